This design comes from an exercise in tuning for small area, a short achievable clock period and few clock cycles on the open sky130 flow, not from production work.
Where RTL was checked, it was by simulation tests only, not by an equivalence proof against the original.
Order is by start time. A run may have started before the one above it ended, and the first run may already hold edits.
Some runs may be left out. An edit can pass the tests and still lose a function that they never use.
Function not checked in runs 9 to 13: the RTL went through the layout flow alone.

==> flow/design.v <==
module interpolation (
    input           clk,
    input           RST,
    input           START,
    input   [5:0]   H0,
    input   [5:0]   V0,
    input   [3:0]   SW,
    input   [3:0]   SH,
    output          REN,
    input   [7:0]   R_DATA,
    output  [11:0]  ADDR,
    output  [7:0]   O_DATA,
    output          O_VALID
);
reg [5:0] reg_H0, reg_H0_next;
reg [5:0] reg_V0, reg_V0_next;
reg [3:0] reg_SW, reg_SW_next;
reg [3:0] reg_SH, reg_SH_next;
reg [11:0] reg_ADDR, reg_ADDR_next;
reg        output_valid, output_valid_next;  
reg        done, done_next;  
assign ADDR = reg_ADDR;
assign REN = 1'b0;
assign O_VALID = output_valid;
reg [9:0] width_sum, width_sum_next;
reg [9:0] height_sum, height_sum_next;
wire [5:0] X_lower, X_upper, Y_lower, Y_upper;
reg [5:0] last_y_row, last_y_row_next;  
reg x_divide, y_divide, x_divide_next, y_divide_next;
assign X_lower = width_sum[9:4];
assign X_upper = x_divide_next ? width_sum[9:4] : width_sum[9:4] + 1;
assign Y_lower = height_sum[9:4];
assign Y_upper = y_divide_next ? height_sum[9:4] : height_sum[9:4] + 1;
wire [5:0] next_X_lower, next_X_upper, next_Y_lower, next_Y_upper;
assign next_X_lower = width_sum_next[9:4];
assign next_X_upper = (width_sum_next[3:0] == 0) ? width_sum_next[9:4] : width_sum_next[9:4] + 1;
assign next_Y_lower = height_sum_next[9:4];
assign next_Y_upper = (height_sum_next[3:0] == 0) ? height_sum_next[9:4] : height_sum_next[9:4] + 1;
reg [3:0] x_ratio, x_ratio_next;  
reg [3:0] y_ratio, y_ratio_next;  
wire [7:0] left_margin, right_margin;
reg [7:0] data_y_lower [0:1];
reg [7:0] data_y_lower_next [0:1];
reg [7:0] data_y_upper [0:1];
reg [7:0] data_y_upper_next [0:1];
reg [4:0] count_cycle, count_cycle_next;
reg [1:0] pre_pre_state, pre_state, state, state_next;
wire pre_pre_state_is_11, pre_pre_state_is_10, pre_pre_state_is_01, pre_pre_state_is_00;
assign pre_pre_state_is_11 = pre_pre_state[1] & pre_pre_state[1];
assign pre_pre_state_is_00 = ~pre_pre_state[1] & ~pre_pre_state[0];
wire [5:0] x_ADDR, y_ADDR;
assign x_ADDR = state[1] ? X_upper : X_lower;
assign y_ADDR = state[0] ? Y_upper : Y_lower;
    Cal_Interpolation cal_inter_left (
        .DATA_1(data_y_lower[0]),
        .DATA_2(data_y_upper[0]),
        .ratio(y_ratio),
        .Out_DATA(left_margin)
    );
    Cal_Interpolation cal_inter_right (
        .DATA_1(data_y_lower[1]),
        .DATA_2(data_y_upper[1]),
        .ratio(y_ratio),
        .Out_DATA(right_margin)
    );
    Cal_Interpolation cal_inter (
        .DATA_1(left_margin),
        .DATA_2(right_margin),
        .ratio(x_ratio),
        .Out_DATA(O_DATA)
    );
always @(*)begin
    count_cycle_next = count_cycle;
    case(state)
        2'b00: begin
            if(y_divide_next | x_divide_next) begin
                state_next = 2'b11;
            end
            else begin
                state_next = 2'b01;
            end
        end
        2'b01: begin
            state_next = 2'b10;
        end
        2'b10: begin
            state_next = 2'b11;
        end
        2'b11: begin
            count_cycle_next = (count_cycle == 5'd16) ? 0 : count_cycle + 1;
            if(X_lower == next_X_lower && Y_upper == next_Y_upper) begin
                state_next = (X_upper == next_X_upper) ? 2'b11 : 2'b01;
            end
            else if(X_upper == next_X_lower) begin
                state_next = 2'b10;
            end
            else begin
                state_next = 2'b00;
            end
        end
    endcase
end
always @(*)begin
    reg_ADDR_next[5:0] = x_ADDR + reg_H0;
    reg_ADDR_next[11:6] = y_ADDR + reg_V0;
    output_valid_next = pre_state[1] & pre_state[0];
end
always @(*)begin
    case(pre_state)
        2'b00: begin
            data_y_lower_next[0] = R_DATA;
            data_y_lower_next[1] = x_divide ? R_DATA : data_y_lower[1];
            data_y_upper_next[0] = y_divide ? R_DATA : data_y_upper[0];
            data_y_upper_next[1] = data_y_upper[1];
        end
        2'b01: begin
            data_y_upper_next[0] = R_DATA;
            data_y_lower_next[0] = data_y_lower[0];
            data_y_lower_next[1] = data_y_lower[1];
            data_y_upper_next[1] = data_y_upper[1];
        end
        2'b10: begin
            data_y_lower_next[1] = R_DATA;
            data_y_lower_next[0] = pre_pre_state_is_11 ? data_y_lower[1] : data_y_lower[0];  
            data_y_upper_next[0] = pre_pre_state_is_11 ? data_y_upper[1] : data_y_upper[0];
            data_y_upper_next[1] = data_y_upper[1];
        end
        2'b11: begin
            data_y_upper_next[1] = R_DATA;
            data_y_lower_next[1] = y_divide ? R_DATA : data_y_lower[1];
            data_y_upper_next[0] = x_divide ? R_DATA : data_y_upper[0];
            data_y_lower_next[0] = y_divide ? data_y_upper[0] :
                                    x_divide ? data_y_lower[1] : data_y_lower[0];
        end
    endcase
end
always @(*)begin
    if(START) begin
        reg_H0_next = H0;
        reg_V0_next = V0;
        reg_SW_next = SW - 1;
        reg_SH_next = SH - 1;
    end
    else begin
        reg_H0_next = reg_H0;
        reg_V0_next = reg_V0;
        reg_SW_next = reg_SW;
        reg_SH_next = reg_SH;
    end
end
always @(*)begin
    if(state == 2'b11) begin
        if(count_cycle == 5'd16) begin
            width_sum_next = 0;
            height_sum_next = height_sum + reg_SH;
        end
        else begin
            width_sum_next = width_sum + reg_SW;
            height_sum_next = height_sum;
        end
    end
    else begin
        width_sum_next = width_sum;
        height_sum_next = height_sum;
    end
    x_divide_next = (width_sum[3:0] == 0);
    y_divide_next = (height_sum[3:0] == 0);
    x_ratio_next = width_sum[3:0];
    y_ratio_next = height_sum[3:0];
    if(height_sum[9:4] == reg_V0_next) begin
        done_next = 0;
    end
    else begin
        done_next = 1;
    end
end
always @(negedge clk) begin
    reg_ADDR <= reg_ADDR_next;
    data_y_lower[0] <= data_y_lower_next[0];
    data_y_lower[1] <= data_y_lower_next[1];
    data_y_upper[0] <= data_y_upper_next[0];
    data_y_upper[1] <= data_y_upper_next[1];
    output_valid <= output_valid_next;
end
always @(posedge clk) begin
    if(RST | START) begin
        width_sum <= 0;
        height_sum <= 0;
        state <= 2'b00;
        pre_state <= 2'b00;
        pre_pre_state <= 2'b00;
        x_divide <= 0;
        y_divide <= 0;
        x_ratio <= 0;
        y_ratio <= 0;
        done <= 1;
        count_cycle <= 0;
    end
    else begin
        width_sum <= width_sum_next;
        height_sum <= height_sum_next;
        state <= state_next;
        pre_state <= state;
        pre_pre_state <= pre_state;
        x_divide <= x_divide_next;
        y_divide <= y_divide_next;
        x_ratio <= x_ratio_next;
        y_ratio <= y_ratio_next;
        done <= done_next;
        count_cycle <= count_cycle_next;
    end
    reg_H0 <= reg_H0_next;
    reg_V0 <= reg_V0_next;
    reg_SW <= reg_SW_next;
    reg_SH <= reg_SH_next;
end
endmodule
module Cal_Interpolation (
    input   [7:0]   DATA_1,
    input   [7:0]   DATA_2,
    input   [3:0]   ratio,
    output  [7:0]   Out_DATA
);
    reg [3:0] flip_ratio;
    wire [7:0] d1_3, d1_2, d1_1, d1_0, d2_3, d2_2, d2_1, d2_0;
    wire [11:0] output_inter;
    assign d1_3 = {8{flip_ratio[3]}} & DATA_1;
    assign d1_2 = {8{flip_ratio[2]}} & DATA_1;
    assign d1_1 = {8{flip_ratio[1]}} & DATA_1;
    assign d1_0 = {8{flip_ratio[0]}} & DATA_1;
    assign d2_3 = {8{ratio[3]}} & DATA_2;
    assign d2_2 = {8{ratio[2]}} & DATA_2;
    assign d2_1 = {8{ratio[1]}} & DATA_2;
    assign d2_0 = {8{ratio[0]}} & DATA_2;
    assign output_inter = {d1_3, 3'b000} + {d1_2, 2'b00} + {d1_1, 1'b0} + d1_0 
                        + {d2_3, 3'b000} + {d2_2, 2'b00} + {d2_1, 1'b0} + d2_0 ;
    assign Out_DATA = (ratio == 4'b0000) ? DATA_1 : output_inter[11:4];
    always @(*)begin
        flip_ratio = ~ratio[3:0] + 1;
    end
endmodule
==> flow/run.sh <==
#!/bin/bash
# synth_recipe.tcl (not shown) runs the flow's synth.tcl, then flattens the netlist and writes it again
# the make line also repeats each setting of config.mk as NAME=value (left out here)
make -C /OpenROAD-flow-scripts/flow DESIGN_CONFIG=/design/flow/config.mk WORK_HOME=/design/flow/orfs CLKGATE_MAP_FILE= SYNTH_SCRIPT=/design/flow/synth_recipe.tcl finish
==> flow/config.mk <==
export PLATFORM = sky130hd
export DESIGN_NAME = interpolation
export DESIGN_NICKNAME = interpolation
export VERILOG_FILES = /design/flow/design.v
export SDC_FILE = /design/flow/constraint.sdc
export NUM_CORES = 4
export LEC_CHECK = 0
export CAP_MARGIN = 20
export CORE_MARGIN = 2
export CORE_UTILIZATION = 40
export SLEW_MARGIN = 20
==> flow/constraint.sdc <==
create_clock -name core_clock -period 32.0 [get_ports {clk}]
set_input_delay 6.4000 -clock core_clock [delete_from_list [all_inputs] [get_ports {clk}]]
set_output_delay 6.4000 -clock core_clock [all_outputs]
set_load 0.01 [all_outputs]
==> flow_summary.toml, run 1 <==
[status]
status = "timing/DRC/antenna clean"

[sta]
tightest_slew_ns = 1.04
maxSlewViolCount = 0
hold_violations = 0
rsz0062_at_grt = "no"
setup_tns_ns = 0
slew_headroom_pct = 30.9
setup_viol = 0
clock_skew_ns = 0.0732

[run]
maxCapViolCount = 0

[critical_path]
critPathTopFamily = "adder cells"
critPathLaunchType = "register"
rr_startpoint = "width_sum[1]$_SDFF_PP0_"
crit_buf_inv = 6
path_class = "register to output pin"
path_common_cell = "fa_1"
r2r_slack_ns = 12.95
cp.arrival_ns = 25.04
crit_required_ns = 25.60
rr_worst_depth = 9
cp_max_fo = 5
timing.rr.end = "reg_ADDR[5]$_DFF_N_"
startpoint = "data_y_upper[0][2]$_DFFE_NP_"
max_stage_delay_ns = 0.59
crit_end = "O_DATA[6]"
cp_num_cells = 31
critPathSlowestCell = "fa_1"
cp-end-kind = "output pin"

[yosys]
synth_commonest_cells = "inv_1, fa_1, nor2_1, and2_1, nand2_1"
synth.area.top_cells = "fa_1, edfxtp_1, dfxtp_1"
ys_seq_area_share_pct = 24.8
avgSynthCellArea_um2 = 9.35
synth-edff-count = 52
ys_seq_elements = 105
yosysMostFrequentCell = "inv_1"
synth_largest_area_cell = "fa_1"
synth_top_area_share_pct = 25.1
netlist_area_um2 = 10600
synth_nets = 1358
yosys_most_used_dff = "dfxtp_1"
yosys.cell_types.count = 62
synthCells = 1133
ys_warn_count = 10
synthArstFlopShare_pct = 0

[grt]
grt_first_pass_wirelength_um = 38500
grt_pass1_vias = 8048
antenna_found_initial = 0
grt_overflow = 0
track_usage_pct = 16.8
grt_max_degree = 33

[die]
dieArea_um2 = 27800
io_pins = 53
coreArea_um2 = 26100
die-height_um = 167
rows = 59
die_w_um = 167
initial_core_util_pct = 40.6

[detailed_routing]
wirelength_um = 22500
wl_per_cell_um = 14.6
drt_drc_violations_left = 0
drt_pass1_iterations = 4
via_per_inst = 4.96
vias = 7661
drt_iter0_drc = 341
postRouteAntennaNets = 0

[layout]
num-fill-cells = 2532
nets = 1430
drive_gt1_share_pct = 4.63
syn2layout_area_growth_pct = 12.8
antennaDiodeCount = 0

[clock_network]
cts_buffer_depth = 2
clockRootBuffer = "clkbuf_16"
clk_latency_ns = 0.43
htreeDepth = 3
clk_pin_slew_ns = 0.08
cts_tree = "built"
cts.sinks = 105
numCtsBuffers = 9

[place]
gp_congestion = 0.886
dp_hpwl_um = 17800
port_buffers = 51

[min_path]
hp-class = "register to register"
min_path_cells = 2
logic make-up (layout without fill, tap and decap cells):
logic type / count (synthesis) / count (layout) / synth area share (%)
other: 1 / 1 / 0.0354
adders and majority gates: 194 / 194 / 32.3
DFF: 105 / 105 / 24.8
buffers and inverters: 206 / 283 / 7.49
and+or+nand+nor: 378 / 378 / 17.7
xor gates and xnor gates: 78 / 78 / 6.45
AOI/OAI and AO/OA: 143 / 143 / 8.45
muxes: 28 / 28 / 2.78
cell type report:
type,count,area (um2),share of cell area (%)
clock buffers,11,275,2.30
clock inverters,50,223,1.86
inverters,162,608,5.09
multi-input cells,822,7220,60.4
flip-flops and latches,105,2620,21.9
well taps,335,419,3.51
repair buffers,60,581,4.86
worst min-delay path: stages, from the launching register on:
cell and delay [ns]:
dfxtp_1 0.34, nand2_1 0.06, a21oi_1 0.05
flip-flops by register name, summed over array words and instances, names as in the netlist:
name / flops
count_cycle: 5
data_y_lower: 16
data_y_upper: 16
height_sum: 10
output_valid: 1
pre_pre_state: 1
pre_state: 2
reg_ADDR: 12
reg_H0: 6
reg_SH: 4
reg_SW: 4
reg_V0: 6
state: 2
width_sum: 10
x_divide: 1
x_ratio: 4
y_divide: 1
y_ratio: 4
placed cells by master, fill, tap and decap left out, types with 2 or more instances in the layout:
cell	Yosys	final
o21a_1	2	2
nor4b_1	2	2
o21bai_1	13	13
mux2_2	11	11
a21oi_2	0	7
nand2b_1	9	9
a21o_1	12	12
o22ai_1	2	2
o21ai_1	2	3
nand4_1	8	8
and3_1	5	5
nand2_1	86	86
mux2i_1	17	16
fa_1	133	133
nor3_1	14	14
nor2b_1	6	6
o211ai_1	3	3
and2_1	97	97
ha_1	61	61
o21ai_0	19	18
edfxtp_1	52	52
xnor2_1	47	46
dfxtp_1	53	53
or2_2	4	4
nor2_2	1	2
nor4_1	5	5
a21oi_1	61	54
or4_1	2	2
nor2_1	108	107
inv_1	162	206
nand3_1	22	22
clkbuf_16	0	11
clkdlybuf4s50_1	0	50
a31oi_1	7	7
buf_4	2	9
a211oi_1	8	8
xor2_1	31	31
clkinv_4	0	2
layer usage:
metal | GRT usage (%) | wire length (um) | part of all wire, % | vias up
met3 | 2.57 | 715 | 3.2 | 20
met2 | 29.9 | 11400 | 51 | 118
met1 | 21.4 | 10100 | 45 | 3751
met4 | 4.61 | 269 | 1.2 | 0
met5 | 0 | 0 | 0 | -
li1 | - | - | - | 3772
worst min-delay path by stage:
stage	slack [ns]	startpoint	endpoint
global placement	0.48	height_sum[2]$_SDFF_PP0_	height_sum[2]$_SDFF_PP0_
global route	0.54	height_sum[0]$_SDFF_PP0_	height_sum[0]$_SDFF_PP0_
floorplan	0.46	height_sum[0]$_SDFF_PP0_	height_sum[0]$_SDFF_PP0_
detailed placement	0.49	height_sum[3]$_SDFF_PP0_	height_sum[3]$_SDFF_PP0_
finish	0.50	height_sum[0]$_SDFF_PP0_	height_sum[0]$_SDFF_PP0_
CTS	0.50	height_sum[3]$_SDFF_PP0_	height_sum[3]$_SDFF_PP0_
through the flow:
step           instances  utilization [%]  hold slack, ns  setup slack (ns)  instance area (um2)
2_1_floorplan       1133                -           0.456              1.62                10600
3_3_place_gp        1480             43.7           0.484             0.619                11400
3_5_place_dp        1480             43.7           0.488             0.501                11400
4_1_cts             1540             45.6           0.503            0.0656                11900
5_1_grt             1545             45.9           0.541            0.0794                11900
6_report            1545             45.9           0.500             0.565                11900
what timing repair did:
action	in CTS	in global routing
buffers inserted	0	5
gates resized for setup	0	11
hold buffers	0	0
setup endpoints to repair	0	3
Testbench counts, summed over its fixed seeds: cycles 126,036.
Power of run 1 is not shown: the default activity estimate is doubtful for this run.
==> inputs of run 2 (changes only) <==
==> flow/design.v (replaced) <==
module interpolation (
    input           clk,
    input           RST,
    input           START,
    input   [5:0]   H0,
    input   [5:0]   V0,
    input   [3:0]   SW,
    input   [3:0]   SH,
    output          REN,
    input   [7:0]   R_DATA,
    output  [11:0]  ADDR,
    output  [7:0]   O_DATA,
    output          O_VALID
);
assign REN = 1'b0;
reg [5:0] h0;
reg [3:0] sw, sh;            
reg [5:0] rrow;              
reg [3:0] ryf;               
reg [3:0] rc;                
reg       rsub;              
reg [11:0] addr;
reg        a_vld, a_bot;     
reg [3:0]  a_yr;
reg        r_vld, r_bot;     
reg [3:0]  r_yr;
reg [7:0] T, B;
reg [3:0] c_yr;
reg       cfull;
reg [7:0] N;
reg       nv;
reg [1:0] cnt;               
reg        active, loaded;
reg [4:0]  oj, oi;
reg [3:0]  xr;
reg [7:0]  vl, vu;
reg [7:0]  odata;
reg        ovalid;
assign ADDR = addr;
assign O_DATA = odata;
assign O_VALID = ovalid;
function [7:0] lerp;
    input [7:0] a, b;
    input [3:0] r;
    reg [8:0]  d;
    reg [11:0] p;
    begin
        d = {1'b0, b} - {1'b0, a};
        p = {{3{d[8]}}, d} * {8'd0, r};
        lerp = a + p[11:4];
    end
endfunction
wire [7:0] vcol = lerp(T, B, c_yr);
wire       row_end = (oj == 5'd16);
wire [4:0] xsum = {1'b0, xr} + {1'b0, sw};
wire       pop_next = row_end | ((xr == 4'd0) ? (sw != 4'd0) : (xsum[4] & (xsum[3:0] != 4'd0)));
wire       avail = nv | cfull;
wire       produce = active & loaded;
wire       want = active & (loaded ? (pop_next & ~(row_end & (oi == 5'd16))) : 1'b1);
wire       take = want & avail;
wire [7:0] src = nv ? N : vcol;
wire       issue = rsub | (cnt != 2'd2) | take;
wire       col_done = rsub | (ryf == 4'd0);
wire [4:0] ysum = {1'b0, ryf} + {1'b0, sh};
wire [7:0] lerp_a = (xr == 4'd0) ? vu : vl;
always @(posedge clk) begin
    addr <= {rrow + {5'd0, rsub}, h0 + {2'd0, rc}};
    a_yr <= ryf;
    a_bot <= rsub;
    r_yr <= a_yr;
    r_bot <= a_bot;
    odata <= lerp(lerp_a, vu, xr);
    if (START) begin
        h0 <= H0;
        sw <= SW - 4'd1;
        sh <= SH - 4'd1;
        rrow <= V0;
        ryf <= 4'd0;
        rc <= 4'd0;
        rsub <= 1'b0;
        a_vld <= 1'b0;
        r_vld <= 1'b0;
        cfull <= 1'b0;
        nv <= 1'b0;
        cnt <= 2'd0;
        active <= 1'b1;
        loaded <= 1'b0;
        oj <= 5'd0;
        oi <= 5'd0;
        xr <= 4'd0;
        ovalid <= 1'b0;
    end else begin
        a_vld <= issue;
        r_vld <= a_vld;
        if (issue) begin
            if (col_done) begin
                rsub <= 1'b0;
                if (rc == sw) begin
                    rc <= 4'd0;
                    ryf <= ysum[3:0];
                    rrow <= rrow + {5'd0, ysum[4]};
                end else begin
                    rc <= rc + 4'd1;
                end
            end else begin
                rsub <= 1'b1;
            end
        end
        cnt <= cnt + {1'b0, issue & ~rsub} - {1'b0, take};
        if (r_vld & ~r_bot)
            T <= R_DATA;
        if (r_vld & (r_bot | (r_yr == 4'd0))) begin
            B <= R_DATA;
            c_yr <= r_yr;
        end
        if (take) begin
            if (nv) begin
                N <= vcol;
                nv <= cfull;
                cfull <= 1'b0;
            end else begin
                cfull <= 1'b0;
            end
        end else if (cfull & ~nv) begin
            N <= vcol;
            nv <= 1'b1;
            cfull <= 1'b0;
        end
        if (r_vld & (r_bot | (r_yr == 4'd0)))
            cfull <= 1'b1;
        ovalid <= produce;
        if (take) begin
            vl <= vu;
            vu <= src;
        end
        if (produce) begin
            if (row_end) begin
                oj <= 5'd0;
                xr <= 4'd0;
                oi <= oi + 5'd1;
                if (oi == 5'd16)
                    active <= 1'b0;
            end else begin
                oj <= oj + 5'd1;
                xr <= xsum[3:0];
            end
            loaded <= ~pop_next | take;
        end else if (take) begin
            loaded <= 1'b1;
        end
        if (RST)
            active <= 1'b0;
    end
end
endmodule
==> flow_summary.toml, run 2 <==
[sta]
hold_violations = 0
clock_skew_ns = 0.0162
slew_headroom_pct = 37.7
setup_viol = 0
period_needed_ns = 7.78
maxSlewViolCount = 0
rsz0062_at_grt = "no"
max_clock_freq_ghz = 0.129
holdWs_ns = 0.326
min_period_over_period_pct = 24.3
setup_tns_ns = 0
tightest_slew_ns = 0.931

[clock_network]
holdBufCountCts = 0
clockRootBuffer = "clkbuf_16"
numCtsBuffers = 17
htreeDepth = 4
clk_pin_slew_ns = 0.05
ctsResizeCount = 0
clk_latency_ns = 0.41
cts.sinks = 126
cts_tree = "built"
cts_buffer_depth = 2
cts_setup_buffers = 0

[yosys]
yosys.cell_types.count = 67
synth_commonest_cells = "inv_1, ha_1, edfxtp_1, nand2_1, dfxtp_1"
ys_seq_elements = 126
yosys_most_used_dff = "edfxtp_1"
synth_nets = 994
ys_warn_count = 1
ys_seq_area_share_pct = 37.5
synthCells = 837
avgSynthCellArea_um2 = 10.1
synthArstFlopShare_pct = 0
netlist_area_um2 = 8440
synth-edff-count = 64
synth_top_area_share_pct = 22.8
synth_largest_area_cell = "edfxtp_1"
synth.area.top_cells = "edfxtp_1, dfxtp_1, ha_1"
yosysMostFrequentCell = "inv_1"

[place]
gp_congestion = 0.798
dp.cells = 1148
dp_hpwl_um = 11700
port_buffers = 51

[detailed_routing]
wirelength_um = 15200
vias = 5583
wl_per_cell_um = 12.9
drt_pass1_iterations = 5
postRouteAntennaNets = 0
drt_drc_violations_left = 0
via_per_inst = 4.73
drt_iter0_drc = 240

[status]
status = "timing/DRC/antenna clean"

[min_path]
min_path_cells = 0
worstHoldStart = "a_yr[0]$_DFF_P_"
whs_endpoint = "r_yr[0]$_DFF_P_"
hp-class = "register to register"

[critical_path]
path_class = "input port to register"
cp.arrival_ns = 7.80
cp_max_fo = 56
rr_startpoint = "xr[0]$_SDFFE_PP0P_"
timing.rr.end = "odata[7]$_DFF_P_"
cp-end-kind = "register"
r2r_slack_ns = 25.20
crit_required_ns = 32.03
critPathLaunchType = "input port"
rr_worst_depth = 28

[layout]
largest-register = "addr"
drive_gt1_share_pct = 6.08
fin_cells = 1180
largest_reg_flops = 12
mostFrequentLayoutCells = "inv_1, ha_1, edfxtp_1, nand2_1, dfxtp_1"
utilization_pct = 46.8
num-fill-cells = 1972
layout_commonest_cell = "inv_1"
nets = 1049
syn2layout_area_growth_pct = 15.8
antennaDiodeCount = 0

[grt]
grt_first_pass_wirelength_um = 26900
antenna_found_initial = 0
grt_overflow = 0
grt_pass1_vias = 5719
grt_max_degree = 57
track_usage_pct = 15.1

[die]
coreArea_um2 = 20900
rows = 53
die_w_um = 149
initial_core_util_pct = 40.4
io_pins = 53
dieArea_um2 = 22300
die-height_um = 149

[run]
maxCapViolCount = 0
==> run 2: cell types whose count changed after synthesis, sizes merged, moves of 27 or more <==
| cell | delta |
|---|---|
| inv | -47 |
| clkbuf | -27 |
| and2 | -65 |
| nor2 | -56 |
| ha | +30 |
| fa | -98 |
==> run 2: stage by stage <==
step	instance area [um2]	setup slack, ns
6_report	9780	24.22
5_1_grt	9780	24.08
4_1_cts	9780	24.20
3_5_place_dp	9230	23.76
3_3_place_gp	9230	23.83
2_1_floorplan	8440	24.10
==> run 2: worst max-delay path by stage <==
stage	from	to	depth (start not counted)
final	START	c_yr[0]$_DFFE_PP_	4
after global routing	START	c_yr[0]$_DFFE_PP_	4
after CTS	START	c_yr[0]$_DFFE_PP_	4
after detailed placement	START	B[4]$_DFFE_PP_	4
after global placement	START	B[4]$_DFFE_PP_	4
after floorplan	START	vl[0]$_DFFE_PP_	3
==> run 2: area by class of cell <==
cell class / instances / area (um2) / area share, %
clock buffer: 28 / 529 / 5.41
clock inverter: 4 / 25.0 / 0.256
inverter: 116 / 435 / 4.45
multi-input combinational: 577 / 4760 / 48.6
sequential: 126 / 3160 / 32.3
tap: 275 / 344 / 3.52
timing repair buffer: 54 / 528 / 5.40
==> run 2: worst max-delay path, stage by stage <==
cell,delay [ns]
buf_2,0.09
buf_4,0.30
nand2b_1,0.26
nor2_1,0.73
==> run 2: logic make-up after synthesis <==
| logic type | share of synthesized area, % |
|---|---|
| simple gates | 14.2 |
| mux | 2.15 |
| flops | 37.5 |
| fa+ha+maj | 21.8 |
| other cells | 0.0444 |
| xor+xnor | 8.61 |
| compound gates | 9.53 |
| buf+inv | 6.21 |
==> run 2: per-layer routing <==
layer,global-route usage (%),wire [um]
met1,20.2,7530
met2,24.7,6960
met3,3.09,414
met4,4.86,277
met5,0,0
Testbench counts for the RTL of run 2, summed over its fixed seeds: cycles 87,218.
Power of run 2 is not shown: the default activity estimate is doubtful for this run.
==> inputs of run 3 (changes only) <==
==> flow/design.v (replaced) <==
module interpolation (
    input           clk,
    input           RST,
    input           START,
    input   [5:0]   H0,
    input   [5:0]   V0,
    input   [3:0]   SW,
    input   [3:0]   SH,
    output          REN,
    input   [7:0]   R_DATA,
    output  [11:0]  ADDR,
    output  [7:0]   O_DATA,
    output          O_VALID
);
assign REN = 1'b0;
reg [5:0] h0;
reg [3:0] sw, sh;            
reg [5:0] rrow;              
reg [3:0] ryf;               
reg [3:0] rc;                
reg       rsub;              
reg [11:0] addr;
reg        a_vld, a_bot;     
reg [3:0]  a_yr;
reg        r_top, r_last;    
reg [7:0] T, B;
reg [3:0] c_yr;
reg       cfull;
reg [7:0] N;
reg       nv;
reg [1:0] cnt;               
reg        active, loaded;
reg [4:0]  oj, oi;
reg [3:0]  xq;                
reg [7:0]  vl, vu;
reg [7:0]  odata;
reg        ovalid;
assign ADDR = addr;
assign O_DATA = odata;
assign O_VALID = ovalid;
function [7:0] lerp;
    input [7:0] a, b;
    input [3:0] r;
    reg [11:0] s;
    begin
        s = {4'd0, a}
          + {4'd0, r[0] ? b : a}
          + {3'd0, r[1] ? b : a, 1'b0}
          + {2'd0, r[2] ? b : a, 2'b0}
          + {1'd0, r[3] ? b : a, 3'b0};
        lerp = s[11:4];
    end
endfunction
wire [7:0] vcol = lerp(T, B, c_yr);
wire       row_end = (oj == 5'd16);
wire [4:0] xdif = {1'b0, xq} - {1'b0, sw};
wire       pop_next = row_end | xdif[4];
wire       avail = nv | cfull;
wire       produce = active & loaded;
wire       want = active & (~loaded | (pop_next & ~(row_end & (oi == 5'd16))));
wire       take = want & avail;
wire [7:0] src = nv ? N : vcol;
wire       issue = rsub | (cnt != 2'd2) | take;
wire       col_done = rsub | (ryf == 4'd0);
wire [4:0] ysum = {1'b0, ryf} + {1'b0, sh};
always @(posedge clk) begin
    addr <= {rrow + {5'd0, rsub}, h0 + {2'd0, rc}};
    a_yr <= ryf;
    a_bot <= rsub;
    odata <= lerp(vu, vl, xq);
    if (r_top)
        T <= R_DATA;
    if (r_last)
        B <= R_DATA;
    if (a_vld & a_bot)
        c_yr <= a_yr;
    if (take) begin
        vl <= vu;
        vu <= src;
    end
    if (nv ? take : ~take)
        N <= vcol;
    if (START) begin
        h0 <= H0;
        sw <= SW - 4'd1;
        sh <= SH - 4'd1;
    end
end
always @(posedge clk) begin
    if (START) begin
        rrow <= V0;
        ryf <= 4'd0;
        rc <= 4'd0;
        rsub <= 1'b0;
        a_vld <= 1'b0;
        r_top <= 1'b0;
        r_last <= 1'b0;
        cfull <= 1'b0;
        nv <= 1'b0;
        cnt <= 2'd0;
        active <= 1'b1;
        loaded <= 1'b0;
        oj <= 5'd0;
        oi <= 5'd0;
        xq <= 4'd0;
        ovalid <= 1'b0;
    end else begin
        a_vld <= issue;
        r_top <= a_vld & ~a_bot;
        r_last <= a_vld & (a_bot | (a_yr == 4'd0));
        if (issue) begin
            if (col_done) begin
                rsub <= 1'b0;
                if (rc == sw) begin
                    rc <= 4'd0;
                    ryf <= ysum[3:0];
                    rrow <= rrow + {5'd0, ysum[4]};
                end else begin
                    rc <= rc + 4'd1;
                end
            end else begin
                rsub <= 1'b1;
            end
        end
        cnt <= cnt + {1'b0, issue & ~rsub} - {1'b0, take};
        if (take)
            nv <= nv & cfull;
        else if (cfull)
            nv <= 1'b1;
        cfull <= r_last | (cfull & nv & ~take);
        ovalid <= produce;
        if (produce) begin
            if (row_end) begin
                oj <= 5'd0;
                xq <= 4'd0;
                oi <= oi + 5'd1;
                if (oi == 5'd16)
                    active <= 1'b0;
            end else begin
                oj <= oj + 5'd1;
                xq <= xdif[3:0];
            end
            loaded <= ~pop_next | take;
        end else if (take) begin
            loaded <= 1'b1;
        end
        if (RST)
            active <= 1'b0;
    end
end
endmodule
==> flow_summary.toml, run 3 <==
[yosys]
synth_top_area_share_pct = 26.2
synth_commonest_cells = "inv_1, edfxtp_1, dfxtp_1, ha_1, mux2i_1"
synth_largest_area_cell = "edfxtp_1"
ys_warn_count = 1
synthArstFlopShare_pct = 0
avgSynthCellArea_um2 = 11.2
synthCells = 657
ys_seq_elements = 122
yosys.cell_types.count = 60
synth.area.top_cells = "edfxtp_1, dfxtp_1, fa_1"
yosysMostFrequentCell = "inv_1"
yosys_most_used_dff = "edfxtp_1"
netlist_area_um2 = 7350
synth_nets = 782
ys_seq_area_share_pct = 42.0
synth-edff-count = 64

[min_path]
hp-class = "register to register"

[detailed_routing]
vias = 4675
wirelength_um = 12600
postRouteAntennaNets = 0
drt_drc_violations_left = 0
wl_per_cell_um = 13.2
drt_pass1_iterations = 4
drt_iter0_drc = 215
via_per_inst = 4.93

[clock_network]
cts_buffer_depth = 2
numCtsBuffers = 17
htreeDepth = 4
clk_pin_slew_ns = 0.05
ctsResizeCount = 0
holdBufCountCts = 0
clk_latency_ns = 0.41
cts_tree = "built"
cts.sinks = 122
cts_setup_buffers = 0
clockRootBuffer = "clkbuf_16"

[critical_path]
critPathTopFamily = "buffers and inverters"
cp_num_cells = 1
crit_required_ns = 25.60
max_stage_delay_ns = 0.54
cp.arrival_ns = 1.26
rr_startpoint = "c_yr[0]$_DFFE_PP_"
cp-end-kind = "output pin"
rr_worst_depth = 14
timing.rr.end = "vu[5]$_DFFE_PP_"
crit_buf_inv = 1
critPathLaunchType = "register"
crit_end = "ADDR[5]"
cp_cell_sequence = "clkdlybuf4s50_1"
r2r_slack_ns = 27.45
path_class = "register to output pin"
critPathSlowestCell = "clkdlybuf4s50_1"
startpoint = "addr[5]$_DFF_P_"
cp_max_fo = 1

[place]
dp_hpwl_um = 9370
port_buffers = 51
gp_congestion = 0.829

[sta]
maxSlewViolCount = 0
rsz0062_at_grt = "no"
slew_headroom_pct = 48.7
tightest_slew_ns = 0.769
hold_violations = 0
max_clock_freq_ghz = 0.131
min_period_over_period_pct = 23.9
period_needed_ns = 7.66
setup_tns_ns = 0
clock_skew_ns = 0.00531
setup_viol = 0

[status]
status = "timing/DRC/antenna clean"

[die]
coreArea_um2 = 18000
die_w_um = 140
dieArea_um2 = 19500
initial_core_util_pct = 40.9
rows = 49
die-height_um = 140
io_pins = 53

[layout]
nets = 831
antennaDiodeCount = 0
largest-register = "addr"
drive_gt1_share_pct = 8.07
layout_commonest_cell = "inv_1"
mostFrequentLayoutCells = "inv_1, edfxtp_1, dfxtp_1, clkdlybuf4s50_1, ha_1"
largest_reg_flops = 12
syn2layout_area_growth_pct = 17.3
num-fill-cells = 1613

[grt]
grt_max_degree = 60
grt_overflow = 0
grt_pass1_vias = 4983
track_usage_pct = 13.7
antenna_found_initial = 0
grt_first_pass_wirelength_um = 22100

[run]
maxCapViolCount = 0
run 3: cell count changes in the layout (fill, tap and decap cells not counted), sizes merged, moves of 4 or more:
cell    change
a21boi      -5
nor2b      -13
a21oi      -13
inv        -22
fa         +10
mux2i      +38
clkbuf      -5
dfxtp       -4
and2       -30
xnor2      -38
nor2       -25
nand2      -30
ha         -42
mux2        +9
run 3: layout make-up:
class                   instances  area [um2]  area share, %
clock buffers                  23         520           6.04
clock inverters                 9        58.8          0.682
inverters                      92         345           4.01
multi-input cells             422        3820           44.3
flip-flops and latches        122        3080           35.8
well taps                     229         287           3.32
repair buffers                 51         508           5.89
run 3: worst min path at each step:
stage                              startpoint              end  slack (ns)  depth (start not counted)
after CTS                 ryf[3]$_SDFFE_PP0P_  a_yr[3]$_DFF_P_        0.40                          0
final                     ryf[3]$_SDFFE_PP0P_  a_yr[3]$_DFF_P_        0.40                          0
after detailed placement  ryf[3]$_SDFFE_PP0P_  a_yr[3]$_DFF_P_        0.39                          0
after global placement    ryf[2]$_SDFFE_PP0P_  a_yr[2]$_DFF_P_        0.38                          0
after floorplan           ryf[3]$_SDFFE_PP0P_  a_yr[3]$_DFF_P_        0.36                          0
after global routing      ryf[3]$_SDFFE_PP0P_  a_yr[3]$_DFF_P_        0.41                          0
run 3: routing by layer:
layer / wire length (um) / global-route usage [%] / vias up
met5: 0 / 0 / -
met4: 235 / 5.64 / 0
met3: 294 / 2.75 / 16
met2: 6370 / 24.1 / 50
met1: 5650 / 16.5 / 2264
li1: - / - / 2345
run 3: kinds of logic (layout without fill, tap and decap cells):
family | count (synthesis) | count (layout) | share of synthesized area (%)
AOI/OAI and AO/OA | 87 | 87 | 7.51
muxes | 64 | 64 | 9.03
and+or+nand+nor | 133 | 133 | 9.66
adders and majority gates | 94 | 94 | 20.6
buffers and inverters | 113 | 175 | 6.06
other | 1 | 1 | 0.0510
xor gates and xnor gates | 43 | 43 | 5.13
DFF | 122 | 122 | 42.0
run 3: stage by stage:
step                      util [%]  area [um2]  instances  worst slack, ns  hold slack, ns
after floorplan                  -        7350        657            24.45           0.363
after detailed placement      44.8        8040        916            24.02           0.389
after global placement        44.8        8040        916            24.09           0.384
after CTS                     48.0        8620        948            24.31           0.397
after global routing          48.0        8620        948            24.29           0.411
final                         48.0        8620        948            24.34           0.396
Testbench counts for the RTL of run 3, summed over its fixed seeds: cycles 87,218.
Power of run 3 is not shown: the default activity estimate is doubtful for this run.
==> inputs of run 4 (changes only) <==
--- a/flow/config.mk
+++ b/flow/config.mk
@@ -9,3 +9,4 @@
 export CORE_MARGIN = 2
 export CORE_UTILIZATION = 40
+export CTS_BUF_LIST = sky130_fd_sc_hd__clkbuf_4
 export SLEW_MARGIN = 20
==> flow_summary.toml, run 4 <==
[critical_path]
cp_cell_sequence = "clkdlybuf4s50_1"
critPathLaunchType = "register"
r2r_slack_ns = 27.45
rr_worst_depth = 14
crit_required_ns = 25.60
timing.rr.end = "vu[5]$_DFFE_PP_"
crit_end = "ADDR[5]"
cp-end-kind = "output pin"
critPathTopFamily = "buffers and inverters"
max_stage_delay_ns = 0.54
path_class = "register to output pin"
cp.arrival_ns = 1.40
startpoint = "addr[5]$_DFF_P_"
cp_max_fo = 1
crit_buf_inv = 1
rr_startpoint = "c_yr[0]$_DFFE_PP_"
cp_num_cells = 1
critPathSlowestCell = "clkdlybuf4s50_1"

[yosys]
synth-edff-count = 64
yosysMostFrequentCell = "inv_1"
netlist_area_um2 = 7350
yosys.cell_types.count = 60
synth_nets = 782
ys_seq_area_share_pct = 42.0
synthCells = 657
ys_warn_count = 1
synth_commonest_cells = "inv_1, edfxtp_1, dfxtp_1, ha_1, mux2i_1"
synthArstFlopShare_pct = 0
synth_largest_area_cell = "edfxtp_1"
synth.area.top_cells = "edfxtp_1, dfxtp_1, fa_1"
ys_seq_elements = 122
yosys_most_used_dff = "edfxtp_1"
synth_top_area_share_pct = 26.2
avgSynthCellArea_um2 = 11.2

[clock_network]
cts_buffer_depth = 2
cts.sinks = 122
clk_pin_slew_ns = 0.10
cts_tree = "built"
clockRootBuffer = "clkbuf_4"
holdBufCountCts = 0
ctsResizeCount = 0
cts_setup_buffers = 0
numCtsBuffers = 17
clk_latency_ns = 0.53
htreeDepth = 4

[die]
io_pins = 53
coreArea_um2 = 18000
die-height_um = 140
rows = 49
initial_core_util_pct = 40.9
dieArea_um2 = 19500
die_w_um = 140

[sta]
setup_tns_ns = 0
hold_violations = 0
tightest_slew_ns = 0.780
setup_viol = 0
maxSlewViolCount = 0
slew_headroom_pct = 48.0
period_needed_ns = 7.80
min_period_over_period_pct = 24.4
rsz0062_at_grt = "no"
clock_skew_ns = 0.0121
max_clock_freq_ghz = 0.128

[detailed_routing]
drt_pass1_iterations = 5
drt_iter0_drc = 214
wirelength_um = 12400
via_per_inst = 4.95
drt_drc_violations_left = 0
vias = 4688
postRouteAntennaNets = 0
wl_per_cell_um = 13.1

[layout]
nets = 831
largest_reg_flops = 12
syn2layout_area_growth_pct = 13.1
largest-register = "addr"
layout_commonest_cell = "inv_1"
mostFrequentLayoutCells = "inv_1, edfxtp_1, dfxtp_1, clkdlybuf4s50_1, ha_1"
antennaDiodeCount = 0
drive_gt1_share_pct = 7.93

[place]
dp_hpwl_um = 9370
port_buffers = 51
gp_congestion = 0.829

[grt]
grt_pass1_vias = 4946
antenna_found_initial = 0
track_usage_pct = 13.7
grt_first_pass_wirelength_um = 21900
grt_max_degree = 60
grt_overflow = 0

[status]
status = "timing/DRC/antenna clean"

[run]
maxCapViolCount = 0

[min_path]
hp-class = "register to register"
## run 4: cell counts after synthesis
Identical to the previous run, type by type.
## run 4: how the worst min path moves through the flow
stage	startpoint	end	slack [ns]	cells after the start
3_3_place_gp	ryf[2]$_SDFFE_PP0P_	a_yr[2]$_DFF_P_	0.38	0
3_5_place_dp	ryf[3]$_SDFFE_PP0P_	a_yr[3]$_DFF_P_	0.39	0
6_report	ryf[3]$_SDFFE_PP0P_	a_yr[3]$_DFF_P_	0.40	0
5_1_grt	ryf[3]$_SDFFE_PP0P_	a_yr[3]$_DFF_P_	0.42	0
4_1_cts	ryf[3]$_SDFFE_PP0P_	a_yr[3]$_DFF_P_	0.40	0
2_1_floorplan	ryf[3]$_SDFFE_PP0P_	a_yr[3]$_DFF_P_	0.36	0
## run 4: logic make-up after synthesis
kind of cell | count (synthesis) | synth area share (%)
AOI/OAI and AO/OA | 87 | 7.51
xor gates and xnor gates | 43 | 5.13
muxes | 64 | 9.03
buffers and inverters | 113 | 6.06
DFF | 122 | 42.0
and+or+nand+nor | 133 | 9.66
other | 1 | 0.0510
adders and majority gates | 94 | 20.6
## run 4: cell type report
type / count / area [um2]
clock buffer: 18 / 135
multi-input combinational: 422 / 3820
timing repair buffer: 51 / 508
tap: 229 / 287
inverter: 92 / 345
sequential: 122 / 3080
fill: 1655 / 9660
clock inverter: 14 / 130
## run 4: metrics by stage
step	cell area, um2	std cells	worst slack, ns	hold slack (ns)	util [%]
floorplan	7350	657	24.45	0.363	-
global placement	8040	916	24.09	0.384	44.8
detailed placement	8040	916	24.02	0.389	44.8
CTS	8300	948	24.13	0.401	46.2
global route	8310	948	24.09	0.419	46.2
finish	8310	948	24.20	0.402	46.2
## run 4: routing by layer
metal | GRT usage [%] | share of wire [%] | up-vias
met3 | 4.09 | 3.0 | 14
li1 | - | - | 2346
met4 | 4.36 | 1.3 | 0
met1 | 16.3 | 45 | 2260
met5 | 0 | 0 | -
met2 | 23.7 | 51 | 68
Power of run 4 is not shown: the default activity estimate is doubtful for this run.
==> inputs of run 5 (changes only) <==
--- a/flow/config.mk
+++ b/flow/config.mk
@@ -9,4 +9,4 @@
 export CORE_MARGIN = 2
 export CORE_UTILIZATION = 40
-export CTS_BUF_LIST = sky130_fd_sc_hd__clkbuf_4
+export CTS_BUF_LIST = sky130_fd_sc_hd__clkbuf_8
 export SLEW_MARGIN = 20
==> flow_summary.toml, run 5 <==
[clock_network]
ctsResizeCount = 0
cts_setup_buffers = 0
clk_latency_ns = 0.44
numCtsBuffers = 17
clockRootBuffer = "clkbuf_8"
clk_pin_slew_ns = 0.07
cts.sinks = 122
htreeDepth = 4
cts_buffer_depth = 2
holdBufCountCts = 0
cts_tree = "built"

[critical_path]
cp_max_fo = 1
cp_cell_sequence = "clkdlybuf4s50_1"
critPathLaunchType = "register"
cp.arrival_ns = 1.29
max_stage_delay_ns = 0.54
path_class = "register to output pin"
timing.rr.end = "vu[5]$_DFFE_PP_"
r2r_slack_ns = 27.46
cp-end-kind = "output pin"
crit_required_ns = 25.60
critPathTopFamily = "buffers and inverters"
rr_worst_depth = 14
crit_buf_inv = 1
critPathSlowestCell = "clkdlybuf4s50_1"
rr_startpoint = "c_yr[0]$_DFFE_PP_"

[grt]
grt_first_pass_wirelength_um = 21900
grt_overflow = 0
grt_max_degree = 60
antenna_found_initial = 0
track_usage_pct = 13.6
grt_pass1_vias = 4915

[sta]
rsz0062_at_grt = "no"
period_needed_ns = 7.69
max_clock_freq_ghz = 0.130
clock_skew_ns = 0.00900
hold_violations = 0
slew_headroom_pct = 47.9
min_period_over_period_pct = 24.0
maxSlewViolCount = 0
setup_viol = 0
setup_tns_ns = 0
tightest_slew_ns = 0.782
holdWs_ns = 0.397

[place]
gp_congestion = 0.829
dp_hpwl_um = 9370
port_buffers = 51

[yosys]
netlist_area_um2 = 7350
avgSynthCellArea_um2 = 11.2
synthArstFlopShare_pct = 0
synth_nets = 782
ys_warn_count = 1
synth_top_area_share_pct = 26.2
ys_seq_area_share_pct = 42.0
synthCells = 657
synth-edff-count = 64
synth_largest_area_cell = "edfxtp_1"
synth_commonest_cells = "inv_1, edfxtp_1, dfxtp_1, ha_1, mux2i_1"
yosys_most_used_dff = "edfxtp_1"
yosys.cell_types.count = 60
synth.area.top_cells = "edfxtp_1, dfxtp_1, fa_1"
ys_seq_elements = 122
yosysMostFrequentCell = "inv_1"

[detailed_routing]
vias = 4684
via_per_inst = 4.94
drt_drc_violations_left = 0
drt_pass1_iterations = 5
wirelength_um = 12500
postRouteAntennaNets = 0
drt_iter0_drc = 234
wl_per_cell_um = 13.2

[run]
maxCapViolCount = 0

[die]
dieArea_um2 = 19500
die-height_um = 140
initial_core_util_pct = 40.9
io_pins = 53
die_w_um = 140
coreArea_um2 = 18000
rows = 49

[min_path]
whs_endpoint = "a_yr[3]$_DFF_P_"
worstHoldStart = "ryf[3]$_SDFFE_PP0P_"
min_path_cells = 0
hp-class = "register to register"

[layout]
layout.area.seq_um2 = 3080
multi_input_area_um2 = 3820
nets = 831
antennaDiodeCount = 0
syn2layout_area_growth_pct = 14.9
layout_commonest_cell = "inv_1"
mostFrequentLayoutCells = "inv_1, edfxtp_1, dfxtp_1, clkdlybuf4s50_1, ha_1"
largest-register = "addr"
num-fill-cells = 1637
largest_reg_flops = 12
drive_gt1_share_pct = 8.07

[status]
status = "timing/DRC/antenna clean"
-- run 5: cell counts after synthesis --
Identical to the previous run, type by type.
-- run 5: worst max-delay path by stage --
stage | start | endpoint | slack [ns] | cells past startpoint
finish | addr[5]$_DFF_P_ | ADDR[5] | 24.31 | 1
global route | addr[3]$_DFF_P_ | ADDR[3] | 24.25 | 1
CTS | addr[5]$_DFF_P_ | ADDR[5] | 24.26 | 1
detailed placement | START | rrow[4]$_DFFE_PP_ | 24.02 | 2
global placement | START | rrow[3]$_DFFE_PP_ | 24.09 | 2
floorplan | START | rrow[0]$_DFFE_PP_ | 24.45 | 3
-- run 5: logic make-up after synthesis --
kind of cell	synth area share [%]
simple gates	9.66
compound gates	7.51
buf+inv	6.06
fa+ha+maj	20.6
xor+xnor	5.13
other cells	0.0510
flops	42.0
mux	9.03
-- run 5: metal layers --
layer	wire length, um	part of all wire [%]	GRT usage (%)
met5	0	0	0
met4	205	1.6	4.84
met3	363	2.9	3.37
met2	6240	50	23.5
met1	5690	46	16.4
-- run 5: layout make-up --
class | count | area share (%)
timing repair buffer | 51 | 6.02
sequential | 122 | 36.5
multi-input combinational | 422 | 45.2
tap | 229 | 3.40
inverter | 92 | 4.09
clock inverter | 12 | 1.45
clock buffer | 20 | 3.26
-- run 5: metrics by stage --
stage	utilization, %	cell area (um2)	setup WS (ns)	instances
3_5_place_dp	44.8	8040	24.02	916
4_1_cts	47.0	8440	24.26	948
5_1_grt	47.0	8440	24.25	948
3_3_place_gp	44.8	8040	24.09	916
2_1_floorplan	-	7350	24.45	657
6_report	47.0	8440	24.31	948
Power of run 5 is not shown: the default activity estimate is doubtful for this run.
==> inputs of run 6 (changes only) <==
--- a/flow/config.mk
+++ b/flow/config.mk
@@ -10,3 +10,5 @@
 export CORE_UTILIZATION = 40
 export CTS_BUF_LIST = sky130_fd_sc_hd__clkbuf_8
+export CTS_CLUSTER_DIAMETER = 200
+export CTS_CLUSTER_SIZE = 60
 export SLEW_MARGIN = 20
==> flow_summary.toml, run 6 <==
[status]
status = "timing/DRC/antenna clean"

[grt]
antenna_found_initial = 0
grt_overflow = 0
grt_pass1_vias = 4915
grt_max_degree = 60
grt_first_pass_wirelength_um = 21900
track_usage_pct = 13.6

[yosys]
avgSynthCellArea_um2 = 11.2
ys_seq_elements = 122
ys_seq_area_share_pct = 42.0
yosys.cell_types.count = 60
synth-edff-count = 64
synthArstFlopShare_pct = 0
yosysMostFrequentCell = "inv_1"
synth_largest_area_cell = "edfxtp_1"
synth_top_area_share_pct = 26.2
synthCells = 657
yosys_most_used_dff = "edfxtp_1"
synth.area.top_cells = "edfxtp_1, dfxtp_1, fa_1"
netlist_area_um2 = 7350
synth_commonest_cells = "inv_1, edfxtp_1, dfxtp_1, ha_1, mux2i_1"
ys_warn_count = 1
synth_nets = 782

[clock_network]
numCtsBuffers = 17
cts_tree = "built"
htreeDepth = 4
ctsResizeCount = 0
clk_latency_ns = 0.44
cts_buffer_depth = 2
cts_setup_buffers = 0
clockRootBuffer = "clkbuf_8"
cts.sinks = 122
clk_pin_slew_ns = 0.07
holdBufCountCts = 0

[layout]
nets = 831
syn2layout_area_growth_pct = 14.9
fin_cells = 948
largest-register = "addr"
drive_gt1_share_pct = 8.07
num-fill-cells = 1637
stdcell_area_um2 = 8440
layout_commonest_cell = "inv_1"
mostFrequentLayoutCells = "inv_1, edfxtp_1, dfxtp_1, clkdlybuf4s50_1, ha_1"
antennaDiodeCount = 0
largest_reg_flops = 12

[place]
dp.cells = 916
dp_hpwl_um = 9370
placed_area_um2 = 8040
port_buffers = 51
gp_congestion = 0.829

[critical_path]
critPathLaunchType = "register"
cp_cell_sequence = "clkdlybuf4s50_1"
timing.rr.end = "vu[5]$_DFFE_PP_"
cp-end-kind = "output pin"
critPathTopFamily = "buffers and inverters"
max_stage_delay_ns = 0.54
crit_required_ns = 25.60
crit_buf_inv = 1
cp.arrival_ns = 1.29
rr_startpoint = "c_yr[0]$_DFFE_PP_"
critPathSlowestCell = "clkdlybuf4s50_1"
path_class = "register to output pin"
cp_max_fo = 1
r2r_slack_ns = 27.46
rr_worst_depth = 14

[sta]
slew_headroom_pct = 47.9
hold_violations = 0
rsz0062_at_grt = "no"
setup_tns_ns = 0
maxSlewViolCount = 0
setup_viol = 0
max_clock_freq_ghz = 0.130
min_period_over_period_pct = 24.0
tightest_slew_ns = 0.782
period_needed_ns = 7.69
clock_skew_ns = 0.00900
holdWs_ns = 0.397

[min_path]
worstHoldStart = "ryf[3]$_SDFFE_PP0P_"
min_path_cells = 0
whs_endpoint = "a_yr[3]$_DFF_P_"
hp-class = "register to register"

[die]
die_w_um = 140
initial_core_util_pct = 40.9
io_pins = 53
coreArea_um2 = 18000
die-height_um = 140
rows = 49
dieArea_um2 = 19500

[detailed_routing]
via_per_inst = 4.94
wl_per_cell_um = 13.2
drt_drc_violations_left = 0
postRouteAntennaNets = 0
drt_iter0_drc = 234
vias = 4684
wirelength_um = 12500
drt_pass1_iterations = 5

[run]
maxCapViolCount = 0
==> run 6: layout make-up <==
| class | count | area (um2) | share of cell area, % |
|---|---|---|---|
| multi-input combinational | 422 | 3820 | 45.2 |
| sequential | 122 | 3080 | 36.5 |
| timing repair buffer | 51 | 508 | 6.02 |
| inverter | 92 | 345 | 4.09 |
| tap | 229 | 287 | 3.40 |
| clock buffer | 20 | 275 | 3.26 |
| clock inverter | 12 | 123 | 1.45 |
==> run 6: worst register-to-register path, stage by stage (launching register included) <==
cell,delay (ns)
edfxtp_1,0.66
mux2i_1,0.18
fa_1,0.52
inv_1,0.05
fa_1,0.53
inv_1,0.06
fa_1,0.46
nor4bb_1,0.41
nand2_1,0.12
fa_1,0.41
nand2b_1,0.17
a21oi_1,0.23
nor3_1,0.09
xnor2_1,0.14
mux2_2,0.26
==> run 6: stage by stage <==
step	util (%)	setup WS, ns
2_1_floorplan	-	24.45
3_3_place_gp	44.8	24.09
3_5_place_dp	44.8	24.02
4_1_cts	47.0	24.26
5_1_grt	47.0	24.25
6_report	47.0	24.31
==> run 6: cells by family (layout without fill, tap and decap cells) <==
| logic type | Yosys count | in the layout | synth area share, % |
|---|---|---|---|
| muxes | 64 | 64 | 9.03 |
| other | 1 | 1 | 0.0510 |
| DFF | 122 | 122 | 42.0 |
| AOI/OAI and AO/OA | 87 | 87 | 7.51 |
| buffers and inverters | 113 | 175 | 6.06 |
| xor gates and xnor gates | 43 | 43 | 5.13 |
| adders and majority gates | 94 | 94 | 20.6 |
| and+or+nand+nor | 133 | 133 | 9.66 |
==> run 6: worst max path at each step <==
| stage | startpoint | to | slack, ns | cells past startpoint |
|---|---|---|---|---|
| 4_1_cts | addr[5]$_DFF_P_ | ADDR[5] | 24.26 | 1 |
| 3_5_place_dp | START | rrow[4]$_DFFE_PP_ | 24.02 | 2 |
| 3_3_place_gp | START | rrow[3]$_DFFE_PP_ | 24.09 | 2 |
| 2_1_floorplan | START | rrow[0]$_DFFE_PP_ | 24.45 | 3 |
| 6_report | addr[5]$_DFF_P_ | ADDR[5] | 24.31 | 1 |
| 5_1_grt | addr[3]$_DFF_P_ | ADDR[3] | 24.25 | 1 |
==> run 6: per-layer routing <==
layer | share of wire, % | global-route usage (%) | vias up | routed length [um]
li1 | - | - | 2343 | -
met1 | 46 | 16.4 | 2265 | 5690
met2 | 50 | 23.5 | 57 | 6240
met3 | 2.9 | 3.37 | 19 | 363
met4 | 1.6 | 4.84 | 0 | 205
met5 | 0 | 0 | - | 0
Power of run 6 is not shown: the default activity estimate is doubtful for this run.
==> inputs of run 7 (changes only) <==
--- a/flow/config.mk
+++ b/flow/config.mk
@@ -9,6 +9,6 @@
 export CORE_MARGIN = 2
 export CORE_UTILIZATION = 40
-export CTS_BUF_LIST = sky130_fd_sc_hd__clkbuf_8
-export CTS_CLUSTER_DIAMETER = 200
-export CTS_CLUSTER_SIZE = 60
+export CTS_BUF_LIST = sky130_fd_sc_hd__clkbuf_16
+export CTS_CLUSTER_DIAMETER = 300
+export CTS_CLUSTER_SIZE = 100
 export SLEW_MARGIN = 20
==> flow_summary.toml, run 7 <==
[die]
io_pins = 53
rows = 49
dieArea_um2 = 19500
initial_core_util_pct = 40.9
die-height_um = 140
die_w_um = 140
coreArea_um2 = 18000

[clock_network]
clk_pin_slew_ns = 0.05
ctsResizeCount = 0
htreeDepth = 4
holdBufCountCts = 0
clockRootBuffer = "clkbuf_16"
numCtsBuffers = 17
cts_setup_buffers = 0
cts_buffer_depth = 2
cts.sinks = 122
clk_latency_ns = 0.41
cts_tree = "built"

[layout]
drive_gt1_share_pct = 7.79
nets = 831
largest_reg_flops = 12
antennaDiodeCount = 0
syn2layout_area_growth_pct = 16.9
layout_commonest_cell = "inv_1"
mostFrequentLayoutCells = "inv_1, edfxtp_1, dfxtp_1, clkdlybuf4s50_1, ha_1"
largest-register = "addr"

[sta]
rsz0062_at_grt = "no"
setup_tns_ns = 0
min_period_over_period_pct = 24.0
max_clock_freq_ghz = 0.130
setup_viol = 0
maxSlewViolCount = 0
clock_skew_ns = 0.00563
period_needed_ns = 7.66
hold_violations = 0
tightest_slew_ns = 0.769
slew_headroom_pct = 48.7

[status]
status = "timing/DRC/antenna clean"

[critical_path]
timing.rr.end = "vu[5]$_DFFE_PP_"
critPathSlowestCell = "clkdlybuf4s50_1"
crit_buf_inv = 1
critPathLaunchType = "register"
crit_end = "ADDR[5]"
cp_cell_sequence = "clkdlybuf4s50_1"
crit_required_ns = 25.60
startpoint = "addr[5]$_DFF_P_"
cp-end-kind = "output pin"
cp_num_cells = 1
path_class = "register to output pin"
rr_worst_depth = 14
rr_startpoint = "c_yr[0]$_DFFE_PP_"
cp_max_fo = 1
cp.arrival_ns = 1.26
critPathTopFamily = "buffers and inverters"
max_stage_delay_ns = 0.54
r2r_slack_ns = 27.45

[yosys]
avgSynthCellArea_um2 = 11.2
ys_seq_area_share_pct = 42.0
synth_commonest_cells = "inv_1, edfxtp_1, dfxtp_1, ha_1, mux2i_1"
synth.area.top_cells = "edfxtp_1, dfxtp_1, fa_1"
ys_warn_count = 1
yosysMostFrequentCell = "inv_1"
yosys_most_used_dff = "edfxtp_1"
ys_seq_elements = 122
synth-edff-count = 64
yosys.cell_types.count = 60
synthCells = 657
synth_nets = 782
synthArstFlopShare_pct = 0
synth_largest_area_cell = "edfxtp_1"
netlist_area_um2 = 7350
synth_top_area_share_pct = 26.2

[grt]
grt_pass1_vias = 5003
grt_overflow = 0
track_usage_pct = 13.8
grt_max_degree = 60
grt_first_pass_wirelength_um = 22200
antenna_found_initial = 0

[detailed_routing]
postRouteAntennaNets = 0
drt_pass1_iterations = 4
vias = 4686
drt_drc_violations_left = 0
wirelength_um = 12600
via_per_inst = 4.94
drt_iter0_drc = 223
wl_per_cell_um = 13.3

[run]
maxCapViolCount = 0

[min_path]
hp-class = "register to register"
min_path_cells = 0

[place]
gp_congestion = 0.829
dp_hpwl_um = 9370
port_buffers = 51
-- run 7: cell count changes in the layout (fill, tap and decap cells not counted) --
cell and delta:
inv_2 +1, clkbuf_16 +19, clkbuf_8 -20, bufinv_16 -2, clkinv_1 +2
-- run 7: metal layers --
layer	global-route usage, %	share of wire (%)	vias to the layer above
li1	-	-	2346
met1	16.5	45	2273
met2	24.2	51	51
met3	2.75	2.4	16
met4	5.64	1.7	0
met5	0	0	-
-- run 7: worst min-delay path by stage --
stage	startpoint	end	slack [ns]
floorplan	ryf[3]$_SDFFE_PP0P_	a_yr[3]$_DFF_P_	0.36
global placement	ryf[2]$_SDFFE_PP0P_	a_yr[2]$_DFF_P_	0.38
detailed placement	ryf[3]$_SDFFE_PP0P_	a_yr[3]$_DFF_P_	0.39
CTS	ryf[3]$_SDFFE_PP0P_	a_yr[3]$_DFF_P_	0.40
global route	ryf[3]$_SDFFE_PP0P_	a_yr[3]$_DFF_P_	0.41
finish	ryf[3]$_SDFFE_PP0P_	a_yr[3]$_DFF_P_	0.40
-- run 7: cell type report --
| class | instances | area [um2] |
|---|---|---|
| Fill cell | 1618 | 9370 |
| Multi-Input combinational cell | 422 | 3820 |
| Sequential cell | 122 | 3080 |
| Timing Repair Buffer | 51 | 508 |
| Clock buffer | 19 | 475 |
| Inverter | 92 | 345 |
| Tap cell | 229 | 287 |
| Clock inverter | 13 | 73.8 |
-- run 7: metrics by stage --
step / utilization (%) / setup slack, ns / instances / hold slack, ns / cell area, um2
final: 47.8 / 24.34 / 948 / 0.397 / 8590
after global routing: 47.8 / 24.29 / 948 / 0.410 / 8590
after CTS: 47.8 / 24.31 / 948 / 0.396 / 8590
after detailed placement: 44.8 / 24.02 / 916 / 0.389 / 8040
after global placement: 44.8 / 24.09 / 916 / 0.384 / 8040
after floorplan: - / 24.45 / 657 / 0.363 / 7350
-- run 7: logic make-up after synthesis --
family          synth area share, %
simple gates                   9.66
other cells                  0.0510
xor+xnor                       5.13
flops                          42.0
fa+ha+maj                      20.6
buf+inv                        6.06
mux                            9.03
compound gates                 7.51
Power of run 7 is not shown: the default activity estimate is doubtful for this run.
==> inputs of run 8 (changes only) <==
==> flow/flow/run.sh (new file) <==
#!/bin/bash
# Standard ORFS flow; the port buffers are buf_2 cells instead of the
# default choice. Each tool's output is logged by ORFS under orfs/logs/;
# the make output goes to flow_make.log here.
set -euo pipefail
export BUFFER_PORTS_ARGS="-buffer_cell sky130_fd_sc_hd__buf_2"
bash standard.sh > flow_make.log 2>&1
==> flow/standard.sh (new file) <==
#!/bin/bash
# synth_recipe.tcl (not shown) runs the flow's synth.tcl, then flattens the netlist and writes it again
# the make line also repeats each setting of config.mk as NAME=value (left out here)
make -C /OpenROAD-flow-scripts/flow DESIGN_CONFIG=/design/flow/config.mk WORK_HOME=/design/flow/orfs CLKGATE_MAP_FILE= SYNTH_SCRIPT=/design/flow/synth_recipe.tcl "${@:-finish}"
--- a/flow/config.mk
+++ b/flow/config.mk
@@ -9,6 +9,3 @@
 export CORE_MARGIN = 2
 export CORE_UTILIZATION = 40
-export CTS_BUF_LIST = sky130_fd_sc_hd__clkbuf_16
-export CTS_CLUSTER_DIAMETER = 300
-export CTS_CLUSTER_SIZE = 100
 export SLEW_MARGIN = 20
removed: flow/run.sh
==> flow_summary.toml, run 8 <==
[detailed_routing]
drt_drc_violations_left = 0
drt_iter0_drc = 222
vias = 4698
wl_per_cell_um = 13.2
postRouteAntennaNets = 0
wirelength_um = 12500
via_per_inst = 4.96
drt_pass1_iterations = 4

[die]
io_pins = 53
initial_core_util_pct = 40.9
die_w_um = 140
coreArea_um2 = 18000
die-height_um = 140
rows = 49
dieArea_um2 = 19500

[grt]
track_usage_pct = 13.6
grt_overflow = 0
antenna_found_initial = 0
grt_pass1_vias = 4908
grt_max_degree = 60
grt_first_pass_wirelength_um = 21800

[critical_path]
cp_max_fo = 1
cp_num_cells = 1
path_class = "register to output pin"
crit_buf_inv = 1
startpoint = "addr[1]$_DFF_P_"
crit_required_ns = 25.60
critPathLaunchType = "register"
cp.arrival_ns = 0.86
max_stage_delay_ns = 0.32
critPathTopFamily = "flip-flops"
timing.rr.end = "vu[5]$_DFFE_PP_"
rr_startpoint = "c_yr[0]$_DFFE_PP_"
critPathSlowestCell = "dfxtp_1"
r2r_slack_ns = 27.52
rr_worst_depth = 14
cp_cell_sequence = "buf_2"
cp-end-kind = "output pin"
crit_end = "ADDR[1]"

[clock_network]
cts_buffer_depth = 2
numCtsBuffers = 17
clockRootBuffer = "clkbuf_16"
cts.sinks = 122
cts_setup_buffers = 0
clk_latency_ns = 0.41
cts_tree = "built"
ctsResizeCount = 0
holdBufCountCts = 0
clk_pin_slew_ns = 0.05
htreeDepth = 4

[layout]
drive_gt1_share_pct = 14.6
stdcell_area_um2 = 8400
antennaDiodeCount = 0
num-fill-cells = 1660
largest-register = "addr"
layout_commonest_cell = "inv_1"
syn2layout_area_growth_pct = 14.4
layout.area.seq_um2 = 3080
multi_input_area_um2 = 3820
largest_reg_flops = 12
mostFrequentLayoutCells = "inv_1, edfxtp_1, dfxtp_1, buf_2, ha_1"
nets = 831

[sta]
max_clock_freq_ghz = 0.138
hold_violations = 0
period_needed_ns = 7.26
maxSlewViolCount = 0
setup_tns_ns = 0
min_period_over_period_pct = 22.7
slew_headroom_pct = 49.4
setup_viol = 0
tightest_slew_ns = 0.759
layout_setup_ws_ns = 24.74
rsz0062_at_grt = "no"
clock_skew_ns = 0.00764

[yosys]
avgSynthCellArea_um2 = 11.2
synth_commonest_cells = "inv_1, edfxtp_1, dfxtp_1, ha_1, mux2i_1"
yosys.area_share.simple_pct = 9.66
yosys_most_used_dff = "edfxtp_1"
ys_warn_count = 1
synth-edff-count = 64
yosysMostFrequentCell = "inv_1"
yosys.cell_types.count = 60
synth_nets = 782
synth_xor_area_share_pct = 5.13
ys_seq_elements = 122
netlist_area_um2 = 7350
synth_top_family_by_area = "adder cells"
synth_top_area_share_pct = 26.2
ys_seq_area_share_pct = 42.0
synth_compound_area_share_pct = 7.51
synthCells = 657
synth_largest_area_cell = "edfxtp_1"
synth_adder_area_share_pct = 20.6
synth_mux_area_share_pct = 9.03
synthArstFlopShare_pct = 0
synth.area.top_cells = "edfxtp_1, dfxtp_1, fa_1"

[place]
placed_area_um2 = 7790
place_ws_ns = 24.01
port_buffers = 51
gp_congestion = 0.818
dp_hpwl_um = 9380

[min_path]
hp-class = "register to register"
worstHoldStart = "ryf[2]$_SDFFE_PP0P_"

[run]
maxCapViolCount = 0

[status]
status = "timing/DRC/antenna clean"
[run 8: cell families after synthesis]
| logic type | Yosys count |
|---|---|
| buffers and inverters | 113 |
| muxes | 64 |
| AOI/OAI and AO/OA | 87 |
| other | 1 |
| and+or+nand+nor | 133 |
| xor gates and xnor gates | 43 |
| adders and majority gates | 94 |
| DFF | 122 |
[run 8: cell type report]
class	count	share of cell area, %
clock buffer	20	5.57
clock inverter	12	1.73
inverter	92	4.11
multi-input combinational	422	45.4
sequential	122	36.7
tap	229	3.41
timing repair buffer	51	3.07
[run 8: worst min path at each step]
stage | depth (start not counted) | to
3_3_place_gp | 0 | a_yr[1]$_DFF_P_
2_1_floorplan | 0 | a_yr[3]$_DFF_P_
3_5_place_dp | 0 | a_yr[2]$_DFF_P_
5_1_grt | 0 | a_yr[2]$_DFF_P_
6_report | 0 | a_yr[2]$_DFF_P_
4_1_cts | 0 | a_yr[2]$_DFF_P_
[run 8: routing by layer]
metal | GRT usage (%) | wire length, um | vias up
li1 | - | - | 2348
met1 | 16.3 | 5720 | 2284
met2 | 23.5 | 6310 | 53
met3 | 3.75 | 317 | 13
met4 | 5.16 | 172 | 0
met5 | 0 | 0 | -
[run 8: stage by stage]
stage          cells  utilization [%]  hold WS (ns)
2_1_floorplan    657                -         0.363
3_3_place_gp     916             43.4         0.384
3_5_place_dp     916             43.4         0.386
4_1_cts          948             46.8         0.391
5_1_grt          948             46.8         0.397
6_report         948             46.8         0.394
Power of run 8 is not shown: the default activity estimate is doubtful for this run.
==> inputs of run 9 (changes only) <==
--- a/flow/design.v
+++ b/flow/design.v
@@ -31,5 +31,5 @@
 reg [1:0] cnt;               
 reg        active, loaded;
-reg [4:0]  oj, oi;
+reg [4:0]  oj, oi;            
 reg [3:0]  xq;                
 reg [7:0]  vl, vu;
@@ -53,10 +53,10 @@
 endfunction
 wire [7:0] vcol = lerp(T, B, c_yr);
-wire       row_end = (oj == 5'd16);
+wire       row_end = (oj == 5'b11000);
 wire [4:0] xdif = {1'b0, xq} - {1'b0, sw};
 wire       pop_next = row_end | xdif[4];
 wire       avail = nv | cfull;
 wire       produce = active & loaded;
-wire       want = active & (~loaded | (pop_next & ~(row_end & (oi == 5'd16))));
+wire       want = active & (~loaded | (pop_next & ~(row_end & (oi == 5'b11000))));
 wire       take = want & avail;
 wire [7:0] src = nv ? N : vcol;
@@ -101,6 +101,6 @@
         active <= 1'b1;
         loaded <= 1'b0;
-        oj <= 5'd0;
-        oi <= 5'd0;
+        oj <= 5'd1;
+        oi <= 5'd1;
         xq <= 4'd0;
         ovalid <= 1'b0;
@@ -132,11 +132,11 @@
         if (produce) begin
             if (row_end) begin
-                oj <= 5'd0;
+                oj <= 5'd1;
                 xq <= 4'd0;
-                oi <= oi + 5'd1;
-                if (oi == 5'd16)
+                oi <= {oi[3:0], oi[4] ^ oi[2]};
+                if (oi == 5'b11000)
                     active <= 1'b0;
             end else begin
-                oj <= oj + 5'd1;
+                oj <= {oj[3:0], oj[4] ^ oj[2]};
                 xq <= xdif[3:0];
             end
==> flow/flow/run.sh (replaced) <==
#!/bin/bash
# Standard ORFS flow with buf_2 port buffers and a clock tree built from
# clkbuf_8 cells with larger sink clusters. The make output goes to
# flow_make.log here; ORFS logs each tool under orfs/logs/.
set -euo pipefail
export BUFFER_PORTS_ARGS="-buffer_cell sky130_fd_sc_hd__buf_2"
export CTS_ARGS="-sink_clustering_enable -repair_clock_nets -sink_clustering_size 40 -sink_clustering_max_diameter 300 -sink_clustering_levels 1 -buf_list sky130_fd_sc_hd__clkbuf_16"
bash standard.sh > flow_make.log 2>&1
==> flow_summary.toml, run 9 <==
[status]
status = "timing/DRC/antenna clean"

[critical_path]
crit_required_ns = 32.07
critPathLaunchType = "input port"
cp-end-kind = "register"
max_stage_delay_ns = 0.71
path_class = "input port to register"
critPathSlowestCell = "buf_2"
critPathTopFamily = "buffers and inverters"
r2r_slack_ns = 27.37
crit_buf_inv = 1
cp_max_fo = 53
timing.rr.end = "vu[7]$_DFFE_PP_"
cp.arrival_ns = 7.61
rr_worst_depth = 15
rr_startpoint = "c_yr[0]$_DFFE_PP_"
cp_cell_sequence = "buf_2 -> or2_1"

[yosys]
synth.area.top_cells = "edfxtp_1, dfxtp_1, fa_1"
synth_largest_area_cell = "edfxtp_1"
yosys.cell_types.count = 53
yosysMostFrequentCell = "inv_1"
ys_seq_area_share_pct = 43.2
synth-edff-count = 64
synth_commonest_cells = "inv_1, edfxtp_1, dfxtp_1, mux2i_1"
yosys_most_used_dff = "edfxtp_1"
ys_seq_elements = 122
avgSynthCellArea_um2 = 11.4
ys_warn_count = 1
netlist_area_um2 = 7130
synthCells = 628
synth_nets = 749
synthArstFlopShare_pct = 0
synth_top_area_share_pct = 26.9

[min_path]
worstHoldStart = "ryf[0]$_SDFFE_PP0P_"
min_path_cells = 0
hp-class = "register to register"
whs_endpoint = "a_yr[0]$_DFF_P_"

[clock_network]
holdBufCountCts = 0
ctsResizeCount = 0
numCtsBuffers = 17
cts_setup_buffers = 0
clk_pin_slew_ns = 0.06
clk_latency_ns = 0.42
clockRootBuffer = "clkbuf_16"
cts_buffer_depth = 2
cts_tree = "built"
htreeDepth = 4
cts.sinks = 122

[grt]
grt_overflow = 0
track_usage_pct = 13.9
grt_first_pass_wirelength_um = 20500
grt_pass1_vias = 4601
antenna_found_initial = 0
grt_max_degree = 54

[sta]
max_clock_freq_ghz = 0.133
slew_headroom_pct = 35.2
min_period_over_period_pct = 23.5
tightest_slew_ns = 0.972
rsz0062_at_grt = "no"
period_needed_ns = 7.54
setup_tns_ns = 0
hold_violations = 0
maxSlewViolCount = 0
clock_skew_ns = 0.00887
layout_setup_ws_ns = 24.46
setup_viol = 0

[layout]
stdcell_area_um2 = 8170
nets = 802
layout_commonest_cell = "inv_1"
drive_gt1_share_pct = 15.9
syn2layout_area_growth_pct = 14.6
largest-register = "addr"
largest_reg_flops = 12
antennaDiodeCount = 0
mostFrequentLayoutCells = "inv_1, edfxtp_1, dfxtp_1, buf_2, mux2i_1"

[place]
place_ws_ns = 24.01
placed_area_um2 = 7600
gp_congestion = 0.773
dp_hpwl_um = 9160
port_buffers = 51

[detailed_routing]
drt_pass1_iterations = 4
vias = 4494
drt_drc_violations_left = 0
wl_per_cell_um = 13.3
postRouteAntennaNets = 0
via_per_inst = 4.89
drt_iter0_drc = 202
wirelength_um = 12200

[die]
coreArea_um2 = 17400
initial_core_util_pct = 41.1
die-height_um = 138
io_pins = 53
dieArea_um2 = 18900
rows = 48
die_w_um = 138

[run]
maxCapViolCount = 0
run 9: cells by family (layout without fill, tap and decap cells):
logic type                 Yosys count  count (layout)  synth area share (%)
other                                1               1                0.0526
buffers and inverters               99             165                  5.31
xor gates and xnor gates            42              42                  5.16
DFF                                122             122                  43.2
adders and majority gates           90              90                  20.5
and+or+nand+nor                    128             128                  8.44
AOI/OAI and AO/OA                   79              79                  7.61
muxes                               67              67                  9.70
run 9: routing by layer:
layer	wire length (um)	part of all wire, %	GRT usage [%]
met1	5240	43	16.0
met2	6410	53	24.4
met3	385	3.2	4.23
met4	159	1.3	5.10
met5	0	0	0
run 9: through the flow:
step | utilization (%) | std cells | hold WS [ns]
floorplan | - | 628 | 0.368
global placement | 43.8 | 887 | 0.422
detailed placement | 43.8 | 887 | 0.414
CTS | 47.1 | 919 | 0.428
global route | 47.1 | 919 | 0.438
finish | 47.1 | 919 | 0.430
run 9: cell type report:
type	instances	area [um2]
Tap cell	225	282
Clock buffer	18	450
Sequential cell	122	3080
Multi-Input combinational cell	407	3670
Clock inverter	14	120
Fill cell	1593	9180
Inverter	81	304
Timing Repair Buffer	52	263
run 9: worst max-delay path by stage:
stage / cells past startpoint / start / slack, ns / endpoint
finish: 2 / START / 24.46 / rrow[3]$_DFFE_PP_
global route: 2 / START / 24.36 / rrow[1]$_DFFE_PP_
CTS: 2 / START / 24.47 / rrow[3]$_DFFE_PP_
detailed placement: 2 / START / 24.01 / rrow[0]$_DFFE_PP_
global placement: 2 / START / 24.04 / rrow[2]$_DFFE_PP_
floorplan: 2 / START / 24.74 / rrow[0]$_DFFE_PP_
Power of run 9 is not shown: the default activity estimate is doubtful for this run.
==> inputs of run 10 (changes only) <==
==> flow/flow/run.sh (replaced) <==
#!/bin/bash
# Standard ORFS flow with buf_2 port buffers and a clock tree built from
# clkbuf_8 cells with larger sink clusters. The make output goes to
# flow_make.log here; ORFS logs each tool under orfs/logs/.
set -euo pipefail
export BUFFER_PORTS_ARGS="-buffer_cell sky130_fd_sc_hd__buf_2"
export CTS_ARGS="-sink_clustering_enable -repair_clock_nets -sink_clustering_size 30 -sink_clustering_max_diameter 200 -buf_list sky130_fd_sc_hd__clkbuf_8"
bash standard.sh > flow_make.log 2>&1
==> flow_summary.toml, run 10 <==
[status]
status = "timing/DRC/antenna clean"

[yosys]
yosys.cell_types.count = 53
netlist_area_um2 = 7130
synthCells = 628
synth-edff-count = 64
ys_warn_count = 1
synth_largest_area_cell = "edfxtp_1"
ys_seq_area_share_pct = 43.2
synth_nets = 749
synth_top_area_share_pct = 26.9
yosys_most_used_dff = "edfxtp_1"
ys_seq_elements = 122
avgSynthCellArea_um2 = 11.4
synth.area.top_cells = "edfxtp_1, dfxtp_1, fa_1"
synth_commonest_cells = "inv_1, edfxtp_1, dfxtp_1, mux2i_1"
yosysMostFrequentCell = "inv_1"
synthArstFlopShare_pct = 0

[critical_path]
r2r_slack_ns = 27.38
rr_worst_depth = 15
cp_cell_sequence = "buf_2 -> or2_1"
critPathLaunchType = "input port"
path_class = "input port to register"
crit_required_ns = 32.11
critPathSlowestCell = "buf_2"
cp.arrival_ns = 7.60
rr_startpoint = "c_yr[0]$_DFFE_PP_"
max_stage_delay_ns = 0.73
cp_max_fo = 53
timing.rr.end = "vu[7]$_DFFE_PP_"
cp-end-kind = "register"
critPathTopFamily = "buffers and inverters"
crit_buf_inv = 1

[sta]
maxSlewViolCount = 0
setup_tns_ns = 0
slew_headroom_pct = 35.1
clock_skew_ns = 0.0110
hold_violations = 0
max_clock_freq_ghz = 0.133
period_needed_ns = 7.50
tightest_slew_ns = 0.973
min_period_over_period_pct = 23.4
setup_viol = 0
rsz0062_at_grt = "no"

[layout]
syn2layout_area_growth_pct = 12.2
drive_gt1_share_pct = 16.1
nets = 802
layout_commonest_cell = "inv_1"
largest-register = "addr"
antennaDiodeCount = 0
largest_reg_flops = 12
mostFrequentLayoutCells = "inv_1, edfxtp_1, dfxtp_1, buf_2, mux2i_1"

[grt]
antenna_found_initial = 0
track_usage_pct = 13.7
grt_pass1_vias = 4590
grt_overflow = 0
grt_max_degree = 54
grt_first_pass_wirelength_um = 20200

[clock_network]
clk_latency_ns = 0.44
cts.sinks = 122
cts_buffer_depth = 2
cts_tree = "built"
cts_setup_buffers = 0
clk_pin_slew_ns = 0.08
ctsResizeCount = 0
numCtsBuffers = 17
holdBufCountCts = 0
clockRootBuffer = "clkbuf_8"
htreeDepth = 4

[die]
initial_core_util_pct = 41.1
coreArea_um2 = 17400
die_w_um = 138
io_pins = 53
die-height_um = 138
rows = 48
dieArea_um2 = 18900

[place]
dp_hpwl_um = 9160
gp_congestion = 0.773
port_buffers = 51

[min_path]
worstHoldStart = "a_bot$_DFF_P_"
whs_endpoint = "r_top$_SDFF_PP0_"
min_path_cells = 1
hp-class = "register to register"

[detailed_routing]
drt_drc_violations_left = 0
drt_iter0_drc = 200
postRouteAntennaNets = 0
wl_per_cell_um = 13.2
drt_pass1_iterations = 4
vias = 4486
via_per_inst = 4.88
wirelength_um = 12100

[run]
maxCapViolCount = 0
==> run 10: through the flow <==
stage          worst slack, ns  instances  util, %  hold WS (ns)  instance area [um2]
4_1_cts                  24.51        919     46.1         0.435                 8010
2_1_floorplan            24.74        628        -         0.368                 7130
3_5_place_dp             24.01        887     43.8         0.414                 7600
6_report                 24.50        919     46.1         0.433                 8010
3_3_place_gp             24.04        887     43.8         0.422                 7600
5_1_grt                  24.42        919     46.1         0.447                 8010
==> run 10: final cells by class <==
class | count | area (um2)
fillers | 1617 | 9350
well taps | 225 | 282
inverters | 81 | 304
clock buffers | 19 | 262
flip-flops and latches | 122 | 3080
multi-input cells | 407 | 3670
clock inverters | 13 | 143
repair buffers | 52 | 263
==> run 10: worst max-delay path by stage <==
stage	startpoint	end	slack, ns	cells after the start
after floorplan	START	rrow[0]$_DFFE_PP_	24.74	2
after global placement	START	rrow[2]$_DFFE_PP_	24.04	2
after detailed placement	START	rrow[0]$_DFFE_PP_	24.01	2
after CTS	START	rrow[5]$_DFFE_PP_	24.51	2
after global routing	START	rrow[1]$_DFFE_PP_	24.42	2
final	START	rrow[1]$_DFFE_PP_	24.50	2
==> run 10: cells by family (layout without fill, tap and decap cells) <==
kind of cell | count (synthesis) | count (layout) | share of synthesized area (%)
AO/OA/AOI/OAI | 79 | 79 | 7.61
XOR/XNOR | 42 | 42 | 5.16
adder cells (fa/ha/maj) | 90 | 90 | 20.5
buffers and inverters | 99 | 165 | 5.31
flip-flops | 122 | 122 | 43.2
multiplexers | 67 | 67 | 9.70
other | 1 | 1 | 0.0526
AND/OR/NAND/NOR | 128 | 128 | 8.44
==> run 10: routing by layer <==
layer	part of all wire, %	vias up	wire (um)	GRT usage [%]
met5	0	-	0	0
met4	1.9	0	227	5.61
met3	2.9	18	351	3.57
li1	-	2237	-	-
met1	43	2181	5210	15.6
met2	52	50	6320	24.5
Power of run 10 is not shown: the default activity estimate is doubtful for this run.
==> inputs of run 11 (changes only) <==
==> flow/flow/run.sh (replaced) <==
#!/bin/bash
# Standard ORFS flow with chosen port buffers: buf_4 on the inputs (placed
# by the pre-global-placement hook), buf_2 on the outputs, and a clock tree
# of clkbuf_8 cells. The make output goes to flow_make.log here; ORFS logs
# each tool under orfs/logs/.
set -euo pipefail
here=$(pwd)
export PRE_GLOBAL_PLACE_TCL=$here/flow/pre_gpl.tcl
export BUFFER_PORTS_ARGS="-outputs -buffer_cell sky130_fd_sc_hd__buf_2"
export CTS_ARGS="-sink_clustering_enable -repair_clock_nets -buf_list sky130_fd_sc_hd__clkbuf_8"
bash standard.sh > flow_make.log 2>&1
==> flow/flow/pre_gpl.tcl (new file) <==
buffer_ports -inputs -buffer_cell sky130_fd_sc_hd__buf_4
==> flow_summary.toml, run 11 <==
[sta]
hold_violations = 0
setup_viol = 0
clock_skew_ns = 0.00923
slew_headroom_pct = 48.8
max_clock_freq_ghz = 0.137
setup_tns_ns = 0
rsz0062_at_grt = "no"
maxSlewViolCount = 0
period_needed_ns = 7.31
min_period_over_period_pct = 22.8
tightest_slew_ns = 0.768

[yosys]
yosys.cell_types.count = 53
synth_largest_area_cell = "edfxtp_1"
netlist_area_um2 = 7130
ys_seq_elements = 122
ys_seq_area_share_pct = 43.2
synth_nets = 749
synthArstFlopShare_pct = 0
synth-edff-count = 64
synth.area.top_cells = "edfxtp_1, dfxtp_1, fa_1"
avgSynthCellArea_um2 = 11.4
yosysMostFrequentCell = "inv_1"
yosys_most_used_dff = "edfxtp_1"
ys_warn_count = 1
synth_top_area_share_pct = 26.9
synth_commonest_cells = "inv_1, edfxtp_1, dfxtp_1, mux2i_1"
synthCells = 628

[die]
rows = 48
coreArea_um2 = 17400
die-height_um = 138
dieArea_um2 = 18900
io_pins = 53
initial_core_util_pct = 41.1
die_w_um = 138

[layout]
syn2layout_area_growth_pct = 10.2
largest-register = "addr"
num-fill-cells = 1607
mostFrequentLayoutCells = "inv_1, edfxtp_1, dfxtp_1, mux2i_1"
largest_reg_flops = 12
drive_gt1_share_pct = 12.3
antennaDiodeCount = 0
nets = 772
layout_commonest_cell = "inv_1"
stdcell_area_um2 = 7860

[grt]
grt_first_pass_wirelength_um = 19900
grt_overflow = 0
grt_pass1_vias = 4578
antenna_found_initial = 0
track_usage_pct = 13.6
grt_max_degree = 54

[critical_path]
r2r_slack_ns = 27.36
crit_buf_inv = 1
critPathSlowestCell = "dfxtp_1"
critPathLaunchType = "register"
crit_required_ns = 25.60
cp_max_fo = 1
max_stage_delay_ns = 0.33
cp.arrival_ns = 0.91
cp-end-kind = "output pin"
path_class = "register to output pin"
cp_cell_sequence = "buf_2"
critPathTopFamily = "flip-flops"

[place]
dp_hpwl_um = 8960
gp_congestion = 0.774
placed_area_um2 = 7450
port_buffers = 51

[detailed_routing]
drt_pass1_iterations = 4
drt_drc_violations_left = 0
wirelength_um = 11600
wl_per_cell_um = 13.0
vias = 4359
drt_iter0_drc = 202
postRouteAntennaNets = 0
via_per_inst = 4.90

[clock_network]
cts_setup_buffers = 0
holdBufCountCts = 0
htreeDepth = 4
ctsResizeCount = 0
clk_pin_slew_ns = 0.08
cts_buffer_depth = 2
cts.sinks = 122
cts_tree = "built"
clockRootBuffer = "clkbuf_8"
clk_latency_ns = 0.45
numCtsBuffers = 17

[status]
status = "timing/DRC/antenna clean"

[run]
maxCapViolCount = 0

[min_path]
hp-class = "register to register"
[run 11: cell counts after synthesis]
No cell type changed its count.
[run 11: cell families after synthesis]
logic type | synth area share, %
buf+inv | 5.31
xor+xnor | 5.16
fa+ha+maj | 20.5
mux | 9.70
compound gates | 7.61
simple gates | 8.44
flops | 43.2
other cells | 0.0526
[run 11: layout make-up]
cell class,instances,area (um2),area share [%]
repair buffers,22,113,1.43
clock buffers,18,248,3.15
multi-input cells,407,3670,46.7
well taps,225,282,3.58
inverters,81,304,3.87
flip-flops and latches,122,3080,39.2
clock inverters,14,159,2.02
[run 11: final timing paths]
check                                        from         endpoint  cells after the start
worst max register to register  c_yr[0]$_DFFE_PP_  vu[7]$_DFFE_PP_                     15
worst min-delay path            rsub$_SDFFE_PP0P_    a_bot$_DFF_P_                      0
worst max-delay path              addr[3]$_DFF_P_          ADDR[3]                      1
worst min register to register  rsub$_SDFFE_PP0P_    a_bot$_DFF_P_                      0
[run 11: per-stage QoR]
stage / setup WS, ns / utilization, % / cells / hold WS [ns]
2_1_floorplan: 24.74 / - / 628 / 0.368
3_3_place_gp: 24.91 / 42.9 / 857 / 0.422
3_5_place_dp: 24.88 / 42.9 / 857 / 0.416
4_1_cts: 24.66 / 45.3 / 889 / 0.431
5_1_grt: 24.65 / 45.3 / 889 / 0.445
6_report: 24.69 / 45.3 / 889 / 0.430
[run 11: worst reg2reg max path: stages (launching register included)]
cell	delay, ns
edfxtp_1	0.64
mux2i_1	0.18
fa_1	0.52
inv_1	0.05
fa_1	0.53
inv_1	0.06
fa_1	0.46
nor4bb_1	0.40
nand2_1	0.12
fa_1	0.41
nor2b_1	0.18
o2111ai_1	0.15
a31oi_1	0.21
nor2_1	0.08
xnor2_1	0.14
mux2_2	0.27
[run 11: metal layers]
layer  vias up  part of all wire (%)  wire length, um  GRT usage (%)
li1       2185                     -                -              -
met2        48                    52             6020           24.1
met4         0                   1.7              194           5.33
met1      2106                    43             5010           15.4
met3        20                   3.1              365           3.79
met5         -                     0                0              0
Power of run 11 is not shown: the default activity estimate is doubtful for this run.
==> inputs of run 12 (changes only) <==
==> flow/flow/run.sh (replaced) <==
#!/bin/bash
# Standard ORFS flow with buf_2 port buffers and a clock tree of clkbuf_8
# cells. The make output goes to flow_make.log here; ORFS logs each tool
# under orfs/logs/.
set -euo pipefail
export BUFFER_PORTS_ARGS="-buffer_cell sky130_fd_sc_hd__buf_2"
export CTS_ARGS="-sink_clustering_enable -repair_clock_nets -buf_list sky130_fd_sc_hd__clkbuf_8"
bash standard.sh > flow_make.log 2>&1
--- a/flow/config.mk
+++ b/flow/config.mk
@@ -9,3 +9,3 @@
 export CORE_MARGIN = 2
 export CORE_UTILIZATION = 40
-export SLEW_MARGIN = 20
+export SLEW_MARGIN = 60
removed: flow/flow/pre_gpl.tcl
==> flow_summary.toml, run 12 <==
[status]
status = "timing/DRC/antenna clean"

[place]
port_buffers = 51
gp_congestion = 0.773
dp_hpwl_um = 9170
placed_area_um2 = 7610

[detailed_routing]
drt_iter0_drc = 180
vias = 4494
via_per_inst = 4.89
wl_per_cell_um = 13.2
drt_drc_violations_left = 0
drt_pass1_iterations = 4
wirelength_um = 12100
postRouteAntennaNets = 0

[yosys]
synthArstFlopShare_pct = 0
synth-edff-count = 64
synth_top_area_share_pct = 26.9
synth_top_family_by_area = "adder cells"
synth_xor_area_share_pct = 5.16
synth_commonest_cells = "inv_1, edfxtp_1, dfxtp_1, mux2i_1"
netlist_area_um2 = 7130
yosysMostFrequentCell = "inv_1"
avgSynthCellArea_um2 = 11.4
yosys_most_used_dff = "edfxtp_1"
ys_seq_area_share_pct = 43.2
synth.area.top_cells = "edfxtp_1, dfxtp_1, fa_1"
synth_compound_area_share_pct = 7.61
yosys.cell_types.count = 53
ys_seq_elements = 122
synth_adder_area_share_pct = 20.5
synth_largest_area_cell = "edfxtp_1"
synthCells = 628
yosys.area_share.simple_pct = 8.44
ys_warn_count = 1
synth_mux_area_share_pct = 9.70
synth_nets = 749

[sta]
maxSlewViolCount = 0
setup_tns_ns = 0
min_period_over_period_pct = 23.0
slew_headroom_pct = 66.4
period_needed_ns = 7.36
tightest_slew_ns = 0.504
max_clock_freq_ghz = 0.136
rsz0062_at_grt = "no"
clock_skew_ns = 0.0152
setup_viol = 0
hold_violations = 0

[die]
io_pins = 53
die_w_um = 138
initial_core_util_pct = 41.1
coreArea_um2 = 17400
rows = 48
dieArea_um2 = 18900
die-height_um = 138

[clock_network]
numCtsBuffers = 17
clk_pin_slew_ns = 0.07
holdBufCountCts = 0
cts.sinks = 122
clk_latency_ns = 0.45
htreeDepth = 4
cts_tree = "built"
cts_buffer_depth = 2
cts_setup_buffers = 0
clockRootBuffer = "clkbuf_8"
ctsResizeCount = 0

[run]
maxCapViolCount = 0

[critical_path]
critPathLaunchType = "register"
timing.rr.end = "vu[7]$_DFFE_PP_"
critPathTopFamily = "flip-flops"
cp_max_fo = 1
cp.arrival_ns = 0.96
crit_required_ns = 25.60
cp_cell_sequence = "buf_2"
crit_buf_inv = 1
r2r_slack_ns = 27.33
rr_worst_depth = 15
max_stage_delay_ns = 0.36
critPathSlowestCell = "dfxtp_1"
path_class = "register to output pin"
cp-end-kind = "output pin"
rr_startpoint = "c_yr[1]$_DFFE_PP_"

[min_path]
min_path_cells = 0
worstHoldStart = "rsub$_SDFFE_PP0P_"
hp-class = "register to register"
whs_endpoint = "a_bot$_DFF_P_"

[grt]
grt_pass1_vias = 4663
grtUsageMet3_pct = 3.46
use_met2_pct = 24.6
busiest_layer = "met2"
grt_max_degree = 54
grt_use_met1_pct = 15.6
antenna_found_initial = 0
track_usage_pct = 13.8
grt_first_pass_wirelength_um = 20400
grt_overflow = 0

[layout]
nets = 802
layout_commonest_cell = "inv_1"
antennaDiodeCount = 0
layout.area.seq_um2 = 3090
largest_reg_flops = 12
stdcell_area_um2 = 8080
mostFrequentLayoutCells = "inv_1, edfxtp_1, dfxtp_1, mux2i_1, buf_2"
largest-register = "addr"
drive_gt1_share_pct = 17.1
syn2layout_area_growth_pct = 13.2
utilization_pct = 46.5
multi_input_area_um2 = 3680
num-fill-cells = 1589
==> run 12: changes by cell type in the layout (fill, tap and decap cells not counted), moves of 2 or more <==
cell and change:
dfxtp_2 +4, inv_6 -2, bufinv_16 +2, buf_2 +29, dfxtp_1 -4
==> run 12: layout make-up <==
type / instances / area share, %
clock inverters: 14 / 2.56
well taps: 225 / 3.49
inverters: 81 / 3.77
repair buffers: 52 / 3.33
multi-input cells: 407 / 45.6
clock buffers: 18 / 3.07
flip-flops and latches: 122 / 38.2
==> run 12: kinds of logic after synthesis <==
kind of cell    Yosys count
compound gates           79
xor+xnor                 42
fa+ha+maj                90
buf+inv                  99
flops                   122
mux                      67
other cells               1
simple gates            128
==> run 12: per-stage QoR <==
step                std cells  hold slack [ns]  worst slack (ns)
detailed placement        887            0.416             24.31
global route              919            0.438             24.59
floorplan                 628            0.368             24.74
global placement          887            0.422             24.04
finish                    919            0.432             24.64
CTS                       919            0.435             24.62
==> run 12: worst max path at each step <==
stage	from	end	slack (ns)	depth (start not counted)
after CTS	ovalid$_SDFF_PP0_	O_VALID	24.62	1
final	ovalid$_SDFF_PP0_	O_VALID	24.64	1
after global routing	ovalid$_SDFF_PP0_	O_VALID	24.59	1
after floorplan	START	rrow[0]$_DFFE_PP_	24.74	2
after detailed placement	START	rrow[3]$_DFFE_PP_	24.31	2
after global placement	START	rrow[2]$_DFFE_PP_	24.04	2
==> run 12: routing by layer <==
metal  vias to the layer above  part of all wire (%)
met5                         -                     0
met4                         0                   1.3
met3                        15                   3.0
met2                        65                    53
met1                      2177                    43
li1                       2237                     -
Power of run 12 is not shown: the default activity estimate is doubtful for this run.
==> inputs of run 13 (changes only) <==
--- a/flow/config.mk
+++ b/flow/config.mk
@@ -9,3 +9,3 @@
 export CORE_MARGIN = 2
 export CORE_UTILIZATION = 40
-export SLEW_MARGIN = 60
+export SLEW_MARGIN = 75
==> flow_summary.toml, run 13 <==
[status]
status = "timing/DRC/antenna clean"

[critical_path]
critPathSlowestCell = "dfxtp_1"
cp-end-kind = "output pin"
crit_required_ns = 25.60
rr_startpoint = "c_yr[0]$_DFFE_PP_"
cp_cell_sequence = "buf_2"
cp.arrival_ns = 0.96
critPathTopFamily = "flip-flops"
timing.rr.end = "vu[7]$_DFFE_PP_"
cp_max_fo = 1
rr_worst_depth = 17
max_stage_delay_ns = 0.37
r2r_slack_ns = 27.36
path_class = "register to output pin"
critPathLaunchType = "register"
crit_buf_inv = 1

[clock_network]
cts_buffer_depth = 2
cts_tree = "built"
cts.sinks = 122
clk_latency_ns = 0.44
ctsResizeCount = 0
clk_pin_slew_ns = 0.07
cts_setup_buffers = 0
holdBufCountCts = 0
clockRootBuffer = "clkbuf_8"
htreeDepth = 4
numCtsBuffers = 17

[sta]
max_clock_freq_ghz = 0.136
min_period_over_period_pct = 23.0
clock_skew_ns = 0.0115
setup_tns_ns = 0
period_needed_ns = 7.36
maxSlewViolCount = 0
rsz0062_at_grt = "no"
setup_viol = 0
hold_violations = 0

[min_path]
whs_endpoint = "a_bot$_DFF_P_"
worstHoldStart = "rsub$_SDFFE_PP0P_"
min_path_cells = 0
hp-class = "register to register"

[detailed_routing]
vias = 4543
postRouteAntennaNets = 0
drt_drc_violations_left = 0
wirelength_um = 12100
wl_per_cell_um = 13.0
drt_pass1_iterations = 4
via_per_inst = 4.90
drt_iter0_drc = 168

[place]
port_buffers = 51
gp_congestion = 0.773
dp.cells = 895
dp_hpwl_um = 9330

[yosys]
synth_commonest_cells = "inv_1, edfxtp_1, dfxtp_1, mux2i_1"
synth_top_area_share_pct = 26.9
yosys_most_used_dff = "edfxtp_1"
yosys.cell_types.count = 53
synth.area.top_cells = "edfxtp_1, dfxtp_1, fa_1"
ys_seq_elements = 122
synth-edff-count = 64
synthCells = 628
synth_nets = 749
synth_largest_area_cell = "edfxtp_1"
netlist_area_um2 = 7130
ys_seq_area_share_pct = 43.2
synthArstFlopShare_pct = 0
avgSynthCellArea_um2 = 11.4
yosysMostFrequentCell = "inv_1"
ys_warn_count = 1

[layout]
drive_gt1_share_pct = 19.4
fin_cells = 927
num-fill-cells = 1600
mostFrequentLayoutCells = "inv_1, edfxtp_1, buf_2, dfxtp_1, mux2i_1"
largest_reg_flops = 12
layout_commonest_cell = "inv_1"
nets = 810
largest-register = "addr"
antennaDiodeCount = 0
syn2layout_area_growth_pct = 13.3

[die]
io_pins = 53
dieArea_um2 = 18900
initial_core_util_pct = 41.1
die-height_um = 138
die_w_um = 138
rows = 48
coreArea_um2 = 17400

[run]
maxCapViolCount = 0

[grt]
grt_pass1_vias = 4600
track_usage_pct = 13.7
busiest_layer = "met2"
grt_overflow = 0
grt_first_pass_wirelength_um = 20300
use_met2_pct = 24.4
grt_use_met1_pct = 16.0
antenna_found_initial = 0
grt_max_degree = 54
grtUsageMet3_pct = 2.91
## run 13: layout make-up
class / instances / area (um2) / share of cell area [%]
Tap cell: 225 / 282 / 3.48
Inverter: 81 / 304 / 3.76
Clock inverter: 14 / 114 / 1.41
Clock buffer: 18 / 248 / 3.06
Sequential cell: 122 / 3090 / 38.2
Timing Repair Buffer: 60 / 317 / 3.91
Multi-Input combinational cell: 407 / 3730 / 46.1
## run 13: worst register-to-register path: stages (launching register included)
cell and delay [ns]:
edfxtp_1 0.35, buf_2 0.18, buf_2 0.17, mux2i_1 0.14
fa_1 0.51, inv_1 0.05, fa_1 0.52, inv_1 0.06
fa_1 0.52, nor4bb_4 0.33, nand2_1 0.11, fa_1 0.42
nor2b_1 0.18, o2111ai_1 0.17, a31oi_1 0.21, nor2_1 0.07
xnor2_1 0.14, mux2_2 0.26
## run 13: per-layer routing
layer | part of all wire [%] | vias to the layer above
met1 | 44 | 2218
met2 | 52 | 54
met4 | 1.5 | 0
met5 | 0 | -
met3 | 2.5 | 13
li1 | - | 2258
## run 13: cell families after synthesis
group	share of synthesized area, %
buffers and inverters	5.31
xor gates and xnor gates	5.16
AOI/OAI and AO/OA	7.61
and+or+nand+nor	8.44
other	0.0526
adders and majority gates	20.5
muxes	9.70
DFF	43.2
## run 13: through the flow
| step | hold slack, ns | instance area (um2) | util [%] | setup slack (ns) |
|---|---|---|---|---|
| after detailed placement | 0.417 | 7710 | 44.4 | 24.65 |
| after global routing | 0.433 | 8090 | 46.6 | 24.60 |
| after global placement | 0.422 | 7600 | 43.8 | 24.04 |
| after CTS | 0.430 | 8080 | 46.5 | 24.63 |
| final | 0.425 | 8090 | 46.6 | 24.64 |
| after floorplan | 0.368 | 7130 | - | 24.74 |
## run 13: worst max path at each step
| stage | start | endpoint | slack (ns) | depth (start not counted) |
|---|---|---|---|---|
| 6_report | ovalid$_SDFF_PP0_ | O_VALID | 24.64 | 1 |
| 3_5_place_dp | START | rrow[0]$_DFFE_PP_ | 24.65 | 2 |
| 4_1_cts | ovalid$_SDFF_PP0_ | O_VALID | 24.63 | 1 |
| 3_3_place_gp | START | rrow[2]$_DFFE_PP_ | 24.04 | 2 |
| 2_1_floorplan | START | rrow[0]$_DFFE_PP_ | 24.74 | 2 |
| 5_1_grt | ovalid$_SDFF_PP0_ | O_VALID | 24.60 | 1 |
Power of run 13 is not shown: the default activity estimate is doubtful for this run.
==> inputs of run 14 (changes only) <==
--- a/flow/design.v
+++ b/flow/design.v
@@ -42,11 +42,16 @@
     input [7:0] a, b;
     input [3:0] r;
-    reg [11:0] s;
+    reg [11:0] x0, x1, x2, x3, x4, s1, c1, s2, c2, s;
     begin
-        s = {4'd0, a}
-          + {4'd0, r[0] ? b : a}
-          + {3'd0, r[1] ? b : a, 1'b0}
-          + {2'd0, r[2] ? b : a, 2'b0}
-          + {1'd0, r[3] ? b : a, 3'b0};
+        x0 = {4'd0, a};
+        x1 = {4'd0, r[0] ? b : a};
+        x2 = {3'd0, r[1] ? b : a, 1'b0};
+        x3 = {2'd0, r[2] ? b : a, 2'b0};
+        x4 = {1'd0, r[3] ? b : a, 3'b0};
+        s1 = x0 ^ x1 ^ x2;
+        c1 = ((x0 & x1) | (x0 & x2) | (x1 & x2)) << 1;
+        s2 = s1 ^ c1 ^ x3;
+        c2 = ((s1 & c1) | (s1 & x3) | (c1 & x3)) << 1;
+        s = s2 + c2 + x4;
         lerp = s[11:4];
     end
--- a/flow/config.mk
+++ b/flow/config.mk
@@ -9,3 +9,3 @@
 export CORE_MARGIN = 2
 export CORE_UTILIZATION = 40
-export SLEW_MARGIN = 75
+export SLEW_MARGIN = 60
==> flow_summary.toml, run 14 <==
[status]
status = "timing/DRC/antenna clean"

[critical_path]
cp-end-kind = "output pin"
critPathTopFamily = "flip-flops"
crit_required_ns = 25.60
r2r_slack_ns = 27.55
critPathLaunchType = "register"
crit_buf_inv = 1
rr_worst_depth = 15
timing.rr.end = "vu[7]$_DFFE_PP_"
startpoint = "odata[7]$_DFF_P_"
rr_startpoint = "c_yr[0]$_DFFE_PP_"
path_class = "register to output pin"
cp_num_cells = 1
cp_cell_sequence = "buf_2"
max_stage_delay_ns = 0.31
cp_max_fo = 1
cp.arrival_ns = 0.87
critPathSlowestCell = "dfxtp_1"

[clock_network]
numCtsBuffers = 17
cts_tree = "built"
htreeDepth = 4
cts_setup_buffers = 0
ctsResizeCount = 0
clk_latency_ns = 0.44
cts_buffer_depth = 2
clockRootBuffer = "clkbuf_8"
clk_pin_slew_ns = 0.07
holdBufCountCts = 0
cts.sinks = 122

[detailed_routing]
drt_iter0_drc = 187
drt_pass1_iterations = 4
wl_per_cell_um = 13.2
vias = 4349
via_per_inst = 4.83
postRouteAntennaNets = 0
wirelength_um = 11900
drt_drc_violations_left = 0

[layout]
mostFrequentLayoutCells = "inv_1, edfxtp_1, dfxtp_1, buf_2, nand2_1"
antennaDiodeCount = 0
largest_reg_flops = 12
drive_gt1_share_pct = 16.6
fin_cells = 900
largest-register = "addr"
syn2layout_area_growth_pct = 12.3
layout_commonest_cell = "inv_1"
stdcell_area_um2 = 7810
nets = 775

[grt]
grt_first_pass_wirelength_um = 20700
grt_overflow = 0
track_usage_pct = 14.2
antenna_found_initial = 0
grt_pass1_vias = 4498
grt_max_degree = 54

[sta]
setup_tns_ns = 0
hold_violations = 0
setup_viol = 0
rsz0062_at_grt = "no"
slew_headroom_pct = 65.3
maxSlewViolCount = 0
max_clock_freq_ghz = 0.137
tightest_slew_ns = 0.511
period_needed_ns = 7.27
clock_skew_ns = 0.0136
min_period_over_period_pct = 22.7

[yosys]
synth_commonest_cells = "inv_1, edfxtp_1, dfxtp_1, nand2_1, fa_1"
yosys.cell_types.count = 55
synthArstFlopShare_pct = 0
yosys_most_used_dff = "edfxtp_1"
ys_seq_elements = 122
synth.area.top_cells = "edfxtp_1, dfxtp_1, fa_1"
avgSynthCellArea_um2 = 11.4
synth_nets = 723
synth-edff-count = 64
synth_largest_area_cell = "edfxtp_1"
synthCells = 610
synth_top_area_share_pct = 27.6
ys_warn_count = 1
ys_seq_area_share_pct = 44.3
yosysMostFrequentCell = "inv_1"
netlist_area_um2 = 6960

[die]
io_pins = 53
die_w_um = 136
dieArea_um2 = 18500
coreArea_um2 = 17200
rows = 48
die-height_um = 136
initial_core_util_pct = 40.5

[place]
dp_hpwl_um = 8730
port_buffers = 51
placed_area_um2 = 7430
gp_congestion = 0.805
dp.cells = 868

[min_path]
whs_endpoint = "a_bot$_DFF_P_"
hp-class = "register to register"
worstHoldStart = "rsub$_SDFFE_PP0P_"
min_path_cells = 0

[run]
maxCapViolCount = 0
-- run 14: how the worst max path moves through the flow --
stage / endpoint / slack (ns)
after global routing: O_DATA[7] / 24.65
after CTS: O_DATA[7] / 24.69
final: O_DATA[7] / 24.73
after floorplan: rrow[0]$_DFFE_PP_ / 24.75
after detailed placement: rrow[0]$_DFFE_PP_ / 24.41
after global placement: rrow[5]$_DFFE_PP_ / 24.11
-- run 14: routing by layer --
| metal | global-route usage (%) | vias to the layer above | share of wire [%] |
|---|---|---|---|
| met5 | 0 | - | 0 |
| li1 | - | 2181 | - |
| met2 | 23.0 | 62 | 48 |
| met3 | 3.50 | 11 | 2.8 |
| met4 | 5.67 | 0 | 1.4 |
| met1 | 18.3 | 2095 | 48 |
-- run 14: final cells by class --
class / count / area [um2]
fill: 1650 / 9360
multi-input combinational: 400 / 3550
sequential: 122 / 3090
tap: 225 / 282
timing repair buffer: 52 / 269
inverter: 69 / 259
clock buffer: 17 / 234
clock inverter: 15 / 134
-- run 14: through the flow --
step	utilization [%]	setup WS [ns]	hold WS [ns]
after floorplan	-	24.75	0.368
after global placement	43.2	24.11	0.399
after detailed placement	43.2	24.41	0.393
after CTS	45.4	24.69	0.407
after global routing	45.5	24.65	0.439
final	45.5	24.73	0.429
-- run 14: kinds of logic (layout without fill, tap and decap cells) --
group / after synthesis / in the layout / share of synthesized area (%)
xor gates and xnor gates: 41 / 41 / 5.16
and+or+nand+nor: 125 / 125 / 8.62
other: 1 / 1 / 0.0539
adders and majority gates: 82 / 82 / 19.8
muxes: 59 / 59 / 8.81
DFF: 122 / 122 / 44.3
AOI/OAI and AO/OA: 92 / 92 / 8.33
buffers and inverters: 88 / 153 / 4.89
Testbench counts for the RTL of run 14, summed over its fixed seeds: cycles 87,218.
Power of run 14 is not shown: the default activity estimate is doubtful for this run.
==> inputs of run 15 (changes only) <==
--- a/flow/config.mk
+++ b/flow/config.mk
@@ -8,4 +8,4 @@
 export CAP_MARGIN = 20
 export CORE_MARGIN = 2
-export CORE_UTILIZATION = 40
+export CORE_UTILIZATION = 60
 export SLEW_MARGIN = 60
==> flow_summary.toml, run 15 <==
[detailed_routing]
wl_met1_um = 5180
drt_pass1_iterations = 4
top_layer = "met4"
drt_iter0_drc = 237
wl_per_cell_um = 13.5
vias = 4311
dr_wl_met3_um = 302
route.met2.wl_um = 5440
via_per_inst = 5.27
drt_drc_violations_left = 0
wirelength_um = 11100
postRouteAntennaNets = 0

[place]
port_buffers = 51
gp_congestion = 0.795
dp_hpwl_um = 8420

[layout]
syn2layout_area_growth_pct = 10.9
nets = 775
drive_gt1_share_pct = 16.7
largest_reg_flops = 12
largest-register = "addr"
mostFrequentLayoutCells = "inv_1, edfxtp_1, dfxtp_1, nand2_1, buf_2"
layout_commonest_cell = "inv_1"
antennaDiodeCount = 0

[clock_network]
cts_buffer_depth = 2
holdBufCountCts = 0
cts.sinks = 122
cts_tree = "built"
htreeDepth = 4
clk_latency_ns = 0.43
clk_pin_slew_ns = 0.07
ctsResizeCount = 0
numCtsBuffers = 17
cts_setup_buffers = 0
clockRootBuffer = "clkbuf_8"

[yosys]
synth_commonest_cells = "inv_1, edfxtp_1, dfxtp_1, nand2_1, fa_1"
ys_warn_count = 1
synth-edff-count = 64
ys_seq_area_share_pct = 44.3
yosys.cell_types.count = 55
synth_largest_area_cell = "edfxtp_1"
netlist_area_um2 = 6960
synth_nets = 723
yosysMostFrequentCell = "inv_1"
yosys_most_used_dff = "edfxtp_1"
avgSynthCellArea_um2 = 11.4
synthArstFlopShare_pct = 0
synth_top_area_share_pct = 27.6
synthCells = 610
ys_seq_elements = 122
synth.area.top_cells = "edfxtp_1, dfxtp_1, fa_1"

[critical_path]
crit_required_ns = 25.60
max_stage_delay_ns = 0.31
r2r_slack_ns = 27.53
cp-end-kind = "output pin"
cp_cell_sequence = "buf_2"
rr_worst_depth = 15
rr_startpoint = "c_yr[1]$_DFFE_PP_"
cp.arrival_ns = 0.85
crit_buf_inv = 1
critPathSlowestCell = "dfxtp_1"
critPathLaunchType = "register"
critPathTopFamily = "flip-flops"
timing.rr.end = "vu[7]$_DFFE_PP_"
cp_max_fo = 1
path_class = "register to output pin"

[sta]
hold_violations = 0
slew_headroom_pct = 64.2
setup_viol = 0
tightest_slew_ns = 0.536
period_needed_ns = 7.25
rsz0062_at_grt = "no"
min_period_over_period_pct = 22.7
setup_tns_ns = 0
max_clock_freq_ghz = 0.138
clock_skew_ns = 0.00891
maxSlewViolCount = 0

[min_path]
worstHoldStart = "rsub$_SDFFE_PP0P_"
hp-class = "register to register"
whs_endpoint = "a_bot$_DFF_P_"
min_path_cells = 0

[die]
die_w_um = 112
io_pins = 53
initial_core_util_pct = 61.2
rows = 39
dieArea_um2 = 12500
die-height_um = 112
coreArea_um2 = 11400

[grt]
track_usage_pct = 19.8
grt_pass1_vias = 4507
grt_max_degree = 54
grt_first_pass_wirelength_um = 19800
grt_overflow = 0
antenna_found_initial = 0

[run]
maxCapViolCount = 0

[status]
status = "timing/DRC/antenna clean"
==> run 15: cell counts after synthesis <==
Identical to the previous run, type by type.
==> run 15: per-stage QoR <==
step           util (%)  hold WS (ns)  std cells  setup slack [ns]  area [um2]
3_3_place_gp       64.4         0.398        786             24.13        7320
6_report           67.9         0.423        818             24.75        7720
5_1_grt            67.9         0.440        818             24.67        7720
4_1_cts            67.7         0.412        818             24.70        7690
3_5_place_dp       64.4         0.398        786             24.42        7320
2_1_floorplan         -         0.368        610             24.75        6960
==> run 15: kinds of logic (layout without fill, tap and decap cells) <==
group / count (synthesis) / in the layout / share of synthesized area, %
buf+inv: 88 / 153 / 4.89
flops: 122 / 122 / 44.3
mux: 59 / 59 / 8.81
xor+xnor: 41 / 41 / 5.16
other cells: 1 / 1 / 0.0539
simple gates: 125 / 125 / 8.62
compound gates: 92 / 92 / 8.33
fa+ha+maj: 82 / 82 / 19.8
==> run 15: metal layers <==
| layer | up-vias | global-route usage [%] |
|---|---|---|
| li1 | 2188 | - |
| met1 | 2064 | 24.7 |
| met2 | 48 | 32.8 |
| met3 | 11 | 5.82 |
| met4 | 0 | 7.90 |
| met5 | - | 0 |
==> run 15: how the worst max path moves through the flow <==
stage / to / cells past startpoint / slack [ns] / from
2_1_floorplan: rrow[0]$_DFFE_PP_ / 2 / 24.75 / START
3_3_place_gp: rrow[5]$_DFFE_PP_ / 2 / 24.13 / START
3_5_place_dp: rrow[5]$_DFFE_PP_ / 2 / 24.42 / START
4_1_cts: ADDR[10] / 1 / 24.70 / addr[10]$_DFF_P_
5_1_grt: ADDR[8] / 1 / 24.67 / addr[8]$_DFF_P_
6_report: ADDR[10] / 1 / 24.75 / addr[10]$_DFF_P_
==> run 15: area by class of cell <==
cell class | instances | area, um2
sequential | 122 | 3090
timing repair buffer | 52 | 269
clock inverter | 15 | 134
inverter | 69 | 259
multi-input combinational | 400 | 3560
tap | 143 | 179
fill | 886 | 3650
clock buffer | 17 | 234
Power of run 15 is not shown: the default activity estimate is doubtful for this run.
==> inputs of run 16 (changes only) <==
--- a/flow/flow/run.sh
+++ b/flow/flow/run.sh
@@ -5,4 +5,4 @@
 set -euo pipefail
 export BUFFER_PORTS_ARGS="-buffer_cell sky130_fd_sc_hd__buf_2"
-export CTS_ARGS="-sink_clustering_enable -repair_clock_nets -buf_list sky130_fd_sc_hd__clkbuf_8"
+export CTS_ARGS="-sink_clustering_enable -repair_clock_nets -root_buf sky130_fd_sc_hd__clkbuf_16 -buf_list sky130_fd_sc_hd__clkbuf_8 -sink_clustering_size 20 -sink_clustering_max_diameter 100 -balance_levels"
 bash standard.sh > flow_make.log 2>&1
--- a/flow/config.mk
+++ b/flow/config.mk
@@ -8,4 +8,4 @@
 export CAP_MARGIN = 20
 export CORE_MARGIN = 2
-export CORE_UTILIZATION = 60
+export CORE_UTILIZATION = 40
 export SLEW_MARGIN = 60
==> flow_summary.toml, run 16 <==
[yosys]
avgSynthCellArea_um2 = 11.4
synth_top_area_share_pct = 27.6
synth-edff-count = 64
netlist_area_um2 = 6960
synth_nets = 723
yosysMostFrequentCell = "inv_1"
synth_largest_area_cell = "edfxtp_1"
synthArstFlopShare_pct = 0
synth.area.top_cells = "edfxtp_1, dfxtp_1, fa_1"
ys_seq_elements = 122
ys_seq_area_share_pct = 44.3
yosys_most_used_dff = "edfxtp_1"
yosys.cell_types.count = 55
synth_commonest_cells = "inv_1, edfxtp_1, dfxtp_1, nand2_1, fa_1"
ys_warn_count = 1
synthCells = 610

[critical_path]
cp_cell_sequence = "buf_2"
path_class = "register to output pin"
max_stage_delay_ns = 0.31
rr_worst_depth = 15
cp_max_fo = 1
critPathLaunchType = "register"
crit_required_ns = 25.60
critPathSlowestCell = "dfxtp_1"
cp.arrival_ns = 0.80
cp-end-kind = "output pin"
critPathTopFamily = "flip-flops"
crit_buf_inv = 1
cp_num_cells = 1

[layout]
fin_cells = 900
antennaDiodeCount = 0
mostFrequentLayoutCells = "inv_1, edfxtp_1, dfxtp_1, buf_2, nand2_1"
layout_commonest_cell = "inv_1"
largest_reg_flops = 12
num-fill-cells = 1646
nets = 775
largest-register = "addr"
drive_gt1_share_pct = 16.6
syn2layout_area_growth_pct = 12.5

[sta]
hold_violations = 0
min_period_over_period_pct = 22.5
maxSlewViolCount = 0
period_needed_ns = 7.20
max_clock_freq_ghz = 0.139
setup_viol = 0
slew_headroom_pct = 65.2
layout_setup_ws_ns = 24.80
clock_skew_ns = 0.0108
tightest_slew_ns = 0.512
rsz0062_at_grt = "no"
setup_tns_ns = 0

[status]
status = "timing/DRC/antenna clean"

[detailed_routing]
postRouteAntennaNets = 0
wl_per_cell_um = 13.2
wirelength_um = 11900
via_per_inst = 4.85
vias = 4369
drt_drc_violations_left = 0
drt_pass1_iterations = 4
drt_iter0_drc = 184

[die]
die_w_um = 136
io_pins = 53
dieArea_um2 = 18500
coreArea_um2 = 17200
die-height_um = 136
rows = 48
initial_core_util_pct = 40.5

[clock_network]
numCtsBuffers = 17
cts.sinks = 122
clk_pin_slew_ns = 0.07
clk_latency_ns = 0.37
holdBufCountCts = 0
htreeDepth = 4
clockRootBuffer = "clkbuf_16"
cts_buffer_depth = 2
cts_setup_buffers = 0
cts_tree = "built"
ctsResizeCount = 0

[min_path]
hp-class = "register to register"
min_path_cells = 0

[grt]
track_usage_pct = 14.2
grt_pass1_vias = 4488
grt_overflow = 0
grt_max_degree = 54
antenna_found_initial = 0
grt_first_pass_wirelength_um = 20700

[place]
gp_congestion = 0.805
dp.cells = 868
dp_hpwl_um = 8730
port_buffers = 51
place_ws_ns = 24.41

[run]
maxCapViolCount = 0
## run 16: cell families (layout without fill, tap and decap cells)
logic type / count (synthesis) / in the layout / synth area share (%)
AOI/OAI and AO/OA: 92 / 92 / 8.33
xor gates and xnor gates: 41 / 41 / 5.16
adders and majority gates: 82 / 82 / 19.8
buffers and inverters: 88 / 153 / 4.89
DFF: 122 / 122 / 44.3
muxes: 59 / 59 / 8.81
other: 1 / 1 / 0.0539
and+or+nand+nor: 125 / 125 / 8.62
## run 16: metal layers
layer	vias up	share of wire [%]	track usage [%]
li1	2179	-	-
met1	2112	48	18.3
met4	0	1.3	4.98
met5	-	0	0
met2	65	47	23.0
met3	13	2.8	3.95
## run 16: final cells by class
type | instances | area [um2] | area share, %
clock buffers | 17 | 245 | 3.13
flip-flops and latches | 122 | 3090 | 39.4
clock inverters | 15 | 134 | 1.71
well taps | 225 | 282 | 3.60
inverters | 69 | 259 | 3.31
multi-input cells | 400 | 3550 | 45.4
repair buffers | 52 | 269 | 3.44
## run 16: worst paths after layout
| kind | slack, ns | endpoint | startpoint |
|---|---|---|---|
| worst max-delay path | 24.80 | ADDR[8] | addr[8]$_DFF_P_ |
| worst min-delay path | 0.43 | a_bot$_DFF_P_ | rsub$_SDFFE_PP0P_ |
| worst max register to register | 27.55 | vu[7]$_DFFE_PP_ | c_yr[0]$_DFFE_PP_ |
| worst min register to register | 0.43 | a_bot$_DFF_P_ | rsub$_SDFFE_PP0P_ |
## run 16: through the flow
stage	area, um2	hold WS (ns)	util, %
final	7830	0.428	45.6
after global routing	7830	0.439	45.6
after CTS	7810	0.407	45.4
after detailed placement	7430	0.393	43.2
after global placement	7420	0.399	43.2
after floorplan	6960	0.368	-
Power of run 16 is not shown: the default activity estimate is doubtful for this run.
==> inputs of run 17 (changes only) <==
==> flow/flow/run.sh (replaced) <==
#!/bin/bash
# Standard ORFS flow with buf_2 port buffers and a clock tree of clkbuf_8
# cells. The make output goes to flow_make.log here; ORFS logs each tool
# under orfs/logs/.
set -euo pipefail
export BUFFER_PORTS_ARGS="-buffer_cell sky130_fd_sc_hd__buf_2"
export CTS_ARGS="-sink_clustering_enable -repair_clock_nets -buf_list sky130_fd_sc_hd__clkbuf_16 -sink_clustering_size 30 -sink_clustering_max_diameter 150"
bash standard.sh > flow_make.log 2>&1
==> flow_summary.toml, run 17 <==
[yosys]
synth_largest_area_cell = "edfxtp_1"
yosys.cell_types.count = 55
synth_commonest_cells = "inv_1, edfxtp_1, dfxtp_1, nand2_1, fa_1"
synthCells = 610
yosys_most_used_dff = "edfxtp_1"
avgSynthCellArea_um2 = 11.4
synth-edff-count = 64
synth_nets = 723
ys_seq_area_share_pct = 44.3
ys_warn_count = 1
netlist_area_um2 = 6960
synth_top_area_share_pct = 27.6
synth.area.top_cells = "edfxtp_1, dfxtp_1, fa_1"
yosysMostFrequentCell = "inv_1"
synthArstFlopShare_pct = 0
ys_seq_elements = 122

[layout]
layout_commonest_cell = "inv_1"
antennaDiodeCount = 0
nets = 775
syn2layout_area_growth_pct = 15.1
largest-register = "addr"
num-fill-cells = 1626
drive_gt1_share_pct = 16.6
mostFrequentLayoutCells = "inv_1, edfxtp_1, dfxtp_1, buf_2, nand2_1"
stdcell_area_um2 = 8010
largest_reg_flops = 12

[critical_path]
cp.arrival_ns = 0.84
cp-end-kind = "output pin"
cp_max_fo = 1
max_stage_delay_ns = 0.31
critPathTopFamily = "flip-flops"
crit_buf_inv = 1
critPathSlowestCell = "dfxtp_1"
cp_cell_sequence = "buf_2"
path_class = "register to output pin"
crit_required_ns = 25.60
critPathLaunchType = "register"

[grt]
grt_max_degree = 54
grt_first_pass_wirelength_um = 20600
grt_pass1_vias = 4514
antenna_found_initial = 0
grt_overflow = 0
track_usage_pct = 14.1

[clock_network]
clk_latency_ns = 0.41
ctsResizeCount = 0
numCtsBuffers = 17
clk_pin_slew_ns = 0.06
cts_tree = "built"
cts_buffer_depth = 2
holdBufCountCts = 0
clockRootBuffer = "clkbuf_16"
cts_setup_buffers = 0
cts.sinks = 122
htreeDepth = 4

[status]
status = "timing/DRC/antenna clean"

[detailed_routing]
via_per_inst = 4.81
drt_pass1_iterations = 4
vias = 4328
wl_per_cell_um = 13.2
drt_iter0_drc = 192
wirelength_um = 11900
postRouteAntennaNets = 0
drt_drc_violations_left = 0

[sta]
period_needed_ns = 7.24
clock_skew_ns = 0.00595
hold_violations = 0
setup_tns_ns = 0
maxSlewViolCount = 0
setup_viol = 0
slew_headroom_pct = 63.4
max_clock_freq_ghz = 0.138
tightest_slew_ns = 0.549
holdWs_ns = 0.422
rsz0062_at_grt = "no"
min_period_over_period_pct = 22.6

[die]
rows = 48
die-height_um = 136
coreArea_um2 = 17200
io_pins = 53
die_w_um = 136
initial_core_util_pct = 40.5
dieArea_um2 = 18500

[place]
placed_area_um2 = 7430
port_buffers = 51
dp_hpwl_um = 8730
gp_congestion = 0.805

[run]
maxCapViolCount = 0

[min_path]
hp-class = "register to register"
[run 17: cell counts after synthesis]
Identical to the previous run, type by type.
[run 17: worst paths after layout]
check | start | cells after the start | to | slack, ns
worst max-delay path | addr[0]$_DFF_P_ | 1 | ADDR[0] | 24.76
worst min-delay path | rsub$_SDFFE_PP0P_ | 0 | a_bot$_DFF_P_ | 0.42
worst max register to register | c_yr[0]$_DFFE_PP_ | 15 | vu[7]$_DFFE_PP_ | 27.56
worst min register to register | rsub$_SDFFE_PP0P_ | 0 | a_bot$_DFF_P_ | 0.42
[run 17: logic make-up after synthesis]
kind of cell	synth area share [%]
XOR/XNOR	5.16
multiplexers	8.81
buffers and inverters	4.89
AND/OR/NAND/NOR	8.62
flip-flops	44.3
other	0.0539
adder cells (fa/ha/maj)	19.8
AO/OA/AOI/OAI	8.33
[run 17: area by class of cell]
cell class | instances | area, um2 | share of cell area, %
Clock buffer | 17 | 425 | 5.31
Clock inverter | 15 | 134 | 1.67
Inverter | 69 | 259 | 3.24
Multi-Input combinational cell | 400 | 3550 | 44.4
Sequential cell | 122 | 3090 | 38.5
Tap cell | 225 | 282 | 3.52
Timing Repair Buffer | 52 | 269 | 3.36
[run 17: through the flow]
| step | setup WS [ns] | utilization, % | cells |
|---|---|---|---|
| detailed placement | 24.41 | 43.2 | 868 |
| global placement | 24.11 | 43.2 | 868 |
| CTS | 24.73 | 46.5 | 900 |
| floorplan | 24.75 | - | 610 |
| finish | 24.76 | 46.6 | 900 |
| global route | 24.70 | 46.6 | 900 |
[run 17: per-layer routing]
metal	GRT usage, %	vias up	part of all wire (%)
met5	0	-	0
met4	5.73	0	1.1
met3	3.39	9	3.0
met2	23.1	58	48
met1	18.1	2078	48
li1	-	2183	-
Power of run 17 is not shown: the default activity estimate is doubtful for this run.
==> inputs of run 18 (changes only) <==
--- a/flow/design.v
+++ b/flow/design.v
@@ -32,5 +32,5 @@
 reg        active, loaded;
 reg [4:0]  oj, oi;            
-reg [3:0]  xq;                
+reg [3:0]  xp;                
 reg [7:0]  vl, vu;
 reg [7:0]  odata;
@@ -39,10 +39,10 @@
 assign O_DATA = odata;
 assign O_VALID = ovalid;
-function [7:0] lerp;
-    input [7:0] a, b;
+function [7:0] lerp3;
+    input [7:0] c, a, b;
     input [3:0] r;
     reg [11:0] x0, x1, x2, x3, x4, s1, c1, s2, c2, s;
     begin
-        x0 = {4'd0, a};
+        x0 = {4'd0, c};
         x1 = {4'd0, r[0] ? b : a};
         x2 = {3'd0, r[1] ? b : a, 1'b0};
@@ -54,11 +54,11 @@
         c2 = ((s1 & c1) | (s1 & x3) | (c1 & x3)) << 1;
         s = s2 + c2 + x4;
-        lerp = s[11:4];
+        lerp3 = s[11:4];
     end
 endfunction
-wire [7:0] vcol = lerp(T, B, c_yr);
+wire [7:0] vcol = lerp3(T, T, B, c_yr);
 wire       row_end = (oj == 5'b11000);
-wire [4:0] xdif = {1'b0, xq} - {1'b0, sw};
-wire       pop_next = row_end | xdif[4];
+wire [4:0] xsum = {1'b0, xp} + {1'b0, sw};
+wire       pop_next = row_end | xsum[4];
 wire       avail = nv | cfull;
 wire       produce = active & loaded;
@@ -73,5 +73,5 @@
     a_yr <= ryf;
     a_bot <= rsub;
-    odata <= lerp(vu, vl, xq);
+    odata <= lerp3(vu, vl, vu, xp);    
     if (r_top)
         T <= R_DATA;
@@ -108,5 +108,5 @@
         oj <= 5'd1;
         oi <= 5'd1;
-        xq <= 4'd0;
+        xp <= 4'd15;
         ovalid <= 1'b0;
     end else begin
@@ -138,5 +138,5 @@
             if (row_end) begin
                 oj <= 5'd1;
-                xq <= 4'd0;
+                xp <= 4'd15;
                 oi <= {oi[3:0], oi[4] ^ oi[2]};
                 if (oi == 5'b11000)
@@ -144,5 +144,5 @@
             end else begin
                 oj <= {oj[3:0], oj[4] ^ oj[2]};
-                xq <= xdif[3:0];
+                xp <= xsum[3:0];
             end
             loaded <= ~pop_next | take;
==> flow/flow/run.sh (replaced) <==
#!/bin/bash
# Standard ORFS flow with buf_2 port buffers and a clock tree of clkbuf_8
# cells. The make output goes to flow_make.log here; ORFS logs each tool
# under orfs/logs/.
set -euo pipefail
export BUFFER_PORTS_ARGS="-buffer_cell sky130_fd_sc_hd__buf_2"
export CTS_ARGS="-sink_clustering_enable -repair_clock_nets -root_buf sky130_fd_sc_hd__clkbuf_16 -buf_list sky130_fd_sc_hd__clkbuf_8 -sink_clustering_size 20 -sink_clustering_max_diameter 100 -balance_levels"
bash standard.sh > flow_make.log 2>&1
==> flow_summary.toml, run 18 <==
[clock_network]
clk_latency_ns = 0.37
cts.sinks = 122
clockRootBuffer = "clkbuf_16"
holdBufCountCts = 0
cts_tree = "built"
clk_pin_slew_ns = 0.07
cts_buffer_depth = 2
htreeDepth = 4
ctsResizeCount = 0
numCtsBuffers = 17
cts_setup_buffers = 0

[yosys]
synthCells = 593
ys_seq_elements = 122
synth_commonest_cells = "edfxtp_1, inv_1, dfxtp_1, fa_1, mux2i_1"
synth_top_area_share_pct = 27.7
yosys_most_used_dff = "edfxtp_1"
synthArstFlopShare_pct = 0
ys_seq_area_share_pct = 44.5
netlist_area_um2 = 6940
synth_largest_area_cell = "edfxtp_1"
synth.area.top_cells = "edfxtp_1, dfxtp_1, fa_1"
synth_nets = 706
yosys.cell_types.count = 50
synth-edff-count = 64
yosysMostFrequentCell = "edfxtp_1"
avgSynthCellArea_um2 = 11.7
ys_warn_count = 1

[sta]
min_period_over_period_pct = 22.5
setup_viol = 0
setup_tns_ns = 0
rsz0062_at_grt = "no"
slew_headroom_pct = 65.2
hold_violations = 0
period_needed_ns = 7.21
tightest_slew_ns = 0.522
maxSlewViolCount = 0
clock_skew_ns = 0.0108
max_clock_freq_ghz = 0.139

[die]
die-height_um = 136
rows = 48
io_pins = 53
coreArea_um2 = 17100
dieArea_um2 = 18400
initial_core_util_pct = 40.5
die_w_um = 136

[grt]
grt_use_met1_pct = 15.7
grt_max_degree = 54
antenna_found_initial = 0
grt_overflow = 0
grt_pass1_vias = 4484
busiest_layer = "met2"
use_met2_pct = 24.0
track_usage_pct = 13.7
grtUsageMet3_pct = 3.48
grt_first_pass_wirelength_um = 19800

[critical_path]
cp-end-kind = "output pin"
cp.arrival_ns = 0.81
crit_buf_inv = 1
crit_required_ns = 25.60
path_class = "register to output pin"
cp_cell_sequence = "buf_2"
critPathSlowestCell = "dfxtp_1"
critPathLaunchType = "register"
max_stage_delay_ns = 0.32
critPathTopFamily = "flip-flops"
cp_max_fo = 1

[layout]
drive_gt1_share_pct = 17.8
utilization_pct = 45.7
layout_commonest_cell = "edfxtp_1"
nets = 756
syn2layout_area_growth_pct = 12.8
stdcell_area_um2 = 7830
antennaDiodeCount = 0
mostFrequentLayoutCells = "edfxtp_1, inv_1, dfxtp_1, buf_2, fa_1"
largest_reg_flops = 12
largest-register = "addr"

[min_path]
hp-class = "register to register"

[detailed_routing]
vias = 4338
drt_iter0_drc = 209
via_per_inst = 4.92
drt_pass1_iterations = 4
wl_per_cell_um = 13.2
drt_drc_violations_left = 0
postRouteAntennaNets = 0
wirelength_um = 11600

[status]
status = "timing/DRC/antenna clean"

[place]
gp_congestion = 0.769
dp_hpwl_um = 8550
port_buffers = 51
placed_area_um2 = 7400

[run]
maxCapViolCount = 0
==> run 18: changes by cell type after synthesis, sizes merged, moves of 4 or more <==
cell | before | now
a21oi | 28 | 20
o21bai | 1 | 5
inv | 68 | 60
nand2 | 50 | 38
nor2 | 27 | 35
mux2i | 41 | 46
mux2 | 18 | 22
or2 | 1 | 6
o21ai | 36 | 22
==> run 18: final timing paths <==
check	from	end	slack (ns)	cells past startpoint
setup / recovery	addr[11]$_DFF_P_	ADDR[11]	24.79	1
hold / removal	ryf[0]$_SDFFE_PP0P_	a_yr[0]$_DFF_P_	0.39	0
setup reg to reg	c_yr[1]$_DFFE_PP_	vu[5]$_DFFE_PP_	27.65	14
hold reg to reg	ryf[0]$_SDFFE_PP0P_	a_yr[0]$_DFF_P_	0.39	0
==> run 18: logic make-up (layout without fill, tap and decap cells) <==
group | after synthesis | after routing | synth area share (%)
compound gates | 78 | 78 | 7.36
other cells | 1 | 1 | 0.0541
fa+ha+maj | 83 | 83 | 20.0
xor+xnor | 40 | 40 | 5.05
mux | 68 | 68 | 10.2
buf+inv | 81 | 144 | 4.53
flops | 122 | 122 | 44.5
simple gates | 120 | 120 | 8.32
==> run 18: layout make-up <==
type / instances / area (um2)
multi-input cells: 390 / 3540
well taps: 225 / 282
fillers: 1583 / 9290
flip-flops and latches: 122 / 3090
clock buffers: 19 / 273
inverters: 61 / 229
clock inverters: 13 / 150
repair buffers: 51 / 262
==> run 18: stage by stage <==
step | instances | hold slack, ns | setup slack [ns]
floorplan | 593 | 0.366 | 24.74
global placement | 849 | 0.387 | 24.07
detailed placement | 849 | 0.389 | 24.30
CTS | 881 | 0.398 | 24.70
global route | 881 | 0.420 | 24.73
finish | 881 | 0.393 | 24.79
==> run 18: metal layers <==
metal	part of all wire [%]	vias to the layer above	wire length, um
li1	-	2122	-
met2	52	70	6050
met5	0	-	0
met1	43	2129	5010
met3	3.2	17	373
met4	1.6	0	187
Testbench counts for the RTL of run 18, summed over its fixed seeds: cycles 87,218.
Power of run 18 is not shown: the default activity estimate is doubtful for this run.
==> inputs of run 19 (changes only) <==
--- a/flow/flow/run.sh
+++ b/flow/flow/run.sh
@@ -4,5 +4,5 @@
 # under orfs/logs/.
 set -euo pipefail
-export BUFFER_PORTS_ARGS="-buffer_cell sky130_fd_sc_hd__buf_2"
+export BUFFER_PORTS_ARGS="-buffer_cell sky130_fd_sc_hd__buf_1"
 export CTS_ARGS="-sink_clustering_enable -repair_clock_nets -root_buf sky130_fd_sc_hd__clkbuf_16 -buf_list sky130_fd_sc_hd__clkbuf_8 -sink_clustering_size 20 -sink_clustering_max_diameter 100 -balance_levels"
 bash standard.sh > flow_make.log 2>&1
==> flow_summary.toml, run 19 <==
[critical_path]
cp_cell_sequence = "buf_1"
critPathLaunchType = "register"
cp-end-kind = "output pin"
r2r_slack_ns = 27.68
critPathTopFamily = "flip-flops"
rr_startpoint = "c_yr[0]$_DFFE_PP_"
timing.rr.end = "vu[5]$_DFFE_PP_"
cp_max_fo = 1
crit_buf_inv = 1
cp.arrival_ns = 0.84
critPathSlowestCell = "dfxtp_1"
max_stage_delay_ns = 0.32
path_class = "register to output pin"
rr_worst_depth = 14
crit_required_ns = 25.60

[min_path]
whs_endpoint = "a_yr[2]$_DFF_P_"
min_path_cells = 0
hp-class = "register to register"
worstHoldStart = "ryf[2]$_SDFFE_PP0P_"

[yosys]
netlist_area_um2 = 6940
ys_seq_elements = 122
synth_nets = 706
synthArstFlopShare_pct = 0
synth_commonest_cells = "edfxtp_1, inv_1, dfxtp_1, fa_1, mux2i_1"
synth_top_area_share_pct = 27.7
yosys.cell_types.count = 50
ys_seq_area_share_pct = 44.5
ys_warn_count = 1
yosysMostFrequentCell = "edfxtp_1"
synth.area.top_cells = "edfxtp_1, dfxtp_1, fa_1"
synth_largest_area_cell = "edfxtp_1"
synth-edff-count = 64
avgSynthCellArea_um2 = 11.7
synthCells = 593
yosys_most_used_dff = "edfxtp_1"

[sta]
slew_headroom_pct = 64.0
tightest_slew_ns = 0.534
period_needed_ns = 7.24
rsz0062_at_grt = "no"
clock_skew_ns = 0.00748
layout_setup_ws_ns = 24.76
max_clock_freq_ghz = 0.138
min_period_over_period_pct = 22.6
setup_tns_ns = 0
hold_violations = 0
maxSlewViolCount = 0
setup_viol = 0

[die]
rows = 48
io_pins = 53
die-height_um = 136
die_w_um = 136
dieArea_um2 = 18400
coreArea_um2 = 17100
initial_core_util_pct = 40.5

[grt]
use_met2_pct = 23.8
grt_first_pass_wirelength_um = 19600
grt_use_met1_pct = 15.5
grt_overflow = 0
grtUsageMet3_pct = 3.63
busiest_layer = "met2"
grt_pass1_vias = 4443
grt_max_degree = 54
track_usage_pct = 13.5
antenna_found_initial = 0

[clock_network]
clk_latency_ns = 0.37
cts.sinks = 122
holdBufCountCts = 0
cts_buffer_depth = 2
clk_pin_slew_ns = 0.07
clockRootBuffer = "clkbuf_16"
cts_setup_buffers = 0
htreeDepth = 4
cts_tree = "built"
ctsResizeCount = 0
numCtsBuffers = 17

[layout]
mostFrequentLayoutCells = "edfxtp_1, inv_1, dfxtp_1, buf_1, fa_1"
nets = 756
layout_commonest_cell = "edfxtp_1"
stdcell_area_um2 = 7810
syn2layout_area_growth_pct = 12.6
antennaDiodeCount = 0
num-fill-cells = 1605
drive_gt1_share_pct = 10.5
largest-register = "addr"
utilization_pct = 45.6
largest_reg_flops = 12

[detailed_routing]
drt_pass1_iterations = 5
wirelength_um = 11500
postRouteAntennaNets = 0
wl_per_cell_um = 13.0
via_per_inst = 4.90
vias = 4313
drt_drc_violations_left = 0
drt_iter0_drc = 136

[status]
status = "timing/DRC/antenna clean"

[place]
dp_hpwl_um = 8540
place_ws_ns = 24.27
port_buffers = 51
placed_area_um2 = 7330
gp_congestion = 0.757

[run]
maxCapViolCount = 0
-- run 19: per-layer routing --
layer  routed length [um]  share of wire, %
met1                 5040                44
met2                 5960                52
met3                  277               2.4
met4                  185               1.6
met5                    0                 0
-- run 19: area by class of cell --
cell class              count  area, um2  area share [%]
well taps                 225        282            3.60
flip-flops and latches    122       3090            39.5
inverters                  61        229            2.93
multi-input cells         390       3550            45.4
clock inverters            15        223            2.85
clock buffers              17        245            3.14
repair buffers             51        199            2.55
-- run 19: how the worst max path moves through the flow --
stage	startpoint	endpoint	depth (start not counted)
3_3_place_gp	START	rrow[0]$_DFFE_PP_	2
6_report	addr[4]$_DFF_P_	ADDR[4]	1
3_5_place_dp	START	rrow[0]$_DFFE_PP_	2
2_1_floorplan	START	rrow[0]$_DFFE_PP_	2
5_1_grt	odata[1]$_DFF_P_	O_DATA[1]	1
4_1_cts	START	rrow[2]$_DFFE_PP_	2
-- run 19: per-stage QoR --
step	instances	hold slack, ns
finish	881	0.393
global route	881	0.417
CTS	881	0.401
detailed placement	849	0.388
global placement	849	0.386
floorplan	593	0.366
-- run 19: cells by family after synthesis --
kind of cell	count (synthesis)	share of synthesized area (%)
xor+xnor	40	5.05
buf+inv	81	4.53
compound gates	78	7.36
other cells	1	0.0541
flops	122	44.5
mux	68	10.2
simple gates	120	8.32
fa+ha+maj	83	20.0
Power of run 19 is not shown: the default activity estimate is doubtful for this run.
==> inputs of run 20 (changes only) <==
==> flow/flow/run.sh (replaced) <==
#!/bin/bash
# Standard ORFS flow with buf_2 port buffers and a clock tree of clkbuf_8
# cells. The make output goes to flow_make.log here; ORFS logs each tool
# under orfs/logs/.
set -euo pipefail
export BUFFER_PORTS_ARGS="-buffer_cell sky130_fd_sc_hd__buf_2"
export CTS_ARGS="-sink_clustering_enable -repair_clock_nets -root_buf sky130_fd_sc_hd__clkbuf_16 -buf_list sky130_fd_sc_hd__clkbuf_8 -sink_clustering_size 20 -sink_clustering_max_diameter 100 -balance_levels -dont_use_dummy_load"
bash standard.sh > flow_make.log 2>&1
==> flow_summary.toml, run 20 <==
[clock_network]
clk_latency_ns = 0.36
cts_setup_buffers = 0
cts_buffer_depth = 2
cts.sinks = 122
clk_pin_slew_ns = 0.07
holdBufCountCts = 0
htreeDepth = 4
cts_tree = "built"
numCtsBuffers = 17
clockRootBuffer = "clkbuf_16"
ctsResizeCount = 0

[run]
maxCapViolCount = 0

[critical_path]
critPathTopFamily = "flip-flops"
path_class = "register to output pin"
critPathLaunchType = "register"
critPathSlowestCell = "dfxtp_1"
max_stage_delay_ns = 0.31
crit_required_ns = 25.60
cp-end-kind = "output pin"
cp_cell_sequence = "buf_2"
cp_max_fo = 1
cp.arrival_ns = 0.80
crit_buf_inv = 1

[yosys]
synthCells = 593
synth_top_area_share_pct = 27.7
yosys.cell_types.count = 50
synth-edff-count = 64
yosysMostFrequentCell = "edfxtp_1"
ys_seq_elements = 122
ys_warn_count = 1
synth.area.top_cells = "edfxtp_1, dfxtp_1, fa_1"
synth_commonest_cells = "edfxtp_1, inv_1, dfxtp_1, fa_1, mux2i_1"
netlist_area_um2 = 6940
synth_largest_area_cell = "edfxtp_1"
yosys_most_used_dff = "edfxtp_1"
synth_nets = 706
avgSynthCellArea_um2 = 11.7
synthArstFlopShare_pct = 0
ys_seq_area_share_pct = 44.5

[sta]
clock_skew_ns = 0.0134
maxSlewViolCount = 0
max_clock_freq_ghz = 0.139
setup_tns_ns = 0
layout_setup_ws_ns = 24.80
hold_violations = 0
slew_headroom_pct = 65.3
period_needed_ns = 7.20
tightest_slew_ns = 0.520
min_period_over_period_pct = 22.5
rsz0062_at_grt = "no"
setup_viol = 0

[die]
die-height_um = 136
dieArea_um2 = 18400
rows = 48
io_pins = 53
coreArea_um2 = 17100
initial_core_util_pct = 40.5
die_w_um = 136

[grt]
track_usage_pct = 13.5
grt_overflow = 0
grt_max_degree = 54
antenna_found_initial = 0
grt_first_pass_wirelength_um = 19700
grt_pass1_vias = 4453

[detailed_routing]
postRouteAntennaNets = 0
wirelength_um = 11500
drt_drc_violations_left = 0
drt_iter0_drc = 167
wl_per_cell_um = 13.3
vias = 4321
drt_pass1_iterations = 6
via_per_inst = 4.99

[place]
port_buffers = 51
dp.cells = 849
dp_hpwl_um = 8550
gp_congestion = 0.769
place_ws_ns = 24.30

[min_path]
hp-class = "register to register"

[layout]
syn2layout_area_growth_pct = 10.3
largest-register = "addr"
layout_commonest_cell = "edfxtp_1"
fin_cells = 866
largest_reg_flops = 12
drive_gt1_share_pct = 16.1
antennaDiodeCount = 0
nets = 756
mostFrequentLayoutCells = "edfxtp_1, inv_1, dfxtp_1, buf_2, fa_1"
num-fill-cells = 1590

[status]
status = "timing/DRC/antenna clean"
run 20: cell counts after synthesis:
No cell type changed its count.
run 20: layout make-up:
type                    instances  area [um2]  area share (%)
well taps                     225         282            3.68
multi-input cells             390        3540            46.3
flip-flops and latches        122        3090            40.4
repair buffers                 51         262            3.42
clock buffers                  17         245            3.21
inverters                      61         229            2.99
run 20: worst paths after layout:
check | start | endpoint | slack, ns | cells after the start
min reg2reg | ryf[0]$_SDFFE_PP0P_ | a_yr[0]$_DFF_P_ | 0.39 | 0
max | addr[4]$_DFF_P_ | ADDR[4] | 24.80 | 1
min | ryf[0]$_SDFFE_PP0P_ | a_yr[0]$_DFF_P_ | 0.39 | 0
max reg2reg | c_yr[0]$_DFFE_PP_ | vu[5]$_DFFE_PP_ | 27.65 | 14
run 20: kinds of logic after synthesis:
family,share of synthesized area [%]
DFF,44.5
and+or+nand+nor,8.32
adders and majority gates,20.0
buffers and inverters,4.53
AOI/OAI and AO/OA,7.36
muxes,10.2
xor gates and xnor gates,5.05
other,0.0541
run 20: layer usage:
metal  global-route usage, %  part of all wire, %  up-vias
met1                    15.7                   44     2129
met5                       0                    0        -
met3                    3.37                  3.2       11
met2                    23.8                   52       72
met4                    5.84                  1.3        0
li1                        -                    -     2109
run 20: per-stage QoR:
| stage | utilization (%) | hold WS, ns | cell area (um2) |
|---|---|---|---|
| 6_report | 44.7 | 0.392 | 7650 |
| 3_5_place_dp | 43.2 | 0.389 | 7400 |
| 4_1_cts | 44.6 | 0.391 | 7640 |
| 3_3_place_gp | 43.2 | 0.387 | 7390 |
| 5_1_grt | 44.7 | 0.410 | 7650 |
| 2_1_floorplan | - | 0.366 | 6940 |
Power of run 20 is not shown: the default activity estimate is doubtful for this run.
==> inputs of run 21 (changes only) <==
==> flow/flow/run.sh (replaced) <==
#!/bin/bash
# Standard ORFS flow with buf_2 port buffers and a clock tree of clkbuf_8
# cells. The make output goes to flow_make.log here; ORFS logs each tool
# under orfs/logs/.
set -euo pipefail
export BUFFER_PORTS_ARGS="-buffer_cell sky130_fd_sc_hd__buf_2"
export CTS_ARGS="-sink_clustering_enable -repair_clock_nets -root_buf sky130_fd_sc_hd__clkbuf_16 -buf_list sky130_fd_sc_hd__clkbuf_8 -dont_use_dummy_load"
bash standard.sh > flow_make.log 2>&1
==> flow_summary.toml, run 21 <==
[clock_network]
ctsResizeCount = 0
clk_pin_slew_ns = 0.07
clockRootBuffer = "clkbuf_16"
numCtsBuffers = 17
cts_buffer_depth = 2
clk_latency_ns = 0.36
cts_tree = "built"
htreeDepth = 4
holdBufCountCts = 0
cts_setup_buffers = 0
cts.sinks = 122

[yosys]
synthArstFlopShare_pct = 0
synth_top_area_share_pct = 27.7
synth-edff-count = 64
avgSynthCellArea_um2 = 11.7
synth_commonest_cells = "edfxtp_1, inv_1, dfxtp_1, fa_1, mux2i_1"
synth_largest_area_cell = "edfxtp_1"
yosys_most_used_dff = "edfxtp_1"
yosysMostFrequentCell = "edfxtp_1"
ys_seq_area_share_pct = 44.5
yosys.cell_types.count = 50
ys_seq_elements = 122
synth.area.top_cells = "edfxtp_1, dfxtp_1, fa_1"
netlist_area_um2 = 6940
synthCells = 593
ys_warn_count = 1
synth_nets = 706

[detailed_routing]
route.met2.wl_um = 5980
vias = 4321
drt_pass1_iterations = 6
wl_per_cell_um = 13.3
drt_drc_violations_left = 0
dr_wl_met3_um = 366
drt_iter0_drc = 167
wl_met1_um = 5010
postRouteAntennaNets = 0
top_layer = "met4"
wirelength_um = 11500
via_per_inst = 4.99

[die]
die-height_um = 136
io_pins = 53
rows = 48
initial_core_util_pct = 40.5
die_w_um = 136
coreArea_um2 = 17100
dieArea_um2 = 18400

[layout]
nets = 756
layout.area.seq_um2 = 3090
drive_gt1_share_pct = 16.1
mostFrequentLayoutCells = "edfxtp_1, inv_1, dfxtp_1, buf_2, fa_1"
layout_commonest_cell = "edfxtp_1"
num-fill-cells = 1590
largest_reg_flops = 12
syn2layout_area_growth_pct = 10.3
multi_input_area_um2 = 3540
antennaDiodeCount = 0
largest-register = "addr"

[place]
gp_congestion = 0.769
port_buffers = 51
dp_hpwl_um = 8550

[grt]
grt_first_pass_wirelength_um = 19700
grt_max_degree = 54
grt_pass1_vias = 4453
antenna_found_initial = 0
track_usage_pct = 13.5
grt_overflow = 0

[sta]
maxSlewViolCount = 0
tightest_slew_ns = 0.520
setup_viol = 0
max_clock_freq_ghz = 0.139
setup_tns_ns = 0
holdWs_ns = 0.392
rsz0062_at_grt = "no"
min_period_over_period_pct = 22.5
period_needed_ns = 7.20
hold_violations = 0
clock_skew_ns = 0.0134
slew_headroom_pct = 65.3

[critical_path]
cp.arrival_ns = 0.80
critPathLaunchType = "register"
cp_max_fo = 1
max_stage_delay_ns = 0.31
critPathSlowestCell = "dfxtp_1"
critPathTopFamily = "flip-flops"
crit_required_ns = 25.60
crit_buf_inv = 1
r2r_slack_ns = 27.65
cp-end-kind = "output pin"
cp_cell_sequence = "buf_2"
path_class = "register to output pin"

[status]
status = "timing/DRC/antenna clean"

[run]
maxCapViolCount = 0

[min_path]
hp-class = "register to register"
-- run 21: cell counts after synthesis --
No cell type changed its count.
-- run 21: cells by family (layout without fill, tap and decap cells) --
family / after synthesis / after routing / share of synthesized area (%)
adder cells (fa/ha/maj): 83 / 83 / 20.0
AO/OA/AOI/OAI: 78 / 78 / 7.36
flip-flops: 122 / 122 / 44.5
XOR/XNOR: 40 / 40 / 5.05
multiplexers: 68 / 68 / 10.2
AND/OR/NAND/NOR: 120 / 120 / 8.32
buffers and inverters: 81 / 129 / 4.53
other: 1 / 1 / 0.0541
-- run 21: area by class of cell --
class	count	area share, %
sequential	122	40.4
tap	225	3.68
clock buffer	17	3.21
inverter	61	2.99
timing repair buffer	51	3.42
multi-input combinational	390	46.3
-- run 21: per-stage QoR --
stage | cell area, um2 | setup WS (ns) | utilization, % | std cells
5_1_grt | 7650 | 24.73 | 44.7 | 866
2_1_floorplan | 6940 | 24.74 | - | 593
6_report | 7650 | 24.80 | 44.7 | 866
3_5_place_dp | 7400 | 24.30 | 43.2 | 849
4_1_cts | 7640 | 24.68 | 44.6 | 866
3_3_place_gp | 7390 | 24.07 | 43.2 | 849
-- run 21: final timing paths --
check	startpoint	to	cells after the start
worst max-delay path	addr[4]$_DFF_P_	ADDR[4]	1
worst min register to register	ryf[0]$_SDFFE_PP0P_	a_yr[0]$_DFF_P_	0
worst min-delay path	ryf[0]$_SDFFE_PP0P_	a_yr[0]$_DFF_P_	0
worst max register to register	c_yr[0]$_DFFE_PP_	vu[5]$_DFFE_PP_	14
-- run 21: layer usage --
layer	global-route usage [%]	vias up
met3	3.37	11
met1	15.7	2129
met2	23.8	72
met4	5.84	0
li1	-	2109
met5	0	-
Power of run 21 is not shown: the default activity estimate is doubtful for this run.
==> inputs of run 22 (changes only) <==
==> flow/flow/run.sh (replaced) <==
#!/bin/bash
# Standard ORFS flow with buf_2 port buffers and a clock tree of clkbuf_8
# cells. The make output goes to flow_make.log here; ORFS logs each tool
# under orfs/logs/.
set -euo pipefail
export BUFFER_PORTS_ARGS="-buffer_cell sky130_fd_sc_hd__buf_2"
export CTS_ARGS="-sink_clustering_enable -repair_clock_nets -root_buf sky130_fd_sc_hd__clkbuf_8 -buf_list sky130_fd_sc_hd__clkbuf_8 -dont_use_dummy_load"
bash standard.sh > flow_make.log 2>&1
==> flow_summary.toml, run 22 <==
[status]
status = "timing/DRC/antenna clean"

[die]
dieArea_um2 = 18400
io_pins = 53
coreArea_um2 = 17100
die_w_um = 136
initial_core_util_pct = 40.5
rows = 48
die-height_um = 136

[clock_network]
cts_tree = "built"
ctsResizeCount = 0
clk_latency_ns = 0.43
numCtsBuffers = 17
clk_pin_slew_ns = 0.07
cts_setup_buffers = 0
htreeDepth = 4
holdBufCountCts = 0
cts.sinks = 122
cts_buffer_depth = 2
clockRootBuffer = "clkbuf_8"

[yosys]
synth_nets = 706
synthArstFlopShare_pct = 0
synth_mux_area_share_pct = 10.2
synth_top_family_by_area = "adder cells"
synth_largest_area_cell = "edfxtp_1"
synth_commonest_cells = "edfxtp_1, inv_1, dfxtp_1, fa_1, mux2i_1"
netlist_area_um2 = 6940
synth_adder_area_share_pct = 20.0
yosysMostFrequentCell = "edfxtp_1"
ys_seq_elements = 122
yosys.area_share.simple_pct = 8.32
synthCells = 593
yosys_most_used_dff = "edfxtp_1"
synth_top_area_share_pct = 27.7
ys_seq_area_share_pct = 44.5
synth.area.top_cells = "edfxtp_1, dfxtp_1, fa_1"
synth_compound_area_share_pct = 7.36
yosys.cell_types.count = 50
synth_xor_area_share_pct = 5.05
avgSynthCellArea_um2 = 11.7
ys_warn_count = 1
synth-edff-count = 64

[detailed_routing]
drt_drc_violations_left = 0
drt_pass1_iterations = 4
wirelength_um = 11500
postRouteAntennaNets = 0
vias = 4309
drt_iter0_drc = 166
wl_per_cell_um = 13.3
via_per_inst = 4.98

[critical_path]
r2r_slack_ns = 27.65
cp_cell_sequence = "buf_2"
critPathLaunchType = "register"
crit_buf_inv = 1
critPathSlowestCell = "dfxtp_1"
cp.arrival_ns = 0.87
rr_worst_depth = 14
cp-end-kind = "output pin"
cp_num_cells = 1
max_stage_delay_ns = 0.31
critPathTopFamily = "flip-flops"
path_class = "register to output pin"
crit_required_ns = 25.60
cp_max_fo = 1

[layout]
largest_reg_flops = 12
antennaDiodeCount = 0
mostFrequentLayoutCells = "edfxtp_1, inv_1, dfxtp_1, buf_2, fa_1"
layout_commonest_cell = "edfxtp_1"
nets = 756
stdcell_area_um2 = 7640
largest-register = "addr"
drive_gt1_share_pct = 16.1
syn2layout_area_growth_pct = 10.1

[grt]
grt_pass1_vias = 4453
grt_max_degree = 54
antenna_found_initial = 0
grt_first_pass_wirelength_um = 19700
track_usage_pct = 13.5
grt_overflow = 0

[sta]
hold_violations = 0
tightest_slew_ns = 0.537
maxSlewViolCount = 0
period_needed_ns = 7.27
slew_headroom_pct = 64.2
min_period_over_period_pct = 22.7
clock_skew_ns = 0.0128
max_clock_freq_ghz = 0.138
rsz0062_at_grt = "no"
setup_viol = 0
setup_tns_ns = 0

[min_path]
hp-class = "register to register"
min_path_cells = 0

[run]
maxCapViolCount = 0

[place]
gp_congestion = 0.769
port_buffers = 51
placed_area_um2 = 7400
dp_hpwl_um = 8550
-- run 22: changes by cell type in the layout (fill, tap and decap cells not counted) --
cell | before | now
clkbuf_16 | 1 | 0
clkbuf_8 | 16 | 17
-- run 22: kinds of logic after synthesis --
logic type      Yosys count
xor+xnor                 40
buf+inv                  81
simple gates            120
fa+ha+maj                83
mux                      68
compound gates           78
flops                   122
other cells               1
-- run 22: final timing paths --
check,from,endpoint
worst min register to register,ryf[0]$_SDFFE_PP0P_,a_yr[0]$_DFF_P_
worst min-delay path,ryf[0]$_SDFFE_PP0P_,a_yr[0]$_DFF_P_
worst max register to register,c_yr[0]$_DFFE_PP_,vu[5]$_DFFE_PP_
worst max-delay path,addr[4]$_DFF_P_,ADDR[4]
-- run 22: stage by stage --
stage          std cells  utilization [%]  hold slack (ns)  setup slack [ns]
6_report             866             44.6            0.392             24.73
5_1_grt              866             44.6            0.410             24.65
4_1_cts              866             44.6            0.392             24.69
3_5_place_dp         849             43.2            0.389             24.30
3_3_place_gp         849             43.2            0.387             24.07
2_1_floorplan        593                -            0.366             24.74
-- run 22: cell type report --
class | count | area [um2]
Tap cell | 225 | 282
Sequential cell | 122 | 3090
Inverter | 61 | 229
Multi-Input combinational cell | 390 | 3540
Fill cell | 1590 | 9480
Clock buffer | 17 | 234
Timing Repair Buffer | 51 | 262
-- run 22: per-layer routing --
metal | wire length (um) | track usage [%] | vias up
li1 | - | - | 2108
met1 | 5050 | 15.7 | 2123
met2 | 5980 | 23.8 | 65
met3 | 325 | 3.37 | 13
met4 | 160 | 5.84 | 0
met5 | 0 | 0 | -
Power of run 22 is not shown: the default activity estimate is doubtful for this run.
==> inputs of run 23 (changes only) <==
==> flow/flow/run.sh (replaced) <==
#!/bin/bash
# Standard ORFS flow with buf_2 port buffers and a clock tree of clkbuf_8
# cells. The make output goes to flow_make.log here; ORFS logs each tool
# under orfs/logs/.
set -euo pipefail
export BUFFER_PORTS_ARGS="-buffer_cell sky130_fd_sc_hd__buf_2"
export CTS_ARGS="-sink_clustering_enable -repair_clock_nets -root_buf sky130_fd_sc_hd__clkbuf_16 -buf_list sky130_fd_sc_hd__clkbuf_4 -dont_use_dummy_load"
bash standard.sh > flow_make.log 2>&1
==> flow_summary.toml, run 23 <==
[detailed_routing]
via_per_inst = 4.98
drt_drc_violations_left = 0
postRouteAntennaNets = 0
vias = 4310
wirelength_um = 11500
drt_pass1_iterations = 4
wl_per_cell_um = 13.2
drt_iter0_drc = 168

[clock_network]
holdBufCountCts = 0
clk_pin_slew_ns = 0.11
ctsResizeCount = 0
numCtsBuffers = 17
clk_latency_ns = 0.36
clockRootBuffer = "clkbuf_16"
cts.sinks = 122
cts_tree = "built"
cts_setup_buffers = 0
cts_buffer_depth = 2
htreeDepth = 4

[yosys]
synth_adder_area_share_pct = 20.0
netlist_area_um2 = 6940
synth_xor_area_share_pct = 5.05
synth_commonest_cells = "edfxtp_1, inv_1, dfxtp_1, fa_1, mux2i_1"
ys_seq_elements = 122
avgSynthCellArea_um2 = 11.7
synth_compound_area_share_pct = 7.36
synth_top_family_by_area = "adder cells"
yosysMostFrequentCell = "edfxtp_1"
synth_top_area_share_pct = 27.7
yosys.cell_types.count = 50
ys_seq_area_share_pct = 44.5
yosys.area_share.simple_pct = 8.32
synth.area.top_cells = "edfxtp_1, dfxtp_1, fa_1"
synthArstFlopShare_pct = 0
synth-edff-count = 64
synth_mux_area_share_pct = 10.2
synth_nets = 706
ys_warn_count = 1
yosys_most_used_dff = "edfxtp_1"
synthCells = 593
synth_largest_area_cell = "edfxtp_1"

[grt]
grt_max_degree = 54
grt_pass1_vias = 4423
track_usage_pct = 13.4
grtUsageMet3_pct = 3.37
grt_overflow = 0
grt_first_pass_wirelength_um = 19600
grt_use_met1_pct = 15.5
antenna_found_initial = 0
busiest_layer = "met2"
use_met2_pct = 23.8

[sta]
slew_headroom_pct = 65.0
setup_tns_ns = 0
min_period_over_period_pct = 22.5
tightest_slew_ns = 0.524
clock_skew_ns = 0.0219
setup_viol = 0
maxSlewViolCount = 0
max_clock_freq_ghz = 0.139
hold_violations = 0
rsz0062_at_grt = "no"
period_needed_ns = 7.21

[critical_path]
crit_required_ns = 25.60
critPathSlowestCell = "dfxtp_1"
path_class = "register to output pin"
rr_startpoint = "c_yr[0]$_DFFE_PP_"
crit_buf_inv = 1
critPathTopFamily = "flip-flops"
startpoint = "addr[4]$_DFF_P_"
critPathLaunchType = "register"
cp_cell_sequence = "buf_2"
cp.arrival_ns = 0.81
cp-end-kind = "output pin"
max_stage_delay_ns = 0.33
cp_max_fo = 1

[status]
status = "timing/DRC/antenna clean"

[min_path]
hp-class = "register to register"
worstHoldStart = "ryf[3]$_SDFFE_PP0P_"

[place]
gp_congestion = 0.769
dp_hpwl_um = 8550
port_buffers = 51

[layout]
mostFrequentLayoutCells = "edfxtp_1, inv_1, dfxtp_1, buf_2, fa_1"
layout_commonest_cell = "edfxtp_1"
drive_gt1_share_pct = 16.1
largest-register = "addr"
antennaDiodeCount = 0
nets = 756
largest_reg_flops = 12
syn2layout_area_growth_pct = 8.82

[die]
dieArea_um2 = 18400
rows = 48
io_pins = 53
coreArea_um2 = 17100
die_w_um = 136
die-height_um = 136
initial_core_util_pct = 40.5

[run]
maxCapViolCount = 0
run 23: cell types whose count changed in the layout (fill, tap and decap cells not counted):
cell / before / now
clkbuf_8: 17 / 0
clkbuf_4: 0 / 16
clkbuf_16: 0 / 1
run 23: path summary, 6_finish.rpt:
| path | to | slack (ns) | cells after the start |
|---|---|---|---|
| worst max-delay path | ADDR[4] | 24.79 | 1 |
| worst min register to register | a_yr[3]$_DFF_P_ | 0.39 | 0 |
| worst max register to register | vu[5]$_DFFE_PP_ | 27.65 | 14 |
| worst min-delay path | a_yr[3]$_DFF_P_ | 0.39 | 0 |
run 23: per-stage QoR:
stage                     area, um2  cells  setup WS [ns]  util (%)  hold WS, ns
after floorplan                6940    593          24.74         -        0.366
after global placement         7390    849          24.07      43.2        0.387
after detailed placement       7400    849          24.30      43.2        0.389
after CTS                      7540    866          24.68      44.1        0.387
after global routing           7550    866          24.71      44.1        0.406
final                          7550    866          24.79      44.1        0.392
run 23: area by class of cell:
type,instances,area (um2)
repair buffers,51,262
well taps,225,282
inverters,61,229
fillers,1595,9570
clock buffers,17,145
multi-input cells,390,3540
flip-flops and latches,122,3090
run 23: kinds of logic (layout without fill, tap and decap cells):
logic type,count (synthesis),in the layout
compound gates,78,78
mux,68,68
flops,122,122
fa+ha+maj,83,83
xor+xnor,40,40
simple gates,120,120
buf+inv,81,129
other cells,1,1
run 23: routing by layer:
| metal | share of wire (%) | wire length, um | up-vias |
|---|---|---|---|
| li1 | - | - | 2112 |
| met1 | 43 | 4920 | 2110 |
| met2 | 52 | 5950 | 70 |
| met3 | 3.4 | 386 | 18 |
| met4 | 1.7 | 192 | 0 |
| met5 | 0 | 0 | - |
Power of run 23 is not shown: the default activity estimate is doubtful for this run.
==> inputs of run 24 (changes only) <==
==> flow/flow/run.sh (replaced) <==
#!/bin/bash
# Standard ORFS flow with buf_2 port buffers and a clock tree of clkbuf_8
# cells. The make output goes to flow_make.log here; ORFS logs each tool
# under orfs/logs/.
set -euo pipefail
export BUFFER_PORTS_ARGS="-buffer_cell sky130_fd_sc_hd__buf_2"
export CTS_ARGS="-sink_clustering_enable -repair_clock_nets -root_buf sky130_fd_sc_hd__clkbuf_16 -buf_list {sky130_fd_sc_hd__clkbuf_4 sky130_fd_sc_hd__clkbuf_8} -dont_use_dummy_load"
bash standard.sh > flow_make.log 2>&1
==> flow_summary.toml, run 24 <==
[clock_network]
cts_buffer_depth = 2
clockRootBuffer = "clkbuf_16"
clk_latency_ns = 0.36
numCtsBuffers = 17
cts.sinks = 122
clk_pin_slew_ns = 0.07
cts_setup_buffers = 0
htreeDepth = 4
cts_tree = "built"
holdBufCountCts = 0
ctsResizeCount = 0

[yosys]
yosysMostFrequentCell = "edfxtp_1"
netlist_area_um2 = 6940
yosys_most_used_dff = "edfxtp_1"
avgSynthCellArea_um2 = 11.7
synthCells = 593
ys_seq_area_share_pct = 44.5
synth-edff-count = 64
synth.area.top_cells = "edfxtp_1, dfxtp_1, fa_1"
yosys.cell_types.count = 50
synth_commonest_cells = "edfxtp_1, inv_1, dfxtp_1, fa_1, mux2i_1"
ys_warn_count = 1
ys_seq_elements = 122
synth_largest_area_cell = "edfxtp_1"
synth_top_area_share_pct = 27.7
synth_nets = 706
synthArstFlopShare_pct = 0

[layout]
num-fill-cells = 1590
syn2layout_area_growth_pct = 10.3
largest_reg_flops = 12
mostFrequentLayoutCells = "edfxtp_1, inv_1, dfxtp_1, buf_2, fa_1"
layout.area.seq_um2 = 3090
drive_gt1_share_pct = 16.1
largest-register = "addr"
multi_input_area_um2 = 3540
layout_commonest_cell = "edfxtp_1"
nets = 756
antennaDiodeCount = 0

[grt]
antenna_found_initial = 0
grt_pass1_vias = 4453
grtUsageMet3_pct = 3.37
grt_first_pass_wirelength_um = 19700
use_met2_pct = 23.8
grt_overflow = 0
busiest_layer = "met2"
track_usage_pct = 13.5
grt_max_degree = 54
grt_use_met1_pct = 15.7

[sta]
clock_skew_ns = 0.0134
max_clock_freq_ghz = 0.139
rsz0062_at_grt = "no"
slew_headroom_pct = 65.3
setup_viol = 0
hold_violations = 0
setup_tns_ns = 0
maxSlewViolCount = 0
min_period_over_period_pct = 22.5
tightest_slew_ns = 0.520
period_needed_ns = 7.20

[detailed_routing]
wl_per_cell_um = 13.3
postRouteAntennaNets = 0
via_per_inst = 4.99
drt_iter0_drc = 167
wirelength_um = 11500
drt_drc_violations_left = 0
drt_pass1_iterations = 6
vias = 4321

[place]
dp_hpwl_um = 8550
port_buffers = 51
gp_congestion = 0.769

[critical_path]
critPathTopFamily = "flip-flops"
critPathLaunchType = "register"
cp-end-kind = "output pin"
max_stage_delay_ns = 0.31
crit_required_ns = 25.60
cp.arrival_ns = 0.80
path_class = "register to output pin"
critPathSlowestCell = "dfxtp_1"
cp_max_fo = 1
crit_buf_inv = 1
cp_cell_sequence = "buf_2"

[die]
io_pins = 53
die-height_um = 136
die_w_um = 136
coreArea_um2 = 17100
initial_core_util_pct = 40.5
dieArea_um2 = 18400
rows = 48

[run]
maxCapViolCount = 0

[status]
status = "timing/DRC/antenna clean"

[min_path]
hp-class = "register to register"
==> run 24: stage by stage <==
stage | util, % | worst slack, ns | hold WS (ns) | cell area [um2] | instances
after global routing | 44.7 | 24.73 | 0.410 | 7650 | 866
after global placement | 43.2 | 24.07 | 0.387 | 7390 | 849
after floorplan | - | 24.74 | 0.366 | 6940 | 593
after CTS | 44.6 | 24.68 | 0.391 | 7640 | 866
final | 44.7 | 24.80 | 0.392 | 7650 | 866
after detailed placement | 43.2 | 24.30 | 0.389 | 7400 | 849
==> run 24: final cells by class <==
cell class / instances / area share (%)
tap: 225 / 3.68
sequential: 122 / 40.4
inverter: 61 / 2.99
clock buffer: 17 / 3.21
multi-input combinational: 390 / 46.3
timing repair buffer: 51 / 3.42
==> run 24: final timing paths <==
check                           cells past startpoint           startpoint  slack (ns)               to
worst max-delay path                                1      addr[4]$_DFF_P_       24.80          ADDR[4]
worst max register to register                     14    c_yr[0]$_DFFE_PP_       27.65  vu[5]$_DFFE_PP_
worst min register to register                      0  ryf[0]$_SDFFE_PP0P_        0.39  a_yr[0]$_DFF_P_
worst min-delay path                                0  ryf[0]$_SDFFE_PP0P_        0.39  a_yr[0]$_DFF_P_
==> run 24: logic make-up after synthesis <==
family                     after synthesis  share of synthesized area [%]
adders and majority gates               83                           20.0
muxes                                   68                           10.2
and+or+nand+nor                        120                           8.32
buffers and inverters                   81                           4.53
AOI/OAI and AO/OA                       78                           7.36
DFF                                    122                           44.5
other                                    1                         0.0541
xor gates and xnor gates                40                           5.05
==> run 24: layer usage <==
metal | share of wire, % | wire length (um)
met1 | 44 | 5010
met2 | 52 | 5980
met3 | 3.2 | 366
met4 | 1.3 | 154
met5 | 0 | 0
Power of run 24 is not shown: the default activity estimate is doubtful for this run.
==> inputs of run 25 (changes only) <==
==> flow/flow/run.sh (replaced) <==
#!/bin/bash
# Standard ORFS flow with buf_2 port buffers and a clock tree of clkbuf_8
# cells. The make output goes to flow_make.log here; ORFS logs each tool
# under orfs/logs/.
set -euo pipefail
export BUFFER_PORTS_ARGS="-buffer_cell sky130_fd_sc_hd__buf_2"
export CTS_ARGS="-sink_clustering_enable -repair_clock_nets -root_buf sky130_fd_sc_hd__clkbuf_8 -buf_list sky130_fd_sc_hd__clkbuf_4 -dont_use_dummy_load"
bash standard.sh > flow_make.log 2>&1
==> flow_summary.toml, run 25 <==
[status]
status = "timing/DRC/antenna clean"

[yosys]
ys_seq_elements = 122
ys_warn_count = 1
synth_top_area_share_pct = 27.7
synthArstFlopShare_pct = 0
yosys_most_used_dff = "edfxtp_1"
synth.area.top_cells = "edfxtp_1, dfxtp_1, fa_1"
synth_commonest_cells = "edfxtp_1, inv_1, dfxtp_1, fa_1, mux2i_1"
avgSynthCellArea_um2 = 11.7
synthCells = 593
synth-edff-count = 64
netlist_area_um2 = 6940
synth_nets = 706
synth_largest_area_cell = "edfxtp_1"
yosysMostFrequentCell = "edfxtp_1"
yosys.cell_types.count = 50
ys_seq_area_share_pct = 44.5

[die]
die_w_um = 136
coreArea_um2 = 17100
io_pins = 53
rows = 48
initial_core_util_pct = 40.5
dieArea_um2 = 18400
die-height_um = 136

[clock_network]
holdBufCountCts = 0
clk_pin_slew_ns = 0.11
numCtsBuffers = 17
clk_latency_ns = 0.41
cts_setup_buffers = 0
ctsResizeCount = 0
cts.sinks = 122
cts_buffer_depth = 2
cts_tree = "built"
clockRootBuffer = "clkbuf_8"
htreeDepth = 4

[layout]
layout_commonest_cell = "edfxtp_1"
mostFrequentLayoutCells = "edfxtp_1, inv_1, dfxtp_1, buf_2, fa_1"
syn2layout_area_growth_pct = 8.66
drive_gt1_share_pct = 16.1
largest_reg_flops = 12
largest-register = "addr"
antennaDiodeCount = 0
nets = 756

[sta]
clock_skew_ns = 0.0224
tightest_slew_ns = 0.515
setup_tns_ns = 0
hold_violations = 0
period_needed_ns = 7.27
rsz0062_at_grt = "no"
max_clock_freq_ghz = 0.138
maxSlewViolCount = 0
slew_headroom_pct = 65.6
setup_viol = 0
min_period_over_period_pct = 22.7

[grt]
grt_pass1_vias = 4423
track_usage_pct = 13.4
grt_overflow = 0
antenna_found_initial = 0
grt_max_degree = 54
grt_first_pass_wirelength_um = 19600

[detailed_routing]
drt_drc_violations_left = 0
wl_met1_um = 4890
dr_wl_met3_um = 395
drt_iter0_drc = 167
wirelength_um = 11500
route.met2.wl_um = 5990
vias = 4301
drt_pass1_iterations = 6
via_per_inst = 4.97
top_layer = "met4"
wl_per_cell_um = 13.3
postRouteAntennaNets = 0

[critical_path]
crit_buf_inv = 1
cp_max_fo = 1
critPathLaunchType = "register"
crit_required_ns = 25.60
critPathTopFamily = "flip-flops"
max_stage_delay_ns = 0.33
critPathSlowestCell = "dfxtp_1"
cp_cell_sequence = "buf_2"
cp-end-kind = "output pin"
path_class = "register to output pin"
cp.arrival_ns = 0.87

[place]
port_buffers = 51
dp_hpwl_um = 8550
gp_congestion = 0.769

[min_path]
hp-class = "register to register"

[run]
maxCapViolCount = 0
[run 25: layout make-up]
type / count / area, um2
fill: 1595 / 9580
multi-input combinational: 390 / 3540
sequential: 122 / 3090
tap: 225 / 282
timing repair buffer: 51 / 262
inverter: 61 / 229
clock buffer: 17 / 134
[run 25: metrics by stage]
step                      instances  area (um2)  setup slack [ns]  utilization (%)  hold slack [ns]
final                           866        7540             24.73             44.0            0.392
after global routing            866        7540             24.64             44.0            0.407
after CTS                       866        7530             24.69             44.0            0.388
after detailed placement        849        7400             24.30             43.2            0.389
after global placement          849        7390             24.07             43.2            0.387
after floorplan                 593        6940             24.74                -            0.366
[run 25: cell families after synthesis]
| kind of cell | count (synthesis) | share of synthesized area, % |
|---|---|---|
| compound gates | 78 | 7.36 |
| xor+xnor | 40 | 5.05 |
| fa+ha+maj | 83 | 20.0 |
| buf+inv | 81 | 4.53 |
| flops | 122 | 44.5 |
| mux | 68 | 10.2 |
| other cells | 1 | 0.0541 |
| simple gates | 120 | 8.32 |
[run 25: worst paths after layout]
check | start | end | slack (ns) | cells past startpoint
setup / recovery | addr[4]$_DFF_P_ | ADDR[4] | 24.73 | 1
hold / removal | ryf[3]$_SDFFE_PP0P_ | a_yr[3]$_DFF_P_ | 0.39 | 0
setup reg to reg | c_yr[0]$_DFFE_PP_ | vu[5]$_DFFE_PP_ | 27.65 | 14
hold reg to reg | ryf[3]$_SDFFE_PP0P_ | a_yr[3]$_DFF_P_ | 0.39 | 0
[run 25: routing by layer]
metal,GRT usage (%),vias to the layer above
li1,-,2110
met4,5.50,0
met5,0,-
met2,23.8,69
met1,15.5,2105
met3,3.37,17
[run 25: worst register-to-register path, stage by stage (launching register included)]
cell and delay (ns):
edfxtp_1 0.63, mux2i_1 0.30, fa_1 0.47, fa_1 0.55
inv_1 0.06, fa_1 0.49, and4b_1 0.22, nand2_1 0.08
fa_1 0.40, nor2b_1 0.13, o21a_1 0.14, o21a_1 0.15
o31a_1 0.14, a21oi_1 0.07, mux2_2 0.27
Power of run 25 is not shown: the default activity estimate is doubtful for this run.
==> inputs of run 26 (changes only) <==
==> flow/flow/run.sh (replaced) <==
#!/bin/bash
# Standard ORFS flow with buf_2 port buffers and a clock tree of clkbuf_4
# leaf cells under a clkbuf_16 root, without dummy loads. The make output goes to flow_make.log here; ORFS logs each tool
# under orfs/logs/.
set -euo pipefail
export BUFFER_PORTS_ARGS="-buffer_cell sky130_fd_sc_hd__buf_2"
export CTS_ARGS="-sink_clustering_enable -repair_clock_nets -root_buf sky130_fd_sc_hd__clkbuf_16 -buf_list sky130_fd_sc_hd__clkbuf_4 -dont_use_dummy_load"
bash standard.sh > flow_make.log 2>&1
==> flow_summary.toml, run 26 <==
[yosys]
synth_commonest_cells = "edfxtp_1, inv_1, dfxtp_1, fa_1, mux2i_1"
yosys_most_used_dff = "edfxtp_1"
synthCells = 593
yosysMostFrequentCell = "edfxtp_1"
ys_seq_elements = 122
ys_warn_count = 1
netlist_area_um2 = 6940
synth_largest_area_cell = "edfxtp_1"
avgSynthCellArea_um2 = 11.7
synth_top_area_share_pct = 27.7
synth.area.top_cells = "edfxtp_1, dfxtp_1, fa_1"
synth_nets = 706
synth-edff-count = 64
synthArstFlopShare_pct = 0
yosys.cell_types.count = 50
ys_seq_area_share_pct = 44.5

[sta]
holdWs_ns = 0.392
setup_tns_ns = 0
slew_headroom_pct = 65.0
rsz0062_at_grt = "no"
setup_viol = 0
tightest_slew_ns = 0.524
clock_skew_ns = 0.0219
min_period_over_period_pct = 22.5
hold_violations = 0
maxSlewViolCount = 0
max_clock_freq_ghz = 0.139
period_needed_ns = 7.21

[critical_path]
crit_required_ns = 25.60
critPathTopFamily = "flip-flops"
critPathSlowestCell = "dfxtp_1"
cp_max_fo = 1
path_class = "register to output pin"
cp_cell_sequence = "buf_2"
max_stage_delay_ns = 0.33
cp-end-kind = "output pin"
cp.arrival_ns = 0.81
crit_buf_inv = 1
critPathLaunchType = "register"

[min_path]
hp-class = "register to register"

[detailed_routing]
drt_drc_violations_left = 0
via_per_inst = 4.98
vias = 4310
drt_pass1_iterations = 4
wl_per_cell_um = 13.2
postRouteAntennaNets = 0
wirelength_um = 11500
drt_iter0_drc = 168

[clock_network]
cts_buffer_depth = 2
holdBufCountCts = 0
cts_tree = "built"
cts.sinks = 122
numCtsBuffers = 17
htreeDepth = 4
clockRootBuffer = "clkbuf_16"
ctsResizeCount = 0
cts_setup_buffers = 0
clk_pin_slew_ns = 0.11
clk_latency_ns = 0.36

[die]
die-height_um = 136
initial_core_util_pct = 40.5
die_w_um = 136
coreArea_um2 = 17100
rows = 48
io_pins = 53
dieArea_um2 = 18400

[layout]
layout_commonest_cell = "edfxtp_1"
largest-register = "addr"
drive_gt1_share_pct = 16.1
num-fill-cells = 1595
antennaDiodeCount = 0
nets = 756
largest_reg_flops = 12
syn2layout_area_growth_pct = 8.82
mostFrequentLayoutCells = "edfxtp_1, inv_1, dfxtp_1, buf_2, fa_1"

[status]
status = "timing/DRC/antenna clean"

[run]
maxCapViolCount = 0

[place]
gp_congestion = 0.769
port_buffers = 51
dp_hpwl_um = 8550

[grt]
grt_pass1_vias = 4423
grt_first_pass_wirelength_um = 19600
grt_max_degree = 54
track_usage_pct = 13.4
antenna_found_initial = 0
grt_overflow = 0
run 26: metrics by stage:
| step | util [%] | cells | setup slack (ns) | instance area, um2 |
|---|---|---|---|---|
| CTS | 44.1 | 866 | 24.68 | 7540 |
| global route | 44.1 | 866 | 24.71 | 7550 |
| finish | 44.1 | 866 | 24.79 | 7550 |
| detailed placement | 43.2 | 849 | 24.30 | 7400 |
| global placement | 43.2 | 849 | 24.07 | 7390 |
| floorplan | - | 593 | 24.74 | 6940 |
run 26: area by class of cell:
type                    instances  area (um2)  share of cell area (%)
multi-input cells             390        3540                    46.9
clock buffers                  17         145                    1.92
repair buffers                 51         262                    3.46
flip-flops and latches        122        3090                    40.9
well taps                     225         282                    3.73
inverters                      61         229                    3.03
run 26: path summary, 6_finish.rpt:
kind                       startpoint              end  slack [ns]  cells after the start
setup reg to reg    c_yr[0]$_DFFE_PP_  vu[5]$_DFFE_PP_       27.65                     14
setup / recovery      addr[4]$_DFF_P_          ADDR[4]       24.79                      1
hold / removal    ryf[3]$_SDFFE_PP0P_  a_yr[3]$_DFF_P_        0.39                      0
hold reg to reg   ryf[3]$_SDFFE_PP0P_  a_yr[3]$_DFF_P_        0.39                      0
run 26: layer usage:
metal  global-route usage, %  share of wire, %  vias up
met5                       0                 0        -
met4                    5.50               1.7        0
met3                    3.37               3.4       18
met2                    23.8                52       70
met1                    15.5                43     2110
li1                        -                 -     2112
run 26: logic make-up after synthesis:
logic type	after synthesis	synth area share, %
xor+xnor	40	5.05
mux	68	10.2
buf+inv	81	4.53
fa+ha+maj	83	20.0
flops	122	44.5
other cells	1	0.0541
compound gates	78	7.36
simple gates	120	8.32
Power of run 26 is not shown: the default activity estimate is doubtful for this run.
==> inputs of run 27 (changes only) <==
--- a/flow/config.mk
+++ b/flow/config.mk
@@ -9,3 +9,3 @@
 export CORE_MARGIN = 2
 export CORE_UTILIZATION = 40
-export SLEW_MARGIN = 60
+export SLEW_MARGIN = 40
==> flow_summary.toml, run 27 <==
[status]
status = "timing/DRC/antenna clean"

[critical_path]
critPathTopFamily = "buffers and inverters"
crit_buf_inv = 1
rr_startpoint = "c_yr[1]$_DFFE_PP_"
cp_max_fo = 53
cp_cell_sequence = "buf_4 -> or2_1"
cp.arrival_ns = 7.28
rr_worst_depth = 14
critPathLaunchType = "input port"
max_stage_delay_ns = 0.44
critPathSlowestCell = "buf_4"
path_class = "input port to register"
cp-end-kind = "register"
r2r_slack_ns = 27.63
timing.rr.end = "vu[5]$_DFFE_PP_"
crit_required_ns = 32.00

[clock_network]
htreeDepth = 4
cts_setup_buffers = 0
ctsResizeCount = 0
numCtsBuffers = 17
clk_pin_slew_ns = 0.08
cts.sinks = 122
cts_tree = "built"
holdBufCountCts = 0
clk_latency_ns = 0.35
cts_buffer_depth = 2
clockRootBuffer = "clkbuf_16"

[detailed_routing]
wirelength_um = 11400
wl_per_cell_um = 13.1
vias = 4293
postRouteAntennaNets = 0
via_per_inst = 4.96
drt_pass1_iterations = 4
drt_iter0_drc = 129
drt_drc_violations_left = 0

[yosys]
netlist_area_um2 = 6940
synth_adder_area_share_pct = 20.0
ys_warn_count = 1
synth.area.top_cells = "edfxtp_1, dfxtp_1, fa_1"
yosys_most_used_dff = "edfxtp_1"
synth_nets = 706
synthArstFlopShare_pct = 0
yosysMostFrequentCell = "edfxtp_1"
yosys.area_share.simple_pct = 8.32
synth_commonest_cells = "edfxtp_1, inv_1, dfxtp_1, fa_1, mux2i_1"
synth_xor_area_share_pct = 5.05
ys_seq_area_share_pct = 44.5
synth_top_family_by_area = "adder cells"
avgSynthCellArea_um2 = 11.7
synthCells = 593
synth_top_area_share_pct = 27.7
synth_mux_area_share_pct = 10.2
ys_seq_elements = 122
synth_largest_area_cell = "edfxtp_1"
synth-edff-count = 64
synth_compound_area_share_pct = 7.36
yosys.cell_types.count = 50

[die]
initial_core_util_pct = 40.5
die_w_um = 136
die-height_um = 136
rows = 48
io_pins = 53
dieArea_um2 = 18400
coreArea_um2 = 17100

[min_path]
whs_endpoint = "a_yr[2]$_DFF_P_"
worstHoldStart = "ryf[2]$_SDFFE_PP0P_"
min_path_cells = 0
hp-class = "register to register"

[layout]
stdcell_area_um2 = 7540
drive_gt1_share_pct = 15.6
mostFrequentLayoutCells = "edfxtp_1, inv_1, dfxtp_1, buf_2, fa_1"
largest_reg_flops = 12
layout_commonest_cell = "edfxtp_1"
antennaDiodeCount = 0
syn2layout_area_growth_pct = 8.71
fin_cells = 866
largest-register = "addr"
nets = 756

[grt]
antenna_found_initial = 0
grt_pass1_vias = 4450
track_usage_pct = 13.5
grt_overflow = 0
grt_first_pass_wirelength_um = 19600
grt_max_degree = 54

[place]
dp.cells = 849
port_buffers = 51
gp_congestion = 0.769
dp_hpwl_um = 8570
placed_area_um2 = 7390

[run]
maxCapViolCount = 0

[sta]
holdWs_ns = 0.395
max_clock_freq_ghz = 0.137
tightest_slew_ns = 0.648
clock_skew_ns = 0.0213
period_needed_ns = 7.28
setup_viol = 0
hold_violations = 0
rsz0062_at_grt = "no"
slew_headroom_pct = 56.8
setup_tns_ns = 0
min_period_over_period_pct = 22.8
maxSlewViolCount = 0
-- run 27: cell counts after synthesis --
No cell type changed its count.
-- run 27: area by class of cell --
type                       instances  area, um2
fill                            1604       9580
multi-input combinational        390       3540
sequential                       122       3080
tap                              225        282
timing repair buffer              51        258
inverter                          61        229
clock buffer                      17        145
-- run 27: metrics by stage --
step,setup WS (ns),utilization [%]
6_report,24.72,44.0
5_1_grt,24.62,44.0
4_1_cts,24.69,44.0
3_5_place_dp,24.30,43.2
3_3_place_gp,24.07,43.2
2_1_floorplan,24.74,-
-- run 27: cells by family after synthesis --
family                   Yosys count
adder cells (fa/ha/maj)           83
multiplexers                      68
AND/OR/NAND/NOR                  120
XOR/XNOR                          40
other                              1
buffers and inverters             81
flip-flops                       122
AO/OA/AOI/OAI                     78
-- run 27: metal layers --
metal | vias up | share of wire (%) | global-route usage [%]
li1 | 2119 | - | -
met1 | 2089 | 43 | 15.4
met2 | 66 | 52 | 24.0
met3 | 19 | 3.0 | 3.14
met4 | 0 | 1.9 | 5.90
met5 | - | 0 | 0
-- run 27: worst max path at each step --
stage	start	end	cells past startpoint
finish	START	rrow[1]$_DFFE_PP_	2
global route	START	rrow[1]$_DFFE_PP_	2
CTS	START	rrow[1]$_DFFE_PP_	2
detailed placement	START	rrow[0]$_DFFE_PP_	2
global placement	START	rrow[0]$_DFFE_PP_	2
floorplan	START	rrow[0]$_DFFE_PP_	2
Power of run 27 is not shown: the default activity estimate is doubtful for this run.
==> inputs of run 28 (changes only) <==
--- a/flow/design.v
+++ b/flow/design.v
@@ -30,6 +30,6 @@
 reg       nv;
 reg [1:0] cnt;               
-reg        active, loaded;
-reg [4:0]  oj, oi;            
+reg        loaded;
+reg [4:0]  oj;                
 reg [3:0]  xp;                
 reg [7:0]  vl, vu;
@@ -62,6 +62,6 @@
 wire       pop_next = row_end | xsum[4];
 wire       avail = nv | cfull;
-wire       produce = active & loaded;
-wire       want = active & (~loaded | (pop_next & ~(row_end & (oi == 5'b11000))));
+wire       produce = loaded;
+wire       want = ~loaded | pop_next;
 wire       take = want & avail;
 wire [7:0] src = nv ? N : vcol;
@@ -104,8 +104,6 @@
         nv <= 1'b0;
         cnt <= 2'd0;
-        active <= 1'b1;
         loaded <= 1'b0;
         oj <= 5'd1;
-        oi <= 5'd1;
         xp <= 4'd15;
         ovalid <= 1'b0;
@@ -134,12 +132,9 @@
             nv <= 1'b1;
         cfull <= r_last | (cfull & nv & ~take);
-        ovalid <= produce;
+        ovalid <= produce & ~RST;
         if (produce) begin
             if (row_end) begin
                 oj <= 5'd1;
                 xp <= 4'd15;
-                oi <= {oi[3:0], oi[4] ^ oi[2]};
-                if (oi == 5'b11000)
-                    active <= 1'b0;
             end else begin
                 oj <= {oj[3:0], oj[4] ^ oj[2]};
@@ -150,6 +145,4 @@
             loaded <= 1'b1;
         end
-        if (RST)
-            active <= 1'b0;
     end
 end
--- a/flow/flow/run.sh
+++ b/flow/flow/run.sh
@@ -1,5 +1,6 @@
 #!/bin/bash
 # Standard ORFS flow with buf_2 port buffers and a clock tree of clkbuf_4
-# leaf cells under a clkbuf_16 root, without dummy loads. The make output goes to flow_make.log here; ORFS logs each tool
+# leaf cells under a clkbuf_16 root, without dummy loads. The make output
+# goes to flow_make.log here; ORFS logs each tool
 # under orfs/logs/.
 set -euo pipefail
--- a/flow/config.mk
+++ b/flow/config.mk
@@ -9,3 +9,3 @@
 export CORE_MARGIN = 2
 export CORE_UTILIZATION = 40
-export SLEW_MARGIN = 40
+export SLEW_MARGIN = 60
==> flow_summary.toml, run 28 <==
[detailed_routing]
postRouteAntennaNets = 0
drt_drc_violations_left = 0
wirelength_um = 11100
drt_iter0_drc = 121
vias = 4173
drt_pass1_iterations = 6
via_per_inst = 4.99
wl_per_cell_um = 13.2

[critical_path]
critPathSlowestCell = "dfxtp_1"
cp.arrival_ns = 0.80
critPathTopFamily = "flip-flops"
critPathLaunchType = "register"
cp_cell_sequence = "buf_2"
path_class = "register to output pin"
cp_max_fo = 1
crit_buf_inv = 1
max_stage_delay_ns = 0.33
cp-end-kind = "output pin"
crit_required_ns = 25.60

[sta]
max_clock_freq_ghz = 0.139
slew_headroom_pct = 63.6
setup_tns_ns = 0
clock_skew_ns = 0.0303
period_needed_ns = 7.20
tightest_slew_ns = 0.539
maxSlewViolCount = 0
setup_viol = 0
hold_violations = 0
rsz0062_at_grt = "no"
min_period_over_period_pct = 22.5

[yosys]
ys_warn_count = 1
synth-edff-count = 64
synthArstFlopShare_pct = 0
synth.area.top_cells = "edfxtp_1, dfxtp_1, fa_1"
synth_commonest_cells = "edfxtp_1, inv_1, dfxtp_1, fa_1, mux2i_1"
synth_largest_area_cell = "edfxtp_1"
yosys.cell_types.count = 50
avgSynthCellArea_um2 = 11.9
ys_seq_area_share_pct = 44.0
yosys_most_used_dff = "edfxtp_1"
ys_seq_elements = 116
synth_nets = 679
netlist_area_um2 = 6740
synth_top_area_share_pct = 28.5
yosysMostFrequentCell = "edfxtp_1"
synthCells = 566

[clock_network]
cts_buffer_depth = 2
htreeDepth = 4
clockRootBuffer = "clkbuf_16"
cts_tree = "built"
clk_pin_slew_ns = 0.09
clk_latency_ns = 0.36
ctsResizeCount = 0
holdBufCountCts = 0
numCtsBuffers = 17
cts_setup_buffers = 0
cts.sinks = 116

[layout]
utilization_pct = 44.6
num-fill-cells = 1559
stdcell_area_um2 = 7370
layout_commonest_cell = "edfxtp_1"
largest-register = "addr"
mostFrequentLayoutCells = "edfxtp_1, inv_1, buf_2, fa_1, dfxtp_1"
syn2layout_area_growth_pct = 9.38
largest_reg_flops = 12
drive_gt1_share_pct = 18.0
nets = 732
antennaDiodeCount = 0

[place]
gp_congestion = 0.801
placed_area_um2 = 7210
dp_hpwl_um = 8300
port_buffers = 51

[die]
dieArea_um2 = 17900
die_w_um = 134
rows = 47
coreArea_um2 = 16500
initial_core_util_pct = 40.8
die-height_um = 134
io_pins = 53

[grt]
track_usage_pct = 13.8
grt_max_degree = 52
grt_overflow = 0
grt_pass1_vias = 4420
grt_first_pass_wirelength_um = 19800
antenna_found_initial = 0

[run]
maxCapViolCount = 0

[status]
status = "timing/DRC/antenna clean"

[min_path]
hp-class = "register to register"
-- run 28: cells by family (layout without fill, tap and decap cells) --
family          count (synthesis)  count (layout)  synth area share, %
other cells                     1               1               0.0556
mux                            69              69                 10.7
flops                         116             116                 44.0
fa+ha+maj                      82              82                 20.5
compound gates                 82              82                 7.59
xor+xnor                       38              38                 5.05
simple gates                  100             100                 7.63
buf+inv                        78             129                 4.55
-- run 28: per-layer routing --
metal	global-route usage, %	wire [um]
met3	3.55	382
met1	16.5	4900
met2	23.8	5610
met4	5.38	176
met5	0	0
-- run 28: final cells by class --
cell class / count / area [um2] / area share (%)
Clock buffer: 17 / 145 / 1.97
Sequential cell: 116 / 2970 / 40.3
Inverter: 60 / 225 / 3.06
Multi-Input combinational cell: 372 / 3490 / 47.4
Tap cell: 220 / 275 / 3.73
Timing Repair Buffer: 52 / 265 / 3.60
-- run 28: final timing paths --
kind	startpoint	end	slack [ns]	cells past startpoint
hold reg to reg	rsub$_SDFFE_PP0P_	a_bot$_DFF_P_	0.42	0
setup reg to reg	c_yr[0]$_DFFE_PP_	vu[7]$_DFFE_PP_	27.51	13
hold / removal	rsub$_SDFFE_PP0P_	a_bot$_DFF_P_	0.42	0
setup / recovery	addr[9]$_DFF_P_	ADDR[9]	24.80	1
-- run 28: stage by stage --
step                setup slack, ns  instances  hold slack, ns
floorplan                     24.61        566           0.368
global placement              24.25        820           0.406
CTS                           24.76        837           0.420
global route                  24.73        837           0.433
finish                        24.80        837           0.421
detailed placement            24.49        820           0.422
Testbench counts for the RTL of run 28, summed over its fixed seeds: cycles 87,218.
Power of run 28 is not shown: the default activity estimate is doubtful for this run.
==> inputs of run 29 (changes only) <==
--- a/flow/design.v
+++ b/flow/design.v
@@ -16,11 +16,10 @@
 reg [5:0] h0;
 reg [3:0] sw, sh;            
+reg       start_q;           
 reg [5:0] rrow;              
 reg [3:0] ryf;               
 reg [3:0] rc;                
 reg       rsub;              
-reg [11:0] addr;
-reg        a_vld, a_bot;     
-reg [3:0]  a_yr;
+reg [11:0] addr;             
 reg        r_top, r_last;    
 reg [7:0] T, B;
@@ -66,11 +65,15 @@
 wire       take = want & avail;
 wire [7:0] src = nv ? N : vcol;
-wire       issue = rsub | (cnt != 2'd2) | take;
+wire       issue = ~start_q & (rsub | (cnt != 2'd2) | take);
 wire       col_done = rsub | (ryf == 4'd0);
+wire       row_done = issue & col_done & (rc == sw);
 wire [4:0] ysum = {1'b0, ryf} + {1'b0, sh};
+wire       rsub_n = issue ? ~col_done : rsub;
+wire [3:0] rc_n = (issue & col_done) ? (row_done ? 4'd0 : rc + 4'd1) : rc;
+wire [3:0] ryf_n = row_done ? ysum[3:0] : ryf;
+wire [5:0] rrow_n = rrow + {5'd0, row_done & ysum[4]};
 always @(posedge clk) begin
-    addr <= {rrow + {5'd0, rsub}, h0 + {2'd0, rc}};
-    a_yr <= ryf;
-    a_bot <= rsub;
+    start_q <= START;
+    addr <= {rrow_n + {5'd0, rsub_n}, h0 + {2'd0, rc_n}};
     odata <= lerp3(vu, vl, vu, xp);    
     if (r_top)
@@ -78,6 +81,6 @@
     if (r_last)
         B <= R_DATA;
-    if (a_vld & a_bot)
-        c_yr <= a_yr;
+    if (issue & rsub)
+        c_yr <= ryf;
     if (take) begin
         vl <= vu;
@@ -98,5 +101,4 @@
         rc <= 4'd0;
         rsub <= 1'b0;
-        a_vld <= 1'b0;
         r_top <= 1'b0;
         r_last <= 1'b0;
@@ -109,21 +111,10 @@
         ovalid <= 1'b0;
     end else begin
-        a_vld <= issue;
-        r_top <= a_vld & ~a_bot;
-        r_last <= a_vld & (a_bot | (a_yr == 4'd0));
-        if (issue) begin
-            if (col_done) begin
-                rsub <= 1'b0;
-                if (rc == sw) begin
-                    rc <= 4'd0;
-                    ryf <= ysum[3:0];
-                    rrow <= rrow + {5'd0, ysum[4]};
-                end else begin
-                    rc <= rc + 4'd1;
-                end
-            end else begin
-                rsub <= 1'b1;
-            end
-        end
+        rrow <= rrow_n;
+        ryf <= ryf_n;
+        rc <= rc_n;
+        rsub <= rsub_n;
+        r_top <= issue & ~rsub;
+        r_last <= issue & col_done;
         cnt <= cnt + {1'b0, issue & ~rsub} - {1'b0, take};
         if (take)
==> flow_summary.toml, run 29 <==
[status]
status = "timing/DRC/antenna clean"

[critical_path]
critPathLaunchType = "register"
critPathTopFamily = "flip-flops"
cp-end-kind = "output pin"
cp_max_fo = 1
cp_cell_sequence = "buf_2"
max_stage_delay_ns = 0.32
startpoint = "addr[4]$_DFF_P_"
crit_buf_inv = 1
critPathSlowestCell = "dfxtp_1"
rr_startpoint = "c_yr[0]$_DFFE_PP_"
crit_required_ns = 25.60
cp.arrival_ns = 0.80
path_class = "register to output pin"

[yosys]
ys_seq_area_share_pct = 41.6
synth.area.top_cells = "edfxtp_1, dfxtp_1, fa_1"
synth_largest_area_cell = "edfxtp_1"
synth_nets = 697
yosysMostFrequentCell = "inv_1"
yosys_most_used_dff = "edfxtp_1"
yosys.cell_types.count = 59
synthCells = 584
ys_warn_count = 1
avgSynthCellArea_um2 = 11.5
netlist_area_um2 = 6740
ys_seq_elements = 111
synth_top_area_share_pct = 25.8
synth-edff-count = 58
synth_commonest_cells = "inv_1, edfxtp_1, dfxtp_1, fa_1, mux2i_1"
synthArstFlopShare_pct = 0

[clock_network]
clk_pin_slew_ns = 0.08
numCtsBuffers = 9
holdBufCountCts = 0
cts.sinks = 111
ctsResizeCount = 0
cts_buffer_depth = 2
clockRootBuffer = "clkbuf_16"
cts_setup_buffers = 0
clk_latency_ns = 0.35
htreeDepth = 3
cts_tree = "built"

[grt]
antenna_found_initial = 0
grt_first_pass_wirelength_um = 19400
grt_max_degree = 50
track_usage_pct = 13.4
grt_overflow = 0
grt_pass1_vias = 4284

[die]
die-height_um = 134
die_w_um = 134
rows = 47
dieArea_um2 = 17900
io_pins = 53
initial_core_util_pct = 40.8
coreArea_um2 = 16500

[place]
port_buffers = 51
place_ws_ns = 24.63
placed_area_um2 = 7190
dp_hpwl_um = 8410
gp_congestion = 0.778

[sta]
setup_viol = 0
layout_setup_ws_ns = 24.80
min_period_over_period_pct = 22.5
period_needed_ns = 7.20
setup_tns_ns = 0
tightest_slew_ns = 0.539
slew_headroom_pct = 64.0
hold_violations = 0
rsz0062_at_grt = "no"
max_clock_freq_ghz = 0.139
maxSlewViolCount = 0
clock_skew_ns = 0.0243

[layout]
layout_commonest_cell = "inv_1"
layout.area.seq_um2 = 2810
nets = 741
largest-register = "addr"
stdcell_area_um2 = 7420
largest_reg_flops = 12
drive_gt1_share_pct = 17.9
num-fill-cells = 1526
antennaDiodeCount = 0
syn2layout_area_growth_pct = 10.1
mostFrequentLayoutCells = "inv_1, edfxtp_1, buf_2, dfxtp_1, fa_1"
multi_input_area_um2 = 3600

[detailed_routing]
vias = 4194
drt_drc_violations_left = 0
wirelength_um = 11100
via_per_inst = 4.96
wl_per_cell_um = 13.1
drt_pass1_iterations = 4
postRouteAntennaNets = 0
drt_iter0_drc = 181

[min_path]
worstHoldStart = "h0[5]$_DFFE_PP_"
hp-class = "register to register"

[run]
maxCapViolCount = 0
run 29: cell type report:
| class | instances | share of cell area, % |
|---|---|---|
| Tap cell | 220 | 3.71 |
| Sequential cell | 111 | 37.9 |
| Clock buffer | 9 | 3.04 |
| Inverter | 65 | 3.29 |
| Timing Repair Buffer | 52 | 3.58 |
| Multi-Input combinational cell | 389 | 48.5 |
run 29: metal layers:
metal / routed length [um] / GRT usage (%) / vias to the layer above
li1: - / - / 2091
met1: 5030 / 16.6 / 2030
met2: 5590 / 23.3 / 57
met3: 296 / 2.19 / 16
met4: 196 / 5.38 / 0
met5: 0 / 0 / -
run 29: cells by family after synthesis:
logic type / Yosys count / share of synthesized area [%]
xor+xnor: 36 / 4.68
other cells: 1 / 0.0557
flops: 111 / 41.6
simple gates: 110 / 8.17
mux: 67 / 10.5
compound gates: 92 / 9.27
buf+inv: 84 / 5.07
fa+ha+maj: 83 / 20.6
run 29: final timing paths:
check | endpoint | depth (start not counted) | slack (ns)
worst min register to register | addr[5]$_DFF_P_ | 1 | 0.46
worst min-delay path | addr[5]$_DFF_P_ | 1 | 0.46
worst max-delay path | ADDR[4] | 1 | 24.80
worst max register to register | N[5]$_DFFE_PP_ | 13 | 27.57
run 29: per-stage QoR:
stage / utilization (%) / instances / hold slack, ns
after detailed placement: 43.5 / 837 / 0.454
after CTS: 44.9 / 846 / 0.474
after floorplan: - / 584 / 0.432
final: 44.9 / 846 / 0.464
after global routing: 44.9 / 846 / 0.485
after global placement: 43.4 / 837 / 0.456
Testbench counts for the RTL of run 29, summed over its fixed seeds: cycles 85,208.
Power of run 29 is not shown: the default activity estimate is doubtful for this run.
==> inputs of run 30 (changes only) <==
--- a/flow/design.v
+++ b/flow/design.v
@@ -14,8 +14,6 @@
 );
 assign REN = 1'b0;
-reg [5:0] h0;
 reg [3:0] sw, sh;            
 reg       start_q;           
-reg [5:0] rrow;              
 reg [3:0] ryf;               
 reg [3:0] rc;                
@@ -70,10 +68,15 @@
 wire [4:0] ysum = {1'b0, ryf} + {1'b0, sh};
 wire       rsub_n = issue ? ~col_done : rsub;
+wire       col_up = issue & col_done;
+wire [5:0] acol_n = addr[5:0] + {row_done ? {2'b11, ~sw} : 6'd0} + {5'd0, col_up};
 wire [3:0] rc_n = (issue & col_done) ? (row_done ? 4'd0 : rc + 4'd1) : rc;
 wire [3:0] ryf_n = row_done ? ysum[3:0] : ryf;
-wire [5:0] rrow_n = rrow + {5'd0, row_done & ysum[4]};
+wire       row_up = issue & ~rsub & (~col_done | (row_done & ysum[4]));
+wire       row_dn = issue & rsub & ~(row_done & ysum[4]);
+wire [5:0] arow_n = addr[11:6] + {{5{row_dn}}, row_dn | row_up};
 always @(posedge clk) begin
     start_q <= START;
-    addr <= {rrow_n + {5'd0, rsub_n}, h0 + {2'd0, rc_n}};
+    addr[5:0] <= START ? H0 : acol_n;
+    addr[11:6] <= START ? V0 : arow_n;
     odata <= lerp3(vu, vl, vu, xp);    
     if (r_top)
@@ -90,5 +93,4 @@
         N <= vcol;
     if (START) begin
-        h0 <= H0;
         sw <= SW - 4'd1;
         sh <= SH - 4'd1;
@@ -97,5 +99,4 @@
 always @(posedge clk) begin
     if (START) begin
-        rrow <= V0;
         ryf <= 4'd0;
         rc <= 4'd0;
@@ -111,5 +112,4 @@
         ovalid <= 1'b0;
     end else begin
-        rrow <= rrow_n;
         ryf <= ryf_n;
         rc <= rc_n;
==> flow_summary.toml, run 30 <==
[status]
status = "timing/DRC/antenna clean"

[place]
port_buffers = 51
gp_congestion = 0.828
dp.cells = 831
dp_hpwl_um = 8300

[clock_network]
cts_tree = "built"
cts_buffer_depth = 2
clk_latency_ns = 0.34
numCtsBuffers = 9
cts.sinks = 99
ctsResizeCount = 0
htreeDepth = 3
clockRootBuffer = "clkbuf_16"
holdBufCountCts = 0
cts_setup_buffers = 0
clk_pin_slew_ns = 0.07

[die]
dieArea_um2 = 17300
io_pins = 53
coreArea_um2 = 15900
die-height_um = 132
die_w_um = 132
initial_core_util_pct = 40.9
rows = 46

[detailed_routing]
vias = 4151
wirelength_um = 10800
drt_pass1_iterations = 4
wl_per_cell_um = 12.9
postRouteAntennaNets = 0
drt_iter0_drc = 119
drt_drc_violations_left = 0
via_per_inst = 4.94

[grt]
grt_first_pass_wirelength_um = 19000
grt_max_degree = 59
antenna_found_initial = 0
track_usage_pct = 13.2
grt_overflow = 0
grt_pass1_vias = 4324

[min_path]
hp-class = "register to register"
whs_endpoint = "rc[3]$_SDFFE_PP0P_"
worstHoldStart = "rc[3]$_SDFFE_PP0P_"
min_path_cells = 2

[sta]
clock_skew_ns = 0.0113
setup_viol = 0
min_period_over_period_pct = 22.7
hold_violations = 0
max_clock_freq_ghz = 0.138
rsz0062_at_grt = "no"
setup_tns_ns = 0
period_needed_ns = 7.26
maxSlewViolCount = 0
tightest_slew_ns = 0.547
slew_headroom_pct = 63.5

[yosys]
synth_mux_area_share_pct = 11.9
synth_xor_area_share_pct = 4.44
ys_seq_elements = 99
yosys_most_used_dff = "edfxtp_1"
avgSynthCellArea_um2 = 11.2
yosysMostFrequentCell = "inv_1"
synth_adder_area_share_pct = 22.0
yosys.cell_types.count = 52
synth_nets = 698
synth_compound_area_share_pct = 7.77
netlist_area_um2 = 6500
ys_seq_area_share_pct = 38.5
yosys.area_share.simple_pct = 9.27
synth-edff-count = 52
synth_top_area_share_pct = 24.0
synth_top_family_by_area = "adder cells"
ys_warn_count = 1
synthCells = 582
synth_commonest_cells = "inv_1, edfxtp_1, fa_1, dfxtp_1, mux2_2"
synth_largest_area_cell = "edfxtp_1"
synthArstFlopShare_pct = 0
synth.area.top_cells = "edfxtp_1, fa_1, dfxtp_1"

[run]
maxCapViolCount = 0

[layout]
antennaDiodeCount = 0
mostFrequentLayoutCells = "inv_1, edfxtp_1, buf_2, fa_1, dfxtp_1"
largest-register = "addr"
syn2layout_area_growth_pct = 10.5
utilization_pct = 45.3
nets = 742
layout_commonest_cell = "inv_1"
drive_gt1_share_pct = 20.0
fin_cells = 840
num-fill-cells = 1526
largest_reg_flops = 12

[critical_path]
path_class = "register to output pin"
cp-end-kind = "output pin"
max_stage_delay_ns = 0.37
crit_buf_inv = 1
r2r_slack_ns = 27.47
cp.arrival_ns = 0.86
timing.rr.end = "vu[5]$_DFFE_PP_"
critPathLaunchType = "register"
rr_worst_depth = 15
critPathSlowestCell = "dfxtp_1"
rr_startpoint = "c_yr[1]$_DFFE_PP_"
cp_max_fo = 4
crit_required_ns = 25.60
cp_cell_sequence = "buf_2"
critPathTopFamily = "flip-flops"
## run 30: how the worst max path moves through the flow
stage / startpoint / end / slack [ns] / depth (start not counted)
floorplan: START / cfull$_SDFF_PP0_ / 24.90 / 3
global placement: START / addr[6]$_DFF_P_ / 24.33 / 2
detailed placement: START / addr[6]$_DFF_P_ / 24.61 / 2
CTS: addr[5]$_DFF_P_ / ADDR[5] / 24.73 / 1
global route: addr[5]$_DFF_P_ / ADDR[5] / 24.68 / 1
finish: addr[5]$_DFF_P_ / ADDR[5] / 24.74 / 1
## run 30: cells by family after synthesis
family	after synthesis
multiplexers	72
flip-flops	99
XOR/XNOR	33
buffers and inverters	97
AO/OA/AOI/OAI	83
other	1
AND/OR/NAND/NOR	112
adder cells (fa/ha/maj)	85
## run 30: cell type report
class                      count  area [um2]  share of cell area (%)
inverter                      77         289                    4.02
timing repair buffer          53         277                    3.85
tap                          216         270                    3.76
multi-input combinational    386        3620                    50.4
clock buffer                   9         225                    3.13
sequential                    99        2500                    34.8
## run 30: routing by layer
metal / GRT usage (%) / share of wire, % / vias up
li1: - / - / 2053
met1: 15.8 / 44 / 2008
met2: 23.1 / 51 / 71
met3: 2.58 / 3.3 / 19
met4: 5.86 / 2.4 / 0
met5: 0 / 0 / -
## run 30: metrics by stage
step | setup WS (ns) | instance area [um2] | hold WS [ns]
floorplan | 24.90 | 6500 | 0.456
global placement | 24.33 | 6940 | 0.477
detailed placement | 24.61 | 6960 | 0.495
CTS | 24.73 | 7180 | 0.505
global route | 24.68 | 7190 | 0.529
finish | 24.74 | 7190 | 0.503
Testbench counts for the RTL of run 30, summed over its fixed seeds: cycles 85,208.
Power of run 30 is not shown: the default activity estimate is doubtful for this run.
==> inputs of run 31 (changes only) <==
--- a/flow/design.v
+++ b/flow/design.v
@@ -15,5 +15,4 @@
 assign REN = 1'b0;
 reg [3:0] sw, sh;            
-reg       start_q;           
 reg [3:0] ryf;               
 reg [3:0] rc;                
@@ -26,5 +25,4 @@
 reg [7:0] N;
 reg       nv;
-reg [1:0] cnt;               
 reg        loaded;
 reg [4:0]  oj;                
@@ -63,5 +61,5 @@
 wire       take = want & avail;
 wire [7:0] src = nv ? N : vcol;
-wire       issue = ~start_q & (rsub | (cnt != 2'd2) | take);
+wire       issue = (rsub | ~(nv & cfull | nv & r_last | cfull & r_last) | take);
 wire       col_done = rsub | (ryf == 4'd0);
 wire       row_done = issue & col_done & (rc == sw);
@@ -76,5 +74,4 @@
 wire [5:0] arow_n = addr[11:6] + {{5{row_dn}}, row_dn | row_up};
 always @(posedge clk) begin
-    start_q <= START;
     addr[5:0] <= START ? H0 : acol_n;
     addr[11:6] <= START ? V0 : arow_n;
@@ -106,5 +103,4 @@
         cfull <= 1'b0;
         nv <= 1'b0;
-        cnt <= 2'd0;
         loaded <= 1'b0;
         oj <= 5'd1;
@@ -117,5 +113,4 @@
         r_top <= issue & ~rsub;
         r_last <= issue & col_done;
-        cnt <= cnt + {1'b0, issue & ~rsub} - {1'b0, take};
         if (take)
             nv <= nv & cfull;
==> flow_summary.toml, run 31 <==
[status]
status = "timing/DRC/antenna clean"

[yosys]
synth.area.top_cells = "edfxtp_1, fa_1, dfxtp_1"
yosys.cell_types.count = 59
synthArstFlopShare_pct = 0
ys_warn_count = 1
avgSynthCellArea_um2 = 11.4
netlist_area_um2 = 6350
synthCells = 557
ys_seq_area_share_pct = 38.5
ys_seq_elements = 96
synth_commonest_cells = "inv_1, edfxtp_1, fa_1, dfxtp_1, mux2_2"
synth_nets = 671
synth_top_area_share_pct = 24.6
yosys_most_used_dff = "edfxtp_1"
yosysMostFrequentCell = "inv_1"
synth_largest_area_cell = "edfxtp_1"
synth-edff-count = 52

[sta]
setup_tns_ns = 0
maxSlewViolCount = 0
slew_headroom_pct = 64.6
holdWs_ns = 0.498
min_period_over_period_pct = 22.7
setup_viol = 0
clock_skew_ns = 0.0160
hold_violations = 0
period_needed_ns = 7.27
max_clock_freq_ghz = 0.138
rsz0062_at_grt = "no"
tightest_slew_ns = 0.530

[clock_network]
numCtsBuffers = 9
cts_setup_buffers = 0
cts_buffer_depth = 2
clk_pin_slew_ns = 0.06
clk_latency_ns = 0.34
htreeDepth = 3
holdBufCountCts = 0
clockRootBuffer = "clkbuf_16"
cts_tree = "built"
ctsResizeCount = 0
cts.sinks = 96

[grt]
grt_max_degree = 59
track_usage_pct = 13.8
grt_overflow = 0
grt_pass1_vias = 4000
grt_first_pass_wirelength_um = 18400
antenna_found_initial = 0

[place]
port_buffers = 51
gp_congestion = 0.787
dp_hpwl_um = 8190

[detailed_routing]
drt_drc_violations_left = 0
wl_per_cell_um = 13.2
vias = 3997
via_per_inst = 4.91
drt_iter0_drc = 118
wirelength_um = 10700
drt_pass1_iterations = 4
postRouteAntennaNets = 0

[critical_path]
cp_cell_sequence = "buf_2"
critPathLaunchType = "register"
cp_max_fo = 4
crit_buf_inv = 1
critPathSlowestCell = "dfxtp_1"
crit_required_ns = 25.60
critPathTopFamily = "flip-flops"
cp-end-kind = "output pin"
max_stage_delay_ns = 0.37
cp.arrival_ns = 0.87
path_class = "register to output pin"

[layout]
mostFrequentLayoutCells = "inv_1, edfxtp_1, buf_2, fa_1"
layout_commonest_cell = "inv_1"
syn2layout_area_growth_pct = 10.9
multi_input_area_um2 = 3540
drive_gt1_share_pct = 20.4
nets = 714
antennaDiodeCount = 0
largest_reg_flops = 12
largest-register = "addr"
num-fill-cells = 1487
layout.area.seq_um2 = 2450

[run]
maxCapViolCount = 0

[die]
die-height_um = 130
dieArea_um2 = 16900
die_w_um = 130
initial_core_util_pct = 40.4
io_pins = 53
rows = 46
coreArea_um2 = 15700

[min_path]
hp-class = "register to register"
## run 31: per-stage QoR
stage          setup slack (ns)  cell area (um2)  utilization [%]  instances
4_1_cts                   24.72             7020             44.7        814
6_report                  24.73             7040             44.8        814
3_5_place_dp              24.60             6800             43.3        805
3_3_place_gp              24.32             6780             43.2        805
2_1_floorplan             24.86             6350                -        557
5_1_grt                   24.69             7040             44.8        814
## run 31: area by class of cell
type / instances / share of cell area, %
Timing Repair Buffer: 52 / 3.82
Tap cell: 216 / 3.84
Sequential cell: 96 / 34.8
Multi-Input combinational cell: 366 / 50.4
Inverter: 75 / 4.00
Clock buffer: 9 / 3.20
## run 31: per-layer routing
metal | part of all wire [%] | global-route usage, % | vias to the layer above
li1 | - | - | 1981
met1 | 46 | 17.2 | 1939
met2 | 50 | 23.7 | 64
met3 | 2.9 | 3.03 | 13
met4 | 1.3 | 4.87 | 0
met5 | 0 | 0 | -
## run 31: cell families after synthesis
logic type,count (synthesis),synth area share [%]
flops,96,38.5
buf+inv,95,5.95
simple gates,93,7.81
compound gates,91,9.66
fa+ha+maj,84,22.3
mux,67,11.4
xor+xnor,30,4.36
other cells,1,0.0591
## run 31: worst paths after layout
| kind | start | end | slack, ns | depth (start not counted) |
|---|---|---|---|---|
| max | addr[5]$_DFF_P_ | ADDR[5] | 24.73 | 1 |
| min | rc[3]$_SDFFE_PP0P_ | rc[3]$_SDFFE_PP0P_ | 0.50 | 1 |
| max reg2reg | c_yr[0]$_DFFE_PP_ | vu[6]$_DFFE_PP_ | 27.35 | 13 |
| min reg2reg | rc[3]$_SDFFE_PP0P_ | rc[3]$_SDFFE_PP0P_ | 0.50 | 1 |
## run 31: worst register-to-register path, delay by kind of cell (launching register included)
kind | cells | cell delay [ns]
AOI/OAI and AO/OA | 4 | 0.93
xor gates and xnor gates | 1 | 0.15
adders and majority gates | 4 | 1.87
buffers and inverters | 2 | 0.09
DFF | 1 | 0.65
muxes | 2 | 0.69
Testbench counts for the RTL of run 31, summed over its fixed seeds: cycles 84,952.
Power of run 31 is not shown: default switching activity piles up to over one toggle a cycle in this logic, so the estimate is an artifact.
==> inputs of run 32 (changes only) <==
--- a/flow/config.mk
+++ b/flow/config.mk
@@ -9,3 +9,4 @@
 export CORE_MARGIN = 2
 export CORE_UTILIZATION = 40
+export GPL_TIMING_DRIVEN = 0
 export SLEW_MARGIN = 60
==> flow_summary.toml, run 32 <==
[clock_network]
htreeDepth = 3
holdBufCountCts = 0
ctsResizeCount = 0
cts_buffer_depth = 2
clk_pin_slew_ns = 0.07
cts_tree = "built"
clk_latency_ns = 0.35
clockRootBuffer = "clkbuf_16"
cts_setup_buffers = 0
cts.sinks = 96
numCtsBuffers = 9

[yosys]
synth_nets = 671
ys_warn_count = 1
avgSynthCellArea_um2 = 11.4
netlist_area_um2 = 6350
synth_commonest_cells = "inv_1, edfxtp_1, fa_1, dfxtp_1, mux2_2"
synth_largest_area_cell = "edfxtp_1"
synthCells = 557
synth-edff-count = 52
synth.area.top_cells = "edfxtp_1, fa_1, dfxtp_1"
synth_top_area_share_pct = 24.6
yosysMostFrequentCell = "inv_1"
ys_seq_area_share_pct = 38.5
synthArstFlopShare_pct = 0
ys_seq_elements = 96
yosys.cell_types.count = 59
yosys_most_used_dff = "edfxtp_1"

[die]
rows = 46
initial_core_util_pct = 40.4
die-height_um = 130
dieArea_um2 = 16900
io_pins = 53
coreArea_um2 = 15700
die_w_um = 130

[critical_path]
critPathSlowestCell = "clkbuf_1"
cp-end-kind = "register"
max_stage_delay_ns = 0.47
critPathLaunchType = "input port"
r2r_slack_ns = 27.44
crit_required_ns = 32.21
cp_max_fo = 13
cp_cell_sequence = "buf_2 -> clkbuf_1 -> buf_1 -> nor2_1"
rr_startpoint = "c_yr[1]$_DFFE_PP_"
path_class = "input port to register"
timing.rr.end = "vu[6]$_DFFE_PP_"
rr_worst_depth = 14
cp.arrival_ns = 7.68

[detailed_routing]
drt_pass1_iterations = 4
wl_per_cell_um = 13.3
drt_iter0_drc = 140
wirelength_um = 11100
postRouteAntennaNets = 0
via_per_inst = 4.86
vias = 4049
drt_drc_violations_left = 0

[sta]
setup_tns_ns = 0
setup_viol = 0
max_clock_freq_ghz = 0.134
hold_violations = 0
rsz0062_at_grt = "no"
holdWs_ns = 0.494
min_period_over_period_pct = 23.3
clock_skew_ns = 0.0118
period_needed_ns = 7.47
tightest_slew_ns = 0.542
slew_headroom_pct = 63.5
maxSlewViolCount = 0

[layout]
largest-register = "addr"
utilization_pct = 45.3
drive_gt1_share_pct = 21.1
largest_reg_flops = 12
mostFrequentLayoutCells = "inv_1, buf_2, edfxtp_1, fa_1, dfxtp_1"
num-fill-cells = 1484
layout_commonest_cell = "inv_1"
nets = 733
syn2layout_area_growth_pct = 12.3
antennaDiodeCount = 0
fin_cells = 833

[min_path]
worstHoldStart = "ryf[0]$_SDFFE_PP0N_"
min_path_cells = 0
whs_endpoint = "c_yr[0]$_DFFE_PP_"
hp-class = "register to register"

[grt]
grt_first_pass_wirelength_um = 19000
grt_overflow = 0
grt_max_degree = 17
track_usage_pct = 14.2
grt_pass1_vias = 4217
antenna_found_initial = 0

[place]
dp_hpwl_um = 8770
port_buffers = 51
dp.cells = 824
gp_congestion = 0.785

[run]
maxCapViolCount = 0

[status]
status = "timing/DRC/antenna clean"
run 32: cell counts after synthesis:
No cell type changed its count.
run 32: layer usage:
metal  part of all wire (%)  track usage [%]  vias up
li1                       -                -     2031
met4                    1.2             4.74        0
met1                     46             17.1     1958
met2                     50             25.1       48
met5                      0                0        -
met3                    3.1             3.44       12
run 32: area by class of cell:
class / count / area [um2] / area share, %
plain buffers: 20 / 105 / 1.47
clock buffers: 9 / 225 / 3.16
inverters: 75 / 282 / 3.95
multi-input cells: 366 / 3550 / 49.8
flip-flops and latches: 96 / 2440 / 34.3
well taps: 216 / 270 / 3.79
repair buffers: 51 / 255 / 3.58
run 32: cell families (layout without fill, tap and decap cells):
family | after synthesis | count (layout) | synth area share (%)
adders and majority gates | 84 | 84 | 22.3
AOI/OAI and AO/OA | 91 | 91 | 9.66
buffers and inverters | 95 | 155 | 5.95
DFF | 96 | 96 | 38.5
and+or+nand+nor | 93 | 93 | 7.81
muxes | 67 | 67 | 11.4
xor gates and xnor gates | 30 | 30 | 4.36
other | 1 | 1 | 0.0591
run 32: worst max-delay path, delay by kind of cell:
kind                   cells  cell delay, ns
and+or+nand+nor            1            0.10
buffers and inverters      3            1.17
run 32: stage by stage:
step,instance area (um2),worst slack (ns)
2_1_floorplan,6350,24.86
4_1_cts,7120,24.51
3_3_place_gp,6870,24.19
5_1_grt,7130,24.39
3_5_place_dp,6890,24.15
6_report,7130,24.53
run 32: worst max path at each step:
stage	start	end	slack, ns	cells past startpoint
floorplan	START	cfull$_SDFF_PP0_	24.86	3
global placement	START	r_last$_SDFF_PP0_	24.19	4
detailed placement	START	oj[1]$_SDFFE_PP0P_	24.15	4
CTS	START	oj[1]$_SDFFE_PP0P_	24.51	4
global route	START	ryf[3]$_SDFFE_PP0N_	24.39	4
finish	START	oj[1]$_SDFFE_PP0P_	24.53	4
Power of run 32 is left out for the same reason.
==> inputs of run 33 (changes only) <==
--- a/flow/flow/run.sh
+++ b/flow/flow/run.sh
@@ -6,4 +6,4 @@
 set -euo pipefail
 export BUFFER_PORTS_ARGS="-buffer_cell sky130_fd_sc_hd__buf_2"
-export CTS_ARGS="-sink_clustering_enable -repair_clock_nets -root_buf sky130_fd_sc_hd__clkbuf_16 -buf_list sky130_fd_sc_hd__clkbuf_4 -dont_use_dummy_load"
+export CTS_ARGS="-sink_clustering_enable -repair_clock_nets -root_buf sky130_fd_sc_hd__clkbuf_16 -buf_list sky130_fd_sc_hd__clkbuf_8 -dont_use_dummy_load"
 bash standard.sh > flow_make.log 2>&1
--- a/flow/config.mk
+++ b/flow/config.mk
@@ -9,4 +9,3 @@
 export CORE_MARGIN = 2
 export CORE_UTILIZATION = 40
-export GPL_TIMING_DRIVEN = 0
 export SLEW_MARGIN = 60
==> flow_summary.toml, run 33 <==
[die]
coreArea_um2 = 15700
io_pins = 53
die-height_um = 130
dieArea_um2 = 16900
die_w_um = 130
initial_core_util_pct = 40.4
rows = 46

[detailed_routing]
wl_per_cell_um = 13.2
drt_drc_violations_left = 0
vias = 3997
drt_pass1_iterations = 4
via_per_inst = 4.91
postRouteAntennaNets = 0
wirelength_um = 10700
drt_iter0_drc = 118

[clock_network]
ctsResizeCount = 0
htreeDepth = 3
clk_latency_ns = 0.34
clockRootBuffer = "clkbuf_16"
cts.sinks = 96
cts_tree = "built"
cts_buffer_depth = 2
clk_pin_slew_ns = 0.06
numCtsBuffers = 9
holdBufCountCts = 0
cts_setup_buffers = 0

[critical_path]
startpoint = "addr[5]$_DFF_P_"
critPathTopFamily = "flip-flops"
critPathSlowestCell = "dfxtp_1"
timing.rr.end = "vu[6]$_DFFE_PP_"
rr_worst_depth = 13
rr_startpoint = "c_yr[0]$_DFFE_PP_"
cp.arrival_ns = 0.87
critPathLaunchType = "register"
crit_buf_inv = 1
cp_max_fo = 4
r2r_slack_ns = 27.35
path_class = "register to output pin"
cp_num_cells = 1
cp_cell_sequence = "buf_2"
crit_required_ns = 25.60
max_stage_delay_ns = 0.37
cp-end-kind = "output pin"

[grt]
antenna_found_initial = 0
grt_first_pass_wirelength_um = 18400
grt_pass1_vias = 4000
grt_max_degree = 59
grt_overflow = 0
track_usage_pct = 13.8

[sta]
slew_headroom_pct = 64.6
hold_violations = 0
clock_skew_ns = 0.0160
setup_tns_ns = 0
rsz0062_at_grt = "no"
max_clock_freq_ghz = 0.138
maxSlewViolCount = 0
setup_viol = 0
tightest_slew_ns = 0.530
period_needed_ns = 7.27
layout_setup_ws_ns = 24.73
min_period_over_period_pct = 22.7

[layout]
nets = 714
largest-register = "addr"
largest_reg_flops = 12
stdcell_area_um2 = 7040
layout_commonest_cell = "inv_1"
antennaDiodeCount = 0
syn2layout_area_growth_pct = 10.9
fin_cells = 814
drive_gt1_share_pct = 20.4
mostFrequentLayoutCells = "inv_1, edfxtp_1, buf_2, fa_1"

[yosys]
avgSynthCellArea_um2 = 11.4
synth.area.top_cells = "edfxtp_1, fa_1, dfxtp_1"
synth_nets = 671
yosys_most_used_dff = "edfxtp_1"
synthCells = 557
netlist_area_um2 = 6350
synthArstFlopShare_pct = 0
ys_warn_count = 1
synth-edff-count = 52
yosysMostFrequentCell = "inv_1"
synth_commonest_cells = "inv_1, edfxtp_1, fa_1, dfxtp_1, mux2_2"
synth_top_area_share_pct = 24.6
yosys.cell_types.count = 59
synth_largest_area_cell = "edfxtp_1"
ys_seq_elements = 96
ys_seq_area_share_pct = 38.5

[place]
place_ws_ns = 24.60
placed_area_um2 = 6800
dp.cells = 805
gp_congestion = 0.787
port_buffers = 51
dp_hpwl_um = 8190

[min_path]
min_path_cells = 1
worstHoldStart = "rc[3]$_SDFFE_PP0P_"
whs_endpoint = "rc[3]$_SDFFE_PP0P_"
hp-class = "register to register"

[status]
status = "timing/DRC/antenna clean"

[run]
maxCapViolCount = 0
run 33: cells by family (layout without fill, tap and decap cells):
| logic type | Yosys count | count (layout) | share of synthesized area (%) |
|---|---|---|---|
| AO/OA/AOI/OAI | 91 | 91 | 9.66 |
| buffers and inverters | 95 | 136 | 5.95 |
| adder cells (fa/ha/maj) | 84 | 84 | 22.3 |
| multiplexers | 67 | 67 | 11.4 |
| flip-flops | 96 | 96 | 38.5 |
| XOR/XNOR | 30 | 30 | 4.36 |
| other | 1 | 1 | 0.0591 |
| AND/OR/NAND/NOR | 93 | 93 | 7.81 |
run 33: cell type report:
class	count	area [um2]
timing repair buffer	52	269
fill	1487	8670
tap	216	270
clock buffer	9	225
sequential	96	2450
inverter	75	282
multi-input combinational	366	3540
run 33: worst reg2reg max path: cells and delay by family, from the launching register on:
family,cells,cell delay [ns]
DFF,1,0.65
adders and majority gates,4,1.87
xor gates and xnor gates,1,0.15
buffers and inverters,2,0.09
muxes,2,0.69
AOI/OAI and AO/OA,4,0.93
run 33: routing by layer:
| metal | vias to the layer above | part of all wire, % | global-route usage [%] |
|---|---|---|---|
| met3 | 13 | 2.9 | 3.03 |
| li1 | 1981 | - | - |
| met1 | 1939 | 46 | 17.2 |
| met2 | 64 | 50 | 23.7 |
| met5 | - | 0 | 0 |
| met4 | 0 | 1.3 | 4.87 |
run 33: worst max path at each step:
stage | endpoint | slack [ns]
3_3_place_gp | addr[6]$_DFF_P_ | 24.32
5_1_grt | ADDR[5] | 24.69
4_1_cts | ADDR[7] | 24.72
6_report | ADDR[5] | 24.73
3_5_place_dp | addr[6]$_DFF_P_ | 24.60
2_1_floorplan | cfull$_SDFF_PP0_ | 24.86
run 33: metrics by stage:
| stage | util [%] | hold slack [ns] |
|---|---|---|
| 2_1_floorplan | - | 0.456 |
| 3_3_place_gp | 43.2 | 0.475 |
| 3_5_place_dp | 43.3 | 0.486 |
| 4_1_cts | 44.7 | 0.498 |
| 5_1_grt | 44.8 | 0.521 |
| 6_report | 44.8 | 0.498 |
Power of run 33 is left out for the same reason.
==> inputs of run 34 (changes only) <==
--- a/flow/flow/run.sh
+++ b/flow/flow/run.sh
@@ -6,4 +6,4 @@
 set -euo pipefail
 export BUFFER_PORTS_ARGS="-buffer_cell sky130_fd_sc_hd__buf_2"
-export CTS_ARGS="-sink_clustering_enable -repair_clock_nets -root_buf sky130_fd_sc_hd__clkbuf_16 -buf_list sky130_fd_sc_hd__clkbuf_8 -dont_use_dummy_load"
+export CTS_ARGS="-sink_clustering_enable -root_buf sky130_fd_sc_hd__clkbuf_16 -buf_list sky130_fd_sc_hd__clkbuf_4 -dont_use_dummy_load"
 bash standard.sh > flow_make.log 2>&1
==> flow_summary.toml, run 34 <==
[layout]
largest_reg_flops = 12
syn2layout_area_growth_pct = 10.9
layout_commonest_cell = "inv_1"
mostFrequentLayoutCells = "inv_1, edfxtp_1, buf_2, fa_1"
nets = 714
num-fill-cells = 1487
largest-register = "addr"
antennaDiodeCount = 0
drive_gt1_share_pct = 20.4

[sta]
setup_tns_ns = 0
clock_skew_ns = 0.0160
slew_headroom_pct = 64.6
tightest_slew_ns = 0.530
maxSlewViolCount = 0
hold_violations = 0
rsz0062_at_grt = "no"
max_clock_freq_ghz = 0.138
holdWs_ns = 0.498
min_period_over_period_pct = 22.7
setup_viol = 0
period_needed_ns = 7.27

[critical_path]
max_stage_delay_ns = 0.37
rr_worst_depth = 13
cp.arrival_ns = 0.87
crit_buf_inv = 1
critPathTopFamily = "flip-flops"
timing.rr.end = "vu[6]$_DFFE_PP_"
crit_required_ns = 25.60
cp_cell_sequence = "buf_2"
cp-end-kind = "output pin"
r2r_slack_ns = 27.35
path_class = "register to output pin"
cp_num_cells = 1
cp_max_fo = 4
critPathLaunchType = "register"
critPathSlowestCell = "dfxtp_1"
rr_startpoint = "c_yr[0]$_DFFE_PP_"

[yosys]
synth_compound_area_share_pct = 9.66
yosys.cell_types.count = 59
synth_top_family_by_area = "adder cells"
ys_warn_count = 1
synth_top_area_share_pct = 24.6
avgSynthCellArea_um2 = 11.4
yosys.area_share.simple_pct = 7.81
ys_seq_area_share_pct = 38.5
synth.area.top_cells = "edfxtp_1, fa_1, dfxtp_1"
netlist_area_um2 = 6350
ys_seq_elements = 96
synth_largest_area_cell = "edfxtp_1"
synthCells = 557
synth_nets = 671
synth_commonest_cells = "inv_1, edfxtp_1, fa_1, dfxtp_1, mux2_2"
synth_xor_area_share_pct = 4.36
yosys_most_used_dff = "edfxtp_1"
synth_adder_area_share_pct = 22.3
yosysMostFrequentCell = "inv_1"
synth_mux_area_share_pct = 11.4
synth-edff-count = 52
synthArstFlopShare_pct = 0

[die]
coreArea_um2 = 15700
die_w_um = 130
dieArea_um2 = 16900
rows = 46
io_pins = 53
initial_core_util_pct = 40.4
die-height_um = 130

[detailed_routing]
drt_drc_violations_left = 0
wl_per_cell_um = 13.2
wirelength_um = 10700
vias = 3997
drt_iter0_drc = 118
drt_pass1_iterations = 4
via_per_inst = 4.91
postRouteAntennaNets = 0

[grt]
grt_overflow = 0
track_usage_pct = 13.8
antenna_found_initial = 0
grt_first_pass_wirelength_um = 18400
grt_max_degree = 59
grt_pass1_vias = 4000

[min_path]
worstHoldStart = "rc[3]$_SDFFE_PP0P_"
whs_endpoint = "rc[3]$_SDFFE_PP0P_"
min_path_cells = 1
hp-class = "register to register"

[clock_network]
numCtsBuffers = 9
clk_latency_ns = 0.34
cts_setup_buffers = 0
holdBufCountCts = 0
clk_pin_slew_ns = 0.06
cts.sinks = 96
htreeDepth = 3
cts_buffer_depth = 2
cts_tree = "built"
clockRootBuffer = "clkbuf_16"
ctsResizeCount = 0

[place]
dp_hpwl_um = 8190
port_buffers = 51
gp_congestion = 0.787

[status]
status = "timing/DRC/antenna clean"

[run]
maxCapViolCount = 0
## run 34: cell counts after synthesis
Identical to the previous run, type by type.
## run 34: per-layer routing
metal	part of all wire, %	track usage (%)	vias to the layer above
met5	0	0	-
met4	1.3	4.87	0
met3	2.9	3.03	13
met2	50	23.7	64
met1	46	17.2	1939
li1	-	-	1981
## run 34: area by class of cell
| cell class | instances | area [um2] | area share [%] |
|---|---|---|---|
| timing repair buffer | 52 | 269 | 3.82 |
| inverter | 75 | 282 | 4.00 |
| clock buffer | 9 | 225 | 3.20 |
| sequential | 96 | 2450 | 34.8 |
| multi-input combinational | 366 | 3540 | 50.4 |
| tap | 216 | 270 | 3.84 |
## run 34: how the worst max path moves through the flow
| stage | endpoint | from |
|---|---|---|
| final | ADDR[5] | addr[5]$_DFF_P_ |
| after global routing | ADDR[5] | addr[5]$_DFF_P_ |
| after CTS | ADDR[7] | addr[7]$_DFF_P_ |
| after detailed placement | addr[6]$_DFF_P_ | START |
| after global placement | addr[6]$_DFF_P_ | START |
| after floorplan | cfull$_SDFF_PP0_ | START |
## run 34: kinds of logic after synthesis
logic type / after synthesis
adder cells (fa/ha/maj): 84
other: 1
AND/OR/NAND/NOR: 93
multiplexers: 67
buffers and inverters: 95
AO/OA/AOI/OAI: 91
XOR/XNOR: 30
flip-flops: 96
## run 34: through the flow
stage               worst slack (ns)  instance area (um2)  std cells  utilization, %
global route                   24.69                 7040        814            44.8
CTS                            24.72                 7020        814            44.7
finish                         24.73                 7040        814            44.8
floorplan                      24.86                 6350        557               -
detailed placement             24.60                 6800        805            43.3
global placement               24.32                 6780        805            43.2
Power of run 34 is left out for the same reason.
==> inputs of run 35 (changes only) <==
--- a/flow/flow/run.sh
+++ b/flow/flow/run.sh
@@ -6,4 +6,4 @@
 set -euo pipefail
 export BUFFER_PORTS_ARGS="-buffer_cell sky130_fd_sc_hd__buf_2"
-export CTS_ARGS="-sink_clustering_enable -root_buf sky130_fd_sc_hd__clkbuf_16 -buf_list sky130_fd_sc_hd__clkbuf_4 -dont_use_dummy_load"
+export CTS_ARGS="-sink_clustering_enable -repair_clock_nets -root_buf sky130_fd_sc_hd__clkbuf_8 -buf_list sky130_fd_sc_hd__clkbuf_4 -dont_use_dummy_load"
 bash standard.sh > flow_make.log 2>&1
==> flow_summary.toml, run 35 <==
[clock_network]
numCtsBuffers = 9
cts.sinks = 96
htreeDepth = 3
holdBufCountCts = 0
cts_setup_buffers = 0
cts_buffer_depth = 2
ctsResizeCount = 0
clockRootBuffer = "clkbuf_8"
cts_tree = "built"
clk_pin_slew_ns = 0.09
clk_latency_ns = 0.38

[yosys]
synth-edff-count = 52
yosys.cell_types.count = 59
synthArstFlopShare_pct = 0
yosys_most_used_dff = "edfxtp_1"
ys_seq_area_share_pct = 38.5
synth_commonest_cells = "inv_1, edfxtp_1, fa_1, dfxtp_1, mux2_2"
synth.area.top_cells = "edfxtp_1, fa_1, dfxtp_1"
synthCells = 557
synth_nets = 671
synth_top_area_share_pct = 24.6
ys_seq_elements = 96
avgSynthCellArea_um2 = 11.4
yosysMostFrequentCell = "inv_1"
ys_warn_count = 1
synth_largest_area_cell = "edfxtp_1"
netlist_area_um2 = 6350

[grt]
grt_first_pass_wirelength_um = 18300
grt_overflow = 0
grt_pass1_vias = 4023
antenna_found_initial = 0
track_usage_pct = 13.7
grt_max_degree = 59

[sta]
layout_setup_ws_ns = 24.70
clock_skew_ns = 0.0222
slew_headroom_pct = 64.4
rsz0062_at_grt = "no"
tightest_slew_ns = 0.533
max_clock_freq_ghz = 0.137
min_period_over_period_pct = 22.8
setup_viol = 0
setup_tns_ns = 0
hold_violations = 0
maxSlewViolCount = 0
period_needed_ns = 7.30

[critical_path]
cp_cell_sequence = "buf_2"
critPathSlowestCell = "dfxtp_1"
r2r_slack_ns = 27.34
path_class = "register to output pin"
crit_buf_inv = 1
crit_required_ns = 25.60
rr_startpoint = "c_yr[0]$_DFFE_PP_"
rr_worst_depth = 13
cp_max_fo = 4
max_stage_delay_ns = 0.38
timing.rr.end = "vu[6]$_DFFE_PP_"
critPathTopFamily = "flip-flops"
cp.arrival_ns = 0.90
cp-end-kind = "output pin"
critPathLaunchType = "register"

[min_path]
hp-class = "register to register"
min_path_cells = 1
whs_endpoint = "rc[3]$_SDFFE_PP0P_"
worstHoldStart = "rc[3]$_SDFFE_PP0P_"

[layout]
largest_reg_flops = 12
antennaDiodeCount = 0
drive_gt1_share_pct = 20.4
layout_commonest_cell = "inv_1"
syn2layout_area_growth_pct = 9.28
fin_cells = 814
nets = 714
largest-register = "addr"
mostFrequentLayoutCells = "inv_1, edfxtp_1, buf_2, fa_1"

[detailed_routing]
postRouteAntennaNets = 0
drt_iter0_drc = 150
wl_per_cell_um = 13.1
drt_pass1_iterations = 4
drt_drc_violations_left = 0
via_per_inst = 4.90
wirelength_um = 10700
vias = 3991

[die]
initial_core_util_pct = 40.4
io_pins = 53
dieArea_um2 = 16900
rows = 46
die-height_um = 130
coreArea_um2 = 15700
die_w_um = 130

[place]
dp.cells = 805
gp_congestion = 0.787
dp_hpwl_um = 8190
port_buffers = 51
place_ws_ns = 24.60

[status]
status = "timing/DRC/antenna clean"

[run]
maxCapViolCount = 0
-- run 35: cells by family after synthesis --
group	count (synthesis)	synth area share, %
and+or+nand+nor	93	7.81
AOI/OAI and AO/OA	91	9.66
adders and majority gates	84	22.3
other	1	0.0591
muxes	67	11.4
buffers and inverters	95	5.95
xor gates and xnor gates	30	4.36
DFF	96	38.5
-- run 35: how the worst max path moves through the flow --
stage,start,endpoint,cells after the start
6_report,addr[5]$_DFF_P_,ADDR[5],1
5_1_grt,addr[5]$_DFF_P_,ADDR[5],1
4_1_cts,addr[7]$_DFF_P_,ADDR[7],1
3_5_place_dp,START,addr[6]$_DFF_P_,2
3_3_place_gp,START,addr[6]$_DFF_P_,2
2_1_floorplan,START,cfull$_SDFF_PP0_,3
-- run 35: metal layers --
layer	GRT usage (%)	part of all wire [%]	vias up
met3	2.46	2.8	13
met1	17.1	46	1939
met5	0	0	-
met2	23.1	49	59
li1	-	-	1980
met4	6.07	1.8	0
-- run 35: area by class of cell --
class                   count  area (um2)
fillers                  1494        8780
inverters                  75         282
flip-flops and latches     96        2450
repair buffers             52         269
multi-input cells         366        3540
well taps                 216         270
clock buffers               9         124
-- run 35: through the flow --
stage               hold slack, ns  util, %  area, um2
floorplan                    0.456        -       6350
global placement             0.475     43.2       6780
detailed placement           0.486     43.3       6800
CTS                          0.502     44.1       6920
global route                 0.516     44.1       6940
finish                       0.500     44.1       6940
-- run 35: worst register-to-register path, cell delays in order, from the launching register on --
cell	delay, ns
edfxtp_1	0.66
mux2_2	0.41
fa_1	0.50
fa_1	0.55
inv_1	0.05
fa_1	0.49
inv_1	0.04
ha_1	0.33
a21o_1	0.19
a41o_1	0.24
a221o_1	0.31
a21o_1	0.19
xor2_1	0.15
mux2_2	0.28
Power of run 35 is left out for the same reason.
==> inputs of run 36 (changes only) <==
--- a/flow/flow/run.sh
+++ b/flow/flow/run.sh
@@ -6,4 +6,4 @@
 set -euo pipefail
 export BUFFER_PORTS_ARGS="-buffer_cell sky130_fd_sc_hd__buf_2"
-export CTS_ARGS="-sink_clustering_enable -repair_clock_nets -root_buf sky130_fd_sc_hd__clkbuf_8 -buf_list sky130_fd_sc_hd__clkbuf_4 -dont_use_dummy_load"
+export CTS_ARGS="-sink_clustering_enable -repair_clock_nets -root_buf sky130_fd_sc_hd__clkbuf_8 -buf_list sky130_fd_sc_hd__clkbuf_2 -dont_use_dummy_load"
 bash standard.sh > flow_make.log 2>&1
==> flow_summary.toml, run 36 <==
[critical_path]
critPathLaunchType = "register"
startpoint = "addr[5]$_DFF_P_"
cp-end-kind = "output pin"
critPathSlowestCell = "dfxtp_1"
cp_cell_sequence = "buf_2"
max_stage_delay_ns = 0.38
path_class = "register to output pin"
rr_startpoint = "c_yr[0]$_DFFE_PP_"
crit_buf_inv = 1
cp_max_fo = 4
critPathTopFamily = "flip-flops"
crit_required_ns = 25.60
cp.arrival_ns = 0.90

[yosys]
netlist_area_um2 = 6350
yosysMostFrequentCell = "inv_1"
synth_adder_area_share_pct = 22.3
ys_seq_elements = 96
yosys_most_used_dff = "edfxtp_1"
ys_seq_area_share_pct = 38.5
synth_nets = 671
synth_xor_area_share_pct = 4.36
synth_mux_area_share_pct = 11.4
synth_commonest_cells = "inv_1, edfxtp_1, fa_1, dfxtp_1, mux2_2"
synth_top_area_share_pct = 24.6
synth.area.top_cells = "edfxtp_1, fa_1, dfxtp_1"
avgSynthCellArea_um2 = 11.4
synthArstFlopShare_pct = 0
yosys.area_share.simple_pct = 7.81
ys_warn_count = 1
yosys.cell_types.count = 59
synth_compound_area_share_pct = 9.66
synth_largest_area_cell = "edfxtp_1"
synth_top_family_by_area = "adder cells"
synthCells = 557
synth-edff-count = 52

[die]
rows = 46
die_w_um = 130
io_pins = 53
initial_core_util_pct = 40.4
dieArea_um2 = 16900
die-height_um = 130
coreArea_um2 = 15700

[clock_network]
cts_buffer_depth = 2
cts_tree = "built"
ctsResizeCount = 0
numCtsBuffers = 9
clockRootBuffer = "clkbuf_8"
clk_latency_ns = 0.38
htreeDepth = 3
cts.sinks = 96
holdBufCountCts = 0
cts_setup_buffers = 0
clk_pin_slew_ns = 0.09

[sta]
slew_headroom_pct = 64.4
clock_skew_ns = 0.0222
maxSlewViolCount = 0
min_period_over_period_pct = 22.8
tightest_slew_ns = 0.533
period_needed_ns = 7.30
rsz0062_at_grt = "no"
hold_violations = 0
setup_tns_ns = 0
max_clock_freq_ghz = 0.137
setup_viol = 0

[place]
dp_hpwl_um = 8190
gp_congestion = 0.787
port_buffers = 51

[status]
status = "timing/DRC/antenna clean"

[detailed_routing]
postRouteAntennaNets = 0
drt_iter0_drc = 150
drt_pass1_iterations = 4
wl_per_cell_um = 13.1
drt_drc_violations_left = 0
wirelength_um = 10700
vias = 3991
via_per_inst = 4.90

[layout]
largest-register = "addr"
largest_reg_flops = 12
nets = 714
drive_gt1_share_pct = 20.4
mostFrequentLayoutCells = "inv_1, edfxtp_1, buf_2, fa_1"
antennaDiodeCount = 0
layout_commonest_cell = "inv_1"
syn2layout_area_growth_pct = 9.28
num-fill-cells = 1494

[grt]
track_usage_pct = 13.7
grt_first_pass_wirelength_um = 18300
antenna_found_initial = 0
grt_max_degree = 59
grt_pass1_vias = 4023
grt_overflow = 0

[run]
maxCapViolCount = 0

[min_path]
hp-class = "register to register"
worstHoldStart = "rc[3]$_SDFFE_PP0P_"
[run 36: cell counts in the layout (fill, tap and decap cells not counted)]
Identical to the previous run, type by type.
[run 36: worst paths after layout]
path / endpoint / slack (ns) / cells past startpoint
max: ADDR[5] / 24.70 / 1
min reg2reg: rc[3]$_SDFFE_PP0P_ / 0.50 / 1
min: rc[3]$_SDFFE_PP0P_ / 0.50 / 1
max reg2reg: vu[6]$_DFFE_PP_ / 27.34 / 13
[run 36: area by class of cell]
| cell class | count | area (um2) | area share (%) |
|---|---|---|---|
| clock buffers | 9 | 124 | 1.79 |
| well taps | 216 | 270 | 3.90 |
| repair buffers | 52 | 269 | 3.88 |
| inverters | 75 | 282 | 4.06 |
| flip-flops and latches | 96 | 2450 | 35.3 |
| multi-input cells | 366 | 3540 | 51.1 |
[run 36: cells by family after synthesis]
group	after synthesis
flip-flops	96
multiplexers	67
AO/OA/AOI/OAI	91
AND/OR/NAND/NOR	93
adder cells (fa/ha/maj)	84
other	1
buffers and inverters	95
XOR/XNOR	30
[run 36: per-layer routing]
| layer | global-route usage [%] | part of all wire (%) |
|---|---|---|
| met1 | 17.1 | 46 |
| met2 | 23.1 | 49 |
| met3 | 2.46 | 2.8 |
| met4 | 6.07 | 1.8 |
| met5 | 0 | 0 |
[run 36: stage by stage]
step	setup slack [ns]	cells	area [um2]	utilization, %	hold WS, ns
floorplan	24.86	557	6350	-	0.456
global placement	24.32	805	6780	43.2	0.475
detailed placement	24.60	805	6800	43.3	0.486
CTS	24.68	814	6920	44.1	0.502
global route	24.65	814	6940	44.1	0.516
finish	24.70	814	6940	44.1	0.500
Power of run 36 is left out for the same reason.
==> inputs of run 37 (changes only) <==
==> flow/flow/run.sh (replaced) <==
#!/bin/bash
# Standard ORFS flow with buf_2 port buffers and a clock tree of clkbuf_8
# cells (root and leaves), without dummy loads. The make output
# goes to flow_make.log here; ORFS logs each tool
# under orfs/logs/.
set -euo pipefail
export BUFFER_PORTS_ARGS="-buffer_cell sky130_fd_sc_hd__buf_2"
export CTS_ARGS="-sink_clustering_enable -repair_clock_nets -root_buf sky130_fd_sc_hd__clkbuf_8 -buf_list sky130_fd_sc_hd__clkbuf_4 -dont_use_dummy_load"
bash standard.sh > flow_make.log 2>&1
==> flow_summary.toml, run 37 <==
[status]
status = "timing/DRC/antenna clean"

[place]
placed_area_um2 = 6800
place_ws_ns = 24.60
gp_congestion = 0.787
dp_hpwl_um = 8190
port_buffers = 51

[die]
die-height_um = 130
die_w_um = 130
rows = 46
initial_core_util_pct = 40.4
io_pins = 53
coreArea_um2 = 15700
dieArea_um2 = 16900

[critical_path]
cp_max_fo = 4
path_class = "register to output pin"
cp.arrival_ns = 0.90
max_stage_delay_ns = 0.38
r2r_slack_ns = 27.34
cp-end-kind = "output pin"
timing.rr.end = "vu[6]$_DFFE_PP_"
crit_required_ns = 25.60
cp_cell_sequence = "buf_2"
critPathLaunchType = "register"
rr_startpoint = "c_yr[0]$_DFFE_PP_"
critPathTopFamily = "flip-flops"
rr_worst_depth = 13
critPathSlowestCell = "dfxtp_1"
crit_buf_inv = 1

[clock_network]
cts_buffer_depth = 2
htreeDepth = 3
clockRootBuffer = "clkbuf_8"
cts_setup_buffers = 0
ctsResizeCount = 0
cts_tree = "built"
clk_pin_slew_ns = 0.09
clk_latency_ns = 0.38
numCtsBuffers = 9
holdBufCountCts = 0
cts.sinks = 96

[layout]
antennaDiodeCount = 0
largest_reg_flops = 12
stdcell_area_um2 = 6940
largest-register = "addr"
nets = 714
layout_commonest_cell = "inv_1"
syn2layout_area_growth_pct = 9.28
num-fill-cells = 1494
mostFrequentLayoutCells = "inv_1, edfxtp_1, buf_2, fa_1"
drive_gt1_share_pct = 20.4

[yosys]
yosys.cell_types.count = 59
ys_seq_area_share_pct = 38.5
synth_commonest_cells = "inv_1, edfxtp_1, fa_1, dfxtp_1, mux2_2"
avgSynthCellArea_um2 = 11.4
yosysMostFrequentCell = "inv_1"
synthCells = 557
synth-edff-count = 52
yosys_most_used_dff = "edfxtp_1"
synth_top_area_share_pct = 24.6
synth.area.top_cells = "edfxtp_1, fa_1, dfxtp_1"
netlist_area_um2 = 6350
synth_nets = 671
ys_warn_count = 1
synth_largest_area_cell = "edfxtp_1"
synthArstFlopShare_pct = 0
ys_seq_elements = 96

[grt]
antenna_found_initial = 0
grt_max_degree = 59
grt_first_pass_wirelength_um = 18300
track_usage_pct = 13.7
grt_overflow = 0
grt_pass1_vias = 4023

[detailed_routing]
wl_per_cell_um = 13.1
drt_drc_violations_left = 0
via_per_inst = 4.90
vias = 3991
wirelength_um = 10700
drt_pass1_iterations = 4
drt_iter0_drc = 150
postRouteAntennaNets = 0

[sta]
period_needed_ns = 7.30
tightest_slew_ns = 0.533
setup_viol = 0
rsz0062_at_grt = "no"
holdWs_ns = 0.500
max_clock_freq_ghz = 0.137
slew_headroom_pct = 64.4
clock_skew_ns = 0.0222
setup_tns_ns = 0
maxSlewViolCount = 0
min_period_over_period_pct = 22.8
layout_setup_ws_ns = 24.70
hold_violations = 0

[min_path]
worstHoldStart = "rc[3]$_SDFFE_PP0P_"
whs_endpoint = "rc[3]$_SDFFE_PP0P_"
hp-class = "register to register"
min_path_cells = 1

[run]
maxCapViolCount = 0
[run 37: cell counts in the layout (fill, tap and decap cells not counted)]
Identical to the previous run, type by type.
[run 37: cell families (layout without fill, tap and decap cells)]
family | count (synthesis) | after routing | synth area share, %
compound gates | 91 | 91 | 9.66
xor+xnor | 30 | 30 | 4.36
fa+ha+maj | 84 | 84 | 22.3
buf+inv | 95 | 136 | 5.95
flops | 96 | 96 | 38.5
mux | 67 | 67 | 11.4
other cells | 1 | 1 | 0.0591
simple gates | 93 | 93 | 7.81
[run 37: worst max-delay path by stage]
stage / startpoint / slack, ns / depth (start not counted) / to
floorplan: START / 24.86 / 3 / cfull$_SDFF_PP0_
global placement: START / 24.32 / 2 / addr[6]$_DFF_P_
detailed placement: START / 24.60 / 2 / addr[6]$_DFF_P_
CTS: addr[7]$_DFF_P_ / 24.68 / 1 / ADDR[7]
global route: addr[5]$_DFF_P_ / 24.65 / 1 / ADDR[5]
finish: addr[5]$_DFF_P_ / 24.70 / 1 / ADDR[5]
[run 37: worst reg2reg max path: cells and delay by family, from the launching register on]
family / cells / cell delay, ns
fa+ha+maj: 4 / 1.87
buf+inv: 2 / 0.09
flops: 1 / 0.66
compound gates: 4 / 0.93
mux: 2 / 0.69
xor+xnor: 1 / 0.15
[run 37: metrics by stage]
step                      instances  util [%]
after floorplan                 557         -
after global placement          805      43.2
after detailed placement        805      43.3
after CTS                       814      44.1
after global routing            814      44.1
final                           814      44.1
[run 37: layout make-up]
cell class                      instances  area [um2]  area share (%)
Sequential cell                        96        2450            35.3
Timing Repair Buffer                   52         269            3.88
Multi-Input combinational cell        366        3540            51.1
Clock buffer                            9         124            1.79
Inverter                               75         282            4.06
Tap cell                              216         270            3.90
[run 37: routing by layer]
| metal | vias to the layer above | track usage [%] | share of wire (%) |
|---|---|---|---|
| met2 | 59 | 23.1 | 49 |
| met4 | 0 | 6.07 | 1.8 |
| met3 | 13 | 2.46 | 2.8 |
| li1 | 1980 | - | - |
| met5 | - | 0 | 0 |
| met1 | 1939 | 17.1 | 46 |
Power of run 37 is left out for the same reason.
==> inputs of run 38 (changes only) <==
--- a/flow/design.v
+++ b/flow/design.v
@@ -48,5 +48,7 @@
         s2 = s1 ^ c1 ^ x3;
         c2 = ((s1 & c1) | (s1 & x3) | (c1 & x3)) << 1;
-        s = s2 + c2 + x4;
+        s1 = s2 ^ c2 ^ x4;
+        c1 = ((s2 & c2) | (s2 & x4) | (c2 & x4)) << 1;
+        s = s1 + c1;
         lerp3 = s[11:4];
     end
==> flow_summary.toml, run 38 <==
[critical_path]
critPathTopFamily = "flip-flops"
path_class = "register to output pin"
cp-end-kind = "output pin"
critPathSlowestCell = "dfxtp_1"
r2r_slack_ns = 27.63
cp_cell_sequence = "buf_2"
cp_max_fo = 3
crit_buf_inv = 1
max_stage_delay_ns = 0.38
critPathLaunchType = "register"
cp.arrival_ns = 0.89
crit_required_ns = 25.60

[layout]
nets = 688
num-fill-cells = 1439
multi_input_area_um2 = 3510
stdcell_area_um2 = 6820
antennaDiodeCount = 0
layout.area.seq_um2 = 2450
mostFrequentLayoutCells = "inv_1, edfxtp_1, buf_2, fa_1"
largest-register = "addr"
layout_commonest_cell = "inv_1"
syn2layout_area_growth_pct = 9.02
largest_reg_flops = 12
drive_gt1_share_pct = 21.3
utilization_pct = 44.7

[clock_network]
clk_latency_ns = 0.37
cts_buffer_depth = 2
htreeDepth = 3
cts_tree = "built"
clk_pin_slew_ns = 0.09
ctsResizeCount = 0
cts.sinks = 96
holdBufCountCts = 0
clockRootBuffer = "clkbuf_8"
cts_setup_buffers = 0
numCtsBuffers = 9

[yosys]
synth_nets = 644
netlist_area_um2 = 6260
synth_top_area_share_pct = 25.0
yosys.cell_types.count = 55
synthCells = 530
avgSynthCellArea_um2 = 11.8
synth_largest_area_cell = "edfxtp_1"
synthArstFlopShare_pct = 0
synth_compound_area_share_pct = 9.18
synth.area.top_cells = "edfxtp_1, fa_1, dfxtp_1"
yosysMostFrequentCell = "inv_1"
synth-edff-count = 52
ys_warn_count = 1
synth_mux_area_share_pct = 11.5
synth_adder_area_share_pct = 22.5
ys_seq_elements = 96
yosys_most_used_dff = "edfxtp_1"
yosys.area_share.simple_pct = 7.22
synth_xor_area_share_pct = 5.52
synth_commonest_cells = "inv_1, edfxtp_1, fa_1, dfxtp_1, mux2_2"
synth_top_family_by_area = "adder cells"
ys_seq_area_share_pct = 39.0

[place]
dp_hpwl_um = 7930
placed_area_um2 = 6690
port_buffers = 51
gp_congestion = 0.758

[die]
io_pins = 53
initial_core_util_pct = 41.0
die_w_um = 129
dieArea_um2 = 16700
coreArea_um2 = 15300
die-height_um = 129
rows = 45

[grt]
grt_max_degree = 56
track_usage_pct = 13.5
grt_pass1_vias = 4171
antenna_found_initial = 0
grt_overflow = 0
grt_first_pass_wirelength_um = 18100

[sta]
clock_skew_ns = 0.0190
holdWs_ns = 0.531
setup_tns_ns = 0
setup_viol = 0
max_clock_freq_ghz = 0.137
hold_violations = 0
slew_headroom_pct = 63.9
min_period_over_period_pct = 22.8
maxSlewViolCount = 0
tightest_slew_ns = 0.540
period_needed_ns = 7.29
rsz0062_at_grt = "no"

[detailed_routing]
drt_pass1_iterations = 4
vias = 3855
via_per_inst = 4.92
wl_per_cell_um = 13.1
drt_iter0_drc = 121
postRouteAntennaNets = 0
drt_drc_violations_left = 0
wirelength_um = 10200

[status]
status = "timing/DRC/antenna clean"

[min_path]
hp-class = "register to register"

[run]
maxCapViolCount = 0
-- run 38: changes by cell type after synthesis, sizes merged, moves of 3 or more --
| cell | delta |
|---|---|
| inv | -20 |
| xnor2 | +9 |
| nor3 | +4 |
| nand3 | -3 |
| nand3b | -3 |
| nand4 | +3 |
| o21ai | -3 |
| or3 | +3 |
-- run 38: stage by stage --
| stage | setup WS (ns) | cells |
|---|---|---|
| after detailed placement | 24.64 | 774 |
| after global routing | 24.65 | 783 |
| after global placement | 24.37 | 774 |
| after floorplan | 24.86 | 530 |
| final | 24.71 | 783 |
| after CTS | 24.66 | 783 |
-- run 38: metal layers --
layer | track usage [%] | share of wire, % | wire length [um]
met1 | 16.0 | 46 | 4680
met2 | 24.3 | 49 | 5060
met3 | 2.35 | 2.9 | 299
met4 | 5.69 | 2.1 | 212
met5 | 0 | 0 | 0
-- run 38: area by class of cell --
class | count | area share, %
multi-input cells | 360 | 51.5
flip-flops and latches | 96 | 35.9
repair buffers | 52 | 3.89
well taps | 211 | 3.87
inverters | 55 | 3.06
clock buffers | 9 | 1.82
-- run 38: final timing paths --
check,endpoint,startpoint,cells past startpoint
worst min-delay path,c_yr[3]$_DFFE_PP_,ryf[3]$_SDFFE_PP0N_,0
worst max register to register,vu[7]$_DFFE_PP_,c_yr[0]$_DFFE_PP_,14
worst max-delay path,ADDR[7],addr[7]$_DFF_P_,1
worst min register to register,c_yr[3]$_DFFE_PP_,ryf[3]$_SDFFE_PP0N_,0
-- run 38: cells by family after synthesis --
kind of cell / Yosys count
other: 1
XOR/XNOR: 36
flip-flops: 96
AND/OR/NAND/NOR: 89
multiplexers: 67
buffers and inverters: 74
AO/OA/AOI/OAI: 84
adder cells (fa/ha/maj): 83
Testbench counts for the RTL of run 38, summed over its fixed seeds: cycles 84,952.
Power of run 38 is left out for the same reason.
==> inputs of run 39 (changes only) <==
==> flow/flow/run.sh (replaced) <==
#!/bin/bash
# Standard ORFS flow with buf_2 port buffers and a clock tree of clkbuf_8
# cells (root and leaves), without dummy loads. The make output
# goes to flow_make.log here; ORFS logs each tool
# under orfs/logs/.
set -euo pipefail
export BUFFER_PORTS_ARGS="-buffer_cell sky130_fd_sc_hd__buf_2"
export CTS_ARGS="-sink_clustering_enable -repair_clock_nets -root_buf sky130_fd_sc_hd__clkbuf_8 -buf_list sky130_fd_sc_hd__clkbuf_4 -dont_use_dummy_load -sink_clustering_size 30 -sink_clustering_max_diameter 150"
bash standard.sh > flow_make.log 2>&1
==> flow_summary.toml, run 39 <==
[status]
status = "timing/DRC/antenna clean"

[yosys]
synth-edff-count = 52
ys_seq_elements = 96
yosys_most_used_dff = "edfxtp_1"
synth_largest_area_cell = "edfxtp_1"
yosysMostFrequentCell = "inv_1"
synth.area.top_cells = "edfxtp_1, fa_1, dfxtp_1"
synthArstFlopShare_pct = 0
synth_top_area_share_pct = 25.0
synth_nets = 644
netlist_area_um2 = 6260
ys_seq_area_share_pct = 39.0
avgSynthCellArea_um2 = 11.8
ys_warn_count = 1
yosys.cell_types.count = 55
synthCells = 530
synth_commonest_cells = "inv_1, edfxtp_1, fa_1, dfxtp_1, mux2_2"

[min_path]
min_path_cells = 0
hp-class = "register to register"

[clock_network]
cts_setup_buffers = 0
holdBufCountCts = 0
ctsResizeCount = 0
clk_pin_slew_ns = 0.09
htreeDepth = 3
clockRootBuffer = "clkbuf_8"
cts_tree = "built"
cts_buffer_depth = 2
cts.sinks = 96
clk_latency_ns = 0.37
numCtsBuffers = 9

[detailed_routing]
vias = 3855
via_per_inst = 4.92
drt_pass1_iterations = 4
postRouteAntennaNets = 0
drt_iter0_drc = 121
drt_drc_violations_left = 0
wirelength_um = 10200
wl_per_cell_um = 13.1

[layout]
multi_input_area_um2 = 3510
syn2layout_area_growth_pct = 9.02
layout_commonest_cell = "inv_1"
layout.area.seq_um2 = 2450
largest-register = "addr"
drive_gt1_share_pct = 21.3
antennaDiodeCount = 0
mostFrequentLayoutCells = "inv_1, edfxtp_1, buf_2, fa_1"
num-fill-cells = 1439
largest_reg_flops = 12
utilization_pct = 44.7
nets = 688

[sta]
tightest_slew_ns = 0.540
max_clock_freq_ghz = 0.137
period_needed_ns = 7.29
hold_violations = 0
clock_skew_ns = 0.0190
slew_headroom_pct = 63.9
rsz0062_at_grt = "no"
setup_tns_ns = 0
maxSlewViolCount = 0
setup_viol = 0
min_period_over_period_pct = 22.8

[critical_path]
max_stage_delay_ns = 0.38
critPathSlowestCell = "dfxtp_1"
cp.arrival_ns = 0.89
critPathTopFamily = "flip-flops"
rr_worst_depth = 14
cp_cell_sequence = "buf_2"
crit_required_ns = 25.60
critPathLaunchType = "register"
cp_max_fo = 3
crit_buf_inv = 1
path_class = "register to output pin"
cp-end-kind = "output pin"
cp_num_cells = 1

[die]
initial_core_util_pct = 41.0
io_pins = 53
coreArea_um2 = 15300
die_w_um = 129
dieArea_um2 = 16700
die-height_um = 129
rows = 45

[grt]
grt_overflow = 0
antenna_found_initial = 0
grt_pass1_vias = 4171
track_usage_pct = 13.5
grt_first_pass_wirelength_um = 18100
grt_max_degree = 56

[run]
maxCapViolCount = 0

[place]
gp_congestion = 0.758
dp_hpwl_um = 7930
port_buffers = 51
## run 39: cell counts in the layout (fill, tap and decap cells not counted)
Identical to the previous run, type by type.
## run 39: final cells by class
type	count	area share [%]
clock buffers	9	1.82
inverters	55	3.06
multi-input cells	360	51.5
flip-flops and latches	96	35.9
well taps	211	3.87
repair buffers	52	3.89
## run 39: cells by family after synthesis
kind of cell | count (synthesis) | synth area share [%]
fa+ha+maj | 83 | 22.5
flops | 96 | 39.0
compound gates | 84 | 9.18
xor+xnor | 36 | 5.52
mux | 67 | 11.5
other cells | 1 | 0.0599
simple gates | 89 | 7.22
buf+inv | 74 | 4.98
## run 39: final timing paths
path                            end  slack (ns)                start
hold / removal    c_yr[3]$_DFFE_PP_        0.53  ryf[3]$_SDFFE_PP0N_
hold reg to reg   c_yr[3]$_DFFE_PP_        0.53  ryf[3]$_SDFFE_PP0N_
setup / recovery            ADDR[7]       24.71      addr[7]$_DFF_P_
setup reg to reg    vu[7]$_DFFE_PP_       27.63    c_yr[0]$_DFFE_PP_
## run 39: stage by stage
step | setup slack [ns] | hold slack, ns | cell area, um2 | cells
2_1_floorplan | 24.86 | 0.456 | 6260 | 530
3_3_place_gp | 24.37 | 0.489 | 6680 | 774
3_5_place_dp | 24.64 | 0.514 | 6690 | 774
4_1_cts | 24.66 | 0.532 | 6820 | 783
5_1_grt | 24.65 | 0.553 | 6820 | 783
6_report | 24.71 | 0.531 | 6820 | 783
## run 39: layer usage
layer / up-vias / wire length (um) / track usage [%] / part of all wire, %
met5: - / 0 / 0 / 0
met2: 52 / 5060 / 24.3 / 49
met1: 1879 / 4680 / 16.0 / 46
li1: 1909 / - / - / -
met3: 15 / 299 / 2.35 / 2.9
met4: 0 / 212 / 5.69 / 2.1
Power of run 39 is left out for the same reason.
==> inputs of run 40 (changes only) <==
==> flow/flow/run.sh (replaced) <==
#!/bin/bash
# Standard ORFS flow with buf_1 input-port buffers, buf_2 output-port
# buffers (the post-global-placement hook resizes them) and a clock tree of
# clkbuf_8 cells (root and leaves), without dummy loads. The make output
# goes to flow_make.log here; ORFS logs each tool under orfs/logs/.
set -euo pipefail
here=$(pwd)
export BUFFER_PORTS_ARGS="-buffer_cell sky130_fd_sc_hd__buf_1"
export POST_GLOBAL_PLACE_TCL=$here/flow/post_gpl.tcl
export CTS_ARGS="-sink_clustering_enable -repair_clock_nets -root_buf sky130_fd_sc_hd__clkbuf_8 -buf_list sky130_fd_sc_hd__clkbuf_4 -dont_use_dummy_load"
bash standard.sh > flow_make.log 2>&1
==> flow/flow/post_gpl.tcl (new file) <==
# Resize the buffer that drives each output port to buf_2.
set buf2 [get_lib_cells sky130_fd_sc_hd__buf_2]
foreach port [get_ports -filter "direction == output"] {
  foreach pin [get_pins -of_objects [get_nets -of_objects $port] -filter "direction == output"] {
    replace_cell [get_cells -of_objects $pin] $buf2
  }
}
==> flow_summary.toml, run 40 <==
[status]
status = "did not finish"
failed_stage = "global placement (3_3_place_gp)"
firstError = "[ERROR STA-0100] unsupported object type Port."

[yosys]
synthCells = 530
ys_seq_area_share_pct = 39.0
synth-edff-count = 52
netlist_area_um2 = 6260
synth_top_area_share_pct = 25.0
synth_largest_area_cell = "edfxtp_1"
synthArstFlopShare_pct = 0
ys_seq_elements = 96
yosys_most_used_dff = "edfxtp_1"
yosys.cell_types.count = 55
ys_warn_count = 1
synth.area.top_cells = "edfxtp_1, fa_1, dfxtp_1"
synth_nets = 644
avgSynthCellArea_um2 = 11.8
yosysMostFrequentCell = "inv_1"
synth_commonest_cells = "inv_1, edfxtp_1, fa_1, dfxtp_1, mux2_2"

[die]
rows = 45
die-height_um = 129
die_w_um = 129
initial_core_util_pct = 41.0
io_pins = 53

[place]
port_buffers = 51
[run 40: cell counts after synthesis]
Identical to the previous run, type by type.
[run 40: logic make-up after synthesis]
logic type	count (synthesis)	synth area share (%)
flops	96	39.0
compound gates	84	9.18
xor+xnor	36	5.52
other cells	1	0.0599
buf+inv	74	4.98
mux	67	11.5
fa+ha+maj	83	22.5
simple gates	89	7.22
==> inputs of run 41 (changes only) <==
==> flow/flow/post_gpl.tcl (replaced) <==
# Resize the buffer that drives each output port to buf_2.
set buf2 [get_lib_cells sky130_fd_sc_hd__buf_2]
foreach port [get_ports -filter "direction == output"] {
  foreach pin [get_pins -of_objects [get_nets [get_full_name $port]] -filter "direction == output"] {
    replace_cell [get_cells -of_objects $pin] $buf2
  }
}
==> flow_summary.toml, run 41 <==
[die]
die-height_um = 129
rows = 45
io_pins = 53
die_w_um = 129
initial_core_util_pct = 41.0
dieArea_um2 = 16700
coreArea_um2 = 15300

[layout]
syn2layout_area_growth_pct = 8.60
layout.area.seq_um2 = 2450
num-fill-cells = 1433
largest_reg_flops = 12
multi_input_area_um2 = 3510
fin_cells = 784
nets = 689
layout_commonest_cell = "inv_1"
stdcell_area_um2 = 6800
largest-register = "addr"
mostFrequentLayoutCells = "inv_1, edfxtp_1, fa_1, mux2_2, dfxtp_1"
drive_gt1_share_pct = 16.6
antennaDiodeCount = 0

[place]
place_ws_ns = 24.57
dp.cells = 774
dp_hpwl_um = 7880
placed_area_um2 = 6660
port_buffers = 51

[critical_path]
path_class = "register to output pin"
cp_cell_sequence = "buf_2"
cp_max_fo = 3
crit_buf_inv = 1
cp-end-kind = "output pin"
crit_required_ns = 25.60
critPathLaunchType = "register"
critPathSlowestCell = "dfxtp_1"
critPathTopFamily = "flip-flops"
max_stage_delay_ns = 0.37
cp.arrival_ns = 0.89

[grt]
grt_overflow = 0
antenna_found_initial = 0
grt_first_pass_wirelength_um = 17900
grt_pass1_vias = 4153
grt_max_degree = 56
track_usage_pct = 13.4

[sta]
min_period_over_period_pct = 22.8
period_needed_ns = 7.29
hold_violations = 0
layout_setup_ws_ns = 24.71
slew_headroom_pct = 66.5
max_clock_freq_ghz = 0.137
rsz0062_at_grt = "no"
tightest_slew_ns = 0.502
setup_viol = 0
maxSlewViolCount = 0
clock_skew_ns = 0.0149
setup_tns_ns = 0

[yosys]
synth_commonest_cells = "inv_1, edfxtp_1, fa_1, dfxtp_1, mux2_2"
avgSynthCellArea_um2 = 11.8
synth_nets = 644
yosys_most_used_dff = "edfxtp_1"
netlist_area_um2 = 6260
yosys.cell_types.count = 55
ys_warn_count = 1
synth-edff-count = 52
synth_top_area_share_pct = 25.0
yosysMostFrequentCell = "inv_1"
ys_seq_elements = 96
synth.area.top_cells = "edfxtp_1, fa_1, dfxtp_1"
synth_largest_area_cell = "edfxtp_1"
synthArstFlopShare_pct = 0
synthCells = 530
ys_seq_area_share_pct = 39.0

[clock_network]
holdBufCountCts = 0
clk_latency_ns = 0.36
htreeDepth = 3
cts_tree = "built"
cts_buffer_depth = 2
numCtsBuffers = 9
clockRootBuffer = "clkbuf_8"
clk_pin_slew_ns = 0.09
ctsResizeCount = 0
cts.sinks = 96
cts_setup_buffers = 0

[detailed_routing]
wl_per_cell_um = 12.9
drt_iter0_drc = 98
via_per_inst = 4.91
postRouteAntennaNets = 0
wirelength_um = 10100
drt_drc_violations_left = 0
vias = 3846
drt_pass1_iterations = 4

[min_path]
hp-class = "register to register"

[status]
status = "timing/DRC/antenna clean"

[run]
maxCapViolCount = 0
==> run 41: cell counts after synthesis <==
No cell type changed its count.
==> run 41: final timing paths <==
kind | start | depth (start not counted) | to | slack [ns]
worst min-delay path | vu[0]$_DFFE_PP_ | 0 | vl[0]$_DFFE_PP_ | 0.52
worst max register to register | c_yr[0]$_DFFE_PP_ | 13 | vu[7]$_DFFE_PP_ | 27.69
worst min register to register | vu[0]$_DFFE_PP_ | 0 | vl[0]$_DFFE_PP_ | 0.52
worst max-delay path | addr[7]$_DFF_P_ | 1 | ADDR[7] | 24.71
==> run 41: per-stage QoR <==
step / utilization, % / hold slack (ns)
2_1_floorplan: - / 0.456
3_3_place_gp: 43.4 / 0.488
3_5_place_dp: 43.6 / 0.507
4_1_cts: 44.4 / 0.537
5_1_grt: 44.5 / 0.551
6_report: 44.5 / 0.524
==> run 41: per-layer routing <==
layer / GRT usage, % / vias to the layer above / part of all wire, % / wire length, um
li1: - / 1909 / - / -
met1: 16.0 / 1869 / 46 / 4640
met2: 23.6 / 53 / 49 / 4910
met3: 2.27 / 15 / 2.7 / 273
met4: 6.52 / 0 / 2.6 / 258
met5: 0 / - / 0 / 0
==> run 41: kinds of logic (layout without fill, tap and decap cells) <==
family	count (synthesis)	in the layout	share of synthesized area, %
AND/OR/NAND/NOR	89	89	7.22
multiplexers	67	67	11.5
other	1	1	0.0599
buffers and inverters	74	117	4.98
AO/OA/AOI/OAI	84	84	9.18
adder cells (fa/ha/maj)	83	83	22.5
XOR/XNOR	36	36	5.52
flip-flops	96	96	39.0
==> run 41: final cells by class <==
| class | count | area share, % |
|---|---|---|
| multi-input combinational | 360 | 51.7 |
| sequential | 96 | 36.0 |
| tap | 211 | 3.89 |
| timing repair buffer | 53 | 3.50 |
| inverter | 55 | 3.07 |
| clock buffer | 9 | 1.82 |
==> run 41: worst register-to-register path, cell delays in order (launching register included) <==
cell	delay, ns
edfxtp_1	0.61
mux2_2	0.41
fa_1	0.44
fa_1	0.43
fa_1	0.46
nand4_1	0.16
nor2_1	0.08
fa_1	0.39
a21o_1	0.19
a21oi_1	0.22
nor2b_1	0.10
o31a_1	0.25
o21ai_0	0.22
a21oi_1	0.11
Power of run 41 is left out for the same reason.
==> inputs of run 42 (changes only) <==
==> flow/flow/post_gpl.tcl (replaced) <==
# Resize the buffer that drives each output port to buf_4, and the
# flip-flop that drives that buffer to dfxtp_4.
set buf2 [get_lib_cells sky130_fd_sc_hd__buf_4]
set ff2 [get_lib_cells sky130_fd_sc_hd__dfxtp_4]
foreach port [get_ports -filter "direction == output"] {
  foreach pin [get_pins -of_objects [get_nets [get_full_name $port]] -filter "direction == output"] {
    set buf [get_cells -of_objects $pin]
    replace_cell $buf $buf2
    foreach ipin [get_pins -of_objects $buf -filter "direction == input"] {
      foreach dpin [get_pins -of_objects [get_nets -of_objects $ipin] -filter "direction == output"] {
        set drv [get_cells -of_objects $dpin]
        if {[get_property [get_lib_cells -of_objects $drv] name] eq "sky130_fd_sc_hd__dfxtp_1"} { replace_cell $drv $ff2 }
      }
    }
  }
}
==> flow_summary.toml, run 42 <==
[die]
io_pins = 53
rows = 45
dieArea_um2 = 16700
initial_core_util_pct = 41.0
die-height_um = 129
coreArea_um2 = 15300
die_w_um = 129

[run]
maxCapViolCount = 0

[critical_path]
max_stage_delay_ns = 0.36
cp-end-kind = "output pin"
critPathTopFamily = "flip-flops"
crit_end = "ADDR[10]"
critPathLaunchType = "register"
timing.rr.end = "vu[7]$_DFFE_PP_"
rr_worst_depth = 14
cp_num_cells = 1
critPathSlowestCell = "dfxtp_4"
path_class = "register to output pin"
cp_max_fo = 2
crit_buf_inv = 1
cp.arrival_ns = 0.88
rr_startpoint = "c_yr[0]$_DFFE_PP_"
startpoint = "addr[10]$_DFF_P_"
crit_required_ns = 25.60
cp_cell_sequence = "buf_4"
r2r_slack_ns = 27.67

[sta]
setup_viol = 0
rsz0062_at_grt = "no"
hold_violations = 0
slew_headroom_pct = 65.8
tightest_slew_ns = 0.513
maxSlewViolCount = 0
period_needed_ns = 7.28
min_period_over_period_pct = 22.7
holdWs_ns = 0.526
clock_skew_ns = 0.0215
max_clock_freq_ghz = 0.137
setup_tns_ns = 0

[yosys]
avgSynthCellArea_um2 = 11.8
synth-edff-count = 52
synthCells = 530
synth_nets = 644
yosys.cell_types.count = 55
synth_top_area_share_pct = 25.0
synthArstFlopShare_pct = 0
netlist_area_um2 = 6260
synth_largest_area_cell = "edfxtp_1"
ys_warn_count = 1
synth.area.top_cells = "edfxtp_1, fa_1, dfxtp_1"
yosys_most_used_dff = "edfxtp_1"
ys_seq_area_share_pct = 39.0
synth_commonest_cells = "inv_1, edfxtp_1, fa_1, dfxtp_1, mux2_2"
ys_seq_elements = 96
yosysMostFrequentCell = "inv_1"

[clock_network]
holdBufCountCts = 0
clk_pin_slew_ns = 0.10
htreeDepth = 3
clockRootBuffer = "clkbuf_8"
clk_latency_ns = 0.38
cts_tree = "built"
cts.sinks = 96
cts_setup_buffers = 0
ctsResizeCount = 0
cts_buffer_depth = 2
numCtsBuffers = 9

[status]
status = "timing/DRC/antenna clean"

[place]
dp_hpwl_um = 7970
placed_area_um2 = 6790
port_buffers = 51

[min_path]
hp-class = "register to register"

[layout]
drive_gt1_share_pct = 20.2
antennaDiodeCount = 0
utilization_pct = 45.4
stdcell_area_um2 = 6930
layout_commonest_cell = "inv_1"
nets = 689
layout.area.seq_um2 = 2530
largest_reg_flops = 12
mostFrequentLayoutCells = "inv_1, edfxtp_1, fa_1, mux2_2, ha_1"
syn2layout_area_growth_pct = 10.7
multi_input_area_um2 = 3510
largest-register = "addr"
num-fill-cells = 1408

[detailed_routing]
drt_drc_violations_left = 0
via_per_inst = 4.88
drt_pass1_iterations = 4
wirelength_um = 10300
drt_iter0_drc = 101
wl_per_cell_um = 13.2
vias = 3829
postRouteAntennaNets = 0

[grt]
track_usage_pct = 13.6
grt_overflow = 0
grt_pass1_vias = 4164
grt_max_degree = 56
antenna_found_initial = 0
grt_first_pass_wirelength_um = 18100
==> run 42: per-layer routing <==
metal | part of all wire [%] | up-vias | GRT usage [%]
li1 | - | 1910 | -
met3 | 2.4 | 13 | 2.19
met2 | 49 | 56 | 24.2
met1 | 47 | 1850 | 16.4
met5 | 0 | - | 0
met4 | 1.8 | 0 | 5.69
==> run 42: logic make-up after synthesis <==
| family | Yosys count | synth area share (%) |
|---|---|---|
| adder cells (fa/ha/maj) | 83 | 22.5 |
| multiplexers | 67 | 11.5 |
| AND/OR/NAND/NOR | 89 | 7.22 |
| XOR/XNOR | 36 | 5.52 |
| AO/OA/AOI/OAI | 84 | 9.18 |
| flip-flops | 96 | 39.0 |
| other | 1 | 0.0599 |
| buffers and inverters | 74 | 4.98 |
==> run 42: final cells by class <==
| cell class | count | area share (%) |
|---|---|---|
| tap | 211 | 3.81 |
| timing repair buffer | 53 | 4.19 |
| clock buffer | 9 | 1.79 |
| multi-input combinational | 360 | 50.7 |
| inverter | 55 | 3.02 |
| sequential | 96 | 36.5 |
==> run 42: metrics by stage <==
step           cells  setup slack, ns
3_3_place_gp     774            24.30
3_5_place_dp     774            24.58
6_report         784            24.72
5_1_grt          784            24.69
4_1_cts          783            24.71
2_1_floorplan    530            24.86
==> run 42: worst min path at each step <==
stage	slack [ns]	endpoint	from	cells after the start
3_5_place_dp	0.51	c_yr[2]$_DFFE_PP_	ryf[2]$_SDFFE_PP0N_	0
2_1_floorplan	0.46	c_yr[0]$_DFFE_PP_	ryf[0]$_SDFFE_PP0N_	0
3_3_place_gp	0.49	c_yr[2]$_DFFE_PP_	ryf[2]$_SDFFE_PP0N_	0
6_report	0.53	c_yr[2]$_DFFE_PP_	ryf[2]$_SDFFE_PP0N_	0
4_1_cts	0.53	c_yr[2]$_DFFE_PP_	ryf[2]$_SDFFE_PP0N_	0
5_1_grt	0.54	c_yr[3]$_DFFE_PP_	ryf[3]$_SDFFE_PP0N_	0
Power of run 42 is not shown: the default activity estimate is doubtful for this run.
==> inputs of run 43 (changes only) <==
--- a/flow/flow/post_gpl.tcl
+++ b/flow/flow/post_gpl.tcl
@@ -1,6 +1,6 @@
-# Resize the buffer that drives each output port to buf_4, and the
-# flip-flop that drives that buffer to dfxtp_4.
-set buf2 [get_lib_cells sky130_fd_sc_hd__buf_4]
-set ff2 [get_lib_cells sky130_fd_sc_hd__dfxtp_4]
+# Resize the buffer that drives each output port to buf_2, and the
+# flip-flop that drives that buffer to dfxtp_2.
+set buf2 [get_lib_cells sky130_fd_sc_hd__buf_2]
+set ff2 [get_lib_cells sky130_fd_sc_hd__dfxtp_2]
 foreach port [get_ports -filter "direction == output"] {
   foreach pin [get_pins -of_objects [get_nets [get_full_name $port]] -filter "direction == output"] {
==> flow_summary.toml, run 43 <==
[layout]
antennaDiodeCount = 0
layout_commonest_cell = "inv_1"
largest-register = "addr"
mostFrequentLayoutCells = "inv_1, edfxtp_1, fa_1, mux2_2, ha_1"
utilization_pct = 44.7
largest_reg_flops = 12
nets = 688
syn2layout_area_growth_pct = 8.94
drive_gt1_share_pct = 20.1

[grt]
antenna_found_initial = 0
grt_max_degree = 56
grt_pass1_vias = 4136
track_usage_pct = 13.8
grt_first_pass_wirelength_um = 18300
grt_overflow = 0

[critical_path]
crit_end = "ADDR[7]"
cp_max_fo = 3
timing.rr.end = "vu[7]$_DFFE_PP_"
critPathSlowestCell = "dfxtp_2"
cp.arrival_ns = 0.87
crit_buf_inv = 1
max_stage_delay_ns = 0.36
cp_cell_sequence = "buf_2"
critPathLaunchType = "register"
cp_num_cells = 1
rr_startpoint = "c_yr[0]$_DFFE_PP_"
r2r_slack_ns = 27.70
crit_required_ns = 25.60
rr_worst_depth = 14
cp-end-kind = "output pin"
critPathTopFamily = "flip-flops"
path_class = "register to output pin"
startpoint = "addr[7]$_DFF_P_"

[sta]
rsz0062_at_grt = "no"
period_needed_ns = 7.27
tightest_slew_ns = 0.518
hold_violations = 0
setup_tns_ns = 0
max_clock_freq_ghz = 0.138
maxSlewViolCount = 0
slew_headroom_pct = 65.3
clock_skew_ns = 0.0245
min_period_over_period_pct = 22.7
setup_viol = 0

[yosys]
avgSynthCellArea_um2 = 11.8
synth.area.top_cells = "edfxtp_1, fa_1, dfxtp_1"
synthArstFlopShare_pct = 0
synthCells = 530
synth_adder_area_share_pct = 22.5
yosys.cell_types.count = 55
synth_largest_area_cell = "edfxtp_1"
ys_seq_area_share_pct = 39.0
synth-edff-count = 52
yosys.area_share.simple_pct = 7.22
synth_xor_area_share_pct = 5.52
yosys_most_used_dff = "edfxtp_1"
synth_top_family_by_area = "adder cells"
synth_mux_area_share_pct = 11.5
synth_nets = 644
synth_compound_area_share_pct = 9.18
ys_warn_count = 1
synth_top_area_share_pct = 25.0
ys_seq_elements = 96
synth_commonest_cells = "inv_1, edfxtp_1, fa_1, dfxtp_1, mux2_2"
yosysMostFrequentCell = "inv_1"
netlist_area_um2 = 6260

[clock_network]
cts_buffer_depth = 2
cts_setup_buffers = 0
clk_latency_ns = 0.38
holdBufCountCts = 0
numCtsBuffers = 9
clk_pin_slew_ns = 0.10
clockRootBuffer = "clkbuf_8"
ctsResizeCount = 0
cts_tree = "built"
cts.sinks = 96
htreeDepth = 3

[status]
status = "timing/DRC/antenna clean"

[die]
die_w_um = 129
dieArea_um2 = 16700
io_pins = 53
rows = 45
coreArea_um2 = 15300
initial_core_util_pct = 41.0
die-height_um = 129

[detailed_routing]
vias = 3867
wirelength_um = 10300
drt_iter0_drc = 86
postRouteAntennaNets = 0
via_per_inst = 4.94
wl_per_cell_um = 13.2
drt_drc_violations_left = 0
drt_pass1_iterations = 4

[place]
port_buffers = 51
dp_hpwl_um = 7970

[min_path]
min_path_cells = 0
hp-class = "register to register"

[run]
maxCapViolCount = 0
run 43: cell types whose count changed in the layout (fill, tap and decap cells not counted):
cell      delta
buf_4       -21
clkbuf_2     -1
buf_2       +21
dfxtp_2     +21
dfxtp_4     -21
run 43: kinds of logic after synthesis:
family	Yosys count
flip-flops	96
AND/OR/NAND/NOR	89
adder cells (fa/ha/maj)	83
multiplexers	67
buffers and inverters	74
AO/OA/AOI/OAI	84
other	1
XOR/XNOR	36
run 43: metal layers:
metal	routed length [um]	up-vias	track usage (%)
met1	4760	1886	16.6
met4	236	0	5.69
met3	321	13	2.93
li1	-	1916	-
met2	5020	52	24.1
met5	0	-	0
run 43: stage by stage:
| step | hold WS (ns) | setup WS, ns | std cells | cell area (um2) |
|---|---|---|---|---|
| 5_1_grt | 0.538 | 24.68 | 783 | 6820 |
| 4_1_cts | 0.530 | 24.70 | 783 | 6810 |
| 3_5_place_dp | 0.507 | 24.57 | 774 | 6680 |
| 6_report | 0.530 | 24.73 | 783 | 6820 |
| 2_1_floorplan | 0.456 | 24.86 | 530 | 6260 |
| 3_3_place_gp | 0.488 | 24.30 | 774 | 6620 |
run 43: how the worst min path moves through the flow:
| stage | start | end | slack, ns |
|---|---|---|---|
| 3_5_place_dp | ryf[2]$_SDFFE_PP0N_ | c_yr[2]$_DFFE_PP_ | 0.51 |
| 2_1_floorplan | ryf[0]$_SDFFE_PP0N_ | c_yr[0]$_DFFE_PP_ | 0.46 |
| 3_3_place_gp | ryf[2]$_SDFFE_PP0N_ | c_yr[2]$_DFFE_PP_ | 0.49 |
| 5_1_grt | ryf[3]$_SDFFE_PP0N_ | c_yr[3]$_DFFE_PP_ | 0.54 |
| 4_1_cts | ryf[3]$_SDFFE_PP0N_ | c_yr[3]$_DFFE_PP_ | 0.53 |
| 6_report | vu[0]$_DFFE_PP_ | vl[0]$_DFFE_PP_ | 0.53 |
run 43: area by class of cell:
type	instances	area [um2]
fillers	1424	8440
multi-input cells	360	3510
flip-flops and latches	96	2470
well taps	211	264
repair buffers	52	233
inverters	55	209
clock buffers	9	124
Power of run 43 is not shown: default switching activity piles up to over one toggle a cycle in this logic, so the estimate is an artifact.
==> inputs of run 44 (changes only) <==
==> flow/flow/post_gpl.tcl (replaced) <==
# Resize the buffer that drives each output port to buf_2.
set buf2 [get_lib_cells sky130_fd_sc_hd__buf_2]
foreach port [get_ports -filter "direction == output"] {
  foreach pin [get_pins -of_objects [get_nets [get_full_name $port]] -filter "direction == output"] {
    replace_cell [get_cells -of_objects $pin] $buf2
  }
}
--- a/flow/config.mk
+++ b/flow/config.mk
@@ -9,3 +9,3 @@
 export CORE_MARGIN = 2
 export CORE_UTILIZATION = 40
-export SLEW_MARGIN = 60
+export SLEW_MARGIN = 20
==> flow_summary.toml, run 44 <==
[place]
dp_hpwl_um = 7930
port_buffers = 51

[critical_path]
cp_cell_sequence = "buf_2"
cp_num_cells = 1
crit_end = "ADDR[7]"
crit_buf_inv = 1
cp_max_fo = 3
timing.rr.end = "vu[7]$_DFFE_PP_"
cp-end-kind = "output pin"
crit_required_ns = 25.60
critPathTopFamily = "flip-flops"
rr_startpoint = "c_yr[0]$_DFFE_PP_"
cp.arrival_ns = 0.89
startpoint = "addr[7]$_DFF_P_"
critPathSlowestCell = "dfxtp_1"
r2r_slack_ns = 27.68
rr_worst_depth = 14
max_stage_delay_ns = 0.37
path_class = "register to output pin"
critPathLaunchType = "register"

[layout]
antennaDiodeCount = 0
largest-register = "addr"
layout_commonest_cell = "inv_1"
nets = 689
largest_reg_flops = 12
syn2layout_area_growth_pct = 8.50
mostFrequentLayoutCells = "inv_1, edfxtp_1, fa_1, dfxtp_1, mux2_2"
drive_gt1_share_pct = 15.5

[die]
die-height_um = 129
die_w_um = 129
io_pins = 53
initial_core_util_pct = 41.0
dieArea_um2 = 16700
rows = 45
coreArea_um2 = 15300

[yosys]
netlist_area_um2 = 6260
synth.area.top_cells = "edfxtp_1, fa_1, dfxtp_1"
avgSynthCellArea_um2 = 11.8
ys_warn_count = 1
yosys.area_share.simple_pct = 7.22
synth_nets = 644
synth_compound_area_share_pct = 9.18
synth_adder_area_share_pct = 22.5
synth_top_area_share_pct = 25.0
synth_commonest_cells = "inv_1, edfxtp_1, fa_1, dfxtp_1, mux2_2"
yosys_most_used_dff = "edfxtp_1"
yosys.cell_types.count = 55
yosysMostFrequentCell = "inv_1"
ys_seq_area_share_pct = 39.0
synth-edff-count = 52
synth_top_family_by_area = "adder cells"
ys_seq_elements = 96
synth_xor_area_share_pct = 5.52
synthArstFlopShare_pct = 0
synth_largest_area_cell = "edfxtp_1"
synthCells = 530
synth_mux_area_share_pct = 11.5

[sta]
clock_skew_ns = 0.0182
setup_viol = 0
maxSlewViolCount = 0
holdWs_ns = 0.514
slew_headroom_pct = 49.5
period_needed_ns = 7.29
rsz0062_at_grt = "no"
max_clock_freq_ghz = 0.137
min_period_over_period_pct = 22.8
tightest_slew_ns = 0.758
hold_violations = 0
setup_tns_ns = 0

[run]
maxCapViolCount = 0

[clock_network]
clockRootBuffer = "clkbuf_8"
clk_latency_ns = 0.37
cts_buffer_depth = 2
holdBufCountCts = 0
cts.sinks = 96
cts_setup_buffers = 0
clk_pin_slew_ns = 0.09
numCtsBuffers = 9
htreeDepth = 3
cts_tree = "built"
ctsResizeCount = 0

[grt]
track_usage_pct = 13.7
antenna_found_initial = 0
grt_max_degree = 56
grt_overflow = 0
grt_pass1_vias = 4166
grt_first_pass_wirelength_um = 18300

[min_path]
hp-class = "register to register"
worstHoldStart = "ryf[2]$_SDFFE_PP0N_"

[detailed_routing]
vias = 3846
postRouteAntennaNets = 0
via_per_inst = 4.91
drt_drc_violations_left = 0
drt_pass1_iterations = 4
wirelength_um = 10300
drt_iter0_drc = 134
wl_per_cell_um = 13.1

[status]
status = "timing/DRC/antenna clean"
-- run 44: cell types whose count changed in the layout (fill, tap and decap cells not counted) --
cell and change:
clkbuf_2 +1, buf_6 -1, nor4_1 +1, a21oi_1 +1, dfxtp_1 +25, a21oi_2 -1, dfxtp_2 -25, buf_12 +1
nor4_2 -1
-- run 44: worst reg2reg max path, stage by stage (launching register included) --
cell and delay [ns]:
edfxtp_1 0.62, mux2i_1 0.18, fa_1 0.52, inv_1 0.05
fa_1 0.51, fa_1 0.48, nand4_1 0.15, nor2_1 0.08
fa_1 0.39, a21o_1 0.19, a21oi_1 0.23, nor2b_1 0.09
o31a_1 0.25, o21ai_0 0.22, a21oi_1 0.12
-- run 44: kinds of logic after synthesis --
logic type / after synthesis
DFF: 96
and+or+nand+nor: 89
AOI/OAI and AO/OA: 84
adders and majority gates: 83
buffers and inverters: 74
muxes: 67
xor gates and xnor gates: 36
other: 1
-- run 44: area by class of cell --
| type | count | area, um2 |
|---|---|---|
| Inverter | 55 | 209 |
| Fill cell | 1426 | 8470 |
| Timing Repair Buffer | 53 | 246 |
| Clock buffer | 9 | 124 |
| Tap cell | 211 | 264 |
| Sequential cell | 96 | 2440 |
| Multi-Input combinational cell | 360 | 3500 |
-- run 44: worst min path at each step --
stage,end,cells after the start
2_1_floorplan,c_yr[0]$_DFFE_PP_,0
3_3_place_gp,c_yr[2]$_DFFE_PP_,0
4_1_cts,c_yr[2]$_DFFE_PP_,0
6_report,c_yr[2]$_DFFE_PP_,0
3_5_place_dp,c_yr[2]$_DFFE_PP_,0
5_1_grt,c_yr[3]$_DFFE_PP_,0
-- run 44: metrics by stage --
stage	worst slack, ns	instances	utilization, %	area [um2]
after floorplan	24.86	530	-	6260
after global placement	24.30	774	43.4	6620
after detailed placement	24.25	774	43.6	6650
after CTS	24.67	783	44.4	6770
after global routing	24.65	784	44.5	6790
final	24.71	784	44.5	6790
-- run 44: routing by layer --
metal | global-route usage, % | vias to the layer above | share of wire (%)
met2 | 24.2 | 56 | 49
met1 | 16.7 | 1860 | 46
li1 | - | 1916 | -
met4 | 5.88 | 0 | 2.2
met3 | 2.23 | 14 | 3.0
met5 | 0 | - | 0
Power of run 44 is left out for the same reason.
==> inputs of run 45 (changes only) <==
--- a/flow/config.mk
+++ b/flow/config.mk
@@ -9,3 +9,3 @@
 export CORE_MARGIN = 2
 export CORE_UTILIZATION = 40
-export SLEW_MARGIN = 20
+export SLEW_MARGIN = 40
==> flow_summary.toml, run 45 <==
[clock_network]
numCtsBuffers = 9
cts_buffer_depth = 2
holdBufCountCts = 0
cts.sinks = 96
cts_setup_buffers = 0
htreeDepth = 3
clk_pin_slew_ns = 0.09
clockRootBuffer = "clkbuf_8"
cts_tree = "built"
ctsResizeCount = 0
clk_latency_ns = 0.37

[sta]
hold_violations = 0
rsz0062_at_grt = "no"
slew_headroom_pct = 48.8
max_clock_freq_ghz = 0.137
period_needed_ns = 7.29
clock_skew_ns = 0.0168
setup_viol = 0
min_period_over_period_pct = 22.8
tightest_slew_ns = 0.768
maxSlewViolCount = 0
holdWs_ns = 0.524
setup_tns_ns = 0

[yosys]
ys_seq_area_share_pct = 39.0
netlist_area_um2 = 6260
synth-edff-count = 52
yosysMostFrequentCell = "inv_1"
synth_commonest_cells = "inv_1, edfxtp_1, fa_1, dfxtp_1, mux2_2"
synth_xor_area_share_pct = 5.52
yosys_most_used_dff = "edfxtp_1"
synth_nets = 644
synth_adder_area_share_pct = 22.5
synth_largest_area_cell = "edfxtp_1"
yosys.area_share.simple_pct = 7.22
synthCells = 530
synth_mux_area_share_pct = 11.5
ys_warn_count = 1
synth_compound_area_share_pct = 9.18
synthArstFlopShare_pct = 0
ys_seq_elements = 96
synth.area.top_cells = "edfxtp_1, fa_1, dfxtp_1"
avgSynthCellArea_um2 = 11.8
yosys.cell_types.count = 55
synth_top_area_share_pct = 25.0
synth_top_family_by_area = "adder cells"

[critical_path]
critPathTopFamily = "flip-flops"
timing.rr.end = "vu[7]$_DFFE_PP_"
rr_worst_depth = 14
max_stage_delay_ns = 0.38
critPathSlowestCell = "dfxtp_1"
cp_cell_sequence = "buf_2"
cp_num_cells = 1
critPathLaunchType = "register"
crit_buf_inv = 1
rr_startpoint = "c_yr[0]$_DFFE_PP_"
cp_max_fo = 3
r2r_slack_ns = 27.66
crit_required_ns = 25.60
cp.arrival_ns = 0.89
path_class = "register to output pin"
cp-end-kind = "output pin"

[die]
die-height_um = 129
coreArea_um2 = 15300
rows = 45
initial_core_util_pct = 41.0
dieArea_um2 = 16700
die_w_um = 129
io_pins = 53

[grt]
track_usage_pct = 13.6
grt_overflow = 0
grt_pass1_vias = 4182
grt_max_degree = 56
grt_first_pass_wirelength_um = 18200
antenna_found_initial = 0

[layout]
drive_gt1_share_pct = 15.4
mostFrequentLayoutCells = "inv_1, edfxtp_1, fa_1, dfxtp_1, mux2_2"
largest_reg_flops = 12
layout_commonest_cell = "inv_1"
largest-register = "addr"
antennaDiodeCount = 0
nets = 688
syn2layout_area_growth_pct = 8.22
num-fill-cells = 1425
utilization_pct = 44.4
multi_input_area_um2 = 3500
layout.area.seq_um2 = 2440

[detailed_routing]
wirelength_um = 10200
vias = 3858
drt_pass1_iterations = 4
wl_per_cell_um = 13.1
postRouteAntennaNets = 0
drt_drc_violations_left = 0
drt_iter0_drc = 84
via_per_inst = 4.93

[min_path]
min_path_cells = 0
hp-class = "register to register"
whs_endpoint = "c_yr[0]$_DFFE_PP_"
worstHoldStart = "ryf[0]$_SDFFE_PP0N_"

[place]
port_buffers = 51
dp_hpwl_um = 7900

[run]
maxCapViolCount = 0

[status]
status = "timing/DRC/antenna clean"
[run 45: changes by cell type in the layout (fill, tap and decap cells not counted), sizes merged]
cell	before	now
buf	52	51
[run 45: logic make-up (layout without fill, tap and decap cells)]
| group | after synthesis | after routing |
|---|---|---|
| fa+ha+maj | 83 | 83 |
| mux | 67 | 67 |
| xor+xnor | 36 | 36 |
| simple gates | 89 | 89 |
| flops | 96 | 96 |
| compound gates | 84 | 84 |
| other cells | 1 | 1 |
| buf+inv | 74 | 116 |
[run 45: how the worst max path moves through the flow]
| stage | start | slack, ns | endpoint |
|---|---|---|---|
| global route | addr[7]$_DFF_P_ | 24.65 | ADDR[7] |
| floorplan | START | 24.86 | addr[0]$_DFF_P_ |
| CTS | addr[7]$_DFF_P_ | 24.68 | ADDR[7] |
| global placement | START | 24.30 | addr[6]$_DFF_P_ |
| detailed placement | START | 24.57 | addr[6]$_DFF_P_ |
| finish | addr[7]$_DFF_P_ | 24.71 | ADDR[7] |
[run 45: final cells by class]
cell class	count	share of cell area, %
tap	211	3.90
sequential	96	36.1
clock buffer	9	1.83
inverter	55	3.09
multi-input combinational	360	51.7
timing repair buffer	52	3.38
[run 45: worst reg2reg max path: stages, from the launching register on]
cell	delay (ns)
edfxtp_1	0.58
mux2i_1	0.21
fa_1	0.52
inv_1	0.05
fa_1	0.52
fa_1	0.48
nand4_1	0.16
nor2_1	0.08
fa_1	0.39
a21o_1	0.19
a21oi_1	0.23
nor2b_1	0.09
o31a_1	0.25
o21ai_0	0.22
a21oi_1	0.11
[run 45: layer usage]
layer | part of all wire, % | GRT usage [%] | vias to the layer above
met3 | 2.4 | 2.35 | 15
met2 | 49 | 23.7 | 54
met5 | 0 | 0 | -
met4 | 2.5 | 6.27 | 0
li1 | - | - | 1914
met1 | 46 | 16.6 | 1875
[run 45: through the flow]
step	setup slack, ns	std cells	instance area (um2)
after global placement	24.30	774	6620
after global routing	24.65	783	6770
after detailed placement	24.57	774	6650
final	24.71	783	6770
after floorplan	24.86	530	6260
after CTS	24.68	783	6770
Power of run 45 is left out for the same reason.

==> afterwards: timing with drivers on the ports <==
In the flow no input, the clock included, has a driving cell. The finished layouts below were timed again as built, in two steps. Step 1 sets driving cells, clkbuf_16 on the clock port and buf_2 on the other inputs (assumed; they add their load-dependent delay and slew). Step 2, shift: input delay + t, output delay - t, t = (earliest + latest rising clock arrival at the registers) / 2. This alone moves slack from input paths to output paths. Slacks: ideal / step 1 / step 2; pairs: ideal / step 1.
| run | shift t [ns] | slack for setup (ns) | clock arrival spread, ns | slew at the worst register clock pin (ns) |
|---|---|---|---|---|
| run 2 | 0.451 | 24.224 / 24.247 / 23.796 | 0.016 / 0.017 | 0.06 / 0.06 |
| run 3 | 0.450 | 24.338 / 24.300 / 24.392 | 0.005 / 0.005 | 0.06 / 0.06 |
| run 4 | 0.562 | 24.204 / 24.169 / 24.400 | 0.013 / 0.013 | 0.12 / 0.12 |
| run 5 | 0.469 | 24.313 / 24.276 / 24.384 | 0.010 / 0.010 | 0.08 / 0.08 |
| run 6 | 0.469 | 24.313 / 24.276 / 24.384 | 0.010 / 0.010 | 0.08 / 0.08 |
| run 7 | 0.451 | 24.336 / 24.297 / 24.388 | 0.006 / 0.005 | 0.06 / 0.06 |
| run 8 | 0.453 | 24.743 / 24.699 / 24.382 | 0.008 / 0.008 | 0.06 / 0.06 |
| run 9 | 0.455 | 24.464 / 24.484 / 24.029 | 0.009 / 0.009 | 0.06 / 0.06 |
| run 10 | 0.474 | 24.503 / 24.515 / 24.042 | 0.015 / 0.015 | 0.08 / 0.08 |
| run 11 | 0.484 | 24.692 / 24.607 / 24.123 | 0.012 / 0.012 | 0.08 / 0.08 |
| run 12 | 0.480 | 24.644 / 24.608 / 24.448 | 0.016 / 0.016 | 0.08 / 0.08 |
| run 13 | 0.474 | 24.642 / 24.607 / 24.631 | 0.015 / 0.015 | 0.08 / 0.08 |
| run 14 | 0.467 | 24.726 / 24.692 / 24.540 | 0.013 / 0.013 | 0.08 / 0.08 |
| run 15 | 0.467 | 24.745 / 24.708 / 24.567 | 0.010 / 0.009 | 0.07 / 0.07 |
| run 16 | 0.401 | 24.802 / 24.763 / 24.539 | 0.011 / 0.011 | 0.08 / 0.08 |
| run 17 | 0.449 | 24.757 / 24.719 / 24.539 | 0.006 / 0.006 | 0.06 / 0.06 |
| run 18 | 0.405 | 24.794 / 24.752 / 24.479 | 0.011 / 0.011 | 0.08 / 0.08 |
| run 19 | 0.401 | 24.756 / 24.718 / 24.473 | 0.008 / 0.008 | 0.08 / 0.08 |
| run 20 | 0.393 | 24.802 / 24.763 / 24.469 | 0.017 / 0.016 | 0.07 / 0.07 |
| run 21 | 0.393 | 24.802 / 24.763 / 24.469 | 0.017 / 0.016 | 0.07 / 0.07 |
| run 22 | 0.461 | 24.730 / 24.695 / 24.470 | 0.015 / 0.016 | 0.07 / 0.07 |
| run 23 | 0.387 | 24.788 / 24.748 / 24.471 | 0.027 / 0.028 | 0.11 / 0.11 |
| run 24 | 0.393 | 24.802 / 24.763 / 24.469 | 0.017 / 0.016 | 0.07 / 0.07 |
| run 25 | 0.439 | 24.731 / 24.696 / 24.475 | 0.028 / 0.028 | 0.11 / 0.11 |
| run 26 | 0.387 | 24.788 / 24.748 / 24.471 | 0.027 / 0.028 | 0.11 / 0.11 |
| run 27 | 0.385 | 24.720 / 24.737 / 24.352 | 0.026 / 0.026 | 0.10 / 0.10 |
| run 28 | 0.386 | 24.796 / 24.755 / 24.484 | 0.037 / 0.037 | 0.11 / 0.11 |
| run 29 | 0.382 | 24.804 / 24.763 / 24.660 | 0.024 / 0.025 | 0.08 / 0.08 |
| run 30 | 0.378 | 24.739 / 24.700 / 24.729 | 0.011 / 0.012 | 0.07 / 0.07 |
| run 31 | 0.378 | 24.733 / 24.692 / 24.741 | 0.016 / 0.016 | 0.07 / 0.07 |
| run 32 | 0.383 | 24.528 / 24.550 / 24.168 | 0.013 / 0.013 | 0.07 / 0.07 |
| run 33 | 0.378 | 24.733 / 24.692 / 24.741 | 0.016 / 0.016 | 0.07 / 0.07 |
| run 34 | 0.378 | 24.733 / 24.692 / 24.741 | 0.016 / 0.016 | 0.07 / 0.07 |
| run 35 | 0.400 | 24.696 / 24.661 / 24.742 | 0.022 / 0.022 | 0.09 / 0.09 |
| run 36 | 0.400 | 24.696 / 24.661 / 24.742 | 0.022 / 0.022 | 0.09 / 0.09 |
| run 37 | 0.400 | 24.696 / 24.661 / 24.742 | 0.022 / 0.022 | 0.09 / 0.09 |
| run 38 | 0.390 | 24.705 / 24.673 / 24.663 | 0.020 / 0.021 | 0.09 / 0.09 |
| run 39 | 0.390 | 24.705 / 24.673 / 24.663 | 0.020 / 0.021 | 0.09 / 0.09 |
| run 41 | 0.392 | 24.714 / 24.679 / 24.772 | 0.016 / 0.016 | 0.09 / 0.09 |
| run 42 | 0.398 | 24.725 / 24.691 / 24.769 | 0.024 / 0.025 | 0.10 / 0.10 |
| run 43 | 0.401 | 24.732 / 24.698 / 24.780 | 0.026 / 0.026 | 0.10 / 0.10 |
| run 44 | 0.393 | 24.706 / 24.673 / 24.707 | 0.019 / 0.019 | 0.09 / 0.09 |
| run 45 | 0.392 | 24.709 / 24.677 / 24.584 | 0.019 / 0.019 | 0.09 / 0.09 |
After both steps every run listed still meets setup and hold. The setup slack of run 11, which loses most, moves by -0.085 ns with the drivers and by -0.569 ns with both steps.
